Background: an optimization exercise with open tools, aiming at small area. Do not read the settings as production practice. RTL that was checked went through simulation tests only; none was proved equivalent to the original. The runs stand in the order in which they began. Some may have run side by side, so a run need not build on the results above it, and the first need not be the original design. Not every run is shown, and edits may drop behaviour that the tests do not exercise. The RTL of runs 2 to 11, 14, 25 to 27, 30, 33 and 34 was laid out without a check of its function. The clock port is modelled as an ideal driver; clocking choices that lean on that would not hold on a real chip. No activity file was given, so power comes from the tool's default toggle rates.

==> flow/run.sh <==
#!/bin/bash
# synth_recipe.tcl (not shown) runs the flow's synth.tcl, then flattens the netlist and writes it again
# the make line also repeats each setting of config.mk as NAME=value (left out here)
make -C /OpenROAD-flow-scripts/flow DESIGN_CONFIG=/design/flow/config.mk WORK_HOME=/design/flow/orfs CLKGATE_MAP_FILE= SYNTH_SCRIPT=/design/flow/synth_recipe.tcl finish
==> flow/constraint.sdc <==
create_clock -name core_clock -period 5.0 [get_ports {clk}]
set_input_delay 1.0000 -clock core_clock [delete_from_list [all_inputs] [get_ports {clk}]]
set_output_delay 1.0000 -clock core_clock [all_outputs]
set_load 0.01 [all_outputs]
==> flow/config.mk <==
export PLATFORM = sky130hd
export DESIGN_NAME = top
export DESIGN_NICKNAME = top
export VERILOG_FILES = /design/flow/design.v
export SDC_FILE = /design/flow/constraint.sdc
export NUM_CORES = 4
export LEC_CHECK = 0
export CAP_MARGIN = 20
export CORE_MARGIN = 2
export CORE_UTILIZATION = 40
export SLEW_MARGIN = 20
==> flow/design.v <==
module Debounce(
	input b,
	input clk,
	output reg d,
	output ex);
	reg [1:0] state;
	assign ex = (state == 2'b11) & ~b;
	always @(posedge clk) begin
		case (state)
			2'b00: begin d <= 1'b0; state <= b ? 2'b01 : 2'b00; end
			2'b01: state <= b ? 2'b10 : 2'b00;
			2'b10: state <= b ? 2'b10 : 2'b11;
			2'b11: begin
				state <= b ? 2'b10 : 2'b00;
				if (~b) d <= 1'b1;
			end
		endcase
	end
endmodule
module progmem(	input  clk,
		input  go,
		input  rst,
		output reg [11:0] data);
	reg [2:0] idx;
	reg [1:0] c;
	wire sel8 = (c == 2'd2) & (idx == 3'd7);
	always @(posedge clk) begin
		if (go)
			c <= sel8 ? 2'd0 : 2'd2;
		else if (rst)
			c <= 2'd0;
		else if (sel8)
			c <= 2'd2;
		else
			c <= (c == 2'd0) ? 2'd0 : 2'd1;
		if (c == 2'd0)
			idx <= 3'd0;
		else if (c == 2'd2 && idx != 3'd7)
			idx <= idx + 3'd1;
	end
	always @(*)
		case (idx)
			3'd0: data = 12'b000000000001;
			3'd1: data = 12'b100001000000;
			3'd2: data = 12'b010000000000;
			3'd3: data = 12'b010100000000;
			3'd4: data = 12'b110001000000;
			3'd5: data = 12'b110100010000;
			3'd6: data = 12'b010000000000;
			default: data = 12'b010100000000;
		endcase
endmodule
module top(	input [1:0]op,
		input [1:0]register,
		input [7:0]data,
		input clk,
		input go,
		input prog,
		input load,
		output reg [7:0]q);
	reg [7:0] R [0:3];
	reg       pend;
	reg [1:0] rs;
	wire [11:0] rom;
	wire        ldpulse;
	wire        gopulse;
	wire        ex;
	Debounce myButton (.b(go), .clk(clk), .d(gopulse), .ex(ex));
	Debounce loader (.b(load), .clk(clk), .d(ldpulse), .ex());
	progmem myProgram (.clk(clk), .go(ldpulse), .rst(prog), .data(rom));
	wire [1:0] o = prog ? rom[11:10] : op;
	wire [1:0] r = prog ? rom[9:8] : register;
	wire [7:0] d = prog ? rom[7:0] : data;
	wire [1:0] s = d[7:6];
	wire [1:0] m = d[5:4];
	wire [1:0] asel = pend ? rs : r;
	wire [7:0] a = R[asel];
	wire [7:0] b = R[s];
	reg [7:0] res;
	always @(*)
		case (o)
			2'b00: res = d;
			2'b10: res = b;
			default: case (m)
				2'b00: res = a + b;
				2'b01: res = a - b;
				2'b10: res = a & b;
				default: res = ~b;
			endcase
		endcase
	wire we = ex & (o != 2'b01) & ~(o == 2'b11 && m == 2'b11 && r != 2'b00);
	always @(posedge clk) begin
		pend <= ex & (o == 2'b01);
		rs <= r;
		if (pend)
			q <= a;
		if (we)
			R[r] <= res;
	end
endmodule
==> run notes, run 1 <==
* Number of port buffers at 23
* MaxCap Viol Count at 0
* Clock Tree Buf Depth at 2
* Remaining global-route overflow at 0
* Antenna cell count at 0
* Slew margin rel. at a little over two fifths
* Post-synth top flop: edfxtp_1
* Post-route ant nets at 0
* Power Internal at ~0.0010 W
* Reg-to-reg setup timing slack at approximately 0.59 ns
* Placer's final routability congestion estimate at 0.912
* NetSw at 0.000558 W
* Status: no timing/DRC/antenna violations
* Synth warn at 3
* Endpoints failing setup at 0
* Clock skew at 0.00855 ns
* Total track usage at 19.5%
* Syn Inst Count at about 320
* Synth top area cells: edfxtp_1, dfxtp_1, ha_1, mux4_1, mux4_2
* Sw frac at roughly a third
* Initial antenna violation count at 0
* Fmax at 210 MHz
* Startpoint Class: primary input
* Vias/cell at about 5.8
* Sequential cell area at between 1000 and 1500 um2
* Static leakage power at roughly 1.5 nW
* Die Y at 95.9 um
* Share of the synthesized area in the top cell type at between 30% and 40%
* Crit path time final at 4.75 ns
* DRC violations left at 0
* Largest net degree at the start of global routing at 18
* Crit share post-route at between 90 and 100%
* VDD IR-drop max at between 0.0001 and 0.00015 V
* Row cnt at 33
* Ports at 24
* CP Max Fanout at 4
* Leading area contributor after synthesis: edfxtp_1
* Synth cell types at 65
* Syn_area_per_cell at ~11 um2
* Post-synth EDFFs at 43
* First-pass GRT wire length at about 13000 um
* Clock Sinks at between 50 and 60
* Mapped Area at around 3400 um2
* Inserted Clock Buffers at 5
* Reg power frac at between 30% and 40%
* Initial core utilization at 41.1%
* Comb power frac at between 40% and 50%
* PD cells at between 300 and 400 nW/um2
* Area Growth Syn to Fin at 19.1%
* WL final at ~8500 um
* CTS tree: done
* H-Tree Depth at 2
* DP HPWL at ~6800 um
* Drt wl/cell at roughly 18 um
* Clock network power share at 18.9%
* Async S/R FF share, synth at 0%
* Slew @ Worst Pin at 0.854 ns
* CTS Hold Bufs at 0
* Clock Latency Late Sink at 0.31 ns
* DR vias at 2719
* Post-CTS Resized at 0
* Crit path DAT at ~4.8 ns
* Final Instance Area at between 4000 and 5000 um2
* Area occupied by multi-input gates at ~1800 um2
* Core area at approximately 8000 um2
* Initial drt markers at 220
* Inst Count DP at ~460
* Most frequent cell after synthesis: edfxtp_1
* Top cells by count, synth: edfxtp_1, nor2_1, nand2_1
* Fillers at around 770
* Critical path class: primary input to register
* Placed cell areas at just under 4000 um2
* Die W at about 96 um
* Worst-path clk slew at 0.10 ns
* CTS Root Buffer Type: clkbuf_8
* CP endpoint kind: register
* DRT Pass-1 Iters at 5
* Sequential fraction of the synthesis area at between 40% and 50%
* Worst hold path type: register to register
* Die Area at roughly 9200 um2
* Post-CTS setup buffers at 0
* Fraction of layout cells with a size suffix above 1 at about 17%
* Vias in the first global route at ~2600
* Required time of the critical path at around 5.1 ns
* Setup Total Neg Slack at 0 ns
* Max Slew Vio Count at 0
* Seq cells post-synth at 53
* Layout Nets at 394
* Hold Vio Cnt, Final at 0
* Post-route insts no fill at 470
* Synth Net Count at between 300 and 400
* RSZ-0062 raised after global routing: no
final cells by class:
cell class                      instances  area share (%)
Timing Repair Buffer                   54            11.5
Clock inverter                          2           0.963
Tap cell                              105            3.26
Clock buffer                            6            1.80
Sequential cell                        53            37.0
Inverter                               14            1.31
Multi-Input combinational cell        236            44.1
sequential cells by signal, summed over array words and instances (netlist names), named ones only:
name / flops
myProgram.idx: 3
q: 8
pend: 1
R: 32
rs: 2
myButton.state: 1
myProgram.c: 2
loader.d: 1
loader.state: 1
power groups by stage:
stage,clock network [W],registers (W),logic [W]
floorplan,0,0.000590,0.000477
global placement,0,0.000596,0.000678
detailed placement,0,0.000597,0.000689
CTS,0.000304,0.000587,0.000694
global route,0.000323,0.000593,0.000771
finish,0.000299,0.000586,0.000701
per-stage QoR:
step,utilization [%],hold slack (ns),worst slack [ns],power [W]
CTS,49.0,0.459,0.240,0.00158
floorplan,-,0.419,0.383,0.00107
finish,49.0,0.457,0.247,0.00159
global placement,47.6,0.431,0.0447,0.00127
detailed placement,47.6,0.439,-0.0652,0.00129
global route,49.0,0.496,0.0726,0.00169
metal layers:
layer  GRT usage (%)  wire, um  vias up
met5               0         0        -
met4            5.83       189        0
li1                -         -     1306
met2            31.3      3960       75
met3            2.58       349       17
met1            27.6      4030     1321
critical path, stage by stage:
cell	delay, ns
clkdlybuf4s50_1	0.46
nor2b_1	0.19
a21oi_2	0.21
mux4_2	0.54
inv_1	0.08
ha_1	0.22
mux2_2	0.28
inv_1	0.07
ha_1	0.21
nor2b_1	0.12
o21ai_0	0.21
a21oi_1	0.13
o21ai_0	0.19
or3b_2	0.50
o32ai_1	0.29
nor3_2	0.12
logic make-up (layout without fill, tap and decap cells):
kind of cell	after synthesis	count (layout)	synth area share [%]
AOI/OAI and AO/OA	76	76	15.4
adders and majority gates	14	14	5.41
xor gates and xnor gates	10	10	2.59
buffers and inverters	26	76	3.30
DFF	53	53	44.1
and+or+nand+nor	114	114	18.1
muxes	22	22	11.0
layout by cell type, fill, tap and decap left out, types with 6 or more instances in the layout:
master | synthesis | final
a21o_1 | 6 | 6
a21oi_1 | 16 | 16
buf_4 | 1 | 31
clkdlybuf4s50_1 | 0 | 23
dfxtp_1 | 10 | 10
edfxtp_1 | 43 | 43
ha_1 | 13 | 13
inv_1 | 14 | 14
mux2i_1 | 8 | 8
nand2_1 | 23 | 23
nand2b_1 | 9 | 9
nor2_1 | 25 | 25
nor2b_1 | 9 | 9
nor3_1 | 10 | 10
o21ai_0 | 16 | 16
xnor2_1 | 9 | 9
final timing paths:
| kind | start | endpoint | cells after the start |
|---|---|---|---|
| worst max register to register | myProgram.idx[1] | R[1][7] | 17 |
| worst min-delay path | myButton.state[0] | myButton.state[0] | 1 |
| worst min register to register | myButton.state[0] | myButton.state[0] | 1 |
| worst max-delay path | prog | R[1][7] | 16 |
==> run 2, diff against run 1 <==
--- a/flow/design.v
+++ b/flow/design.v
@@ -4,16 +4,10 @@
 	output reg d,
 	output ex);
-	reg [1:0] state;
-	assign ex = (state == 2'b11) & ~b;
+	reg s1, s0;
+	assign ex = s1 & s0 & ~b;
 	always @(posedge clk) begin
-		case (state)
-			2'b00: begin d <= 1'b0; state <= b ? 2'b01 : 2'b00; end
-			2'b01: state <= b ? 2'b10 : 2'b00;
-			2'b10: state <= b ? 2'b10 : 2'b11;
-			2'b11: begin
-				state <= b ? 2'b10 : 2'b00;
-				if (~b) d <= 1'b1;
-			end
-		endcase
+		s1 <= (s1 & ~s0) | (b & (s1 | s0));
+		s0 <= ~s0 & (s1 ^ b);
+		d <= ex;
 	end
 endmodule
@@ -23,19 +17,15 @@
 		output reg [11:0] data);
 	reg [2:0] idx;
-	reg [1:0] c;
-	wire sel8 = (c == 2'd2) & (idx == 3'd7);
+	reg p, e;
+	wire top7 = &idx;
+	wire sel8 = p & top7;
+	wire nz   = p | e;
+	wire inc  = p & ~top7;
 	always @(posedge clk) begin
-		if (go)
-			c <= sel8 ? 2'd0 : 2'd2;
-		else if (rst)
-			c <= 2'd0;
-		else if (sel8)
-			c <= 2'd2;
-		else
-			c <= (c == 2'd0) ? 2'd0 : 2'd1;
-		if (c == 2'd0)
-			idx <= 3'd0;
-		else if (c == 2'd2 && idx != 3'd7)
-			idx <= idx + 3'd1;
+		p <= go ? ~sel8 : (~rst & sel8);
+		e <= ~go & ~rst & ~sel8 & nz;
+		idx[0] <= nz & (idx[0] ^ inc);
+		idx[1] <= nz & (idx[1] ^ (inc & idx[0]));
+		idx[2] <= nz & (idx[2] ^ (inc & idx[0] & idx[1]));
 	end
 	always @(*)
@@ -77,16 +67,20 @@
 	wire [7:0] a = R[asel];
 	wire [7:0] b = R[s];
-	reg [7:0] res;
-	always @(*)
-		case (o)
-			2'b00: res = d;
-			2'b10: res = b;
-			default: case (m)
-				2'b00: res = a + b;
-				2'b01: res = a - b;
-				2'b10: res = a & b;
-				default: res = ~b;
-			endcase
-		endcase
+	wire imm  = (o == 2'b00);
+	wire ar   = (o == 2'b11);
+	wire andm = ar & (m == 2'b10);
+	wire useA = ar & ~m[1];
+	wire sub  = ar & (m == 2'b01);
+	wire inv  = ar & m[0];
+	wire [7:0] x = a & {8{useA}};
+	wire [7:0] y = (imm ? d : b) ^ {8{inv}};
+	wire [8:0] c;
+	assign c[0] = sub;
+	genvar i;
+	generate for (i = 0; i < 8; i = i + 1) begin : fa
+		assign c[i+1] = (x[i] & y[i]) | (x[i] & c[i]) | (y[i] & c[i]);
+	end endgenerate
+	wire [7:0] sum = x ^ y ^ c[7:0];
+	wire [7:0] res = andm ? (a & b) : sum;
 	wire we = ex & (o != 2'b01) & ~(o == 2'b11 && m == 2'b11 && r != 2'b00);
 	always @(posedge clk) begin
==> run 2 against run 1 <==
Utilization up 5.3 points. Worst setup slack worse by 0.68 ns. Largest cell class is now flip-flops and latches. Global-route usage decreased by 0.26 points. Now fails the layout checks on setup timing.
==> run notes, run 2 <==
* Status: complete, but fails checks (was no timing/DRC/antenna violations)
* SO Viols: setup timing
* Die Area at 7760 um2 (was 9200 um2)
* Number of port buffers at 23 (unchanged)
* VDD IR-drop max at 0.000144 V (was 0.000138 V)
* Fraction of layout cells with a size suffix above 1 at 31.9% (was 16.7%)
* Slew margin rel. at 40.4% (was 42.9%)
* Leading area contributor after synthesis: edfxtp_1 (unchanged)
* Share of the synthesized area in the top cell type at 44.6% (was 38.2%)
* Hold slack at 0.462 ns (was 0.457 ns)
* Static leakage power at 1.34 nW (was 1.51 nW)
* Slew @ Worst Pin at 0.891 ns (was 0.854 ns)
* Sequential fraction of the synthesis area at 52.4% (was 44.1%)
* First-pass GRT wire length at 11000 um (was 13300 um)
* Max FFs per register at 32 (unchanged)
* Fillers at 611 (was 765)
* Total track usage at 19.3% (was 19.5%)
* Crit share post-route at 109% (was 95.1%)
* CP Max Fanout at 6 (was 4)
* DR vias at 2112 (was 2719)
* CTS tree: done (unchanged)
* H-Tree Depth at 2 (unchanged)
* Hold Vio Cnt, Final at 0 (unchanged)
* Synth cell types at 50 (was 65)
* Remaining global-route overflow at 0 (unchanged)
* Fmax at 184 MHz (was 210 MHz)
* DRC violations left at 0 (unchanged)
* Post-route ant nets at 0 (unchanged)
* Endpoints failing setup at 4 (was 0)
* Row cnt at 30 (was 33)
* RSZ-0062 raised after global routing: yes (was no)
* Worst hold path type: register to register (unchanged)
* MaxCap Viol Count at 0 (unchanged)
* Clock Tree Buf Depth at 2 (unchanged)
* Register name with the most flops: R (unchanged)
* DP HPWL at 4790 um (was 6760 um)
* Layout Nets at 332 (was 394)
* PD cells at 244 nW/um2 (was 394 nW/um2)
* CTS Root Buffer Type: clkbuf_8 (unchanged)
* CP endpoint kind: register (unchanged)
* Vias in the first global route at 2177 (was 2555)
* Clock skew at 0.00385 ns (was 0.00855 ns)
* Clock Latency Late Sink at 0.30 ns (was 0.31 ns)
* Startpoint Class: primary input (unchanged)
* Async S/R FF share, synth at 0% (unchanged)
* Post-synth top flop: edfxtp_1 (unchanged)
* Reg-to-reg setup timing slack at -0.10 ns (was 0.59 ns)
* Setup ws final at -0.438 ns (was 0.247 ns)
* Max Slew Vio Count at 0 (unchanged)
* Top cells by count, synth: edfxtp_1, nand2_1, nor2_1 (was edfxtp_1, nor2_1, nand2_1)
* Placer's final routability congestion estimate at 0.814 (was 0.912)
* Synth warn at 3 (unchanged)
* Syn_area_per_cell at 11.9 um2 (was 10.7 um2)
* Initial antenna violation count at 0 (unchanged)
* Die W at 88.1 um (was 95.9 um)
* Post-synth EDFFs at 42 (was 43)
* Mapped Area at 2830 um2 (was 3380 um2)
* DRT Pass-1 Iters at 4 (was 5)
* Synth Net Count at 263 (was 345)
* Biggest regs: R: 32 flops, q: 8 flops, myProgram.idx: 3 flops (unchanged)
* Placed cell areas at 3440 um2 (was 3920 um2)
* WHS Path Cells at 1 (unchanged)
* Core area at 6830 um2 (was 8220 um2)
* Clock Sinks at 53 (unchanged)
* Most frequent cell after synthesis: edfxtp_1 (unchanged)
* Vias/cell at 5.24 (was 5.79)
* Initial drt markers at 82 (was 220)
* Crit path DAT at 5.49 ns (was 4.81 ns)
* Initial core utilization at 41.4% (was 41.1%)
* WL final at 6680 um (was 8520 um)
* Critical path class: primary input to register (unchanged)
* FF-to-FF path depth at 19 (was 17)
* Final Instance Area at 3710 um2 (was 4030 um2)
* Hold path start: loader.d (was myButton.state[0])
* Commonest non-fill, non-tap cell in the layout: buf_4 (was edfxtp_1)
* Inserted Clock Buffers at 5 (unchanged)
* Commonest non-fill, non-tap cells in the layout: buf_4, edfxtp_1, nand2_1, clkdlybuf4s50_1, nor2_1 (was edfxtp_1, buf_4, nor2_1, nand2_1, clkdlybuf4s50_1)
* Synth top area cells: edfxtp_1, dfxtp_1, mux4_2, fa_1, nand2_1 (was edfxtp_1, dfxtp_1, ha_1, mux4_1, mux4_2)
* Ports at 24 (unchanged)
* RR Endpoint: R[1][7] (unchanged)
* Antenna cell count at 0 (unchanged)
* Drt wl/cell at 16.6 um (was 18.1 um)
* CP startpoint: prog (unchanged)
* Die Y at 88.1 um (was 95.9 um)
* Crit path time final at 5.44 ns (was 4.75 ns)
* R2R Path Start: myProgram.idx[2] (was myProgram.idx[1])
* Syn Inst Count at 238 (was 315)
* Worst hold endpoint: myProgram.e (was myButton.state[0])
* Required time of the critical path at 5.06 ns (about the same)
* Largest net degree at the start of global routing at 17 (was 18)
* Worst-path clk slew at 0.09 ns (was 0.10 ns)
* Area Growth Syn to Fin at 31.2% (was 19.1%)
* Seq cells post-synth at 53 (unchanged)
-- run 2: routing by layer --
metal  global-route usage [%]  wire length, um  vias up
met4                     4.96               78        0
met5                        0                0        -
met2                     35.1             3440       47
li1                         -                -     1005
met1                     23.9             2890     1052
met3                     3.11              270        8
-- run 2: cell families (layout without fill, tap and decap cells) --
kind of cell	after synthesis	after routing	synth area share, %
AND/OR/NAND/NOR	89	89	16.7
AO/OA/AOI/OAI	44	44	10.7
buffers and inverters	19	88	2.83
flip-flops	53	53	52.4
adder cells (fa/ha/maj)	9	9	5.84
multiplexers	13	13	8.19
XOR/XNOR	11	11	3.41
-- run 2: power breakdown --
part	switching, W	internal (W)
logic	0.0000855	0.0000842
registers	0.0000101	0.000502
clock network	0.000130	0.0000947
total	0.000225	0.000681
-- run 2: worst max-delay path: stages --
cell      delay (ns)
buf_6           0.09
buf_6           0.12
buf_4           0.14
a31oi_4         0.23
a211oi_4        0.06
a31oi_4         0.18
a21oi_2         0.08
xor2_1          0.16
fa_2            0.36
inv_2           0.07
fa_2            0.19
inv_2           0.04
fa_2            0.33
fa_2            0.35
fa_2            0.35
fa_2            0.34
fa_2            0.35
xor2_1          0.18
or4_4           0.43
a32o_1          0.27
a21o_1          0.19
-- run 2: repair_timing --
action                     CTS  global route
buffers inserted            14             0
setup endpoints to repair    8             4
pin swaps                    3             0
hold buffers                 0             0
resized for setup           35             1
cloned                       1             0
-- run 2: cell type report --
class,count,area (um2),area share [%]
multi-input cells,166,1380,37.3
inverters,7,26.3,0.708
clock inverters,1,3.75,0.101
clock buffers,6,72.6,1.96
well taps,96,120,3.24
repair buffers,74,623,16.8
flip-flops and latches,53,1480,39.9
-- run 2: worst max path at each step --
stage | slack, ns | end
after floorplan | -0.60 | R[0][7]
after global placement | -1.16 | R[1][7]
after detailed placement | -1.22 | R[1][7]
after CTS | -0.42 | R[0][7]
after global routing | -0.58 | R[1][7]
final | -0.44 | R[1][7]
-- run 2: per-stage QoR --
stage	util [%]	setup slack, ns	power (W)	TNS, ns	cells
CTS	54.3	-0.419	0.000911	-1.68	403
finish	54.3	-0.438	0.000906	-1.75	403
global route	54.3	-0.582	0.000944	-2.33	403
global placement	50.4	-1.16	0.000670	-7.09	382
detailed placement	50.4	-1.22	0.000673	-7.75	382
floorplan	-	-0.602	0.000613	-2.41	238
==> run 3, diff against run 2 <==
--- a/flow/config.mk
+++ b/flow/config.mk
@@ -8,4 +8,5 @@
 export CAP_MARGIN = 20
 export CORE_MARGIN = 2
-export CORE_UTILIZATION = 40
+export CORE_UTILIZATION = 60
+export GPL_TIMING_DRIVEN = 0
 export SLEW_MARGIN = 20
==> run 3 against run 2 <==
The layout still fails its checks (setup timing). Sequential cell count did not move. Register-to-register slack lost 0.21 ns. Global-route usage up 11 points. Critical path depth did not move. Die area down 32%. Clock power rose by 7%. Highest routed layer unchanged.
==> run notes, run 3 <==
* Status: complete, but fails checks (unchanged)
* SO Viols: setup timing (unchanged)
* DRC violations left at 0 (unchanged)
* Clock Tree Buf Depth at 2 (unchanged)
* Inserted Clock Buffers at 5 (unchanged)
* Leading area contributor after synthesis: edfxtp_1 (unchanged)
* DRT Pass-1 Iters at 7 (was 4)
* Post-route ant nets at 0 (unchanged)
* Total track usage at 29.8% (was 19.3%)
* Max Slew Vio Count at 0 (unchanged)
* Fraction of layout cells with a size suffix above 1 at 32.2% (was 31.9%)
* Fmax at 177 MHz (was 184 MHz)
* Clock skew at 0.0103 ns (was 0.00385 ns)
* Drt wl/cell at 21.0 um (was 16.6 um)
* Startpoint Class: primary input (unchanged)
* Row cnt at 24 (was 30)
* Comb power frac at 19.1% (was 18.7%)
* Hold path start: loader.s0 (was loader.d)
* Initial drt markers at 235 (was 82)
* Commonest non-fill, non-tap cell in the layout: edfxtp_1 (was buf_4)
* Setup ws final at -0.663 ns (was -0.438 ns)
* Remaining global-route overflow at 0 (unchanged)
* Max FFs per register at 32 (unchanged)
* CP endpoint kind: register (unchanged)
* RSZ-0062 raised after global routing: yes (unchanged)
* Clock network power share at 25.8% (was 24.8%)
* Synth warn at 3 (unchanged)
* Worst hold path type: register to register (unchanged)
* Seq cells post-synth at 53 (unchanged)
* Async S/R FF share, synth at 0% (unchanged)
* PD cells at 253 nW/um2 (was 244 nW/um2)
* Slew @ Worst Pin at 0.846 ns (was 0.891 ns)
* Reg power frac at 55.1% (was 56.5%)
* Number of port buffers at 23 (unchanged)
* Post-synth top flop: edfxtp_1 (unchanged)
* Endpoints failing setup at 4 (unchanged)
* Top cells by count, synth: edfxtp_1, nand2_1, nor2_1 (unchanged)
* Die Y at 72.7 um (was 88.1 um)
* Largest net degree at the start of global routing at 17 (unchanged)
* CTS Root Buffer Type: clkbuf_8 (unchanged)
* Area Growth Syn to Fin at 30.4% (was 31.2%)
* Power Internal at 0.000687 W (was 0.000681 W)
* Vias/cell at 6.38 (was 5.24)
* Final Instance Area at 3690 um2 (was 3710 um2)
* Placer's final routability congestion estimate at 0.895 (was 0.814)
* Sequential fraction of the synthesis area at 52.4% (unchanged)
* Commonest non-fill, non-tap cells in the layout: edfxtp_1, buf_4, nand2_1, clkdlybuf4s50_1, nor2_1 (was buf_4, edfxtp_1, nand2_1, clkdlybuf4s50_1, nor2_1)
* CP Max Fanout at 5 (was 6)
* Hold Vio Cnt, Final at 0 (unchanged)
* DP HPWL at 4570 um (was 4790 um)
* Crit share post-route at 113% (was 109%)
* CTS tree: done (unchanged)
* Core area at 4440 um2 (was 6830 um2)
* R2R Path Start: myProgram.idx[0] (was myProgram.idx[2])
* VDD IR-drop max at 0.000255 V (was 0.000144 V)
* Worst-path clk slew at 0.09 ns (about the same)
* Syn_area_per_cell at 11.9 um2 (unchanged)
* Pre-CTS WS at -1.62 ns (was -1.22 ns)
* Slew margin rel. at 43.2% (was 40.4%)
* Biggest regs: R: 32 flops, q: 8 flops, myProgram.idx: 3 flops (unchanged)
* Layout Nets at 325 (was 332)
* Sequential cell area at 1480 um2 (unchanged)
* Initial core utilization at 63.6% (was 41.4%)
* Static leakage power at 1.34 nW (about the same)
* Post-synth EDFFs at 42 (unchanged)
* Synth Net Count at 263 (unchanged)
* DR vias at 2251 (was 2112)
* Critical path class: primary input to register (unchanged)
* Sw frac at 26.4% (was 24.8%)
* CTS Hold Bufs at 0 (unchanged)
* Vias in the first global route at 2255 (was 2177)
* Area occupied by multi-input gates at 1400 um2 (was 1380 um2)
* Die Area at 5280 um2 (was 7760 um2)
* WL final at 7400 um (was 6680 um)
* Mapped Area at 2830 um2 (unchanged)
* Placed cell areas at 3210 um2 (was 3440 um2)
* Crit path DAT at 5.72 ns (was 5.49 ns)
* Ports at 24 (unchanged)
* Clock Sinks at 53 (unchanged)
* Clock Latency Late Sink at 0.31 ns (was 0.30 ns)
* Antenna cell count at 0 (unchanged)
* MaxCap Viol Count at 0 (unchanged)
* Register name with the most flops: R (unchanged)
* CP startpoint: prog (unchanged)
* Share of the synthesized area in the top cell type at 44.6% (unchanged)
* Initial antenna violation count at 0 (unchanged)
* First-pass GRT wire length at 11400 um (was 11000 um)
* H-Tree Depth at 2 (unchanged)
* Syn Inst Count at 238 (unchanged)
* Required time of the critical path at 5.05 ns (was 5.06 ns)
* Synth cell types at 50 (unchanged)
* Hold slack at 0.449 ns (was 0.462 ns)
* Crit path time final at 5.66 ns (was 5.44 ns)
* Most frequent cell after synthesis: edfxtp_1 (unchanged)
* Die W at 72.7 um (was 88.1 um)
* NetSw at 0.000246 W (was 0.000225 W)
* Synth top area cells: edfxtp_1, dfxtp_1, mux4_2, fa_1, nand2_1 (unchanged)
* Setup Total Neg Slack at -2.65 ns (was -1.75 ns)
* Fillers at 258 (was 611)
[run 3: cell counts after synthesis]
No cell type changed its count.
[run 3: final timing paths]
kind                    end  slack [ns]  cells past startpoint
setup / recovery    R[3][7]       -0.66                     21
hold / removal    loader.s0        0.45                      1
setup reg to reg    R[3][7]       -0.31                     19
hold reg to reg   loader.s0        0.45                      1
[run 3: repair_timing]
item	in CTS	in global routing
setup endpoints to repair	12	8
setup buffers	28	5
pin swaps	23	15
resized for setup	56	2
[run 3: layer usage]
metal  vias to the layer above  wire [um]  track usage, %
li1                       1002          -               -
met1                      1079       2910            37.5
met2                       138       3550            48.4
met3                        32        683            9.67
met4                         0        263            11.3
met5                         -          0               0
[run 3: power groups by stage]
stage | combinational, W | sequential, W | clock (W)
after floorplan | 0.0000923 | 0.000520 | 0
after global placement | 0.000133 | 0.000523 | 0
after detailed placement | 0.000136 | 0.000524 | 0
after CTS | 0.000167 | 0.000513 | 0.000240
after global routing | 0.000189 | 0.000516 | 0.000257
final | 0.000179 | 0.000514 | 0.000240
[run 3: logic make-up (layout without fill, tap and decap cells)]
kind of cell | after synthesis | count (layout) | share of synthesized area [%]
multiplexers | 13 | 13 | 8.19
XOR/XNOR | 11 | 11 | 3.41
AND/OR/NAND/NOR | 89 | 89 | 16.7
AO/OA/AOI/OAI | 44 | 44 | 10.7
adder cells (fa/ha/maj) | 9 | 9 | 5.84
buffers and inverters | 19 | 82 | 2.83
flip-flops | 53 | 53 | 52.4
[run 3: final cells by class]
cell class,instances,area share (%)
clock buffers,6,1.97
multi-input cells,166,37.8
plain buffers,10,4.04
repair buffers,57,13.2
inverters,7,0.712
flip-flops and latches,53,40.2
clock inverters,2,0.373
well taps,52,1.76
[run 3: critical path, stage by stage]
cell and delay [ns]:
buf_12 0.11, clkbuf_16 0.14, nand2b_4 0.17, and2_4 0.18, a211oi_4 0.24, a31oi_4 0.06
a21oi_2 0.17, xor2_2 0.10, fa_2 0.37, inv_2 0.07, fa_2 0.19, inv_2 0.04
fa_2 0.34, fa_2 0.35, fa_2 0.35, fa_2 0.37, fa_2 0.38, xor2_2 0.20
or4_4 0.42, a32o_1 0.27, a21o_1 0.19
[run 3: through the flow]
step	power [W]	std cells	util, %
floorplan	0.000613	238	-
detailed placement	0.000660	314	72.2
finish	0.000933	353	83.0
global placement	0.000656	313	71.9
global route	0.000961	353	83.0
CTS	0.000920	348	82.0
==> run 4, diff against run 3 <==
--- a/flow/design.v
+++ b/flow/design.v
@@ -50,20 +50,21 @@
 		output reg [7:0]q);
 	reg [7:0] R [0:3];
-	reg       pend;
-	reg [1:0] rs;
+	reg [1:0] o;
+	reg [1:0] r;
+	reg [7:0] d;
 	wire [11:0] rom;
 	wire        ldpulse;
-	wire        gopulse;
-	wire        ex;
-	Debounce myButton (.b(go), .clk(clk), .d(gopulse), .ex(ex));
+	wire        button;
+	Debounce myButton (.b(go), .clk(clk), .d(button), .ex());
 	Debounce loader (.b(load), .clk(clk), .d(ldpulse), .ex());
 	progmem myProgram (.clk(clk), .go(ldpulse), .rst(prog), .data(rom));
-	wire [1:0] o = prog ? rom[11:10] : op;
-	wire [1:0] r = prog ? rom[9:8] : register;
-	wire [7:0] d = prog ? rom[7:0] : data;
+	always @(posedge clk) begin
+		o <= prog ? rom[11:10] : op;
+		r <= prog ? rom[9:8] : register;
+		d <= prog ? rom[7:0] : data;
+	end
 	wire [1:0] s = d[7:6];
 	wire [1:0] m = d[5:4];
-	wire [1:0] asel = pend ? rs : r;
-	wire [7:0] a = R[asel];
+	wire [7:0] a = R[r];
 	wire [7:0] b = R[s];
 	wire imm  = (o == 2'b00);
@@ -83,9 +84,7 @@
 	wire [7:0] sum = x ^ y ^ c[7:0];
 	wire [7:0] res = andm ? (a & b) : sum;
-	wire we = ex & (o != 2'b01) & ~(o == 2'b11 && m == 2'b11 && r != 2'b00);
+	wire we = button & (o != 2'b01) & ~(o == 2'b11 && m == 2'b11 && r != 2'b00);
 	always @(posedge clk) begin
-		pend <= ex & (o == 2'b01);
-		rs <= r;
-		if (pend)
+		if (button & (o == 2'b01))
 			q <= a;
 		if (we)
==> run 4 against run 3 <==
The run now finishes clean. Final area decreased by 2.0%. Cell count decreased by 5.4%. First-iteration DRC count decreased by 17%. Via count decreased by 13%. Worst hold slack improved by 0.012 ns. Critical path type is now register to register.
==> run notes, run 4 <==
* Clock skew at 0.00955 ns (was 0.0103 ns)
* Pre-CTS WS at -0.194 ns (was -1.62 ns)
* Synth cell types at 40 (was 50)
* Die Y at 75.0 um (was 72.7 um)
* Seq cells post-synth at 63 (was 53)
* Clock Sinks at 63 (was 53)
* Hold path start: loader.d (was loader.s0)
* Cell mode on critical path: fa_2 (unchanged)
* Crit-path cells: buf_6 > mux4_2 > xnor2_2 > nand2_1 > o21ai_2 > fa_2 > fa_1 > inv_1 > fa_1 > fa_1 > fa_2 > fa_2 > fa_2 > xor2_1 > xnor2_1 > nor3b_1 > a221o_1 (was buf_12 > clkbuf_16 > nand2b_4 > and2_4 > a211oi_4 > a31oi_4 > a21oi_2 > xor2_2 > fa_2 > inv_2 > fa_2 > inv_2 > fa_2 > fa_2 > fa_2 > fa_2 > fa_2 > xor2_2 > or4_4 > a32o_1 > a21o_1)
* Area Growth Syn to Fin at 19.5% (was 30.4%)
* Required time of the critical path at 5.07 ns (was 5.05 ns)
* Top cells by count, synth: edfxtp_1, dfxtp_1, nand2_1 (was edfxtp_1, nand2_1, nor2_1)
* Largest net degree at the start of global routing at 12 (was 17)
* Crit path time final at 4.82 ns (was 5.66 ns)
* Placed cell areas at 3340 um2 (was 3210 um2)
* Fmax at 207 MHz (was 177 MHz)
* CTS tree: done (unchanged)
* Vias in the first global route at 2070 (was 2255)
* Slowest CP cell: mux4_2 (was or4_4)
* Commonest non-fill, non-tap cells in the layout: edfxtp_1, clkdlybuf4s50_1, nand2_1, dfxtp_1, nor2_1 (was edfxtp_1, buf_4, nand2_1, clkdlybuf4s50_1, nor2_1)
* RSZ-0062 raised after global routing: no (was yes)
* DP HPWL at 4810 um (was 4570 um)
* Fillers at 299 (was 258)
* Ports at 24 (unchanged)
* Leading area contributor after synthesis: edfxtp_1 (unchanged)
* Area occupied by multi-input gates at 1300 um2 (was 1400 um2)
* Register name with the most flops: R (unchanged)
* Max FFs per register at 32 (unchanged)
* Syn_area_per_cell at 13.4 um2 (was 11.9 um2)
* R2R Path Start: d[6] (was myProgram.idx[0])
* CP Max Fanout at 4 (was 5)
* PD cells at 345 nW/um2 (was 253 nW/um2)
* Initial antenna violation count at 0 (unchanged)
* Number of port buffers at 22 (was 23)
* FF-to-FF path depth at 17 (was 19)
* Post-synth top flop: edfxtp_1 (unchanged)
* VDD IR-drop max at 0.000258 V (was 0.000255 V)
* Setup ws final at 0.179 ns (was -0.663 ns)
* CP endpoint kind: register (unchanged)
* Clock Latency Late Sink at 0.35 ns (was 0.31 ns)
* Remaining global-route overflow at 0 (unchanged)
* Async S/R FF share, synth at 0% (unchanged)
* Row cnt at 25 (was 24)
* Startpoint Class: register (was primary input)
* Reg-to-reg setup timing slack at 0.18 ns (was -0.31 ns)
* Synth warn at 3 (unchanged)
* Worst hold path type: register to register (unchanged)
* Antenna cell count at 0 (unchanged)
* Placer's final routability congestion estimate at 0.888 (was 0.895)
* Biggest regs: R: 32 flops, d: 8 flops, q: 8 flops (was R: 32 flops, q: 8 flops, myProgram.idx: 3 flops)
* Post-synth EDFFs at 42 (unchanged)
* Worst-path clk slew at 0.07 ns (was 0.09 ns)
* Worst hold endpoint: myProgram.e (was loader.s0)
* Slew @ Worst Pin at 0.733 ns (was 0.846 ns)
* First-pass GRT wire length at 10400 um (was 11400 um)
* Most frequent cell after synthesis: edfxtp_1 (unchanged)
* Static leakage power at 1.23 nW (was 1.34 nW)
* CTS Root Buffer Type: clkbuf_8 (unchanged)
* WL final at 6650 um (was 7400 um)
* Initial core utilization at 63.2% (was 63.6%)
* DRC violations left at 0 (unchanged)
* Total track usage at 26.8% (was 29.8%)
* Mapped Area at 3030 um2 (was 2830 um2)
* Crit-path max cell delay at 0.55 ns (was 0.42 ns)
* WHS Path Cells at 1 (unchanged)
* DRT Pass-1 Iters at 4 (was 7)
* Layout Nets at 287 (was 325)
* RR Endpoint: R[2][7] (was R[3][7])
* Crit share post-route at 96.4% (was 113%)
* Post-route ant nets at 0 (unchanged)
* Sequential cell area at 1680 um2 (was 1480 um2)
* Status: no timing/DRC/antenna violations (was complete, but fails checks)
* DR vias at 1949 (was 2251)
* Inst Count DP at 315 (was 314)
* CTS Hold Bufs at 0 (unchanged)
* Core area at 4790 um2 (was 4440 um2)
* Critical path class: register to register (was primary input to register)
* Syn Inst Count at 225 (was 238)
* Max Slew Vio Count at 0 (unchanged)
* Initial drt markers at 195 (was 235)
* Total power at 0.00125 W (was 0.000933 W)
* Die W at 75.0 um (was 72.7 um)
* Endpoints failing setup at 0 (was 4)
* Die Area at 5630 um2 (was 5280 um2)
* Clock Tree Buf Depth at 2 (unchanged)
* Crit path DAT at 4.89 ns (was 5.72 ns)
* Vias/cell at 5.84 (was 6.38)
* Slew margin rel. at 50.9% (was 43.2%)
* Hold Vio Cnt, Final at 0 (unchanged)
* Inserted Clock Buffers at 9 (was 5)
* Drt wl/cell at 19.9 um (was 21.0 um)
* Post-route insts no fill at 334 (was 353)
* H-Tree Depth at 3 (was 2)
* Final Instance Area at 3620 um2 (was 3690 um2)
* Synth Net Count at 250 (was 263)
* Fraction of layout cells with a size suffix above 1 at 21.3% (was 32.2%)
* Synth top area cells: edfxtp_1, dfxtp_1, mux4_2, fa_1, xnor2_1 (was edfxtp_1, dfxtp_1, mux4_2, fa_1, nand2_1)
* MaxCap Viol Count at 0 (unchanged)
* Sequential fraction of the synthesis area at 55.6% (was 52.4%)
* Share of the synthesized area in the top cell type at 41.7% (was 44.6%)
* Hold slack at 0.461 ns (was 0.449 ns)
* Commonest non-fill, non-tap cell in the layout: edfxtp_1 (unchanged)
==> run 4: cell types whose count changed after synthesis, moves of 7 or more <==
cell and change:
mux4_2 +8, dfxtp_1 +10, a31oi_1 -8, a211oi_1 -7, nand2_1 -8, a21oi_1 +9
xnor2_1 +7
==> run 4: what timing repair did <==
action                     4_1_cts  5_1_grt
setup endpoints to repair        4        4
gates resized for setup          4        7
pin swaps                        2        2
setup buffers                    1        2
==> run 4: worst max path at each step <==
stage / from / to / slack, ns / cells past startpoint
final: d[6] / R[2][7] / 0.18 / 17
after detailed placement: d[6] / R[3][7] / -0.19 / 17
after global routing: d[6] / R[3][7] / 0.04 / 17
after floorplan: d[6] / R[0][7] / 0.24 / 17
after CTS: d[6] / R[2][7] / 0.008 / 17
after global placement: d[6] / R[0][7] / -0.08 / 17
==> run 4: where the power goes <==
part / switching [W] / internal, W
Combinational: 0.0000800 / 0.0000685
Sequential: 0.0000165 / 0.000589
Clock: 0.000203 / 0.000291
==> run 4: stage by stage <==
step | setup TNS, ns | util [%]
global route | 0 | 75.6
floorplan | 0 | -
CTS | 0 | 74.8
global placement | -0.318 | 69.6
detailed placement | -0.775 | 69.9
finish | 0 | 75.6
==> run 4: worst max-delay path: cells and delay by family (launching register included) <==
| family | cells | cell delay [ns] |
|---|---|---|
| flip-flops | 1 | 0.37 |
| multiplexers | 1 | 0.55 |
| buffers and inverters | 2 | 0.19 |
| AO/OA/AOI/OAI | 2 | 0.42 |
| AND/OR/NAND/NOR | 2 | 0.16 |
| XOR/XNOR | 3 | 0.51 |
| adder cells (fa/ha/maj) | 7 | 2.33 |
==> run 4: kinds of logic (layout without fill, tap and decap cells) <==
family	after synthesis	after routing	share of synthesized area [%]
AND/OR/NAND/NOR	71	71	11.9
flip-flops	63	63	55.6
XOR/XNOR	12	12	3.47
adder cells (fa/ha/maj)	9	9	5.46
AO/OA/AOI/OAI	29	29	5.87
buffers and inverters	16	58	2.56
multiplexers	25	25	15.1
==> run 4: metal layers <==
metal	global-route usage, %	wire length, um	vias up
li1	-	-	900
met1	34.1	2740	979
met2	46.1	3480	54
met3	5.76	300	16
met4	8.93	137	0
met5	0	0	-
==> run 4: cell type report <==
| type | instances | area share [%] |
|---|---|---|
| flip-flops and latches | 63 | 46.5 |
| clock inverters | 6 | 2.32 |
| clock buffers | 10 | 3.81 |
| repair buffers | 26 | 6.92 |
| plain buffers | 11 | 1.73 |
| inverters | 5 | 0.519 |
| multi-input cells | 146 | 35.8 |
| well taps | 67 | 2.32 |
==> run 5, diff against run 4 <==
--- a/flow/config.mk
+++ b/flow/config.mk
@@ -8,5 +8,4 @@
 export CAP_MARGIN = 20
 export CORE_MARGIN = 2
-export CORE_UTILIZATION = 60
-export GPL_TIMING_DRIVEN = 0
+export CORE_UTILIZATION = 40
 export SLEW_MARGIN = 20
==> run 5 against run 4 <==
Still clean. Cell count is 8.4% higher. Worst hold slack worse by 0.013 ns. Final area up 0.35%. Critical path depth decreased by 1. Clock skew grew 0.0011 ns. Critical endpoint is now R[1][7].
==> run notes, run 5 <==
* Status: no timing/DRC/antenna violations (unchanged)
* Crit path time final at 4.75 ns (was 4.82 ns)
* Sequential cell area at 1680 um2 (unchanged)
* Layout Nets at 283 (was 287)
* Leading area contributor after synthesis: edfxtp_1 (unchanged)
* H-Tree Depth at 3 (unchanged)
* Biggest regs: R: 32 flops, d: 8 flops, q: 8 flops (unchanged)
* First-pass GRT wire length at 9700 um (was 10400 um)
* CP Max Fanout at 4 (unchanged)
* Clock skew at 0.0107 ns (was 0.00955 ns)
* Sequential fraction of the synthesis area at 55.6% (unchanged)
* Vias in the first global route at 1896 (was 2070)
* Synth top area cells: edfxtp_1, dfxtp_1, mux4_2, fa_1, xnor2_1 (unchanged)
* DRC violations left at 0 (unchanged)
* Sw frac at 22.3% (was 24.0%)
* Syn_area_per_cell at 13.4 um2 (unchanged)
* Power Internal at 0.000956 W (was 0.000949 W)
* Startpoint Class: register (unchanged)
* Remaining global-route overflow at 0 (unchanged)
* RR Endpoint: R[1][7] (was R[2][7])
* Antenna cell count at 0 (unchanged)
* Ports at 24 (unchanged)
* Required time of the critical path at 5.07 ns (about the same)
* Largest net degree at the start of global routing at 19 (was 12)
* Vias/cell at 5.06 (was 5.84)
* Async S/R FF share, synth at 0% (unchanged)
* Die W at 91.0 um (was 75.0 um)
* Total power at 0.00123 W (was 0.00125 W)
* Most frequent cell after synthesis: edfxtp_1 (unchanged)
* Clock Sinks at 63 (unchanged)
* Post-CTS Resized at 0 (was 4)
* Reg-to-reg setup timing slack at 0.25 ns (was 0.18 ns)
* Crit path DAT at 4.81 ns (was 4.89 ns)
* WL final at 5910 um (was 6650 um)
* MaxCap Viol Count at 0 (unchanged)
* Post-synth EDFFs at 42 (unchanged)
* Die Area at 8280 um2 (was 5630 um2)
* Fillers at 656 (was 299)
* Fraction of layout cells with a size suffix above 1 at 19.0% (was 21.3%)
* Commonest non-fill, non-tap cells in the layout: edfxtp_1, clkdlybuf4s50_1, nand2_1, dfxtp_1, nor2_1 (unchanged)
* Number of port buffers at 23 (was 22)
* Reg power frac at 49.1% (was 48.5%)
* Hold Vio Cnt, Final at 0 (unchanged)
* R2R Path Start: d[6] (unchanged)
* Slew @ Worst Pin at 1.03 ns (was 0.733 ns)
* Mapped Area at 3030 um2 (unchanged)
* Inserted Clock Buffers at 9 (unchanged)
* Clock Latency Late Sink at 0.34 ns (was 0.35 ns)
* Max Slew Vio Count at 0 (unchanged)
* CP startpoint: d[6] (unchanged)
* DP HPWL at 4290 um (was 4810 um)
* Fmax at 211 MHz (was 207 MHz)
* Slew margin rel. at 30.2% (was 50.9%)
* FF-to-FF path depth at 16 (was 17)
* Initial drt markers at 112 (was 195)
* Initial core utilization at 41.5% (was 63.2%)
* Syn Inst Count at 225 (unchanged)
* Share of the synthesized area in the top cell type at 41.7% (unchanged)
* Area occupied by multi-input gates at 1270 um2 (was 1300 um2)
* RSZ-0062 raised after global routing: no (unchanged)
* Total track usage at 15.8% (was 26.8%)
* DRT Pass-1 Iters at 4 (unchanged)
* Row cnt at 31 (was 25)
* Drt wl/cell at 16.3 um (was 19.9 um)
* Synth Net Count at 250 (unchanged)
* Synth warn at 3 (unchanged)
* Critical path class: register to register (unchanged)
* CTS tree: done (unchanged)
* Core area at 7290 um2 (was 4790 um2)
* PD cells at 339 nW/um2 (was 345 nW/um2)
* Comb power frac at 11.1% (was 11.9%)
* Synth cell types at 40 (unchanged)
* Max FFs per register at 32 (unchanged)
* Initial antenna violation count at 0 (unchanged)
* NetSw at 0.000275 W (was 0.000300 W)
* Top cells by count, synth: edfxtp_1, dfxtp_1, nand2_1 (unchanged)
* Post-route ant nets at 0 (unchanged)
* Static leakage power at 1.23 nW (about the same)
* CTS Root Buffer Type: clkbuf_8 (unchanged)
* Commonest non-fill, non-tap cell in the layout: edfxtp_1 (unchanged)
* Endpoints failing setup at 0 (unchanged)
* Clock Tree Buf Depth at 2 (unchanged)
* Crit path capture: R[1][7] (was R[2][7])
* Setup Total Neg Slack at 0 ns (unchanged)
* Register name with the most flops: R (unchanged)
* Worst-path clk slew at 0.07 ns (about the same)
* Post-synth top flop: edfxtp_1 (unchanged)
* Die Y at 91.0 um (was 75.0 um)
* CTS Hold Bufs at 0 (unchanged)
* Seq cells post-synth at 63 (unchanged)
* Worst hold path type: register to register (unchanged)
* Area Growth Syn to Fin at 19.9% (was 19.5%)
* Post-CTS setup buffers at 0 (was 1)
* VDD IR-drop max at 0.000122 V (was 0.000258 V)
* DR vias at 1833 (was 1949)
* Clock network power share at 39.8% (was 39.6%)
* Crit share post-route at 95.0% (was 96.4%)
* CP endpoint kind: register (unchanged)
* Placer's final routability congestion estimate at 0.761 (was 0.888)
[run 5: cell counts after synthesis]
Identical to the previous run, type by type.
[run 5: layout make-up]
class | instances | share of cell area (%)
multi-input cells | 146 | 35.0
repair buffers | 33 | 8.41
inverters | 5 | 0.517
flip-flops and latches | 63 | 46.4
clock inverters | 2 | 0.966
well taps | 99 | 3.41
clock buffers | 14 | 5.34
[run 5: cells by family (layout without fill, tap and decap cells)]
family                   Yosys count  after routing  synth area share (%)
AND/OR/NAND/NOR                   71             71                  11.9
flip-flops                        63             63                  55.6
AO/OA/AOI/OAI                     29             29                  5.87
multiplexers                      25             25                  15.1
buffers and inverters             16             54                  2.56
XOR/XNOR                          12             12                  3.47
adder cells (fa/ha/maj)            9              9                  5.46
[run 5: power by group through the flow]
stage / logic, W / registers [W] / clock network, W
after floorplan: 0.0000949 / 0.000611 / 0
after global placement: 0.000136 / 0.000615 / 0
after detailed placement: 0.000138 / 0.000616 / 0
after CTS: 0.000138 / 0.000604 / 0.000499
after global routing: 0.000153 / 0.000607 / 0.000516
final: 0.000136 / 0.000604 / 0.000491
[run 5: metrics by stage]
step	hold WS (ns)	instances	worst slack, ns	area, um2	util [%]
global route	0.483	362	0.0233	3630	49.8
finish	0.448	362	0.252	3630	49.8
floorplan	0.419	225	0.237	3030	-
CTS	0.453	362	0.184	3620	49.7
global placement	0.428	346	0.251	3400	46.6
detailed placement	0.440	346	0.208	3400	46.6
[run 5: worst max-delay path, cell delays in order (launching register included)]
cell	delay, ns
dfxtp_2	0.36
mux4_2	0.54
xnor2_1	0.15
nand2_1	0.06
o21ai_0	0.10
fa_2	0.26
fa_1	0.16
inv_1	0.05
fa_1	0.37
fa_1	0.38
fa_1	0.41
fa_1	0.43
fa_1	0.44
xor2_1	0.18
xnor2_1	0.20
nor3b_1	0.08
a221o_1	0.31
[run 5: how the worst min path moves through the flow]
stage           startpoint  depth (start not counted)  slack, ns     endpoint
4_1_cts          loader.s0                          1       0.45    loader.s0
3_5_place_dp      loader.d                          1       0.44  myProgram.e
6_report       myButton.s0                          1       0.45  myButton.s0
2_1_floorplan    loader.s0                          1       0.42    loader.s0
5_1_grt           loader.d                          1       0.48  myProgram.e
3_3_place_gp     loader.s0                          1       0.43    loader.s0
[run 5: layer usage]
metal,share of wire (%),GRT usage [%]
met5,0,0
met4,2.5,8.84
met3,3.6,3.32
met2,47,24.3
met1,47,20.7
==> run 6, diff against run 5 <==
--- a/flow/config.mk
+++ b/flow/config.mk
@@ -9,3 +9,6 @@
 export CORE_MARGIN = 2
 export CORE_UTILIZATION = 40
+export CTS_BUF_LIST = sky130_fd_sc_hd__clkbuf_8
+export CTS_CLUSTER_DIAMETER = 60
+export CTS_CLUSTER_SIZE = 20
 export SLEW_MARGIN = 20
==> run 6 against run 5 <==
Clock skew about the same. Largest cell class unchanged. Sequential power about the same. Routed wire length about the same. Non-clock buffer count unchanged. Register-to-register slack about the same. Critical endpoint unchanged. Synthesized area unchanged. Critical path type unchanged. Cell count unchanged. Count of clock-buffer cells in the layout down 2.
==> run notes, run 6 <==
* Status: no timing/DRC/antenna violations (unchanged)
* Worst-path clk slew at 0.07 ns (about the same)
* VDD IR-drop max at 0.000122 V (about the same)
* Clock Latency Late Sink at 0.34 ns (about the same)
* Share of the synthesized area in the top cell type at 41.7% (unchanged)
* Static leakage power at 1.24 nW (was 1.23 nW)
* FF-to-FF path depth at 16 (unchanged)
* DR vias at 1833 (unchanged)
* DRC violations left at 0 (unchanged)
* Post-CTS setup buffers at 0 (unchanged)
* Simple-gate share of the synthesized area at 11.9% (unchanged)
* Die Y at 91.0 um (unchanged)
* Synth Net Count at 250 (unchanged)
* CTS tree: done (unchanged)
* Async S/R FF share, synth at 0% (unchanged)
* Initial antenna violation count at 0 (unchanged)
* Synth cell types at 40 (unchanged)
* Initial drt markers at 113 (was 112)
* DP HPWL at 4290 um (unchanged)
* CTS Root Buffer Type: clkbuf_8 (unchanged)
* Synth Area in Compound Gates at 5.87% (unchanged)
* Die Area at 8280 um2 (unchanged)
* RR Endpoint: R[1][7] (unchanged)
* CP startpoint: d[6] (unchanged)
* Largest family of logic cells by synthesized area: multiplexers (unchanged)
* Crit path capture: R[1][7] (unchanged)
* Commonest non-fill, non-tap cell in the layout: edfxtp_1 (unchanged)
* First-pass GRT wire length at 9700 um (unchanged)
* Fmax at 211 MHz (unchanged)
* PD cells at 344 nW/um2 (was 339 nW/um2)
* Slew @ Worst Pin at 1.03 ns (unchanged)
* Top cells by count, synth: edfxtp_1, dfxtp_1, nand2_1 (unchanged)
* Post-synth top flop: edfxtp_1 (unchanged)
* Seq cells post-synth at 63 (unchanged)
* Worst hold path type: register to register (unchanged)
* Crit path time final at 4.75 ns (unchanged)
* Sequential fraction of the synthesis area at 55.6% (unchanged)
* Biggest regs: R: 32 flops, d: 8 flops, q: 8 flops (unchanged)
* Final Instance Area at 3630 um2 (about the same)
* Leading area contributor after synthesis: edfxtp_1 (unchanged)
* Crit path DAT at 4.81 ns (about the same)
* Post-route ant nets at 0 (unchanged)
* Slew margin rel. at 30.2% (unchanged)
* Post-synth EDFFs at 42 (unchanged)
* Fillers at 656 (unchanged)
* WL final at 5910 um (about the same)
* Register name with the most flops: R (unchanged)
* CP Max Fanout at 4 (unchanged)
* R2R Path Start: d[6] (unchanged)
* Startpoint Class: register (unchanged)
* Vias/cell at 5.06 (unchanged)
* Most frequent cell after synthesis: edfxtp_1 (unchanged)
* Required time of the critical path at 5.07 ns (about the same)
* Clock Sinks at 63 (unchanged)
* Syn Inst Count at 225 (unchanged)
* Fraction of layout cells with a size suffix above 1 at 19.0% (unchanged)
* Die W at 91.0 um (unchanged)
* Hold Vio Cnt, Final at 0 (unchanged)
* Core area at 7290 um2 (unchanged)
* Antenna cell count at 0 (unchanged)
* Max Slew Vio Count at 0 (unchanged)
* Critical path class: register to register (unchanged)
* Mapped Area at 3030 um2 (unchanged)
* DRT Pass-1 Iters at 4 (unchanged)
* Synth warn at 3 (unchanged)
* Synth Area in XOR/XNOR at 3.47% (unchanged)
* Reg-to-reg setup timing slack at 0.25 ns (about the same)
* Placed cell areas at 3400 um2 (unchanged)
* RSZ-0062 raised after global routing: no (unchanged)
* Synth top area cells: edfxtp_1, dfxtp_1, mux4_2, fa_1, xnor2_1 (unchanged)
* CP endpoint kind: register (unchanged)
* Inserted Clock Buffers at 9 (unchanged)
* Total track usage at 15.8% (unchanged)
* Setup Total Neg Slack at 0 ns (unchanged)
* Sequential cell area at 1680 um2 (unchanged)
* Crit share post-route at 95.0% (unchanged)
* Ports at 24 (unchanged)
* H-Tree Depth at 3 (unchanged)
* Drt wl/cell at 16.3 um (about the same)
* Area Growth Syn to Fin at 20.1% (was 19.9%)
* Vias in the first global route at 1896 (unchanged)
* Area occupied by multi-input gates at 1270 um2 (unchanged)
* Remaining global-route overflow at 0 (unchanged)
* Row cnt at 31 (unchanged)
* Fraction of the mapped netlist area in adder cells at 5.46% (unchanged)
* Syn_area_per_cell at 13.4 um2 (unchanged)
* Mux share of post-synthesis cell area at 15.1% (unchanged)
* Endpoints failing setup at 0 (unchanged)
* Layout Nets at 283 (unchanged)
* Largest net degree at the start of global routing at 19 (unchanged)
* Commonest non-fill, non-tap cells in the layout: edfxtp_1, clkdlybuf4s50_1, nand2_1, dfxtp_1, nor2_1 (unchanged)
* Placer's final routability congestion estimate at 0.761 (unchanged)
* Number of port buffers at 23 (unchanged)
* Clock skew at 0.0107 ns (about the same)
* Max FFs per register at 32 (unchanged)
* Initial core utilization at 41.5% (unchanged)
* MaxCap Viol Count at 0 (unchanged)
* Clock Tree Buf Depth at 2 (unchanged)
==> run 6: cell counts after synthesis <==
No cell type changed its count.
==> run 6: kinds of logic after synthesis <==
group | count (synthesis)
mux | 25
buf+inv | 16
fa+ha+maj | 9
compound gates | 29
simple gates | 71
xor+xnor | 12
flops | 63
==> run 6: worst min path at each step <==
stage | cells past startpoint | start | endpoint | slack [ns]
floorplan | 1 | loader.s0 | loader.s0 | 0.42
detailed placement | 1 | loader.d | myProgram.e | 0.44
CTS | 1 | loader.s0 | loader.s0 | 0.45
finish | 1 | myButton.s0 | myButton.s0 | 0.45
global route | 1 | loader.d | myProgram.e | 0.48
global placement | 1 | loader.s0 | loader.s0 | 0.43
==> run 6: cell type report <==
| type | count | share of cell area, % |
|---|---|---|
| Tap cell | 99 | 3.41 |
| Sequential cell | 63 | 46.3 |
| Clock inverter | 4 | 1.89 |
| Inverter | 5 | 0.517 |
| Timing Repair Buffer | 33 | 8.40 |
| Multi-Input combinational cell | 146 | 34.9 |
| Clock buffer | 12 | 4.55 |
==> run 6: routing by layer <==
| layer | track usage [%] | wire [um] | share of wire, % | vias up |
|---|---|---|---|---|
| li1 | - | - | - | 888 |
| met1 | 20.7 | 2770 | 47 | 901 |
| met2 | 24.3 | 2780 | 47 | 30 |
| met3 | 3.32 | 212 | 3.6 | 14 |
| met4 | 8.84 | 150 | 2.5 | 0 |
| met5 | 0 | 0 | 0 | - |
==> run 6: worst max-delay path, cell delays in order, from the launching register on <==
cell	delay (ns)
dfxtp_2	0.36
mux4_2	0.54
xnor2_1	0.15
nand2_1	0.06
o21ai_0	0.10
fa_2	0.26
fa_1	0.16
inv_1	0.05
fa_1	0.37
fa_1	0.38
fa_1	0.41
fa_1	0.43
fa_1	0.44
xor2_1	0.18
xnor2_1	0.20
nor3b_1	0.08
a221o_1	0.31
==> run 6: timing repair <==
action	in CTS	in global routing
hold buffers	0	0
resized for setup	0	2
endpoints found under the setup margin	0	4
==> run 6: through the flow <==
step / setup WS, ns / hold slack (ns) / std cells / power [W] / util [%]
global placement: 0.251 / 0.428 / 346 / 0.000751 / 46.6
global route: 0.0221 / 0.483 / 362 / 0.00129 / 49.8
finish: 0.252 / 0.448 / 362 / 0.00125 / 49.8
CTS: 0.183 / 0.453 / 362 / 0.00126 / 49.8
detailed placement: 0.208 / 0.440 / 346 / 0.000753 / 46.6
floorplan: 0.237 / 0.419 / 225 / 0.000706 / -
==> run 6: power breakdown <==
group	internal (W)	switching, W	leakage [nW]
clock network	0.000319	0.000189	0.124
registers	0.000589	0.0000154	0.555
logic	0.0000665	0.0000699	0.559
total	0.000974	0.000275	1.24
==> run 7, diff against run 6 <==
--- a/flow/config.mk
+++ b/flow/config.mk
@@ -9,6 +9,7 @@
 export CORE_MARGIN = 2
 export CORE_UTILIZATION = 40
-export CTS_BUF_LIST = sky130_fd_sc_hd__clkbuf_8
-export CTS_CLUSTER_DIAMETER = 60
-export CTS_CLUSTER_SIZE = 20
+export CTS_BUF_LIST = sky130_fd_sc_hd__clkbuf_4
+export CTS_CLUSTER_DIAMETER = 100
+export CTS_CLUSTER_SIZE = 30
+export GPL_TIMING_DRIVEN = 0
 export SLEW_MARGIN = 20
==> run 7 against run 6 <==
Cell count rose by 1.1%. Sequential share of layout area rose by 0.34 points. Fmax fell by 1.4%. Largest cell class unchanged. Largest power group unchanged. Total power fell by 9.2%. Non-clock buffer count rose by 4.
==> run notes, run 7 <==
* Number of port buffers at 22 (was 23)
* Post-route ant nets at 0 (unchanged)
* Register name with the most flops: R (unchanged)
* DR vias at 1857 (was 1833)
* FF-to-FF path depth at 17 (was 16)
* Commonest non-fill, non-tap cell in the layout: edfxtp_1 (unchanged)
* Biggest regs: R: 32 flops, d: 8 flops, q: 8 flops (unchanged)
* Crit path DAT at 4.95 ns (was 4.81 ns)
* Layout Nets at 287 (was 283)
* DRT Pass-1 Iters at 4 (unchanged)
* Async S/R FF share, synth at 0% (unchanged)
* CP Max Fanout at 10 (was 4)
* Clock skew at 0.0151 ns (was 0.0107 ns)
* Reg-to-reg setup timing slack at 0.18 ns (was 0.25 ns)
* Post-synth EDFFs at 42 (unchanged)
* CTS Hold Bufs at 0 (unchanged)
* R2R Path Start: d[6] (unchanged)
* Row cnt at 31 (unchanged)
* Leading area contributor after synthesis: edfxtp_1 (unchanged)
* Hold Vio Cnt, Final at 0 (unchanged)
* Hold path start: loader.s0 (was myButton.s0)
* NetSw at 0.000269 W (was 0.000275 W)
* Crit-path cells: buf_12 > mux4_2 > xnor2_2 > nand2_1 > o21ai_2 > fa_2 > fa_1 > inv_1 > fa_1 > fa_2 > fa_2 > fa_2 > fa_2 > xor2_2 > xnor2_1 > buf_4 > a221o_1 (was mux4_2 > xnor2_1 > nand2_1 > o21ai_0 > fa_2 > fa_1 > inv_1 > fa_1 > fa_1 > fa_1 > fa_1 > fa_1 > xor2_1 > xnor2_1 > nor3b_1 > a221o_1)
* RSZ-0062 raised after global routing: no (unchanged)
* Area Growth Syn to Fin at 19.4% (was 20.1%)
* Status: no timing/DRC/antenna violations (unchanged)
* Sw frac at 23.8% (was 22.0%)
* Share of the synthesized area in the top cell type at 41.7% (unchanged)
* Required time of the critical path at 5.13 ns (was 5.07 ns)
* Initial drt markers at 121 (was 113)
* First-pass GRT wire length at 9530 um (was 9700 um)
* Clock network power share at 34.1% (was 40.7%)
* Worst hold endpoint: loader.s0 (was myButton.s0)
* Worst hold path type: register to register (unchanged)
* Placer's final routability congestion estimate at 0.770 (was 0.761)
* Reg power frac at 53.2% (was 48.4%)
* Clock Sinks at 63 (unchanged)
* Synth Net Count at 250 (unchanged)
* Inst Count DP at 347 (was 346)
* CTS Root Buffer Type: clkbuf_4 (was clkbuf_8)
* Seq cells post-synth at 63 (unchanged)
* Largest net degree at the start of global routing at 12 (was 19)
* Startpoint Class: register (unchanged)
* Remaining global-route overflow at 0 (unchanged)
* Final Instance Area at 3610 um2 (was 3630 um2)
* Drt wl/cell at 15.7 um (was 16.3 um)
* Slowest CP cell: mux4_2 (unchanged)
* Syn_area_per_cell at 13.4 um2 (unchanged)
* Worst-path clk slew at 0.11 ns (was 0.07 ns)
* Most frequent cell after synthesis: edfxtp_1 (unchanged)
* Initial antenna violation count at 0 (unchanged)
* DRC violations left at 0 (unchanged)
* Mapped Area at 3030 um2 (unchanged)
* Die Area at 8280 um2 (unchanged)
* Slew margin rel. at 45.4% (was 30.2%)
* Inserted Clock Buffers at 9 (unchanged)
* Sequential fraction of the synthesis area at 55.6% (unchanged)
* Vias in the first global route at 1857 (was 1896)
* Static leakage power at 1.21 nW (was 1.24 nW)
* MaxCap Viol Count at 0 (unchanged)
* Die Y at 91.0 um (unchanged)
* RR Endpoint: R[2][7] (was R[1][7])
* Comb power frac at 12.8% (was 10.9%)
* Post-synth top flop: edfxtp_1 (unchanged)
* Antenna cell count at 0 (unchanged)
* Post-route insts no fill at 366 (was 362)
* Vias/cell at 5.07 (was 5.06)
* Crit-path max cell delay at 0.56 ns (was 0.54 ns)
* Endpoints failing setup at 0 (unchanged)
* WL final at 5760 um (was 5910 um)
* Slew @ Worst Pin at 0.816 ns (was 1.03 ns)
* Total track usage at 15.4% (was 15.8%)
* Fmax at 208 MHz (was 211 MHz)
* Cell mode on critical path: fa_2 (was fa_1)
* DP HPWL at 4260 um (was 4290 um)
* WHS Path Cells at 1 (unchanged)
* Power Internal at 0.000864 W (was 0.000974 W)
* Placed cell areas at 3380 um2 (was 3400 um2)
* Commonest non-fill, non-tap cells in the layout: edfxtp_1, clkdlybuf4s50_1, nand2_1, dfxtp_1, nor2_1 (unchanged)
* Fillers at 669 (was 656)
* Initial core utilization at 41.5% (unchanged)
* Ports at 24 (unchanged)
* Syn Inst Count at 225 (unchanged)
* Synth top area cells: edfxtp_1, dfxtp_1, mux4_2, fa_1, xnor2_1 (unchanged)
* Crit share post-route at 96.3% (was 95.0%)
* Max FFs per register at 32 (unchanged)
* CP endpoint kind: register (unchanged)
* Synth warn at 3 (unchanged)
* Die W at 91.0 um (unchanged)
* H-Tree Depth at 3 (unchanged)
* Clock Tree Buf Depth at 2 (unchanged)
* CTS tree: done (unchanged)
* Area occupied by multi-input gates at 1310 um2 (was 1270 um2)
* Max Slew Vio Count at 0 (unchanged)
* Hold slack at 0.451 ns (was 0.448 ns)
* Critical path class: register to register (unchanged)
* Top cells by count, synth: edfxtp_1, dfxtp_1, nand2_1 (unchanged)
* Sequential cell area at 1690 um2 (was 1680 um2)
* Core area at 7290 um2 (unchanged)
* VDD IR-drop max at 0.000182 V (was 0.000122 V)
* Fraction of layout cells with a size suffix above 1 at 22.1% (was 19.0%)
* Clock Latency Late Sink at 0.40 ns (was 0.34 ns)
* PD cells at 314 nW/um2 (was 344 nW/um2)
* Synth cell types at 40 (unchanged)
* Crit path time final at 4.82 ns (was 4.75 ns)
-- run 7: cell counts after synthesis --
No cell type changed its count.
-- run 7: timing repair --
item | CTS | global route
resized for setup | 7 | 7
endpoints found under the setup margin | 4 | 4
pin swaps | 1 | 4
setup buffers | 1 | 2
-- run 7: power by group through the flow --
stage | sequential (W) | combinational [W] | clock, W
after CTS | 0.000603 | 0.000140 | 0.000401
after global routing | 0.000606 | 0.000161 | 0.000423
final | 0.000603 | 0.000145 | 0.000386
after floorplan | 0.000611 | 0.0000949 | 0
after detailed placement | 0.000615 | 0.000136 | 0
after global placement | 0.000615 | 0.000134 | 0
-- run 7: logic make-up (layout without fill, tap and decap cells) --
kind of cell             count (synthesis)  after routing  share of synthesized area, %
adder cells (fa/ha/maj)                  9              9                          5.46
buffers and inverters                   16             58                          2.56
flip-flops                              63             63                          55.6
AND/OR/NAND/NOR                         71             71                          11.9
AO/OA/AOI/OAI                           29             29                          5.87
multiplexers                            25             25                          15.1
XOR/XNOR                                12             12                          3.47
-- run 7: layout make-up --
class / instances / share of cell area (%)
plain buffers: 11 / 1.87
clock buffers: 10 / 2.08
clock inverters: 6 / 2.36
inverters: 5 / 0.520
multi-input cells: 146 / 36.2
flip-flops and latches: 63 / 46.7
well taps: 99 / 3.43
repair buffers: 26 / 6.93
-- run 7: how the worst max path moves through the flow --
stage / start / to / slack (ns)
detailed placement: d[6] / R[3][7] / -0.26
floorplan: d[6] / R[0][7] / 0.24
CTS: d[6] / R[1][7] / 0.02
global placement: d[6] / R[2][7] / -0.20
finish: d[6] / R[2][7] / 0.18
global route: d[6] / R[1][7] / 0.02
-- run 7: per-layer routing --
layer	vias to the layer above	track usage, %	wire [um]
met2	36	23.1	2670
met3	13	2.74	176
li1	904	-	-
met1	904	21.4	2780
met5	-	0	0
met4	0	7.95	130
-- run 7: metrics by stage --
step                      utilization (%)  setup WS (ns)  total power (W)  TNS [ns]
after floorplan                         -          0.237         0.000706         0
after global placement               46.2         -0.201         0.000749    -0.803
after detailed placement             46.4         -0.263         0.000752     -1.05
after CTS                            48.9         0.0160          0.00114         0
after global routing                 49.5         0.0191          0.00119         0
final                                49.5          0.183          0.00113         0
-- run 7: critical path: cells and delay by family (launching register included) --
kind | cells | cell delay (ns)
fa+ha+maj | 7 | 2.23
mux | 1 | 0.56
xor+xnor | 3 | 0.48
compound gates | 2 | 0.48
flops | 1 | 0.38
buf+inv | 3 | 0.33
simple gates | 1 | 0.08
==> run 8, diff against run 7 <==
==> flow/flow/run.sh (new file) <==
#!/bin/bash
# Standard synthesis and layout (standard.sh), with two layout choices changed:
#  - port buffers are buf_1 cells (the resizer may still upsize them);
#  - clock tree synthesis uses clkbuf_4 cells and inserts no dummy loads.
set -euo pipefail
bash standard.sh synth > synth.log 2>&1
bash standard.sh finish \
  "BUFFER_PORTS_ARGS=-buffer_cell sky130_fd_sc_hd__buf_1" \
  "CTS_ARGS=-sink_clustering_enable -repair_clock_nets -dont_use_dummy_load -buf_list sky130_fd_sc_hd__clkbuf_4" \
  > layout.log 2>&1
==> flow/standard.sh (new file) <==
#!/bin/bash
# synth_recipe.tcl (not shown) runs the flow's synth.tcl, then flattens the netlist and writes it again
# the make line also repeats each setting of config.mk as NAME=value (left out here)
make -C /OpenROAD-flow-scripts/flow DESIGN_CONFIG=/design/flow/config.mk WORK_HOME=/design/flow/orfs CLKGATE_MAP_FILE= SYNTH_SCRIPT=/design/flow/synth_recipe.tcl "${@:-finish}"
--- a/flow/config.mk
+++ b/flow/config.mk
@@ -9,7 +9,4 @@
 export CORE_MARGIN = 2
 export CORE_UTILIZATION = 40
-export CTS_BUF_LIST = sky130_fd_sc_hd__clkbuf_4
-export CTS_CLUSTER_DIAMETER = 100
-export CTS_CLUSTER_SIZE = 30
 export GPL_TIMING_DRIVEN = 0
 export SLEW_MARGIN = 20
removed: flow/run.sh
==> run 8 against run 7 <==
Sequential share of layout area rose by 3.7 points. Routed wire length grew 4.5%. Largest cell class unchanged. First-iteration DRC count increased by 37%. Highest routed layer unchanged. Clock power shrank 38%. Sequential cell count unchanged. Via count is 0.59% higher. Clock skew increased by 0.021 ns. Cell count is 2.5% lower. Largest power group unchanged. Worst setup slack worse by 0.058 ns. Synthesized area unchanged.
==> run notes, run 8 <==
* Status: no timing/DRC/antenna violations (unchanged)
* Drt wl/cell at 16.8 um (was 15.7 um)
* Placer's final routability congestion estimate at 0.825 (was 0.770)
* Core area at 7290 um2 (unchanged)
* Async S/R FF share, synth at 0% (unchanged)
* CTS tree: done (unchanged)
* Fraction of layout cells with a size suffix above 1 at 18.2% (was 22.1%)
* Biggest regs: R: 32 flops, d: 8 flops, q: 8 flops (unchanged)
* Layout Nets at 285 (was 287)
* RSZ-0062 raised after global routing: no (unchanged)
* Die Area at 8280 um2 (unchanged)
* Worst hold path type: register to register (unchanged)
* Crit path time final at 4.87 ns (was 4.82 ns)
* CP Max Fanout at 10 (unchanged)
* Crit path DAT at 5.00 ns (was 4.95 ns)
* Initial antenna violation count at 0 (unchanged)
* DR vias at 1868 (was 1857)
* Crit share post-route at 97.5% (was 96.3%)
* Slowest CP cell: mux4_2 (unchanged)
* WL final at 6010 um (was 5760 um)
* Share of the synthesized area in the top cell type at 41.7% (unchanged)
* Slew @ Worst Pin at 0.786 ns (was 0.816 ns)
* DRC violations left at 0 (unchanged)
* Max FFs per register at 32 (unchanged)
* Post-route ant nets at 0 (unchanged)
* Leading area contributor after synthesis: edfxtp_1 (unchanged)
* Most frequent cell after synthesis: edfxtp_1 (unchanged)
* PD cells at 292 nW/um2 (was 314 nW/um2)
* Setup Total Neg Slack at 0 ns (unchanged)
* Area Growth Syn to Fin at 10.6% (was 19.4%)
* Crit-path cells: buf_12 > mux4_2 > xnor2_1 > nand2_1 > o21ai_2 > fa_2 > fa_1 > inv_1 > fa_1 > fa_1 > fa_2 > fa_2 > fa_2 > xor2_1 > xnor2_1 > nor3b_1 > a221o_1 (was buf_12 > mux4_2 > xnor2_2 > nand2_1 > o21ai_2 > fa_2 > fa_1 > inv_1 > fa_1 > fa_2 > fa_2 > fa_2 > fa_2 > xor2_2 > xnor2_1 > buf_4 > a221o_1)
* Post-synth EDFFs at 42 (unchanged)
* Top delay family on crit path: adder cells (unchanged)
* Synth top area cells: edfxtp_1, dfxtp_1, mux4_2, fa_1, xnor2_1 (unchanged)
* Hold Vio Cnt, Final at 0 (unchanged)
* Remaining global-route overflow at 0 (unchanged)
* CTS Root Buffer Type: clkbuf_4 (unchanged)
* Syn Inst Count at 225 (unchanged)
* Cell mode on critical path: fa_2 (unchanged)
* Commonest non-fill, non-tap cells in the layout: edfxtp_1, buf_1, nand2_1, dfxtp_1, nor2_1 (was edfxtp_1, clkdlybuf4s50_1, nand2_1, dfxtp_1, nor2_1)
* Synth Net Count at 250 (unchanged)
* Hold slack at 0.453 ns (was 0.451 ns)
* Required time of the critical path at 5.12 ns (was 5.13 ns)
* MaxCap Viol Count at 0 (unchanged)
* Total track usage at 15.7% (was 15.4%)
* Inserted Clock Buffers at 9 (unchanged)
* Critical path class: register to register (unchanged)
* CP endpoint kind: register (unchanged)
* Post-synth top flop: edfxtp_1 (unchanged)
* Synth cell types at 40 (unchanged)
* Sequential fraction of the synthesis area at 55.6% (unchanged)
* Crit-path max cell delay at 0.55 ns (was 0.56 ns)
* Ports at 24 (unchanged)
* CTS Hold Bufs at 0 (unchanged)
* Top cells by count, synth: edfxtp_1, dfxtp_1, nand2_1 (unchanged)
* Total power at 0.000977 W (was 0.00113 W)
* Vias in the first global route at 1828 (was 1857)
* Antenna cell count at 0 (unchanged)
* Static leakage power at 1.09 nW (was 1.21 nW)
* Max Slew Vio Count at 0 (unchanged)
* Largest net degree at the start of global routing at 11 (was 12)
* CP Buf/Inv Count at 2 (was 3)
* Startpoint Class: register (unchanged)
* Number of port buffers at 22 (unchanged)
* Vias/cell at 5.23 (was 5.07)
* Clock Sinks at 63 (unchanged)
* Clock Latency Late Sink at 0.40 ns (about the same)
* DP HPWL at 4340 um (was 4260 um)
* DRT Pass-1 Iters at 4 (unchanged)
* Clock Tree Buf Depth at 2 (unchanged)
* Slew margin rel. at 47.4% (was 45.4%)
* H-Tree Depth at 3 (unchanged)
* Fmax at 205 MHz (was 208 MHz)
* Die Y at 91.0 um (unchanged)
* Clock skew at 0.0365 ns (was 0.0151 ns)
* Endpoints failing setup at 0 (unchanged)
* Seq cells post-synth at 63 (unchanged)
* Row cnt at 31 (unchanged)
* Synth warn at 3 (unchanged)
* Die W at 91.0 um (unchanged)
* VDD IR-drop max at 0.000138 V (was 0.000182 V)
* Commonest non-fill, non-tap cell in the layout: edfxtp_1 (unchanged)
* Initial core utilization at 41.5% (unchanged)
* Fillers at 680 (was 669)
* Syn_area_per_cell at 13.4 um2 (unchanged)
* Worst-path clk slew at 0.10 ns (was 0.11 ns)
* Register name with the most flops: R (unchanged)
* Initial drt markers at 166 (was 121)
* First-pass GRT wire length at 9680 um (was 9530 um)
* Mapped Area at 3030 um2 (unchanged)
## run 8: changes by cell type in the layout (fill, tap and decap cells not counted), sizes merged
| cell | before | now |
|---|---|---|
| buf | 10 | 30 |
| clkbuf | 15 | 14 |
| clkinv | 2 | 0 |
| bufinv | 2 | 0 |
| clkdlybuf4s50 | 22 | 0 |
| clkinvlp | 2 | 0 |
## run 8: repair_timing
item                       in CTS  in global routing
setup buffers                   1                  0
gates resized for setup         9                  2
pin swaps                       1                  1
cloned                          0                  0
setup endpoints to repair       4                  4
## run 8: through the flow
stage,cells,setup WS [ns],area (um2),utilization (%)
floorplan,225,0.237,3030,-
global placement,346,-0.181,3230,44.3
detailed placement,347,-0.246,3240,44.5
CTS,357,0.0293,3340,45.8
global route,357,0.00150,3350,45.9
finish,357,0.126,3350,45.9
## run 8: path summary, 6_finish.rpt
path               startpoint           to  slack (ns)  depth (start not counted)
setup / recovery         d[6]      R[2][7]        0.13                         17
hold / removal    myButton.s0  myButton.s0        0.45                          1
setup reg to reg         d[6]      R[2][7]        0.13                         17
hold reg to reg   myButton.s0  myButton.s0        0.45                          1
## run 8: cells by family after synthesis
group	count (synthesis)	synth area share, %
AO/OA/AOI/OAI	29	5.87
XOR/XNOR	12	3.47
adder cells (fa/ha/maj)	9	5.46
buffers and inverters	16	2.56
flip-flops	63	55.6
multiplexers	25	15.1
AND/OR/NAND/NOR	71	11.9
## run 8: metal layers
layer	vias to the layer above	wire length, um	GRT usage (%)
met1	939	2840	20.7
met3	5	236	3.40
met2	33	2850	24.6
li1	891	-	-
met4	0	84	7.95
met5	-	0	0
## run 8: worst register-to-register path: stages, from the launching register on
cell and delay [ns]:
dfxtp_4 0.39, buf_12 0.15, mux4_2 0.55, xnor2_1 0.15
nand2_1 0.09, o21ai_2 0.10, fa_2 0.22, fa_1 0.17
inv_1 0.06, fa_1 0.38, fa_1 0.39, fa_2 0.37
fa_2 0.38, fa_2 0.42, xor2_1 0.18, xnor2_1 0.20
nor3b_1 0.08, a221o_1 0.35
## run 8: cell type report
class,instances,area (um2),area share [%]
repair buffers,24,95.1,2.84
inverters,5,18.8,0.561
well taps,99,124,3.70
plain buffers,11,67.6,2.02
flip-flops and latches,63,1690,50.4
clock buffers,9,67.6,2.02
multi-input cells,146,1290,38.5
## run 8: power by group
group	internal [W]	total (W)	switching [W]
Clock	0.0000836	0.000241	0.000157
Sequential	0.000588	0.000604	0.0000156
Combinational	0.0000588	0.000133	0.0000741
Total	0.000730	0.000977	0.000247
==> run 9, diff against run 8 <==
--- a/flow/flow/run.sh
+++ b/flow/flow/run.sh
@@ -7,4 +7,4 @@
 bash standard.sh finish \
   "BUFFER_PORTS_ARGS=-buffer_cell sky130_fd_sc_hd__buf_1" \
-  "CTS_ARGS=-sink_clustering_enable -repair_clock_nets -dont_use_dummy_load -buf_list sky130_fd_sc_hd__clkbuf_4" \
+  "CTS_ARGS=-sink_clustering_enable -repair_clock_nets -dont_use_dummy_load -buf_list sky130_fd_sc_hd__clkbuf_4 -sink_clustering_size 20 -sink_clustering_max_diameter 100" \
   > layout.log 2>&1
==> run 9 against run 8 <==
Worst hold slack unchanged. Still clean. Combinational power about the same. Critical endpoint unchanged. Register-to-register slack about the same. Final area unchanged. Via count unchanged. Non-clock buffer count unchanged. Global-route usage unchanged. Worst setup slack unchanged. Routed wire length unchanged. Synthesized area unchanged. Highest routed layer unchanged. Clock skew unchanged. Sequential power about the same.
==> run notes, run 9 <==
* Synth Net Count at 250 (unchanged)
* Inserted Clock Buffers at 9 (unchanged)
* Syn_area_per_cell at 13.4 um2 (unchanged)
* Status: no timing/DRC/antenna violations (unchanged)
* Met3 wire length at 236 um (unchanged)
* Largest net degree at the start of global routing at 11 (unchanged)
* Commonest non-fill, non-tap cell in the layout: edfxtp_1 (unchanged)
* Syn Inst Count at 225 (unchanged)
* Register name with the most flops: R (unchanged)
* Remaining global-route overflow at 0 (unchanged)
* Hold path start: myButton.s0 (unchanged)
* Synth Area in Compound Gates at 5.87% (unchanged)
* Initial antenna violation count at 0 (unchanged)
* Max FFs per register at 32 (unchanged)
* Critical path class: register to register (unchanged)
* Clock Tree Buf Depth at 2 (unchanged)
* Fmax at 205 MHz (unchanged)
* Mapped Area at 3030 um2 (unchanged)
* Required time of the critical path at 5.12 ns (about the same)
* Inst Count DP at 347 (unchanged)
* CTS Root Buffer Type: clkbuf_4 (unchanged)
* DR vias at 1868 (unchanged)
* Post-synth top flop: edfxtp_1 (unchanged)
* Slew margin rel. at 47.4% (unchanged)
* RR Endpoint: R[2][7] (unchanged)
* Post-route ant nets at 0 (unchanged)
* DR WL met2 at 2850 um (unchanged)
* Hold Vio Cnt, Final at 0 (unchanged)
* Async S/R FF share, synth at 0% (unchanged)
* PD cells at 292 nW/um2 (unchanged)
* Crit path DAT at 5.00 ns (about the same)
* Post-route insts no fill at 357 (unchanged)
* CTS tree: done (unchanged)
* Die Y at 91.0 um (unchanged)
* Initial core utilization at 41.5% (unchanged)
* Worst hold endpoint: myButton.s0 (unchanged)
* Die Area at 8280 um2 (unchanged)
* Synth Area in XOR/XNOR at 3.47% (unchanged)
* Fraction of layout cells with a size suffix above 1 at 18.2% (unchanged)
* Static leakage power at 1.09 nW (unchanged)
* Total track usage at 15.7% (unchanged)
* Initial drt markers at 166 (unchanged)
* Fraction of the mapped netlist area in adder cells at 5.46% (unchanged)
* Synth top area cells: edfxtp_1, dfxtp_1, mux4_2, fa_1, xnor2_1 (unchanged)
* Mux share of post-synthesis cell area at 15.1% (unchanged)
* VDD IR-drop max at 0.000138 V (unchanged)
* MaxCap Viol Count at 0 (unchanged)
* Largest family of logic cells by synthesized area: multiplexers (unchanged)
* M1 WL at 2840 um (unchanged)
* FF-to-FF path depth at 17 (unchanged)
* Clock Latency Late Sink at 0.40 ns (about the same)
* Startpoint Class: register (unchanged)
* Leading area contributor after synthesis: edfxtp_1 (unchanged)
* R2R Path Start: d[6] (unchanged)
* Reg-to-reg setup timing slack at 0.13 ns (about the same)
* H-Tree Depth at 3 (unchanged)
* Synth warn at 3 (unchanged)
* WHS Path Cells at 1 (unchanged)
* DRC violations left at 0 (unchanged)
* Vias/cell at 5.23 (unchanged)
* Sequential fraction of the synthesis area at 55.6% (unchanged)
* Core area at 7290 um2 (unchanged)
* Drt wl/cell at 16.8 um (unchanged)
* Clock Sinks at 63 (unchanged)
* Worst-path clk slew at 0.10 ns (about the same)
* Crit share post-route at 97.5% (unchanged)
* Commonest non-fill, non-tap cells in the layout: edfxtp_1, buf_1, nand2_1, dfxtp_1, nor2_1 (unchanged)
* Biggest regs: R: 32 flops, d: 8 flops, q: 8 flops (unchanged)
* Ports at 24 (unchanged)
* WL final at 6010 um (unchanged)
* Number of port buffers at 22 (unchanged)
* Post-synth EDFFs at 42 (unchanged)
* Total power at 0.000977 W (unchanged)
* CP Max Fanout at 10 (unchanged)
* Highest Signal Layer: met4 (unchanged)
* Top cells by count, synth: edfxtp_1, dfxtp_1, nand2_1 (unchanged)
* Synth cell types at 40 (unchanged)
* DP HPWL at 4340 um (unchanged)
* RSZ-0062 raised after global routing: no (unchanged)
* Vias in the first global route at 1828 (unchanged)
* Most frequent cell after synthesis: edfxtp_1 (unchanged)
* Max Slew Vio Count at 0 (unchanged)
* Worst hold path type: register to register (unchanged)
* DRT Pass-1 Iters at 4 (unchanged)
* CTS Hold Bufs at 0 (unchanged)
* Placer's final routability congestion estimate at 0.825 (unchanged)
* Share of the synthesized area in the top cell type at 41.7% (unchanged)
* Slew @ Worst Pin at 0.786 ns (unchanged)
* CP endpoint kind: register (unchanged)
* First-pass GRT wire length at 9680 um (unchanged)
* Antenna cell count at 0 (unchanged)
* Area Growth Syn to Fin at 10.6% (unchanged)
* Endpoints failing setup at 0 (unchanged)
* Die W at 91.0 um (unchanged)
* Seq cells post-synth at 63 (unchanged)
* Row cnt at 31 (unchanged)
* Layout Nets at 285 (unchanged)
* Crit path time final at 4.87 ns (unchanged)
* Clock skew at 0.0365 ns (unchanged)
* Simple-gate share of the synthesized area at 11.9% (unchanged)
==> run 9: final cells by class <==
cell class | instances | area [um2]
fillers | 680 | 3950
inverters | 5 | 18.8
repair buffers | 24 | 95.1
plain buffers | 11 | 67.6
multi-input cells | 146 | 1290
clock buffers | 9 | 67.6
well taps | 99 | 124
flip-flops and latches | 63 | 1690
==> run 9: where the power goes <==
group	internal [W]	leakage [nW]	switching, W	total (W)
sequential	0.000588	0.556	0.0000156	0.000604
clock	0.0000836	0.0414	0.000157	0.000241
combinational	0.0000588	0.494	0.0000741	0.000133
==> run 9: metal layers <==
layer / global-route usage (%) / vias up
li1: - / 891
met1: 20.7 / 939
met2: 24.6 / 33
met3: 3.40 / 5
met4: 7.95 / 0
met5: 0 / -
==> run 9: kinds of logic after synthesis <==
group / after synthesis
simple gates: 71
flops: 63
compound gates: 29
mux: 25
buf+inv: 16
xor+xnor: 12
fa+ha+maj: 9
==> run 9: stage by stage <==
stage               cell area (um2)  hold WS [ns]  TNS [ns]  util [%]  setup slack [ns]
finish                         3350         0.453         0      45.9             0.126
detailed placement             3240         0.445    -0.983      44.5            -0.246
CTS                            3340         0.459         0      45.8            0.0293
floorplan                      3030         0.419         0         -             0.237
global route                   3350         0.472         0      45.9           0.00150
global placement               3230         0.430    -0.722      44.3            -0.181
==> run 9: worst max path at each step <==
stage	start	depth (start not counted)	endpoint
2_1_floorplan	d[6]	17	R[0][7]
3_3_place_gp	d[6]	17	R[3][7]
3_5_place_dp	d[6]	17	R[3][7]
4_1_cts	d[6]	17	R[2][7]
5_1_grt	d[6]	17	R[0][7]
6_report	d[6]	17	R[2][7]
==> run 9: worst max-delay path, cell delays in order, from the launching register on <==
cell	delay, ns
dfxtp_4	0.39
buf_12	0.15
mux4_2	0.55
xnor2_1	0.15
nand2_1	0.09
o21ai_2	0.10
fa_2	0.22
fa_1	0.17
inv_1	0.06
fa_1	0.38
fa_1	0.39
fa_2	0.37
fa_2	0.38
fa_2	0.42
xor2_1	0.18
xnor2_1	0.20
nor3b_1	0.08
a221o_1	0.35
==> run 9: timing repair <==
item,in CTS,in global routing
endpoints found under the setup margin,4,4
pin swaps,1,1
gates resized for setup,9,2
buffers inserted,1,0
==> run 10, diff against run 9 <==
--- a/flow/flow/run.sh
+++ b/flow/flow/run.sh
@@ -7,4 +7,4 @@
 bash standard.sh finish \
   "BUFFER_PORTS_ARGS=-buffer_cell sky130_fd_sc_hd__buf_1" \
-  "CTS_ARGS=-sink_clustering_enable -repair_clock_nets -dont_use_dummy_load -buf_list sky130_fd_sc_hd__clkbuf_4 -sink_clustering_size 20 -sink_clustering_max_diameter 100" \
+  "CTS_ARGS=-sink_clustering_enable -repair_clock_nets -dont_use_dummy_load -buf_list sky130_fd_sc_hd__clkbuf_8 -sink_clustering_size 32 -sink_clustering_max_diameter 150" \
   > layout.log 2>&1
==> run 10 against run 9 <==
Still clean. Synthesized cell count is the same. Utilization grew 0.77 points. Routed wire length shrank 0.42%. Clock power grew 35%. Synthesized area is the same. Clock skew shrank 0.013 ns. Die area is the same. Total power grew 8.8%. Final area grew 1.7%. Fmax grew 0.96%.
==> run notes, run 10 <==
* Status: no timing/DRC/antenna violations (unchanged)
* Leading area contributor after synthesis: edfxtp_1 (unchanged)
* First-pass GRT wire length at 9690 um (was 9680 um)
* Clock Sinks at 63 (unchanged)
* Mapped Area at 3030 um2 (unchanged)
* Hold slack at 0.448 ns (was 0.453 ns)
* Static leakage power at 1.12 nW (was 1.09 nW)
* Startpoint Class: register (unchanged)
* H-Tree Depth at 3 (unchanged)
* PD cells at 312 nW/um2 (was 292 nW/um2)
* NetSw at 0.000255 W (was 0.000247 W)
* Crit path DAT at 4.88 ns (was 5.00 ns)
* Hold Vio Cnt, Final at 0 (unchanged)
* Worst hold path type: register to register (unchanged)
* Crit path time final at 4.83 ns (was 4.87 ns)
* Initial drt markers at 94 (was 166)
* Remaining global-route overflow at 0 (unchanged)
* Number of port buffers at 22 (unchanged)
* CP Buf/Inv Count at 2 (unchanged)
* Largest net degree at the start of global routing at 11 (unchanged)
* Initial antenna violation count at 0 (unchanged)
* Worst-path clk slew at 0.06 ns (was 0.10 ns)
* Inserted Clock Buffers at 9 (unchanged)
* Clock skew at 0.0239 ns (was 0.0365 ns)
* Die W at 91.0 um (unchanged)
* CP endpoint kind: register (unchanged)
* Max FFs per register at 32 (unchanged)
* Layout Nets at 286 (was 285)
* Top cells by count, synth: edfxtp_1, dfxtp_1, nand2_1 (unchanged)
* Commonest non-fill, non-tap cells in the layout: edfxtp_1, buf_1, nand2_1, dfxtp_1, nor2_1 (unchanged)
* Crit-path max cell delay at 0.54 ns (was 0.55 ns)
* Inst Count DP at 347 (unchanged)
* Die Y at 91.0 um (unchanged)
* Max Slew Vio Count at 0 (unchanged)
* Endpoints failing setup at 0 (unchanged)
* WL final at 5990 um (was 6010 um)
* Post-synth top flop: edfxtp_1 (unchanged)
* Slew margin rel. at 47.9% (was 47.4%)
* Vias in the first global route at 1813 (was 1828)
* Ports at 24 (unchanged)
* MaxCap Viol Count at 0 (unchanged)
* DR vias at 1848 (was 1868)
* Clock Latency Late Sink at 0.33 ns (was 0.40 ns)
* DP HPWL at 4340 um (unchanged)
* Share of the synthesized area in the top cell type at 41.7% (unchanged)
* Crit share post-route at 96.6% (was 97.5%)
* Placed cell areas at 3240 um2 (unchanged)
* Core area at 7290 um2 (unchanged)
* Total power at 0.00106 W (was 0.000977 W)
* Placer's final routability congestion estimate at 0.825 (unchanged)
* Power Internal at 0.000808 W (was 0.000730 W)
* Synth warn at 3 (unchanged)
* Pre-CTS WS at -0.246 ns (unchanged)
* Syn Inst Count at 225 (unchanged)
* Synth cell types at 40 (unchanged)
* CTS Root Buffer Type: clkbuf_8 (was clkbuf_4)
* Critical path class: register to register (unchanged)
* Synth top area cells: edfxtp_1, dfxtp_1, mux4_2, fa_1, xnor2_1 (unchanged)
* Top delay family on crit path: adder cells (unchanged)
* DRC violations left at 0 (unchanged)
* Syn_area_per_cell at 13.4 um2 (unchanged)
* Crit-path cells: buf_6 > mux4_2 > xnor2_1 > nand2_1 > o21ai_2 > fa_2 > fa_1 > inv_1 > fa_1 > fa_1 > fa_2 > fa_2 > fa_2 > xor2_1 > xnor2_1 > nor3b_1 > a221o_1 (was buf_12 > mux4_2 > xnor2_1 > nand2_1 > o21ai_2 > fa_2 > fa_1 > inv_1 > fa_1 > fa_1 > fa_2 > fa_2 > fa_2 > xor2_1 > xnor2_1 > nor3b_1 > a221o_1)
* Sequential fraction of the synthesis area at 55.6% (unchanged)
* Row cnt at 31 (unchanged)
* Required time of the critical path at 5.05 ns (was 5.12 ns)
* Reg-to-reg setup timing slack at 0.17 ns (was 0.13 ns)
* VDD IR-drop max at 0.000144 V (was 0.000138 V)
* Slew @ Worst Pin at 0.779 ns (was 0.786 ns)
* Sw frac at 24.0% (was 25.2%)
* CTS tree: done (unchanged)
* Comb power frac at 12.5% (was 13.6%)
* Commonest non-fill, non-tap cell in the layout: edfxtp_1 (unchanged)
* Cell mode on critical path: fa_2 (unchanged)
* Vias/cell at 5.16 (was 5.23)
* Biggest regs: R: 32 flops, d: 8 flops, q: 8 flops (unchanged)
* Drt wl/cell at 16.7 um (was 16.8 um)
* Initial core utilization at 41.5% (unchanged)
* Async S/R FF share, synth at 0% (unchanged)
* Post-route ant nets at 0 (unchanged)
* Clock Tree Buf Depth at 2 (unchanged)
* Fraction of layout cells with a size suffix above 1 at 18.9% (was 18.2%)
* RSZ-0062 raised after global routing: no (unchanged)
* CP Max Fanout at 4 (was 10)
* Antenna cell count at 0 (unchanged)
* DRT Pass-1 Iters at 4 (unchanged)
* Reg power frac at 56.9% (was 61.8%)
* Final Instance Area at 3400 um2 (was 3350 um2)
* Fillers at 672 (was 680)
* Most frequent cell after synthesis: edfxtp_1 (unchanged)
* Post-route insts no fill at 358 (was 357)
* Setup ws final at 0.172 ns (was 0.126 ns)
* Area Growth Syn to Fin at 12.5% (was 10.6%)
* Post-synth EDFFs at 42 (unchanged)
* Total track usage at 15.8% (was 15.7%)
* Slowest CP cell: mux4_2 (unchanged)
* Register name with the most flops: R (unchanged)
* Synth Net Count at 250 (unchanged)
* Fmax at 207 MHz (was 205 MHz)
* Seq cells post-synth at 63 (unchanged)
* Die Area at 8280 um2 (unchanged)
* Clock network power share at 30.6% (was 24.6%)
-- run 10: cell counts after synthesis --
Identical to the previous run, type by type.
-- run 10: what timing repair did --
action,CTS,global route
setup endpoints to repair,4,4
pin swaps,1,1
resized for setup,3,7
setup buffers,2,0
hold buffers,0,0
-- run 10: power by group through the flow --
stage          clock network (W)  logic [W]  registers, W
2_1_floorplan                  0  0.0000949      0.000611
3_3_place_gp                   0   0.000126      0.000614
3_5_place_dp                   0   0.000129      0.000615
4_1_cts                 0.000337   0.000132      0.000605
5_1_grt                 0.000362   0.000148      0.000607
6_report                0.000325   0.000133      0.000605
-- run 10: cell families after synthesis --
family | after synthesis | synth area share [%]
AO/OA/AOI/OAI | 29 | 5.87
flip-flops | 63 | 55.6
AND/OR/NAND/NOR | 71 | 11.9
buffers and inverters | 16 | 2.56
multiplexers | 25 | 15.1
XOR/XNOR | 12 | 3.47
adder cells (fa/ha/maj) | 9 | 5.46
-- run 10: through the flow --
stage	util [%]	TNS (ns)
3_3_place_gp	44.3	-0.722
3_5_place_dp	44.5	-0.983
6_report	46.7	0
5_1_grt	46.7	0
2_1_floorplan	-	0
4_1_cts	46.5	0
-- run 10: layer usage --
metal	wire length [um]	vias to the layer above	GRT usage [%]
met1	2860	910	20.8
met4	91	0	6.82
li1	-	891	-
met3	240	8	4.15
met5	0	-	0
met2	2800	39	24.8
-- run 10: worst paths after layout --
path                      end   startpoint  depth (start not counted)
setup / recovery      R[2][7]         d[6]                         17
hold / removal    myButton.s0  myButton.s0                          1
setup reg to reg      R[2][7]         d[6]                         17
hold reg to reg   myButton.s0  myButton.s0                          1
-- run 10: cell type report --
type / count / area, um2 / area share (%)
Sequential cell: 63 / 1680 / 49.4
Buffer: 11 / 62.6 / 1.84
Timing Repair Buffer: 25 / 103 / 3.01
Clock buffer: 9 / 124 / 3.64
Tap cell: 99 / 124 / 3.64
Inverter: 5 / 18.8 / 0.551
Multi-Input combinational cell: 146 / 1290 / 37.9
-- run 10: worst reg2reg max path, cell delays in order, from the launching register on --
cell and delay, ns:
dfxtp_2 0.37, buf_6 0.12, mux4_2 0.54, xnor2_1 0.15
nand2_1 0.09, o21ai_2 0.10, fa_2 0.22, fa_1 0.17
inv_1 0.06, fa_1 0.38, fa_1 0.39, fa_2 0.37
fa_2 0.38, fa_2 0.41, xor2_1 0.18, xnor2_1 0.20
nor3b_1 0.08, a221o_1 0.35
==> run 11, diff against run 10 <==
--- a/flow/design.v
+++ b/flow/design.v
@@ -74,6 +74,6 @@
 	wire sub  = ar & (m == 2'b01);
 	wire inv  = ar & m[0];
-	wire [7:0] x = a & {8{useA}};
-	wire [7:0] y = (imm ? d : b) ^ {8{inv}};
+	wire [7:0] x = imm ? d : (a & ({8{useA}} | (b & {8{andm}})));
+	wire [7:0] y = (b ^ {8{inv}}) & {8{~imm & ~andm}};
 	wire [8:0] c;
 	assign c[0] = sub;
@@ -83,5 +83,5 @@
 	end endgenerate
 	wire [7:0] sum = x ^ y ^ c[7:0];
-	wire [7:0] res = andm ? (a & b) : sum;
+	wire [7:0] res = sum;
 	wire we = button & (o != 2'b01) & ~(o == 2'b11 && m == 2'b11 && r != 2'b00);
 	always @(posedge clk) begin
--- a/flow/flow/run.sh
+++ b/flow/flow/run.sh
@@ -7,4 +7,4 @@
 bash standard.sh finish \
   "BUFFER_PORTS_ARGS=-buffer_cell sky130_fd_sc_hd__buf_1" \
-  "CTS_ARGS=-sink_clustering_enable -repair_clock_nets -dont_use_dummy_load -buf_list sky130_fd_sc_hd__clkbuf_8 -sink_clustering_size 32 -sink_clustering_max_diameter 150" \
+  "CTS_ARGS=-sink_clustering_enable -repair_clock_nets -dont_use_dummy_load -buf_list sky130_fd_sc_hd__clkbuf_4" \
   > layout.log 2>&1
==> run 11 against run 10 <==
Still clean on timing, DRC and antenna. Sequential share of layout area rose by 2.0 points. Utilization decreased by 1.4 points. Worst hold slack lost 0.0060 ns. Synthesized cell count shrank 8.0%. Non-clock buffer count is 2 lower. Final area decreased by 3.9%. Count of clock-buffer cells in the layout stayed put. Via count down 3.6%. Critical path depth fell by 2. Total power is 8.6% lower. Register-to-register slack improved by 0.04 ns.
==> run notes, run 11 <==
* CP startpoint: d[6] (unchanged)
* Slew margin rel. at 37.8% (was 47.9%)
* Synth warn at 3 (unchanged)
* Syn Inst Count at 207 (was 225)
* DRC violations left at 0 (unchanged)
* Number of port buffers at 22 (unchanged)
* Commonest non-fill, non-tap cells in the layout: edfxtp_1, buf_1, nand2_1, dfxtp_1, nor2_1 (unchanged)
* Setup Total Neg Slack at 0 ns (unchanged)
* Hold path start: loader.s0 (was myButton.s0)
* Area Growth Syn to Fin at 10.1% (was 12.5%)
* Vias/cell at 5.27 (was 5.16)
* Initial core utilization at 41.2% (was 41.5%)
* Leading area contributor after synthesis: edfxtp_1 (unchanged)
* FF-to-FF path depth at 15 (was 17)
* Sequential fraction of the synthesis area at 56.6% (was 55.6%)
* Max FFs per register at 32 (unchanged)
* Remaining global-route overflow at 0 (unchanged)
* WL final at 5960 um (was 5990 um)
* CTS Hold Bufs at 0 (unchanged)
* Clock skew at 0.0431 ns (was 0.0239 ns)
* DP HPWL at 4170 um (was 4340 um)
* Clock Sinks at 63 (unchanged)
* MaxCap Viol Count at 0 (unchanged)
* Crit path DAT at 4.92 ns (was 4.88 ns)
* Layout Nets at 266 (was 286)
* Final core utilization at 45.3% (was 46.7%)
* Ports at 24 (unchanged)
* WHS Path Cells at 2 (was 1)
* Startpoint Class: register (unchanged)
* Initial drt markers at 88 (was 94)
* Total track usage at 16.1% (was 15.8%)
* Worst-path clk slew at 0.10 ns (was 0.06 ns)
* First-pass GRT wire length at 9600 um (was 9690 um)
* Synth top area cells: edfxtp_1, dfxtp_1, mux4_2, mux4_1, fa_1 (was edfxtp_1, dfxtp_1, mux4_2, fa_1, xnor2_1)
* CP endpoint kind: register (unchanged)
* Async S/R FF share, synth at 0% (unchanged)
* Max Slew Vio Count at 0 (unchanged)
* Clock Latency Late Sink at 0.41 ns (was 0.33 ns)
* Most frequent cell after synthesis: edfxtp_1 (unchanged)
* H-Tree Depth at 3 (unchanged)
* Initial antenna violation count at 0 (unchanged)
* Row cnt at 31 (unchanged)
* Fmax at 209 MHz (was 207 MHz)
* Reg-to-reg setup timing slack at 0.21 ns (was 0.17 ns)
* Clock Tree Buf Depth at 2 (unchanged)
* Die W at 90.2 um (was 91.0 um)
* R2R Path Start: d[6] (unchanged)
* Post-CTS setup buffers at 0 (was 2)
* CP Max Fanout at 9 (was 4)
* Inserted Clock Buffers at 9 (unchanged)
* Register name with the most flops: R (unchanged)
* Post-synth top flop: edfxtp_1 (unchanged)
* Seq cells post-synth at 63 (unchanged)
* PD cells at 297 nW/um2 (was 312 nW/um2)
* Drt wl/cell at 17.6 um (was 16.7 um)
* Commonest non-fill, non-tap cell in the layout: edfxtp_1 (unchanged)
* RSZ-0062 raised after global routing: no (unchanged)
* Total power at 0.000972 W (was 0.00106 W)
* Crit share post-route at 95.8% (was 96.6%)
* Core area at 7210 um2 (was 7290 um2)
* Die Area at 8130 um2 (was 8280 um2)
* Placer's final routability congestion estimate at 0.782 (was 0.825)
* CTS Root Buffer Type: clkbuf_4 (was clkbuf_8)
* Vias in the first global route at 1786 (was 1813)
* RR Endpoint: R[0][7] (was R[2][7])
* Post-CTS Resized at 0 (was 3)
* Biggest regs: R: 32 flops, d: 8 flops, q: 8 flops (unchanged)
* Crit path capture: R[0][7] (was R[2][7])
* VDD IR-drop max at 0.000129 V (was 0.000144 V)
* Post-synth EDFFs at 42 (unchanged)
* Crit path time final at 4.79 ns (was 4.83 ns)
* Status: no timing/DRC/antenna violations (unchanged)
* CTS tree: done (unchanged)
* Syn_area_per_cell at 14.3 um2 (was 13.4 um2)
* Antenna cell count at 0 (unchanged)
* Static leakage power at 1.19 nW (was 1.12 nW)
* Synth cell types at 37 (was 40)
* Slew @ Worst Pin at 0.930 ns (was 0.779 ns)
* Mapped Area at 2970 um2 (was 3030 um2)
* Required time of the critical path at 5.13 ns (was 5.05 ns)
* Share of the synthesized area in the top cell type at 42.5% (was 41.7%)
* Final Instance Area at 3270 um2 (was 3400 um2)
* Top cells by count, synth: edfxtp_1, dfxtp_1, nand2_1 (unchanged)
* Largest net degree at the start of global routing at 11 (unchanged)
* Fraction of layout cells with a size suffix above 1 at 13.4% (was 18.9%)
* DR vias at 1782 (was 1848)
* Hold slack at 0.442 ns (was 0.448 ns)
* Worst hold path type: register to register (unchanged)
* DRT Pass-1 Iters at 4 (unchanged)
* Die Y at 90.2 um (was 91.0 um)
* Critical path class: register to register (unchanged)
* Synth Net Count at 232 (was 250)
* Endpoints failing setup at 0 (unchanged)
* Placed cell areas at 3190 um2 (was 3240 um2)
* Post-route ant nets at 0 (unchanged)
* Hold Vio Cnt, Final at 0 (unchanged)
==> run 11: routing by layer <==
| layer | up-vias | track usage, % | routed length [um] |
|---|---|---|---|
| met5 | - | 0 | 0 |
| met4 | 0 | 6.92 | 141 |
| met3 | 13 | 5.62 | 316 |
| met2 | 54 | 26.0 | 2880 |
| met1 | 880 | 19.6 | 2620 |
| li1 | 835 | - | - |
==> run 11: cell families (layout without fill, tap and decap cells) <==
logic type | count (synthesis) | in the layout | synth area share (%)
flip-flops | 63 | 63 | 56.6
AND/OR/NAND/NOR | 57 | 57 | 9.31
multiplexers | 27 | 27 | 16.8
AO/OA/AOI/OAI | 24 | 24 | 6.15
buffers and inverters | 21 | 53 | 3.75
adder cells (fa/ha/maj) | 9 | 9 | 5.56
XOR/XNOR | 6 | 6 | 1.77
==> run 11: area by class of cell <==
cell class / count / area, um2
fillers: 656 / 3950
flip-flops and latches: 63 / 1680
multi-input cells: 123 / 1190
well taps: 99 / 124
repair buffers: 23 / 90.1
plain buffers: 11 / 77.6
clock buffers: 9 / 67.6
inverters: 10 / 37.5
==> run 11: worst min path at each step <==
stage	to	slack (ns)
5_1_grt	myProgram.e	0.47
3_5_place_dp	loader.s0	0.44
4_1_cts	loader.d	0.45
6_report	loader.d	0.44
2_1_floorplan	loader.s0	0.42
3_3_place_gp	loader.s0	0.43
==> run 11: metrics by stage <==
step | cells | setup slack, ns
after global placement | 328 | 0.159
final | 338 | 0.210
after floorplan | 207 | 0.593
after global routing | 338 | 0.0176
after CTS | 338 | 0.0936
after detailed placement | 329 | 0.122
==> run 11: worst max-delay path, stage by stage (launching register included) <==
cell	delay [ns]
dfxtp_1	0.34
buf_6	0.17
mux4_1	0.63
nand2_1	0.10
nand2_1	0.05
a22oi_1	0.22
fa_1	0.23
fa_1	0.17
inv_1	0.06
fa_1	0.38
fa_1	0.43
fa_1	0.42
fa_1	0.47
fa_1	0.44
xnor2_1	0.27
xnor2_2	0.14
==> run 11: power breakdown <==
part / internal, W / switching [W] / total (W)
Clock: 0.0000832 / 0.000146 / 0.000229
Combinational: 0.0000611 / 0.0000735 / 0.000135
Sequential: 0.000593 / 0.0000149 / 0.000608
Total: 0.000737 / 0.000235 / 0.000972
==> run 12, diff against run 11 <==
--- a/flow/design.v
+++ b/flow/design.v
@@ -5,8 +5,8 @@
 	output ex);
 	reg s1, s0;
-	assign ex = s1 & s0 & ~b;
+	assign ex = s1 & ~s0 & ~b;
 	always @(posedge clk) begin
-		s1 <= (s1 & ~s0) | (b & (s1 | s0));
-		s0 <= ~s0 & (s1 ^ b);
+		s0 <= b;
+		s1 <= (s1 & s0) | (s1 & b) | (s0 & b);
 		d <= ex;
 	end
@@ -17,12 +17,11 @@
 		output reg [11:0] data);
 	reg [2:0] idx;
-	reg p, e;
+	reg nz, p;
 	wire top7 = &idx;
 	wire sel8 = p & top7;
-	wire nz   = p | e;
 	wire inc  = p & ~top7;
 	always @(posedge clk) begin
-		p <= go ? ~sel8 : (~rst & sel8);
-		e <= ~go & ~rst & ~sel8 & nz;
+		nz <= go ? ~sel8 : (~rst & nz);
+		p  <= go ? ~sel8 : (~rst & sel8);
 		idx[0] <= nz & (idx[0] ^ inc);
 		idx[1] <= nz & (idx[1] ^ (inc & idx[0]));
==> run 12 against run 11 <==
Fmax increased by 1.1%. Global-route usage shrank 1.3 points. Cell count is 1.5% lower. Synthesized area decreased by 0.88%. Via count down 2.7%. Routed wire length is 6.5% lower. Utilization rose by 0.14 points. Critical path type unchanged. Largest power group unchanged.
==> run notes, run 12 <==
* Leading area contributor after synthesis: edfxtp_1 (unchanged)
* First-pass GRT wire length at 8810 um (was 9600 um)
* Post-synth EDFFs at 40 (was 42)
* Static leakage power at 1.20 nW (was 1.19 nW)
* Drt wl/cell at 16.7 um (was 17.6 um)
* Ports at 24 (unchanged)
* Fillers at 652 (was 656)
* Area Growth Syn to Fin at 10.8% (was 10.1%)
* CP startpoint: d[6] (unchanged)
* Die W at 89.8 um (was 90.2 um)
* Remaining global-route overflow at 0 (unchanged)
* Number of port buffers at 23 (was 22)
* Endpoints failing setup at 0 (unchanged)
* PD cells at 293 nW/um2 (was 297 nW/um2)
* Antenna cell count at 0 (unchanged)
* Slew @ Worst Pin at 0.799 ns (was 0.930 ns)
* Power Internal at 0.000726 W (was 0.000737 W)
* H-Tree Depth at 3 (unchanged)
* Vias/cell at 5.21 (was 5.27)
* Die Y at 89.8 um (was 90.2 um)
* Sequential fraction of the synthesis area at 56.4% (was 56.6%)
* Placer's final routability congestion estimate at 0.762 (was 0.782)
* Inserted Clock Buffers at 9 (unchanged)
* Final core utilization at 45.5% (was 45.3%)
* Clock Latency Late Sink at 0.40 ns (was 0.41 ns)
* Reg power frac at 62.0% (was 62.5%)
* Synth Net Count at 226 (was 232)
* Setup Total Neg Slack at 0 ns (unchanged)
* Total track usage at 14.8% (was 16.1%)
* Core area at 7180 um2 (was 7210 um2)
* Required time of the critical path at 5.12 ns (was 5.13 ns)
* Commonest non-fill, non-tap cell in the layout: edfxtp_1 (unchanged)
* Async S/R FF share, synth at 0% (unchanged)
* Fraction of layout cells with a size suffix above 1 at 15.4% (was 13.4%)
* DR vias at 1734 (was 1782)
* RSZ-0062 raised after global routing: no (unchanged)
* DP HPWL at 3990 um (was 4170 um)
* Max FFs per register at 32 (unchanged)
* Synth cell types at 40 (was 37)
* Synth warn at 3 (unchanged)
* Initial core utilization at 41.0% (was 41.2%)
* MaxCap Viol Count at 0 (unchanged)
* Hold Vio Cnt, Final at 0 (unchanged)
* DRC violations left at 0 (unchanged)
* Mapped Area at 2940 um2 (was 2970 um2)
* Crit path time final at 4.74 ns (was 4.79 ns)
* Crit share post-route at 94.7% (was 95.8%)
* Most frequent cell after synthesis: edfxtp_1 (unchanged)
* Row cnt at 31 (unchanged)
* Startpoint Class: register (unchanged)
* Status: no timing/DRC/antenna violations (unchanged)
* Initial antenna violation count at 0 (unchanged)
* WL final at 5570 um (was 5960 um)
* Fmax at 211 MHz (was 209 MHz)
* Crit path DAT at 4.85 ns (was 4.92 ns)
* Clock network power share at 24.5% (was 23.6%)
* Commonest non-fill, non-tap cells in the layout: edfxtp_1, dfxtp_1, buf_1, nand2_1 (was edfxtp_1, buf_1, nand2_1, dfxtp_1, nor2_1)
* Vias in the first global route at 1685 (was 1786)
* Syn Inst Count at 201 (was 207)
* CTS Hold Bufs at 0 (unchanged)
* Register name with the most flops: R (unchanged)
* Syn_area_per_cell at 14.6 um2 (was 14.3 um2)
* Clock Sinks at 63 (unchanged)
* CP endpoint kind: register (unchanged)
* Worst hold path type: register to register (unchanged)
* Post-route ant nets at 0 (unchanged)
* Initial drt markers at 78 (was 88)
* CTS tree: done (unchanged)
* CTS Root Buffer Type: clkbuf_4 (unchanged)
* Total power at 0.000956 W (was 0.000972 W)
* Post-synth top flop: edfxtp_1 (unchanged)
* VDD IR-drop max at 0.000117 V (was 0.000129 V)
* Critical path class: register to register (unchanged)
* Synth top area cells: edfxtp_1, dfxtp_1, mux4_2, mux4_1, fa_1 (unchanged)
* DRT Pass-1 Iters at 4 (unchanged)
* CP Max Fanout at 9 (unchanged)
* Layout Nets at 261 (was 266)
* Seq cells post-synth at 63 (unchanged)
* Share of the synthesized area in the top cell type at 40.8% (was 42.5%)
* Hold path start: loader.s0 (unchanged)
* Max Slew Vio Count at 0 (unchanged)
* Clock skew at 0.0281 ns (was 0.0431 ns)
* Sw frac at 24.0% (was 24.1%)
* Die Area at 8060 um2 (was 8130 um2)
* Worst-path clk slew at 0.10 ns (about the same)
* R2R Path Start: d[6] (unchanged)
* Slew margin rel. at 46.6% (was 37.8%)
* Largest net degree at the start of global routing at 11 (unchanged)
* Clock Tree Buf Depth at 2 (unchanged)
* Comb power frac at 13.5% (was 13.9%)
* Biggest regs: R: 32 flops, d: 8 flops, q: 8 flops (unchanged)
* Placed cell areas at 3170 um2 (was 3190 um2)
* NetSw at 0.000230 W (was 0.000235 W)
* Top cells by count, synth: edfxtp_1, dfxtp_1, nand2_1 (unchanged)
* Final Instance Area at 3260 um2 (was 3270 um2)
[run 12: cell count changes after synthesis, moves of 2 or more]
| cell | delta |
|---|---|
| nor3b_1 | +2 |
| nand2_1 | -2 |
| xnor2_1 | -3 |
| nor2b_1 | -2 |
| dfxtp_1 | +2 |
| nor2_1 | -7 |
| and2_1 | +2 |
| maj3_1 | +2 |
| edfxtp_1 | -2 |
[run 12: power groups by stage]
stage / registers, W / logic (W) / clock network (W)
6_report: 0.000593 / 0.000129 / 0.000234
3_3_place_gp: 0.000604 / 0.000121 / 0
3_5_place_dp: 0.000604 / 0.000123 / 0
4_1_cts: 0.000593 / 0.000125 / 0.000248
5_1_grt: 0.000595 / 0.000140 / 0.000265
2_1_floorplan: 0.000601 / 0.0000879 / 0
[run 12: path summary, 6_finish.rpt]
| kind | to | slack (ns) | cells past startpoint |
|---|---|---|---|
| worst max-delay path | R[1][7] | 0.26 | 14 |
| worst min-delay path | loader.d | 0.41 | 1 |
| worst max register to register | R[1][7] | 0.26 | 14 |
| worst min register to register | loader.d | 0.41 | 1 |
[run 12: kinds of logic (layout without fill, tap and decap cells)]
| group | count (synthesis) | count (layout) | share of synthesized area [%] |
|---|---|---|---|
| DFF | 63 | 63 | 56.4 |
| and+or+nand+nor | 49 | 49 | 8.59 |
| muxes | 27 | 27 | 17.0 |
| AOI/OAI and AO/OA | 26 | 26 | 6.71 |
| buffers and inverters | 21 | 54 | 3.78 |
| adders and majority gates | 11 | 11 | 6.29 |
| xor gates and xnor gates | 4 | 4 | 1.19 |
[run 12: area by class of cell]
cell class / count / area, um2 / share of cell area [%]
Multi-Input combinational cell: 117 / 1200 / 36.7
Inverter: 10 / 37.5 / 1.15
Timing Repair Buffer: 24 / 93.8 / 2.88
Sequential cell: 63 / 1660 / 50.9
Clock buffer: 9 / 67.6 / 2.07
Buffer: 11 / 81.3 / 2.49
Tap cell: 99 / 124 / 3.80
[run 12: worst max-delay path: stages (launching register included)]
cell	delay (ns)
dfxtp_1	0.34
buf_6	0.16
mux4_2	0.56
mux2i_1	0.15
a22oi_1	0.21
fa_1	0.25
fa_1	0.17
inv_1	0.05
fa_1	0.39
fa_2	0.39
fa_1	0.46
fa_1	0.47
fa_1	0.48
xnor2_2	0.22
xnor2_2	0.12
[run 12: what timing repair did]
| action | in CTS | in global routing |
|---|---|---|
| resized for setup | 1 | 7 |
| buffers inserted | 0 | 0 |
| setup endpoints to repair | 4 | 4 |
[run 12: through the flow]
stage,std cells,hold WS [ns],setup WS [ns]
CTS,333,0.401,0.0114
finish,333,0.405,0.263
detailed placement,324,0.414,0.000429
global placement,323,0.407,0.0578
global route,333,0.433,0.0525
floorplan,201,0.398,0.519
[run 12: routing by layer]
layer / vias up / GRT usage, % / routed length, um
li1: 829 / - / -
met1: 860 / 19.0 / 2580
met2: 37 / 23.0 / 2640
met3: 8 / 5.53 / 264
met4: 0 / 5.38 / 83
met5: - / 0 / 0
==> run 13, diff against run 12 <==
--- a/flow/design.v
+++ b/flow/design.v
@@ -10,4 +10,23 @@
 		s1 <= (s1 & s0) | (s1 & b) | (s0 & b);
 		d <= ex;
+	end
+endmodule
+module GoButton(
+	input b,
+	input clk,
+	input rd,
+	input [1:0] r,
+	output pr,
+	output [1:0] rs,
+	output ex);
+	reg s1, s0, p;
+	assign ex = ~p & s1 & ~s0 & ~b;
+	assign pr = p;
+	assign rs = {s1, s0};
+	wire pn = ex & rd;
+	always @(posedge clk) begin
+		p <= pn;
+		s0 <= pn ? r[0] : b;
+		s1 <= pn ? r[1] : (~p & ((s1 & s0) | (s1 & b) | (s0 & b)));
 	end
 endmodule
@@ -49,21 +68,19 @@
 		output reg [7:0]q);
 	reg [7:0] R [0:3];
-	reg [1:0] o;
-	reg [1:0] r;
-	reg [7:0] d;
+	wire      pend;
+	wire [1:0] rs;
 	wire [11:0] rom;
 	wire        ldpulse;
-	wire        button;
-	Debounce myButton (.b(go), .clk(clk), .d(button), .ex());
+	wire        ex;
+	GoButton myButton (.b(go), .clk(clk), .rd(o == 2'b01), .r(r), .pr(pend), .rs(rs), .ex(ex));
 	Debounce loader (.b(load), .clk(clk), .d(ldpulse), .ex());
 	progmem myProgram (.clk(clk), .go(ldpulse), .rst(prog), .data(rom));
-	always @(posedge clk) begin
-		o <= prog ? rom[11:10] : op;
-		r <= prog ? rom[9:8] : register;
-		d <= prog ? rom[7:0] : data;
-	end
+	wire [1:0] o = prog ? rom[11:10] : op;
+	wire [1:0] r = prog ? rom[9:8] : register;
+	wire [7:0] d = prog ? rom[7:0] : data;
 	wire [1:0] s = d[7:6];
 	wire [1:0] m = d[5:4];
-	wire [7:0] a = R[r];
+	wire [1:0] asel = pend ? rs : r;
+	wire [7:0] a = R[asel];
 	wire [7:0] b = R[s];
 	wire imm  = (o == 2'b00);
@@ -81,9 +98,8 @@
 		assign c[i+1] = (x[i] & y[i]) | (x[i] & c[i]) | (y[i] & c[i]);
 	end endgenerate
-	wire [7:0] sum = x ^ y ^ c[7:0];
-	wire [7:0] res = sum;
-	wire we = button & (o != 2'b01) & ~(o == 2'b11 && m == 2'b11 && r != 2'b00);
+	wire [7:0] res = x ^ y ^ c[7:0];
+	wire we = ex & (o != 2'b01) & ~(o == 2'b11 && m == 2'b11 && r != 2'b00);
 	always @(posedge clk) begin
-		if (button & (o == 2'b01))
+		if (pend)
 			q <= a;
 		if (we)
--- a/flow/flow/run.sh
+++ b/flow/flow/run.sh
@@ -7,4 +7,4 @@
 bash standard.sh finish \
   "BUFFER_PORTS_ARGS=-buffer_cell sky130_fd_sc_hd__buf_1" \
-  "CTS_ARGS=-sink_clustering_enable -repair_clock_nets -dont_use_dummy_load -buf_list sky130_fd_sc_hd__clkbuf_4" \
+  "CTS_ARGS=-sink_clustering_enable -repair_clock_nets -dont_use_dummy_load -buf_list sky130_fd_sc_hd__clkbuf_8" \
   > layout.log 2>&1
==> run 13 against run 12 <==
Clock power shrank 9.0%. Worst setup slack lost 0.066 ns. Sequential cell count shrank 12. Total power shrank 13%. Via count grew 4.3%. Worst hold slack gained 0.027 ns. Critical path type is now primary input to register.
==> run notes, run 13 <==
* Crit path time final at 4.80 ns (was 4.74 ns)
* Placed cell areas at 2950 um2 (was 3170 um2)
* Status: no timing/DRC/antenna violations (unchanged)
* Max FFs per register at 32 (unchanged)
* CTS tree: done (unchanged)
* First-pass GRT wire length at 8710 um (was 8810 um)
* Worst hold path type: register to register (unchanged)
* RSZ-0062 raised after global routing: no (unchanged)
* PD cells at 263 nW/um2 (was 293 nW/um2)
* Slew margin rel. at 41.3% (was 46.6%)
* WL final at 5650 um (was 5570 um)
* MaxCap Viol Count at 0 (unchanged)
* Setup Total Neg Slack at 0 ns (unchanged)
* Final Instance Area at 3160 um2 (was 3260 um2)
* Total power at 0.000832 W (was 0.000956 W)
* R2R Path Start: myButton.p (was d[6])
* Clock Sinks at 51 (was 63)
* Commonest non-fill, non-tap cells in the layout: edfxtp_1, nand2_1, buf_1, a21oi_1, dfxtp_1 (was edfxtp_1, dfxtp_1, buf_1, nand2_1)
* CP startpoint: prog (was d[6])
* Initial drt markers at 133 (was 78)
* Vias in the first global route at 1687 (was 1685)
* Post-synth top flop: edfxtp_1 (unchanged)
* Total track usage at 15.8% (was 14.8%)
* Critical path class: primary input to register (was register to register)
* Initial core utilization at 40.8% (was 41.0%)
* Post-route ant nets at 0 (unchanged)
* Clock Latency Late Sink at 0.30 ns (was 0.40 ns)
* Leading area contributor after synthesis: edfxtp_1 (unchanged)
* Number of port buffers at 23 (unchanged)
* Die Area at 7530 um2 (was 8060 um2)
* Seq cells post-synth at 51 (was 63)
* Share of the synthesized area in the top cell type at 43.8% (was 40.8%)
* DRC violations left at 0 (unchanged)
* Static leakage power at 1.17 nW (was 1.20 nW)
* Remaining global-route overflow at 0 (unchanged)
* Synth Net Count at 239 (was 226)
* DP HPWL at 3970 um (was 3990 um)
* DR vias at 1808 (was 1734)
* Biggest regs: R: 32 flops, q: 8 flops, myProgram.idx: 3 flops (was R: 32 flops, d: 8 flops, q: 8 flops)
* Endpoints failing setup at 0 (unchanged)
* Synth cell types at 48 (was 40)
* Hold slack at 0.433 ns (was 0.405 ns)
* Initial antenna violation count at 0 (unchanged)
* Worst-path clk slew at 0.09 ns (was 0.10 ns)
* Inserted Clock Buffers at 5 (was 9)
* Clock Tree Buf Depth at 2 (unchanged)
* Mapped Area at 2740 um2 (was 2940 um2)
* CTS Hold Bufs at 0 (unchanged)
* Vias/cell at 5.46 (was 5.21)
* CP endpoint kind: register (unchanged)
* Core area at 6720 um2 (was 7180 um2)
* Drt wl/cell at 17.1 um (was 16.7 um)
* Hold Vio Cnt, Final at 0 (unchanged)
* DRT Pass-1 Iters at 4 (unchanged)
* Placer's final routability congestion estimate at 0.858 (was 0.762)
* Register name with the most flops: R (unchanged)
* Fmax at 208 MHz (was 211 MHz)
* Hold path start: loader.s0 (unchanged)
* Post-synth EDFFs at 40 (unchanged)
* Top cells by count, synth: edfxtp_1, nand2_1, a21oi_1 (was edfxtp_1, dfxtp_1, nand2_1)
* Largest net degree at the start of global routing at 16 (was 11)
* Async S/R FF share, synth at 0% (unchanged)
* Startpoint Class: primary input (was register)
* CTS Root Buffer Type: clkbuf_8 (was clkbuf_4)
* Crit share post-route at 96.1% (was 94.7%)
* Slew @ Worst Pin at 0.878 ns (was 0.799 ns)
* VDD IR-drop max at 0.0000962 V (was 0.000117 V)
* Area Growth Syn to Fin at 15.3% (was 10.8%)
* Layout Nets at 278 (was 261)
* Antenna cell count at 0 (unchanged)
* Die Y at 86.8 um (was 89.8 um)
* Most frequent cell after synthesis: edfxtp_1 (unchanged)
* Clock skew at 0.0119 ns (was 0.0281 ns)
* Syn Inst Count at 214 (was 201)
* H-Tree Depth at 2 (was 3)
* Syn_area_per_cell at 12.8 um2 (was 14.6 um2)
* Crit path DAT at 4.85 ns (about the same)
* Synth warn at 4 (was 3)
* Required time of the critical path at 5.04 ns (was 5.12 ns)
* Die W at 86.8 um (was 89.8 um)
* Sequential fraction of the synthesis area at 51.9% (was 56.4%)
* Row cnt at 30 (was 31)
* Max Slew Vio Count at 0 (unchanged)
* Fraction of layout cells with a size suffix above 1 at 23.9% (was 15.4%)
* Commonest non-fill, non-tap cell in the layout: edfxtp_1 (unchanged)
* CP Max Fanout at 6 (was 9)
* Ports at 24 (unchanged)
* Synth top area cells: edfxtp_1, dfxtp_1, mux4_2, fa_1, nand2_1 (was edfxtp_1, dfxtp_1, mux4_2, mux4_1, fa_1)
==> run 13: changes by cell type after synthesis, moves of 6 or more <==
cell,change
a21oi_1,+14
mux4_1,-6
a211oi_1,+7
nand2_1,+6
dfxtp_1,-12
==> run 13: worst max-delay path, cell delays in order <==
cell      delay [ns]
buf_6           0.12
o211ai_1        0.10
o21ai_2         0.13
mux2i_4         0.19
mux4_2          0.57
a21oi_2         0.17
fa_2            0.23
fa_2            0.19
inv_1           0.05
fa_2            0.34
fa_2            0.43
fa_2            0.41
fa_2            0.36
inv_2           0.07
fa_2            0.22
xnor2_2         0.13
xnor2_2         0.12
==> run 13: final timing paths <==
check                           endpoint  slack [ns]  depth (start not counted)
worst max register to register   R[1][7]        0.29                         14
worst min-delay path            loader.d        0.43                          1
worst min register to register  loader.d        0.43                          1
worst max-delay path             R[1][7]        0.20                         17
==> run 13: area by class of cell <==
type,count,area (um2)
Inverter,9,36.3
Fill cell,598,3560
Sequential cell,51,1420
Buffer,7,76.3
Multi-Input combinational cell,147,1290
Clock buffer,5,68.8
Timing Repair Buffer,32,163
Tap cell,80,100
==> run 13: power breakdown <==
group,leakage [nW],internal (W),total (W),switching (W)
clock network,0.0359,0.0000905,0.000213,0.000122
logic,0.682,0.0000596,0.000135,0.0000753
registers,0.454,0.000479,0.000484,0.00000592
total,1.17,0.000629,0.000832,0.000204
==> run 13: cell families after synthesis <==
family          count (synthesis)  synth area share [%]
simple gates                   64                  11.9
flops                          51                  51.9
mux                            20                  11.8
xor+xnor                       12                  3.84
buf+inv                        16                  3.33
fa+ha+maj                      10                  6.39
compound gates                 41                  10.9
==> run 13: through the flow <==
stage	instances	setup slack, ns	utilization, %
after global routing	331	0.0411	47.0
after floorplan	214	0.0510	-
after global placement	317	-0.705	43.7
after CTS	328	0.0123	45.8
final	331	0.197	47.0
after detailed placement	318	-0.733	43.9
==> run 13: metal layers <==
metal / global-route usage (%) / up-vias / part of all wire [%]
met5: 0 / - / 0
met2: 27.9 / 52 / 53
met1: 19.5 / 884 / 40
li1: - / 863 / -
met4: 5.40 / 0 / 2.4
met3: 2.57 / 9 / 4.6
==> run 13: what timing repair did <==
action | CTS | global route
pin swaps | 2 | 10
gates resized for setup | 6 | 17
buffers inserted | 5 | 4
setup endpoints to repair | 8 | 8
==> run 14, diff against run 13 <==
==> flow/design.v (replaced) <==
module Debounce(
	input b,
	input clk,
	output reg d,
	output ex);
	reg s1, s0;
	assign ex = s1 & ~s0 & ~b;
	always @(posedge clk) begin
		s0 <= b;
		s1 <= (s1 & s0) | (s1 & b) | (s0 & b);
		d <= ex;
	end
endmodule
module GoButton(
	input b,
	input clk,
	input rd,
	input [1:0] r,
	output pr,
	output [1:0] rs,
	output ex);
	reg s1, s0, p;
	assign ex = ~p & s1 & ~s0 & ~b;
	assign pr = p;
	assign rs = {s1, s0};
	wire pn = ex & rd;
	always @(posedge clk) begin
		p <= pn;
		s0 <= pn ? r[0] : b;
		s1 <= pn ? r[1] : (~p & ((s1 & s0) | (s1 & b) | (s0 & b)));
	end
endmodule
module progmem(	input  clk,
		input  go,
		input  rst,
		output reg [2:0] idx);
	reg nz, p;
	wire top7 = &idx;
	wire sel8 = p & top7;
	wire inc  = p & ~top7;
	always @(posedge clk) begin
		nz <= go ? ~sel8 : (~rst & nz);
		p  <= go ? ~sel8 : (~rst & sel8);
		idx[0] <= nz & (idx[0] ^ inc);
		idx[1] <= nz & (idx[1] ^ (inc & idx[0]));
		idx[2] <= nz & (idx[2] ^ (inc & idx[0] & idx[1]));
	end
endmodule
module top(	input [1:0]op,
		input [1:0]register,
		input [7:0]data,
		input clk,
		input go,
		input prog,
		input load,
		output reg [7:0]q);
	reg [7:0] R [0:3];
	wire      pend;
	wire [1:0] rs;
	wire [2:0] k;
	wire       ldpulse;
	wire       ex;
	wire       rd;
	wire [1:0] r;
	GoButton myButton (.b(go), .clk(clk), .rd(rd), .r(r), .pr(pend), .rs(rs), .ex(ex));
	Debounce loader (.b(load), .clk(clk), .d(ldpulse), .ex());
	progmem myProgram (.clk(clk), .go(ldpulse), .rst(prog), .idx(k));
	wire k0 = (k == 3'd0);
	wire k1 = (k == 3'd1);
	wire k5 = (k == 3'd5);
	wire kar = (k[2:1] == 2'b10);
	wire [1:0] m = data[5:4];
	wire nar = (op == 2'b11);
	assign rd = prog ? k[1] : (op == 2'b01);
	assign r = prog ? {1'b0, k[0] & (k[1] | k[2])} : register;
	wire [1:0] s = prog ? {1'b0, k1 | (k == 3'd4)} : data[7:6];
	wire imm_n = ~prog & (op == 2'b00);
	wire imm_p = prog & k0;
	wire useA = prog ? kar : (nar & ~m[1]);
	wire andm = ~prog & nar & (m == 2'b10);
	wire sub  = prog ? k5 : (nar & (m == 2'b01));
	wire inv  = prog ? k5 : (nar & m[0]);
	wire wr   = prog ? ~k[1] : ((op != 2'b01) & ~(nar && m == 2'b11 && register != 2'b00));
	wire [1:0] asel = pend ? rs : r;
	wire [7:0] a = R[asel];
	wire [7:0] b = R[s];
	wire [7:0] x = (data & {8{imm_n}}) | {7'd0, imm_p} | (a & ({8{useA}} | (b & {8{andm}})));
	wire [7:0] y = (b ^ {8{inv}}) & {8{~imm_n & ~imm_p & ~andm}};
	wire [8:0] c;
	assign c[0] = sub;
	genvar i;
	generate for (i = 0; i < 8; i = i + 1) begin : fa
		assign c[i+1] = (x[i] & y[i]) | (x[i] & c[i]) | (y[i] & c[i]);
	end endgenerate
	wire [7:0] res = x ^ y ^ c[7:0];
	wire we = ex & wr;
	always @(posedge clk) begin
		if (pend)
			q <= a;
		if (we)
			R[r] <= res;
	end
endmodule
--- a/flow/flow/run.sh
+++ b/flow/flow/run.sh
@@ -2,5 +2,5 @@
 # Standard synthesis and layout (standard.sh), with two layout choices changed:
 #  - port buffers are buf_1 cells (the resizer may still upsize them);
-#  - clock tree synthesis uses clkbuf_4 cells and inserts no dummy loads.
+#  - clock tree synthesis uses clkbuf_8 cells and inserts no dummy loads.
 set -euo pipefail
 bash standard.sh synth > synth.log 2>&1
==> run 14 against run 13 <==
The layout now fails its checks (setup timing). Total power shrank 3.2%. Worst hold slack got worse by 0.0062 ns. Die area down 3.0%. Utilization grew 0.43 points. Worst setup slack got worse by 0.36 ns. Clock skew is 0.00072 ns lower. First-iteration DRC count fell by 47%. Cell count shrank 11%. Count of clock-buffer cells in the layout unchanged. Synthesized cell count shrank 14%. Global-route usage shrank 0.30 points. Largest cell class unchanged.
==> run notes, run 14 <==
* Total power at 0.000806 W (was 0.000832 W)
* Syn Inst Count at 185 (was 214)
* Vias/cell at 5.40 (was 5.46)
* Final core utilization at 47.5% (was 47.0%)
* Post-synth top flop: edfxtp_1 (unchanged)
* Biggest regs: R: 32 flops, q: 8 flops, myProgram.idx: 3 flops (unchanged)
* PD cells at 266 nW/um2 (was 263 nW/um2)
* Async S/R FF share, synth at 0% (unchanged)
* Initial drt markers at 71 (was 133)
* Clock Sinks at 51 (unchanged)
* Simple-gate share of the synthesized area at 10.8% (was 11.9%)
* H-Tree Depth at 2 (unchanged)
* Crit-path max cell delay at 0.55 ns (was 0.57 ns)
* Leading area contributor after synthesis: edfxtp_1 (unchanged)
* Synth top area cells: edfxtp_1, dfxtp_1, mux4_1, mux4_2, fa_1 (was edfxtp_1, dfxtp_1, mux4_2, fa_1, nand2_1)
* Clock Latency Late Sink at 0.30 ns (about the same)
* Startpoint Class: primary input (unchanged)
* WL final at 5290 um (was 5650 um)
* Share of the synthesized area in the top cell type at 45.3% (was 43.8%)
* Core area at 6390 um2 (was 6720 um2)
* Status: complete, but fails checks (was no timing/DRC/antenna violations)
* Synth warn at 4 (unchanged)
* Commonest non-fill, non-tap cells in the layout: edfxtp_1, nand2_1, buf_1, dfxtp_1 (was edfxtp_1, nand2_1, buf_1, a21oi_1, dfxtp_1)
* Hold Vio Cnt, Final at 0 (unchanged)
* DR vias at 1592 (was 1808)
* Initial core utilization at 41.5% (was 40.8%)
* Placed cell areas at 2850 um2 (was 2950 um2)
* Placer's final routability congestion estimate at 0.760 (was 0.858)
* VDD IR-drop max at 0.000163 V (was 0.0000962 V)
* First-pass GRT wire length at 8360 um (was 8710 um)
* Die Area at 7300 um2 (was 7530 um2)
* Slowest CP cell: mux4_2 (unchanged)
* Drt wl/cell at 17.9 um (was 17.1 um)
* CTS Hold Bufs at 0 (unchanged)
* Worst-path clk slew at 0.09 ns (about the same)
* Inserted Clock Buffers at 5 (unchanged)
* Slew @ Worst Pin at 0.930 ns (was 0.878 ns)
* Endpoints failing setup at 8 (was 0)
* RSZ-0062 raised after global routing: yes (was no)
* Crit path time final at 5.16 ns (was 4.80 ns)
* Number of port buffers at 23 (unchanged)
* M1 WL at 2370 um (was 2280 um)
* CP Max Fanout at 5 (was 6)
* Setup ws final at -0.161 ns (was 0.197 ns)
* Clock Tree Buf Depth at 2 (unchanged)
* Post-route ant nets at 0 (unchanged)
* CP endpoint kind: register (unchanged)
* CTS tree: done (unchanged)
* Synth Area in XOR/XNOR at 4.25% (was 3.84%)
* Sequential cell area at 1420 um2 (unchanged)
* Worst hold path type: register to register (unchanged)
* Largest net degree at the start of global routing at 15 (was 16)
* Mux share of post-synthesis cell area at 15.8% (was 11.8%)
* Syn_area_per_cell at 14.3 um2 (was 12.8 um2)
* Ports at 24 (unchanged)
* Remaining global-route overflow at 0 (unchanged)
* Row cnt at 29 (was 30)
* Crit-path cells: buf_8 > and2b_1 > a21oi_4 > mux4_2 > xor2_1 > nand2_1 > fa_2 > fa_2 > fa_2 > fa_2 > fa_2 > fa_2 > fa_2 > xor2_2 > xnor2_2 (was buf_6 > o211ai_1 > o21ai_2 > mux2i_4 > mux4_2 > a21oi_2 > fa_2 > fa_2 > inv_1 > fa_2 > fa_2 > fa_2 > fa_2 > inv_2 > fa_2 > xnor2_2 > xnor2_2)
* CTS Root Buffer Type: clkbuf_8 (unchanged)
* Clock skew at 0.0112 ns (was 0.0119 ns)
* Seq cells post-synth at 51 (unchanged)
* Commonest non-fill, non-tap cell in the layout: edfxtp_1 (unchanged)
* Most frequent cell after synthesis: edfxtp_1 (unchanged)
* Initial antenna violation count at 0 (unchanged)
* Critical path class: primary input to register (unchanged)
* MaxCap Viol Count at 0 (unchanged)
* Required time of the critical path at 5.03 ns (was 5.04 ns)
* Max Slew Vio Count at 0 (unchanged)
* Post-synth EDFFs at 40 (unchanged)
* Sequential fraction of the synthesis area at 53.6% (was 51.9%)
* Die W at 85.4 um (was 86.8 um)
* Cell mode on critical path: fa_2 (unchanged)
* Top cells by count, synth: edfxtp_1, nand2_1, dfxtp_1 (was edfxtp_1, nand2_1, a21oi_1)
* DP HPWL at 3570 um (was 3970 um)
* Static leakage power at 1.11 nW (was 1.17 nW)
* Fillers at 573 (was 598)
* Mapped Area at 2650 um2 (was 2740 um2)
* Area occupied by multi-input gates at 1240 um2 (was 1290 um2)
* Synth Net Count at 210 (was 239)
* Crit share post-route at 103% (was 96.1%)
* Synth Area in Compound Gates at 6.65% (was 10.9%)
* Met3 wire length at 124 um (was 262 um)
* Area Growth Syn to Fin at 14.2% (was 15.3%)
* Die Y at 85.4 um (was 86.8 um)
* Total track usage at 15.5% (was 15.8%)
* Vias in the first global route at 1595 (was 1687)
* Slew margin rel. at 37.8% (was 41.3%)
* Crit path DAT at 5.19 ns (was 4.85 ns)
* SO Viols: setup timing
* CP Buf/Inv Count at 1 (was 3)
* DR WL met2 at 2730 um (was 2970 um)
* Antenna cell count at 0 (unchanged)
* Register name with the most flops: R (unchanged)
* Largest family of logic cells by synthesized area: multiplexers (was simple AND/OR/NAND/NOR gates)
* Layout Nets at 245 (was 278)
* Highest Signal Layer: met4 (unchanged)
* Fraction of the mapped netlist area in adder cells at 6.60% (was 6.39%)
* DRC violations left at 0 (unchanged)
* Max FFs per register at 32 (unchanged)
* Fraction of layout cells with a size suffix above 1 at 21.1% (was 23.9%)
* Final Instance Area at 3030 um2 (was 3160 um2)
* Fmax at 194 MHz (was 208 MHz)
* DRT Pass-1 Iters at 4 (unchanged)
* Top delay family on crit path: adder cells (unchanged)
* Synth cell types at 46 (was 48)
## run 14: cell types whose count changed in the layout (fill, tap and decap cells not counted), sizes merged, moves of 5 or more
cell	before	now
a21oi	15	2
mux4	8	15
a22oi	2	8
mux2i	9	2
buf	38	31
xnor2	7	1
nand2	26	31
a211oi	7	0
xor2	5	11
nor2b	11	4
## run 14: metrics by stage
stage                     instances  setup WS (ns)  hold WS [ns]  setup TNS (ns)
after floorplan                 185         -0.413         0.398           -2.92
after global placement          285          -1.09         0.409          -10.79
after detailed placement        285         -0.997         0.414           -9.29
after CTS                       292         -0.177         0.428          -0.930
after global routing            295         -0.318         0.458           -1.97
final                           295         -0.161         0.427          -0.802
## run 14: cell families (layout without fill, tap and decap cells)
group	count (synthesis)	count (layout)
compound gates	22	22
xor+xnor	12	12
fa+ha+maj	10	10
buf+inv	12	45
flops	51	51
mux	19	19
simple gates	59	59
## run 14: area by class of cell
type	instances	area share, %
inverters	9	1.11
clock buffers	5	2.27
well taps	77	3.18
repair buffers	28	4.71
plain buffers	3	1.03
flip-flops and latches	51	46.9
multi-input cells	122	40.8
## run 14: final timing paths
path	startpoint	endpoint	slack, ns	cells after the start
max	prog	R[3][7]	-0.16	15
min	loader.s0	loader.d	0.43	1
max reg2reg	myProgram.idx[2]	R[3][7]	0.12	15
min reg2reg	loader.s0	loader.d	0.43	1
## run 14: timing repair
action / in CTS / in global routing
pin swaps: 2 / 0
resized for setup: 13 / 2
buffers inserted: 2 / 3
setup endpoints to repair: 12 / 8
## run 14: metal layers
layer | up-vias | global-route usage [%]
met5 | - | 0
met4 | 0 | 5.05
met3 | 9 | 3.02
met2 | 15 | 26.5
met1 | 805 | 19.8
li1 | 763 | -
## run 14: power by group
part           total, W  switching [W]  internal, W
Sequential     0.000482     0.00000567     0.000476
Clock          0.000213       0.000122    0.0000906
Combinational  0.000111      0.0000628    0.0000478
==> run 15, diff against run 14 <==
--- a/flow/design.v
+++ b/flow/design.v
@@ -89,9 +89,15 @@
 	wire [8:0] c;
 	assign c[0] = sub;
+	assign c[4] = 1'b0;
 	genvar i;
 	generate for (i = 0; i < 8; i = i + 1) begin : fa
-		assign c[i+1] = (x[i] & y[i]) | (x[i] & c[i]) | (y[i] & c[i]);
+		if (i != 3)
+			assign c[i+1] = (x[i] & y[i]) | (x[i] & c[i]) | (y[i] & c[i]);
 	end endgenerate
-	wire [7:0] res = x ^ y ^ c[7:0];
+	wire [7:0] sum = x ^ y ^ c[7:0];
+	wire [3:0] u = sum[7:4];
+	wire c4 = (x[3] & y[3]) | (x[3] & c[3]) | (y[3] & c[3]);
+	wire [3:0] allone = {u[2] & u[1] & u[0], u[1] & u[0], u[0], 1'b1};
+	wire [7:0] res = {u ^ (allone & {4{c4}}), sum[3:0]};
 	wire we = ex & wr;
 	always @(posedge clk) begin
==> run 15 against run 14 <==
The run now finishes clean. Highest routed layer unchanged. Non-clock buffer count rose by 4. Count of clock-buffer cells in the layout stayed put. Synthesized cell count rose by 5.4%. Critical endpoint is now R[2][7]. Largest power group unchanged. Utilization grew 0.44 points. Synthesized area grew 2.0%.
==> run notes, run 15 <==
* Inserted Clock Buffers at 5 (unchanged)
* Syn Inst Count at 195 (was 185)
* Number of port buffers at 22 (was 23)
* Initial drt markers at 116 (was 71)
* CP Max Fanout at 8 (was 5)
* Hold Vio Cnt, Final at 0 (unchanged)
* Area Growth Syn to Fin at 14.3% (was 14.2%)
* Hold slack at 0.423 ns (was 0.427 ns)
* Endpoints failing setup at 0 (was 8)
* Synth warn at 4 (unchanged)
* Leading area contributor after synthesis: edfxtp_1 (unchanged)
* Worst hold path type: register to register (unchanged)
* Syn_area_per_cell at 13.9 um2 (was 14.3 um2)
* Commonest non-fill, non-tap cell in the layout: edfxtp_1 (unchanged)
* Fmax at 210 MHz (was 194 MHz)
* MaxCap Viol Count at 0 (unchanged)
* Post-synth top flop: edfxtp_1 (unchanged)
* Cell mode on critical path: fa_2 (unchanged)
* Crit-path cells: clkbuf_4 > nand2b_4 > o22a_1 > buf_6 > mux4_2 > xor2_1 > nand2_1 > fa_2 > fa_2 > fa_2 > fa_2 > inv_1 > and3_1 > nand2_1 > xor2_2 > xnor2_2 > xnor2_2 (was buf_8 > and2b_1 > a21oi_4 > mux4_2 > xor2_1 > nand2_1 > fa_2 > fa_2 > fa_2 > fa_2 > fa_2 > fa_2 > fa_2 > xor2_2 > xnor2_2)
* VDD IR-drop max at 0.0000784 V (was 0.000163 V)
* Status: no timing/DRC/antenna violations (was complete, but fails checks)
* Crit path time final at 4.76 ns (was 5.16 ns)
* WL final at 5660 um (was 5290 um)
* Clock Sinks at 51 (unchanged)
* Register name with the most flops: R (unchanged)
* Max FFs per register at 32 (unchanged)
* Max Slew Vio Count at 0 (unchanged)
* Slew margin rel. at 48.2% (was 37.8%)
* CP endpoint kind: register (unchanged)
* Worst path depth at 17 (was 15)
* Clock skew at 0.0224 ns (was 0.0112 ns)
* PD cells at 262 nW/um2 (was 266 nW/um2)
* Slew @ Worst Pin at 0.777 ns (was 0.930 ns)
* Layout Nets at 257 (was 245)
* First-pass GRT wire length at 8810 um (was 8360 um)
* Post-synth EDFFs at 40 (unchanged)
* Top delay family on crit path: adder cells (unchanged)
* CP Buf/Inv Count at 3 (was 1)
* Vias in the first global route at 1630 (was 1595)
* Placer's final routability congestion estimate at 0.755 (was 0.760)
* Crit path DAT at 4.86 ns (was 5.19 ns)
* Die Y at 86.2 um (was 85.4 um)
* Row cnt at 29 (unchanged)
* DR vias at 1694 (was 1592)
* Initial core utilization at 41.9% (was 41.5%)
* Sequential fraction of the synthesis area at 52.5% (was 53.6%)
* Die W at 86.2 um (was 85.4 um)
* Vias/cell at 5.54 (was 5.40)
* Drt wl/cell at 18.5 um (was 17.9 um)
* Die Area at 7440 um2 (was 7300 um2)
* Clock Tree Buf Depth at 2 (unchanged)
* Post-route ant nets at 0 (unchanged)
* Biggest regs: R: 32 flops, q: 8 flops, myProgram.idx: 3 flops (unchanged)
* Remaining global-route overflow at 0 (unchanged)
* Total track usage at 16.3% (was 15.5%)
* Commonest non-fill, non-tap cells in the layout: edfxtp_1, nand2_1, buf_1, dfxtp_1, inv_1 (was edfxtp_1, nand2_1, buf_1, dfxtp_1)
* Most frequent cell after synthesis: edfxtp_1 (unchanged)
* CTS tree: done (unchanged)
* DRC violations left at 0 (unchanged)
* Clock Latency Late Sink at 0.31 ns (was 0.30 ns)
* Async S/R FF share, synth at 0% (unchanged)
* Fillers at 579 (was 573)
* Crit-path max cell delay at 0.51 ns (was 0.55 ns)
* Placed cell areas at 2940 um2 (was 2850 um2)
* Crit share post-route at 95.2% (was 103%)
* Critical path class: primary input to register (unchanged)
* RSZ-0062 raised after global routing: no (was yes)
* Synth Net Count at 221 (was 210)
* Core area at 6460 um2 (was 6390 um2)
* Largest net degree at the start of global routing at 16 (was 15)
* Slowest CP cell: mux4_2 (unchanged)
* Seq cells post-synth at 51 (unchanged)
* Antenna cell count at 0 (unchanged)
* DP HPWL at 4240 um (was 3570 um)
* Startpoint Class: primary input (unchanged)
* Final Instance Area at 3090 um2 (was 3030 um2)
* Static leakage power at 1.15 nW (was 1.11 nW)
* Initial antenna violation count at 0 (unchanged)
* Worst-path clk slew at 0.08 ns (was 0.09 ns)
* Fraction of layout cells with a size suffix above 1 at 19.7% (was 21.1%)
* Ports at 24 (unchanged)
* H-Tree Depth at 2 (unchanged)
* Share of the synthesized area in the top cell type at 44.4% (was 45.3%)
* DRT Pass-1 Iters at 4 (unchanged)
* CTS Root Buffer Type: clkbuf_8 (unchanged)
* Required time of the critical path at 5.10 ns (was 5.03 ns)
* Mapped Area at 2710 um2 (was 2650 um2)
* WHS Path Cells at 1 (unchanged)
* Top cells by count, synth: edfxtp_1, nand2_1, dfxtp_1 (unchanged)
* Synth cell types at 46 (unchanged)
* FF-to-FF path depth at 16 (was 15)
* Synth top area cells: edfxtp_1, dfxtp_1, mux4_1, mux4_2, fa_1 (unchanged)
-- run 15: path summary, 6_finish.rpt --
check / startpoint / to / slack (ns)
setup / recovery: prog / R[2][7] / 0.24
hold / removal: loader.s0 / loader.d / 0.42
setup reg to reg: myProgram.idx[0] / R[2][7] / 0.53
hold reg to reg: loader.s0 / loader.d / 0.42
-- run 15: timing repair --
action,4_1_cts,5_1_grt
cloned,0,0
resized for setup,7,6
buffers inserted,1,2
hold buffers,0,0
pin swaps,0,3
endpoints found under the setup margin,4,4
-- run 15: through the flow --
stage | std cells | setup slack [ns] | TNS [ns] | utilization, % | total power (W)
after global placement | 294 | -0.511 | -2.63 | 44.8 | 0.000601
after detailed placement | 298 | -0.636 | -3.84 | 45.5 | 0.000605
after CTS | 304 | 0.0533 | 0 | 47.2 | 0.000814
after global routing | 306 | 0.0603 | 0 | 47.9 | 0.000844
final | 306 | 0.241 | 0 | 47.9 | 0.000812
after floorplan | 195 | 0.0449 | 0 | - | 0.000571
-- run 15: worst register-to-register path: stages, from the launching register on --
cell	delay (ns)
dfxtp_1	0.48
xnor2_1	0.18
o22a_1	0.16
buf_6	0.10
mux4_2	0.51
xor2_1	0.15
nand2_1	0.10
fa_2	0.43
fa_2	0.41
fa_2	0.39
fa_2	0.40
inv_1	0.08
and3_1	0.18
nand2_1	0.09
xor2_2	0.17
xnor2_2	0.15
xnor2_2	0.28
-- run 15: cells by family (layout without fill, tap and decap cells) --
group,Yosys count,in the layout,synth area share (%)
simple gates,58,58,10.7
mux,19,19,15.3
compound gates,26,26,6.94
buf+inv,15,49,2.73
flops,51,51,52.5
fa+ha+maj,11,11,6.66
xor+xnor,15,15,5.13
-- run 15: routing by layer --
layer	GRT usage (%)	up-vias	share of wire (%)	wire (um)
met5	0	-	0	0
met4	5.11	0	1.6	91
met3	3.24	7	3.9	221
met2	26.2	41	49	2760
met1	22.4	840	46	2590
li1	-	806	-	-
-- run 15: final cells by class --
| cell class | instances | area [um2] | area share [%] |
|---|---|---|---|
| inverters | 9 | 33.8 | 1.09 |
| repair buffers | 29 | 135 | 4.37 |
| plain buffers | 6 | 43.8 | 1.42 |
| multi-input cells | 129 | 1290 | 41.8 |
| clock buffers | 5 | 68.8 | 2.22 |
| well taps | 77 | 96.3 | 3.11 |
| flip-flops and latches | 51 | 1420 | 46.0 |
-- run 15: report_power, final --
group	leakage (nW)	internal, W	switching [W]
combinational	0.655	0.0000515	0.0000679
clock	0.0359	0.0000904	0.000119
sequential	0.455	0.000477	0.00000593
total	1.15	0.000619	0.000193
==> run 16, diff against run 15 <==
--- a/flow/config.mk
+++ b/flow/config.mk
@@ -6,7 +6,7 @@
 export NUM_CORES = 4
 export LEC_CHECK = 0
-export CAP_MARGIN = 20
+export CAP_MARGIN = 0
 export CORE_MARGIN = 2
 export CORE_UTILIZATION = 40
 export GPL_TIMING_DRIVEN = 0
-export SLEW_MARGIN = 20
+export SLEW_MARGIN = 0
==> run 16 against run 15 <==
Register-to-register slack got worse by 0.05 ns. Global-route usage down 0.58 points. Still clean on timing, DRC and antenna. Largest power group unchanged. Critical path depth unchanged.
==> run notes, run 16 <==
* Critical path class: primary input to register (unchanged)
* Vias/cell at 5.55 (was 5.54)
* Vias in the first global route at 1579 (was 1630)
* First-pass GRT wire length at 8550 um (was 8810 um)
* WL final at 5560 um (was 5660 um)
* Antenna cell count at 0 (unchanged)
* CTS Hold Bufs at 0 (unchanged)
* Mapped Area at 2710 um2 (unchanged)
* Commonest non-fill, non-tap cell in the layout: edfxtp_1 (unchanged)
* Synth warn at 4 (unchanged)
* Layout Nets at 253 (was 257)
* Post-route ant nets at 0 (unchanged)
* Row cnt at 29 (unchanged)
* Post-synth top flop: edfxtp_1 (unchanged)
* H-Tree Depth at 2 (unchanged)
* CP endpoint kind: register (unchanged)
* Power Internal at 0.000619 W (about the same)
* Post-route insts no fill at 302 (was 306)
* Syn Inst Count at 195 (unchanged)
* Clock Sinks at 51 (unchanged)
* Async S/R FF share, synth at 0% (unchanged)
* M1 WL at 2610 um (was 2590 um)
* Worst-path clk slew at 0.08 ns (about the same)
* Synth Net Count at 221 (unchanged)
* Core area at 6460 um2 (unchanged)
* CTS Root Buffer Type: clkbuf_8 (unchanged)
* Fraction of layout cells with a size suffix above 1 at 18.2% (was 19.7%)
* Worst hold path type: register to register (unchanged)
* Remaining global-route overflow at 0 (unchanged)
* Crit path capture: R[2][7] (unchanged)
* Inst Count DP at 294 (was 298)
* Sequential fraction of the synthesis area at 52.5% (unchanged)
* Biggest regs: R: 32 flops, q: 8 flops, myProgram.idx: 3 flops (unchanged)
* Synth top area cells: edfxtp_1, dfxtp_1, mux4_1, mux4_2, fa_1 (unchanged)
* Clock skew at 0.0158 ns (was 0.0224 ns)
* Seq cells post-synth at 51 (unchanged)
* Placer's final routability congestion estimate at 0.755 (unchanged)
* Clock Latency Late Sink at 0.31 ns (about the same)
* DR WL met2 at 2680 um (was 2760 um)
* NetSw at 0.000195 W (was 0.000193 W)
* Crit share post-route at 96.3% (was 95.2%)
* R2R Path Start: myProgram.idx[0] (unchanged)
* Endpoints failing setup at 0 (unchanged)
* Die W at 86.2 um (unchanged)
* Ports at 24 (unchanged)
* Max FFs per register at 32 (unchanged)
* Crit path DAT at 4.93 ns (was 4.86 ns)
* Synth cell types at 46 (unchanged)
* Drt wl/cell at 18.4 um (was 18.5 um)
* Fillers at 589 (was 579)
* Initial antenna violation count at 0 (unchanged)
* Commonest non-fill, non-tap cells in the layout: edfxtp_1, nand2_1, buf_1, dfxtp_1, inv_1 (unchanged)
* Crit-path max cell delay at 0.52 ns (was 0.51 ns)
* Slew @ Worst Pin at 0.934 ns (was 0.777 ns)
* FF-to-FF path depth at 16 (unchanged)
* CTS tree: done (unchanged)
* Status: no timing/DRC/antenna violations (unchanged)
* Max Slew Vio Count at 0 (unchanged)
* Die Area at 7440 um2 (unchanged)
* MaxCap Viol Count at 0 (unchanged)
* Met3 wire length at 205 um (was 221 um)
* Inserted Clock Buffers at 5 (unchanged)
* Number of port buffers at 22 (unchanged)
* Clock network power share at 26.0% (was 25.8%)
* Comb power frac at 14.6% (was 14.7%)
* VDD IR-drop max at 0.0000861 V (was 0.0000784 V)
* Cell mode on critical path: fa_2 (unchanged)
* DRC violations left at 0 (unchanged)
* Register name with the most flops: R (unchanged)
* PD cells at 265 nW/um2 (was 262 nW/um2)
* Most frequent cell after synthesis: edfxtp_1 (unchanged)
* Fmax at 208 MHz (was 210 MHz)
* Slew margin rel. at 37.4% (was 48.2%)
* Final core utilization at 47.5% (was 47.9%)
* Placed cell areas at 2910 um2 (was 2940 um2)
* Static leakage power at 1.12 nW (was 1.15 nW)
* Slowest CP cell: mux4_2 (unchanged)
* Largest net degree at the start of global routing at 15 (was 16)
* Post-synth EDFFs at 40 (unchanged)
* Crit path time final at 4.81 ns (was 4.76 ns)
* Area Growth Syn to Fin at 13.4% (was 14.3%)
* Startpoint Class: primary input (unchanged)
* Die Y at 86.2 um (unchanged)
* Reg-to-reg setup timing slack at 0.48 ns (was 0.53 ns)
* RSZ-0062 raised after global routing: no (unchanged)
* Total track usage at 15.7% (was 16.3%)
* Highest Signal Layer: met4 (unchanged)
* Final Instance Area at 3070 um2 (was 3090 um2)
* Share of the synthesized area in the top cell type at 44.4% (unchanged)
* DR vias at 1677 (was 1694)
* Top cells by count, synth: edfxtp_1, nand2_1, dfxtp_1 (unchanged)
* Syn_area_per_cell at 13.9 um2 (unchanged)
* Leading area contributor after synthesis: edfxtp_1 (unchanged)
* Clock Tree Buf Depth at 2 (unchanged)
* Required time of the critical path at 5.11 ns (was 5.10 ns)
* CP Max Fanout at 8 (unchanged)
* DRT Pass-1 Iters at 4 (unchanged)
* Crit-path cells: clkbuf_4 > nand2b_4 > o22a_1 > buf_6 > mux4_2 > xor2_1 > nand2_1 > fa_2 > fa_2 > fa_2 > fa_1 > inv_1 > and3_4 > nand2_1 > xor2_2 > xnor2_2 > xnor2_2 (was clkbuf_4 > nand2b_4 > o22a_1 > buf_6 > mux4_2 > xor2_1 > nand2_1 > fa_2 > fa_2 > fa_2 > fa_2 > inv_1 > and3_1 > nand2_1 > xor2_2 > xnor2_2 > xnor2_2)
* Initial drt markers at 108 (was 116)
* DP HPWL at 3950 um (was 4240 um)
* RR Endpoint: R[2][7] (unchanged)
* CP startpoint: prog (unchanged)
* Reg power frac at 59.4% (was 59.5%)
* Hold Vio Cnt, Final at 0 (unchanged)
* Sw frac at 24.0% (was 23.7%)
* Initial core utilization at 41.9% (unchanged)
==> run 16: cell counts after synthesis <==
Identical to the previous run, type by type.
==> run 16: cell type report <==
| type | instances | area, um2 | area share [%] |
|---|---|---|---|
| sequential | 51 | 1420 | 46.3 |
| multi-input combinational | 129 | 1300 | 42.3 |
| timing repair buffer | 25 | 105 | 3.43 |
| tap | 77 | 96.3 | 3.14 |
| clock buffer | 5 | 68.8 | 2.24 |
| buffer | 6 | 46.3 | 1.51 |
| inverter | 9 | 33.8 | 1.10 |
==> run 16: per-layer routing <==
layer	track usage [%]	vias up
li1	-	801
met1	21.6	828
met5	0	-
met2	25.7	42
met3	2.86	6
met4	4.69	0
==> run 16: cell families after synthesis <==
group                    count (synthesis)  share of synthesized area, %
buffers and inverters                   15                          2.73
multiplexers                            19                          15.3
flip-flops                              51                          52.5
AO/OA/AOI/OAI                           26                          6.94
adder cells (fa/ha/maj)                 11                          6.66
XOR/XNOR                                15                          5.13
AND/OR/NAND/NOR                         58                          10.7
==> run 16: worst max-delay path, delay by kind of cell <==
kind / cells / cell delay [ns]
XOR/XNOR: 4 / 0.74
AND/OR/NAND/NOR: 4 / 0.45
buffers and inverters: 3 / 0.38
adder cells (fa/ha/maj): 4 / 1.71
AO/OA/AOI/OAI: 1 / 0.14
multiplexers: 1 / 0.52
==> run 16: through the flow <==
step	setup slack, ns	power (W)	TNS, ns	hold slack (ns)
after global placement	-0.511	0.000601	-2.63	0.408
after floorplan	0.0449	0.000571	0	0.398
after CTS	0.0542	0.000812	0	0.428
after detailed placement	-0.631	0.000604	-3.80	0.416
after global routing	0.0140	0.000842	0	0.439
final	0.186	0.000814	0	0.424
==> run 16: repair_timing <==
item	4_1_cts	5_1_grt
gates resized for setup	6	8
buffers inserted	1	2
endpoints found under the setup margin	4	4
pin swaps	0	2
==> run 16: power by group through the flow <==
stage                      logic, W  clock network, W  registers, W
final                      0.000119          0.000212      0.000483
after global placement     0.000108                 0      0.000493
after floorplan           0.0000791                 0      0.000492
after detailed placement   0.000111                 0      0.000493
after global routing       0.000130          0.000227      0.000485
after CTS                  0.000115          0.000214      0.000484
==> run 16: worst min path at each step <==
stage,slack [ns],from,cells after the start,to
6_report,0.42,loader.s0,1,loader.d
4_1_cts,0.43,loader.s0,1,loader.d
5_1_grt,0.44,loader.s0,1,loader.d
3_3_place_gp,0.41,loader.s0,1,loader.d
3_5_place_dp,0.42,loader.s0,1,loader.d
2_1_floorplan,0.40,loader.s0,1,loader.d
==> run 17, diff against run 16 <==
==> flow/flow/run.sh (replaced) <==
#!/bin/bash
# Standard synthesis and layout (standard.sh), with these layout choices changed:
#  - synthesis buffers are removed before global placement (pre_gpl.tcl);
#  - port buffers are buf_1 cells (the resizer may still upsize them);
#  - clock tree synthesis uses clkbuf_8 cells and inserts no dummy loads;
#  - after clock tree synthesis, cells are sized down where slack allows
#    (post_cts.tcl).
set -euo pipefail
F="$(pwd)/flow"
bash standard.sh synth > synth.log 2>&1
bash standard.sh finish \
  "PRE_GLOBAL_PLACE_TCL=$F/pre_gpl.tcl" \
  "POST_CTS_TCL=$F/post_cts.tcl" \
  "BUFFER_PORTS_ARGS=-buffer_cell sky130_fd_sc_hd__buf_1" \
  "CTS_ARGS=-sink_clustering_enable -repair_clock_nets -dont_use_dummy_load -buf_list sky130_fd_sc_hd__clkbuf_8" \
  > layout.log 2>&1
==> flow/flow/post_cts.tcl (new file) <==
# After clock tree synthesis and its timing repair: size cells down where the
# setup slack allows, keeping 50 ps of margin, then legalize again.
repair_timing -recover_power 100 -setup_margin 0.05 -verbose
detailed_placement
check_placement -verbose
==> flow/flow/pre_gpl.tcl (new file) <==
# Before global placement: drop the buffers synthesis inserted. Port buffers
# are added right after this by the standard global_place.tcl (buffer_ports),
# and repair_design re-buffers any net that needs it.
remove_buffers
==> run 17 against run 16 <==
Sequential cell count did not move. Utilization fell by 0.41 points. Critical path type unchanged. Highest routed layer unchanged. Count of clock-buffer cells in the layout did not move. Non-clock buffer count fell by 3. Still clean on timing, DRC and antenna.
==> run notes, run 17 <==
* Status: no timing/DRC/antenna violations (unchanged)
* Initial antenna violation count at 0 (unchanged)
* Max FFs per register at 32 (unchanged)
* Critical path class: primary input to register (unchanged)
* Hold Vio Cnt, Final at 0 (unchanged)
* Worst hold path type: register to register (unchanged)
* Drt wl/cell at 19.2 um (was 18.4 um)
* FF-to-FF path depth at 15 (was 16)
* Crit share post-route at 95.5% (was 96.3%)
* Number of port buffers at 23 (was 22)
* VDD IR-drop max at 0.000121 V (was 0.0000861 V)
* Die Area at 7440 um2 (unchanged)
* Power Internal at 0.000619 W (about the same)
* DP HPWL at 3940 um (was 3950 um)
* Sequential cell area at 1420 um2 (unchanged)
* Sw frac at 24.2% (was 24.0%)
* Post-synth top flop: edfxtp_1 (unchanged)
* Area occupied by multi-input gates at 1290 um2 (was 1300 um2)
* Post-synth EDFFs at 40 (unchanged)
* CTS tree: done (unchanged)
* DRT Pass-1 Iters at 4 (unchanged)
* Slew @ Worst Pin at 0.919 ns (was 0.934 ns)
* Fraction of layout cells with a size suffix above 1 at 17.1% (was 18.2%)
* Top cells by count, synth: edfxtp_1, nand2_1, dfxtp_1 (unchanged)
* Endpoints failing setup at 0 (unchanged)
* R2R Path Start: myProgram.idx[2] (was myProgram.idx[0])
* RSZ-0062 raised after global routing: no (unchanged)
* Synth Net Count at 221 (unchanged)
* Seq cells post-synth at 51 (unchanged)
* Biggest regs: R: 32 flops, q: 8 flops, myProgram.idx: 3 flops (unchanged)
* Sequential fraction of the synthesis area at 52.5% (unchanged)
* Leading area contributor after synthesis: edfxtp_1 (unchanged)
* Static leakage power at 1.12 nW (about the same)
* Initial drt markers at 139 (was 108)
* Fmax at 209 MHz (was 208 MHz)
* Crit path capture: R[0][7] (was R[2][7])
* WL final at 5730 um (was 5560 um)
* CP Max Fanout at 17 (was 8)
* Antenna cell count at 0 (unchanged)
* Hold path start: loader.s0 (unchanged)
* Clock network power share at 26.2% (was 26.0%)
* Required time of the critical path at 5.03 ns (was 5.11 ns)
* Total track usage at 16.4% (was 15.7%)
* Max Slew Vio Count at 0 (unchanged)
* Core area at 6460 um2 (unchanged)
* Synth cell types at 46 (unchanged)
* Fillers at 564 (was 589)
* Syn Inst Count at 195 (unchanged)
* Inst Count DP at 289 (was 294)
* Share of the synthesized area in the top cell type at 44.4% (unchanged)
* PD cells at 268 nW/um2 (was 265 nW/um2)
* Vias/cell at 5.65 (was 5.55)
* Most frequent cell after synthesis: edfxtp_1 (unchanged)
* Ports at 24 (unchanged)
* Worst-path clk slew at 0.09 ns (was 0.08 ns)
* Clock skew at 0.0201 ns (was 0.0158 ns)
* Remaining global-route overflow at 0 (unchanged)
* Final Instance Area at 3040 um2 (was 3070 um2)
* Layout Nets at 250 (was 253)
* Initial core utilization at 41.9% (unchanged)
* DRC violations left at 0 (unchanged)
* Post-route insts no fill at 299 (was 302)
* Startpoint Class: primary input (unchanged)
* CP endpoint kind: register (unchanged)
* Syn_area_per_cell at 13.9 um2 (unchanged)
* Commonest non-fill, non-tap cell in the layout: edfxtp_1 (unchanged)
* CP startpoint: prog (unchanged)
* First-pass GRT wire length at 9010 um (was 8550 um)
* Die Y at 86.2 um (unchanged)
* Register name with the most flops: R (unchanged)
* Largest net degree at the start of global routing at 18 (was 15)
* Vias in the first global route at 1613 (was 1579)
* RR Endpoint: R[0][7] (was R[2][7])
* Crit path time final at 4.78 ns (was 4.81 ns)
* Mapped Area at 2710 um2 (unchanged)
* Synth top area cells: edfxtp_1, dfxtp_1, mux4_1, mux4_2, fa_1 (unchanged)
* Row cnt at 29 (unchanged)
* NetSw at 0.000198 W (was 0.000195 W)
* Synth warn at 4 (unchanged)
* Crit path DAT at 4.80 ns (was 4.93 ns)
* Slew margin rel. at 38.4% (was 37.4%)
* Placer's final routability congestion estimate at 0.810 (was 0.755)
* Post-route ant nets at 0 (unchanged)
* Placed cell areas at 2880 um2 (was 2910 um2)
* Clock Latency Late Sink at 0.31 ns (about the same)
* Reg power frac at 59.3% (was 59.4%)
* Area Growth Syn to Fin at 12.4% (was 13.4%)
* Clock Sinks at 51 (unchanged)
* Die W at 86.2 um (unchanged)
* MaxCap Viol Count at 0 (unchanged)
* Reg-to-reg setup timing slack at 0.46 ns (was 0.48 ns)
* Commonest non-fill, non-tap cells in the layout: edfxtp_1, nand2_1, buf_1, dfxtp_1, inv_1 (unchanged)
* Async S/R FF share, synth at 0% (unchanged)
* DR vias at 1690 (was 1677)
* Comb power frac at 14.5% (was 14.6%)
[run 17: through the flow]
| stage | power (W) | setup slack (ns) | hold WS [ns] | utilization (%) | setup TNS, ns |
|---|---|---|---|---|---|
| after floorplan | 0.000571 | 0.0449 | 0.398 | - | 0 |
| after global placement | 0.000599 | -0.848 | 0.408 | 44.2 | -8.28 |
| after detailed placement | 0.000601 | -0.931 | 0.411 | 44.5 | -10.08 |
| after global routing | 0.000848 | 0.0504 | 0.463 | 47.1 | 0 |
| final | 0.000816 | 0.225 | 0.428 | 47.1 | 0 |
[run 17: how the worst min path moves through the flow]
stage | slack [ns] | cells past startpoint | to
final | 0.43 | 1 | loader.d
after global routing | 0.46 | 1 | loader.d
after detailed placement | 0.41 | 1 | loader.d
after global placement | 0.41 | 1 | loader.d
after floorplan | 0.40 | 1 | loader.d
[run 17: power groups by stage]
stage	Sequential, W	Clock [W]	Combinational (W)
final	0.000484	0.000214	0.000118
after floorplan	0.000492	0	0.0000791
after global routing	0.000486	0.000233	0.000130
after detailed placement	0.000494	0	0.000108
after global placement	0.000493	0	0.000105
[run 17: worst max-delay path, cell delays in order]
cell and delay, ns:
buf_6 0.14, nand2b_1 0.13, o22a_4 0.17, mux4_2 0.53
xor2_1 0.15, nand2_1 0.09, fa_2 0.40, fa_1 0.47
fa_2 0.42, fa_1 0.42, inv_1 0.09, and3_1 0.18
nand2_1 0.09, xor2_2 0.17, xnor2_2 0.15, xnor2_2 0.18
[run 17: cell families (layout without fill, tap and decap cells)]
logic type,Yosys count,count (layout),synth area share [%]
mux,19,19,15.3
simple gates,58,58,10.7
compound gates,26,26,6.94
xor+xnor,15,15,5.13
buf+inv,15,42,2.73
flops,51,51,52.5
fa+ha+maj,11,11,6.66
[run 17: per-layer routing]
metal	share of wire (%)	wire length [um]	GRT usage, %
met1	47	2680	23.6
met3	4.6	266	3.43
met2	46	2650	24.5
met5	0	0	0
met4	2.4	135	6.39
[run 17: area by class of cell]
cell class | count | share of cell area (%)
clock buffers | 5 | 2.26
inverters | 9 | 1.11
multi-input cells | 129 | 42.5
flip-flops and latches | 51 | 46.7
well taps | 77 | 3.17
repair buffers | 28 | 4.24
==> run 18, diff against run 17 <==
--- a/flow/flow/run.sh
+++ b/flow/flow/run.sh
@@ -5,5 +5,5 @@
 #  - clock tree synthesis uses clkbuf_8 cells and inserts no dummy loads;
 #  - after clock tree synthesis, cells are sized down where slack allows
-#    (post_cts.tcl).
+#    (post_cts.tcl), and again after global routing (RECOVER_POWER).
 set -euo pipefail
 F="$(pwd)/flow"
@@ -12,4 +12,5 @@
   "PRE_GLOBAL_PLACE_TCL=$F/pre_gpl.tcl" \
   "POST_CTS_TCL=$F/post_cts.tcl" \
+  "RECOVER_POWER=100" \
   "BUFFER_PORTS_ARGS=-buffer_cell sky130_fd_sc_hd__buf_1" \
   "CTS_ARGS=-sink_clustering_enable -repair_clock_nets -dont_use_dummy_load -buf_list sky130_fd_sc_hd__clkbuf_8" \
==> run 18 against run 17 <==
Worst hold slack about the same. Via count up 0.59%. Highest routed layer unchanged. Critical endpoint unchanged. Synthesized cell count did not move. Sequential share of layout area up 0.51 points. Global-route usage unchanged. Worst setup slack lost 0.0068 ns. The layout now fails its checks (capacitance limit, slew limit). Synthesized area is the same. Fmax fell by 0.14%. Combinational power hardly changed. Clock skew about the same. Utilization decreased by 0.50 points. Critical path depth did not move.
==> run notes, run 18 <==
* Status: complete, but fails checks (was no timing/DRC/antenna violations)
* SO Viols: capacitance limit, slew limit
* Share of the synthesized area in the top cell type at 44.4% (unchanged)
* Fraction of layout cells with a size suffix above 1 at 14.0% (was 17.1%)
* Sequential fraction of the synthesis area at 52.5% (unchanged)
* Die Y at 86.2 um (unchanged)
* Clock skew at 0.0197 ns (was 0.0201 ns)
* Ports at 24 (unchanged)
* Layout Nets at 250 (unchanged)
* Critical path class: primary input to register (unchanged)
* Core area at 6460 um2 (unchanged)
* Hold Vio Cnt, Final at 0 (unchanged)
* Row cnt at 29 (unchanged)
* PD cells at 270 nW/um2 (was 268 nW/um2)
* Final Instance Area at 3010 um2 (was 3040 um2)
* DRT Pass-1 Iters at 4 (unchanged)
* Vias in the first global route at 1613 (unchanged)
* Placed cell areas at 2880 um2 (unchanged)
* Seq cells post-synth at 51 (unchanged)
* Initial drt markers at 140 (was 139)
* Slowest CP cell: mux4_2 (unchanged)
* Crit-path cells: buf_6 > nand2b_1 > o22a_4 > mux4_2 > xor2_1 > nand2_1 > fa_2 > fa_1 > fa_2 > fa_1 > inv_1 > and3_1 > nand2_1 > xor2_1 > xnor2_2 > xnor2_2 (was buf_6 > nand2b_1 > o22a_4 > mux4_2 > xor2_1 > nand2_1 > fa_2 > fa_1 > fa_2 > fa_1 > inv_1 > and3_1 > nand2_1 > xor2_2 > xnor2_2 > xnor2_2)
* Remaining global-route overflow at 0 (unchanged)
* Number of port buffers at 23 (unchanged)
* CP endpoint kind: register (unchanged)
* Crit-path max cell delay at 0.54 ns (was 0.53 ns)
* Slew margin rel. at -5.41% (was 38.4%)
* Top delay family on crit path: adder cells (unchanged)
* Hold slack at 0.428 ns (about the same)
* Placer's final routability congestion estimate at 0.810 (unchanged)
* Leading area contributor after synthesis: edfxtp_1 (unchanged)
* Syn_area_per_cell at 13.9 um2 (unchanged)
* Post-synth EDFFs at 40 (unchanged)
* Worst hold path type: register to register (unchanged)
* Post-route insts no fill at 299 (unchanged)
* Die Area at 7440 um2 (unchanged)
* First-pass GRT wire length at 9010 um (unchanged)
* Crit path DAT at 4.81 ns (was 4.80 ns)
* Crit path time final at 4.78 ns (about the same)
* Vias/cell at 5.69 (was 5.65)
* Antenna cell count at 0 (unchanged)
* Initial antenna violation count at 0 (unchanged)
* CP Max Fanout at 17 (unchanged)
* Commonest non-fill, non-tap cell in the layout: edfxtp_1 (unchanged)
* Clock Sinks at 51 (unchanged)
* Commonest non-fill, non-tap cells in the layout: edfxtp_1, nand2_1, buf_1, dfxtp_1, inv_1 (unchanged)
* MaxCap Viol Count at 3 (was 0)
* Area Growth Syn to Fin at 11.2% (was 12.4%)
* Startpoint Class: primary input (unchanged)
* Max Slew Vio Count at 27 (was 0)
* Worst-path clk slew at 0.09 ns (about the same)
* VDD IR-drop max at 0.000120 V (was 0.000121 V)
* Initial core utilization at 41.9% (unchanged)
* Post-synth top flop: edfxtp_1 (unchanged)
* Biggest regs: R: 32 flops, q: 8 flops, myProgram.idx: 3 flops (unchanged)
* DRC violations left at 0 (unchanged)
* Static leakage power at 1.10 nW (was 1.12 nW)
* Largest net degree at the start of global routing at 18 (unchanged)
* CP Buf/Inv Count at 2 (unchanged)
* Slew @ Worst Pin at 1.57 ns (was 0.919 ns)
* RSZ-0062 raised after global routing: no (unchanged)
* DP HPWL at 3940 um (unchanged)
* Top cells by count, synth: edfxtp_1, nand2_1, dfxtp_1 (unchanged)
* Synth cell types at 46 (unchanged)
* WL final at 5700 um (was 5730 um)
* Synth Net Count at 221 (unchanged)
* Mapped Area at 2710 um2 (unchanged)
* Die W at 86.2 um (unchanged)
* Inst Count DP at 289 (unchanged)
* Drt wl/cell at 19.1 um (was 19.2 um)
* Async S/R FF share, synth at 0% (unchanged)
* Register name with the most flops: R (unchanged)
* Setup ws final at 0.218 ns (was 0.225 ns)
* Post-route ant nets at 0 (unchanged)
* Fmax at 209 MHz (about the same)
* Most frequent cell after synthesis: edfxtp_1 (unchanged)
* Clock Latency Late Sink at 0.31 ns (about the same)
* Endpoints failing setup at 0 (unchanged)
* DR vias at 1700 (was 1690)
* Required time of the critical path at 5.03 ns (about the same)
* Synth top area cells: edfxtp_1, dfxtp_1, mux4_1, mux4_2, fa_1 (unchanged)
* Total power at 0.000813 W (was 0.000816 W)
* Pre-CTS WS at -0.931 ns (unchanged)
* Total track usage at 16.4% (unchanged)
* Max FFs per register at 32 (unchanged)
* CTS tree: done (unchanged)
* Syn Inst Count at 195 (unchanged)
* Synth warn at 4 (unchanged)
* Crit share post-route at 95.6% (was 95.5%)
-- run 18: cell counts after synthesis --
No cell type changed its count.
-- run 18: per-stage QoR --
step	TNS, ns	utilization [%]
2_1_floorplan	0	-
3_3_place_gp	-8.28	44.2
3_5_place_dp	-10.08	44.5
5_1_grt	0	46.6
6_report	0	46.6
-- run 18: layout make-up --
type	count	area [um2]
Inverter	9	33.8
Tap cell	77	96.3
Fill cell	573	3450
Multi-Input combinational cell	129	1260
Sequential cell	51	1420
Timing Repair Buffer	28	124
Clock buffer	5	68.8
-- run 18: path summary, 6_finish.rpt --
check / cells past startpoint / from / slack, ns / end
worst max-delay path: 16 / prog / 0.22 / R[0][7]
worst min-delay path: 1 / loader.s0 / 0.43 / loader.d
worst max register to register: 15 / myProgram.idx[2] / 0.46 / R[0][7]
worst min register to register: 1 / loader.s0 / 0.43 / loader.d
-- run 18: power breakdown --
part / switching, W / internal, W / total [W]
sequential: 0.00000655 / 0.000478 / 0.000484
clock: 0.000122 / 0.0000905 / 0.000213
combinational: 0.0000662 / 0.0000498 / 0.000116
-- run 18: cells by family (layout without fill, tap and decap cells) --
| group | Yosys count | in the layout | synth area share (%) |
|---|---|---|---|
| AO/OA/AOI/OAI | 26 | 26 | 6.94 |
| XOR/XNOR | 15 | 15 | 5.13 |
| adder cells (fa/ha/maj) | 11 | 11 | 6.66 |
| buffers and inverters | 15 | 42 | 2.73 |
| flip-flops | 51 | 51 | 52.5 |
| multiplexers | 19 | 19 | 15.3 |
| AND/OR/NAND/NOR | 58 | 58 | 10.7 |
-- run 18: worst register-to-register path, cell delays in order, from the launching register on --
cell and delay [ns]:
dfxtp_1 0.50, xnor2_1 0.20, o22a_4 0.21, mux4_2 0.54, xor2_1 0.16, nand2_1 0.09
fa_2 0.40, fa_1 0.47, fa_2 0.42, fa_1 0.42, inv_1 0.09, and3_1 0.18
nand2_1 0.07, xor2_1 0.23, xnor2_2 0.11, xnor2_2 0.18
-- run 18: metal layers --
layer	wire [um]	track usage [%]	vias up
li1	-	-	795
met1	2520	23.6	843
met2	2680	24.5	53
met3	377	3.43	9
met4	123	6.39	0
met5	0	0	-
==> run 19, diff against run 18 <==
--- a/flow/flow/run.sh
+++ b/flow/flow/run.sh
@@ -5,5 +5,5 @@
 #  - clock tree synthesis uses clkbuf_8 cells and inserts no dummy loads;
 #  - after clock tree synthesis, cells are sized down where slack allows
-#    (post_cts.tcl), and again after global routing (RECOVER_POWER).
+#    (post_cts.tcl), and again after global routing (post_grt.tcl).
 set -euo pipefail
 F="$(pwd)/flow"
@@ -12,5 +12,5 @@
   "PRE_GLOBAL_PLACE_TCL=$F/pre_gpl.tcl" \
   "POST_CTS_TCL=$F/post_cts.tcl" \
-  "RECOVER_POWER=100" \
+  "POST_GLOBAL_ROUTE_TCL=$F/post_grt.tcl" \
   "BUFFER_PORTS_ARGS=-buffer_cell sky130_fd_sc_hd__buf_1" \
   "CTS_ARGS=-sink_clustering_enable -repair_clock_nets -dont_use_dummy_load -buf_list sky130_fd_sc_hd__clkbuf_8" \
==> flow/flow/area_recover.tcl (new file) <==
# Greedy area recovery: swap each combinational cell for a smaller drive
# strength of the same cell (same function, same pins) while the setup slack
# stays at least the margin (ns) and no slew or capacitance limit is broken.
proc area_recover { margin {mode -placement} } {
  set block [ord::get_db_block]
  set db [ord::get_db]
  set dont_use {*lpflow* *probe* *clkbuf* *clkinv* *clkdly* *dlygate* *df* *dl* *sdf* *edf* *tap* *fill* *decap* *conb*}
  # masters by base name (the name without its drive strength suffix)
  foreach lib [$db getLibs] {
    foreach m [$lib getMasters] {
      set n [$m getName]
      if { ![regexp {^(.*)_([0-9]+)$} $n -> base drive] } { continue }
      set skip 0
      foreach p $dont_use { if { [string match $p $n] } { set skip 1 } }
      if { $skip } { continue }
      lappend group($base) $m
    }
  }
  set limit [expr $margin * 1e-9]
  set saved 0.0
  set changed 1
  while { $changed } {
    set changed 0
    foreach inst [$block getInsts] {
      set m [$inst getMaster]
      set n [$m getName]
      if { ![regexp {^(.*)_([0-9]+)$} $n -> base drive] } { continue }
      if { ![info exists group($base)] } { continue }
      if { [lsearch -exact $group($base) $m] < 0 } { continue }
      set a0 [expr [$m getWidth] * [$m getHeight]]
      set cands {}
      foreach em $group($base) {
        set a [expr [$em getWidth] * [$em getHeight]]
        if { $a < $a0 } { lappend cands [list $a [$em getName]] }
      }
      set iname [$inst getName]
      foreach c [lsort -real -index 0 $cands] {
        replace_cell [get_cells $iname] [get_lib_cells */[lindex $c 1]]
        estimate_parasitics $mode
        if { [sta::worst_slack_cmd max] >= $limit
             && [sta::max_slew_violation_count] == 0
             && [sta::max_capacitance_violation_count] == 0 } {
          set saved [expr $saved + $a0 - [lindex $c 0]]
          set changed 1
          break
        }
        replace_cell [get_cells $iname] [get_lib_cells */$n]
      }
    }
  }
  estimate_parasitics $mode
  puts "area_recover: [expr $saved / 1e6] um2 less"
}
==> flow/flow/post_grt.tcl (new file) <==
# After global routing: swap cells for smaller drive strengths while the
# setup slack stays at least 60 ps, then legalize and reroute what moved.
source [file join [file dirname [info script]] area_recover.tcl]
global_route -start_incremental
area_recover 0.06 -global_routing
detailed_placement
check_placement -verbose
global_route -end_incremental
estimate_parasitics -global_routing
report_worst_slack -max
write_guides $::env(RESULTS_DIR)/route.guide
==> run 19 against run 18 <==
Non-clock buffer count stayed put. Now clean on timing, DRC and antenna. Synthesized area stayed put. Critical endpoint unchanged. Fmax is 0.14% higher. Critical path depth stayed put. Via count is 0.59% lower. Utilization is 0.50 points higher.
==> run notes, run 19 <==
* Status: no timing/DRC/antenna violations (was complete, but fails checks)
* Clock Sinks at 51 (unchanged)
* Die W at 86.2 um (unchanged)
* Mux share of post-synthesis cell area at 15.3% (unchanged)
* DRT Pass-1 Iters at 4 (unchanged)
* Critical path class: primary input to register (unchanged)
* Initial core utilization at 41.9% (unchanged)
* Register name with the most flops: R (unchanged)
* Number of port buffers at 23 (unchanged)
* Inst Count DP at 289 (unchanged)
* Fmax at 209 MHz (about the same)
* Most frequent cell after synthesis: edfxtp_1 (unchanged)
* Remaining global-route overflow at 0 (unchanged)
* Setup ws final at 0.225 ns (was 0.218 ns)
* Max FFs per register at 32 (unchanged)
* Setup Total Neg Slack at 0 ns (unchanged)
* Synth top area cells: edfxtp_1, dfxtp_1, mux4_1, mux4_2, fa_1 (unchanged)
* Row cnt at 29 (unchanged)
* Synth Net Count at 221 (unchanged)
* Largest family of logic cells by synthesized area: multiplexers (unchanged)
* Synth Area in Compound Gates at 6.94% (unchanged)
* CP Max Fanout at 17 (unchanged)
* Initial antenna violation count at 0 (unchanged)
* Worst-path clk slew at 0.09 ns (about the same)
* Simple-gate share of the synthesized area at 10.7% (unchanged)
* Post-route insts no fill at 299 (unchanged)
* Largest net degree at the start of global routing at 18 (unchanged)
* VDD IR-drop max at 0.000121 V (was 0.000120 V)
* Startpoint Class: primary input (unchanged)
* MaxCap Viol Count at 0 (was 3)
* Sequential cell area at 1420 um2 (unchanged)
* Fraction of layout cells with a size suffix above 1 at 17.1% (was 14.0%)
* Synth cell types at 46 (unchanged)
* Clock network power share at 26.2% (about the same)
* Vias/cell at 5.65 (was 5.69)
* Total track usage at 16.4% (unchanged)
* Sequential fraction of the synthesis area at 52.5% (unchanged)
* Antenna cell count at 0 (unchanged)
* Clock Latency Late Sink at 0.31 ns (about the same)
* Share of the synthesized area in the top cell type at 44.4% (unchanged)
* Seq cells post-synth at 51 (unchanged)
* Vias in the first global route at 1613 (unchanged)
* Final Instance Area at 3040 um2 (was 3010 um2)
* Ports at 24 (unchanged)
* Core area at 6460 um2 (unchanged)
* Crit path time final at 4.78 ns (about the same)
* Crit share post-route at 95.5% (was 95.6%)
* Worst hold path type: register to register (unchanged)
* Hold slack at 0.428 ns (about the same)
* DRC violations left at 0 (unchanged)
* Die Y at 86.2 um (unchanged)
* NetSw at 0.000198 W (was 0.000195 W)
* Synth Area in XOR/XNOR at 5.13% (unchanged)
* Static leakage power at 1.12 nW (was 1.10 nW)
* Initial drt markers at 139 (was 140)
* CP endpoint kind: register (unchanged)
* Top cells by count, synth: edfxtp_1, nand2_1, dfxtp_1 (unchanged)
* DR vias at 1690 (was 1700)
* First-pass GRT wire length at 9010 um (unchanged)
* Required time of the critical path at 5.03 ns (about the same)
* PD cells at 268 nW/um2 (was 270 nW/um2)
* Pre-CTS WS at -0.931 ns (unchanged)
* Syn_area_per_cell at 13.9 um2 (unchanged)
* Layout Nets at 250 (unchanged)
* Post-synth top flop: edfxtp_1 (unchanged)
* WL final at 5730 um (was 5700 um)
* Commonest non-fill, non-tap cell in the layout: edfxtp_1 (unchanged)
* Comb power frac at 14.5% (was 14.3%)
* Placer's final routability congestion estimate at 0.810 (unchanged)
* Synth warn at 4 (unchanged)
* Max Slew Vio Count at 0 (was 27)
* Commonest non-fill, non-tap cells in the layout: edfxtp_1, nand2_1, buf_1, dfxtp_1, inv_1 (unchanged)
* Sw frac at 24.2% (was 24.0%)
* WHS Path Cells at 1 (unchanged)
* Slew margin rel. at 38.4% (was -5.41%)
* Drt wl/cell at 19.2 um (was 19.1 um)
* Reg power frac at 59.3% (was 59.6%)
* Slew @ Worst Pin at 0.919 ns (was 1.57 ns)
* Mapped Area at 2710 um2 (unchanged)
* Power Internal at 0.000619 W (was 0.000618 W)
* Fraction of the mapped netlist area in adder cells at 6.66% (unchanged)
* Leading area contributor after synthesis: edfxtp_1 (unchanged)
* Hold Vio Cnt, Final at 0 (unchanged)
* Area occupied by multi-input gates at 1290 um2 (was 1260 um2)
* CTS tree: done (unchanged)
* Die Area at 7440 um2 (unchanged)
* DP HPWL at 3940 um (unchanged)
* Biggest regs: R: 32 flops, q: 8 flops, myProgram.idx: 3 flops (unchanged)
* Async S/R FF share, synth at 0% (unchanged)
* Clock skew at 0.0201 ns (was 0.0197 ns)
* FF-to-FF path depth at 15 (unchanged)
* Fillers at 564 (was 573)
* Placed cell areas at 2880 um2 (unchanged)
* Crit path DAT at 4.80 ns (was 4.81 ns)
* Endpoints failing setup at 0 (unchanged)
* Syn Inst Count at 195 (unchanged)
* Post-synth EDFFs at 40 (unchanged)
* Post-route ant nets at 0 (unchanged)
* Area Growth Syn to Fin at 12.4% (was 11.2%)
run 19: changes by cell type in the layout (fill, tap and decap cells not counted), sizes merged:
cell,delta
buf,+1
clkbuf,-1
run 19: power by group through the flow:
stage / Clock [W] / Sequential (W) / Combinational [W]
floorplan: 0 / 0.000492 / 0.0000791
global placement: 0 / 0.000493 / 0.000105
detailed placement: 0 / 0.000494 / 0.000108
finish: 0.000214 / 0.000484 / 0.000118
run 19: stage by stage:
step | power (W) | utilization (%)
after floorplan | 0.000571 | -
after global placement | 0.000599 | 44.2
after detailed placement | 0.000601 | 44.5
final | 0.000816 | 47.1
run 19: final timing paths:
path,from,endpoint,slack [ns]
setup / recovery,prog,R[0][7],0.22
hold reg to reg,loader.s0,loader.d,0.43
setup reg to reg,myProgram.idx[2],R[0][7],0.46
hold / removal,loader.s0,loader.d,0.43
run 19: per-layer routing:
metal | vias up | track usage, % | share of wire (%)
met2 | 39 | 24.5 | 46
met4 | 0 | 6.39 | 2.4
li1 | 791 | - | -
met5 | - | 0 | 0
met1 | 849 | 23.6 | 47
met3 | 11 | 3.43 | 4.6
run 19: cell type report:
cell class	instances	area share [%]
sequential	51	46.7
multi-input combinational	129	42.5
timing repair buffer	28	4.24
tap	77	3.17
clock buffer	5	2.26
inverter	9	1.11
run 19: logic make-up after synthesis:
kind of cell | after synthesis
buffers and inverters | 15
AO/OA/AOI/OAI | 26
adder cells (fa/ha/maj) | 11
multiplexers | 19
AND/OR/NAND/NOR | 58
XOR/XNOR | 15
flip-flops | 51
run 19: critical path, stage by stage:
cell and delay [ns]:
buf_6 0.14, nand2b_1 0.13, o22a_4 0.17, mux4_2 0.53, xor2_1 0.15, nand2_1 0.09
fa_2 0.40, fa_1 0.47, fa_2 0.42, fa_1 0.42, inv_1 0.09, and3_1 0.18
nand2_1 0.09, xor2_2 0.17, xnor2_2 0.15, xnor2_2 0.18
==> run 20, diff against run 19 <==
--- a/flow/flow/area_recover.tcl
+++ b/flow/flow/area_recover.tcl
@@ -17,5 +17,8 @@
     }
   }
-  set limit [expr $margin * 1e-9]
+  # a swap may not bring the worst setup slack below the margin, or below
+  # what it already is when it is lower
+  estimate_parasitics $mode
+  set limit [expr min($margin * 1e-9, [sta::worst_slack_cmd max])]
   set saved 0.0
   set changed 1
--- a/flow/config.mk
+++ b/flow/config.mk
@@ -8,5 +8,5 @@
 export CAP_MARGIN = 0
 export CORE_MARGIN = 2
-export CORE_UTILIZATION = 40
+export CORE_UTILIZATION = 55
 export GPL_TIMING_DRIVEN = 0
 export SLEW_MARGIN = 0
==> run 20 against run 19 <==
Sequential cell count is the same. Final area shrank 2.1%. Register-to-register slack lost 0.04 ns. Die area shrank 26%. Total power shrank 1.1%. Count of clock-buffer cells in the layout is the same. Global-route usage grew 7.5 points. First-iteration DRC count shrank 2.9%. Highest routed layer unchanged. Combinational power is essentially flat. Critical path depth is the same. Worst setup slack lost 0.066 ns. Largest power group unchanged. Fmax shrank 1.4%.
==> run notes, run 20 <==
* Crit path DAT at 4.86 ns (was 4.80 ns)
* Reg power frac at 60.0% (was 59.3%)
* CTS tree: done (unchanged)
* Reg-to-reg setup timing slack at 0.42 ns (was 0.46 ns)
* Drt wl/cell at 20.5 um (was 19.2 um)
* DRT Pass-1 Iters at 5 (was 4)
* Vias/cell at 5.99 (was 5.65)
* Async S/R FF share, synth at 0% (unchanged)
* Endpoints failing setup at 0 (unchanged)
* Met2 Resource Use GR at 42.2% (was 24.5%)
* Worst-path clk slew at 0.08 ns (was 0.09 ns)
* Die Area at 5500 um2 (was 7440 um2)
* Status: no timing/DRC/antenna violations (unchanged)
* RR Endpoint: R[3][7] (was R[0][7])
* DRC violations left at 0 (unchanged)
* Max Slew Vio Count at 0 (unchanged)
* Die Y at 74.1 um (was 86.2 um)
* NetSw at 0.000190 W (was 0.000198 W)
* Total track usage at 23.9% (was 16.4%)
* Clock network power share at 25.4% (was 26.2%)
* Post-route ant nets at 0 (unchanged)
* Slew @ Worst Pin at 1.01 ns (was 0.919 ns)
* Crit path time final at 4.84 ns (was 4.78 ns)
* Met1 GRT Util at 30.0% (was 23.6%)
* VDD IR-drop max at 0.000171 V (was 0.000121 V)
* Comb power frac at 14.6% (was 14.5%)
* Number of port buffers at 23 (unchanged)
* Setup ws final at 0.158 ns (was 0.225 ns)
* Startpoint Class: primary input (unchanged)
* Syn_area_per_cell at 13.9 um2 (unchanged)
* FF-to-FF path depth at 15 (unchanged)
* Critical path class: primary input to register (unchanged)
* Top cells by count, synth: edfxtp_1, nand2_1, dfxtp_1 (unchanged)
* Clock skew at 0.0127 ns (was 0.0201 ns)
* Post-synth EDFFs at 40 (unchanged)
* Fmax at 207 MHz (was 209 MHz)
* Biggest regs: R: 32 flops, q: 8 flops, myProgram.idx: 3 flops (unchanged)
* Pre-CTS WS at -1.01 ns (was -0.931 ns)
* Commonest non-fill, non-tap cell in the layout: edfxtp_1 (unchanged)
* Initial core utilization at 57.3% (was 41.9%)
* Syn Inst Count at 195 (unchanged)
* Post-synth top flop: edfxtp_1 (unchanged)
* Setup Total Neg Slack at 0 ns (unchanged)
* Required time of the critical path at 5.02 ns (was 5.03 ns)
* Hold Vio Cnt, Final at 0 (unchanged)
* Row cnt at 25 (was 29)
* Core area at 4720 um2 (was 6460 um2)
* Sw frac at 23.6% (was 24.2%)
* Remaining global-route overflow at 0 (unchanged)
* Seq cells post-synth at 51 (unchanged)
* Die W at 74.1 um (was 86.2 um)
* DR vias at 1726 (was 1690)
* Worst hold path type: register to register (unchanged)
* Slew margin rel. at 31.4% (was 38.4%)
* Share of the synthesized area in the top cell type at 44.4% (unchanged)
* PD cells at 271 nW/um2 (was 268 nW/um2)
* Synth top area cells: edfxtp_1, dfxtp_1, mux4_1, mux4_2, fa_1 (unchanged)
* Sequential fraction of the synthesis area at 52.5% (unchanged)
* DP HPWL at 4050 um (was 3940 um)
* Leading area contributor after synthesis: edfxtp_1 (unchanged)
* WL final at 5890 um (was 5730 um)
* Gr busiest metal: met2 (unchanged)
* CP Max Fanout at 18 (was 17)
* Most frequent cell after synthesis: edfxtp_1 (unchanged)
* Synth warn at 4 (unchanged)
* Crit share post-route at 96.8% (was 95.5%)
* Antenna cell count at 0 (unchanged)
* Vias in the first global route at 1777 (was 1613)
* Hold path start: loader.s0 (unchanged)
* Power Internal at 0.000617 W (was 0.000619 W)
* Ports at 24 (unchanged)
* Fraction of layout cells with a size suffix above 1 at 17.2% (was 17.1%)
* Placer's final routability congestion estimate at 0.869 (was 0.810)
* Clock Latency Late Sink at 0.29 ns (was 0.31 ns)
* Commonest non-fill, non-tap cells in the layout: edfxtp_1, nand2_1, buf_1, mux4_2, dfxtp_1 (was edfxtp_1, nand2_1, buf_1, dfxtp_1, inv_1)
* Initial drt markers at 135 (was 139)
* Synth cell types at 46 (unchanged)
* MaxCap Viol Count at 0 (unchanged)
* Grt met3 use at 4.74% (was 3.43%)
* Layout Nets at 249 (was 250)
* WHS Path Cells at 1 (unchanged)
* CP endpoint kind: register (unchanged)
* Clock Sinks at 51 (unchanged)
* Static leakage power at 1.07 nW (was 1.12 nW)
* Max FFs per register at 32 (unchanged)
* R2R Path Start: myProgram.idx[2] (unchanged)
* Area Growth Syn to Fin at 10.1% (was 12.4%)
* Initial antenna violation count at 0 (unchanged)
* Synth Net Count at 221 (unchanged)
* Largest net degree at the start of global routing at 18 (unchanged)
* Worst hold endpoint: loader.d (unchanged)
* First-pass GRT wire length at 9140 um (was 9010 um)
* Register name with the most flops: R (unchanged)
* Mapped Area at 2710 um2 (unchanged)
## run 20: cell type report
cell class                 instances  area (um2)
fill                             381        1740
inverter                           9        33.8
clock buffer                       5        68.8
tap                               67        83.8
multi-input combinational        130        1260
timing repair buffer              26         106
sequential                        51        1420
## run 20: kinds of logic after synthesis
| group | count (synthesis) | share of synthesized area (%) |
|---|---|---|
| simple gates | 58 | 10.7 |
| flops | 51 | 52.5 |
| compound gates | 26 | 6.94 |
| mux | 19 | 15.3 |
| xor+xnor | 15 | 5.13 |
| buf+inv | 15 | 2.73 |
| fa+ha+maj | 11 | 6.66 |
## run 20: worst max-delay path, cell delays in order
cell	delay [ns]
buf_6	0.14
nand2b_1	0.14
o22a_4	0.18
mux4_2	0.52
xor2_1	0.15
nand2_1	0.10
fa_2	0.44
fa_1	0.47
fa_2	0.42
fa_1	0.42
inv_1	0.09
and3_1	0.20
nand2_1	0.09
xor2_2	0.16
xnor2_2	0.15
xnor2_2	0.17
## run 20: metrics by stage
stage	cells	hold WS, ns	power [W]	utilization (%)	instance area, um2
global placement	279	0.410	0.000595	60.2	2840
finish	288	0.450	0.000807	63.1	2980
detailed placement	279	0.439	0.000603	60.6	2860
floorplan	195	0.398	0.000571	-	2710
## run 20: worst max-delay path by stage
stage	start	to	slack, ns	cells after the start
3_5_place_dp	prog	R[0][7]	-1.01	15
3_3_place_gp	prog	R[2][7]	-0.83	15
6_report	prog	R[3][7]	0.16	16
2_1_floorplan	prog	R[0][7]	0.04	17
## run 20: power by group through the flow
stage	sequential [W]	clock [W]	combinational, W
finish	0.000484	0.000205	0.000118
detailed placement	0.000494	0	0.000109
global placement	0.000493	0	0.000102
floorplan	0.000492	0	0.0000791
## run 20: per-layer routing
| metal | wire length [um] | up-vias |
|---|---|---|
| li1 | - | 786 |
| met1 | 2250 | 871 |
| met2 | 3130 | 62 |
| met3 | 442 | 7 |
| met4 | 70 | 0 |
| met5 | 0 | - |
==> run 21, diff against run 20 <==
--- a/flow/config.mk
+++ b/flow/config.mk
@@ -8,5 +8,5 @@
 export CAP_MARGIN = 0
 export CORE_MARGIN = 2
-export CORE_UTILIZATION = 55
+export CORE_UTILIZATION = 40
 export GPL_TIMING_DRIVEN = 0
 export SLEW_MARGIN = 0
==> run 21 against run 20 <==
Still clean. Die area grew 35%. Via count shrank 2.9%. First-iteration DRC count grew 23%. Non-clock buffer count grew 2. Synthesized cell count is the same. Critical path depth is the same. Utilization shrank 17 points. Fmax grew 1.5%. Largest cell class unchanged. Largest power group unchanged. Highest routed layer unchanged.
==> run notes, run 21 <==
* Ports at 24 (unchanged)
* Crit path time final at 4.77 ns (was 4.84 ns)
* Mapped Area at 2710 um2 (unchanged)
* Critical path class: primary input to register (unchanged)
* Post-synth top flop: edfxtp_1 (unchanged)
* Clock Sinks at 51 (unchanged)
* Seq cells post-synth at 51 (unchanged)
* Synth Net Count at 221 (unchanged)
* Initial antenna violation count at 0 (unchanged)
* RR Endpoint: R[0][7] (was R[3][7])
* CP startpoint: prog (unchanged)
* Initial drt markers at 166 (was 135)
* MaxCap Viol Count at 0 (unchanged)
* Slew margin rel. at 36.7% (was 31.4%)
* Post-synth EDFFs at 40 (unchanged)
* NetSw at 0.000195 W (was 0.000190 W)
* Crit path DAT at 4.79 ns (was 4.86 ns)
* Crit share post-route at 95.4% (was 96.8%)
* Total track usage at 16.4% (was 23.9%)
* Initial core utilization at 41.9% (was 57.3%)
* Hold path start: loader.s0 (unchanged)
* Slew @ Worst Pin at 0.944 ns (was 1.01 ns)
* Final core utilization at 45.9% (was 63.1%)
* Commonest non-fill, non-tap cell in the layout: edfxtp_1 (unchanged)
* WL final at 5710 um (was 5890 um)
* Antenna cell count at 0 (unchanged)
* Row cnt at 29 (was 25)
* Area Growth Syn to Fin at 9.67% (was 10.1%)
* Async S/R FF share, synth at 0% (unchanged)
* Worst hold endpoint: loader.d (unchanged)
* Fmax at 210 MHz (was 207 MHz)
* Inst Count DP at 289 (was 279)
* CP endpoint kind: register (unchanged)
* Remaining global-route overflow at 0 (unchanged)
* WHS Path Cells at 1 (unchanged)
* Placer's final routability congestion estimate at 0.810 (was 0.869)
* Status: no timing/DRC/antenna violations (unchanged)
* Top cells by count, synth: edfxtp_1, nand2_1, dfxtp_1 (unchanged)
* Syn_area_per_cell at 13.9 um2 (unchanged)
* Max FFs per register at 32 (unchanged)
* Top delay family on crit path: adder cells (unchanged)
* Hold Vio Cnt, Final at 0 (unchanged)
* Reg-to-reg setup timing slack at 0.47 ns (was 0.42 ns)
* CP Buf/Inv Count at 2 (unchanged)
* Number of port buffers at 23 (unchanged)
* Power Internal at 0.000617 W (about the same)
* Commonest non-fill, non-tap cells in the layout: edfxtp_1, nand2_1, buf_1, mux4_2, dfxtp_1 (unchanged)
* Max Slew Vio Count at 0 (unchanged)
* Reg power frac at 59.6% (was 60.0%)
* Die W at 86.2 um (was 74.1 um)
* Synth warn at 4 (unchanged)
* Crit-path cells: buf_6 > nand2b_1 > o22a_4 > mux4_2 > xor2_1 > nand2_1 > fa_2 > fa_1 > fa_2 > fa_1 > inv_1 > and3_1 > nand2_1 > xor2_1 > xnor2_2 > xnor2_2 (was buf_6 > nand2b_1 > o22a_4 > mux4_2 > xor2_1 > nand2_1 > fa_2 > fa_1 > fa_2 > fa_1 > inv_1 > and3_1 > nand2_1 > xor2_2 > xnor2_2 > xnor2_2)
* Clock network power share at 26.1% (was 25.4%)
* CTS tree: done (unchanged)
* Slowest CP cell: mux4_2 (unchanged)
* Register name with the most flops: R (unchanged)
* Vias in the first global route at 1613 (was 1777)
* VDD IR-drop max at 0.000121 V (was 0.000171 V)
* Clock skew at 0.0205 ns (was 0.0127 ns)
* First-pass GRT wire length at 9010 um (was 9140 um)
* Largest net degree at the start of global routing at 18 (unchanged)
* Worst-path clk slew at 0.09 ns (was 0.08 ns)
* Clock Latency Late Sink at 0.31 ns (was 0.29 ns)
* R2R Path Start: myProgram.idx[2] (unchanged)
* Setup Total Neg Slack at 0 ns (unchanged)
* Core area at 6460 um2 (was 4720 um2)
* DRC violations left at 0 (unchanged)
* Sequential fraction of the synthesis area at 52.5% (unchanged)
* Biggest regs: R: 32 flops, q: 8 flops, myProgram.idx: 3 flops (unchanged)
* Post-route insts no fill at 299 (was 288)
* Worst hold path type: register to register (unchanged)
* Die Y at 86.2 um (was 74.1 um)
* Crit-path max cell delay at 0.53 ns (was 0.52 ns)
* Die Area at 7440 um2 (was 5500 um2)
* Static leakage power at 1.07 nW (about the same)
* Leading area contributor after synthesis: edfxtp_1 (unchanged)
* Synth top area cells: edfxtp_1, dfxtp_1, mux4_1, mux4_2, fa_1 (unchanged)
* Comb power frac at 14.2% (was 14.6%)
* Required time of the critical path at 5.03 ns (was 5.02 ns)
* Startpoint Class: primary input (unchanged)
* Fraction of layout cells with a size suffix above 1 at 16.7% (was 17.2%)
* Synth cell types at 46 (unchanged)
* PD cells at 274 nW/um2 (was 271 nW/um2)
* DP HPWL at 3940 um (was 4050 um)
* Post-route ant nets at 0 (unchanged)
* Share of the synthesized area in the top cell type at 44.4% (unchanged)
* Pre-CTS WS at -0.931 ns (was -1.01 ns)
* DRT Pass-1 Iters at 4 (was 5)
* Vias/cell at 5.61 (was 5.99)
* Layout Nets at 250 (was 249)
* Setup ws final at 0.232 ns (was 0.158 ns)
* Drt wl/cell at 19.1 um (was 20.5 um)
* CP Max Fanout at 17 (was 18)
* Syn Inst Count at 195 (unchanged)
* Endpoints failing setup at 0 (unchanged)
* Most frequent cell after synthesis: edfxtp_1 (unchanged)
* DR vias at 1676 (was 1726)
* Hold slack at 0.429 ns (was 0.450 ns)
* Sw frac at 24.0% (was 23.6%)
* FF-to-FF path depth at 15 (unchanged)
## run 21: cell counts after synthesis
Identical to the previous run, type by type.
## run 21: power by group through the flow
stage               combinational (W)  sequential (W)  clock, W
floorplan                   0.0000791        0.000492         0
global placement             0.000105        0.000493         0
detailed placement           0.000108        0.000494         0
finish                       0.000116        0.000484  0.000212
## run 21: kinds of logic after synthesis
family	count (synthesis)	synth area share, %
xor gates and xnor gates	15	5.13
muxes	19	15.3
adders and majority gates	11	6.66
and+or+nand+nor	58	10.7
AOI/OAI and AO/OA	26	6.94
buffers and inverters	15	2.73
DFF	51	52.5
## run 21: layer usage
layer / global-route usage, % / up-vias / share of wire, %
met1: 23.6 / 833 / 44
met5: 0 / - / 0
met2: 24.5 / 52 / 47
met4: 6.39 / 0 / 0.77
li1: - / 787 / -
met3: 3.43 / 4 / 8.1
## run 21: final cells by class
class / count / area, um2
clock buffers: 5 / 68.8
fillers: 580 / 3490
inverters: 9 / 33.8
multi-input cells: 129 / 1230
flip-flops and latches: 51 / 1420
well taps: 77 / 96.3
repair buffers: 28 / 115
## run 21: how the worst max path moves through the flow
stage	to	depth (start not counted)	slack (ns)
finish	R[0][7]	16	0.23
global placement	R[2][7]	15	-0.85
floorplan	R[0][7]	17	0.04
detailed placement	R[0][7]	15	-0.93
## run 21: through the flow
stage          area [um2]  power, W
6_report             2970  0.000812
3_3_place_gp         2860  0.000599
3_5_place_dp         2880  0.000601
2_1_floorplan        2710  0.000571
==> run 22, diff against run 21 <==
==> flow/flow/post_grt.tcl (replaced) <==
# After global routing: swap cells for smaller drive strengths while the
# setup slack stays at least 0 ps (the final slack comes out higher), then legalize and reroute what moved.
source [file join [file dirname [info script]] area_recover.tcl]
global_route -start_incremental
area_recover 0.0 -global_routing
detailed_placement
check_placement -verbose
global_route -end_incremental
estimate_parasitics -global_routing
report_worst_slack -max
write_guides $::env(RESULTS_DIR)/route.guide
==> run 22 against run 21 <==
Still clean on timing, DRC and antenna. Routed wire length is 0.40% higher. Die area unchanged. Combinational power about the same. Sequential share of layout area is 0.24 points higher. Worst hold slack worse by 0.0011 ns. Register-to-register slack got worse by 0.05 ns. Non-clock buffer count unchanged. Sequential cell count is the same. Worst setup slack got worse by 0.043 ns. Utilization fell by 0.23 points. Count of clock-buffer cells in the layout unchanged. Cell count unchanged.
==> run notes, run 22 <==
* Area Growth Syn to Fin at 9.11% (was 9.67%)
* Endpoints failing setup at 0 (unchanged)
* Number of port buffers at 23 (unchanged)
* Leading area contributor after synthesis: edfxtp_1 (unchanged)
* Post-synth top flop: edfxtp_1 (unchanged)
* Die Y at 86.2 um (unchanged)
* WL final at 5730 um (was 5710 um)
* Commonest non-fill, non-tap cells in the layout: edfxtp_1, nand2_1, buf_1, mux4_2, dfxtp_1 (unchanged)
* Crit-path cells: buf_6 > nand2b_1 > o22a_2 > mux4_2 > xor2_1 > nand2_1 > fa_2 > fa_1 > fa_2 > fa_1 > inv_1 > and3_1 > nand2_1 > xor2_1 > xnor2_1 > xnor2_2 (was buf_6 > nand2b_1 > o22a_4 > mux4_2 > xor2_1 > nand2_1 > fa_2 > fa_1 > fa_2 > fa_1 > inv_1 > and3_1 > nand2_1 > xor2_1 > xnor2_2 > xnor2_2)
* DRC violations left at 0 (unchanged)
* Register name with the most flops: R (unchanged)
* Clock skew at 0.0197 ns (was 0.0205 ns)
* Synth top area cells: edfxtp_1, dfxtp_1, mux4_1, mux4_2, fa_1 (unchanged)
* Vias in the first global route at 1613 (unchanged)
* First-pass GRT wire length at 9010 um (unchanged)
* Total power at 0.000813 W (was 0.000812 W)
* Remaining global-route overflow at 0 (unchanged)
* Share of the synthesized area in the top cell type at 44.4% (unchanged)
* Die Area at 7440 um2 (unchanged)
* Seq cells post-synth at 51 (unchanged)
* Max Slew Vio Count at 0 (unchanged)
* Synth Net Count at 221 (unchanged)
* VDD IR-drop max at 0.000121 V (about the same)
* Die W at 86.2 um (unchanged)
* Max FFs per register at 32 (unchanged)
* Most frequent cell after synthesis: edfxtp_1 (unchanged)
* Initial antenna violation count at 0 (unchanged)
* CP endpoint kind: register (unchanged)
* Top cells by count, synth: edfxtp_1, nand2_1, dfxtp_1 (unchanged)
* Slew @ Worst Pin at 0.908 ns (was 0.944 ns)
* Startpoint Class: primary input (unchanged)
* DRT Pass-1 Iters at 6 (was 4)
* Layout Nets at 250 (unchanged)
* Placer's final routability congestion estimate at 0.810 (unchanged)
* Initial core utilization at 41.9% (unchanged)
* Reg-to-reg setup timing slack at 0.42 ns (was 0.47 ns)
* Crit path DAT at 4.84 ns (was 4.79 ns)
* Core area at 6460 um2 (unchanged)
* Post-route ant nets at 0 (unchanged)
* MaxCap Viol Count at 0 (unchanged)
* Clock Latency Late Sink at 0.31 ns (about the same)
* Slowest CP cell: mux4_2 (unchanged)
* Static leakage power at 1.06 nW (was 1.07 nW)
* Antenna cell count at 0 (unchanged)
* Worst-path clk slew at 0.09 ns (about the same)
* DR vias at 1685 (was 1676)
* Ports at 24 (unchanged)
* Syn_area_per_cell at 13.9 um2 (unchanged)
* Hold slack at 0.428 ns (was 0.429 ns)
* Fraction of layout cells with a size suffix above 1 at 16.2% (was 16.7%)
* Crit-path max cell delay at 0.54 ns (was 0.53 ns)
* PD cells at 275 nW/um2 (was 274 nW/um2)
* Crit path time final at 4.81 ns (was 4.77 ns)
* Crit share post-route at 96.2% (was 95.4%)
* Sequential fraction of the synthesis area at 52.5% (unchanged)
* CP Buf/Inv Count at 2 (unchanged)
* Row cnt at 29 (unchanged)
* CP Max Fanout at 17 (unchanged)
* Biggest regs: R: 32 flops, q: 8 flops, myProgram.idx: 3 flops (unchanged)
* Required time of the critical path at 5.03 ns (about the same)
* Vias/cell at 5.64 (was 5.61)
* CTS tree: done (unchanged)
* Status: no timing/DRC/antenna violations (unchanged)
* Drt wl/cell at 19.2 um (was 19.1 um)
* Slew margin rel. at 39.2% (was 36.7%)
* Top delay family on crit path: adder cells (unchanged)
* Post-synth EDFFs at 40 (unchanged)
* Synth warn at 4 (unchanged)
* Fmax at 208 MHz (was 210 MHz)
* Initial drt markers at 154 (was 166)
* Async S/R FF share, synth at 0% (unchanged)
* Largest net degree at the start of global routing at 18 (unchanged)
* Total track usage at 16.4% (unchanged)
* Commonest non-fill, non-tap cell in the layout: edfxtp_1 (unchanged)
* Hold Vio Cnt, Final at 0 (unchanged)
* Synth cell types at 46 (unchanged)
* DP HPWL at 3940 um (unchanged)
* Syn Inst Count at 195 (unchanged)
* Mapped Area at 2710 um2 (unchanged)
* Fillers at 582 (was 580)
* Clock Sinks at 51 (unchanged)
* Critical path class: primary input to register (unchanged)
* Worst hold path type: register to register (unchanged)
## run 22: final cells by class
| type | instances | area, um2 | share of cell area, % |
|---|---|---|---|
| inverter | 9 | 33.8 | 1.14 |
| tap | 77 | 96.3 | 3.26 |
| sequential | 51 | 1420 | 48.2 |
| clock buffer | 5 | 68.8 | 2.33 |
| timing repair buffer | 28 | 115 | 3.90 |
| multi-input combinational | 129 | 1220 | 41.2 |
## run 22: final timing paths
kind,startpoint,endpoint,cells after the start
hold reg to reg,loader.s0,loader.d,1
hold / removal,loader.s0,loader.d,1
setup / recovery,prog,R[0][7],16
setup reg to reg,myProgram.idx[2],R[0][7],15
## run 22: metrics by stage
| stage | cell area (um2) | setup slack [ns] | std cells | util (%) | TNS (ns) |
|---|---|---|---|---|---|
| after global placement | 2860 | -0.848 | 289 | 44.2 | -8.28 |
| after detailed placement | 2880 | -0.931 | 289 | 44.5 | -10.08 |
| after floorplan | 2710 | 0.0449 | 195 | - | 0 |
| final | 2950 | 0.189 | 299 | 45.7 | 0 |
## run 22: cells by family after synthesis
kind of cell    synth area share, %
compound gates                 6.94
buf+inv                        2.73
mux                            15.3
fa+ha+maj                      6.66
xor+xnor                       5.13
flops                          52.5
simple gates                   10.7
## run 22: routing by layer
layer,global-route usage [%],wire [um],vias to the layer above,share of wire [%]
met5,0,0,-,0
met4,6.39,125,0,2.2
li1,-,-,786,-
met3,3.43,243,10,4.2
met1,23.6,2700,848,47
met2,24.5,2660,41,46
## run 22: power by group
group / switching [W] / internal [W]
sequential: 0.00000641 / 0.000478
clock: 0.000124 / 0.0000905
combinational: 0.0000669 / 0.0000474
total: 0.000197 / 0.000615
==> run 23, diff against run 22 <==
==> flow/flow/post_cts.tcl (replaced) <==
# After clock tree synthesis and its timing repair: swap cells for smaller
# drive strengths while the setup slack stays at least 50 ps, then legalize.
source [file join [file dirname [info script]] area_recover.tcl]
area_recover 0.05 -placement
detailed_placement
check_placement -verbose
==> flow/flow/post_grt.tcl (replaced) <==
# After global routing: swap cells for smaller drive strengths while the
# setup slack stays at least 60 ps, then legalize and reroute what moved.
source [file join [file dirname [info script]] area_recover.tcl]
global_route -start_incremental
area_recover 0.06 -global_routing
detailed_placement
check_placement -verbose
global_route -end_incremental
estimate_parasitics -global_routing
report_worst_slack -max
write_guides $::env(RESULTS_DIR)/route.guide
==> run 23 against run 22 <==
Sequential power barely moved. Sequential share of layout area fell by 0.24 points. Critical path depth did not move. Critical endpoint unchanged. First-iteration DRC count rose by 6.5%. Utilization rose by 0.23 points. Still clean on timing, DRC and antenna. Worst hold slack barely moved. Highest routed layer unchanged. Non-clock buffer count did not move. Synthesized cell count did not move. Register-to-register slack improved by 0.06 ns.
==> run notes, run 23 <==
* Crit share post-route at 95.3% (was 96.2%)
* Seq cells post-synth at 51 (unchanged)
* Area Growth Syn to Fin at 9.67% (was 9.11%)
* Leading area contributor after synthesis: edfxtp_1 (unchanged)
* VDD IR-drop max at 0.000122 V (was 0.000121 V)
* Synth Area in Compound Gates at 6.94% (unchanged)
* Number of port buffers at 23 (unchanged)
* MaxCap Viol Count at 0 (unchanged)
* Initial drt markers at 164 (was 154)
* RR Endpoint: R[0][7] (unchanged)
* WHS Path Cells at 1 (unchanged)
* Fraction of the mapped netlist area in adder cells at 6.66% (unchanged)
* Remaining global-route overflow at 0 (unchanged)
* FF-to-FF path depth at 15 (unchanged)
* Drt wl/cell at 18.9 um (was 19.2 um)
* Die Y at 86.2 um (unchanged)
* Vias in the first global route at 1628 (was 1613)
* Ports at 24 (unchanged)
* Slew @ Worst Pin at 0.911 ns (was 0.908 ns)
* Status: no timing/DRC/antenna violations (unchanged)
* Clock Sinks at 51 (unchanged)
* Share of the synthesized area in the top cell type at 44.4% (unchanged)
* Initial core utilization at 41.9% (unchanged)
* Critical path class: primary input to register (unchanged)
* CP endpoint kind: register (unchanged)
* Worst hold endpoint: loader.d (unchanged)
* Synth Area in XOR/XNOR at 5.13% (unchanged)
* Max FFs per register at 32 (unchanged)
* Placed cell areas at 2880 um2 (unchanged)
* Largest net degree at the start of global routing at 18 (unchanged)
* Antenna cell count at 0 (unchanged)
* Async S/R FF share, synth at 0% (unchanged)
* Sequential fraction of the synthesis area at 52.5% (unchanged)
* DR vias at 1695 (was 1685)
* Crit path DAT at 4.79 ns (was 4.84 ns)
* Final Instance Area at 2970 um2 (was 2950 um2)
* Pre-CTS WS at -0.931 ns (unchanged)
* Worst-path clk slew at 0.09 ns (about the same)
* Endpoints failing setup at 0 (unchanged)
* Vias/cell at 5.67 (was 5.64)
* Fillers at 581 (was 582)
* Required time of the critical path at 5.03 ns (about the same)
* Post-route ant nets at 0 (unchanged)
* Top cells by count, synth: edfxtp_1, nand2_1, dfxtp_1 (unchanged)
* Die Area at 7440 um2 (unchanged)
* First-pass GRT wire length at 9050 um (was 9010 um)
* Largest family of logic cells by synthesized area: multiplexers (unchanged)
* Biggest regs: R: 32 flops, q: 8 flops, myProgram.idx: 3 flops (unchanged)
* Synth Net Count at 221 (unchanged)
* Syn_area_per_cell at 13.9 um2 (unchanged)
* PD cells at 274 nW/um2 (was 275 nW/um2)
* Synth cell types at 46 (unchanged)
* WL final at 5660 um (was 5730 um)
* Post-synth EDFFs at 40 (unchanged)
* Core area at 6460 um2 (unchanged)
* Total track usage at 16.4% (about the same)
* Reg power frac at 59.5% (was 59.6%)
* Max Slew Vio Count at 0 (unchanged)
* Synth top area cells: edfxtp_1, dfxtp_1, mux4_1, mux4_2, fa_1 (unchanged)
* Most frequent cell after synthesis: edfxtp_1 (unchanged)
* Clock skew at 0.0199 ns (was 0.0197 ns)
* Setup Total Neg Slack at 0 ns (unchanged)
* Fraction of layout cells with a size suffix above 1 at 16.7% (was 16.2%)
* Hold Vio Cnt, Final at 0 (unchanged)
* Commonest non-fill, non-tap cell in the layout: edfxtp_1 (unchanged)
* Static leakage power at 1.07 nW (was 1.06 nW)
* Mux share of post-synthesis cell area at 15.3% (unchanged)
* Power Internal at 0.000617 W (was 0.000615 W)
* Row cnt at 29 (unchanged)
* Clock network power share at 26.3% (was 26.4%)
* Commonest non-fill, non-tap cells in the layout: edfxtp_1, nand2_1, buf_1, mux4_2, dfxtp_1 (unchanged)
* Reg-to-reg setup timing slack at 0.48 ns (was 0.42 ns)
* Fmax at 210 MHz (was 208 MHz)
* NetSw at 0.000197 W (about the same)
* Slew margin rel. at 39.0% (was 39.2%)
* Initial antenna violation count at 0 (unchanged)
* Syn Inst Count at 195 (unchanged)
* Crit path time final at 4.77 ns (was 4.81 ns)
* Register name with the most flops: R (unchanged)
* Post-synth top flop: edfxtp_1 (unchanged)
* CTS tree: done (unchanged)
* Hold path start: loader.s0 (unchanged)
* DRC violations left at 0 (unchanged)
* DRT Pass-1 Iters at 4 (was 6)
* Worst hold path type: register to register (unchanged)
* Startpoint Class: primary input (unchanged)
* CP Max Fanout at 17 (unchanged)
* Setup ws final at 0.233 ns (was 0.189 ns)
* Mapped Area at 2710 um2 (unchanged)
* DP HPWL at 3940 um (unchanged)
* Clock Latency Late Sink at 0.31 ns (about the same)
* Comb power frac at 14.2% (was 14.1%)
* Simple-gate share of the synthesized area at 10.7% (unchanged)
* Synth warn at 4 (unchanged)
* R2R Path Start: myProgram.idx[2] (unchanged)
* Sw frac at 24.2% (was 24.3%)
* Layout Nets at 250 (unchanged)
* Placer's final routability congestion estimate at 0.810 (unchanged)
* Die W at 86.2 um (unchanged)
run 23: cell count changes in the layout (fill, tap and decap cells not counted):
| cell | delta |
|---|---|
| buf_2 | +1 |
| clkbuf_2 | -1 |
| o22a_2 | -1 |
| o22a_4 | +1 |
| xnor2_1 | -1 |
| xnor2_2 | +1 |
run 23: final cells by class:
cell class / instances / area, um2 / share of cell area, %
multi-input combinational: 129 / 1230 / 41.5
tap: 77 / 96.3 / 3.25
sequential: 51 / 1420 / 47.9
timing repair buffer: 28 / 115 / 3.88
clock buffer: 5 / 68.8 / 2.32
inverter: 9 / 33.8 / 1.14
run 23: per-layer routing:
metal / global-route usage, % / up-vias / routed length, um
met3: 4.00 / 12 / 261
met4: 4.97 / 0 / 110
met1: 23.2 / 849 / 2610
met5: 0 / - / 0
li1: - / 785 / -
met2: 25.4 / 49 / 2680
run 23: logic make-up (layout without fill, tap and decap cells):
family | Yosys count | count (layout)
and+or+nand+nor | 58 | 58
DFF | 51 | 51
AOI/OAI and AO/OA | 26 | 26
muxes | 19 | 19
xor gates and xnor gates | 15 | 15
buffers and inverters | 15 | 42
adders and majority gates | 11 | 11
run 23: power groups by stage:
| stage | Combinational, W | Sequential, W | Clock [W] |
|---|---|---|---|
| after floorplan | 0.0000791 | 0.000492 | 0 |
| final | 0.000116 | 0.000484 | 0.000214 |
| after detailed placement | 0.000108 | 0.000494 | 0 |
| after global placement | 0.000105 | 0.000493 | 0 |
run 23: metrics by stage:
stage | total power (W) | hold slack [ns] | util (%) | std cells
floorplan | 0.000571 | 0.398 | - | 195
global placement | 0.000599 | 0.408 | 44.2 | 289
detailed placement | 0.000601 | 0.411 | 44.5 | 289
finish | 0.000813 | 0.429 | 45.9 | 299
run 23: how the worst max path moves through the flow:
stage,slack (ns),to,cells past startpoint,from
after floorplan,0.04,R[0][7],17,prog
after detailed placement,-0.93,R[0][7],15,prog
final,0.23,R[0][7],16,prog
after global placement,-0.85,R[2][7],15,prog
run 23: worst max-delay path: stages:
cell and delay, ns:
buf_6 0.14, nand2b_1 0.13, o22a_4 0.17, mux4_2 0.53, xor2_1 0.15, nand2_1 0.10, fa_2 0.39, fa_1 0.47
fa_2 0.42, fa_1 0.42, inv_1 0.09, and3_1 0.18, nand2_1 0.07, xor2_1 0.23, xnor2_2 0.11, xnor2_2 0.18
==> run 24, diff against run 23 <==
--- a/flow/flow/run.sh
+++ b/flow/flow/run.sh
@@ -3,5 +3,6 @@
 #  - synthesis buffers are removed before global placement (pre_gpl.tcl);
 #  - port buffers are buf_1 cells (the resizer may still upsize them);
-#  - clock tree synthesis uses clkbuf_8 cells and inserts no dummy loads;
+#  - clock tree synthesis uses clkbuf_8 cells and inserts no dummy loads
+#    (post_cts.tcl then swaps some for clkbuf_4 where the clock slew allows);
 #  - after clock tree synthesis, cells are sized down where slack allows
 #    (post_cts.tcl), and again after global routing (post_grt.tcl).
--- a/flow/flow/area_recover.tcl
+++ b/flow/flow/area_recover.tcl
@@ -55,2 +55,29 @@
   puts "area_recover: [expr $saved / 1e6] um2 less"
 }
+
+# Clock tree buffers: swap each for clkbuf_4 while every flip-flop clock pin
+# keeps a slew of at most max_slew (ns) and the setup slack stays as above.
+proc clock_recover { max_slew margin {mode -placement} } {
+  set_propagated_clock [all_clocks]
+  estimate_parasitics $mode
+  set limit [expr min($margin * 1e-9, [sta::worst_slack_cmd max])]
+  set saved 0
+  foreach inst [get_cells clkbuf_*] {
+    set cell [get_property $inst ref_name]
+    if { $cell != "sky130_fd_sc_hd__clkbuf_8" } { continue }
+    replace_cell $inst [get_lib_cells */sky130_fd_sc_hd__clkbuf_4]
+    estimate_parasitics $mode
+    set worst 0
+    foreach pin [get_pins -hierarchical */CLK] {
+      set s [get_property $pin slew_max]
+      if { $s > $worst } { set worst $s }
+    }
+    if { $worst <= $max_slew && [sta::worst_slack_cmd max] >= $limit } {
+      incr saved
+    } else {
+      replace_cell $inst [get_lib_cells */$cell]
+    }
+  }
+  estimate_parasitics $mode
+  puts "clock_recover: $saved clock buffers now clkbuf_4"
+}
==> flow/flow/post_cts.tcl (replaced) <==
# After clock tree synthesis and its timing repair: size cells down where the
# setup slack allows, keeping 50 ps of margin; swap clock tree buffers for
# clkbuf_4 where every flip-flop clock pin keeps a slew of at most 115 ps;
# then legalize again.
source [file join [file dirname [info script]] area_recover.tcl]
repair_timing -recover_power 100 -setup_margin 0.05 -verbose
clock_recover 0.115 0.05
detailed_placement
check_placement -verbose
==> run 24 against run 23 <==
First-iteration DRC count fell by 11%. Sequential power barely moved. Worst setup slack got worse by 0.026 ns. Critical path depth did not move. Synthesized area did not move. Critical path type unchanged. Register-to-register slack got worse by 0.08 ns. Largest power group unchanged. Count of clock-buffer cells in the layout did not move.
==> run notes, run 24 <==
* Status: no timing/DRC/antenna violations (unchanged)
* Post-route ant nets at 0 (unchanged)
* Area occupied by multi-input gates at 1250 um2 (was 1230 um2)
* CP endpoint kind: register (unchanged)
* Slew margin rel. at 38.8% (was 39.0%)
* Commonest non-fill, non-tap cells in the layout: edfxtp_1, nand2_1, buf_1, mux4_2, dfxtp_1 (unchanged)
* Clock Latency Late Sink at 0.36 ns (was 0.31 ns)
* R2R Path Start: myProgram.idx[2] (unchanged)
* RR Endpoint: R[0][7] (unchanged)
* Highest Signal Layer: met4 (unchanged)
* Seq cells post-synth at 51 (unchanged)
* Static leakage power at 1.07 nW (about the same)
* Die Y at 86.2 um (unchanged)
* DRC violations left at 0 (unchanged)
* Initial antenna violation count at 0 (unchanged)
* Synth warn at 4 (unchanged)
* Clock skew at 0.0266 ns (was 0.0199 ns)
* Remaining global-route overflow at 0 (unchanged)
* CP Max Fanout at 17 (unchanged)
* Worst-path clk slew at 0.09 ns (about the same)
* Hold slack at 0.428 ns (was 0.429 ns)
* Commonest non-fill, non-tap cell in the layout: edfxtp_1 (unchanged)
* VDD IR-drop max at 0.000121 V (was 0.000122 V)
* Fraction of layout cells with a size suffix above 1 at 15.5% (was 16.7%)
* Top cells by count, synth: edfxtp_1, nand2_1, dfxtp_1 (unchanged)
* Met3 wire length at 327 um (was 261 um)
* WHS Path Cells at 1 (unchanged)
* First-pass GRT wire length at 9010 um (was 9050 um)
* Core area at 6460 um2 (unchanged)
* Crit path time final at 4.79 ns (was 4.77 ns)
* Synth cell types at 46 (unchanged)
* Inst Count DP at 289 (unchanged)
* Sequential cell area at 1420 um2 (unchanged)
* Fmax at 209 MHz (was 210 MHz)
* Number of port buffers at 23 (unchanged)
* Worst hold endpoint: loader.d (unchanged)
* Initial drt markers at 146 (was 164)
* Slew @ Worst Pin at 0.913 ns (was 0.911 ns)
* Area Growth Syn to Fin at 9.48% (was 9.67%)
* Post-synth top flop: edfxtp_1 (unchanged)
* MaxCap Viol Count at 0 (unchanged)
* Leading area contributor after synthesis: edfxtp_1 (unchanged)
* Vias in the first global route at 1613 (was 1628)
* Crit share post-route at 95.9% (was 95.3%)
* Reg-to-reg setup timing slack at 0.40 ns (was 0.48 ns)
* Max Slew Vio Count at 0 (unchanged)
* DR WL met2 at 2580 um (was 2680 um)
* Initial core utilization at 41.9% (unchanged)
* Register name with the most flops: R (unchanged)
* CTS tree: done (unchanged)
* PD cells at 268 nW/um2 (was 274 nW/um2)
* Die W at 86.2 um (unchanged)
* Antenna cell count at 0 (unchanged)
* WL final at 5620 um (was 5660 um)
* Post-route insts no fill at 297 (was 299)
* Total power at 0.000793 W (was 0.000813 W)
* Worst hold path type: register to register (unchanged)
* Vias/cell at 5.70 (was 5.67)
* Die Area at 7440 um2 (unchanged)
* DP HPWL at 3940 um (unchanged)
* M1 WL at 2580 um (was 2610 um)
* Fillers at 578 (was 581)
* Most frequent cell after synthesis: edfxtp_1 (unchanged)
* Hold Vio Cnt, Final at 0 (unchanged)
* Row cnt at 29 (unchanged)
* DRT Pass-1 Iters at 4 (unchanged)
* Setup ws final at 0.207 ns (was 0.233 ns)
* Required time of the critical path at 5.07 ns (was 5.03 ns)
* Async S/R FF share, synth at 0% (unchanged)
* Drt wl/cell at 18.9 um (about the same)
* DR vias at 1692 (was 1695)
* Mapped Area at 2710 um2 (unchanged)
* Hold path start: loader.s0 (unchanged)
* Startpoint Class: primary input (unchanged)
* Synth Net Count at 221 (unchanged)
* Endpoints failing setup at 0 (unchanged)
* Post-synth EDFFs at 40 (unchanged)
* Sequential fraction of the synthesis area at 52.5% (unchanged)
* FF-to-FF path depth at 15 (unchanged)
* Layout Nets at 248 (was 250)
* Biggest regs: R: 32 flops, q: 8 flops, myProgram.idx: 3 flops (unchanged)
* Syn Inst Count at 195 (unchanged)
* Total track usage at 16.4% (about the same)
* Crit path DAT at 4.86 ns (was 4.79 ns)
* Pre-CTS WS at -0.931 ns (unchanged)
* Syn_area_per_cell at 13.9 um2 (unchanged)
* Placer's final routability congestion estimate at 0.810 (unchanged)
* Max FFs per register at 32 (unchanged)
* Critical path class: primary input to register (unchanged)
* Share of the synthesized area in the top cell type at 44.4% (unchanged)
* Largest net degree at the start of global routing at 18 (unchanged)
* Ports at 24 (unchanged)
* Synth top area cells: edfxtp_1, dfxtp_1, mux4_1, mux4_2, fa_1 (unchanged)
* Clock Sinks at 51 (unchanged)
==> run 24: changes by cell type in the layout (fill, tap and decap cells not counted), sizes merged <==
cell	delta
clkbuf	+1
buf	-3
==> run 24: area by class of cell <==
class / count / share of cell area [%]
tap: 77 / 3.25
sequential: 51 / 48.0
inverter: 9 / 1.14
clock buffer: 5 / 1.90
timing repair buffer: 26 / 3.59
multi-input combinational: 129 / 42.1
==> run 24: metrics by stage <==
| step | area [um2] | setup TNS (ns) | utilization [%] |
|---|---|---|---|
| detailed placement | 2880 | -10.08 | 44.5 |
| global placement | 2860 | -8.28 | 44.2 |
| finish | 2960 | 0 | 45.9 |
| floorplan | 2710 | 0 | - |
==> run 24: power breakdown <==
group          total [W]  switching (W)  internal (W)
Combinational   0.000115      0.0000668     0.0000480
Sequential      0.000484     0.00000628      0.000478
Clock           0.000195       0.000122     0.0000730
Total           0.000793       0.000195      0.000598
==> run 24: worst max-delay path by stage <==
stage          endpoint  depth (start not counted)  from  slack, ns
3_3_place_gp    R[2][7]                         15  prog      -0.85
2_1_floorplan   R[0][7]                         17  prog       0.04
3_5_place_dp    R[0][7]                         15  prog      -0.93
6_report        R[0][7]                         16  prog       0.21
==> run 24: per-layer routing <==
metal	vias up	global-route usage (%)
met1	836	23.6
met2	60	24.5
li1	786	-
met3	10	3.43
met4	0	6.39
met5	-	0
==> run 24: cells by family (layout without fill, tap and decap cells) <==
family	after synthesis	in the layout	synth area share, %
AOI/OAI and AO/OA	26	26	6.94
muxes	19	19	15.3
buffers and inverters	15	40	2.73
DFF	51	51	52.5
xor gates and xnor gates	15	15	5.13
and+or+nand+nor	58	58	10.7
adders and majority gates	11	11	6.66
==> run 24: worst max-delay path, cell delays in order <==
cell and delay, ns:
buf_6 0.14, nand2b_1 0.13, o22a_4 0.17, mux4_2 0.54
xor2_1 0.16, nand2_1 0.10, fa_2 0.39, fa_1 0.47
fa_1 0.47, fa_1 0.42, inv_1 0.09, and3_1 0.18
nand2_1 0.07, xor2_1 0.23, xnor2_2 0.11, xnor2_2 0.18
==> run 25, diff against run 24 <==
--- a/flow/design.v
+++ b/flow/design.v
@@ -89,15 +89,9 @@
 	wire [8:0] c;
 	assign c[0] = sub;
-	assign c[4] = 1'b0;
 	genvar i;
 	generate for (i = 0; i < 8; i = i + 1) begin : fa
-		if (i != 3)
-			assign c[i+1] = (x[i] & y[i]) | (x[i] & c[i]) | (y[i] & c[i]);
+		assign c[i+1] = (x[i] & y[i]) | (x[i] & c[i]) | (y[i] & c[i]);
 	end endgenerate
-	wire [7:0] sum = x ^ y ^ c[7:0];
-	wire [3:0] u = sum[7:4];
-	wire c4 = (x[3] & y[3]) | (x[3] & c[3]) | (y[3] & c[3]);
-	wire [3:0] allone = {u[2] & u[1] & u[0], u[1] & u[0], u[0], 1'b1};
-	wire [7:0] res = {u ^ (allone & {4{c4}}), sum[3:0]};
+	wire [7:0] res = x ^ y ^ c[7:0];
 	wire we = ex & wr;
 	always @(posedge clk) begin
--- a/flow/flow/run.sh
+++ b/flow/flow/run.sh
@@ -3,6 +3,5 @@
 #  - synthesis buffers are removed before global placement (pre_gpl.tcl);
 #  - port buffers are buf_1 cells (the resizer may still upsize them);
-#  - clock tree synthesis uses clkbuf_8 cells and inserts no dummy loads
-#    (post_cts.tcl then swaps some for clkbuf_4 where the clock slew allows);
+#  - clock tree synthesis uses clkbuf_8 cells and inserts no dummy loads;
 #  - after clock tree synthesis, cells are sized down where slack allows
 #    (post_cts.tcl), and again after global routing (post_grt.tcl).
--- a/flow/flow/area_recover.tcl
+++ b/flow/flow/area_recover.tcl
@@ -55,29 +55,2 @@
   puts "area_recover: [expr $saved / 1e6] um2 less"
 }
-
-# Clock tree buffers: swap each for clkbuf_4 while every flip-flop clock pin
-# keeps a slew of at most max_slew (ns) and the setup slack stays as above.
-proc clock_recover { max_slew margin {mode -placement} } {
-  set_propagated_clock [all_clocks]
-  estimate_parasitics $mode
-  set limit [expr min($margin * 1e-9, [sta::worst_slack_cmd max])]
-  set saved 0
-  foreach inst [get_cells clkbuf_*] {
-    set cell [get_property $inst ref_name]
-    if { $cell != "sky130_fd_sc_hd__clkbuf_8" } { continue }
-    replace_cell $inst [get_lib_cells */sky130_fd_sc_hd__clkbuf_4]
-    estimate_parasitics $mode
-    set worst 0
-    foreach pin [get_pins -hierarchical */CLK] {
-      set s [get_property $pin slew_max]
-      if { $s > $worst } { set worst $s }
-    }
-    if { $worst <= $max_slew && [sta::worst_slack_cmd max] >= $limit } {
-      incr saved
-    } else {
-      replace_cell $inst [get_lib_cells */$cell]
-    }
-  }
-  estimate_parasitics $mode
-  puts "clock_recover: $saved clock buffers now clkbuf_4"
-}
==> flow/flow/post_cts.tcl (replaced) <==
# After clock tree synthesis and its timing repair: size cells down where the
# setup slack allows, keeping 50 ps of margin, then legalize again.
repair_timing -recover_power 100 -setup_margin 0.05 -verbose
detailed_placement
check_placement -verbose
==> run 25 against run 24 <==
Count of clock-buffer cells in the layout unchanged. Clock skew decreased by 0.013 ns. First-iteration DRC count decreased by 38%. Fmax decreased by 8.0%. Critical path type unchanged. Now fails the layout checks on setup timing. Highest routed layer unchanged. Critical endpoint is now R[1][7].
==> run notes, run 25 <==
* Status: complete, but fails checks (was no timing/DRC/antenna violations)
* SO Viols: setup timing
* Initial antenna violation count at 0 (unchanged)
* Async S/R FF share, synth at 0% (unchanged)
* WL final at 5270 um (was 5620 um)
* Slew margin rel. at 39.4% (was 38.8%)
* Syn Inst Count at 185 (was 195)
* Total power at 0.000800 W (was 0.000793 W)
* Setup ws final at -0.207 ns (was 0.207 ns)
* Crit-path max cell delay at 0.53 ns (was 0.54 ns)
* Seq cells post-synth at 51 (unchanged)
* Die Area at 7300 um2 (was 7440 um2)
* Static leakage power at 1.05 nW (was 1.07 nW)
* Worst-path clk slew at 0.09 ns (about the same)
* Biggest regs: R: 32 flops, q: 8 flops, myProgram.idx: 3 flops (unchanged)
* Initial core utilization at 41.5% (was 41.9%)
* Register name with the most flops: R (unchanged)
* Synth Net Count at 210 (was 221)
* MaxCap Viol Count at 0 (unchanged)
* Post-synth EDFFs at 40 (unchanged)
* Clock skew at 0.0139 ns (was 0.0266 ns)
* CTS tree: done (unchanged)
* Ports at 24 (unchanged)
* Placed cell areas at 2820 um2 (was 2880 um2)
* Crit share post-route at 104% (was 95.9%)
* Antenna cell count at 0 (unchanged)
* DR vias at 1546 (was 1692)
* Syn_area_per_cell at 14.3 um2 (was 13.9 um2)
* Core area at 6390 um2 (was 6460 um2)
* Max Slew Vio Count at 0 (unchanged)
* Total track usage at 15.8% (was 16.4%)
* First-pass GRT wire length at 8410 um (was 9010 um)
* Cell mode on critical path: fa_2 (was fa_1)
* Required time of the critical path at 5.02 ns (was 5.07 ns)
* Max FFs per register at 32 (unchanged)
* Layout Nets at 242 (was 248)
* Worst hold path type: register to register (unchanged)
* Fmax at 192 MHz (was 209 MHz)
* CP endpoint kind: register (unchanged)
* Drt wl/cell at 18.1 um (was 18.9 um)
* Post-route insts no fill at 292 (was 297)
* Remaining global-route overflow at 0 (unchanged)
* Most frequent cell after synthesis: edfxtp_1 (unchanged)
* Leading area contributor after synthesis: edfxtp_1 (unchanged)
* Post-synth top flop: edfxtp_1 (unchanged)
* Synth cell types at 46 (unchanged)
* Synth warn at 4 (unchanged)
* Crit path DAT at 5.23 ns (was 4.86 ns)
* Commonest non-fill, non-tap cells in the layout: edfxtp_1, nand2_1, buf_1, mux4_2, dfxtp_1 (unchanged)
* Placer's final routability congestion estimate at 0.762 (was 0.810)
* Top cells by count, synth: edfxtp_1, nand2_1, dfxtp_1 (unchanged)
* Inst Count DP at 282 (was 289)
* Fraction of layout cells with a size suffix above 1 at 20.9% (was 15.5%)
* Final core utilization at 45.9% (about the same)
* Startpoint Class: primary input (unchanged)
* Final Instance Area at 2930 um2 (was 2960 um2)
* DP HPWL at 3610 um (was 3940 um)
* Vias in the first global route at 1600 (was 1613)
* Commonest non-fill, non-tap cell in the layout: edfxtp_1 (unchanged)
* Hold Vio Cnt, Final at 0 (unchanged)
* Synth top area cells: edfxtp_1, dfxtp_1, mux4_1, mux4_2, fa_1 (unchanged)
* Die Y at 85.4 um (was 86.2 um)
* Sequential fraction of the synthesis area at 53.6% (was 52.5%)
* Endpoints failing setup at 8 (was 0)
* Number of port buffers at 23 (unchanged)
* Die W at 85.4 um (was 86.2 um)
* Initial drt markers at 91 (was 146)
* Slew @ Worst Pin at 0.906 ns (was 0.913 ns)
* Area Growth Syn to Fin at 10.6% (was 9.48%)
* Slowest CP cell: mux4_2 (unchanged)
* Largest net degree at the start of global routing at 16 (was 18)
* Share of the synthesized area in the top cell type at 45.3% (was 44.4%)
* Setup Total Neg Slack at -1.11 ns (was 0 ns)
* Crit-path cells: buf_8 > nor2b_2 > a21oi_4 > mux4_2 > xor2_1 > nand2_1 > fa_2 > fa_2 > fa_2 > fa_2 > fa_2 > fa_2 > fa_2 > xor2_2 > xnor2_2 (was buf_6 > nand2b_1 > o22a_4 > mux4_2 > xor2_1 > nand2_1 > fa_2 > fa_1 > fa_1 > fa_1 > inv_1 > and3_1 > nand2_1 > xor2_1 > xnor2_2 > xnor2_2)
* Crit path time final at 5.21 ns (was 4.79 ns)
* Clock Sinks at 51 (unchanged)
* Clock Latency Late Sink at 0.30 ns (was 0.36 ns)
* Post-route ant nets at 0 (unchanged)
* Vias/cell at 5.29 (was 5.70)
* Critical path class: primary input to register (unchanged)
* PD cells at 273 nW/um2 (was 268 nW/um2)
* Mapped Area at 2650 um2 (was 2710 um2)
* Row cnt at 29 (unchanged)
* CP Max Fanout at 8 (was 17)
* DRT Pass-1 Iters at 4 (unchanged)
* Fillers at 572 (was 578)
* DRC violations left at 0 (unchanged)
* VDD IR-drop max at 0.000149 V (was 0.000121 V)
[run 25: changes by cell type after synthesis, sizes merged, moves of 3 or more]
cell   previous run  this run
xnor2             7         1
nor3              8         3
a22oi             4         8
nand2            27        31
a22o              4         1
xor2              8        11
[run 25: layout make-up]
class,instances,area [um2],share of cell area (%)
clock buffer,5,68.8,2.35
inverter,9,33.8,1.15
multi-input combinational,122,1190,40.6
sequential,51,1420,48.5
tap,77,96.3,3.28
timing repair buffer,28,123,4.18
[run 25: metal layers]
metal / GRT usage [%] / up-vias / part of all wire (%)
met5: 0 / - / 0
met2: 26.8 / 28 / 51
li1: - / 757 / -
met1: 20.3 / 757 / 43
met4: 4.04 / 0 / 0.83
met3: 3.79 / 4 / 5.1
[run 25: cells by family after synthesis]
kind of cell | synth area share, %
DFF | 53.6
adders and majority gates | 6.60
AOI/OAI and AO/OA | 6.65
muxes | 15.8
and+or+nand+nor | 10.8
xor gates and xnor gates | 4.25
buffers and inverters | 2.31
[run 25: per-stage QoR]
stage | worst slack, ns | hold WS (ns)
finish | -0.207 | 0.431
detailed placement | -1.35 | 0.420
floorplan | -0.413 | 0.398
global placement | -1.31 | 0.413
[run 25: path summary, 6_finish.rpt]
path	start	end	slack, ns	cells past startpoint
worst max-delay path	prog	R[1][7]	-0.21	15
worst min-delay path	loader.s0	loader.d	0.43	1
worst max register to register	myProgram.idx[2]	R[1][7]	0.08	14
worst min register to register	loader.s0	loader.d	0.43	1
[run 25: power breakdown]
group	leakage (nW)	switching [W]	internal, W
Combinational	0.556	0.0000616	0.0000455
Sequential	0.455	0.00000557	0.000476
Clock	0.0359	0.000120	0.0000905
[run 25: worst max-delay path, delay by kind of cell]
kind                       cells  cell delay, ns
AOI/OAI and AO/OA              1            0.16
xor gates and xnor gates       3            0.49
adders and majority gates      7            2.65
buffers and inverters          1            0.11
muxes                          1            0.53
and+or+nand+nor                2            0.26
==> run 26, diff against run 25 <==
--- a/flow/design.v
+++ b/flow/design.v
@@ -87,9 +87,14 @@
 	wire [7:0] x = (data & {8{imm_n}}) | {7'd0, imm_p} | (a & ({8{useA}} | (b & {8{andm}})));
 	wire [7:0] y = (b ^ {8{inv}}) & {8{~imm_n & ~imm_p & ~andm}};
+	wire [3:0] g = x[3:0] & y[3:0];
+	wire [3:0] p = x[3:0] ^ y[3:0];
 	wire [8:0] c;
 	assign c[0] = sub;
+	assign c[4] = g[3] | (p[3] & g[2]) | (p[3] & p[2] & g[1]) | (p[3] & p[2] & p[1] & g[0])
+	            | (p[3] & p[2] & p[1] & p[0] & c[0]);
 	genvar i;
 	generate for (i = 0; i < 8; i = i + 1) begin : fa
-		assign c[i+1] = (x[i] & y[i]) | (x[i] & c[i]) | (y[i] & c[i]);
+		if (i != 3)
+			assign c[i+1] = (x[i] & y[i]) | (x[i] & c[i]) | (y[i] & c[i]);
 	end endgenerate
 	wire [7:0] res = x ^ y ^ c[7:0];
==> run 26 against run 25 <==
The run now finishes clean. Sequential power about the same. First-iteration DRC count up 41%. Sequential share of layout area down 1.4 points. Clock skew down 0.0048 ns. Critical path depth unchanged. Via count up 10%.
==> run notes, run 26 <==
* Crit share post-route at 96.5% (was 104%)
* Share of the synthesized area in the top cell type at 43.3% (was 45.3%)
* Seq cells post-synth at 51 (unchanged)
* Synth warn at 4 (unchanged)
* DRT Pass-1 Iters at 4 (unchanged)
* Clock Sinks at 51 (unchanged)
* Largest family of logic cells by synthesized area: multiplexers (unchanged)
* Top cells by count, synth: edfxtp_1, nand2_1, mux4_2 (was edfxtp_1, nand2_1, dfxtp_1)
* DR vias at 1700 (was 1546)
* Async S/R FF share, synth at 0% (unchanged)
* Worst-path clk slew at 0.09 ns (about the same)
* WHS Path Cells at 1 (unchanged)
* Fmax at 207 MHz (was 192 MHz)
* Status: no timing/DRC/antenna violations (was complete, but fails checks)
* Synth Net Count at 230 (was 210)
* Worst hold path type: register to register (unchanged)
* CP endpoint kind: register (unchanged)
* RR Endpoint: R[1][7] (unchanged)
* Post-synth EDFFs at 40 (unchanged)
* Max FFs per register at 32 (unchanged)
* Vias in the first global route at 1741 (was 1600)
* Mapped Area at 2780 um2 (was 2650 um2)
* First-pass GRT wire length at 9050 um (was 8410 um)
* Hold path start: loader.s0 (unchanged)
* Syn Inst Count at 202 (was 185)
* VDD IR-drop max at 0.0000985 V (was 0.000149 V)
* Row cnt at 30 (was 29)
* Met1 GRT Util at 20.6% (was 20.3%)
* Static leakage power at 1.12 nW (was 1.05 nW)
* Number of port buffers at 23 (unchanged)
* Syn_area_per_cell at 13.7 um2 (was 14.3 um2)
* CTS tree: done (unchanged)
* Area Growth Syn to Fin at 8.83% (was 10.6%)
* Initial core utilization at 41.1% (was 41.5%)
* Synth cell types at 49 (was 46)
* Pre-CTS WS at -0.959 ns (was -1.35 ns)
* Crit path DAT at 4.86 ns (was 5.23 ns)
* Post-route ant nets at 0 (unchanged)
* Synth top area cells: edfxtp_1, mux4_2, dfxtp_1, fa_1, nand2_1 (was edfxtp_1, dfxtp_1, mux4_1, mux4_2, fa_1)
* Critical path class: primary input to register (unchanged)
* Grt met3 use at 3.22% (was 3.79%)
* CP Max Fanout at 14 (was 8)
* Synth Area in XOR/XNOR at 4.37% (was 4.25%)
* Required time of the critical path at 5.03 ns (was 5.02 ns)
* Register name with the most flops: R (unchanged)
* Worst hold endpoint: loader.d (unchanged)
* Crit path time final at 4.83 ns (was 5.21 ns)
* Core area at 6760 um2 (was 6390 um2)
* Max Slew Vio Count at 0 (unchanged)
* Sequential fraction of the synthesis area at 51.2% (was 53.6%)
* Initial drt markers at 128 (was 91)
* Leading area contributor after synthesis: edfxtp_1 (unchanged)
* Fraction of the mapped netlist area in adder cells at 7.39% (was 6.60%)
* Die Area at 7620 um2 (was 7300 um2)
* Ports at 24 (unchanged)
* Biggest regs: R: 32 flops, q: 8 flops, myProgram.idx: 3 flops (unchanged)
* DRC violations left at 0 (unchanged)
* Synth Area in Compound Gates at 8.20% (was 6.65%)
* Final core utilization at 44.7% (was 45.9%)
* DP HPWL at 3880 um (was 3610 um)
* FF-to-FF path depth at 13 (was 14)
* Startpoint Class: primary input (unchanged)
* Slew @ Worst Pin at 0.956 ns (was 0.906 ns)
* Reg-to-reg setup timing slack at 0.50 ns (was 0.08 ns)
* Hold Vio Cnt, Final at 0 (unchanged)
* Fraction of layout cells with a size suffix above 1 at 15.5% (was 20.9%)
* Simple-gate share of the synthesized area at 11.2% (was 10.8%)
* Clock Latency Late Sink at 0.30 ns (about the same)
* Vias/cell at 5.45 (was 5.29)
* Met2 Resource Use GR at 27.3% (was 26.8%)
* Clock skew at 0.00910 ns (was 0.0139 ns)
* R2R Path Start: myButton.p (was myProgram.idx[2])
* Drt wl/cell at 18.4 um (was 18.1 um)
* Post-synth top flop: edfxtp_1 (unchanged)
* Mux share of post-synthesis cell area at 14.4% (was 15.8%)
* MaxCap Viol Count at 0 (unchanged)
* Die W at 87.3 um (was 85.4 um)
* PD cells at 270 nW/um2 (was 273 nW/um2)
* Die Y at 87.3 um (was 85.4 um)
* Commonest non-fill, non-tap cell in the layout: edfxtp_1 (unchanged)
* Antenna cell count at 0 (unchanged)
* Initial antenna violation count at 0 (unchanged)
* Slew margin rel. at 36.0% (was 39.4%)
* Setup ws final at 0.173 ns (was -0.207 ns)
* Remaining global-route overflow at 0 (unchanged)
* Total track usage at 16.5% (was 15.8%)
* Largest net degree at the start of global routing at 15 (was 16)
* Layout Nets at 262 (was 242)
* Placer's final routability congestion estimate at 0.770 (was 0.762)
* Total power at 0.000816 W (was 0.000800 W)
* Commonest non-fill, non-tap cells in the layout: edfxtp_1, nand2_1, buf_1, mux4_2, inv_1 (was edfxtp_1, nand2_1, buf_1, mux4_2, dfxtp_1)
* Most frequent cell after synthesis: edfxtp_1 (unchanged)
* Endpoints failing setup at 0 (was 8)
* WL final at 5730 um (was 5270 um)
* Gr busiest metal: met2 (unchanged)
run 26: cell type report:
| cell class | instances | area [um2] |
|---|---|---|
| Timing Repair Buffer | 28 | 114 |
| Fill cell | 633 | 3730 |
| Inverter | 14 | 52.6 |
| Tap cell | 80 | 100 |
| Clock buffer | 5 | 68.8 |
| Multi-Input combinational cell | 134 | 1260 |
| Sequential cell | 51 | 1420 |
run 26: through the flow:
step | hold WS, ns | setup TNS (ns) | std cells | area, um2
3_5_place_dp | 0.419 | -7.85 | 302 | 2930
2_1_floorplan | 0.398 | 0 | 202 | 2780
3_3_place_gp | 0.413 | -7.70 | 302 | 2930
6_report | 0.431 | 0 | 312 | 3020
run 26: worst max-delay path by stage:
stage / start / endpoint
global placement: prog / R[1][7]
detailed placement: prog / R[1][7]
finish: prog / R[1][7]
floorplan: prog / R[0][7]
run 26: critical path, cell delays in order:
cell	delay, ns
buf_4	0.17
nand2b_1	0.21
o21ai_1	0.33
clkbuf_1	0.40
mux4_2	0.43
a22o_1	0.22
ha_1	0.32
nand2_1	0.06
nor2_1	0.09
a211oi_1	0.07
fa_2	0.39
fa_2	0.42
fa_2	0.41
xnor2_2	0.15
xnor2_2	0.17
run 26: per-layer routing:
| layer | up-vias | part of all wire (%) |
|---|---|---|
| met2 | 44 | 51 |
| met3 | 15 | 4.8 |
| met1 | 829 | 41 |
| met4 | 0 | 3.1 |
| met5 | - | 0 |
| li1 | 812 | - |
run 26: report_power, final:
group          total [W]  internal, W  leakage [nW]  switching (W)
clock           0.000213    0.0000905        0.0359       0.000123
sequential      0.000484     0.000477         0.455     0.00000618
combinational   0.000119    0.0000500         0.629      0.0000689
run 26: cell families (layout without fill, tap and decap cells):
family | count (synthesis) | after routing
simple gates | 59 | 59
flops | 51 | 51
compound gates | 28 | 28
mux | 21 | 21
buf+inv | 17 | 47
fa+ha+maj | 13 | 13
xor+xnor | 13 | 13
==> run 27, diff against run 26 <==
--- a/flow/design.v
+++ b/flow/design.v
@@ -87,16 +87,15 @@
 	wire [7:0] x = (data & {8{imm_n}}) | {7'd0, imm_p} | (a & ({8{useA}} | (b & {8{andm}})));
 	wire [7:0] y = (b ^ {8{inv}}) & {8{~imm_n & ~imm_p & ~andm}};
-	wire [3:0] g = x[3:0] & y[3:0];
-	wire [3:0] p = x[3:0] ^ y[3:0];
 	wire [8:0] c;
 	assign c[0] = sub;
-	assign c[4] = g[3] | (p[3] & g[2]) | (p[3] & p[2] & g[1]) | (p[3] & p[2] & p[1] & g[0])
-	            | (p[3] & p[2] & p[1] & p[0] & c[0]);
+	assign c[6] = 1'b0;
 	genvar i;
 	generate for (i = 0; i < 8; i = i + 1) begin : fa
-		if (i != 3)
+		if (i != 5)
 			assign c[i+1] = (x[i] & y[i]) | (x[i] & c[i]) | (y[i] & c[i]);
 	end endgenerate
-	wire [7:0] res = x ^ y ^ c[7:0];
+	wire [7:0] sum = x ^ y ^ c[7:0];
+	wire c6 = (x[5] & y[5]) | (x[5] & c[5]) | (y[5] & c[5]);
+	wire [7:0] res = {sum[7] ^ (c6 & sum[6]), sum[6] ^ c6, sum[5:0]};
 	wire we = ex & wr;
 	always @(posedge clk) begin
--- a/flow/flow/run.sh
+++ b/flow/flow/run.sh
@@ -3,5 +3,6 @@
 #  - synthesis buffers are removed before global placement (pre_gpl.tcl);
 #  - port buffers are buf_1 cells (the resizer may still upsize them);
-#  - clock tree synthesis uses clkbuf_8 cells and inserts no dummy loads;
+#  - clock tree synthesis uses clkbuf_8 cells and inserts no dummy loads
+#    (post_cts.tcl then swaps some for clkbuf_4 where the clock slew allows);
 #  - after clock tree synthesis, cells are sized down where slack allows
 #    (post_cts.tcl), and again after global routing (post_grt.tcl).
--- a/flow/flow/area_recover.tcl
+++ b/flow/flow/area_recover.tcl
@@ -1,5 +1,6 @@
 # Greedy area recovery: swap each combinational cell for a smaller drive
 # strength of the same cell (same function, same pins) while the setup slack
-# stays at least the margin (ns) and no slew or capacitance limit is broken.
+# stays at least the margin (ns) and slews and loads stay 20% below their
+# limits.
 proc area_recover { margin {mode -placement} } {
   set block [ord::get_db_block]
@@ -21,4 +22,7 @@
   estimate_parasitics $mode
   set limit [expr min($margin * 1e-9, [sta::worst_slack_cmd max])]
+  # and slews and loads keep 20% below their limits (or what they had)
+  set slew_min [expr min(0.2, [sta::max_slew_check_slack_limit])]
+  set cap_min [expr min(0.2, [sta::max_capacitance_check_slack_limit])]
   set saved 0.0
   set changed 1
@@ -42,6 +46,6 @@
         estimate_parasitics $mode
         if { [sta::worst_slack_cmd max] >= $limit
-             && [sta::max_slew_violation_count] == 0
-             && [sta::max_capacitance_violation_count] == 0 } {
+             && [sta::max_slew_check_slack_limit] >= $slew_min
+             && [sta::max_capacitance_check_slack_limit] >= $cap_min } {
           set saved [expr $saved + $a0 - [lindex $c 0]]
           set changed 1
@@ -55,2 +59,29 @@
   puts "area_recover: [expr $saved / 1e6] um2 less"
 }
+
+# Clock tree buffers: swap each for clkbuf_4 while every flip-flop clock pin
+# keeps a slew of at most max_slew (ns) and the setup slack stays as above.
+proc clock_recover { max_slew margin {mode -placement} } {
+  set_propagated_clock [all_clocks]
+  estimate_parasitics $mode
+  set limit [expr min($margin * 1e-9, [sta::worst_slack_cmd max])]
+  set saved 0
+  foreach inst [get_cells clkbuf_*] {
+    set cell [get_property $inst ref_name]
+    if { $cell != "sky130_fd_sc_hd__clkbuf_8" } { continue }
+    replace_cell $inst [get_lib_cells */sky130_fd_sc_hd__clkbuf_4]
+    estimate_parasitics $mode
+    set worst 0
+    foreach pin [get_pins -hierarchical */CLK] {
+      set s [get_property $pin slew_max]
+      if { $s > $worst } { set worst $s }
+    }
+    if { $worst <= $max_slew && [sta::worst_slack_cmd max] >= $limit } {
+      incr saved
+    } else {
+      replace_cell $inst [get_lib_cells */$cell]
+    }
+  }
+  estimate_parasitics $mode
+  puts "clock_recover: $saved clock buffers now clkbuf_4"
+}
==> flow/flow/post_cts.tcl (replaced) <==
# After clock tree synthesis and its timing repair: size cells down where the
# setup slack allows, keeping 50 ps of margin; swap clock tree buffers for
# clkbuf_4 where every flip-flop clock pin keeps a slew of at most 115 ps;
# then legalize again.
source [file join [file dirname [info script]] area_recover.tcl]
repair_timing -recover_power 100 -setup_margin 0.05 -verbose
clock_recover 0.115 0.05
detailed_placement
check_placement -verbose
==> run 27 against run 26 <==
Still clean on timing, DRC and antenna. Non-clock buffer count increased by 4. Via count decreased by 2.9%. Fmax decreased by 1.5%. Die area decreased by 2.7%. Clock power decreased by 9.9%. Clock skew increased by 0.031 ns. Critical path depth increased by 1. Worst hold slack got worse by 0.0069 ns. Cell count decreased by 4.2%. Count of clock-buffer cells in the layout unchanged. Critical path type unchanged.
==> run notes, run 27 <==
* Number of port buffers at 23 (unchanged)
* Worst hold path type: register to register (unchanged)
* Antenna cell count at 0 (unchanged)
* Fraction of layout cells with a size suffix above 1 at 24.8% (was 15.5%)
* Vias in the first global route at 1632 (was 1741)
* Row cnt at 29 (was 30)
* Remaining global-route overflow at 0 (unchanged)
* Commonest non-fill, non-tap cells in the layout: edfxtp_1, nand2_1, buf_1, mux4_2 (was edfxtp_1, nand2_1, buf_1, mux4_2, inv_1)
* Placer's final routability congestion estimate at 0.760 (was 0.770)
* WL final at 5470 um (was 5730 um)
* Sw frac at 24.3% (about the same)
* Commonest non-fill, non-tap cell in the layout: edfxtp_1 (unchanged)
* Clock skew at 0.0403 ns (was 0.00910 ns)
* Placed cell areas at 2890 um2 (was 2930 um2)
* CP Max Fanout at 7 (was 14)
* Async S/R FF share, synth at 0% (unchanged)
* Crit-path max cell delay at 0.53 ns (was 0.43 ns)
* Die W at 86.1 um (was 87.3 um)
* Endpoints failing setup at 0 (unchanged)
* Required time of the critical path at 5.08 ns (was 5.03 ns)
* Met2 Resource Use GR at 25.7% (was 27.3%)
* Startpoint Class: primary input (unchanged)
* Status: no timing/DRC/antenna violations (unchanged)
* Total track usage at 16.0% (was 16.5%)
* DR vias at 1650 (was 1700)
* Vias/cell at 5.52 (was 5.45)
* WHS Path Cells at 1 (unchanged)
* Fmax at 204 MHz (was 207 MHz)
* CP endpoint kind: register (unchanged)
* Slew @ Worst Pin at 0.928 ns (was 0.956 ns)
* Crit-path cells: buf_6 > nor2b_4 > mux4_2 > xor2_1 > nand2_1 > fa_2 > fa_2 > fa_2 > fa_2 > fa_2 > fa_2 > inv_2 > ha_4 > xor2_2 > xnor2_1 > xnor2_2 (was buf_4 > nand2b_1 > o21ai_1 > clkbuf_1 > mux4_2 > a22o_1 > ha_1 > nand2_1 > nor2_1 > a211oi_1 > fa_2 > fa_2 > fa_2 > xnor2_2 > xnor2_2)
* Post-synth top flop: edfxtp_1 (unchanged)
* Initial drt markers at 120 (was 128)
* DP HPWL at 3690 um (was 3880 um)
* Static leakage power at 1.07 nW (was 1.12 nW)
* Pre-CTS WS at -1.38 ns (was -0.959 ns)
* Crit path time final at 4.90 ns (was 4.83 ns)
* Die Y at 86.1 um (was 87.3 um)
* Syn_area_per_cell at 14.3 um2 (was 13.7 um2)
* Setup ws final at 0.0986 ns (was 0.173 ns)
* Synth top area cells: edfxtp_1, mux4_2, dfxtp_1, fa_1, nand2_1 (unchanged)
* Mapped Area at 2700 um2 (was 2780 um2)
* Slowest CP cell: mux4_2 (unchanged)
* PD cells at 263 nW/um2 (was 270 nW/um2)
* Biggest regs: R: 32 flops, q: 8 flops, myProgram.idx: 3 flops (unchanged)
* Clock Latency Late Sink at 0.38 ns (was 0.30 ns)
* Area Growth Syn to Fin at 11.8% (was 8.83%)
* MaxCap Viol Count at 0 (unchanged)
* Leading area contributor after synthesis: edfxtp_1 (unchanged)
* Initial antenna violation count at 0 (unchanged)
* Seq cells post-synth at 51 (unchanged)
* Critical path class: primary input to register (unchanged)
* Post-route ant nets at 0 (unchanged)
* Synth Net Count at 215 (was 230)
* Worst-path clk slew at 0.08 ns (was 0.09 ns)
* Share of the synthesized area in the top cell type at 44.5% (was 43.3%)
* Slew margin rel. at 37.8% (was 36.0%)
* Top cells by count, synth: edfxtp_1, nand2_1, inv_1 (was edfxtp_1, nand2_1, mux4_2)
* Clock Sinks at 51 (unchanged)
* Ports at 24 (unchanged)
* CTS tree: done (unchanged)
* Power Internal at 0.000602 W (was 0.000618 W)
* Most frequent cell after synthesis: edfxtp_1 (unchanged)
* Hold Vio Cnt, Final at 0 (unchanged)
* Reg power frac at 60.9% (was 59.3%)
* Sequential fraction of the synthesis area at 52.7% (was 51.2%)
* Cell mode on critical path: fa_2 (unchanged)
* Synth cell types at 47 (was 49)
* DRC violations left at 0 (unchanged)
* Syn Inst Count at 189 (was 202)
* Crit share post-route at 98.0% (was 96.5%)
* Max Slew Vio Count at 0 (unchanged)
* VDD IR-drop max at 0.000105 V (was 0.0000985 V)
* Crit path DAT at 4.98 ns (was 4.86 ns)
* Register name with the most flops: R (unchanged)
* Drt wl/cell at 18.3 um (was 18.4 um)
* Die Area at 7420 um2 (was 7620 um2)
* Largest net degree at the start of global routing at 16 (was 15)
* FF-to-FF path depth at 16 (was 13)
* Core area at 6420 um2 (was 6760 um2)
* Layout Nets at 250 (was 262)
* Final Instance Area at 3020 um2 (about the same)
* Gr busiest metal: met2 (unchanged)
* Post-synth EDFFs at 40 (unchanged)
* Synth warn at 4 (unchanged)
* DRT Pass-1 Iters at 4 (unchanged)
* Comb power frac at 15.0% (was 14.6%)
* Grt met3 use at 3.56% (was 3.22%)
* Clock network power share at 24.2% (was 26.1%)
* Initial core utilization at 42.0% (was 41.1%)
* Met1 GRT Util at 20.9% (was 20.6%)
* Max FFs per register at 32 (unchanged)
* NetSw at 0.000193 W (was 0.000198 W)
* First-pass GRT wire length at 8630 um (was 9050 um)
## run 27: cell types whose count changed after synthesis, sizes merged, moves of 3 or more
cell	previous run	this run
a21oi	5	1
mux2i	5	2
nor3	3	7
nor2	9	1
## run 27: routing by layer
layer  part of all wire [%]  vias to the layer above
li1                       -                      775
met1                     43                      808
met2                     48                       53
met3                    5.0                       14
met4                    3.1                        0
met5                      0                        -
## run 27: cell families after synthesis
| logic type | count (synthesis) | synth area share (%) |
|---|---|---|
| DFF | 51 | 52.7 |
| xor gates and xnor gates | 13 | 4.22 |
| and+or+nand+nor | 52 | 10.8 |
| AOI/OAI and AO/OA | 26 | 7.98 |
| adders and majority gates | 11 | 6.68 |
| muxes | 19 | 15.0 |
| buffers and inverters | 17 | 2.69 |
## run 27: per-stage QoR
stage / hold WS, ns / power, W / setup TNS (ns) / std cells / utilization [%]
3_5_place_dp: 0.412 / 0.000603 / -15.19 / 285 / 45.1
2_1_floorplan: 0.398 / 0.000571 / -0.573 / 189 / -
3_3_place_gp: 0.407 / 0.000602 / -16.41 / 285 / 44.7
6_report: 0.424 / 0.000794 / 0 / 299 / 47.0
## run 27: final timing paths
path                                       start        to  slack [ns]
worst max-delay path                        prog   R[0][7]         0.1
worst min-delay path                   loader.s0  loader.d        0.42
worst max register to register  myProgram.idx[2]   R[0][7]        0.30
worst min register to register         loader.s0  loader.d        0.42
## run 27: power groups by stage
stage           logic, W  clock network [W]  registers (W)
6_report        0.000119           0.000192       0.000483
3_5_place_dp    0.000110                  0       0.000493
3_3_place_gp    0.000109                  0       0.000493
2_1_floorplan  0.0000793                  0       0.000492
## run 27: worst max-delay path: cells and delay by family
kind | cells | cell delay [ns]
xor+xnor | 4 | 0.59
fa+ha+maj | 7 | 2.42
buf+inv | 2 | 0.20
mux | 1 | 0.53
simple gates | 2 | 0.23
## run 27: cell type report
type                    count  area (um2)
clock buffers               5        56.3
fillers                   577        3410
inverters                  13        48.8
multi-input cells         121        1230
flip-flops and latches     51        1420
well taps                  77        96.3
repair buffers             32         166
==> run 28, diff against run 27 <==
==> flow/design.v (replaced) <==
module Debounce(
	input b,
	input clk,
	output reg d,
	output ex);
	reg s1, s0;
	assign ex = s1 & ~s0 & ~b;
	always @(posedge clk) begin
		s0 <= b;
		s1 <= (s1 & s0) | (s1 & b) | (s0 & b);
		d <= ex;
	end
endmodule
module progmem(	input  clk,
		input  go,
		input  rst,
		output reg [11:0] data);
	reg [2:0] idx;
	reg nz, p;
	wire top7 = &idx;
	wire sel8 = p & top7;
	wire inc  = p & ~top7;
	always @(posedge clk) begin
		nz <= go ? ~sel8 : (~rst & nz);
		p  <= go ? ~sel8 : (~rst & sel8);
		idx[0] <= nz & (idx[0] ^ inc);
		idx[1] <= nz & (idx[1] ^ (inc & idx[0]));
		idx[2] <= nz & (idx[2] ^ (inc & idx[0] & idx[1]));
	end
	always @(*)
		case (idx)
			3'd0: data = 12'b000000000001;
			3'd1: data = 12'b100001000000;
			3'd2: data = 12'b010000000000;
			3'd3: data = 12'b010100000000;
			3'd4: data = 12'b110001000000;
			3'd5: data = 12'b110100010000;
			3'd6: data = 12'b010000000000;
			default: data = 12'b010100000000;
		endcase
endmodule
module top(	input [1:0]op,
		input [1:0]register,
		input [7:0]data,
		input clk,
		input go,
		input prog,
		input load,
		output reg [7:0]q);
	reg [7:0] R [0:3];
	reg [1:0] o;
	reg [1:0] r;
	reg [7:0] d;
	wire [11:0] rom;
	wire        ldpulse;
	wire        button;
	Debounce myButton (.b(go), .clk(clk), .d(button), .ex());
	Debounce loader (.b(load), .clk(clk), .d(ldpulse), .ex());
	progmem myProgram (.clk(clk), .go(ldpulse), .rst(prog), .data(rom));
	always @(posedge clk) begin
		o <= prog ? rom[11:10] : op;
		r <= prog ? rom[9:8] : register;
		d <= prog ? rom[7:0] : data;
	end
	wire [1:0] s = d[7:6];
	wire [1:0] m = d[5:4];
	wire [7:0] a = R[r];
	wire [7:0] b = R[s];
	wire imm  = (o == 2'b00);
	wire ar   = (o == 2'b11);
	wire andm = ar & (m == 2'b10);
	wire useA = ar & ~m[1];
	wire sub  = ar & (m == 2'b01);
	wire inv  = ar & m[0];
	wire [7:0] x = imm ? d : (a & ({8{useA}} | (b & {8{andm}})));
	wire [7:0] y = (b ^ {8{inv}}) & {8{~imm & ~andm}};
	wire [8:0] c;
	assign c[0] = sub;
	genvar i;
	generate for (i = 0; i < 8; i = i + 1) begin : fa
		assign c[i+1] = (x[i] & y[i]) | (x[i] & c[i]) | (y[i] & c[i]);
	end endgenerate
	wire [7:0] sum = x ^ y ^ c[7:0];
	wire [7:0] res = sum;
	wire we = button & (o != 2'b01) & ~(o == 2'b11 && m == 2'b11 && r != 2'b00);
	always @(posedge clk) begin
		if (button & (o == 2'b01))
			q <= a;
		if (we)
			R[r] <= res;
	end
endmodule
==> run 28 against run 27 <==
Sequential cell count up 12. Critical path depth down 2. Synthesized cell count up 6.3%. Count of clock-buffer cells in the layout up 4. Synthesized area up 9.1%. First-iteration DRC count down 29%. Fmax up 3.4%. Utilization down 2.7 points. Via count down 0.18%. Combinational power down 7%. Clock power up 35%. Critical endpoint is now R[1][7]. Highest routed layer unchanged.
==> run notes, run 28 <==
* Syn Inst Count at 201 (was 189)
* Clock Sinks at 63 (was 51)
* Synth Net Count at 226 (was 215)
* Top delay family on crit path: adder cells (unchanged)
* Vias/cell at 5.11 (was 5.52)
* Critical path class: register to register (was primary input to register)
* DRC violations left at 0 (unchanged)
* Ports at 24 (unchanged)
* Synth cell types at 40 (was 47)
* FF-to-FF path depth at 14 (was 16)
* Hold Vio Cnt, Final at 0 (unchanged)
* CP Buf/Inv Count at 1 (was 2)
* Commonest non-fill, non-tap cells in the layout: edfxtp_1, buf_1, dfxtp_1, nand2_1 (was edfxtp_1, nand2_1, buf_1, mux4_2)
* Final core utilization at 44.3% (was 47.0%)
* Seq cells post-synth at 63 (was 51)
* Area occupied by multi-input gates at 1170 um2 (was 1230 um2)
* WL final at 5600 um (was 5470 um)
* Crit share post-route at 94.8% (was 98.0%)
* CP Max Fanout at 9 (was 7)
* DP HPWL at 3940 um (was 3690 um)
* Initial drt markers at 85 (was 120)
* First-pass GRT wire length at 9050 um (was 8630 um)
* Worst path depth at 14 (was 16)
* Syn_area_per_cell at 14.6 um2 (was 14.3 um2)
* Largest net degree at the start of global routing at 17 (was 16)
* Sequential cell area at 1670 um2 (was 1420 um2)
* CP endpoint kind: register (unchanged)
* Vias in the first global route at 1665 (was 1632)
* Crit-path cells: mux4_2 > nand2_1 > nand2_1 > a22oi_1 > fa_1 > fa_1 > inv_1 > fa_1 > fa_1 > fa_1 > fa_1 > fa_1 > xnor2_1 > xnor2_2 (was buf_6 > nor2b_4 > mux4_2 > xor2_1 > nand2_1 > fa_2 > fa_2 > fa_2 > fa_2 > fa_2 > fa_2 > inv_2 > ha_4 > xor2_2 > xnor2_1 > xnor2_2)
* Post-route ant nets at 0 (unchanged)
* Layout Nets at 250 (unchanged)
* Crit path time final at 4.74 ns (was 4.90 ns)
* Remaining global-route overflow at 0 (unchanged)
* MaxCap Viol Count at 0 (unchanged)
* WHS Path Cells at 1 (unchanged)
* Number of port buffers at 23 (unchanged)
* VDD IR-drop max at 0.000102 V (was 0.000105 V)
* Commonest non-fill, non-tap cell in the layout: edfxtp_1 (unchanged)
* Biggest regs: R: 32 flops, d: 8 flops, q: 8 flops (was R: 32 flops, q: 8 flops, myProgram.idx: 3 flops)
* Drt wl/cell at 17.4 um (was 18.3 um)
* Worst hold path type: register to register (unchanged)
* Row cnt at 31 (was 29)
* Die Y at 89.8 um (was 86.1 um)
* Leading area contributor after synthesis: edfxtp_1 (unchanged)
* Post-synth top flop: edfxtp_1 (unchanged)
* Hold slack at 0.405 ns (was 0.424 ns)
* Core area at 7180 um2 (was 6420 um2)
* Post-synth EDFFs at 40 (unchanged)
* CTS tree: done (unchanged)
* Register name with the most flops: R (unchanged)
* Mapped Area at 2940 um2 (was 2700 um2)
* Slew @ Worst Pin at 0.819 ns (was 0.928 ns)
* Fraction of layout cells with a size suffix above 1 at 12.1% (was 24.8%)
* Die Area at 8060 um2 (was 7420 um2)
* Max Slew Vio Count at 0 (unchanged)
* Fillers at 666 (was 577)
* Initial core utilization at 41.0% (was 42.0%)
* Fmax at 211 MHz (was 204 MHz)
* Sequential fraction of the synthesis area at 56.4% (was 52.7%)
* Max FFs per register at 32 (unchanged)
* Total power at 0.000971 W (was 0.000794 W)
* DR vias at 1647 (was 1650)
* Most frequent cell after synthesis: edfxtp_1 (unchanged)
* DRT Pass-1 Iters at 4 (unchanged)
* Area Growth Syn to Fin at 7.86% (was 11.8%)
* Synth warn at 3 (was 4)
* Clock Latency Late Sink at 0.34 ns (was 0.38 ns)
* Crit-path max cell delay at 0.59 ns (was 0.53 ns)
* Static leakage power at 1.15 nW (was 1.07 nW)
* Crit path DAT at 4.80 ns (was 4.98 ns)
* Share of the synthesized area in the top cell type at 40.8% (was 44.5%)
* Die W at 89.8 um (was 86.1 um)
* Total track usage at 15.1% (was 16.0%)
* Clock skew at 0.0459 ns (was 0.0403 ns)
* Top cells by count, synth: edfxtp_1, dfxtp_1, nand2_1 (was edfxtp_1, nand2_1, inv_1)
* Placer's final routability congestion estimate at 0.806 (was 0.760)
* Setup Total Neg Slack at 0 ns (unchanged)
* Slowest CP cell: mux4_2 (unchanged)
* Slew margin rel. at 45.2% (was 37.8%)
* Synth top area cells: edfxtp_1, dfxtp_1, mux4_2, mux4_1, fa_1 (was edfxtp_1, mux4_2, dfxtp_1, fa_1, nand2_1)
* Required time of the critical path at 5.06 ns (was 5.08 ns)
* PD cells at 306 nW/um2 (was 263 nW/um2)
* Antenna cell count at 0 (unchanged)
* Startpoint Class: register (was primary input)
* Initial antenna violation count at 0 (unchanged)
* Worst-path clk slew at 0.10 ns (was 0.08 ns)
* Endpoints failing setup at 0 (unchanged)
* Status: no timing/DRC/antenna violations (unchanged)
* Async S/R FF share, synth at 0% (unchanged)
* Cell mode on critical path: fa_1 (was fa_2)
run 28: worst paths after layout:
check | start | endpoint | slack [ns]
max reg2reg | d[6] | R[1][7] | 0.26
min | loader.s0 | loader.d | 0.41
min reg2reg | loader.s0 | loader.d | 0.41
max | d[6] | R[1][7] | 0.26
run 28: worst register-to-register path, cell delays in order (launching register included):
cell and delay [ns]:
dfxtp_4 0.44, mux4_2 0.59, nand2_1 0.10, nand2_1 0.05, a22oi_1 0.23, fa_1 0.26, fa_1 0.17, inv_1 0.05
fa_1 0.37, fa_1 0.43, fa_1 0.48, fa_1 0.49, fa_1 0.46, xnor2_1 0.26, xnor2_2 0.13
run 28: layer usage:
metal	wire length [um]	up-vias	global-route usage, %
met5	0	-	0
met1	2710	808	20.8
met3	223	6	3.86
met4	86	0	7.05
met2	2590	34	22.7
li1	-	799	-
run 28: through the flow:
step                instance area, um2  worst slack (ns)  cells
finish                            3180             0.261    322
detailed placement                3090            -0.185    313
global placement                  3080            -0.144    312
floorplan                         2940             0.519    201
run 28: cells by family (layout without fill, tap and decap cells):
| family | count (synthesis) | after routing | synth area share, % |
|---|---|---|---|
| buffers and inverters | 21 | 43 | 3.78 |
| AND/OR/NAND/NOR | 49 | 49 | 8.59 |
| XOR/XNOR | 4 | 4 | 1.19 |
| AO/OA/AOI/OAI | 26 | 26 | 6.71 |
| multiplexers | 27 | 27 | 17.0 |
| adder cells (fa/ha/maj) | 11 | 11 | 6.29 |
| flip-flops | 63 | 63 | 56.4 |
run 28: final cells by class:
class / count / share of cell area, %
inverters: 10 / 1.18
clock buffers: 9 / 2.52
flip-flops and latches: 63 / 52.6
well taps: 99 / 3.90
repair buffers: 24 / 2.84
multi-input cells: 117 / 37.0
run 28: power by group:
| group | internal (W) | leakage (nW) | switching (W) | total, W |
|---|---|---|---|---|
| Sequential | 0.000582 | 0.556 | 0.0000194 | 0.000602 |
| Clock | 0.000101 | 0.0466 | 0.000157 | 0.000259 |
| Combinational | 0.0000527 | 0.551 | 0.0000582 | 0.000111 |
| Total | 0.000736 | 1.15 | 0.000235 | 0.000971 |
==> run 29, diff against run 28 <==
==> flow/design.v: back to that of run 15 <==
==> run 29 against run 28 <==
Total power is 18% lower. Combinational power rose by 4%. Still clean. First-iteration DRC count rose by 72%. Sequential power is about 20% lower. Clock power down 25%. Critical path depth is 2 higher. Worst setup slack got worse by 0.054 ns. Largest cell class unchanged.
==> run notes, run 29 <==
* Status: no timing/DRC/antenna violations (unchanged)
* Crit-path cells: buf_6 > nand2b_1 > o22a_4 > mux4_2 > xor2_1 > nand2_1 > fa_2 > fa_1 > fa_1 > fa_1 > inv_1 > and3_1 > nand2_1 > xor2_1 > xnor2_2 > xnor2_2 (was mux4_2 > nand2_1 > nand2_1 > a22oi_1 > fa_1 > fa_1 > inv_1 > fa_1 > fa_1 > fa_1 > fa_1 > fa_1 > xnor2_1 > xnor2_2)
* Mux share of post-synthesis cell area at 15.3% (was 17.0%)
* Top cells by count, synth: edfxtp_1, nand2_1, dfxtp_1 (was edfxtp_1, dfxtp_1, nand2_1)
* DR vias at 1692 (was 1647)
* Vias in the first global route at 1613 (was 1665)
* Final Instance Area at 2960 um2 (was 3180 um2)
* Synth warn at 4 (was 3)
* Share of the synthesized area in the top cell type at 44.4% (was 40.8%)
* Register name with the most flops: R (unchanged)
* Worst hold path type: register to register (unchanged)
* Placed cell areas at 2880 um2 (was 3090 um2)
* Antenna cell count at 0 (unchanged)
* Die Area at 7440 um2 (was 8060 um2)
* Syn_area_per_cell at 13.9 um2 (was 14.6 um2)
* Sequential fraction of the synthesis area at 52.5% (was 56.4%)
* Post-route insts no fill at 297 (was 322)
* Required time of the critical path at 5.07 ns (was 5.06 ns)
* MaxCap Viol Count at 0 (unchanged)
* Gr busiest metal: met2 (unchanged)
* Initial drt markers at 146 (was 85)
* Most frequent cell after synthesis: edfxtp_1 (unchanged)
* Setup Total Neg Slack at 0 ns (unchanged)
* Met2 Resource Use GR at 24.5% (was 22.7%)
* Initial core utilization at 41.9% (was 41.0%)
* Synth Net Count at 221 (was 226)
* Inst Count DP at 289 (was 313)
* Slowest CP cell: mux4_2 (unchanged)
* Crit path time final at 4.79 ns (was 4.74 ns)
* Fraction of the mapped netlist area in adder cells at 6.66% (was 6.29%)
* Placer's final routability congestion estimate at 0.810 (was 0.806)
* Synth Area in XOR/XNOR at 5.13% (was 1.19%)
* Vias/cell at 5.70 (was 5.11)
* Area Growth Syn to Fin at 9.48% (was 7.86%)
* DP HPWL at 3940 um (about the same)
* Biggest regs: R: 32 flops, q: 8 flops, myProgram.idx: 3 flops (was R: 32 flops, d: 8 flops, q: 8 flops)
* Post-synth top flop: edfxtp_1 (unchanged)
* Synth top area cells: edfxtp_1, dfxtp_1, mux4_1, mux4_2, fa_1 (was edfxtp_1, dfxtp_1, mux4_2, mux4_1, fa_1)
* Clock skew at 0.0266 ns (was 0.0459 ns)
* Number of port buffers at 23 (unchanged)
* Crit path DAT at 4.86 ns (was 4.80 ns)
* Hold Vio Cnt, Final at 0 (unchanged)
* Core area at 6460 um2 (was 7180 um2)
* Fraction of layout cells with a size suffix above 1 at 15.5% (was 12.1%)
* Crit-path max cell delay at 0.54 ns (was 0.59 ns)
* Grt met3 use at 3.43% (was 3.86%)
* PD cells at 268 nW/um2 (was 306 nW/um2)
* CP Buf/Inv Count at 2 (was 1)
* Startpoint Class: primary input (was register)
* Critical path class: primary input to register (was register to register)
* Fmax at 209 MHz (was 211 MHz)
* Async S/R FF share, synth at 0% (unchanged)
* Crit share post-route at 95.9% (was 94.8%)
* Top delay family on crit path: adder cells (unchanged)
* Post-synth EDFFs at 40 (unchanged)
* CP Max Fanout at 17 (was 9)
* Met1 GRT Util at 23.6% (was 20.8%)
* Largest family of logic cells by synthesized area: multiplexers (unchanged)
* CTS tree: done (unchanged)
* Layout Nets at 248 (was 250)
* Remaining global-route overflow at 0 (unchanged)
* Initial antenna violation count at 0 (unchanged)
* Max FFs per register at 32 (unchanged)
* Endpoints failing setup at 0 (unchanged)
* Drt wl/cell at 18.9 um (was 17.4 um)
* Die W at 86.2 um (was 89.8 um)
* Synth cell types at 46 (was 40)
* Max Slew Vio Count at 0 (unchanged)
* First-pass GRT wire length at 9010 um (was 9050 um)
* Synth Area in Compound Gates at 6.94% (was 6.71%)
* DRT Pass-1 Iters at 4 (unchanged)
* Largest net degree at the start of global routing at 18 (was 17)
* Clock Sinks at 51 (was 63)
* Cell mode on critical path: fa_1 (unchanged)
* Leading area contributor after synthesis: edfxtp_1 (unchanged)
* Simple-gate share of the synthesized area at 10.7% (was 8.58%)
* DRC violations left at 0 (unchanged)
* Final core utilization at 45.9% (was 44.3%)
* Commonest non-fill, non-tap cell in the layout: edfxtp_1 (unchanged)
* Ports at 24 (unchanged)
* Syn Inst Count at 195 (was 201)
* WL final at 5620 um (was 5600 um)
* Die Y at 86.2 um (was 89.8 um)
* Static leakage power at 1.07 nW (was 1.15 nW)
* Seq cells post-synth at 51 (was 63)
* Slew margin rel. at 38.8% (was 45.2%)
* Slew @ Worst Pin at 0.913 ns (was 0.819 ns)
* Worst-path clk slew at 0.09 ns (was 0.10 ns)
* Mapped Area at 2710 um2 (was 2940 um2)
* Commonest non-fill, non-tap cells in the layout: edfxtp_1, nand2_1, buf_1, mux4_2, dfxtp_1 (was edfxtp_1, buf_1, dfxtp_1, nand2_1)
* VDD IR-drop max at 0.000121 V (was 0.000102 V)
* Total track usage at 16.4% (was 15.1%)
* Row cnt at 29 (was 31)
* CP endpoint kind: register (unchanged)
* Clock Latency Late Sink at 0.36 ns (was 0.34 ns)
* Post-route ant nets at 0 (unchanged)
## run 29: kinds of logic after synthesis
kind of cell | count (synthesis)
mux | 19
fa+ha+maj | 11
flops | 51
xor+xnor | 15
compound gates | 26
buf+inv | 15
simple gates | 58
## run 29: stage by stage
step	power (W)	setup slack [ns]	hold slack (ns)
after floorplan	0.000571	0.0449	0.398
after detailed placement	0.000601	-0.931	0.411
final	0.000793	0.207	0.428
after global placement	0.000599	-0.848	0.408
## run 29: layer usage
metal / up-vias / routed length, um
li1: 786 / -
met1: 836 / 2580
met2: 60 / 2580
met3: 10 / 327
met4: 0 / 129
met5: - / 0
## run 29: power by group
part           internal [W]  total [W]  switching (W)
clock             0.0000730   0.000195       0.000122
combinational     0.0000480   0.000115      0.0000668
sequential         0.000478   0.000484     0.00000628
## run 29: area by class of cell
| class | instances | area [um2] |
|---|---|---|
| Sequential cell | 51 | 1420 |
| Clock buffer | 5 | 56.3 |
| Inverter | 9 | 33.8 |
| Timing Repair Buffer | 26 | 106 |
| Tap cell | 77 | 96.3 |
| Multi-Input combinational cell | 129 | 1250 |
| Fill cell | 578 | 3500 |
## run 29: worst paths after layout
kind	startpoint	to	slack [ns]	cells past startpoint
max	prog	R[0][7]	0.21	16
min	loader.s0	loader.d	0.43	1
max reg2reg	myProgram.idx[2]	R[0][7]	0.40	15
min reg2reg	loader.s0	loader.d	0.43	1
## run 29: worst register-to-register path: cells and delay by family (launching register included)
family / cells / cell delay (ns)
flops: 1 / 0.51
fa+ha+maj: 4 / 1.76
mux: 1 / 0.54
compound gates: 1 / 0.21
buf+inv: 1 / 0.09
simple gates: 3 / 0.35
xor+xnor: 5 / 0.88
==> run 30, diff against run 29 <==
--- a/flow/design.v
+++ b/flow/design.v
@@ -82,7 +82,7 @@
 	wire inv  = prog ? k5 : (nar & m[0]);
 	wire wr   = prog ? ~k[1] : ((op != 2'b01) & ~(nar && m == 2'b11 && register != 2'b00));
-	wire [1:0] asel = pend ? rs : r;
-	wire [7:0] a = R[asel];
-	wire [7:0] b = R[s];
+	wire [1:0] bsel = pend ? rs : s;
+	wire [7:0] a = R[r];
+	wire [7:0] b = R[bsel];
 	wire [7:0] x = (data & {8{imm_n}}) | {7'd0, imm_p} | (a & ({8{useA}} | (b & {8{andm}})));
 	wire [7:0] y = (b ^ {8{inv}}) & {8{~imm_n & ~imm_p & ~andm}};
@@ -103,5 +103,5 @@
 	always @(posedge clk) begin
 		if (pend)
-			q <= a;
+			q <= b;
 		if (we)
 			R[r] <= res;
==> run 30 against run 29 <==
Critical endpoint is now R[2][7]. Still clean. Clock skew is 0.0059 ns lower. Largest power group unchanged. Combinational power is essentially flat. Highest routed layer unchanged. Non-clock buffer count grew 5. Global-route usage decreased by 0.71 points.
==> run notes, run 30 <==
* Status: no timing/DRC/antenna violations (unchanged)
* Static leakage power at 1.19 nW (was 1.07 nW)
* Initial core utilization at 40.9% (was 41.9%)
* Synth Net Count at 233 (was 221)
* Top cells by count, synth: edfxtp_1, mux2i_1, nand2_1 (was edfxtp_1, nand2_1, dfxtp_1)
* First-pass GRT wire length at 8690 um (was 9010 um)
* WHS Path Cells at 1 (unchanged)
* Total track usage at 15.7% (was 16.4%)
* Remaining global-route overflow at 0 (unchanged)
* Slew @ Worst Pin at 0.935 ns (was 0.913 ns)
* Largest net degree at the start of global routing at 17 (was 18)
* Fraction of layout cells with a size suffix above 1 at 13.5% (was 15.5%)
* Vias in the first global route at 1726 (was 1613)
* CP endpoint kind: register (unchanged)
* Hold Vio Cnt, Final at 0 (unchanged)
* MaxCap Viol Count at 0 (unchanged)
* Leading area contributor after synthesis: edfxtp_1 (unchanged)
* Crit path DAT at 4.85 ns (was 4.86 ns)
* Core area at 6760 um2 (was 6460 um2)
* Hold slack at 0.420 ns (was 0.428 ns)
* Share of the synthesized area in the top cell type at 43.5% (was 44.4%)
* Sequential fraction of the synthesis area at 51.4% (was 52.5%)
* Final Instance Area at 3020 um2 (was 2960 um2)
* DRT Pass-1 Iters at 4 (unchanged)
* CTS tree: done (unchanged)
* Number of port buffers at 23 (unchanged)
* Synth cell types at 46 (unchanged)
* Synth top area cells: edfxtp_1, mux2i_1, dfxtp_1, mux4_2, fa_1 (was edfxtp_1, dfxtp_1, mux4_1, mux4_2, fa_1)
* Fmax at 213 MHz (was 209 MHz)
* Layout Nets at 265 (was 248)
* Crit-path max cell delay at 0.47 ns (was 0.54 ns)
* Register name with the most flops: R (unchanged)
* Crit share post-route at 93.9% (was 95.9%)
* Vias/cell at 5.38 (was 5.70)
* Post-route ant nets at 0 (unchanged)
* Slew margin rel. at 37.4% (was 38.8%)
* Startpoint Class: primary input (unchanged)
* Commonest non-fill, non-tap cells in the layout: edfxtp_1, buf_1, mux2i_1, nand2_1 (was edfxtp_1, nand2_1, buf_1, mux4_2, dfxtp_1)
* Worst hold path type: register to register (unchanged)
* DR vias at 1706 (was 1692)
* Initial antenna violation count at 0 (unchanged)
* Critical path class: primary input to register (unchanged)
* Die Y at 87.1 um (was 86.2 um)
* DRC violations left at 0 (unchanged)
* Mapped Area at 2760 um2 (was 2710 um2)
* DP HPWL at 3830 um (was 3940 um)
* Drt wl/cell at 17.1 um (was 18.9 um)
* Slowest CP cell: fa_1 (was mux4_2)
* Commonest non-fill, non-tap cell in the layout: edfxtp_1 (unchanged)
* Setup Total Neg Slack at 0 ns (unchanged)
* Endpoints failing setup at 0 (unchanged)
* Async S/R FF share, synth at 0% (unchanged)
* Top delay family on crit path: adder cells (unchanged)
* Required time of the critical path at 5.15 ns (was 5.07 ns)
* WL final at 5430 um (was 5620 um)
* Area Growth Syn to Fin at 9.19% (was 9.48%)
* Post-synth top flop: edfxtp_1 (unchanged)
* Antenna cell count at 0 (unchanged)
* Max Slew Vio Count at 0 (unchanged)
* Worst-path clk slew at 0.09 ns (about the same)
* Max FFs per register at 32 (unchanged)
* Placer's final routability congestion estimate at 0.777 (was 0.810)
* Row cnt at 30 (was 29)
* Die Area at 7590 um2 (was 7440 um2)
* Crit path time final at 4.69 ns (was 4.79 ns)
* VDD IR-drop max at 0.0000909 V (was 0.000121 V)
* CP Max Fanout at 15 (was 17)
* Die W at 87.1 um (was 86.2 um)
* CP Buf/Inv Count at 2 (unchanged)
* Biggest regs: R: 32 flops, q: 8 flops, myProgram.idx: 3 flops (unchanged)
* Placed cell areas at 2920 um2 (was 2880 um2)
* Synth warn at 4 (unchanged)
* Syn_area_per_cell at 13.4 um2 (was 13.9 um2)
* Clock skew at 0.0206 ns (was 0.0266 ns)
* Syn Inst Count at 207 (was 195)
* Most frequent cell after synthesis: edfxtp_1 (unchanged)
* Ports at 24 (unchanged)
* Reg-to-reg setup timing slack at 0.57 ns (was 0.40 ns)
* Initial drt markers at 94 (was 146)
* Crit-path cells: buf_4 > nand2b_2 > o22ai_1 > mux2i_4 > mux2i_4 > nand2_1 > nand2_1 > a221oi_1 > fa_2 > fa_1 > fa_1 > fa_1 > inv_1 > and3_1 > nand2_1 > xor2_1 > xnor2_1 > xnor2_1 (was buf_6 > nand2b_1 > o22a_4 > mux4_2 > xor2_1 > nand2_1 > fa_2 > fa_1 > fa_1 > fa_1 > inv_1 > and3_1 > nand2_1 > xor2_1 > xnor2_2 > xnor2_2)
* Worst path depth at 18 (was 16)
* Clock Latency Late Sink at 0.34 ns (was 0.36 ns)
* Seq cells post-synth at 51 (unchanged)
* PD cells at 264 nW/um2 (was 268 nW/um2)
* Clock Sinks at 51 (unchanged)
* Post-synth EDFFs at 40 (unchanged)
* FF-to-FF path depth at 17 (was 15)
==> run 30: cells by family after synthesis <==
logic type	Yosys count	share of synthesized area (%)
flip-flops	51	51.4
adder cells (fa/ha/maj)	11	6.52
AO/OA/AOI/OAI	20	6.07
AND/OR/NAND/NOR	61	11.7
buffers and inverters	14	2.58
XOR/XNOR	14	4.44
multiplexers	36	17.3
==> run 30: layout make-up <==
| type | instances | area [um2] |
|---|---|---|
| fill | 615 | 3740 |
| sequential | 51 | 1420 |
| multi-input combinational | 142 | 1270 |
| timing repair buffer | 31 | 130 |
| tap | 80 | 100 |
| clock buffer | 5 | 62.6 |
| inverter | 8 | 30.0 |
==> run 30: final timing paths <==
check / from / to
min: loader.s0 / loader.d
max: prog / R[2][7]
max reg2reg: myProgram.idx[2] / R[2][7]
min reg2reg: loader.s0 / loader.d
==> run 30: stage by stage <==
stage	std cells	setup slack, ns	power (W)	util (%)
2_1_floorplan	207	0.0386	0.000573	-
3_3_place_gp	304	-1.47	0.000601	43.1
3_5_place_dp	305	-0.997	0.000602	43.3
6_report	317	0.307	0.000796	44.7
==> run 30: routing by layer <==
metal | vias to the layer above | routed length (um) | GRT usage [%]
li1 | 819 | - | -
met1 | 830 | 2270 | 19.7
met2 | 50 | 2730 | 26.6
met3 | 7 | 354 | 3.79
met4 | 0 | 72 | 5.03
met5 | - | 0 | 0
==> run 30: report_power, final <==
| part | total, W | switching [W] | leakage, nW | internal (W) |
|---|---|---|---|---|
| Combinational | 0.000112 | 0.0000648 | 0.700 | 0.0000474 |
| Clock | 0.000201 | 0.000120 | 0.0334 | 0.0000815 |
| Sequential | 0.000483 | 0.00000587 | 0.455 | 0.000477 |
==> run 31, diff against run 30 <==
--- a/flow/design.v
+++ b/flow/design.v
@@ -82,7 +82,7 @@
 	wire inv  = prog ? k5 : (nar & m[0]);
 	wire wr   = prog ? ~k[1] : ((op != 2'b01) & ~(nar && m == 2'b11 && register != 2'b00));
-	wire [1:0] bsel = pend ? rs : s;
-	wire [7:0] a = R[r];
-	wire [7:0] b = R[bsel];
+	wire [1:0] asel = pend ? rs : r;
+	wire [7:0] a = R[asel];
+	wire [7:0] b = R[s];
 	wire [7:0] x = (data & {8{imm_n}}) | {7'd0, imm_p} | (a & ({8{useA}} | (b & {8{andm}})));
 	wire [7:0] y = (b ^ {8{inv}}) & {8{~imm_n & ~imm_p & ~andm}};
@@ -103,5 +103,5 @@
 	always @(posedge clk) begin
 		if (pend)
-			q <= b;
+			q <= a;
 		if (we)
 			R[r] <= res;
--- a/flow/config.mk
+++ b/flow/config.mk
@@ -8,5 +8,5 @@
 export CAP_MARGIN = 0
 export CORE_MARGIN = 2
-export CORE_UTILIZATION = 40
+export CORE_UTILIZATION = 35
 export GPL_TIMING_DRIVEN = 0
 export SLEW_MARGIN = 0
==> run 31 against run 30 <==
Via count down 0.59%. Count of clock-buffer cells in the layout unchanged. Sequential share of layout area increased by 0.37 points. Worst hold slack better by 0.012 ns. Final area decreased by 0.87%. Sequential power is essentially flat. Worst setup slack got worse by 0.15 ns. Combinational power is essentially flat. Sequential cell count is the same. Critical path depth fell by 3. Fmax is 3.0% lower. Global-route usage down 1.7 points.
==> run notes, run 31 <==
* Post-synth top flop: edfxtp_1 (unchanged)
* Vias in the first global route at 1688 (was 1726)
* Inst Count DP at 314 (was 305)
* Die Y at 91.9 um (was 87.1 um)
* Top delay family on crit path: adder cells (unchanged)
* Layout Nets at 247 (was 265)
* Top cells by count, synth: edfxtp_1, nand2_1, dfxtp_1 (was edfxtp_1, mux2i_1, nand2_1)
* Worst-path clk slew at 0.08 ns (was 0.09 ns)
* Drt wl/cell at 17.4 um (was 17.1 um)
* DR vias at 1696 (was 1706)
* Crit-path cells: buf_1 > nor2b_2 > mux4_2 > xor2_1 > nand2_1 > fa_2 > fa_1 > fa_1 > fa_1 > inv_1 > and3_1 > nand2_1 > xor2_2 > xnor2_2 > xnor2_2 (was buf_4 > nand2b_2 > o22ai_1 > mux2i_4 > mux2i_4 > nand2_1 > nand2_1 > a221oi_1 > fa_2 > fa_1 > fa_1 > fa_1 > inv_1 > and3_1 > nand2_1 > xor2_1 > xnor2_1 > xnor2_1)
* Worst hold path type: register to register (unchanged)
* PD cells at 263 nW/um2 (was 264 nW/um2)
* Static leakage power at 1.07 nW (was 1.19 nW)
* Row cnt at 32 (was 30)
* Register name with the most flops: R (unchanged)
* Syn_area_per_cell at 13.9 um2 (was 13.4 um2)
* Clock Sinks at 51 (unchanged)
* Total track usage at 13.9% (was 15.7%)
* Antenna cell count at 0 (unchanged)
* Share of the synthesized area in the top cell type at 44.4% (was 43.5%)
* Critical path class: primary input to register (unchanged)
* Post-synth EDFFs at 40 (unchanged)
* Crit-path max cell delay at 0.49 ns (was 0.47 ns)
* Pre-CTS WS at -1.01 ns (was -0.997 ns)
* CTS tree: done (unchanged)
* DRC violations left at 0 (unchanged)
* Required time of the critical path at 5.07 ns (was 5.15 ns)
* Placer's final routability congestion estimate at 0.776 (was 0.777)
* CP Buf/Inv Count at 2 (unchanged)
* Crit path DAT at 4.91 ns (was 4.85 ns)
* Clock Latency Late Sink at 0.35 ns (was 0.34 ns)
* Mapped Area at 2710 um2 (was 2760 um2)
* Initial drt markers at 70 (was 94)
* Cell mode on critical path: fa_1
* MaxCap Viol Count at 0 (unchanged)
* Seq cells post-synth at 51 (unchanged)
* Ports at 24 (unchanged)
* Slew @ Worst Pin at 0.945 ns (was 0.935 ns)
* WL final at 5600 um (was 5430 um)
* Post-route insts no fill at 321 (was 317)
* Fillers at 741 (was 615)
* Die Area at 8450 um2 (was 7590 um2)
* Final Instance Area at 2990 um2 (was 3020 um2)
* Crit path time final at 4.84 ns (was 4.69 ns)
* Commonest non-fill, non-tap cell in the layout: edfxtp_1 (unchanged)
* Syn Inst Count at 195 (was 207)
* Biggest regs: R: 32 flops, q: 8 flops, myProgram.idx: 3 flops (unchanged)
* Die W at 91.9 um (was 87.1 um)
* VDD IR-drop max at 0.0000883 V (was 0.0000909 V)
* Most frequent cell after synthesis: edfxtp_1 (unchanged)
* Endpoints failing setup at 0 (unchanged)
* CP endpoint kind: register (unchanged)
* Clock skew at 0.0165 ns (was 0.0206 ns)
* DRT Pass-1 Iters at 4 (unchanged)
* Reg-to-reg setup timing slack at 0.38 ns (was 0.57 ns)
* Async S/R FF share, synth at 0% (unchanged)
* Final core utilization at 39.3% (was 44.7%)
* Post-route ant nets at 0 (unchanged)
* Fmax at 207 MHz (was 213 MHz)
* Largest net degree at the start of global routing at 18 (was 17)
* Number of port buffers at 23 (unchanged)
* Area Growth Syn to Fin at 10.6% (was 9.19%)
* Initial antenna violation count at 0 (unchanged)
* Placed cell areas at 2900 um2 (was 2920 um2)
* Status: no timing/DRC/antenna violations (unchanged)
* Core area at 7610 um2 (was 6760 um2)
* Remaining global-route overflow at 0 (unchanged)
* First-pass GRT wire length at 8780 um (was 8690 um)
* Crit share post-route at 96.8% (was 93.9%)
* Commonest non-fill, non-tap cells in the layout: edfxtp_1, nand2_1, buf_1, mux4_2, dfxtp_1 (was edfxtp_1, buf_1, mux2i_1, nand2_1)
* Slowest CP cell: fa_1 (unchanged)
* Leading area contributor after synthesis: edfxtp_1 (unchanged)
* Synth Net Count at 221 (was 233)
* Fraction of layout cells with a size suffix above 1 at 17.4% (was 13.5%)
* Setup ws final at 0.160 ns (was 0.307 ns)
* Slew margin rel. at 36.7% (was 37.4%)
* Max FFs per register at 32 (unchanged)
* Synth cell types at 46 (unchanged)
* Synth warn at 4 (unchanged)
* DP HPWL at 4010 um (was 3830 um)
* CP Max Fanout at 8 (was 15)
* Max Slew Vio Count at 0 (unchanged)
* Hold Vio Cnt, Final at 0 (unchanged)
* Initial core utilization at 35.6% (was 40.9%)
* Sequential fraction of the synthesis area at 52.5% (was 51.4%)
* Vias/cell at 5.28 (was 5.38)
* Setup Total Neg Slack at 0 ns (unchanged)
* Synth top area cells: edfxtp_1, dfxtp_1, mux4_1, mux4_2, fa_1 (was edfxtp_1, mux2i_1, dfxtp_1, mux4_2, fa_1)
* Startpoint Class: primary input (unchanged)
-- run 31: cell families (layout without fill, tap and decap cells) --
kind of cell | count (synthesis) | in the layout | synth area share (%)
DFF | 51 | 51 | 52.5
adders and majority gates | 11 | 11 | 6.66
xor gates and xnor gates | 15 | 15 | 5.13
AOI/OAI and AO/OA | 26 | 26 | 6.94
muxes | 19 | 19 | 15.3
and+or+nand+nor | 58 | 58 | 10.7
buffers and inverters | 15 | 39 | 2.73
-- run 31: area by class of cell --
class | instances | area [um2] | area share (%)
inverters | 9 | 33.8 | 1.13
clock buffers | 5 | 56.3 | 1.88
flip-flops and latches | 51 | 1420 | 47.5
repair buffers | 25 | 104 | 3.47
well taps | 102 | 128 | 4.27
multi-input cells | 129 | 1250 | 41.7
-- run 31: power by group --
group          switching, W  internal [W]  leakage, nW
clock network      0.000117     0.0000729       0.0308
registers        0.00000607      0.000477        0.455
logic             0.0000664     0.0000477        0.582
-- run 31: metrics by stage --
step | power [W] | hold WS, ns
after floorplan | 0.000571 | 0.398
after global placement | 0.000598 | 0.410
after detailed placement | 0.000602 | 0.421
final | 0.000788 | 0.432
-- run 31: worst reg2reg max path: cells and delay by family, from the launching register on --
kind,cells,cell delay [ns]
muxes,1,0.52
buffers and inverters,1,0.08
DFF,1,0.51
adders and majority gates,4,1.82
xor gates and xnor gates,5,0.84
and+or+nand+nor,3,0.36
AOI/OAI and AO/OA,1,0.21
-- run 31: worst paths after layout --
path / cells after the start / end / startpoint
setup reg to reg: 15 / R[2][7] / myProgram.idx[2]
hold / removal: 1 / loader.d / loader.s0
setup / recovery: 15 / R[2][7] / data[7]
hold reg to reg: 1 / loader.d / loader.s0
-- run 31: metal layers --
layer,vias up,track usage (%),share of wire [%]
met5,-,0,0
met4,0,5.47,2.8
met3,17,2.55,4.9
met2,47,23.8,49
met1,850,17.5,43
li1,782,-,-
==> run 32, diff against run 31 <==
--- a/flow/config.mk
+++ b/flow/config.mk
@@ -8,5 +8,5 @@
 export CAP_MARGIN = 0
 export CORE_MARGIN = 2
-export CORE_UTILIZATION = 35
+export CORE_UTILIZATION = 50
 export GPL_TIMING_DRIVEN = 0
 export SLEW_MARGIN = 0
==> run 32 against run 31 <==
Largest power group unchanged. Total power down 0.42%. Combinational power about the same. Via count down 2.7%. Fmax up 0.51%. Critical path type unchanged. Still clean on timing, DRC and antenna. Global-route usage up 5.6 points.
==> run notes, run 32 <==
* Reg power frac at 61.7% (was 61.4%)
* Die W at 77.6 um (was 91.9 um)
* Post-synth EDFFs at 40 (unchanged)
* Vias in the first global route at 1747 (was 1688)
* Sequential fraction of the synthesis area at 52.5% (unchanged)
* Max Slew Vio Count at 0 (unchanged)
* Drt wl/cell at 18.9 um (was 17.4 um)
* Register name with the most flops: R (unchanged)
* Async S/R FF share, synth at 0% (unchanged)
* Commonest non-fill, non-tap cell in the layout: edfxtp_1 (unchanged)
* Layout Nets at 248 (was 247)
* Hold Vio Cnt, Final at 0 (unchanged)
* Syn_area_per_cell at 13.9 um2 (unchanged)
* Number of port buffers at 23 (unchanged)
* Worst-path clk slew at 0.08 ns (about the same)
* Vias/cell at 5.69 (was 5.28)
* Synth top area cells: edfxtp_1, dfxtp_1, mux4_1, mux4_2, fa_1 (unchanged)
* Row cnt at 26 (was 32)
* Core area at 5170 um2 (was 7610 um2)
* Synth warn at 4 (unchanged)
* Largest net degree at the start of global routing at 18 (unchanged)
* Slew margin rel. at 38.3% (was 36.7%)
* Initial core utilization at 52.3% (was 35.6%)
* VDD IR-drop max at 0.000188 V (was 0.0000883 V)
* Worst hold path type: register to register (unchanged)
* Critical path class: primary input to register (unchanged)
* Biggest regs: R: 32 flops, q: 8 flops, myProgram.idx: 3 flops (unchanged)
* WL final at 5490 um (was 5600 um)
* CP Buf/Inv Count at 2 (unchanged)
* Initial antenna violation count at 0 (unchanged)
* Static leakage power at 1.07 nW (about the same)
* Seq cells post-synth at 51 (unchanged)
* Hold slack at 0.454 ns (was 0.432 ns)
* CP endpoint kind: register (unchanged)
* Crit path time final at 4.82 ns (was 4.84 ns)
* Share of the synthesized area in the top cell type at 44.4% (unchanged)
* Post-synth top flop: edfxtp_1 (unchanged)
* DR vias at 1651 (was 1696)
* R2R Path Start: myProgram.idx[2] (unchanged)
* Crit-path max cell delay at 0.55 ns (was 0.49 ns)
* Synth cell types at 46 (unchanged)
* CTS tree: done (unchanged)
* Clock Sinks at 51 (unchanged)
* Hold path start: loader.s0 (unchanged)
* Die Area at 6010 um2 (was 8450 um2)
* Crit share post-route at 96.3% (was 96.8%)
* Crit path DAT at 4.89 ns (was 4.91 ns)
* Most frequent cell after synthesis: edfxtp_1 (unchanged)
* Clock skew at 0.0300 ns (was 0.0165 ns)
* Ports at 24 (unchanged)
* Top delay family on crit path: adder cells (unchanged)
* CP startpoint: prog (was data[7])
* DRT Pass-1 Iters at 4 (unchanged)
* DP HPWL at 3940 um (was 4010 um)
* Max FFs per register at 32 (unchanged)
* Crit-path cells: buf_4 > nand2b_1 > o22a_2 > mux4_2 > xor2_1 > nand2_1 > fa_2 > fa_1 > fa_1 > fa_1 > inv_1 > and3_1 > nand2_1 > xor2_2 > xnor2_2 > xnor2_2 (was buf_1 > nor2b_2 > mux4_2 > xor2_1 > nand2_1 > fa_2 > fa_1 > fa_1 > fa_1 > inv_1 > and3_1 > nand2_1 > xor2_2 > xnor2_2 > xnor2_2)
* MaxCap Viol Count at 0 (unchanged)
* Required time of the critical path at 5.08 ns (was 5.07 ns)
* Placed cell areas at 2860 um2 (was 2900 um2)
* Commonest non-fill, non-tap cells in the layout: edfxtp_1, nand2_1, buf_1, mux4_2, dfxtp_1 (unchanged)
* Comb power frac at 14.1% (was 14.5%)
* NetSw at 0.000187 W (was 0.000190 W)
* Mapped Area at 2710 um2 (unchanged)
* Syn Inst Count at 195 (unchanged)
* Status: no timing/DRC/antenna violations (unchanged)
* Cell mode on critical path: fa_1 (unchanged)
* Setup Total Neg Slack at 0 ns (unchanged)
* PD cells at 266 nW/um2 (was 263 nW/um2)
* Post-route ant nets at 0 (unchanged)
* Endpoints failing setup at 0 (unchanged)
* Clock network power share at 24.2% (was 24.1%)
* Fraction of layout cells with a size suffix above 1 at 15.5% (was 17.4%)
* Top cells by count, synth: edfxtp_1, nand2_1, dfxtp_1 (unchanged)
* Slew @ Worst Pin at 0.921 ns (was 0.945 ns)
* Placer's final routability congestion estimate at 0.830 (was 0.776)
* Antenna cell count at 0 (unchanged)
* Leading area contributor after synthesis: edfxtp_1 (unchanged)
* Power Internal at 0.000597 W (was 0.000598 W)
* Total track usage at 19.5% (was 13.9%)
* Synth Net Count at 221 (unchanged)
* Initial drt markers at 87 (was 70)
* Die Y at 77.6 um (was 91.9 um)
* Fmax at 208 MHz (was 207 MHz)
* Startpoint Class: primary input (unchanged)
* Sw frac at 23.8% (was 24.1%)
* Final Instance Area at 2950 um2 (was 2990 um2)
* Area Growth Syn to Fin at 9.20% (was 10.6%)
* Slowest CP cell: mux4_2 (was fa_1)
* Clock Latency Late Sink at 0.36 ns (was 0.35 ns)
* First-pass GRT wire length at 8660 um (was 8780 um)
* Remaining global-route overflow at 0 (unchanged)
* Fillers at 441 (was 741)
* CP Max Fanout at 17 (was 8)
* DRC violations left at 0 (unchanged)
run 32: cell counts after synthesis:
Identical to the previous run, type by type.
run 32: cell type report:
cell class / count / area, um2 / share of cell area, %
Sequential cell: 51 / 1420 / 48.1
Multi-Input combinational cell: 129 / 1250 / 42.4
Clock buffer: 5 / 56.3 / 1.91
Timing Repair Buffer: 26 / 103 / 3.47
Tap cell: 70 / 87.6 / 2.96
Inverter: 9 / 33.8 / 1.14
run 32: metrics by stage:
step	util, %	cells	worst slack, ns	total power (W)
final	57.1	290	0.184	0.000784
after detailed placement	55.3	282	-0.872	0.000600
after floorplan	-	195	0.0449	0.000571
after global placement	55.0	282	-0.805	0.000594
run 32: logic make-up (layout without fill, tap and decap cells):
kind of cell / count (synthesis) / in the layout / synth area share [%]
XOR/XNOR: 15 / 15 / 5.13
flip-flops: 51 / 51 / 52.5
buffers and inverters: 15 / 40 / 2.73
AO/OA/AOI/OAI: 26 / 26 / 6.94
multiplexers: 19 / 19 / 15.3
AND/OR/NAND/NOR: 58 / 58 / 10.7
adder cells (fa/ha/maj): 11 / 11 / 6.66
run 32: path summary, 6_finish.rpt:
kind,cells past startpoint,slack (ns),endpoint
max,16,0.18,R[1][7]
min,1,0.45,loader.d
max reg2reg,15,0.43,R[1][7]
min reg2reg,1,0.45,loader.d
run 32: power by group through the flow:
stage / clock network [W] / logic [W] / registers, W
final: 0.000190 / 0.000111 / 0.000484
after floorplan: 0 / 0.0000791 / 0.000492
after global placement: 0 / 0.000101 / 0.000493
after detailed placement: 0 / 0.000106 / 0.000494
run 32: metal layers:
metal  routed length, um  vias up  global-route usage, %
li1                    -      788                      -
met1                2330      833                   23.9
met2                2970       25                   35.1
met3                 133        5                   3.95
met4                  61        0                   5.36
met5                   0        -                      0
==> run 33, diff against run 32 <==
--- a/flow/design.v
+++ b/flow/design.v
@@ -85,6 +85,6 @@
 	wire [7:0] a = R[asel];
 	wire [7:0] b = R[s];
-	wire [7:0] x = (data & {8{imm_n}}) | {7'd0, imm_p} | (a & ({8{useA}} | (b & {8{andm}})));
-	wire [7:0] y = (b ^ {8{inv}}) & {8{~imm_n & ~imm_p & ~andm}};
+	wire [7:0] x = a & ({8{useA}} | (b & {8{andm}}));
+	wire [7:0] y = imm_n ? data : imm_p ? 8'd1 : (b ^ {8{inv}}) & {8{~andm}};
 	wire [8:0] c;
 	assign c[0] = sub;
--- a/flow/config.mk
+++ b/flow/config.mk
@@ -8,5 +8,5 @@
 export CAP_MARGIN = 0
 export CORE_MARGIN = 2
-export CORE_UTILIZATION = 50
+export CORE_UTILIZATION = 40
 export GPL_TIMING_DRIVEN = 0
 export SLEW_MARGIN = 0
==> run 33 against run 32 <==
Clock skew fell by 0.021 ns. Critical path type unchanged. Critical path depth fell by 2. Global-route usage fell by 3.5 points. Non-clock buffer count rose by 2. First-iteration DRC count fell by 23%. Count of clock-buffer cells in the layout did not move. Via count rose by 6.4%. Worst setup slack improved by 0.0013 ns. Utilization fell by 13 points. Largest power group unchanged. Synthesized cell count rose by 12%. Sequential cell count did not move. Worst hold slack got worse by 0.020 ns. Largest cell class unchanged.
==> run notes, run 33 <==
* Static leakage power at 1.11 nW (was 1.07 nW)
* DRC violations left at 0 (unchanged)
* Gr busiest metal: met2 (unchanged)
* Async S/R FF share, synth at 0% (unchanged)
* Commonest non-fill, non-tap cells in the layout: edfxtp_1, buf_1, nor2_1, a21oi_1 (was edfxtp_1, nand2_1, buf_1, mux4_2, dfxtp_1)
* Clock Latency Late Sink at 0.34 ns (was 0.36 ns)
* Slew margin rel. at 24.7% (was 38.3%)
* Area Growth Syn to Fin at 5.86% (was 9.20%)
* Worst-path clk slew at 0.09 ns (was 0.08 ns)
* Initial core utilization at 41.5% (was 52.3%)
* Largest net degree at the start of global routing at 18 (unchanged)
* Fraction of layout cells with a size suffix above 1 at 7.38% (was 15.5%)
* Worst path depth at 14 (was 16)
* Synth warn at 4 (unchanged)
* FF-to-FF path depth at 15 (unchanged)
* Mapped Area at 2840 um2 (was 2710 um2)
* Met1 GRT Util at 19.8% (was 23.9%)
* Crit-path max cell delay at 0.60 ns (was 0.55 ns)
* Synth top area cells: edfxtp_1, dfxtp_1, mux4_2, fa_1, mux2i_1 (was edfxtp_1, dfxtp_1, mux4_1, mux4_2, fa_1)
* R2R Path Start: myButton.p (was myProgram.idx[2])
* Reg-to-reg setup timing slack at 0.59 ns (was 0.43 ns)
* CP endpoint kind: register (unchanged)
* Slew @ Worst Pin at 1.13 ns (was 0.921 ns)
* Remaining global-route overflow at 0 (unchanged)
* Synth Net Count at 244 (was 221)
* Hold slack at 0.434 ns (was 0.454 ns)
* Synth cell types at 50 (was 46)
* Syn Inst Count at 218 (was 195)
* Antenna cell count at 0 (unchanged)
* Setup ws final at 0.185 ns (was 0.184 ns)
* Pre-CTS WS at -0.518 ns (was -0.872 ns)
* First-pass GRT wire length at 9070 um (was 8660 um)
* Crit-path cells: buf_2 > nor2b_1 > a21oi_2 > buf_4 > mux4_2 > xor2_1 > a22o_1 > ha_1 > fa_1 > fa_1 > nand4_1 > xnor2_1 > xnor2_1 > xnor2_1 (was buf_4 > nand2b_1 > o22a_2 > mux4_2 > xor2_1 > nand2_1 > fa_2 > fa_1 > fa_1 > fa_1 > inv_1 > and3_1 > nand2_1 > xor2_2 > xnor2_2 > xnor2_2)
* Slowest CP cell: fa_1 (was mux4_2)
* Max Slew Vio Count at 0 (unchanged)
* Total track usage at 16.0% (was 19.5%)
* Met2 Resource Use GR at 28.7% (was 35.1%)
* PD cells at 262 nW/um2 (was 266 nW/um2)
* Critical path class: primary input to register (unchanged)
* Syn_area_per_cell at 13.0 um2 (was 13.9 um2)
* Initial drt markers at 67 (was 87)
* Share of the synthesized area in the top cell type at 42.3% (was 44.4%)
* Top delay family on crit path: adder cells (unchanged)
* Final Instance Area at 3000 um2 (was 2950 um2)
* Ports at 24 (unchanged)
* Post-synth top flop: edfxtp_1 (unchanged)
* Crit share post-route at 96.3% (about the same)
* Required time of the critical path at 5.10 ns (was 5.08 ns)
* Initial antenna violation count at 0 (unchanged)
* Drt wl/cell at 16.6 um (was 18.9 um)
* Fillers at 681 (was 441)
* DR vias at 1756 (was 1651)
* CP Buf/Inv Count at 2 (unchanged)
* Crit path time final at 4.81 ns (was 4.82 ns)
* Biggest regs: R: 32 flops, q: 8 flops, myProgram.idx: 3 flops (unchanged)
* Clock skew at 0.00928 ns (was 0.0300 ns)
* Core area at 6830 um2 (was 5170 um2)
* CP startpoint: prog (unchanged)
* Post-route ant nets at 0 (unchanged)
* CP Max Fanout at 17 (unchanged)
* Max FFs per register at 32 (unchanged)
* Startpoint Class: primary input (unchanged)
* Layout Nets at 272 (was 248)
* Grt met3 use at 3.17% (was 3.95%)
* Seq cells post-synth at 51 (unchanged)
* Vias/cell at 5.16 (was 5.69)
* CTS tree: done (unchanged)
* Most frequent cell after synthesis: edfxtp_1 (unchanged)
* MaxCap Viol Count at 0 (unchanged)
* Endpoints failing setup at 0 (unchanged)
* Fmax at 208 MHz (about the same)
* Total power at 0.000787 W (was 0.000784 W)
* Die W at 88.2 um (was 77.6 um)
* Clock Sinks at 51 (unchanged)
* DRT Pass-1 Iters at 5 (was 4)
* Commonest non-fill, non-tap cell in the layout: edfxtp_1 (unchanged)
* Placer's final routability congestion estimate at 0.764 (was 0.830)
* Placed cell areas at 3000 um2 (was 2860 um2)
* Hold Vio Cnt, Final at 0 (unchanged)
* Crit path capture: R[1][7] (unchanged)
* WL final at 5650 um (was 5490 um)
* Worst hold path type: register to register (unchanged)
* Row cnt at 30 (was 26)
* VDD IR-drop max at 0.000134 V (was 0.000188 V)
* Status: no timing/DRC/antenna violations (unchanged)
* DP HPWL at 3930 um (was 3940 um)
* Top cells by count, synth: edfxtp_1, nor2_1, a21oi_1 (was edfxtp_1, nand2_1, dfxtp_1)
* Die Y at 88.2 um (was 77.6 um)
* Number of port buffers at 23 (unchanged)
* Cell mode on critical path: xnor2_1 (was fa_1)
* Vias in the first global route at 1811 (was 1747)
* Leading area contributor after synthesis: edfxtp_1 (unchanged)
* Crit path DAT at 4.92 ns (was 4.89 ns)
* Die Area at 7780 um2 (was 6010 um2)
* Sequential fraction of the synthesis area at 50.1% (was 52.5%)
* Register name with the most flops: R (unchanged)
* Post-synth EDFFs at 40 (unchanged)
* Setup Total Neg Slack at 0 ns (unchanged)
* RR Endpoint: R[1][7] (unchanged)
-- run 33: cell count changes after synthesis, moves of 3 or more --
cell	change
nor3_1	-6
nand2_1	-19
inv_1	-3
nor2b_1	+8
mux4_1	-8
a22o_1	+3
nor2_1	+12
mux2_1	+7
mux2i_1	+9
nand3_1	+3
a21oi_1	+13
-- run 33: area by class of cell --
cell class / count / area, um2 / area share, %
Timing Repair Buffer: 28 / 110 / 3.67
Inverter: 6 / 22.5 / 0.750
Tap cell: 96 / 120 / 4.00
Clock buffer: 5 / 62.6 / 2.08
Sequential cell: 51 / 1420 / 47.3
Multi-Input combinational cell: 154 / 1270 / 42.2
-- run 33: power breakdown --
part / switching (W) / internal, W / leakage [nW] / total, W
combinational: 0.0000614 / 0.0000446 / 0.619 / 0.000106
sequential: 0.00000558 / 0.000474 / 0.454 / 0.000480
clock: 0.000120 / 0.0000815 / 0.0334 / 0.000201
total: 0.000187 / 0.000600 / 1.11 / 0.000787
-- run 33: worst min-delay path by stage --
stage | end | depth (start not counted) | slack [ns] | start
2_1_floorplan | loader.d | 1 | 0.40 | loader.s0
3_5_place_dp | loader.d | 1 | 0.41 | loader.s0
6_report | loader.d | 1 | 0.43 | loader.s0
3_3_place_gp | loader.d | 1 | 0.41 | loader.s0
-- run 33: metrics by stage --
stage	std cells	utilization, %
after global placement	330	43.7
final	340	44.0
after detailed placement	331	43.9
after floorplan	218	-
-- run 33: metal layers --
layer | up-vias | wire (um)
li1 | 861 | -
met1 | 876 | 2470
met2 | 15 | 2960
met3 | 4 | 162
met4 | 0 | 56
met5 | - | 0
-- run 33: logic make-up after synthesis --
kind of cell	count (synthesis)	share of synthesized area (%)
DFF	51	50.1
AOI/OAI and AO/OA	40	11.0
muxes	25	12.3
buffers and inverters	13	2.95
adders and majority gates	11	6.35
xor gates and xnor gates	15	4.89
and+or+nand+nor	63	12.4
==> run 34, diff against run 33 <==
--- a/flow/design.v
+++ b/flow/design.v
@@ -35,10 +35,11 @@
 		input  rst,
 		output reg [2:0] idx);
-	reg nz, p;
+	reg p, e;
 	wire top7 = &idx;
 	wire sel8 = p & top7;
 	wire inc  = p & ~top7;
+	wire nz   = p | e;
 	always @(posedge clk) begin
-		nz <= go ? ~sel8 : (~rst & nz);
+		e  <= ~go & ~rst & ~sel8 & nz;
 		p  <= go ? ~sel8 : (~rst & sel8);
 		idx[0] <= nz & (idx[0] ^ inc);
@@ -85,6 +86,6 @@
 	wire [7:0] a = R[asel];
 	wire [7:0] b = R[s];
-	wire [7:0] x = a & ({8{useA}} | (b & {8{andm}}));
-	wire [7:0] y = imm_n ? data : imm_p ? 8'd1 : (b ^ {8{inv}}) & {8{~andm}};
+	wire [7:0] x = (data & {8{imm_n}}) | {7'd0, imm_p} | (a & ({8{useA}} | (b & {8{andm}})));
+	wire [7:0] y = (b ^ {8{inv}}) & {8{~imm_n & ~imm_p & ~andm}};
 	wire [8:0] c;
 	assign c[0] = sub;
==> run 34 against run 33 <==
Synthesized cell count fell by 13%. Total power increased by 0.21%. Global-route usage is 0.42 points higher. Combinational power rose by 8%. Synthesized area decreased by 4.0%. Non-clock buffer count down 2. Sequential cell count unchanged. Cell count shrank 13%. Fmax rose by 1.0%. Clock power fell by 5%.
==> run notes, run 34 <==
* Crit-path cells: buf_6 > nand2b_1 > o22a_4 > mux4_2 > xor2_1 > nand2_1 > fa_2 > fa_1 > fa_1 > fa_1 > inv_1 > and3_1 > nand2_1 > xor2_2 > xnor2_2 > xnor2_2 (was buf_2 > nor2b_1 > a21oi_2 > buf_4 > mux4_2 > xor2_1 > a22o_1 > ha_1 > fa_1 > fa_1 > nand4_1 > xnor2_1 > xnor2_1 > xnor2_1)
* Vias in the first global route at 1697 (was 1811)
* Die W at 86.5 um (was 88.2 um)
* Commonest non-fill, non-tap cells in the layout: edfxtp_1, buf_1, mux4_2, nor2_1 (was edfxtp_1, buf_1, nor2_1, a21oi_1)
* R2R Path Start: myProgram.idx[2] (was myButton.p)
* Slowest CP cell: mux4_2 (was fa_1)
* Reg-to-reg setup timing slack at 0.42 ns (was 0.59 ns)
* VDD IR-drop max at 0.0000832 V (was 0.000134 V)
* Final core utilization at 44.3% (was 44.0%)
* Syn_area_per_cell at 14.4 um2 (was 13.0 um2)
* Die Y at 86.5 um (was 88.2 um)
* RR Endpoint: R[0][7] (was R[1][7])
* CP Max Fanout at 17 (unchanged)
* Share of the synthesized area in the top cell type at 44.1% (was 42.3%)
* Core area at 6680 um2 (was 6830 um2)
* Synth Net Count at 215 (was 244)
* Post-route insts no fill at 295 (was 340)
* Inst Count DP at 287 (was 331)
* Max FFs per register at 32 (unchanged)
* Syn Inst Count at 189 (was 218)
* Fraction of layout cells with a size suffix above 1 at 17.2% (was 7.38%)
* Setup ws final at 0.234 ns (was 0.185 ns)
* MaxCap Viol Count at 0 (unchanged)
* Fmax at 210 MHz (was 208 MHz)
* Post-synth top flop: edfxtp_1 (unchanged)
* Leading area contributor after synthesis: edfxtp_1 (unchanged)
* Most frequent cell after synthesis: edfxtp_1 (unchanged)
* Static leakage power at 1.08 nW (was 1.11 nW)
* Post-route ant nets at 0 (unchanged)
* CTS tree: done (unchanged)
* Ports at 24 (unchanged)
* Seq cells post-synth at 51 (unchanged)
* Startpoint Class: primary input (unchanged)
* Hold path start: loader.s0 (unchanged)
* Drt wl/cell at 19.1 um (was 16.6 um)
* Worst-path clk slew at 0.08 ns (was 0.09 ns)
* Biggest regs: R: 32 flops, q: 8 flops, myProgram.idx: 3 flops (unchanged)
* Pre-CTS WS at -0.971 ns (was -0.518 ns)
* Sequential fraction of the synthesis area at 52.2% (was 50.1%)
* Layout Nets at 243 (was 272)
* Crit share post-route at 95.3% (was 96.3%)
* Endpoints failing setup at 0 (unchanged)
* Vias/cell at 5.53 (was 5.16)
* Crit-path max cell delay at 0.53 ns (was 0.60 ns)
* Setup Total Neg Slack at 0 ns (unchanged)
* Crit path DAT at 4.84 ns (was 4.92 ns)
* Remaining global-route overflow at 0 (unchanged)
* Area Growth Syn to Fin at 8.77% (was 5.86%)
* Clock Latency Late Sink at 0.36 ns (was 0.34 ns)
* Die Area at 7490 um2 (was 7780 um2)
* Clock skew at 0.0344 ns (was 0.00928 ns)
* DRC violations left at 0 (unchanged)
* WHS Path Cells at 1 (unchanged)
* Total track usage at 16.4% (was 16.0%)
* Critical path class: primary input to register (unchanged)
* PD cells at 266 nW/um2 (was 262 nW/um2)
* DP HPWL at 3830 um (was 3930 um)
* Synth top area cells: edfxtp_1, mux4_1, dfxtp_1, mux4_2, fa_1 (was edfxtp_1, dfxtp_1, mux4_2, fa_1, mux2i_1)
* Number of port buffers at 23 (unchanged)
* Placer's final routability congestion estimate at 0.731 (was 0.764)
* Slew margin rel. at 34.9% (was 24.7%)
* Register name with the most flops: R (unchanged)
* Status: no timing/DRC/antenna violations (unchanged)
* Max Slew Vio Count at 0 (unchanged)
* Async S/R FF share, synth at 0% (unchanged)
* DRT Pass-1 Iters at 4 (was 5)
* Initial core utilization at 40.8% (was 41.5%)
* Clock Sinks at 51 (unchanged)
* Initial drt markers at 119 (was 67)
* Crit path time final at 4.77 ns (was 4.81 ns)
* Antenna cell count at 0 (unchanged)
* Synth warn at 4 (unchanged)
* Top cells by count, synth: edfxtp_1, nor2_1, dfxtp_1, nand2_1 (was edfxtp_1, nor2_1, a21oi_1)
* Post-synth EDFFs at 40 (unchanged)
* DR vias at 1630 (was 1756)
* Initial antenna violation count at 0 (unchanged)
* Worst hold path type: register to register (unchanged)
* Required time of the critical path at 5.07 ns (was 5.10 ns)
* Worst hold endpoint: loader.d (unchanged)
* Mapped Area at 2720 um2 (was 2840 um2)
* WL final at 5630 um (was 5650 um)
* First-pass GRT wire length at 8990 um (was 9070 um)
* Slew @ Worst Pin at 0.973 ns (was 1.13 ns)
* FF-to-FF path depth at 15 (unchanged)
* Cell mode on critical path: fa_1 (was xnor2_1)
* CP endpoint kind: register (unchanged)
* Commonest non-fill, non-tap cell in the layout: edfxtp_1 (unchanged)
* Fillers at 638 (was 681)
* Row cnt at 30 (unchanged)
* Hold Vio Cnt, Final at 0 (unchanged)
* Synth cell types at 47 (was 50)
* Largest net degree at the start of global routing at 18 (unchanged)
-- run 34: cell types whose count changed in the layout (fill, tap and decap cells not counted), moves of 7 or more --
cell     change
a21oi_1     -13
mux2_1       -7
mux2i_1      -8
mux4_2       +8
nor2b_1      -8
-- run 34: critical path: cells and delay by family --
family / cells / cell delay (ns)
buffers and inverters: 2 / 0.23
adders and majority gates: 4 / 1.74
xor gates and xnor gates: 4 / 0.64
and+or+nand+nor: 4 / 0.50
muxes: 1 / 0.53
AOI/OAI and AO/OA: 1 / 0.17
-- run 34: how the worst max path moves through the flow --
stage	start	endpoint	slack, ns	cells after the start
floorplan	prog	R[0][7]	0.04	16
global placement	prog	R[0][7]	-0.95	15
detailed placement	prog	R[3][7]	-0.97	15
finish	prog	R[0][7]	0.23	16
-- run 34: layout make-up --
cell class	count	area, um2	share of cell area (%)
Inverter	9	33.8	1.14
Clock buffer	5	56.3	1.90
Multi-Input combinational cell	124	1240	42.0
Tap cell	80	100	3.38
Sequential cell	51	1420	48.0
Timing Repair Buffer	26	106	3.59
-- run 34: per-stage QoR --
step	cell area, um2	power [W]	hold WS [ns]
6_report	2960	0.000789	0.429
3_5_place_dp	2870	0.000600	0.413
3_3_place_gp	2870	0.000598	0.408
2_1_floorplan	2720	0.000571	0.398
-- run 34: kinds of logic (layout without fill, tap and decap cells) --
kind of cell	after synthesis	in the layout	share of synthesized area, %
and+or+nand+nor	47	47	9.14
xor gates and xnor gates	15	15	5.10
DFF	51	51	52.2
adders and majority gates	11	11	6.61
AOI/OAI and AO/OA	32	32	8.96
buffers and inverters	14	40	2.66
muxes	19	19	15.3
-- run 34: layer usage --
layer / wire, um / share of wire (%) / GRT usage [%] / vias up
met5: 0 / 0 / 0 / -
met4: 55 / 0.98 / 3.41 / 0
met3: 129 / 2.3 / 3.14 / 5
met2: 3040 / 54 / 28.9 / 16
met1: 2400 / 43 / 21.2 / 841
li1: - / - / - / 768
-- run 34: power breakdown --
group | internal, W | switching, W
Sequential | 0.000477 | 0.00000555
Combinational | 0.0000491 | 0.0000658
Clock | 0.0000729 | 0.000118
Total | 0.000599 | 0.000189
==> run 35, diff against run 34 <==
--- a/flow/design.v
+++ b/flow/design.v
@@ -35,11 +35,10 @@
 		input  rst,
 		output reg [2:0] idx);
-	reg p, e;
+	reg nz, p;
 	wire top7 = &idx;
 	wire sel8 = p & top7;
 	wire inc  = p & ~top7;
-	wire nz   = p | e;
 	always @(posedge clk) begin
-		e  <= ~go & ~rst & ~sel8 & nz;
+		nz <= go ? ~sel8 : (~rst & nz);
 		p  <= go ? ~sel8 : (~rst & sel8);
 		idx[0] <= nz & (idx[0] ^ inc);
--- a/flow/flow/run.sh
+++ b/flow/flow/run.sh
@@ -5,4 +5,6 @@
 #  - clock tree synthesis uses clkbuf_8 cells and inserts no dummy loads
 #    (post_cts.tcl then swaps some for clkbuf_4 where the clock slew allows);
+#  - no timing repair right after clock tree synthesis (it runs after global
+#    routing, with better parasitics);
 #  - after clock tree synthesis, cells are sized down where slack allows
 #    (post_cts.tcl), and again after global routing (post_grt.tcl).
@@ -13,4 +15,5 @@
   "PRE_GLOBAL_PLACE_TCL=$F/pre_gpl.tcl" \
   "POST_CTS_TCL=$F/post_cts.tcl" \
+  "SKIP_CTS_REPAIR_TIMING=1" \
   "POST_GLOBAL_ROUTE_TCL=$F/post_grt.tcl" \
   "BUFFER_PORTS_ARGS=-buffer_cell sky130_fd_sc_hd__buf_1" \
==> run 35 against run 34 <==
Still clean. Fmax down 0.27%. Sequential cell count is the same. Routed wire length increased by 0.60%. Die area fell by 0.66%. Sequential power is essentially flat. Worst setup slack worse by 0.013 ns. Synthesized cell count increased by 3.2%. Clock power rose by 2%. Global-route usage fell by 0.078 points. Critical path type unchanged. Critical endpoint unchanged. Largest power group unchanged.
==> run notes, run 35 <==
* Synth warn at 4 (unchanged)
* Reg-to-reg setup timing slack at 0.41 ns (was 0.42 ns)
* Crit path DAT at 4.92 ns (was 4.84 ns)
* Max Slew Vio Count at 0 (unchanged)
* Initial antenna violation count at 0 (unchanged)
* Worst hold path type: register to register (unchanged)
* Status: no timing/DRC/antenna violations (unchanged)
* Post-synth EDFFs at 40 (unchanged)
* Final Instance Area at 2960 um2 (about the same)
* Hold slack at 0.428 ns (was 0.429 ns)
* VDD IR-drop max at 0.000121 V (was 0.0000832 V)
* Initial core utilization at 41.9% (was 40.8%)
* Crit path capture: R[0][7] (unchanged)
* Mux share of post-synthesis cell area at 15.3% (about the same)
* Hold Vio Cnt, Final at 0 (unchanged)
* Worst-path clk slew at 0.09 ns (was 0.08 ns)
* First-pass GRT wire length at 9000 um (was 8990 um)
* Core area at 6460 um2 (was 6680 um2)
* Die Y at 86.2 um (was 86.5 um)
* Mapped Area at 2710 um2 (was 2720 um2)
* Placer's final routability congestion estimate at 0.810 (was 0.731)
* Static leakage power at 1.07 nW (was 1.08 nW)
* Seq cells post-synth at 51 (unchanged)
* Leading area contributor after synthesis: edfxtp_1 (unchanged)
* Commonest non-fill, non-tap cells in the layout: edfxtp_1, buf_1, nand2_1, mux4_2, dfxtp_1 (was edfxtp_1, buf_1, mux4_2, nor2_1)
* Remaining global-route overflow at 0 (unchanged)
* Total track usage at 16.4% (about the same)
* Max FFs per register at 32 (unchanged)
* Synth Net Count at 221 (was 215)
* Required time of the critical path at 5.14 ns (was 5.07 ns)
* CP Max Fanout at 17 (unchanged)
* Number of port buffers at 23 (unchanged)
* Synth Area in Compound Gates at 6.94% (was 8.96%)
* Placed cell areas at 2880 um2 (was 2870 um2)
* Drt wl/cell at 18.9 um (was 19.1 um)
* DP HPWL at 3940 um (was 3830 um)
* Vias/cell at 5.59 (was 5.53)
* Total power at 0.000795 W (was 0.000789 W)
* Clock skew at 0.0263 ns (was 0.0344 ns)
* Crit share post-route at 95.6% (was 95.3%)
* DRC violations left at 0 (unchanged)
* Layout Nets at 251 (was 243)
* MaxCap Viol Count at 0 (unchanged)
* Async S/R FF share, synth at 0% (unchanged)
* Endpoints failing setup at 0 (unchanged)
* Initial drt markers at 156 (was 119)
* DR vias at 1678 (was 1630)
* Die Area at 7440 um2 (was 7490 um2)
* Row cnt at 29 (was 30)
* DRT Pass-1 Iters at 4 (unchanged)
* Biggest regs: R: 32 flops, q: 8 flops, myProgram.idx: 3 flops (unchanged)
* Sequential fraction of the synthesis area at 52.5% (was 52.2%)
* Post-synth top flop: edfxtp_1 (unchanged)
* Synth cell types at 46 (was 47)
* FF-to-FF path depth at 15 (unchanged)
* R2R Path Start: myProgram.idx[2] (unchanged)
* Clock Sinks at 51 (unchanged)
* PD cells at 268 nW/um2 (was 266 nW/um2)
* Fraction of the mapped netlist area in adder cells at 6.66% (was 6.61%)
* Ports at 24 (unchanged)
* CTS tree: done (unchanged)
* Fmax at 209 MHz (was 210 MHz)
* CP startpoint: prog (unchanged)
* Post-route ant nets at 0 (unchanged)
* Syn_area_per_cell at 13.9 um2 (was 14.4 um2)
* Fraction of layout cells with a size suffix above 1 at 17.0% (was 17.2%)
* RR Endpoint: R[0][7] (unchanged)
* Fillers at 584 (was 638)
* Slew margin rel. at 38.5% (was 34.9%)
* Synth top area cells: edfxtp_1, dfxtp_1, mux4_1, mux4_2, fa_1 (was edfxtp_1, mux4_1, dfxtp_1, mux4_2, fa_1)
* Top cells by count, synth: edfxtp_1, nand2_1, dfxtp_1 (was edfxtp_1, nor2_1, dfxtp_1, nand2_1)
* WL final at 5660 um (was 5630 um)
* Slew @ Worst Pin at 0.918 ns (was 0.973 ns)
* Antenna cell count at 0 (unchanged)
* Register name with the most flops: R (unchanged)
* Clock Latency Late Sink at 0.36 ns (about the same)
* Largest family of logic cells by synthesized area: multiplexers (unchanged)
* Crit path time final at 4.78 ns (was 4.77 ns)
* Syn Inst Count at 195 (was 189)
* Simple-gate share of the synthesized area at 10.7% (was 9.14%)
* Share of the synthesized area in the top cell type at 44.4% (was 44.1%)
* Vias in the first global route at 1603 (was 1697)
* CP endpoint kind: register (unchanged)
* Largest net degree at the start of global routing at 18 (unchanged)
* Die W at 86.2 um (was 86.5 um)
* Commonest non-fill, non-tap cell in the layout: edfxtp_1 (unchanged)
* Critical path class: primary input to register (unchanged)
* Most frequent cell after synthesis: edfxtp_1 (unchanged)
* Area Growth Syn to Fin at 9.57% (was 8.77%)
* Synth Area in XOR/XNOR at 5.13% (was 5.10%)
* Startpoint Class: primary input (unchanged)
[run 35: changes by cell type after synthesis, sizes merged, moves of 2 or more]
| cell | previous run | this run |
|---|---|---|
| nand2 | 12 | 27 |
| a21o | 8 | 1 |
| nor2 | 12 | 5 |
| nor3 | 3 | 8 |
| and2 | 1 | 3 |
| nand2b | 5 | 3 |
[run 35: kinds of logic (layout without fill, tap and decap cells)]
group	count (synthesis)	count (layout)
mux	19	19
flops	51	51
xor+xnor	15	15
buf+inv	15	43
fa+ha+maj	11	11
compound gates	26	26
simple gates	58	58
[run 35: worst max-delay path: stages]
cell and delay (ns):
buf_4 0.23, nand2b_4 0.08, o22a_4 0.21, mux4_2 0.46, xor2_1 0.15, nand2_1 0.09, fa_2 0.39, fa_1 0.47
fa_1 0.48, fa_1 0.42, inv_1 0.09, and3_1 0.18, nand2_1 0.07, xor2_1 0.22, xnor2_2 0.11, xnor2_2 0.26
[run 35: how the worst min path moves through the flow]
stage | endpoint | from | slack (ns) | depth (start not counted)
after floorplan | loader.d | loader.s0 | 0.40 | 1
after global placement | loader.d | loader.s0 | 0.41 | 1
after detailed placement | loader.d | loader.s0 | 0.41 | 1
final | loader.d | loader.s0 | 0.43 | 1
[run 35: power by group]
group          internal (W)  switching (W)  leakage (nW)
clock             0.0000729       0.000122        0.0308
sequential         0.000478     0.00000635         0.455
combinational     0.0000485      0.0000675         0.579
total              0.000599       0.000196          1.07
[run 35: through the flow]
step / worst slack, ns / std cells / TNS, ns / utilization, %
2_1_floorplan: 0.0449 / 195 / 0 / -
3_3_place_gp: -0.848 / 289 / -8.28 / 44.2
6_report: 0.221 / 300 / 0 / 45.9
3_5_place_dp: -0.931 / 289 / -10.08 / 44.5
[run 35: layer usage]
layer / routed length (um) / vias to the layer above / global-route usage (%) / share of wire (%)
met5: 0 / - / 0 / 0
met4: 75 / 0 / 4.97 / 1.3
met3: 341 / 6 / 4.00 / 6.0
met2: 2650 / 54 / 25.1 / 47
met1: 2590 / 833 / 23.2 / 46
li1: - / 785 / - / -
[run 35: area by class of cell]
cell class | count | area, um2 | share of cell area [%]
tap | 77 | 96.3 | 3.25
timing repair buffer | 29 | 114 | 3.84
clock buffer | 5 | 56.3 | 1.90
sequential | 51 | 1420 | 48.0
multi-input combinational | 129 | 1240 | 41.9
inverter | 9 | 33.8 | 1.14

==> static timing again, ports no longer ideal <==
No port has a modelled driver above. Below, the same layouts with a new extraction and two added sets of constraints. Step 1: set_driving_cell puts a clkbuf_16 on clk and a buf_2 on each other input, an assumption about the parent block. Step 2, shift: input delay + t, output delay - t, t = (earliest + latest rising clock arrival at the registers) / 2. This alone moves slack from input paths to output paths. a / b / c = ideal ports / drivers / drivers and shift; a / b = the first two.
run	t, ns	slack for setup (ns)	worst data-port slew with drivers (ns)	pins driven straight from the clock port
run 1	0.338	0.247 / 0.257 / -0.081	0.03	1
run 2	0.332	-0.438 / -0.438 / -0.770	0.04	1
run 3	0.335	-0.663 / -0.683 / -1.018	0.06	1
run 4	0.370	0.179 / 0.179 / 0.179	0.04	1
run 5	0.366	0.252 / 0.252 / 0.252	0.03	1
run 6	0.366	0.252 / 0.252 / 0.252	0.03	1
run 7	0.416	0.183 / 0.183 / 0.183	0.04	1
run 8	0.408	0.126 / 0.126 / 0.126	0.03	1
run 9	0.408	0.126 / 0.126 / 0.126	0.03	1
run 10	0.349	0.172 / 0.172 / 0.172	0.03	1
run 11	0.417	0.210 / 0.210 / 0.210	0.03	1
run 12	0.418	0.263 / 0.263 / 0.263	0.03	1
run 13	0.323	0.197 / 0.193 / -0.129	0.04	1
run 14	0.323	-0.161 / -0.186 / -0.508	0.05	1
run 15	0.326	0.241 / 0.246 / -0.079	0.03	1
run 16	0.329	0.186 / 0.183 / -0.146	0.04	1
run 17	0.327	0.225 / 0.222 / -0.105	0.04	1
run 18	0.324	0.218 / 0.214 / -0.110	0.04	1
run 19	0.327	0.225 / 0.222 / -0.105	0.04	1
run 20	0.314	0.158 / 0.153 / -0.160	0.04	1
run 21	0.324	0.232 / 0.227 / -0.096	0.04	1
run 22	0.326	0.189 / 0.184 / -0.142	0.04	1
run 23	0.325	0.233 / 0.229 / -0.096	0.04	1
run 24	0.374	0.207 / 0.202 / -0.172	0.04	1
run 25	0.318	-0.207 / -0.229 / -0.547	0.05	1
run 26	0.325	0.173 / 0.179 / -0.146	0.03	1
run 27	0.388	0.099 / 0.058 / -0.330	0.10	1
run 28	0.351	0.261 / 0.261 / 0.261	0.04	1
run 29	0.374	0.207 / 0.202 / -0.172	0.04	1
run 30	0.361	0.307 / 0.312 / -0.049	0.04	1
run 31	0.373	0.160 / 0.164 / -0.209	0.04	1
run 32	0.370	0.184 / 0.184 / -0.186	0.04	1
run 33	0.357	0.185 / 0.193 / -0.164	0.03	1
run 34	0.370	0.234 / 0.229 / -0.142	0.04	1
run 35	0.376	0.221 / 0.218 / -0.158	0.04	1
For run 27, which loses most, drivers alone change the setup slack by -0.041 ns; drivers and shift together by -0.429 ns.
